This is an optimization exercise on Yosys and OpenROAD, whose aim is small area and a short achievable clock period, not a production implementation. RTL that was checked went through simulation tests only; none was proved equivalent to the original. The runs stand in the order in which they began. Some may have run side by side, so a run need not build on the results above it, and the first need not be the original design. Not every run is shown, and edits may drop behaviour that the tests do not exercise. Function not checked in runs 2 to 15, 19, 20, 24, 33 to 35, 48 and 49: the RTL went through the layout flow alone. The clock cells of runs 10 and 12 to 51 come from the design's own scripts or RTL, not from TritonCTS. The flow treats the clock pin as an ideal source. Dropping or thinning the clock tree relies on that and would not hold on a real chip. No activity file was given, so power comes from the tool's default toggle rates.

[flow/design.v]
module fifo(
    input         clk,         
    input         rst,         
    input  [7:0]  data_in,     
    input         w_en,        
    input         r_en,        
    output reg [7:0] data_out,  
    output        full,        
    output        empty        
);
    reg [5:0] w_ptr;    
    reg [5:0] r_ptr;    
    reg [7:0] fifo [31:0];
    always @(posedge clk) begin
        if (!rst) begin
            w_ptr <= 0;
        end 
        else begin
            if (w_en && !full) begin
                fifo[w_ptr[4:0]] <= data_in;  
                w_ptr <= w_ptr + 1;           
            end
        end
    end
    always @(posedge clk) begin
        if (!rst) begin
            r_ptr    <= 0;
            data_out <= 0;
        end 
        else begin
            if (r_en && !empty) begin
                data_out <= fifo[r_ptr[4:0]];  
                r_ptr    <= r_ptr + 1;         
            end
        end
    end
    assign empty = (w_ptr == r_ptr);
    assign full = ({~w_ptr[5], w_ptr[4:0]} == r_ptr);
endmodule
[flow/run.sh]
#!/bin/bash
# synth_recipe.tcl (not shown) runs the flow's synth.tcl, then flattens the netlist and writes it again
# the make line also repeats each setting of config.mk as NAME=value (left out here)
make -C /OpenROAD-flow-scripts/flow DESIGN_CONFIG=/design/flow/config.mk WORK_HOME=/design/flow/orfs CLKGATE_MAP_FILE= SYNTH_SCRIPT=/design/flow/synth_recipe.tcl finish
[flow/config.mk]
export PLATFORM = sky130hd
export DESIGN_NAME = fifo
export DESIGN_NICKNAME = fifo
export VERILOG_FILES = /design/flow/design.v
export SDC_FILE = /design/flow/constraint.sdc
export NUM_CORES = 4
export LEC_CHECK = 0
export CAP_MARGIN = 20
export CORE_MARGIN = 2
export CORE_UTILIZATION = 40
export SETUP_SLACK_MARGIN = 0.8
export SLEW_MARGIN = 20
[flow/constraint.sdc]
create_clock -name core_clock -period 2.4 [get_ports {clk}]
set_input_delay 0.4800 -clock core_clock [delete_from_list [all_inputs] [get_ports {clk}]]
set_output_delay 0.4800 -clock core_clock [all_outputs]
set_load 0.01 [all_outputs]
==> results by group, run 1 <==
Status
  • Outcome: complete, no violations

Cells and area
  • Layout cells sized above 1: 34.49%
  • Nets: 656
  • FILL cells: 2,134
  • Sequential cell area: 8105 um^2
  • Multi-input logic area: 3065 um^2
  • Layout Cells excl Fill: 1,003
  • Final core utilization: 50.00%
  • Area Overhead vs Synth: 23.64%

Placed design
  • Placed cells: 938
  • Buffers on Ports: 21
  • Final Wtd Congestion: 0.8197
  • Post-DP HPWL: 16.60 mm
  • Dpl ws: 75.13 ps

Global routing
  • Largest net degree at the start of global routing: 33
  • Number of global-route vias before repair: 5,830
  • First-pass GRT wire length: 39.27 mm
  • Initial antenna violation count: 0
  • GR Overflow Total: 0
  • GRT Util Overall: 18.92%

Yosys
  • Synth Area in XOR/XNOR: 0.8888%
  • Compound-cell area share of the yosys netlist: 5.564%
  • Adder-cell area share of the yosys netlist: 0.5772%
  • Yosys warning total: 1
  • Area leader, netlist: edfxtp_1
  • Synth Cell Area: 10,840 um^2
  • Syn nets: 583
  • Yosys top cell area share: 70.92%
  • Syn Area/Cell: 19.15 um^2
  • Simple-Gate Fraction of Synth Area: 3.301%
  • Synthesized instance count: 566
  • Largest family of logic cells by synthesized area: multiplexers
  • Number of synthesized register bits: 276
  • Mux contribution to synthesized area: 13.18%
  • Seq/Total Area, Yosys: 74.62%
  • Netlist cell types: 40
  • Largest cells by area after synthesis: edfxtp_1 71%, mux4_2 9.6%, dfxtp_1 3.7%

Clock network
  • Clock-pin slew on the worst setup and hold paths: 70 ps
  • Hold Buf Count CTS: 0
  • H-tree depth: 1
  • Worst skew pair latency: 540 ps
  • Clock Path Buffers: 3
  • CTS Buf Count: 29
  • Clock root cell: clkbuf_16
  • CTS sink cnt: 276
  • CTS tree: done

Setup path
  • Startpoint type of the worst setup path: flop
  • WS Path Type: flop to output port
  • Worst-path maximum fanout: 5
  • Worst EP arrival: 1710 ps
  • Req. time, crit path: 1920 ps
  • Crit path capture type: output port

Timing
  • Final Max Slew Viols: 0
  • Hold Fails Final Rpt: 0
  • Final hold slack: 516.5 ps
  • Setup violators final: 0
  • Setup WS post-layout: 210.3 ps
  • Relative max-transition margin: 43.55%
  • Worst-margin pin slew: 845.8 ps
  • Crit share post-route: 91.24%
  • Clock Skews: 7.332 ps
  • Crit path time final: 2190 ps
  • RSZ-0062 raised after global routing: true
  • Max frequency: 0.4567 GHz

Worst hold path
  • Worst Hold Class: flop to flop

Floorplanning
  • Starting Density: 40.44%
  • Die Ht: 168.6 um
  • Core footprint: 26,800 um^2
  • I/O pins: 22
  • Die width: 168.6 um
  • Die area: 28,430 um^2
  • Row cnt: 60

Power and ir drop
  • PnR Total Power: 11.73 mW
  • Worst vdd ir: 0.7404 mV
  • Leak Pwr: 4.211 nW
  • P per Cell Area: 875.4 nW/um^2

Route
  • Vias/cell: 5.637
  • DR vias: 5,654
  • Drc violations: 0
  • Initial DRT Pass Iterations: 5
  • Remaining antenna violation count: 0
  • WL final: 26.68 mm
  • Routed wire per std cell: 26.60 um
  • DRT iter0 DRCs: 373

Flow run
  • Number of max-cap violations: 0
-- state kept, by name, indices dropped and copies added (netlist names) --
register and flops:
data_out 8, fifo 256, r_ptr 6, w_ptr 6
-- synth_stat cells (all sizes together) --
master,number
mux4,48
or3b,1
ha,5
xnor2,7
nor3,1
nor2,44
a22o,16
o311ai,2
and4,1
edfxtp,256
dfxtp,20
o221ai,8
a21oi,21
o31a,1
xor2,4
a2111oi,8
a22oi,8
or4,1
or3,4
o22ai,9
mux2i,34
a21bo,1
buf,18
and2,1
o21ai,3
nand3b,5
o31ai,2
clkbuf,14
nand3,10
nor2b,2
and3,1
nand2,5
or2,1
inv,4
-- layer usage --
metal / up-vias / global-route usage (%) / wire (um) / share of wire, %
met5: - / 0 / 0 / 0
met4: 0 / 6.634 / 921 / 3.5
met3: 48 / 3.647 / 1393 / 5.2
met2: 175 / 30.97 / 13090 / 49
met1: 2956 / 25.58 / 11270 / 42
li1: 2475 / - / - / -
-- repair_timing --
action	CTS	global route
pin swaps	3	12
buffers inserted	3	7
resized for setup	33	46
setup endpoints to repair	286	286
cloned	0	1
-- critical path, cell delays in order (launching register included) --
cell	delay [ps]
dfxtp_4	450
xnor2_4	140
nand3_2	110
or2_4	270
nor2_4	80
buf_6	100
-- layout by cell type (no fill, tap or decap), types with 4 or more instances in the layout --
master / synthesis / final
nor2_4: 0 / 34
clkinv_1: 0 / 5
a22oi_1: 8 / 5
a21oi_1: 21 / 16
o221ai_1: 8 / 8
nand3_1: 10 / 5
clkbuf_16: 0 / 30
nand3_4: 0 / 4
dlymetal6s2s_1: 0 / 4
a22o_1: 16 / 16
o22ai_1: 9 / 9
xor2_1: 4 / 4
nor2_1: 44 / 9
inv_1: 4 / 4
clkdlybuf4s50_1: 0 / 11
a2111oi_4: 0 / 5
mux4_2: 46 / 47
buf_12: 0 / 8
edfxtp_1: 256 / 256
xnor2_1: 7 / 4
a21oi_2: 0 / 5
nand2_1: 5 / 4
clkbuf_2: 0 / 4
nand3b_1: 5 / 5
buf_4: 3 / 34
buf_6: 3 / 9
dfxtp_1: 20 / 12
ha_1: 5 / 5
inv_6: 0 / 4
mux2i_1: 34 / 34
dfxtp_2: 0 / 5
bufinv_16: 0 / 6
-- kinds of logic (layout without fill, tap and decap cells) --
logic type / Yosys count / count (layout)
flip-flops: 276 / 276
multiplexers: 82 / 82
AO/OA/AOI/OAI: 79 / 79
AND/OR/NAND/NOR: 77 / 77
buffers and inverters: 36 / 131
XOR/XNOR: 11 / 11
adder cells (fa/ha/maj): 5 / 5
other: 0 / 1
-- power breakdown --
| group | internal (mW) | switching, mW |
|---|---|---|
| combinational | 0.781 | 0.794 |
| clock | 2.88 | 1.91 |
| sequential | 5.31 | 0.0656 |
-- per-stage QoR --
step / TNS (ps) / area, um^2
floorplan: 0 / 11210
global placement: -85.44 / 12000
detailed placement: 0 / 12000
CTS: 0 / 13160
global route: 0 / 13400
finish: 0 / 13400
-- worst paths after layout --
kind | from | end | slack [ps] | cells past startpoint
worst max-delay path | r_ptr[0] | empty | 210 | 5
worst min-delay path | data_out[0] | data_out[0] | 520 | 1
worst max register to register | r_ptr[0] | data_out[4] | 220 | 6
worst min register to register | data_out[0] | data_out[0] | 520 | 1
-- area by class of cell --
type	instances	share of cell area, %
multi-input cells	254	22.87
inverters	4	0.1120
clock buffers	31	5.471
clock inverters	22	2.138
repair buffers	74	5.723
flip-flops and latches	276	60.48
diodes	1	0.01867
well taps	341	3.184
==> inputs of run 2 (changes only) <==
==> flow/design.v (replaced) <==
module fifo(
    input         clk,
    input         rst,         
    input  [7:0]  data_in,
    input         w_en,
    input         r_en,
    output reg [7:0] data_out,
    output reg    full,
    output reg    empty
);
    reg [7:0] q [0:31];
    reg [7:0] lo;    
    reg [4:0] hi;    
    wire wok = w_en & ~full;
    wire rd  = r_en & ~empty;
    wire inc = wok & ~rd;
    wire dec = rd & ~wok;
    wire [31:0] wsel;
    genvar j;
    generate
        for (j = 0; j < 32; j = j + 1) begin : g_sel
            assign wsel[j] = w_en & lo[j % 8] & hi[j / 8];
        end
    endgenerate
    wire [7:0] x [0:31];
    generate
        for (j = 0; j < 32; j = j + 1) begin : g_x
            assign x[j] = wsel[j] ? data_in : q[j];
        end
        for (j = 0; j < 31; j = j + 1) begin : g_q
            always @(posedge clk)
                q[j] <= rd ? x[j + 1] : x[j];
        end
    endgenerate
    always @(posedge clk)
        q[31] <= x[31];
    always @(posedge clk) begin
        if (!rst) begin
            lo       <= 8'b1;
            hi       <= 5'b1;
            empty    <= 1'b1;
            full     <= 1'b0;
            data_out <= 8'b0;
        end else begin
            if (rd)
                data_out <= q[0];
            if (inc) begin
                lo <= {lo[6:0], lo[7]};
                if (lo[7])
                    hi <= {hi[3:0], 1'b0};
            end else if (dec) begin
                lo <= {lo[0], lo[7:1]};
                if (lo[0])
                    hi <= {1'b0, hi[4:1]};
            end
            empty <= (empty & ~inc) | (lo[1] & hi[0] & dec);
            full  <= (full & ~dec) | (lo[7] & hi[3] & inc);
        end
    end
endmodule
==> run 2 against run 1 <==
Effect of this change: global-route usage up 0.13 points; largest power group unchanged; via count rose by 49%; die area increased by 4.6%; synthesized area grew 4.7%; critical path depth increased by 2; register-to-register slack better by 600 ps; combinational power rose by 53%; largest cell class unchanged; sequential cell count grew 3; fmax is 38% higher; critical endpoint is now q[8][1]; critical path type is now flop to flop; clock power decreased by 9.4%.
==> results by group, run 2 <==
Cells and area
  • Diode count: 0 (-1)
  • Sequential cell area: 5680 um^2 (-30%)
  • Area Overhead vs Synth: 19.45%
  • Nets: 1,143 (+74%)
  • Commonest non-fill, non-tap cell in the layout: dfxtp_1
  • Most frequent cells in the layout: 263 x dfxtp_1, 209 x o221a_2, 170 x nand2b_1, 62 x nand2_1, 59 x buf_4
  • Max reg flops: 256 (unchanged)
  • Finished Cell Area: 13,560 um^2 (+1.2%)
  • Layout cells sized above 1: 41.44% (+6.9 points)
  • Multi-input logic area: 5628 um^2 (+84%)
  • FILL cells: 2,582 (+21%)

Setup path
  • Worst-path maximum fanout: 9 (+4)
  • Startpoint type of the worst setup path: flop
  • Req. time, crit path: 2820 ps (+900 ps)
  • WS Path Type: flop to flop
  • R2R cell count: 7 (+1)
  • Crit path capture type: flop
  • Worst EP arrival: 2000 ps (+290 ps)

Power and ir drop
  • Pint: 10.03 mW (+12%)
  • Leak Pwr: 5.003 nW (+19%)
  • Clock power share: 32.5% (-8.3 points)
  • P per Cell Area: 983.4 nW/um^2 (+12%)
  • Seq pwr share: 49.4% (+3.6 points)
  • Combinational share of power: 18.1% (+4.7 points)
  • Worst vdd ir: 0.6697 mV (-9.6%)
  • Switch share: 24.73% (+1.2 points)
  • Net Sw Power: 3.297 mW (+19%)
  • PnR Total Power: 13.33 mW (+14%)

Global routing
  • Largest net degree at the start of global routing: 33 (unchanged)
  • First-pass GRT wire length: 46.09 mm (+17%)
  • GR Overflow Total: 0 (unchanged)
  • Number of global-route vias before repair: 8,491 (+46%)
  • GRT Util Overall: 19.05% (+0.13 points)
  • Initial antenna violation count: 1 (+1)

Timing
  • Hold Fails Final Rpt: 0 (unchanged)
  • Crit share post-route: 65.93% (-25 points)
  • Worst-margin pin slew: 481.9 ps (-363.9 ps)
  • Final hold slack: 451.1 ps (-65.41 ps)
  • Final Max Slew Viols: 0 (unchanged)
  • Crit path time final: 1582 ps (-607.5 ps)
  • RSZ-0062 raised after global routing: true
  • Clock Skews: 14.69 ps (+7.355 ps)
  • Max frequency: 0.6320 GHz (+38%)
  • Relative max-transition margin: 67.77% (+24 points)
  • Setup violators final: 0 (unchanged)

Yosys
  • Synthesized instance count: 1,059 (+87%)
  • Number of synthesized register bits: 279 (+1.1%)
  • Area leader, netlist: dfxtp_1
  • Largest cells by area after synthesis: dfxtp_1 48%, o221a_2 21%, nand2b_1 9.4%
  • Async S/R FF share, synth: 0% (unchanged)
  • Syn Area/Cell: 10.72 um^2 (-44%)
  • Post-synth EDFFs: 8 (-97%)
  • Yosys top cell area share: 47.80% (-23 points)
  • Ys flop type: dfxtp_1
  • Synth Cell Area: 11,350 um^2 (+4.7%)
  • Syn nets: 1,071 (+84%)
  • Seq/Total Area, Yosys: 49.92% (-25 points)
  • Count leader, synth: dfxtp_1
  • Netlist cell types: 36 (-10%)
  • Yosys warning total: 2 (+1)
  • Most instantiated cells after synthesis: 271 x dfxtp_1, 209 x o221a_2, 170 x nand2b_1

Route
  • Initial DRT Pass Iterations: 5 (unchanged)
  • WL final: 27.58 mm (+3.4%)
  • Top sig layer: met5
  • DRT iter0 DRCs: 686 (+84%)
  • Drc violations: 0 (unchanged)
  • Remaining antenna violation count: 0 (unchanged)
  • Wire length on met2: 12.23 mm (-6.6%)
  • Met1 WL: 13.95 mm (+24%)
  • DR vias: 8,422 (+49%)
  • WL met3: 928 um (-33%)
  • Vias/cell: 5.508 (-2.3%)
  • Routed wire per std cell: 18.03 um (-32%)

Placed design
  • Buffers on Ports: 21 (unchanged)
  • Post-DP HPWL: 18.83 mm (+13%)
  • Placed Area: 12,370 um^2 (+3.1%)
  • Final Wtd Congestion: 0.8231 (+0.41%)

Floorplanning
  • Starting Density: 40.74% (+0.30 points)
  • Die Ht: 172.4 um (+2.3%)
  • Row cnt: 61 (+1.7%)
  • I/O pins: 22 (unchanged)
  • Die width: 172.4 um (+2.3%)
  • Core footprint: 27,860 um^2 (+3.9%)
  • Die area: 29,740 um^2 (+4.6%)

Worst hold path
  • Cell depth of the worst hold path: 2 (+1)
  • Worst Hold Class: flop to flop

Clock network
  • Hold Buf Count CTS: 0 (unchanged)
  • CTS sink cnt: 279 (+1.1%)
  • CTS tree: done
  • Clock-pin slew on the worst setup and hold paths: 60 ps (about the same)
  • Clock root cell: clkbuf_16
  • Worst skew pair latency: 540 ps (about the same)
  • CTS Buf Count: 29 (unchanged)
  • H-tree depth: 1 (unchanged)
  • Clock Path Buffers: 3 (unchanged)

Flow run
  • Number of max-cap violations: 0 (unchanged)

Status
  • Outcome: complete, no violations
[run 2: power groups by stage]
stage	combinational, mW	sequential [mW]	clock [mW]
global route	2.69	6.72	4.62
detailed placement	2.38	6.64	0
CTS	2.43	6.57	4.43
floorplan	1.99	6.40	0
global placement	2.33	6.66	0
finish	2.42	6.58	4.33
[run 2: final timing paths]
kind | from | to | slack [ps]
worst max-delay path | empty | q[8][1] | 820
worst min register to register | data_out[1] | data_out[1] | 450
worst max register to register | empty | q[8][1] | 820
worst min-delay path | data_out[1] | data_out[1] | 450
[run 2: kinds of logic after synthesis]
group / share of synthesized area (%)
AO/OA/AOI/OAI: 25.60
AND/OR/NAND/NOR: 19.27
multiplexers: 2.701
buffers and inverters: 2.370
XOR/XNOR: 0.1434
flip-flops: 49.92
[run 2: layout make-up]
| cell class | count | share of cell area (%) |
|---|---|---|
| tap | 378 | 3.489 |
| multi-input combinational | 726 | 41.51 |
| inverter | 2 | 0.05538 |
| timing repair buffer | 93 | 6.294 |
| clock buffer | 44 | 6.285 |
| clock inverter | 7 | 0.4615 |
| sequential | 279 | 41.90 |
[run 2: timing repair]
item	in CTS	in global routing
cloned	0	1
endpoints found under the hold margin	0	0
setup buffers	3	1
resized for setup	94	21
endpoints found under the setup margin	274	84
[run 2: metrics by stage]
step	utilization (%)	setup slack, ps	std cells	TNS [ps]
after floorplan	-	785.9	1059	0
after global placement	44.42	-35.75	1473	-657.7
after detailed placement	44.42	-98.72	1473	-1933
after CTS	48.43	742.4	1527	0
after global routing	48.66	747.0	1529	0
final	48.66	817.8	1529	0
[run 2: metal layers]
metal / track usage (%) / vias up
met3: 2.609 / 42
li1: - / 4136
met1: 27.14 / 4111
met4: 3.836 / 2
met2: 30.89 / 131
met5: 0 / -
[run 2: worst max-delay path, cell delays in order (launching register included)]
cell and delay, ps:
dfxtp_4 370, nand2b_1 180, buf_6 160, buf_4 170, a21oi_2 120, buf_6 130, or2b_1 230, o221a_2 120
==> inputs of run 3 (changes only) <==
--- a/flow/design.v
+++ b/flow/design.v
@@ -19,7 +19,10 @@
     genvar j;
     generate
         for (j = 0; j < 32; j = j + 1) begin : g_sel
-            assign wsel[j] = w_en & lo[j % 8] & hi[j / 8];
+            if (j == 1)
+                assign wsel[j] = w_en & (lo[0] | lo[1]) & hi[0];
+            else
+                assign wsel[j] = w_en & lo[j % 8] & hi[j / 8];
         end
     endgenerate
     wire [7:0] x [0:31];
@@ -29,7 +32,7 @@
         end
         for (j = 0; j < 31; j = j + 1) begin : g_q
             always @(posedge clk)
-                q[j] <= rd ? x[j + 1] : x[j];
+                q[j] <= r_en ? x[j + 1] : x[j];
         end
     endgenerate
     always @(posedge clk)
--- a/flow/config.mk
+++ b/flow/config.mk
@@ -7,6 +7,8 @@
 export LEC_CHECK = 0
 export CAP_MARGIN = 20
 export CORE_MARGIN = 2
-export CORE_UTILIZATION = 40
-export SETUP_SLACK_MARGIN = 0.8
+export CORE_UTILIZATION = 65
+export CTS_CLUSTER_DIAMETER = 80
+export CTS_CLUSTER_SIZE = 30
+export SETUP_SLACK_MARGIN = 1.2
 export SLEW_MARGIN = 20
==> run 3 against run 2 <==
Effect of this change: still clean on timing, DRC and antenna; via count fell by 9.5%; fmax fell by 2.3%; critical path depth fell by 1; design area rose by 13%; global-route usage rose by 7.3 points; sequential cell count did not move; sequential power fell by 22%; combinational power fell by 44%; routed wire length rose by 2.1%; total power fell by 32%; synthesized area rose by 7.7%; hold slack improved by 20 ps; critical endpoint is now hi[3].
==> results by group, run 3 <==
Cells and area
  • Commonest non-fill, non-tap cell in the layout: mux2i_1
  • Layout Cells excl Fill: 1,244 (-19%)
  • Multi-input logic area: 7662 um^2 (+36%)
  • Layout cells sized above 1: 34.26% (-7.2 points)
  • Most frequent cells in the layout: 323 x mux2i_1, 249 x dfxtp_1, 93 x mux2i_4, 85 x mux2i_2, 30 x nand3_4
  • Area Overhead vs Synth: 25.09%
  • Finished Cell Area: 15,290 um^2 (+13%)
  • Final core utilization: 82.32% (+34 points)
  • FILL cells: 978 (-62%)
  • Max reg flops: 256 (unchanged)
  • Sequential cell area: 5720 um^2 (+0.70%)
  • Diode count: 0 (unchanged)
  • Nets: 1,022 (-11%)

Global routing
  • GRT Util Overall: 26.30% (+7.3 points)
  • Initial antenna violation count: 0 (-1)
  • Number of global-route vias before repair: 7,602 (-10%)
  • First-pass GRT wire length: 41.99 mm (-8.9%)
  • Largest net degree at the start of global routing: 68 (+110%)
  • GR Overflow Total: 0 (unchanged)

Yosys
  • Syn Area/Cell: 12.50 um^2 (+17%)
  • Count leader, synth: mux2i_1
  • Seq/Total Area, Yosys: 46.34% (-3.6 points)
  • Adder-cell area share of the yosys netlist: 0.3070% (+0.31 points)
  • Syn nets: 993 (-7.3%)
  • Most instantiated cells after synthesis: 499 x mux2i_1, 271 x dfxtp_1, 33 x buf_2
  • Simple-Gate Fraction of Synth Area: 5.986% (-13 points)
  • Largest family of logic cells by synthesized area: multiplexers
  • Number of synthesized register bits: 279 (unchanged)
  • Async S/R FF share, synth: 0% (unchanged)
  • Post-synth EDFFs: 8 (unchanged)
  • Area leader, netlist: dfxtp_1
  • Synth Area in XOR/XNOR: 0% (-0.14 points)
  • Compound-cell area share of the yosys netlist: 1.596% (-24 points)
  • Synthesized instance count: 978 (-7.6%)
  • Largest cells by area after synthesis: dfxtp_1 44%, mux2i_1 41%, nand3_4 4.2%
  • Netlist cell types: 33 (-8.3%)
  • Ys flop type: dfxtp_1
  • Yosys warning total: 2 (unchanged)
  • Synth Cell Area: 12,230 um^2 (+7.7%)
  • Yosys top cell area share: 44.37% (-3.4 points)
  • Mux contribution to synthesized area: 42.04% (+39 points)

Timing
  • Relative max-transition margin: 52.16% (-16 points)
  • Clock Skews: 23.31 ps (+8.624 ps)
  • Worst-margin pin slew: 717.6 ps (+235.7 ps)
  • RSZ-0062 raised after global routing: true
  • Max frequency: 0.6176 GHz (-2.3%)
  • Hold Fails Final Rpt: 0 (unchanged)
  • Crit share post-route: 67.47% (+1.5 points)
  • Final hold slack: 470.7 ps (+19.66 ps)
  • Crit path time final: 1619 ps (+37.09 ps)
  • Setup violators final: 0 (unchanged)
  • Final Max Slew Viols: 0 (unchanged)
  • Setup WS post-layout: 780.7 ps (-37.09 ps)
  • Sum Neg Setup Slack: 0 ps (unchanged)

Power and ir drop
  • Worst vdd ir: 0.6153 mV (-8.1%)
  • P per Cell Area: 596.0 nW/um^2 (-39%)
  • PnR Total Power: 9.115 mW (-32%)
  • Leak Pwr: 6.429 nW (+29%)

Floorplanning
  • Die width: 141.2 um (-18%)
  • Die Ht: 141.2 um (-18%)
  • Core footprint: 18,580 um^2 (-33%)
  • I/O pins: 22 (unchanged)
  • Die area: 19,920 um^2 (-33%)
  • Starting Density: 65.80% (+25 points)
  • Row cnt: 50 (-18%)

Placed design
  • Post-DP HPWL: 15.40 mm (-18%)
  • Placed Area: 12,580 um^2 (+1.7%)
  • Final Wtd Congestion: 0.7961 (-3.3%)
  • Placed cells: 1,180 (-20%)
  • Dpl ws: 396.5 ps (+495.2 ps)
  • Buffers on Ports: 21 (unchanged)

Route
  • WL final: 28.16 mm (+2.1%)
  • DR vias: 7,620 (-9.5%)
  • DRT iter0 DRCs: 482 (-30%)
  • Drc violations: 0 (unchanged)
  • Routed wire per std cell: 22.64 um (+26%)
  • Remaining antenna violation count: 0 (unchanged)
  • Vias/cell: 6.125 (+11%)
  • Initial DRT Pass Iterations: 4 (-1)

Setup path
  • WS Path Type: flop to flop
  • Worst EP arrival: 2030 ps (+30 ps)
  • Crit path capture type: flop
  • Worst-path maximum fanout: 5 (-4)
  • Startpoint type of the worst setup path: flop
  • Req. time, crit path: 2810 ps (about the same)

Clock network
  • CTS Buf Count: 13 (-55%)
  • Clock Path Buffers: 3 (unchanged)
  • H-tree depth: 1 (unchanged)
  • CTS sink cnt: 279 (unchanged)
  • CTS tree: done
  • Worst skew pair latency: 490 ps (-50 ps)
  • Hold Buf Count CTS: 0 (unchanged)
  • Clock root cell: clkbuf_16
  • Clock-pin slew on the worst setup and hold paths: 120 ps (+60 ps)

Status
  • Outcome: complete, no violations

Worst hold path
  • Worst Hold Class: flop to flop

Flow run
  • Number of max-cap violations: 0 (unchanged)
## run 3: cell types whose count changed after synthesis, sizes merged, moves of 21 or more
| cell | previous run | this run |
|---|---|---|
| mux2i | 1 | 500 |
| or2 | 32 | 0 |
| a21oi | 38 | 1 |
| buf | 25 | 46 |
| o221a | 219 | 0 |
| nand3 | 10 | 34 |
| nand2 | 114 | 24 |
| o22ai | 24 | 0 |
| nand2b | 170 | 5 |
| nor2 | 51 | 0 |
## run 3: path summary, 6_finish.rpt
check | startpoint | endpoint | slack [ps] | cells after the start
max reg2reg | empty | hi[3] | 780 | 6
min reg2reg | data_out[0] | data_out[0] | 470 | 2
max | empty | hi[3] | 780 | 6
min | data_out[0] | data_out[0] | 470 | 2
## run 3: final cells by class
| type | count | area share [%] |
|---|---|---|
| Multi-Input combinational cell | 614 | 50.10 |
| Sequential cell | 279 | 37.40 |
| Timing Repair Buffer | 88 | 7.731 |
| Clock buffer | 15 | 2.241 |
| Tap cell | 234 | 1.914 |
| Clock inverter | 3 | 0.3109 |
| Inverter | 11 | 0.3027 |
## run 3: cell families (layout without fill, tap and decap cells)
family,after synthesis,in the layout
AND/OR/NAND/NOR,72,72
AO/OA/AOI/OAI,29,29
buffers and inverters,86,117
adder cells (fa/ha/maj),3,3
multiplexers,509,510
flip-flops,279,279
## run 3: report_power, final
part | internal, mW | switching, mW | total, mW
combinational | 0.676 | 0.686 | 1.36
clock | 1.15 | 1.45 | 2.60
sequential | 4.96 | 0.193 | 5.15
total | 6.79 | 2.33 | 9.12
## run 3: routing by layer
metal / up-vias / wire length [um] / track usage (%) / share of wire (%)
li1: 3589 / - / - / -
met1: 3819 / 12550 / 36.55 / 45
met2: 161 / 13950 / 44.00 / 50
met3: 51 / 938 / 2.853 / 3.3
met4: 0 / 716 / 7.158 / 2.5
met5: - / 0 / 0 / 0
## run 3: what timing repair did
action / CTS / global route
pin swaps: 9 / 2
gates resized for setup: 235 / 174
cloned: 2 / 0
setup buffers: 27 / 17
setup endpoints to repair: 296 / 281
## run 3: critical path, cell delays in order, from the launching register on
cell      delay [ps]
dfxtp_2          390
nand2b_4         180
ha_4             210
buf_12           110
mux2i_4          290
o21ai_0          130
a21boi_1         220
==> inputs of run 4 (changes only) <==
--- a/flow/config.mk
+++ b/flow/config.mk
@@ -7,8 +7,6 @@
 export LEC_CHECK = 0
 export CAP_MARGIN = 20
 export CORE_MARGIN = 2
-export CORE_UTILIZATION = 65
-export CTS_CLUSTER_DIAMETER = 80
-export CTS_CLUSTER_SIZE = 30
+export CORE_UTILIZATION = 40
 export SETUP_SLACK_MARGIN = 1.2
 export SLEW_MARGIN = 20
==> run 4 against run 3 <==
Effect of this change: register-to-register slack improved by 130 ps; sequential share of layout area shrank 1.5 points; synthesized area unchanged; critical path depth is 5 lower; highest routed layer unchanged; largest cell class unchanged; combinational power about the same; die area rose by 61%; non-clock buffer count grew 10.
==> results by group, run 4 <==
Placed design
  • Post-DP HPWL: 15.08 mm (-2.1%)
  • Dpl ws: 378.6 ps (-17.89 ps)
  • Final Wtd Congestion: 0.7196 (-9.6%)
  • Buffers on Ports: 21 (unchanged)

Global routing
  • Number of global-route vias before repair: 7,380 (-2.9%)
  • GRT Util Overall: 16.18% (-10 points)
  • First-pass GRT wire length: 41.43 mm (-1.3%)
  • GR Overflow Total: 0 (unchanged)
  • Initial antenna violation count: 0 (unchanged)
  • Largest net degree at the start of global routing: 145 (+110%)

Setup path
  • R2R cell count: 6 (unchanged)
  • Family with the most delay on the worst path: flip-flops
  • R2r endpoint: lo[0]
  • Worst-path cell chain: buf_6
  • Crit path max-delay cell type: dfxtp_2
  • Crit path capture type: output port
  • Req. time, crit path: 1920 ps (-890 ps)
  • WS Path Type: flop to output port
  • Worst r2r src: full
  • Crit. Startpoint: full
  • Startpoint type of the worst setup path: flop
  • Buf+Inv Stages, Crit Path: 1 (unchanged)
  • CP max stage delay: 360 ps (-30 ps)
  • FF-to-FF setup slack: 910 ps (+130 ps)
  • WP depth: 1 (-5)
  • Worst-path maximum fanout: 3 (-2)
  • Worst EP arrival: 1030 ps (-1000 ps)

Yosys
  • Post-synth EDFFs: 8 (unchanged)
  • Most instantiated cells after synthesis: 499 x mux2i_1, 271 x dfxtp_1, 33 x buf_2
  • Synthesized instance count: 978 (unchanged)
  • Largest cells by area after synthesis: dfxtp_1 44%, mux2i_1 41%, nand3_4 4.2%
  • Area leader, netlist: dfxtp_1
  • Yosys warning total: 2 (unchanged)
  • Netlist cell types: 33 (unchanged)
  • Async S/R FF share, synth: 0% (unchanged)
  • Synth Cell Area: 12,230 um^2 (unchanged)
  • Number of synthesized register bits: 279 (unchanged)
  • Ys flop type: dfxtp_1
  • Count leader, synth: mux2i_1
  • Syn nets: 993 (unchanged)
  • Seq/Total Area, Yosys: 46.34% (unchanged)
  • Yosys top cell area share: 44.37% (unchanged)
  • Syn Area/Cell: 12.50 um^2 (unchanged)

Route
  • Initial DRT Pass Iterations: 4 (unchanged)
  • DRT iter0 DRCs: 288 (-40%)
  • WL final: 26.23 mm (-6.8%)
  • Vias/cell: 5.151 (-16%)
  • DR vias: 7,485 (-1.8%)
  • Routed wire per std cell: 18.05 um (-20%)
  • Remaining antenna violation count: 0 (unchanged)
  • Drc violations: 0 (unchanged)

Power and ir drop
  • PnR Total Power: 10.97 mW (+20%)
  • Worst vdd ir: 0.4848 mV (-21%)
  • P per Cell Area: 687.5 nW/um^2 (+15%)
  • Leak Pwr: 6.666 nW (+3.7%)

Cells and area
  • Most frequent cells in the layout: 316 x mux2i_1, 249 x dfxtp_1, 113 x mux2i_2, 72 x mux2i_4, 34 x buf_6
  • Diode count: 0 (unchanged)
  • Layout cells sized above 1: 36.80% (+2.5 points)
  • Commonest non-fill, non-tap cell in the layout: mux2i_1
  • Nets: 1,049 (+2.6%)
  • Max reg flops: 256 (unchanged)
  • FILL cells: 2,486 (+150%)
  • Area Overhead vs Synth: 30.44%

Floorplanning
  • Die width: 178.8 um (+27%)
  • Die area: 31,980 um^2 (+61%)
  • Core footprint: 30,350 um^2 (+63%)
  • I/O pins: 22 (unchanged)
  • Row cnt: 64 (+28%)
  • Starting Density: 40.29% (-26 points)
  • Die Ht: 178.8 um (+27%)

Clock network
  • CTS Buf Count: 30 (+17)
  • Clock-pin slew on the worst setup and hold paths: 60 ps (-60 ps)
  • CTS sink cnt: 279 (unchanged)
  • Clock Path Buffers: 3 (unchanged)
  • CTS tree: done
  • H-tree depth: 1 (unchanged)
  • Worst skew pair latency: 560 ps (+70 ps)
  • Clock root cell: clkbuf_16

Timing
  • Max frequency: 0.6637 GHz (+7.5%)
  • Hold Fails Final Rpt: 0 (unchanged)
  • Final hold slack: 454.0 ps (-16.79 ps)
  • Setup WS post-layout: 893.2 ps (+112.5 ps)
  • Worst-margin pin slew: 943.4 ps (+225.8 ps)
  • Final Max Slew Viols: 0 (unchanged)
  • Crit share post-route: 62.78% (-4.7 points)
  • Relative max-transition margin: 37.10% (-15 points)
  • RSZ-0062 raised after global routing: true
  • Crit path time final: 1507 ps (-112.5 ps)
  • Sum Neg Setup Slack: 0 ps (unchanged)
  • Setup violators final: 0 (unchanged)
  • Clock Skews: 26.16 ps (+2.848 ps)

Status
  • Outcome: complete, no violations

Worst hold path
  • Hold Startpoint: q[31][6]
  • Cell depth of the worst hold path: 2 (unchanged)
  • Worst Hold Class: flop to flop
  • WHS Endpoint: q[31][6]

Flow run
  • Number of max-cap violations: 0 (unchanged)
[run 4: cell counts after synthesis]
No cell type changed its count.
[run 4: power by group]
part / internal (mW) / total, mW / switching (mW) / leakage, nW
combinational: 0.696 / 1.36 / 0.667 / 3.91
sequential: 4.96 / 5.13 / 0.161 / 2.29
clock: 2.63 / 4.48 / 1.84 / 0.473
[run 4: per-stage QoR]
stage          instance area (um^2)  util, %  instances
6_report                      15950    52.55       1453
5_1_grt                       15950    52.55       1453
4_1_cts                       15010    49.47       1439
3_5_place_dp                  12840    42.30       1344
3_3_place_gp                  12840    42.30       1344
2_1_floorplan                 12330        -        978
[run 4: timing repair]
item	4_1_cts	5_1_grt
pin swaps	20	10
endpoints found under the setup margin	289	288
setup buffers	37	14
gates resized for setup	249	145
hold buffers	0	0
gates cloned	3	0
[run 4: how the worst max path moves through the flow]
stage / slack [ps] / end
2_1_floorplan: 590 / hi[1]
3_3_place_gp: 420 / lo[0]
3_5_place_dp: 380 / lo[0]
4_1_cts: 870 / full
5_1_grt: 830 / hi[2]
6_report: 890 / full
[run 4: logic make-up (layout without fill, tap and decap cells)]
group | after synthesis | after routing | synth area share [%]
fa+ha+maj | 3 | 3 | 0.3070
simple gates | 72 | 72 | 5.987
buf+inv | 86 | 164 | 3.735
compound gates | 29 | 29 | 1.596
mux | 509 | 510 | 42.04
flops | 279 | 279 | 46.34
[run 4: area by class of cell]
class / instances / area, um^2 / share of cell area, %
multi-input combinational: 614 / 7517 / 47.13
sequential: 279 / 5723 / 35.88
timing repair buffer: 98 / 1206 / 7.563
clock buffer: 48 / 889.6 / 5.578
tap: 396 / 495.5 / 3.107
clock inverter: 7 / 71.32 / 0.4472
inverter: 11 / 46.29 / 0.2903
[run 4: metal layers]
layer / vias up / wire (um) / global-route usage, %
li1: 3679 / - / -
met1: 3687 / 13800 / 24.01
met2: 84 / 11190 / 24.49
met3: 35 / 795 / 2.545
met4: 0 / 450 / 3.828
met5: - / 0 / 0
==> inputs of run 5 (changes only) <==
==> flow/design.v (replaced) <==
module fifo(
    input         clk,
    input         rst,         
    input  [7:0]  data_in,
    input         w_en,
    input         r_en,
    output reg [7:0] data_out,
    output reg    full,
    output reg    empty
);
    reg [7:0] mem [0:31];
    reg [7:0] wlo, rlo;    
    reg [3:0] whi, rhi;    
    reg [5:0] cnt;         
    wire wok = w_en & ~full;
    wire rd  = r_en & ~empty;
    genvar j, g;
    generate
        for (j = 0; j < 32; j = j + 1) begin : g_w
            always @(posedge clk)
                if (wok & wlo[j % 8] & whi[j / 8])
                    mem[j] <= data_in;
        end
    endgenerate
    wire [7:0] grp [0:3];
    generate
        for (g = 0; g < 4; g = g + 1) begin : g_r
            assign grp[g] = ({8{rlo[0]}} & mem[8 * g + 0]) | ({8{rlo[1]}} & mem[8 * g + 1])
                          | ({8{rlo[2]}} & mem[8 * g + 2]) | ({8{rlo[3]}} & mem[8 * g + 3])
                          | ({8{rlo[4]}} & mem[8 * g + 4]) | ({8{rlo[5]}} & mem[8 * g + 5])
                          | ({8{rlo[6]}} & mem[8 * g + 6]) | ({8{rlo[7]}} & mem[8 * g + 7]);
        end
    endgenerate
    wire [7:0] head = ({8{rhi[0]}} & grp[0]) | ({8{rhi[1]}} & grp[1])
                    | ({8{rhi[2]}} & grp[2]) | ({8{rhi[3]}} & grp[3]);
    wire inc = wok & ~rd;
    wire dec = rd & ~wok;
    always @(posedge clk) begin
        if (!rst) begin
            wlo      <= 8'b1;
            whi      <= 4'b1;
            rlo      <= 8'b1;
            rhi      <= 4'b1;
            cnt      <= 6'd0;
            empty    <= 1'b1;
            full     <= 1'b0;
            data_out <= 8'b0;
        end else begin
            if (wok) begin
                wlo <= {wlo[6:0], wlo[7]};
                if (wlo[7])
                    whi <= {whi[2:0], whi[3]};
            end
            if (rd) begin
                data_out <= head;
                rlo <= {rlo[6:0], rlo[7]};
                if (rlo[7])
                    rhi <= {rhi[2:0], rhi[3]};
            end
            if (inc)
                cnt <= cnt + 6'd1;
            else if (dec)
                cnt <= cnt - 6'd1;
            empty <= (empty & ~inc) | ((cnt == 6'd1) & dec);
            full  <= (full & ~dec) | ((cnt == 6'd31) & inc);
        end
    end
endmodule
--- a/flow/config.mk
+++ b/flow/config.mk
@@ -8,5 +8,5 @@
 export CAP_MARGIN = 20
 export CORE_MARGIN = 2
 export CORE_UTILIZATION = 40
-export SETUP_SLACK_MARGIN = 1.2
+export SETUP_SLACK_MARGIN = 0.8
 export SLEW_MARGIN = 20
==> run 5 against run 4 <==
Effect of this change: combinational power down 61%; synthesized area fell by 11%; sequential cell count rose by 17; largest power group unchanged; critical path depth rose by 4.
==> results by group, run 5 <==
Status
  • Outcome: complete, no violations

Yosys
  • Count leader, synth: edfxtp_1
  • Post-synth EDFFs: 256 (+248)
  • Synth Cell Area: 10,910 um^2 (-11%)
  • Synthesized instance count: 683 (-30%)
  • Number of synthesized register bits: 296 (+6.1%)
  • Area leader, netlist: edfxtp_1
  • Syn nets: 700 (-30%)
  • Yosys warning total: 2 (unchanged)
  • Seq/Total Area, Yosys: 77.78% (+31 points)
  • Most instantiated cells after synthesis: 256 x edfxtp_1, 128 x a22oi_1, 45 x clkbuf_1
  • Yosys top cell area share: 70.44% (+26 points)
  • Largest cells by area after synthesis: edfxtp_1 70%, a22oi_1 8.8%, dfxtp_1 7.3%
  • Ys flop type: edfxtp_1
  • Syn Area/Cell: 15.98 um^2 (+28%)
  • Async S/R FF share, synth: 0% (unchanged)
  • Netlist cell types: 30 (-9.1%)

Route
  • WL final: 27.64 mm (+5.4%)
  • Initial DRT Pass Iterations: 8 (+4)
  • Remaining antenna violation count: 0 (unchanged)
  • Routed wire per std cell: 25.08 um (+39%)
  • Drc violations: 0 (unchanged)
  • Vias/cell: 5.897 (+14%)
  • DRT iter0 DRCs: 756 (+160%)
  • DR vias: 6,498 (-13%)

Timing
  • Clock Skews: 8.778 ps (-17.38 ps)
  • Worst-margin pin slew: 565.2 ps (-378.3 ps)
  • Crit path time final: 1790 ps (+282.9 ps)
  • Sum Neg Setup Slack: 0 ps (unchanged)
  • RSZ-0062 raised after global routing: true
  • Final Max Slew Viols: 0 (unchanged)
  • Hold Fails Final Rpt: 0 (unchanged)
  • Relative max-transition margin: 62.32% (+25 points)
  • Crit share post-route: 74.57% (+12 points)
  • Max frequency: 0.5587 GHz (-16%)
  • Setup violators final: 0 (unchanged)

Cells and area
  • Area Overhead vs Synth: 21.47%
  • Max reg flops: 256 (unchanged)
  • Diode count: 0 (unchanged)
  • Final core utilization: 49.33% (-3.2 points)
  • Nets: 757 (-28%)
  • Layout cells sized above 1: 27.73% (-9.1 points)
  • Finished Cell Area: 13,260 um^2 (-17%)
  • FILL cells: 2,204 (-11%)
  • Most frequent cells in the layout: 256 x edfxtp_1, 81 x a22oi_1, 47 x a22oi_2, 38 x nand2_1
  • Commonest non-fill, non-tap cell in the layout: edfxtp_1

Setup path
  • R2R cell count: 5 (-1)
  • Worst-path maximum fanout: 34 (+31)
  • WS Path Type: flop to flop
  • FF-to-FF setup slack: 610 ps (-300 ps)
  • Startpoint type of the worst setup path: flop
  • R2r endpoint: data_out[5]
  • Worst r2r src: rlo[2]
  • Req. time, crit path: 2800 ps (+880 ps)
  • Worst EP arrival: 2190 ps (+1160 ps)
  • Crit path capture type: flop

Clock network
  • CTS sink cnt: 296 (+6.1%)
  • CTS tree: done
  • Worst skew pair latency: 540 ps (-20 ps)
  • CTS Buf Count: 29 (-3.3%)
  • H-tree depth: 1 (unchanged)
  • Clock Path Buffers: 3 (unchanged)
  • Clock-pin slew on the worst setup and hold paths: 60 ps (about the same)
  • Hold Buf Count CTS: 0 (unchanged)
  • Clock root cell: clkbuf_16

Placed design
  • Placed Area: 11,710 um^2 (-8.8%)
  • Buffers on Ports: 21 (unchanged)
  • Post-DP HPWL: 17.08 mm (+13%)
  • Final Wtd Congestion: 0.8786 (+22%)

Floorplanning
  • Die area: 28,620 um^2 (-11%)
  • I/O pins: 22 (unchanged)
  • Starting Density: 40.61% (+0.32 points)
  • Core footprint: 26,880 um^2 (-11%)
  • Row cnt: 60 (-6.3%)
  • Die Ht: 169.2 um (-5.4%)
  • Die width: 169.2 um (-5.4%)

Power and ir drop
  • Leak Pwr: 4.299 nW (-36%)
  • P per Cell Area: 800.2 nW/um^2 (+16%)
  • Worst vdd ir: 0.6488 mV (+34%)

Global routing
  • GR Overflow Total: 0 (unchanged)
  • GRT Util Overall: 19.37% (+3.2 points)
  • Initial antenna violation count: 0 (unchanged)
  • First-pass GRT wire length: 41.28 mm (-0.38%)
  • Largest net degree at the start of global routing: 41 (-72%)
  • Number of global-route vias before repair: 6,401 (-13%)

Flow run
  • Number of max-cap violations: 0 (unchanged)

Worst hold path
  • Cell depth of the worst hold path: 2 (unchanged)
  • Hold Startpoint: empty
  • Worst Hold Class: flop to flop
  • WHS Endpoint: empty
[run 5: through the flow]
step	std cells	total power [mW]	setup WS [ps]	hold WS, ps
floorplan	683	6.002	282.8	475.4
global placement	1024	6.250	53.73	496.5
detailed placement	1024	6.261	56.48	483.7
CTS	1092	10.63	631.6	495.6
global route	1102	10.90	567.6	535.9
finish	1102	10.61	610.3	496.6
[run 5: layer usage]
layer	part of all wire, %	track usage (%)	up-vias
li1	-	-	2872
met1	42	26.91	3300
met2	49	32.35	267
met3	6.8	2.519	59
met4	3.0	5.277	0
met5	0	0	-
[run 5: power by group]
group | leakage [nW] | switching, mW | internal, mW
sequential | 2.64 | 0.0527 | 5.63
combinational | 1.20 | 0.311 | 0.221
clock | 0.460 | 1.84 | 2.56
[run 5: how the worst max path moves through the flow]
stage | from | end | slack (ps) | cells after the start
floorplan | w_en | cnt[5] | 280 | 10
global placement | w_en | cnt[5] | 50 | 8
detailed placement | w_en | cnt[5] | 60 | 8
CTS | rlo[4] | data_out[5] | 630 | 5
global route | full | cnt[5] | 570 | 7
finish | rlo[2] | data_out[5] | 610 | 5
[run 5: kinds of logic after synthesis]
kind of cell | Yosys count | synth area share, %
buf+inv | 55 | 1.915
xor+xnor | 5 | 0.4013
flops | 296 | 77.78
compound gates | 187 | 12.47
mux | 1 | 0.09173
simple gates | 134 | 6.765
fa+ha+maj | 5 | 0.5733
[run 5: critical path, cell delays in order (launching register included)]
cell and delay (ps):
dfxtp_1 330, buf_12 190, a22oi_2 200, nand4_1 200, a222oi_1 610, a21oi_1 120
[run 5: what timing repair did]
action                                  4_1_cts  5_1_grt
endpoints found under the setup margin       46      217
pin swaps                                    29       30
buffers inserted                             15       10
gates cloned                                  1        0
resized for setup                           100       63
[run 5: cell type report]
cell class | count | area [um^2] | share of cell area (%)
flip-flops and latches | 296 | 8516 | 64.24
clock inverters | 16 | 152.6 | 1.151
multi-input cells | 332 | 2587 | 19.52
repair buffers | 77 | 794.5 | 5.993
clock buffers | 36 | 762.0 | 5.748
inverters | 4 | 17.52 | 0.1321
well taps | 341 | 426.7 | 3.218
==> inputs of run 6 (changes only) <==
--- a/flow/config.mk
+++ b/flow/config.mk
@@ -8,5 +8,5 @@
 export CAP_MARGIN = 20
 export CORE_MARGIN = 2
 export CORE_UTILIZATION = 40
-export SETUP_SLACK_MARGIN = 0.8
+export SETUP_SLACK_MARGIN = 1.1
 export SLEW_MARGIN = 20
==> run 6 against run 5 <==
Effect of this change: clock power grew 4%; total power grew 2.4%; via count grew 3.8%; register-to-register slack lost 60 ps; die area is the same; highest routed layer unchanged; utilization grew 2.9 points; sequential power is essentially flat.
==> results by group, run 6 <==
Placed design
  • Placed Area: 11,860 um^2 (+1.2%)
  • Post-DP HPWL: 16.18 mm (-5.3%)
  • Buffers on Ports: 21 (unchanged)
  • Final Wtd Congestion: 0.8520 (-3.0%)

Timing
  • Sum Neg Setup Slack: 0 ps (unchanged)
  • Crit share post-route: 77.02% (+2.5 points)
  • Final Max Slew Viols: 0 (unchanged)
  • Crit path time final: 1849 ps (+58.87 ps)
  • Relative max-transition margin: 55.27% (-7.0 points)
  • Worst-margin pin slew: 670.0 ps (+104.8 ps)
  • Setup violators final: 0 (unchanged)
  • RSZ-0062 raised after global routing: true
  • Max frequency: 0.5410 GHz (-3.2%)
  • Hold Fails Final Rpt: 0 (unchanged)
  • Clock Skews: 26.02 ps (+17.24 ps)

Route
  • WL met3: 1.874 mm (-0.32%)
  • WL final: 29.90 mm (+8.2%)
  • DRT iter0 DRCs: 653 (-14%)
  • Vias/cell: 5.980 (+1.4%)
  • Routed wire per std cell: 26.50 um (+5.7%)
  • DR vias: 6,745 (+3.8%)
  • Initial DRT Pass Iterations: 7 (-1)
  • Met1 WL: 11.88 mm (+3.4%)
  • Wire length on met2: 15.04 mm (+12%)
  • Top sig layer: met4
  • Drc violations: 0 (unchanged)
  • Remaining antenna violation count: 0 (unchanged)

Yosys
  • Synth Cell Area: 10,910 um^2 (unchanged)
  • Adder-cell area share of the yosys netlist: 0.5733% (unchanged)
  • Most instantiated cells after synthesis: 256 x edfxtp_1, 128 x a22oi_1, 45 x clkbuf_1
  • Number of synthesized register bits: 296 (unchanged)
  • Count leader, synth: edfxtp_1
  • Netlist cell types: 30 (unchanged)
  • Ys flop type: edfxtp_1
  • Syn Area/Cell: 15.98 um^2 (unchanged)
  • Yosys warning total: 2 (unchanged)
  • Compound-cell area share of the yosys netlist: 12.47% (unchanged)
  • Area leader, netlist: edfxtp_1
  • Synthesized instance count: 683 (unchanged)
  • Async S/R FF share, synth: 0% (unchanged)
  • Seq/Total Area, Yosys: 77.78% (unchanged)
  • Mux contribution to synthesized area: 0.09172% (unchanged)
  • Largest family of logic cells by synthesized area: compound AO/OA/AOI/OAI gates
  • Largest cells by area after synthesis: edfxtp_1 70%, a22oi_1 8.8%, dfxtp_1 7.3%
  • Yosys top cell area share: 70.44% (unchanged)
  • Syn nets: 700 (unchanged)
  • Synth Area in XOR/XNOR: 0.4013% (unchanged)
  • Post-synth EDFFs: 256 (unchanged)
  • Simple-Gate Fraction of Synth Area: 6.765% (unchanged)

Setup path
  • Worst-path cell chain: buf_8 > a22oi_2 > nand4_1 > a222oi_1 > a21oi_1
  • Family with the most delay on the worst path: compound AO/OA/AOI/OAI gates
  • WS Path Type: flop to flop
  • Worst-path maximum fanout: 7 (-79%)
  • Buf+Inv Stages, Crit Path: 1 (unchanged)
  • Req. time, crit path: 2830 ps (+30 ps)
  • Crit path max-delay cell type: a222oi_1
  • Crit path capture type: flop
  • Startpoint type of the worst setup path: flop
  • CP max stage delay: 580 ps (-30 ps)
  • Worst EP arrival: 2280 ps (+90 ps)

Clock network
  • Clock-pin slew on the worst setup and hold paths: 70 ps (about the same)
  • Worst skew pair latency: 570 ps (+30 ps)
  • H-tree depth: 1 (unchanged)
  • Clock Path Buffers: 3 (unchanged)
  • Clock root cell: clkbuf_16
  • CTS sink cnt: 296 (unchanged)
  • CTS tree: done
  • CTS Buf Count: 31 (+6.9%)
  • Hold Buf Count CTS: 0 (unchanged)

Floorplanning
  • Die area: 28,620 um^2 (unchanged)
  • Core footprint: 26,880 um^2 (unchanged)
  • Starting Density: 40.61% (unchanged)
  • I/O pins: 22 (unchanged)
  • Die Ht: 169.2 um (unchanged)
  • Die width: 169.2 um (unchanged)
  • Row cnt: 60 (unchanged)

Power and ir drop
  • Worst vdd ir: 0.6353 mV (-2.1%)
  • P per Cell Area: 773.9 nW/um^2 (-3.3%)
  • Leak Pwr: 4.509 nW (+4.9%)

Global routing
  • GRT Util Overall: 20.43% (+1.1 points)
  • First-pass GRT wire length: 43.29 mm (+4.9%)
  • Number of global-route vias before repair: 6,665 (+4.1%)
  • Initial antenna violation count: 0 (unchanged)
  • Largest net degree at the start of global routing: 41 (unchanged)
  • GR Overflow Total: 0 (unchanged)

Flow run
  • Number of max-cap violations: 0 (unchanged)

Cells and area
  • Diode count: 0 (unchanged)
  • Area Overhead vs Synth: 28.65%
  • Nets: 782 (+3.3%)
  • Commonest non-fill, non-tap cell in the layout: edfxtp_1
  • Max reg flops: 256 (unchanged)
  • FILL cells: 2,126 (-3.5%)
  • Finished Cell Area: 14,040 um^2 (+5.9%)
  • Most frequent cells in the layout: 256 x edfxtp_1, 65 x a22oi_1, 63 x a22oi_2, 36 x and3_4, 35 x nand4_1
  • Layout cells sized above 1: 33.80% (+6.1 points)

Worst hold path
  • Worst Hold Class: flop to flop

Status
  • Outcome: complete, no violations
run 6: cell counts after synthesis:
Identical to the previous run, type by type.
run 6: path summary, 6_finish.rpt:
kind                    start          end  slack [ps]  cells past startpoint
setup / recovery       rlo[6]  data_out[1]         550                      5
hold / removal    data_out[6]  data_out[6]         550                      2
setup reg to reg       rlo[6]  data_out[1]         550                      5
hold reg to reg   data_out[6]  data_out[6]         550                      2
run 6: repair_timing:
| item | CTS | global route |
|---|---|---|
| buffers inserted | 21 | 20 |
| resized for setup | 129 | 86 |
| pin swaps | 31 | 54 |
| cloned | 10 | 3 |
| endpoints found under the setup margin | 297 | 298 |
run 6: cell type report:
class / instances / area [um^2] / share of cell area [%]
tap: 341 / 426.7 / 3.039
inverter: 4 / 25.02 / 0.1782
sequential: 296 / 8524 / 60.72
clock inverter: 17 / 160.2 / 1.141
timing repair buffer: 96 / 1237 / 8.814
multi-input combinational: 336 / 2864 / 20.40
clock buffer: 38 / 802.0 / 5.713
run 6: metrics by stage:
stage | total power [mW] | hold slack (ps) | std cells | util, % | setup WS, ps
floorplan | 6.028 | 484.6 | 683 | - | 283.3
global placement | 6.225 | 507.2 | 1019 | 44.11 | 99.44
detailed placement | 6.237 | 506.8 | 1019 | 44.11 | 37.90
CTS | 10.82 | 550.5 | 1105 | 50.30 | 615.3
global route | 11.15 | 580.6 | 1128 | 52.24 | 540.7
finish | 10.86 | 551.5 | 1128 | 52.24 | 551.4
run 6: logic make-up (layout without fill, tap and decap cells):
family                   count (synthesis)  after routing
adder cells (fa/ha/maj)                  5              5
multiplexers                             1              1
flip-flops                             296            296
AO/OA/AOI/OAI                          187            187
buffers and inverters                   55            155
AND/OR/NAND/NOR                        134            138
XOR/XNOR                                 5              5
run 6: worst reg2reg max path, cell delays in order, from the launching register on:
cell	delay, ps
dfxtp_4	420
buf_8	180
a22oi_2	170
nand4_1	230
a222oi_1	580
a21oi_1	140
run 6: where the power goes:
part           total (mW)  leakage [nW]  internal [mW]  switching, mW
sequential           5.68          2.64           5.63         0.0539
clock                4.58         0.464           2.67           1.91
combinational       0.600          1.41          0.266          0.334
total                10.9          4.51           8.57           2.29
run 6: metal layers:
| layer | vias up | global-route usage, % |
|---|---|---|
| met4 | 0 | 7.209 |
| met5 | - | 0 |
| met2 | 259 | 34.80 |
| met3 | 72 | 3.288 |
| met1 | 3479 | 26.70 |
| li1 | 2935 | - |
==> inputs of run 7 (changes only) <==
==> flow/design.v (replaced) <==
module fifo(
    input         clk,
    input         rst,         
    input  [7:0]  data_in,
    input         w_en,
    input         r_en,
    output reg [7:0] data_out,
    output reg    full,
    output reg    empty
);
    reg [7:0] mem_e [0:15];
    reg [7:0] mem_o [0:15];
    reg       wpar;             
    reg [3:0] wlo, whi;         
    reg       rpar;             
    reg [3:0] elo, ehi;         
    reg [3:0] olo, ohi;         
    reg [7:0] clo;              
    reg [4:0] chi;              
    reg [7:0] rd_e, rd_o;       
    reg [7:0] wd;               
    reg       byp;              
    wire wok = w_en & ~full;
    wire rd  = r_en & ~empty;
    wire inc = wok & ~rd;
    wire dec = rd & ~wok;
    wire wok_e = wok & ~wpar;
    wire wok_o = wok & wpar;
    genvar i;
    generate
        for (i = 0; i < 16; i = i + 1) begin : g_w
            always @(posedge clk) begin
                if (wok_e & wlo[i % 4] & whi[i / 4])
                    mem_e[i] <= data_in;
                if (wok_o & wlo[i % 4] & whi[i / 4])
                    mem_o[i] <= data_in;
            end
        end
    endgenerate
    function [7:0] bank_read;
        input [127:0] m;
        input [3:0]   lo;
        input [3:0]   hi;
        integer g, k;
        reg [7:0] grp;
        begin
            bank_read = 8'b0;
            for (g = 0; g < 4; g = g + 1) begin
                grp = 8'b0;
                for (k = 0; k < 4; k = k + 1)
                    grp = grp | ({8{lo[k]}} & m[(4 * g + k) * 8 +: 8]);
                bank_read = bank_read | ({8{hi[g]}} & grp);
            end
        end
    endfunction
    wire [127:0] flat_e, flat_o;
    generate
        for (i = 0; i < 16; i = i + 1) begin : g_flat
            assign flat_e[i * 8 +: 8] = mem_e[i];
            assign flat_o[i * 8 +: 8] = mem_o[i];
        end
    endgenerate
    always @(posedge clk) begin
        rd_e <= bank_read(flat_e, elo, ehi);
        rd_o <= bank_read(flat_o, olo, ohi);
        wd   <= data_in;
        byp  <= wok & (rd ? (clo[1] & chi[0]) : empty);
    end
    wire [7:0] head = byp ? wd : (rpar ? rd_o : rd_e);
    always @(posedge clk) begin
        if (!rst) begin
            wpar     <= 1'b0;
            wlo      <= 4'b1;
            whi      <= 4'b1;
            rpar     <= 1'b0;
            elo      <= 4'b1;
            ehi      <= 4'b1;
            olo      <= 4'b1;
            ohi      <= 4'b1;
            clo      <= 8'b1;
            chi      <= 5'b1;
            empty    <= 1'b1;
            full     <= 1'b0;
            data_out <= 8'b0;
        end else begin
            if (wok) begin
                wpar <= ~wpar;
                if (wpar) begin
                    wlo <= {wlo[2:0], wlo[3]};
                    if (wlo[3])
                        whi <= {whi[2:0], whi[3]};
                end
            end
            if (rd) begin
                data_out <= head;
                rpar <= ~rpar;
                if (rpar) begin
                    olo <= {olo[2:0], olo[3]};
                    if (olo[3])
                        ohi <= {ohi[2:0], ohi[3]};
                end else begin
                    elo <= {elo[2:0], elo[3]};
                    if (elo[3])
                        ehi <= {ehi[2:0], ehi[3]};
                end
            end
            if (inc) begin
                clo <= {clo[6:0], clo[7]};
                if (clo[7])
                    chi <= {chi[3:0], 1'b0};
            end else if (dec) begin
                clo <= {clo[0], clo[7:1]};
                if (clo[0])
                    chi <= {1'b0, chi[4:1]};
            end
            empty <= (empty & ~inc) | (clo[1] & chi[0] & dec);
            full  <= (full & ~dec) | (clo[7] & chi[3] & inc);
        end
    end
endmodule
--- a/flow/config.mk
+++ b/flow/config.mk
@@ -7,6 +7,6 @@
 export LEC_CHECK = 0
 export CAP_MARGIN = 20
 export CORE_MARGIN = 2
-export CORE_UTILIZATION = 40
-export SETUP_SLACK_MARGIN = 1.1
+export CORE_UTILIZATION = 55
+export SETUP_SLACK_MARGIN = 1.0
 export SLEW_MARGIN = 20
==> run 7 against run 6 <==
Effect of this change: still clean; register-to-register slack improved by 270 ps; worst setup slack improved by 270 ps; cell count increased by 4.1%; sequential share of layout area increased by 1.4 points; routed wire length decreased by 3.0%; design area increased by 5.5%; utilization increased by 15 points; die area decreased by 18%; critical path depth unchanged; clock-buffer cell count increased by 12; non-clock buffer count decreased by 5; first-iteration DRC count increased by 12%; critical path type unchanged; critical endpoint is now mem_o[15][6]; largest cell class unchanged; largest power group unchanged.
==> results by group, run 7 <==
Status
  • Outcome: complete, no violations

Cells and area
  • Nets: 883 (+13%)
  • Most frequent cells in the layout: 256 x edfxtp_1, 128 x a22o_1, 56 x dfxtp_1, 48 x buf_4, 38 x clkbuf_16
  • Area Overhead vs Synth: 20.52%
  • FILL cells: 1,528 (-28%)
  • Final core utilization: 67.69% (+15 points)
  • Diode count: 0 (unchanged)

Setup path
  • Crit path capture type: flop
  • WS Path Type: flop to flop
  • Worst-path cell chain: buf_4 > buf_6 > and4b_2 > buf_6 > and2_4
  • R2R cell count: 5 (unchanged)
  • Worst r2r src: full
  • Buf+Inv Stages, Crit Path: 3 (+2)
  • Req. time, crit path: 2610 ps (-220 ps)
  • CP max stage delay: 350 ps (-230 ps)
  • Worst-path maximum fanout: 8 (+1)
  • Worst EP arrival: 1780 ps (-500 ps)

Yosys
  • Syn nets: 807 (+15%)
  • Count leader, synth: edfxtp_1
  • Compound-cell area share of the yosys netlist: 14.49% (+2.0 points)
  • Most instantiated cells after synthesis: 256 x edfxtp_1, 128 x a22o_1, 74 x dfxtp_1
  • Synth Cell Area: 12,300 um^2 (+13%)
  • Synthesized instance count: 793 (+16%)
  • Yosys warning total: 3 (+1)
  • Seq/Total Area, Yosys: 74.57% (-3.2 points)
  • Yosys top cell area share: 62.52% (-7.9 points)
  • Simple-Gate Fraction of Synth Area: 6.238% (-0.53 points)
  • Synth Area in XOR/XNOR: 0% (-0.40 points)
  • Syn Area/Cell: 15.51 um^2 (-3.0%)

Global routing
  • First-pass GRT wire length: 42.47 mm (-1.9%)
  • Initial antenna violation count: 0 (unchanged)
  • Number of global-route vias before repair: 6,994 (+4.9%)
  • GR Overflow Total: 0 (unchanged)

Timing
  • Hold Fails Final Rpt: 0 (unchanged)
  • Relative max-transition margin: 57.76% (+2.5 points)
  • Crit path time final: 1576 ps (-272.8 ps)
  • RSZ-0062 raised after global routing: true
  • Crit share post-route: 65.66% (-11 points)
  • Max frequency: 0.6346 GHz (+17%)
  • Setup violators final: 0 (unchanged)
  • Worst-margin pin slew: 632.8 ps (-37.21 ps)

Worst hold path
  • WHS Endpoint: data_out[7]
  • Cell depth of the worst hold path: 2 (unchanged)

Route
  • Drc violations: 0 (unchanged)
  • Remaining antenna violation count: 0 (unchanged)
  • WL final: 28.99 mm (-3.0%)
  • DRT iter0 DRCs: 731 (+12%)
  • Vias/cell: 6.117 (+2.3%)
  • DR vias: 7,181 (+6.5%)

Placed design
  • Final Wtd Congestion: 0.8570 (+0.59%)
  • Post-DP HPWL: 17.25 mm (+6.6%)
  • Placed cells: 1,065 (+4.5%)
  • Buffers on Ports: 21 (unchanged)

Floorplanning
  • Die Ht: 153.5 um (-9.3%)
  • I/O pins: 22 (unchanged)
  • Starting Density: 56.17% (+16 points)

Clock network
  • CTS sink cnt: 330 (+11%)
  • CTS Buf Count: 36 (+16%)
  • CTS tree: done
  • Clock root cell: clkbuf_16
  • Clock-pin slew on the worst setup and hold paths: 60 ps (about the same)
  • Worst skew pair latency: 510 ps (-60 ps)

Power and ir drop
  • Worst vdd ir: 0.4773 mV (-25%)
  • Clock power share: 44.3% (+2.1 points)
  • P per Cell Area: 831.5 nW/um^2 (+7.5%)
  • Pint: 9.865 mW (+15%)
  • Leak Pwr: 5.126 nW (+14%)
  • Combinational share of power: 4.6% (-0.9 points)
  • Seq pwr share: 51.1% (-1.2 points)
  • Switch share: 19.94% (-1.2 points)

Flow run
  • Number of max-cap violations: 0 (unchanged)
-- run 7: kinds of logic after synthesis --
family,count (synthesis)
multiplexers,30
AND/OR/NAND/NOR,128
AO/OA/AOI/OAI,243
adder cells (fa/ha/maj),2
flip-flops,330
buffers and inverters,60
-- run 7: final cells by class --
type / instances / area [um^2] / share of cell area [%]
well taps: 280 / 350.3 / 2.364
flip-flops and latches: 330 / 9206 / 62.13
clock inverters: 13 / 172.7 / 1.165
clock buffers: 50 / 1015 / 6.848
multi-input cells: 406 / 3179 / 21.46
inverters: 4 / 15.01 / 0.1013
repair buffers: 91 / 879.6 / 5.936
-- run 7: worst min-delay path, stage by stage, from the launching register on --
cell	delay [ps]
dfxtp_2	320
nand2_1	50
a21boi_1	50
-- run 7: metal layers --
layer  routed length (um)  vias to the layer above  global-route usage [%]
met4                  711                        0                   8.257
met1                13310                     3570                   37.13
met2                12620                      274                   34.77
met3                 2345                       64                   5.919
met5                    0                        -                       0
li1                     -                     3273                       -
-- run 7: how the worst max path moves through the flow --
stage / startpoint / to / depth (start not counted)
2_1_floorplan: r_en / chi[4] / 7
3_3_place_gp: w_en / chi[4] / 7
3_5_place_dp: w_en / chi[4] / 7
4_1_cts: full / chi[4] / 6
5_1_grt: full / chi[4] / 6
6_report: full / mem_o[15][6] / 5
-- run 7: power by group through the flow --
| stage | Sequential (mW) | Combinational, mW | Clock (mW) |
|---|---|---|---|
| after CTS | 6.30 | 0.515 | 5.53 |
| after global routing | 6.30 | 0.601 | 5.76 |
| after detailed placement | 6.42 | 0.464 | 0 |
| after global placement | 6.41 | 0.453 | 0 |
| after floorplan | 6.38 | 0.254 | 0 |
| final | 6.30 | 0.561 | 5.46 |
-- run 7: what timing repair did --
action | 4_1_cts | 5_1_grt
pin swaps | 10 | 8
buffers inserted | 16 | 24
endpoints found under the setup margin | 318 | 302
cloned | 5 | 1
hold endpoints to repair | 0 | 0
resized for setup | 161 | 50
-- run 7: per-stage QoR --
| stage | area (um^2) | setup slack [ps] | hold slack (ps) | power, mW |
|---|---|---|---|---|
| final | 14820 | 824.2 | 457.9 | 12.32 |
| after global routing | 14820 | 753.5 | 478.8 | 12.66 |
| after CTS | 14500 | 851.1 | 460.2 | 12.34 |
| after detailed placement | 12950 | 72.51 | 446.8 | 6.881 |
| after global placement | 12950 | 120.0 | 443.0 | 6.866 |
| after floorplan | 12430 | 761.2 | 457.6 | 6.638 |
==> inputs of run 8 (changes only) <==
--- a/flow/config.mk
+++ b/flow/config.mk
@@ -7,6 +7,6 @@
 export LEC_CHECK = 0
 export CAP_MARGIN = 20
 export CORE_MARGIN = 2
-export CORE_UTILIZATION = 55
-export SETUP_SLACK_MARGIN = 1.0
+export CORE_UTILIZATION = 40
+export SETUP_SLACK_MARGIN = 0.8
 export SLEW_MARGIN = 20
==> run 8 against run 7 <==
Effect of this change: synthesized cell count unchanged; still clean; critical path depth rose by 1; total power down 4.8%; first-iteration DRC count is 6.0% lower; clock power decreased by 8.4%.
==> results by group, run 8 <==
Placed design
  • Dpl ws: 66.37 ps (-6.138 ps)
  • Final Wtd Congestion: 0.7922 (-7.6%)
  • Placed cells: 1,206 (+13%)
  • Buffers on Ports: 21 (unchanged)
  • Post-DP HPWL: 16.17 mm (-6.2%)

Power and ir drop
  • PnR Total Power: 11.73 mW (-4.8%)
  • Worst vdd ir: 0.5099 mV (+6.8%)
  • P per Cell Area: 816.4 nW/um^2 (-1.8%)
  • Leak Pwr: 4.946 nW (-3.5%)

Status
  • Outcome: complete, no violations

Setup path
  • Req. time, crit path: 2790 ps (+180 ps)
  • Startpoint type of the worst setup path: flop
  • WS Path Type: flop to flop
  • Crit path capture type: flop
  • R2R cell count: 6 (+1)
  • Worst EP arrival: 1980 ps (+200 ps)
  • Worst-path maximum fanout: 8 (unchanged)

Cells and area
  • Diode count: 0 (unchanged)
  • Most frequent cells in the layout: 256 x edfxtp_1, 128 x a22o_1, 71 x dfxtp_1, 54 x o21ai_0, 49 x buf_4
  • Layout cells sized above 1: 14.17%
  • FILL cells: 2,610 (+71%)
  • Nets: 863 (-2.3%)
  • Commonest non-fill, non-tap cell in the layout: edfxtp_1
  • Layout Cells excl Fill: 1,271
  • Area Overhead vs Synth: 16.85%

Yosys
  • Synth Cell Area: 12,300 um^2 (unchanged)
  • Post-synth EDFFs: 256
  • Async S/R FF share, synth: 0%
  • Yosys top cell area share: 62.52% (unchanged)
  • Syn nets: 807 (unchanged)
  • Largest cells by area after synthesis: edfxtp_1 63%, dfxtp_1 12%, a22o_1 9.1%
  • Number of synthesized register bits: 330
  • Synthesized instance count: 793 (unchanged)
  • Most instantiated cells after synthesis: 256 x edfxtp_1, 128 x a22o_1, 74 x dfxtp_1
  • Area leader, netlist: edfxtp_1
  • Seq/Total Area, Yosys: 74.57% (unchanged)
  • Yosys warning total: 3 (unchanged)
  • Ys flop type: edfxtp_1
  • Netlist cell types: 38
  • Syn Area/Cell: 15.51 um^2 (unchanged)
  • Count leader, synth: edfxtp_1

Clock network
  • H-tree depth: 2
  • Hold Buf Count CTS: 0
  • CTS tree: done
  • Clock Path Buffers: 3
  • CTS Buf Count: 34 (-5.6%)
  • Clock-pin slew on the worst setup and hold paths: 60 ps (about the same)
  • Worst skew pair latency: 500 ps (about the same)
  • CTS sink cnt: 330 (unchanged)
  • Clock root cell: clkbuf_16

Floorplanning
  • Die Ht: 179.3 um (+17%)
  • Row cnt: 64
  • Core footprint: 30,430 um^2
  • I/O pins: 22 (unchanged)
  • Starting Density: 40.41% (-16 points)
  • Die width: 179.3 um
  • Die area: 32,160 um^2

Timing
  • Worst-margin pin slew: 481.3 ps (-151.5 ps)
  • Clock Skews: 10.89 ps
  • Crit share post-route: 66.01% (+0.35 points)
  • Setup violators final: 0 (unchanged)
  • Final Max Slew Viols: 0
  • Hold Fails Final Rpt: 0 (unchanged)
  • Sum Neg Setup Slack: 0 ps
  • Relative max-transition margin: 67.87% (+10 points)
  • Crit path time final: 1584 ps (+8.425 ps)
  • RSZ-0062 raised after global routing: true
  • Setup WS post-layout: 815.8 ps (-8.425 ps)
  • Max frequency: 0.6312 GHz (-0.53%)

Route
  • Initial DRT Pass Iterations: 5
  • Drc violations: 0 (unchanged)
  • DRT iter0 DRCs: 687 (-6.0%)
  • DR vias: 6,872 (-4.3%)
  • WL final: 27.29 mm (-5.9%)
  • Remaining antenna violation count: 0 (unchanged)
  • Routed wire per std cell: 21.47 um
  • Vias/cell: 5.407 (-12%)

Global routing
  • GRT Util Overall: 17.40%
  • Largest net degree at the start of global routing: 50
  • GR Overflow Total: 0 (unchanged)
  • Initial antenna violation count: 0 (unchanged)
  • Number of global-route vias before repair: 6,635 (-5.1%)
  • First-pass GRT wire length: 41.42 mm (-2.5%)

Flow run
  • Number of max-cap violations: 0 (unchanged)

Worst hold path
  • Cell depth of the worst hold path: 2 (unchanged)
  • Worst Hold Class: flop to flop
run 8: cell type report:
class | count | area, um^2 | share of cell area [%]
sequential | 330 | 9178 | 63.88
multi-input combinational | 403 | 2939 | 20.46
clock buffer | 50 | 1017 | 7.080
timing repair buffer | 76 | 669.4 | 4.659
tap | 396 | 495.5 | 3.449
clock inverter | 12 | 53.80 | 0.3745
inverter | 4 | 15.01 | 0.1045
run 8: kinds of logic (layout without fill, tap and decap cells):
group / count (synthesis) / in the layout / synth area share, %
flip-flops: 330 / 330 / 74.57
AO/OA/AOI/OAI: 243 / 243 / 14.49
AND/OR/NAND/NOR: 128 / 128 / 6.238
buffers and inverters: 60 / 142 / 1.974
multiplexers: 30 / 30 / 2.524
adder cells (fa/ha/maj): 2 / 2 / 0.2035
run 8: stage by stage:
stage               hold slack (ps)  util [%]  area (um^2)
floorplan                     457.6         -        12350
global placement              441.1     43.58        13260
detailed placement            446.3     43.58        13260
CTS                           452.4     47.14        14350
global route                  476.3     47.22        14370
finish                        451.2     47.22        14370
run 8: timing repair:
| action | CTS | global route |
|---|---|---|
| setup endpoints to repair | 242 | 45 |
| setup buffers | 2 | 1 |
| gates cloned | 0 | 0 |
| resized for setup | 20 | 24 |
run 8: critical path, stage by stage (launching register included):
cell and delay (ps):
dfxtp_4 380, nand2b_4 190, inv_2 80, ha_4 130
and3b_2 240, buf_4 150, o311a_1 310
run 8: routing by layer:
metal / global-route usage [%] / up-vias / wire [um]
met3: 2.799 / 41 / 1418
met1: 25.11 / 3429 / 12590
li1: - / 3226 / -
met4: 4.200 / 0 / 486
met5: 0 / - / 0
met2: 27.68 / 176 / 12800
run 8: worst paths after layout:
path,start,end,slack [ps]
max,full,chi[2],820
min,data_out[7],data_out[7],450
max reg2reg,full,chi[2],820
min reg2reg,data_out[7],data_out[7],450
run 8: report_power, final:
part	internal [mW]	switching (mW)
Sequential	6.23	0.0480
Clock	2.94	2.06
Combinational	0.177	0.274
Total	9.35	2.38
==> inputs of run 9 (changes only) <==
==> flow/design.v (replaced) <==
module fifo(
    input         clk,
    input         rst,         
    input  [7:0]  data_in,
    input         w_en,
    input         r_en,
    output reg [7:0] data_out,
    output reg    full,
    output reg    empty
);
    reg [7:0] mem_e [0:15];
    reg [7:0] mem_o [0:15];
    reg        wpar;            
    reg [3:0]  wlo, whi;        
    reg        rpar;            
    reg [15:0] erow;            
    reg [15:0] orow;            
    reg [7:0]  clo;             
    reg [4:0]  chi;             
    reg [7:0]  cand_e, cand_o;  
    wire wok = w_en & ~full;
    wire rd  = r_en & ~empty;
    wire inc = wok & ~rd;
    wire dec = rd & ~wok;
    wire wok_e = wok & ~wpar;
    wire wok_o = wok & wpar;
    genvar i;
    generate
        for (i = 0; i < 16; i = i + 1) begin : g_w
            always @(posedge clk) begin
                if (wok_e & wlo[i % 4] & whi[i / 4])
                    mem_e[i] <= data_in;
                if (wok_o & wlo[i % 4] & whi[i / 4])
                    mem_o[i] <= data_in;
            end
        end
    endgenerate
    reg [7:0] bank_e, bank_o;
    integer k;
    always @* begin
        bank_e = 8'b0;
        bank_o = 8'b0;
        for (k = 0; k < 16; k = k + 1) begin
            bank_e = bank_e | ({8{erow[k]}} & mem_e[k]);
            bank_o = bank_o | ({8{orow[k]}} & mem_o[k]);
        end
    end
    wire low = empty | (clo[1] & chi[0]);
    always @(posedge clk) begin
        cand_e <= (wok_e & low) ? data_in : bank_e;
        cand_o <= (wok_o & low) ? data_in : bank_o;
    end
    always @(posedge clk) begin
        if (!rst) begin
            wpar     <= 1'b0;
            wlo      <= 4'b1;
            whi      <= 4'b1;
            rpar     <= 1'b0;
            erow     <= 16'b1;
            orow     <= 16'b1;
            clo      <= 8'b1;
            chi      <= 5'b1;
            empty    <= 1'b1;
            full     <= 1'b0;
            data_out <= 8'b0;
        end else begin
            if (wok) begin
                wpar <= ~wpar;
                if (wpar) begin
                    wlo <= {wlo[2:0], wlo[3]};
                    if (wlo[3])
                        whi <= {whi[2:0], whi[3]};
                end
            end
            if (rd) begin
                data_out <= rpar ? cand_o : cand_e;
                rpar <= ~rpar;
                if (rpar)
                    orow <= {orow[14:0], orow[15]};
                else
                    erow <= {erow[14:0], erow[15]};
            end
            if (inc) begin
                clo <= {clo[6:0], clo[7]};
                if (clo[7])
                    chi <= {chi[3:0], 1'b0};
            end else if (dec) begin
                clo <= {clo[0], clo[7:1]};
                if (clo[0])
                    chi <= {1'b0, chi[4:1]};
            end
            empty <= (empty & ~inc) | (clo[1] & chi[0] & dec);
            full  <= (full & ~dec) | (clo[7] & chi[3] & inc);
        end
    end
endmodule
==> flow/flow/run.sh (new file) <==
#!/bin/bash
set -euo pipefail
bash standard.sh finish PRE_CTS_TCL="$PWD/flow/my_cts.tcl" > standard.log 2>&1
==> flow/flow/my_cts.tcl (new file) <==
# Replaces clock_tree_synthesis with a two-level tree: one root buffer fed by
# the clock port, and K leaf buffers, each driving one cluster of clock sinks
# (k-means on sink locations). Every sink sees the same two buffer stages.
rename clock_tree_synthesis orig_clock_tree_synthesis
source [file join [file dirname [info script]] my_cts_params.tcl]

proc my_kmeans {pts k iters} {
  # pts: list of {x y}; returns list of cluster index per point
  set n [llength $pts]
  set sorted [lsort -real -index 0 $pts]
  set cents {}
  for {set i 0} {$i < $k} {incr i} {
    lappend cents [lindex $sorted [expr {int(($i + 0.5) * $n / $k)}]]
  }
  set asg {}
  for {set it 0} {$it < $iters} {incr it} {
    set asg {}
    foreach p $pts {
      set best 0; set bd 1e30; set ci 0
      foreach c $cents {
        set dx [expr {[lindex $p 0] - [lindex $c 0]}]
        set dy [expr {[lindex $p 1] - [lindex $c 1]}]
        set d [expr {$dx * $dx + $dy * $dy}]
        if {$d < $bd} { set bd $d; set best $ci }
        incr ci
      }
      lappend asg $best
    }
    # balance: cap cluster size, move overflow points to nearest non-full cluster
    set newc {}
    for {set c 0} {$c < $k} {incr c} { set sx($c) 0.0; set sy($c) 0.0; set sn($c) 0 }
    foreach p $pts a $asg {
      set sx($a) [expr {$sx($a) + [lindex $p 0]}]
      set sy($a) [expr {$sy($a) + [lindex $p 1]}]
      incr sn($a)
    }
    for {set c 0} {$c < $k} {incr c} {
      if {$sn($c) > 0} {
        lappend newc [list [expr {$sx($c) / $sn($c)}] [expr {$sy($c) / $sn($c)}]]
      } else {
        lappend newc [lindex $cents $c]
      }
    }
    set cents $newc
  }
  return [list $asg $cents]
}

proc clock_tree_synthesis {args} {
  global my_cts_k my_cts_leaf my_cts_root
  set k $my_cts_k
  set leafm $my_cts_leaf
  set rootm $my_cts_root
  set db [ord::get_db]
  set block [ord::get_db_block]
  set clknet [$block findNet clk]
  set sinks {}
  set pts {}
  foreach it [$clknet getITerms] {
    set inst [$it getInst]
    set loc [$inst getLocation]
    set bb [$inst getBBox]
    lappend sinks $it
    lappend pts [list [expr {([$bb xMin] + [$bb xMax]) / 2.0}] [expr {([$bb yMin] + [$bb yMax]) / 2.0}]]
  }
  puts "my_cts: [llength $sinks] sinks, $k leaves"
  lassign [my_kmeans $pts $k 30] asg cents
  set lm [$db findMaster $leafm]
  set rm [$db findMaster $rootm]
  # root
  set rootnet [odb::dbNet_create $block clknet_root]
  $rootnet setSigType CLOCK
  set root [odb::dbInst_create $block $rm clkbuf_root]
  # center of leaves
  set cx 0.0; set cy 0.0
  foreach c $cents { set cx [expr {$cx + [lindex $c 0]}]; set cy [expr {$cy + [lindex $c 1]}] }
  set cx [expr {int($cx / $k)}]; set cy [expr {int($cy / $k)}]
  $root setLocation $cx $cy
  $root setPlacementStatus PLACED
  [$root findITerm A] connect $clknet
  [$root findITerm X] connect $rootnet
  for {set c 0} {$c < $k} {incr c} {
    set n [odb::dbNet_create $block clknet_leaf_$c]
    $n setSigType CLOCK
    set b [odb::dbInst_create $block $lm clkbuf_leaf_$c]
    set cc [lindex $cents $c]
    $b setLocation [expr {int([lindex $cc 0])}] [expr {int([lindex $cc 1])}]
    $b setPlacementStatus PLACED
    [$b findITerm A] connect $rootnet
    [$b findITerm X] connect $n
    set leafnet($c) $n
    set cnt($c) 0
  }
  foreach it $sinks a $asg {
    $it disconnect
    $it connect $leafnet($a)
    incr cnt($a)
  }
  set_propagated_clock [all_clocks]
  for {set c 0} {$c < $k} {incr c} { puts "my_cts: leaf $c at [lindex $cents $c]: $cnt($c) sinks" }
  return ""
}
==> flow/flow/my_cts_params.tcl (new file) <==
set my_cts_k 10
set my_cts_leaf sky130_fd_sc_hd__clkbuf_16
set my_cts_root sky130_fd_sc_hd__clkbuf_16
==> flow/standard.sh (new file) <==
#!/bin/bash
# synth_recipe.tcl (not shown) runs the flow's synth.tcl, then flattens the netlist and writes it again
# the make line also repeats each setting of config.mk as NAME=value (left out here)
make -C /OpenROAD-flow-scripts/flow DESIGN_CONFIG=/design/flow/config.mk WORK_HOME=/design/flow/orfs CLKGATE_MAP_FILE= SYNTH_SCRIPT=/design/flow/synth_recipe.tcl "${@:-finish}"
removed: flow/run.sh
==> run 9 against run 8 <==
Effect of this change: the flow now stops in clock tree synthesis; synthesized cell count grew 1.1%; synthesized area grew 1.2%.
==> results by group, run 9 <==
Yosys
  • Syn Area/Cell: 15.52 um^2 (+0.11%)
  • Most instantiated cells after synthesis: 256 x edfxtp_1, 81 x dfxtp_1, 70 x nand2_1
  • Largest cells by area after synthesis: edfxtp_1 62%, dfxtp_1 13%, a221oi_1 3.9%
  • Syn nets: 816 (+1.1%)
  • Synth Cell Area: 12,450 um^2 (+1.2%)
  • Area leader, netlist: edfxtp_1
  • Post-synth EDFFs: 256 (unchanged)
  • Seq/Total Area, Yosys: 74.78% (+0.21 points)
  • Count leader, synth: edfxtp_1
  • Yosys top cell area share: 61.75% (-0.77 points)
  • Async S/R FF share, synth: 0% (unchanged)
  • Number of synthesized register bits: 337 (+2.1%)
  • Synthesized instance count: 802 (+1.1%)
  • Ys flop type: edfxtp_1
  • Yosys warning total: 3 (unchanged)
  • Netlist cell types: 43 (+13%)

Floorplanning
  • Starting Density: 40.69% (+0.29 points)
  • Die width: 180.4 um (+0.61%)
  • Row cnt: 64 (unchanged)
  • I/O pins: 22 (unchanged)
  • Die Ht: 180.4 um (+0.61%)

Status
  • Outcome: stopped before the end
  • Halt Stage: clock tree synthesis
  • Log Error: Error: cts.tcl, 36 can't read "my_cts_k": no such variable

Placed design
  • Placed Area: 13,350 um^2 (+0.65%)
  • Buffers on Ports: 21 (unchanged)
  • Placed cells: 1,219 (+1.1%)
  • Post-DP HPWL: 18.37 mm (+14%)
  • Final Wtd Congestion: 0.8191 (+3.4%)
run 9: through the flow:
step,setup slack [ps],hold WS (ps)
after detailed placement,248.8,486.4
after global placement,261.9,485.6
after floorplan,799.1,447.2
run 9: logic make-up after synthesis:
family / after synthesis / synth area share, %
DFF: 337 / 74.78
AOI/OAI and AO/OA: 195 / 12.19
and+or+nand+nor: 178 / 6.885
buffers and inverters: 60 / 3.216
muxes: 29 / 2.654
adders and majority gates: 2 / 0.2010
xor gates and xnor gates: 1 / 0.07037
run 9: power by group through the flow:
stage / Clock [mW] / Combinational, mW / Sequential (mW)
after floorplan: 0 / 0.281 / 6.52
after global placement: 0 / 0.532 / 6.55
after detailed placement: 0 / 0.535 / 6.55
run 9: worst max path at each step:
stage,endpoint,slack [ps],start
after floorplan,clo[0],800,r_en
after global placement,mem_e[14][1],260,w_en
after detailed placement,clo[4],250,w_en
==> inputs of run 10 (changes only) <==
--- a/flow/flow/my_cts.tcl
+++ b/flow/flow/my_cts.tcl
@@ -1,6 +1,7 @@
-# Replaces clock_tree_synthesis with a two-level tree: one root buffer fed by
-# the clock port, and K leaf buffers, each driving one cluster of clock sinks
-# (k-means on sink locations). Every sink sees the same two buffer stages.
+# Replaces clock_tree_synthesis with a two-level tree: K leaf buffers, each
+# driving one cluster of clock sinks (k-means on sink locations), fed by up to
+# R root buffers (k-means on the leaf locations), which the clock port feeds.
+# Every sink sees the same two buffer stages.
 rename clock_tree_synthesis orig_clock_tree_synthesis
 source [file join [file dirname [info script]] my_cts_params.tcl]
 
@@ -67,18 +68,20 @@
   lassign [my_kmeans $pts $k 30] asg cents
   set lm [$db findMaster $leafm]
   set rm [$db findMaster $rootm]
-  # root
-  set rootnet [odb::dbNet_create $block clknet_root]
-  $rootnet setSigType CLOCK
-  set root [odb::dbInst_create $block $rm clkbuf_root]
-  # center of leaves
-  set cx 0.0; set cy 0.0
-  foreach c $cents { set cx [expr {$cx + [lindex $c 0]}]; set cy [expr {$cy + [lindex $c 1]}] }
-  set cx [expr {int($cx / $k)}]; set cy [expr {int($cy / $k)}]
-  $root setLocation $cx $cy
-  $root setPlacementStatus PLACED
-  [$root findITerm A] connect $clknet
-  [$root findITerm X] connect $rootnet
+  # group the leaves under R root buffers, each fed by the clock port
+  set r $::my_cts_r
+  lassign [my_kmeans $cents $r 30] rasg rcents
+  for {set q 0} {$q < $r} {incr q} {
+    if {[lsearch -exact $rasg $q] < 0} { continue }
+    set rootnet($q) [odb::dbNet_create $block clknet_root_$q]
+    $rootnet($q) setSigType CLOCK
+    set root [odb::dbInst_create $block $rm clkbuf_root_$q]
+    set rc [lindex $rcents $q]
+    $root setLocation [expr {int([lindex $rc 0])}] [expr {int([lindex $rc 1])}]
+    $root setPlacementStatus PLACED
+    [$root findITerm A] connect $clknet
+    [$root findITerm X] connect $rootnet($q)
+  }
   for {set c 0} {$c < $k} {incr c} {
     set n [odb::dbNet_create $block clknet_leaf_$c]
     $n setSigType CLOCK
@@ -86,7 +89,7 @@
     set cc [lindex $cents $c]
     $b setLocation [expr {int([lindex $cc 0])}] [expr {int([lindex $cc 1])}]
     $b setPlacementStatus PLACED
-    [$b findITerm A] connect $rootnet
+    [$b findITerm A] connect $rootnet([lindex $rasg $c])
     [$b findITerm X] connect $n
     set leafnet($c) $n
     set cnt($c) 0
==> flow/flow/my_cts_params.tcl (replaced) <==
set ::my_cts_k 16
set ::my_cts_r 4
set ::my_cts_leaf sky130_fd_sc_hd__clkbuf_16
set ::my_cts_root sky130_fd_sc_hd__clkbuf_16
--- a/flow/config.mk
+++ b/flow/config.mk
@@ -8,5 +8,6 @@
 export CAP_MARGIN = 20
 export CORE_MARGIN = 2
 export CORE_UTILIZATION = 40
-export SETUP_SLACK_MARGIN = 0.8
+export SETUP_SLACK_MARGIN = 1.1
 export SLEW_MARGIN = 20
+export TNS_END_PERCENT = 5
==> run 10 against run 9 <==
Effect of this change: the run now finishes clean; synthesized area is the same; synthesized cell count is the same.
==> results by group, run 10 <==
Placed design
  • Buffers on Ports: 21 (unchanged)
  • Dpl ws: 172.7 ps (-76.07 ps)
  • Post-DP HPWL: 18.41 mm (+0.21%)
  • Placed cells: 1,192 (-2.2%)
  • Final Wtd Congestion: 0.7997 (-2.4%)

Route
  • Drc violations: 0
  • DR vias: 7,229
  • Routed wire per std cell: 24.42 um
  • Initial DRT Pass Iterations: 7
  • WL final: 30.20 mm
  • DRT iter0 DRCs: 784
  • Remaining antenna violation count: 0
  • Vias/cell: 5.844

Global routing
  • GR Overflow Total: 0
  • Initial antenna violation count: 1
  • Number of global-route vias before repair: 6,909
  • Largest net degree at the start of global routing: 38
  • First-pass GRT wire length: 43.96 mm
  • GRT Util Overall: 17.60%

Yosys
  • Area leader, netlist: edfxtp_1
  • Syn nets: 816 (unchanged)
  • Seq/Total Area, Yosys: 74.78% (unchanged)
  • Async S/R FF share, synth: 0% (unchanged)
  • Largest family of logic cells by synthesized area: compound AO/OA/AOI/OAI gates
  • Yosys warning total: 3 (unchanged)
  • Most instantiated cells after synthesis: 256 x edfxtp_1, 81 x dfxtp_1, 70 x nand2_1
  • Simple-Gate Fraction of Synth Area: 6.885% (unchanged)
  • Netlist cell types: 43 (unchanged)
  • Synthesized instance count: 802 (unchanged)
  • Mux contribution to synthesized area: 2.654% (unchanged)
  • Adder-cell area share of the yosys netlist: 0.2010% (unchanged)
  • Count leader, synth: edfxtp_1
  • Syn Area/Cell: 15.52 um^2 (unchanged)
  • Synth Cell Area: 12,450 um^2 (unchanged)
  • Synth Area in XOR/XNOR: 0.07036% (unchanged)
  • Number of synthesized register bits: 337 (unchanged)
  • Largest cells by area after synthesis: edfxtp_1 62%, dfxtp_1 13%, a221oi_1 3.9%
  • Post-synth EDFFs: 256 (unchanged)
  • Compound-cell area share of the yosys netlist: 12.19% (unchanged)
  • Yosys top cell area share: 61.75% (unchanged)
  • Ys flop type: edfxtp_1

Setup path
  • Worst EP arrival: 1820 ps
  • WS Path Type: flop to flop
  • Crit. Startpoint: erow[10]
  • Startpoint type of the worst setup path: flop
  • Worst r2r src: erow[10]
  • Req. time, crit path: 2600 ps
  • Worst-path maximum fanout: 10
  • Crit path capture type: flop

Floorplanning
  • Die area: 32,550 um^2
  • Die width: 180.4 um (unchanged)
  • Row cnt: 64 (unchanged)
  • Die Ht: 180.4 um (unchanged)
  • I/O pins: 22 (unchanged)
  • Starting Density: 40.69% (unchanged)
  • Core footprint: 30,590 um^2

Clock network
  • Clock-pin slew on the worst setup and hold paths: 100 ps
  • Hold Buf Count CTS: 0
  • Worst skew pair latency: 340 ps

Timing
  • Clock Skews: 69.34 ps
  • Setup violators final: 0
  • Sum Neg Setup Slack: 0 ps
  • Crit path time final: 1611 ps
  • Final hold slack: 488.4 ps
  • RSZ-0062 raised after global routing: true
  • Max frequency: 0.6207 GHz
  • Final Max Slew Viols: 0
  • Crit share post-route: 67.13%
  • Relative max-transition margin: 57.24%
  • Worst-margin pin slew: 640.4 ps
  • Hold Fails Final Rpt: 0
  • Setup WS post-layout: 789.0 ps

Cells and area
  • Nets: 856
  • Layout cells sized above 1: 22.98%
  • Area Overhead vs Synth: 15.36%
  • Commonest non-fill, non-tap cell in the layout: edfxtp_1
  • FILL cells: 2,618
  • Most frequent cells in the layout: 256 x edfxtp_1, 67 x nand2_1, 61 x dfxtp_1, 54 x a22o_1, 41 x a21oi_1
  • Final core utilization: 46.94%
  • Layout Cells excl Fill: 1,237

Worst hold path
  • Worst Hold Class: flop to flop
  • Hold Startpoint: chi[4]

Power and ir drop
  • Leak Pwr: 4.723 nW
  • Worst vdd ir: 0.3883 mV
  • P per Cell Area: 704.3 nW/um^2

Flow run
  • Number of max-cap violations: 0

Status
  • Outcome: complete, no violations
## run 10: cell counts after synthesis
No cell type changed its count.
## run 10: logic make-up after synthesis
logic type,Yosys count
AO/OA/AOI/OAI,195
XOR/XNOR,1
adder cells (fa/ha/maj),2
buffers and inverters,60
flip-flops,337
multiplexers,29
AND/OR/NAND/NOR,178
## run 10: what timing repair did
item	in CTS	in global routing
pin swaps	8	22
setup buffers	5	14
resized for setup	85	71
hold endpoints to repair	0	0
cloned	4	1
setup endpoints to repair	455	452
## run 10: final cells by class
type / instances / area, um^2 / area share [%]
antenna: 1 / 2.502 / 0.01743
buffer: 20 / 500.5 / 3.485
inverter: 5 / 26.28 / 0.1830
multi-input combinational: 409 / 3256 / 22.67
sequential: 337 / 9361 / 65.19
tap: 396 / 495.5 / 3.450
timing repair buffer: 69 / 718.2 / 5.001
## run 10: path summary, 6_finish.rpt
| check | slack [ps] | end | depth (start not counted) |
|---|---|---|---|
| max reg2reg | 790 | cand_e[2] | 4 |
| max | 790 | cand_e[2] | 4 |
| min reg2reg | 490 | chi[4] | 2 |
| min | 490 | chi[4] | 2 |
## run 10: power breakdown
part,switching [mW],internal [mW]
clock network,1.64,1.50
registers,0.0670,6.34
logic,0.334,0.242
## run 10: metal layers
layer	GRT usage, %	vias to the layer above	share of wire [%]
li1	-	3222	-
met1	25.61	3694	44
met2	28.64	260	47
met3	2.243	53	6.8
met4	3.419	0	2.5
met5	0	-	0
## run 10: worst max-delay path, stage by stage (launching register included)
cell	delay [ps]
dfxtp_4	390
a22o_1	250
a221oi_4	250
nand4_1	250
mux2_4	320
## run 10: per-stage QoR
step                      power, mW  cell area [um^2]
final                         10.11             14360
after global routing          10.42             14360
after CTS                     10.16             13920
after detailed placement      7.079             13150
after global placement        7.073             13150
after floorplan               6.807             12530
==> inputs of run 11 (changes only) <==
==> flow/run.sh (new file) <==
#!/bin/bash
# synth_recipe.tcl (not shown) runs the flow's synth.tcl, then flattens the netlist and writes it again
# the make line also repeats each setting of config.mk as NAME=value (left out here)
make -C /OpenROAD-flow-scripts/flow DESIGN_CONFIG=/design/flow/config.mk WORK_HOME=/design/flow/orfs CLKGATE_MAP_FILE= SYNTH_SCRIPT=/design/flow/synth_recipe.tcl finish
removed: flow/flow/run.sh
removed: flow/flow/my_cts.tcl
removed: flow/flow/my_cts_params.tcl
removed: flow/standard.sh
==> run 11 against run 10 <==
Effect of this change: cell count grew 2.2%; critical path depth is the same; sequential power is essentially flat; first-iteration DRC count grew 13%; design area grew 2.7%; total power grew 21%; worst setup slack gained 1.0 ps; register-to-register slack is essentially flat; combinational power grew 1%; synthesized area is the same; clock skew shrank 57 ps; via count grew 1.1%.
==> results by group, run 11 <==
Timing
  • Sum Neg Setup Slack: 0 ps (unchanged)
  • Final hold slack: 482.9 ps (-5.505 ps)
  • Worst-margin pin slew: 604.3 ps (-36.07 ps)
  • Max frequency: 0.6211 GHz (about the same)
  • Crit path time final: 1610 ps (-1.034 ps)
  • Setup violators final: 0 (unchanged)
  • Hold Fails Final Rpt: 0 (unchanged)
  • Clock Skews: 12.30 ps (-57.05 ps)
  • Crit share post-route: 67.08% (about the same)
  • Relative max-transition margin: 59.59% (+2.3 points)
  • Final Max Slew Viols: 0 (unchanged)
  • RSZ-0062 raised after global routing: true

Setup path
  • Crit path capture type: flop
  • WS Path Type: flop to flop
  • Startpoint type of the worst setup path: flop
  • CP max stage delay: 380 ps (about the same)
  • Worst EP arrival: 2010 ps (+190 ps)
  • Worst-path cell chain: a22o_1 > a221oi_2 > nand4_1 > mux2_4
  • R2r endpoint: cand_e[7]
  • Buf+Inv Stages, Crit Path: 0 (unchanged)
  • Crit path max-delay cell type: dfxtp_4
  • FF-to-FF setup slack: 790 ps (about the same)
  • Worst-path maximum fanout: 9 (-1)
  • Worst r2r src: erow[5]
  • R2R cell count: 4 (unchanged)
  • Req. time, crit path: 2800 ps (+200 ps)
  • Family with the most delay on the worst path: compound AO/OA/AOI/OAI gates

Floorplanning
  • Die area: 32,550 um^2 (unchanged)
  • Core footprint: 30,590 um^2 (unchanged)
  • Die Ht: 180.4 um (unchanged)
  • Row cnt: 64 (unchanged)
  • I/O pins: 22 (unchanged)
  • Starting Density: 40.69% (unchanged)
  • Die width: 180.4 um (unchanged)

Yosys
  • Ys flop type: edfxtp_1
  • Count leader, synth: edfxtp_1
  • Number of synthesized register bits: 337 (unchanged)
  • Yosys warning total: 3 (unchanged)
  • Most instantiated cells after synthesis: 256 x edfxtp_1, 81 x dfxtp_1, 70 x nand2_1
  • Synth Cell Area: 12,450 um^2 (unchanged)
  • Seq/Total Area, Yosys: 74.78% (unchanged)
  • Post-synth EDFFs: 256 (unchanged)
  • Netlist cell types: 43 (unchanged)
  • Yosys top cell area share: 61.75% (unchanged)
  • Async S/R FF share, synth: 0% (unchanged)
  • Synthesized instance count: 802 (unchanged)
  • Syn Area/Cell: 15.52 um^2 (unchanged)
  • Largest cells by area after synthesis: edfxtp_1 62%, dfxtp_1 13%, a221oi_1 3.9%
  • Syn nets: 816 (unchanged)
  • Area leader, netlist: edfxtp_1

Power and ir drop
  • P per Cell Area: 831.3 nW/um^2 (+18%)
  • Worst vdd ir: 0.4058 mV (+4.5%)
  • Leak Pwr: 4.901 nW (+3.8%)
  • PnR Total Power: 12.27 mW (+21%)

Global routing
  • GR Overflow Total: 0 (unchanged)
  • First-pass GRT wire length: 44.55 mm (+1.4%)
  • Largest net degree at the start of global routing: 38 (unchanged)
  • Initial antenna violation count: 0 (-1)
  • GRT Util Overall: 18.18% (+0.58 points)
  • Number of global-route vias before repair: 7,019 (+1.6%)

Cells and area
  • Most frequent cells in the layout: 256 x edfxtp_1, 68 x nand2_1, 54 x a22o_1, 54 x dfxtp_1, 41 x a21oi_1
  • Layout cells sized above 1: 24.77% (+1.8 points)
  • Diode count: 0 (-1)
  • Nets: 857 (+0.12%)
  • Commonest non-fill, non-tap cell in the layout: edfxtp_1
  • Area Overhead vs Synth: 18.52%
  • Finished Cell Area: 14,750 um^2 (+2.7%)

Worst hold path
  • Hold Startpoint: chi[4]
  • WHS Endpoint: chi[4]
  • Cell depth of the worst hold path: 2 (unchanged)
  • Worst Hold Class: flop to flop

Clock network
  • Clock-pin slew on the worst setup and hold paths: 60 ps (-40 ps)
  • Clock root cell: clkbuf_16
  • Clock Path Buffers: 3
  • CTS Buf Count: 34
  • Worst skew pair latency: 510 ps (+170 ps)
  • CTS sink cnt: 337
  • CTS tree: done
  • H-tree depth: 2

Flow run
  • Number of max-cap violations: 0 (unchanged)

Placed design
  • Final Wtd Congestion: 0.7997 (unchanged)
  • Post-DP HPWL: 18.41 mm (unchanged)
  • Buffers on Ports: 21 (unchanged)
  • Placed Area: 13,150 um^2 (unchanged)

Route
  • Drc violations: 0 (unchanged)
  • Remaining antenna violation count: 0 (unchanged)
  • WL final: 30.28 mm (+0.26%)
  • Vias/cell: 5.782 (-1.1%)
  • Initial DRT Pass Iterations: 5 (-2)
  • DRT iter0 DRCs: 882 (+13%)
  • DR vias: 7,309 (+1.1%)
  • Routed wire per std cell: 23.96 um (-1.9%)

Status
  • Outcome: complete, no violations
-- run 11: cell counts after synthesis --
No cell type changed its count.
-- run 11: cells by family after synthesis --
family,Yosys count,synth area share (%)
buffers and inverters,60,3.216
AND/OR/NAND/NOR,178,6.885
XOR/XNOR,1,0.07037
AO/OA/AOI/OAI,195,12.19
multiplexers,29,2.654
flip-flops,337,74.78
adder cells (fa/ha/maj),2,0.2010
-- run 11: where the power goes --
| part | switching (mW) | leakage [nW] | internal [mW] | total, mW |
|---|---|---|---|---|
| Combinational | 0.328 | 1.38 | 0.255 | 0.582 |
| Sequential | 0.0682 | 2.98 | 6.35 | 6.42 |
| Clock | 2.16 | 0.543 | 3.11 | 5.27 |
| Total | 2.56 | 4.90 | 9.71 | 12.3 |
-- run 11: worst max path at each step --
stage,start,endpoint,slack (ps),cells past startpoint
6_report,erow[5],cand_e[7],790,4
5_1_grt,erow[7],cand_e[2],810,3
4_1_cts,erow[5],cand_e[7],830,4
3_5_place_dp,w_en,mem_o[14][7],170,3
3_3_place_gp,w_en,mem_o[13][7],160,3
2_1_floorplan,r_en,clo[0],800,8
-- run 11: cell type report --
type                    count  area (um^2)
inverters                   5        18.77
well taps                 396        495.5
clock inverters            21        216.5
flip-flops and latches    337         9365
clock buffers              40        893.4
multi-input cells         406         3107
repair buffers             59        658.1
fillers                  2583        15840
-- run 11: timing repair --
action	in CTS	in global routing
hold buffers	0	0
setup buffers	6	2
endpoints found under the setup margin	345	353
hold endpoints to repair	0	0
gates resized for setup	130	28
pin swaps	15	13
cloned	2	1
-- run 11: worst min-delay path, cell delays in order (launching register included) --
cell     delay, ps
dfxtp_1        310
nand3_1         70
a21oi_1         60
-- run 11: stage by stage --
| step | instances | utilization (%) | setup slack [ps] |
|---|---|---|---|
| after CTS | 1261 | 47.73 | 827.8 |
| after global routing | 1264 | 48.23 | 810.0 |
| after floorplan | 802 | - | 804.0 |
| after global placement | 1192 | 42.99 | 164.7 |
| after detailed placement | 1192 | 42.99 | 172.7 |
| final | 1264 | 48.23 | 790.0 |
-- run 11: per-layer routing --
layer	vias up	global-route usage (%)	routed length, um
met4	0	5.355	632
li1	3243	-	-
met3	42	3.011	2050
met2	288	28.79	14280
met1	3736	25.94	13320
met5	-	0	0
==> inputs of run 12 (changes only) <==
==> flow/flow/run.sh (new file) <==
#!/bin/bash
set -euo pipefail
bash standard.sh finish PRE_CTS_TCL="$PWD/flow/my_cts.tcl" \
  BUFFER_PORTS_ARGS="-buffer_cell sky130_fd_sc_hd__buf_4" \
  MATCH_CELL_FOOTPRINT=0 > standard.log 2>&1
==> flow/flow/my_cts.tcl: back to that of run 10 <==
==> flow/flow/my_cts_params.tcl (new file) <==
set ::my_cts_k 16
set ::my_cts_r 4
set ::my_cts_leaf sky130_fd_sc_hd__clkbuf_16
set ::my_cts_root sky130_fd_sc_hd__clkbuf_16
==> flow/standard.sh (new file) <==
#!/bin/bash
# synth_recipe.tcl (not shown) runs the flow's synth.tcl, then flattens the netlist and writes it again
# the make line also repeats each setting of config.mk as NAME=value (left out here)
make -C /OpenROAD-flow-scripts/flow DESIGN_CONFIG=/design/flow/config.mk WORK_HOME=/design/flow/orfs CLKGATE_MAP_FILE= SYNTH_SCRIPT=/design/flow/synth_recipe.tcl "${@:-finish}"
--- a/flow/config.mk
+++ b/flow/config.mk
@@ -10,4 +10,3 @@
 export CORE_UTILIZATION = 40
 export SETUP_SLACK_MARGIN = 1.1
 export SLEW_MARGIN = 20
-export TNS_END_PERCENT = 5
removed: flow/run.sh
==> run 12 against run 11 <==
Effect of this change: still clean on timing, DRC and antenna; routed wire length rose by 0.11%; cell count fell by 2.5%; hold slack got worse by 65 ps; clock skew rose by 68 ps; synthesized area did not move; sequential share of layout area rose by 1.1 points; clock power fell by 41%; first-iteration DRC count fell by 20%; critical endpoint is now cand_e[4].
==> results by group, run 12 <==
Setup path
  • Family with the most delay on the worst path: flip-flops
  • WS Path Type: flop to flop
  • Worst-path cell chain: a221oi_2 > nand4_1 > mux2_4
  • Worst EP arrival: 1780 ps (-230 ps)
  • Startpoint type of the worst setup path: flop
  • Worst-path maximum fanout: 10 (+1)
  • FF-to-FF setup slack: 810 ps (+20 ps)
  • Buf+Inv Stages, Crit Path: 0 (unchanged)
  • Crit path max-delay cell type: dfxtp_1
  • Crit path capture type: flop
  • R2r endpoint: cand_e[4]
  • Req. time, crit path: 2590 ps (-210 ps)
  • CP max stage delay: 500 ps (+120 ps)
  • Worst r2r src: erow[1]
  • R2R cell count: 3 (-1)

Timing
  • Hold Fails Final Rpt: 0 (unchanged)
  • Setup violators final: 0 (unchanged)
  • Relative max-transition margin: 60.19% (+0.61 points)
  • Worst-margin pin slew: 596.3 ps (-8.036 ps)
  • Max frequency: 0.6307 GHz (+1.5%)
  • Final Max Slew Viols: 0 (unchanged)
  • Sum Neg Setup Slack: 0 ps (unchanged)
  • RSZ-0062 raised after global routing: true
  • Crit path time final: 1585 ps (-24.51 ps)
  • Clock Skews: 80.40 ps (+68.10 ps)
  • Crit share post-route: 66.06% (-1.0 points)
  • Final hold slack: 418.2 ps (-64.70 ps)

Yosys
  • Post-synth EDFFs: 256 (unchanged)
  • Yosys warning total: 3 (unchanged)
  • Synth Cell Area: 12,450 um^2 (unchanged)
  • Area leader, netlist: edfxtp_1
  • Largest cells by area after synthesis: edfxtp_1 62%, dfxtp_1 13%, a221oi_1 3.9%
  • Number of synthesized register bits: 337 (unchanged)
  • Compound-cell area share of the yosys netlist: 12.19% (unchanged)
  • Count leader, synth: edfxtp_1
  • Simple-Gate Fraction of Synth Area: 6.885% (unchanged)
  • Adder-cell area share of the yosys netlist: 0.2010% (unchanged)
  • Synth Area in XOR/XNOR: 0.07036% (unchanged)
  • Async S/R FF share, synth: 0% (unchanged)
  • Mux contribution to synthesized area: 2.654% (unchanged)
  • Syn nets: 816 (unchanged)
  • Ys flop type: edfxtp_1
  • Syn Area/Cell: 15.52 um^2 (unchanged)
  • Netlist cell types: 43 (unchanged)
  • Most instantiated cells after synthesis: 256 x edfxtp_1, 81 x dfxtp_1, 70 x nand2_1
  • Synthesized instance count: 802 (unchanged)
  • Yosys top cell area share: 61.75% (unchanged)
  • Seq/Total Area, Yosys: 74.78% (unchanged)
  • Largest family of logic cells by synthesized area: compound AO/OA/AOI/OAI gates

Power and ir drop
  • P per Cell Area: 697.2 nW/um^2 (-16%)
  • Worst vdd ir: 0.3308 mV (-18%)
  • Clock power share: 30.9% (-12 points)
  • Net Sw Power: 2.045 mW (-20%)
  • PnR Total Power: 10.13 mW (-17%)
  • Pint: 8.082 mW (-17%)
  • Leak Pwr: 4.795 nW (-2.2%)
  • Combinational share of power: 5.8% (+1.1 points)
  • Switch share: 20.20% (-0.65 points)
  • Seq pwr share: 63.3% (+11 points)

Global routing
  • Initial antenna violation count: 1 (+1)
  • GR Overflow Total: 0 (unchanged)
  • Number of global-route vias before repair: 6,986 (-0.47%)
  • GRT Util Overall: 17.89% (-0.30 points)
  • First-pass GRT wire length: 44.97 mm (+0.94%)
  • Largest net degree at the start of global routing: 35 (-7.9%)

Cells and area
  • Layout Cells excl Fill: 1,232 (-2.5%)
  • Diode count: 0 (unchanged)
  • Nets: 852 (-0.58%)
  • Layout cells sized above 1: 31.22% (+6.5 points)
  • Finished Cell Area: 14,530 um^2 (-1.5%)
  • Commonest non-fill, non-tap cell in the layout: edfxtp_1
  • Most frequent cells in the layout: 256 x edfxtp_1, 54 x a22o_1, 52 x nand2_1, 47 x dfxtp_1
  • Area Overhead vs Synth: 16.69%

Worst hold path
  • WHS Endpoint: wlo[0]
  • Cell depth of the worst hold path: 2 (unchanged)
  • Worst Hold Class: primary input to flop
  • Hold Startpoint: rst

Clock network
  • Worst skew pair latency: 360 ps (-150 ps)
  • Clock-pin slew on the worst setup and hold paths: 90 ps (+30 ps)
  • Hold Buf Count CTS: 0 (unchanged)

Floorplanning
  • Die width: 180.4 um (unchanged)
  • Die Ht: 180.4 um (unchanged)
  • Starting Density: 40.69% (unchanged)
  • Row cnt: 64 (unchanged)
  • Die area: 32,550 um^2 (unchanged)
  • Core footprint: 30,590 um^2 (unchanged)
  • I/O pins: 22 (unchanged)

Placed design
  • Placed cells: 1,171 (-1.8%)
  • Final Wtd Congestion: 0.7977 (-0.25%)
  • Buffers on Ports: 21 (unchanged)
  • Placed Area: 12,960 um^2 (-1.5%)
  • Post-DP HPWL: 18.13 mm (-1.5%)

Route
  • DR vias: 7,084 (-3.1%)
  • Drc violations: 0 (unchanged)
  • Met1 WL: 13.79 mm (+3.5%)
  • DRT iter0 DRCs: 702 (-20%)
  • WL met3: 1.305 mm (-36%)
  • WL final: 30.32 mm (+0.11%)
  • Wire length on met2: 14.73 mm (+3.1%)
  • Initial DRT Pass Iterations: 4 (-1)
  • Vias/cell: 5.750 (-0.56%)
  • Routed wire per std cell: 24.61 um (+2.7%)
  • Top sig layer: met5
  • Remaining antenna violation count: 0 (unchanged)

Status
  • Outcome: complete, no violations

Flow run
  • Number of max-cap violations: 0 (unchanged)
-- run 12: cell counts after synthesis --
No cell type changed its count.
-- run 12: cell families after synthesis --
| logic type | Yosys count |
|---|---|
| flops | 337 |
| compound gates | 195 |
| simple gates | 178 |
| buf+inv | 60 |
| mux | 29 |
| fa+ha+maj | 2 |
| xor+xnor | 1 |
-- run 12: power groups by stage --
stage	clock network, mW	registers [mW]	logic (mW)
2_1_floorplan	0	6.52	0.299
3_5_place_dp	0	6.55	0.468
4_1_cts	3.18	6.41	0.530
5_1_grt	3.39	6.42	0.626
6_report	3.13	6.41	0.586
3_3_place_gp	0	6.55	0.461
-- run 12: final cells by class --
cell class	instances	area (um^2)
inverter	5	36.28
buffer	20	500.5
tap	396	495.5
sequential	337	9382
timing repair inverter	2	17.52
fill	2595	16060
timing repair buffer	62	606.8
multi-input combinational	410	3488
-- run 12: what timing repair did --
| item | in CTS | in global routing |
|---|---|---|
| resized for setup | 106 | 85 |
| pin swaps | 21 | 22 |
| setup endpoints to repair | 329 | 261 |
| cloned | 7 | 1 |
| setup buffers | 20 | 13 |
-- run 12: worst max path at each step --
stage / start / endpoint / cells past startpoint
after floorplan: r_en / clo[0] / 8
after global placement: erow[10] / cand_e[3] / 4
after detailed placement: w_en / clo[6] / 9
after CTS: mem_e[0][4] / cand_e[4] / 5
after global routing: erow[1] / cand_e[4] / 3
final: erow[1] / cand_e[4] / 3
-- run 12: per-layer routing --
metal  vias up  global-route usage [%]
met2       165                   30.09
met3        36                   1.496
li1       3221                       -
met1      3660                   26.24
met5         -                       0
met4         2                   2.065
-- run 12: through the flow --
stage,setup WS [ps],util [%]
floorplan,827.5,-
global placement,510.8,42.36
detailed placement,474.5,42.36
CTS,861.0,46.13
global route,818.8,47.49
finish,814.5,47.49
==> inputs of run 13 (changes only) <==
--- a/flow/config.mk
+++ b/flow/config.mk
@@ -10,3 +10,4 @@
 export CORE_UTILIZATION = 40
 export SETUP_SLACK_MARGIN = 1.1
 export SLEW_MARGIN = 20
+export TNS_END_PERCENT = 5
==> run 13 against run 12 <==
Effect of this change: largest power group unchanged; combinational power is 9.9% lower; largest cell class unchanged; clock power about the same; hold slack worse by 16 ps; utilization decreased by 1.9 points; sequential share of layout area grew 2.5 points.
==> results by group, run 13 <==
Power and ir drop
  • PnR Total Power: 10.05 mW (-0.79%)
  • P per Cell Area: 719.8 nW/um^2 (+3.2%)
  • Leak Pwr: 4.499 nW (-6.2%)
  • Worst vdd ir: 0.3482 mV (+5.3%)

Setup path
  • Worst-path maximum fanout: 9 (-1)
  • Worst setup endpoint: cand_e[5]
  • Worst r2r src: erow[0]
  • FF-to-FF setup slack: 850 ps (+30 ps)
  • WS Path Type: flop to flop
  • R2R cell count: 4 (+1)
  • Worst EP arrival: 1750 ps (-30 ps)
  • Crit. Startpoint: erow[0]
  • R2r endpoint: cand_e[5]
  • Crit path capture type: flop
  • Req. time, crit path: 2590 ps (about the same)
  • Startpoint type of the worst setup path: flop

Timing
  • Worst-margin pin slew: 642.4 ps (+46.15 ps)
  • Setup violators final: 0 (unchanged)
  • Final Max Slew Viols: 0 (unchanged)
  • Clock Skews: 54.71 ps (-25.68 ps)
  • Sum Neg Setup Slack: 0 ps (unchanged)
  • RSZ-0062 raised after global routing: true
  • Relative max-transition margin: 57.11% (-3.1 points)
  • Crit path time final: 1555 ps (-30.62 ps)
  • Max frequency: 0.6431 GHz (+2.0%)
  • Hold Fails Final Rpt: 0 (unchanged)
  • Crit share post-route: 64.79% (-1.3 points)
  • Final hold slack: 402.7 ps (-15.54 ps)

Yosys
  • Syn Area/Cell: 15.52 um^2 (unchanged)
  • Count leader, synth: edfxtp_1
  • Number of synthesized register bits: 337 (unchanged)
  • Netlist cell types: 43 (unchanged)
  • Synth Cell Area: 12,450 um^2 (unchanged)
  • Async S/R FF share, synth: 0% (unchanged)
  • Area leader, netlist: edfxtp_1
  • Largest cells by area after synthesis: edfxtp_1 62%, dfxtp_1 13%, a221oi_1 3.9%
  • Yosys top cell area share: 61.75% (unchanged)
  • Yosys warning total: 3 (unchanged)
  • Most instantiated cells after synthesis: 256 x edfxtp_1, 81 x dfxtp_1, 70 x nand2_1
  • Seq/Total Area, Yosys: 74.78% (unchanged)
  • Synthesized instance count: 802 (unchanged)
  • Ys flop type: edfxtp_1
  • Post-synth EDFFs: 256 (unchanged)
  • Syn nets: 816 (unchanged)

Route
  • Initial DRT Pass Iterations: 5 (+1)
  • DRT iter0 DRCs: 686 (-2.3%)
  • WL final: 28.88 mm (-4.7%)
  • Drc violations: 0 (unchanged)
  • Remaining antenna violation count: 0 (unchanged)
  • Vias/cell: 5.715 (-0.61%)
  • Routed wire per std cell: 23.85 um (-3.1%)
  • DR vias: 6,921 (-2.3%)

Global routing
  • GR Overflow Total: 0 (unchanged)
  • First-pass GRT wire length: 43.15 mm (-4.1%)
  • Number of global-route vias before repair: 6,775 (-3.0%)
  • Largest net degree at the start of global routing: 40 (+14%)
  • GRT Util Overall: 17.14% (-0.75 points)
  • Initial antenna violation count: 0 (-1)

Cells and area
  • Layout Cells excl Fill: 1,211 (-1.7%)
  • Nets: 831 (-2.5%)
  • Most frequent cells in the layout: 256 x edfxtp_1, 68 x nand2_1, 55 x a22o_1, 55 x dfxtp_1
  • Diode count: 0 (unchanged)
  • Layout cells sized above 1: 23.68% (-7.5 points)
  • Area Overhead vs Synth: 12.13%
  • Commonest non-fill, non-tap cell in the layout: edfxtp_1
  • Finished Cell Area: 13,960 um^2 (-3.9%)
  • FILL cells: 2,601 (+0.23%)

Clock network
  • Clock-pin slew on the worst setup and hold paths: 80 ps (about the same)
  • Hold Buf Count CTS: 0 (unchanged)
  • Worst skew pair latency: 350 ps (about the same)

Placed design
  • Final Wtd Congestion: 0.7778 (-2.5%)
  • Placed cells: 1,169 (-0.17%)
  • Buffers on Ports: 21 (unchanged)
  • Post-DP HPWL: 17.57 mm (-3.1%)
  • Placed Area: 12,810 um^2 (-1.1%)

Floorplanning
  • Row cnt: 64 (unchanged)
  • Starting Density: 40.69% (unchanged)
  • Die Ht: 180.4 um (unchanged)
  • I/O pins: 22 (unchanged)
  • Die area: 32,550 um^2 (unchanged)
  • Core footprint: 30,590 um^2 (unchanged)
  • Die width: 180.4 um (unchanged)

Flow run
  • Number of max-cap violations: 0 (unchanged)

Worst hold path
  • Worst Hold Class: primary input to flop

Status
  • Outcome: complete, no violations
[run 13: cell types whose count changed in the layout (fill, tap and decap cells not counted), moves of 10 or more]
cell	before	now
and3_4	40	14
and3_2	0	25
nand2_1	52	68
a21oi_1	25	40
a21oi_2	16	1
buf_6	13	1
nand2_4	13	3
[run 13: through the flow]
step	util (%)	setup WS, ps
3_3_place_gp	41.88	505.9
4_1_cts	44.86	842.7
2_1_floorplan	-	827.5
3_5_place_dp	41.88	447.9
6_report	45.63	845.1
5_1_grt	45.63	805.4
[run 13: where the power goes]
part	internal (mW)	leakage (nW)	switching [mW]
clock	1.49	0.246	1.61
combinational	0.212	1.27	0.316
sequential	6.34	2.98	0.0752
total	8.05	4.50	2.00
[run 13: kinds of logic (layout without fill, tap and decap cells)]
family | Yosys count | after routing | share of synthesized area (%)
mux | 29 | 29 | 2.654
fa+ha+maj | 2 | 2 | 0.2010
xor+xnor | 1 | 1 | 0.07037
compound gates | 195 | 195 | 12.19
simple gates | 178 | 181 | 6.885
flops | 337 | 337 | 74.78
buf+inv | 60 | 70 | 3.216
[run 13: worst max-delay path, cell delays in order, from the launching register on]
cell and delay (ps):
dfxtp_4 390, a22o_1 270, a221oi_2 260, nand4_1 230
mux2_4 300
[run 13: what timing repair did]
item / in CTS / in global routing
gates resized for setup: 92 / 40
setup endpoints to repair: 331 / 322
cloned: 4 / 0
pin swaps: 11 / 15
setup buffers: 9 / 9
[run 13: worst min-delay path by stage]
stage	slack (ps)	cells past startpoint	endpoint	from
final	400	2	empty	rst
after global routing	390	2	orow[0]	rst
after floorplan	450	2	chi[4]	chi[4]
after CTS	390	2	clo[0]	rst
after detailed placement	480	2	chi[4]	chi[4]
after global placement	480	2	full	full
[run 13: cell type report]
| cell class | instances | area [um^2] | share of cell area, % |
|---|---|---|---|
| Timing Repair Buffer | 44 | 356.6 | 2.555 |
| Sequential cell | 337 | 9364 | 67.08 |
| Timing Repair inverter | 1 | 8.758 | 0.06275 |
| Multi-Input combinational cell | 408 | 3199 | 22.92 |
| Buffer | 20 | 500.5 | 3.586 |
| Inverter | 5 | 33.78 | 0.2420 |
| Tap cell | 396 | 495.5 | 3.550 |
[run 13: layer usage]
layer  up-vias  global-route usage [%]  part of all wire (%)
met4         0                   3.065                   1.7
met2       208                   27.69                    48
li1       3173                       -                     -
met1      3510                   25.06                    44
met5         -                       0                     0
met3        30                   2.385                   6.2
==> inputs of run 14 (changes only) <==
==> flow/design.v (replaced) <==
module fifo(
    input         clk,
    input         rst,         
    input  [7:0]  data_in,
    input         w_en,
    input         r_en,
    output reg [7:0] data_out,
    output reg    full,
    output reg    empty
);
    reg [7:0] mem [0:3][0:7];
    reg [3:0] wb;               
    reg [7:0] wr;               
    reg [3:0] rb;               
    reg [7:0] crow [0:3];       
    reg [7:0] clo;              
    reg [4:0] chi;              
    reg [7:0] cand [0:3];       
    wire wok = w_en & ~full;
    wire rd  = r_en & ~empty;
    wire inc = wok & ~rd;
    wire dec = rd & ~wok;
    wire low = chi[0] & (clo[0] | clo[1] | clo[2] | clo[3]);
    genvar b, i;
    generate
        for (b = 0; b < 4; b = b + 1) begin : g_bank
            for (i = 0; i < 8; i = i + 1) begin : g_row
                always @(posedge clk)
                    if (wok & wb[b] & wr[i])
                        mem[b][i] <= data_in;
            end
            reg [7:0] sel;
            integer k;
            always @* begin
                sel = 8'b0;
                for (k = 0; k < 8; k = k + 1)
                    sel = sel | ({8{crow[b][k]}} & mem[b][k]);
            end
            always @(posedge clk)
                cand[b] <= (wok & wb[b] & low) ? data_in : sel;
            always @(posedge clk)
                if (!rst)
                    crow[b] <= 8'b1;
                else if (rd & rb[b])
                    crow[b] <= {crow[b][6:0], crow[b][7]};
        end
    endgenerate
    wire [7:0] head = ({8{rb[0]}} & cand[0]) | ({8{rb[1]}} & cand[1])
                    | ({8{rb[2]}} & cand[2]) | ({8{rb[3]}} & cand[3]);
    always @(posedge clk) begin
        if (!rst) begin
            wb       <= 4'b1;
            wr       <= 8'b1;
            rb       <= 4'b1;
            clo      <= 8'b1;
            chi      <= 5'b1;
            empty    <= 1'b1;
            full     <= 1'b0;
            data_out <= 8'b0;
        end else begin
            if (wok) begin
                wb <= {wb[2:0], wb[3]};
                if (wb[3])
                    wr <= {wr[6:0], wr[7]};
            end
            if (rd) begin
                data_out <= head;
                rb <= {rb[2:0], rb[3]};
            end
            if (inc) begin
                clo <= {clo[6:0], clo[7]};
                if (clo[7])
                    chi <= {chi[3:0], 1'b0};
            end else if (dec) begin
                clo <= {clo[0], clo[7:1]};
                if (clo[0])
                    chi <= {1'b0, chi[4:1]};
            end
            empty <= (empty & ~inc) | (clo[1] & chi[0] & dec);
            full  <= (full & ~dec) | (clo[7] & chi[3] & inc);
        end
    end
endmodule
--- a/flow/config.mk
+++ b/flow/config.mk
@@ -8,6 +8,6 @@
 export CAP_MARGIN = 20
 export CORE_MARGIN = 2
 export CORE_UTILIZATION = 40
-export SETUP_SLACK_MARGIN = 1.1
+export SETUP_SLACK_MARGIN = 1.3
 export SLEW_MARGIN = 20
 export TNS_END_PERCENT = 5
==> run 14 against run 13 <==
Effect of this change: still clean; worst setup slack gained 4.2 ps; utilization decreased by 0.84 points; synthesized area up 5.6%; sequential power grew 5.8%; fmax rose by 0.27%; die area is 5.5% higher; largest power group unchanged.
==> results by group, run 14 <==
Power and ir drop
  • Clock power share: 30.7% (-0.2 points)
  • Worst vdd ir: 0.3601 mV (+3.4%)
  • Net Sw Power: 2.069 mW (+3.3%)
  • Seq pwr share: 64.7% (+0.9 points)
  • Leak Pwr: 4.840 nW (+7.6%)
  • Pint: 8.416 mW (+4.6%)
  • Switch share: 19.73% (-0.20 points)
  • P per Cell Area: 721.2 nW/um^2 (+0.20%)
  • PnR Total Power: 10.48 mW (+4.4%)
  • Combinational share of power: 4.6% (-0.7 points)

Timing
  • RSZ-0062 raised after global routing: true
  • Crit share post-route: 64.61% (-0.18 points)
  • Crit path time final: 1551 ps (-4.234 ps)
  • Hold Fails Final Rpt: 0 (unchanged)
  • Final Max Slew Viols: 0 (unchanged)
  • Clock Skews: 31.84 ps (-22.88 ps)
  • Sum Neg Setup Slack: 0 ps (unchanged)
  • Worst-margin pin slew: 709.8 ps (+67.38 ps)
  • Max frequency: 0.6449 GHz (+0.27%)
  • Relative max-transition margin: 52.68% (-4.4 points)
  • Setup violators final: 0 (unchanged)

Cells and area
  • Nets: 875 (+5.3%)
  • Finished Cell Area: 14,540 um^2 (+4.1%)
  • Sequential cell area: 9768 um^2 (+4.3%)
  • Diode count: 0 (unchanged)
  • Multi-input logic area: 3311 um^2 (+3.5%)
  • Commonest non-fill, non-tap cell in the layout: edfxtp_1
  • FILL cells: 2,843 (+9.3%)
  • Max reg flops: 256
  • Layout cells sized above 1: 14.67% (-9.0 points)
  • Area Overhead vs Synth: 10.57%
  • Most frequent cells in the layout: 256 x edfxtp_1, 144 x a22oi_1, 96 x dfxtp_1, 40 x buf_4, 38 x mux2i_1

Status
  • Outcome: complete, no violations

Route
  • DRT iter0 DRCs: 608 (-11%)
  • Vias/cell: 5.463 (-4.4%)
  • DR vias: 7,108 (+2.7%)
  • Drc violations: 0 (unchanged)
  • Routed wire per std cell: 22.38 um (-6.2%)
  • Initial DRT Pass Iterations: 5 (unchanged)
  • WL final: 29.12 mm (+0.80%)
  • Remaining antenna violation count: 0 (unchanged)

Yosys
  • Most instantiated cells after synthesis: 256 x edfxtp_1, 144 x a22oi_1, 103 x dfxtp_1
  • Seq/Total Area, Yosys: 74.16% (-0.62 points)
  • Netlist cell types: 31 (-28%)
  • Yosys top cell area share: 58.48% (-3.3 points)
  • Number of synthesized register bits: 359 (+6.5%)
  • Async S/R FF share, synth: 0% (unchanged)
  • Synth Cell Area: 13,150 um^2 (+5.6%)
  • Largest cells by area after synthesis: edfxtp_1 58%, dfxtp_1 16%, a22oi_1 8.2%
  • Post-synth EDFFs: 256 (unchanged)
  • Area leader, netlist: edfxtp_1
  • Syn nets: 864 (+5.9%)
  • Syn Area/Cell: 15.47 um^2 (-0.36%)
  • Count leader, synth: edfxtp_1
  • Synthesized instance count: 850 (+6.0%)
  • Yosys warning total: 4 (+1)
  • Ys flop type: edfxtp_1

Setup path
  • Buf+Inv Stages, Crit Path: 3 (+3)
  • WS Path Type: flop to output port
  • Family with the most delay on the worst path: flip-flops
  • Most frequent CP cell: buf_4
  • Startpoint type of the worst setup path: flop
  • CP max stage delay: 380 ps (about the same)
  • Worst-path cell chain: buf_6 > buf_4 > buf_4
  • Crit path max-delay cell type: dfxtp_4
  • Req. time, crit path: 1920 ps (-670 ps)
  • Crit path capture type: output port
  • Worst EP arrival: 1070 ps (-680 ps)
  • Worst-path maximum fanout: 6 (-3)

Global routing
  • GRT Util Overall: 16.89% (-0.25 points)
  • First-pass GRT wire length: 43.64 mm (+1.1%)
  • Largest net degree at the start of global routing: 66 (+65%)
  • GR Overflow Total: 0 (unchanged)
  • Met1 usage: 24.95% (-0.11 points)
  • M2 GR Usage: 27.37% (-0.32 points)
  • GRT busiest layer: met2
  • M3 GR Usage: 1.553% (-0.83 points)
  • Initial antenna violation count: 0 (unchanged)
  • Number of global-route vias before repair: 6,824 (+0.72%)

Flow run
  • Number of max-cap violations: 0 (unchanged)

Worst hold path
  • Worst Hold Class: flop to flop

Placed design
  • Buffers on Ports: 21 (unchanged)
  • Post-DP HPWL: 18.06 mm (+2.8%)
  • Final Wtd Congestion: 0.8088 (+4.0%)
  • Placed Area: 13,720 um^2 (+7.1%)

Floorplanning
  • Row cnt: 66 (+3.1%)
  • I/O pins: 22 (unchanged)
  • Die Ht: 185.3 um (+2.7%)
  • Core footprint: 32,450 um^2 (+6.1%)
  • Starting Density: 40.51% (-0.19 points)
  • Die width: 185.3 um (+2.7%)
  • Die area: 34,330 um^2 (+5.5%)

Clock network
  • Hold Buf Count CTS: 0 (unchanged)
  • Clock-pin slew on the worst setup and hold paths: 80 ps (about the same)
  • Worst skew pair latency: 320 ps (-30 ps)
-- run 14: cell count changes in the layout (fill, tap and decap cells not counted), sizes merged, moves of 24 or more --
cell / previous run / this run
nor2: 39 / 5
a221oi: 56 / 0
a21oi: 41 / 9
a22o: 56 / 0
and2: 2 / 47
nand4: 8 / 32
a22oi: 16 / 144
mux2: 8 / 32
and3: 41 / 0
nand2: 72 / 14
nor2b: 1 / 36
-- run 14: layer usage --
layer,vias to the layer above,routed length [um]
met3,35,1369
met4,0,651
met5,-,0
met2,162,13760
met1,3605,13330
li1,3306,-
-- run 14: kinds of logic after synthesis --
family | synth area share, %
DFF | 74.16
AOI/OAI and AO/OA | 11.01
and+or+nand+nor | 7.071
muxes | 5.634
buffers and inverters | 1.932
adders and majority gates | 0.1903
-- run 14: area by class of cell --
cell class	count	share of cell area, %
flip-flops and latches	359	67.20
multi-input cells	429	22.78
well taps	442	3.804
plain buffers	20	3.443
repair buffers	46	2.531
inverters	4	0.1894
repair inverters	1	0.06025
-- run 14: timing repair --
| item | 4_1_cts | 5_1_grt |
|---|---|---|
| pin swaps | 5 | 2 |
| buffers inserted | 14 | 4 |
| cloned | 2 | 2 |
| setup endpoints to repair | 365 | 366 |
| gates resized for setup | 34 | 24 |
-- run 14: path summary, 6_finish.rpt --
kind / startpoint / end / slack, ps / cells past startpoint
worst max-delay path: full / full / 850 / 3
worst min-delay path: chi[3] / chi[4] / 500 / 2
worst max register to register: wb[1] / cand[1][3] / 850 / 4
worst min register to register: chi[3] / chi[4] / 500 / 2
-- run 14: worst reg2reg max path: cells and delay by family (launching register included) --
kind / cells / cell delay [ps]
mux: 1 / 320
buf+inv: 1 / 180
simple gates: 2 / 540
flops: 1 / 410
-- run 14: power groups by stage --
stage	clock (mW)	sequential, mW	combinational [mW]
finish	3.22	6.78	0.486
global route	3.50	6.79	0.527
CTS	3.28	6.78	0.466
detailed placement	0	6.93	0.423
global placement	0	6.93	0.416
floorplan	0	6.89	0.254
-- run 14: stage by stage --
stage               setup slack [ps]  instances  utilization [%]  hold slack (ps)
CTS                            850.7       1295            44.46            484.1
floorplan                      741.0        850                -            430.4
global placement               395.9       1259            42.27            463.5
finish                         849.4       1301            44.79            500.2
detailed placement             370.0       1259            42.27            465.8
global route                   785.1       1301            44.79            511.3
==> inputs of run 15 (changes only) <==
--- a/flow/config.mk
+++ b/flow/config.mk
@@ -8,6 +8,6 @@
 export CAP_MARGIN = 20
 export CORE_MARGIN = 2
 export CORE_UTILIZATION = 40
-export SETUP_SLACK_MARGIN = 1.3
+export SETUP_SLACK_MARGIN = 1.1
 export SLEW_MARGIN = 20
 export TNS_END_PERCENT = 5
==> run 15 against run 14 <==
Effect of this change: total power barely moved; die area did not move; synthesized cell count did not move; first-iteration DRC count fell by 6.7%; sequential power barely moved; routed wire length rose by 1.8%; critical endpoint is now cand[0][6]; largest power group unchanged; highest routed layer unchanged.
==> results by group, run 15 <==
Route
  • Initial DRT Pass Iterations: 5 (unchanged)
  • DRT iter0 DRCs: 567 (-6.7%)
  • Drc violations: 0 (unchanged)
  • WL final: 29.63 mm (+1.8%)
  • DR vias: 7,096 (-0.17%)
  • Remaining antenna violation count: 0 (unchanged)
  • Routed wire per std cell: 22.78 um (+1.8%)
  • Vias/cell: 5.454 (-0.17%)

Floorplanning
  • Die Ht: 185.3 um (unchanged)
  • Die area: 34,330 um^2 (unchanged)
  • Core footprint: 32,450 um^2 (unchanged)
  • Row cnt: 66 (unchanged)
  • I/O pins: 22 (unchanged)
  • Die width: 185.3 um (unchanged)
  • Starting Density: 40.51% (unchanged)

Timing
  • Max frequency: 0.6446 GHz (about the same)
  • Sum Neg Setup Slack: 0 ps (unchanged)
  • Relative max-transition margin: 66.43% (+14 points)
  • Setup violators final: 0 (unchanged)
  • Hold Fails Final Rpt: 0 (unchanged)
  • Crit share post-route: 64.64% (about the same)
  • Crit path time final: 1551 ps (+0.8010 ps)
  • Final hold slack: 459.3 ps (-40.83 ps)
  • RSZ-0062 raised after global routing: true
  • Final Max Slew Viols: 0 (unchanged)
  • Clock Skews: 48.61 ps (+16.77 ps)
  • Worst-margin pin slew: 503.6 ps (-206.2 ps)

Cells and area
  • Commonest non-fill, non-tap cell in the layout: edfxtp_1
  • Multi-input logic area: 3277 um^2 (-1.0%)
  • Finished Cell Area: 14,490 um^2 (-0.30%)
  • Final core utilization: 44.66% (-0.13 points)
  • Most frequent cells in the layout: 256 x edfxtp_1, 144 x a22oi_1, 99 x dfxtp_1, 44 x buf_4, 38 x mux2i_1
  • Nets: 875 (unchanged)
  • Max reg flops: 256 (unchanged)
  • Area Overhead vs Synth: 10.24%
  • Layout cells sized above 1: 13.97% (-0.70 points)
  • Sequential cell area: 9762 um^2 (about the same)
  • FILL cells: 2,891 (+1.7%)
  • Diode count: 0 (unchanged)

Global routing
  • GR Overflow Total: 0 (unchanged)
  • GRT Util Overall: 17.08% (+0.19 points)
  • Largest net degree at the start of global routing: 37 (-44%)
  • First-pass GRT wire length: 44.58 mm (+2.2%)
  • Number of global-route vias before repair: 7,205 (+5.6%)
  • Initial antenna violation count: 0 (unchanged)

Setup path
  • Worst EP arrival: 1770 ps (+700 ps)
  • R2R cell count: 5 (+1)
  • Req. time, crit path: 2620 ps (+700 ps)
  • Startpoint type of the worst setup path: flop
  • Worst r2r src: clo[3]
  • Crit path capture type: flop
  • Worst-path maximum fanout: 8 (+2)
  • FF-to-FF setup slack: 850 ps (about the same)
  • WS Path Type: flop to flop
  • R2r endpoint: cand[0][6]

Clock network
  • Clock-pin slew on the worst setup and hold paths: 100 ps (+20 ps)
  • Hold Buf Count CTS: 0 (unchanged)
  • Worst skew pair latency: 340 ps (+20 ps)

Yosys
  • Post-synth EDFFs: 256 (unchanged)
  • Yosys top cell area share: 58.48% (unchanged)
  • Synthesized instance count: 850 (unchanged)
  • Syn nets: 864 (unchanged)
  • Largest cells by area after synthesis: edfxtp_1 58%, dfxtp_1 16%, a22oi_1 8.2%
  • Synth Cell Area: 13,150 um^2 (unchanged)
  • Async S/R FF share, synth: 0% (unchanged)
  • Most instantiated cells after synthesis: 256 x edfxtp_1, 144 x a22oi_1, 103 x dfxtp_1
  • Count leader, synth: edfxtp_1
  • Yosys warning total: 4 (unchanged)
  • Area leader, netlist: edfxtp_1
  • Netlist cell types: 31 (unchanged)
  • Ys flop type: edfxtp_1
  • Number of synthesized register bits: 359 (unchanged)
  • Syn Area/Cell: 15.47 um^2 (unchanged)
  • Seq/Total Area, Yosys: 74.16% (unchanged)

Power and ir drop
  • Leak Pwr: 4.812 nW (-0.57%)
  • Worst vdd ir: 0.3925 mV (+9.0%)
  • P per Cell Area: 723.1 nW/um^2 (+0.26%)

Placed design
  • Placed Area: 13,720 um^2 (unchanged)
  • Post-DP HPWL: 18.36 mm (+1.7%)
  • Final Wtd Congestion: 0.7978 (-1.4%)
  • Buffers on Ports: 21 (unchanged)

Flow run
  • Number of max-cap violations: 0 (unchanged)

Worst hold path
  • Worst Hold Class: primary input to flop
  • Hold Startpoint: rst
  • Cell depth of the worst hold path: 2 (unchanged)
  • WHS Endpoint: empty

Status
  • Outcome: complete, no violations
-- run 15: cell type report --
class,count,share of cell area (%)
inverters,4,0.2072
repair buffers,46,2.495
repair inverters,1,0.06043
plain buffers,20,3.453
flip-flops and latches,359,67.36
well taps,442,3.816
multi-input cells,429,22.61
-- run 15: worst max-delay path, cell delays in order (launching register included) --
cell     delay, ps
dfxtp_4        360
o41ai_4        350
buf_6          190
nor2b_1         50
buf_4          170
mux2_1         320
-- run 15: metal layers --
layer | global-route usage [%] | part of all wire (%)
met2 | 28.49 | 47
met4 | 3.143 | 2.0
met1 | 24.35 | 46
met3 | 1.947 | 4.1
met5 | 0 | 0
-- run 15: kinds of logic (layout without fill, tap and decap cells) --
group,Yosys count,in the layout,synth area share [%]
AO/OA/AOI/OAI,201,201,11.01
buffers and inverters,65,71,1.932
adder cells (fa/ha/maj),2,2,0.1903
flip-flops,359,359,74.16
AND/OR/NAND/NOR,153,156,7.071
multiplexers,70,70,5.634
-- run 15: what timing repair did --
action                     CTS  global route
resized for setup           35            14
pin swaps                    3             1
buffers inserted             9             8
setup endpoints to repair  339           349
hold endpoints to repair     0             0
cloned                       0             4
-- run 15: power by group --
group	leakage, nW	internal (mW)	switching (mW)
Combinational	1.41	0.193	0.273
Clock	0.246	1.50	1.73
Sequential	3.15	6.71	0.0773
Total	4.81	8.40	2.08
-- run 15: how the worst max path moves through the flow --
stage	endpoint	slack [ps]	start
2_1_floorplan	chi[4]	740	r_en
3_5_place_dp	chi[4]	380	w_en
4_1_cts	cand[0][6]	850	clo[3]
3_3_place_gp	chi[4]	400	w_en
6_report	cand[0][6]	850	clo[3]
5_1_grt	chi[4]	790	full
-- run 15: stage by stage --
stage               instances  power [mW]  setup slack, ps
finish                   1301       10.48            848.6
floorplan                 850       7.134            741.0
detailed placement       1260       7.348            381.4
CTS                      1289       10.51            853.3
global placement         1260       7.341            397.4
global route             1301       10.79            794.5
==> inputs of run 16 (changes only) <==
==> flow/design.v (replaced) <==
module fifo(
    input         clk,
    input         rst,         
    input  [7:0]  data_in,
    input         w_en,
    input         r_en,
    output reg [7:0] data_out,
    output reg    full,
    output reg    empty
);
    reg [7:0] mem [0:3][0:7];
    reg [3:0] wb;               
    reg [7:0] wr;               
    reg [3:0] rb;               
    reg [7:0] crow [0:3];       
    reg [3:0] cm;               
    reg [8:0] cq;               
    reg [7:0] cand [0:3];       
    wire wok = w_en & ~full;
    wire rd  = r_en & ~empty;
    wire low = cq[0];
    genvar b, i;
    generate
        for (b = 0; b < 4; b = b + 1) begin : g_bank
            for (i = 0; i < 8; i = i + 1) begin : g_row
                always @(posedge clk)
                    if (wok & wb[b] & wr[i])
                        mem[b][i] <= data_in;
            end
            reg [7:0] sel;
            integer k;
            always @* begin
                sel = 8'b0;
                for (k = 0; k < 8; k = k + 1)
                    sel = sel | ({8{crow[b][k]}} & mem[b][k]);
            end
            always @(posedge clk)
                cand[b] <= (w_en & wb[b] & low) ? data_in : sel;
            always @(posedge clk)
                if (!rst)
                    crow[b] <= 8'b1;
                else if (rd & rb[b])
                    crow[b] <= {crow[b][6:0], crow[b][7]};
        end
    endgenerate
    wire [3:0] cm_inc = {cm[2:0], cm[3]};
    wire [8:0] cq_inc = cm[3] ? {cq[7:0], 1'b0} : cq;
    wire [3:0] cm_dec = {cm[0], cm[3:1]};
    wire [8:0] cq_dec = cm[0] ? {1'b0, cq[8:1]} : cq;
    wire       one    = cq[0] & cm[1];
    wire       n31    = cq[7] & cm[3];
    wire [3:0] cm_w = full ? cm : cm_inc;
    wire [8:0] cq_w = full ? cq : cq_inc;
    wire       e_w  = 1'b0;
    wire       f_w  = full | n31;
    wire [3:0] cm_r = empty ? cm : cm_dec;
    wire [8:0] cq_r = empty ? cq : cq_dec;
    wire       e_r  = empty | one;
    wire       f_r  = 1'b0;
    wire [3:0] cm_wr = empty ? cm_inc : (full ? cm_dec : cm);
    wire [8:0] cq_wr = empty ? cq_inc : (full ? cq_dec : cq);
    wire       f_wr  = 1'b0;
    wire [7:0] head = ({8{rb[0]}} & cand[0]) | ({8{rb[1]}} & cand[1])
                    | ({8{rb[2]}} & cand[2]) | ({8{rb[3]}} & cand[3]);
    always @(posedge clk) begin
        if (!rst) begin
            wb       <= 4'b1;
            wr       <= 8'b1;
            rb       <= 4'b1;
            cm       <= 4'b1;
            cq       <= 9'b1;
            empty    <= 1'b1;
            full     <= 1'b0;
            data_out <= 8'b0;
        end else begin
            if (wok) begin
                wb <= {wb[2:0], wb[3]};
                if (wb[3])
                    wr <= {wr[6:0], wr[7]};
            end
            if (rd) begin
                data_out <= head;
                rb <= {rb[2:0], rb[3]};
            end
            case ({w_en, r_en})
                2'b10: begin
                    cm    <= cm_w;
                    cq    <= cq_w;
                    empty <= e_w;
                    full  <= f_w;
                end
                2'b01: begin
                    cm    <= cm_r;
                    cq    <= cq_r;
                    empty <= e_r;
                    full  <= f_r;
                end
                2'b11: begin
                    cm    <= cm_wr;
                    cq    <= cq_wr;
                    empty <= 1'b0;
                    full  <= f_wr;
                end
                default: ;
            endcase
        end
    end
endmodule
==> run 16 against run 15 <==
Effect of this change: die area about the same; routed wire length increased by 12%; cell count increased by 3.5%; combinational power increased by 9.4%; worst setup slack improved by 150 ps.
==> results by group, run 16 <==
Floorplanning
  • Core footprint: 32,450 um^2 (unchanged)
  • Row cnt: 66 (unchanged)
  • Die width: 185.4 um (about the same)
  • Die Ht: 185.4 um (about the same)
  • Die area: 34,360 um^2 (about the same)
  • Starting Density: 40.54% (about the same)
  • I/O pins: 22 (unchanged)

Cells and area
  • Diode count: 0 (unchanged)
  • Layout cells sized above 1: 17.90% (+3.9 points)
  • Most frequent cells in the layout: 256 x edfxtp_1, 80 x dfxtp_1, 64 x a22o_1, 57 x nand2_1, 51 x a221oi_1
  • Nets: 919 (+5.0%)
  • Commonest non-fill, non-tap cell in the layout: edfxtp_1
  • Final core utilization: 45.55% (+0.89 points)
  • Max reg flops: 256 (unchanged)
  • FILL cells: 2,803 (-3.0%)
  • Area Overhead vs Synth: 12.35%

Yosys
  • Yosys top cell area share: 58.43% (about the same)
  • Seq/Total Area, Yosys: 74.10% (about the same)
  • Ys flop type: edfxtp_1
  • Mux contribution to synthesized area: 0.5326% (-5.1 points)
  • Number of synthesized register bits: 359 (unchanged)
  • Async S/R FF share, synth: 0% (unchanged)
  • Simple-Gate Fraction of Synth Area: 7.437% (+0.37 points)
  • Syn Area/Cell: 14.62 um^2 (-5.5%)
  • Post-synth EDFFs: 256 (unchanged)
  • Area leader, netlist: edfxtp_1
  • Largest family of logic cells by synthesized area: compound AO/OA/AOI/OAI gates
  • Compound-cell area share of the yosys netlist: 15.63% (+4.6 points)
  • Yosys warning total: 4 (unchanged)
  • Largest cells by area after synthesis: edfxtp_1 58%, dfxtp_1 16%, a221oi_1 4.3%
  • Netlist cell types: 41 (+32%)
  • Adder-cell area share of the yosys netlist: 0% (-0.19 points)
  • Synth Cell Area: 13,160 um^2 (about the same)
  • Synth Area in XOR/XNOR: 0% (unchanged)
  • Syn nets: 912 (+5.6%)
  • Count leader, synth: edfxtp_1
  • Most instantiated cells after synthesis: 256 x edfxtp_1, 103 x dfxtp_1, 64 x a221oi_1, 64 x a22o_1, 60 x clkbuf_1
  • Synthesized instance count: 900 (+5.9%)

Status
  • Outcome: complete, no violations

Global routing
  • Number of global-route vias before repair: 7,538 (+4.6%)
  • Largest net degree at the start of global routing: 42 (+14%)
  • GR Overflow Total: 0 (unchanged)
  • First-pass GRT wire length: 49.18 mm (+10%)
  • GRT Util Overall: 19.06% (+2.0 points)
  • Initial antenna violation count: 0 (unchanged)

Setup path
  • WS Path Type: flop to flop
  • Crit path max-delay cell type: dfxtp_1
  • Worst-path maximum fanout: 10 (+2)
  • Crit path capture type: flop
  • Startpoint type of the worst setup path: flop
  • Req. time, crit path: 2610 ps (about the same)
  • CP max stage delay: 470 ps (+110 ps)
  • Worst-path cell chain: a22o_1 > a221oi_1 > a31oi_1
  • Worst EP arrival: 1620 ps (-150 ps)

Timing
  • Crit path time final: 1403 ps (-148.6 ps)
  • Relative max-transition margin: 64.03% (-2.4 points)
  • Clock Skews: 56.36 ps (+7.748 ps)
  • Hold Fails Final Rpt: 0 (unchanged)
  • RSZ-0062 raised after global routing: true
  • Setup violators final: 0 (unchanged)
  • Sum Neg Setup Slack: 0 ps (unchanged)
  • Worst-margin pin slew: 539.5 ps (+35.94 ps)
  • Max frequency: 0.7129 GHz (+11%)
  • Crit share post-route: 58.45% (-6.2 points)
  • Final Max Slew Viols: 0 (unchanged)

Route
  • WL final: 33.20 mm (+12%)
  • Routed wire per std cell: 24.65 um (+8.2%)
  • Drc violations: 0 (unchanged)
  • Remaining antenna violation count: 0 (unchanged)
  • DRT iter0 DRCs: 804 (+42%)
  • DR vias: 7,964 (+12%)
  • Vias/cell: 5.912 (+8.4%)
  • Initial DRT Pass Iterations: 5 (unchanged)

Placed design
  • Buffers on Ports: 21 (unchanged)
  • Final Wtd Congestion: 0.8288 (+3.9%)
  • Post-DP HPWL: 20.48 mm (+12%)

Power and ir drop
  • Worst vdd ir: 0.3382 mV (-14%)
  • Combinational share of power: 4.8% (+0.4 points)
  • Pint: 8.403 mW (about the same)
  • Clock power share: 30.7% (about the same)
  • Switch share: 20.23% (+0.38 points)
  • Seq pwr share: 64.4% (-0.3 points)
  • Net Sw Power: 2.131 mW (+2.4%)
  • P per Cell Area: 712.7 nW/um^2 (-1.4%)
  • Leak Pwr: 4.778 nW (-0.70%)

Clock network
  • Hold Buf Count CTS: 0 (unchanged)
  • Clock-pin slew on the worst setup and hold paths: 100 ps (about the same)
  • Worst skew pair latency: 340 ps (about the same)

Flow run
  • Number of max-cap violations: 0 (unchanged)

Worst hold path
  • Worst Hold Class: primary input to flop
-- run 16: metrics by stage --
step	worst slack (ps)	std cells	power [mW]	area, um^2	hold slack (ps)
after floorplan	999.5	900	7.161	13360	458.8
after global placement	500.7	1311	7.389	13900	480.8
after detailed placement	443.3	1311	7.390	13900	488.1
after CTS	913.0	1343	10.55	14580	454.0
after global routing	985.2	1347	10.84	14780	477.5
final	997.2	1347	10.53	14780	460.2
-- run 16: power groups by stage --
stage | logic (mW) | registers, mW | clock network, mW
2_1_floorplan | 0.276 | 6.88 | 0
3_3_place_gp | 0.459 | 6.93 | 0
3_5_place_dp | 0.462 | 6.93 | 0
4_1_cts | 0.494 | 6.79 | 3.27
5_1_grt | 0.555 | 6.80 | 3.49
6_report | 0.510 | 6.79 | 3.24
-- run 16: timing repair --
action | 4_1_cts | 5_1_grt
setup buffers | 11 | 1
gates cloned | 1 | 3
pin swaps | 3 | 8
gates resized for setup | 18 | 42
setup endpoints to repair | 347 | 327
hold endpoints to repair | 0 | 0
-- run 16: metal layers --
layer / up-vias / wire, um / track usage, %
met1: 4007 / 14390 / 28.49
met4: 0 / 914 / 4.476
li1: 3559 / - / -
met5: - / 0 / 0
met3: 57 / 2369 / 1.750
met2: 341 / 15530 / 30.16
-- run 16: worst max-delay path, delay by kind of cell (launching register included) --
family / cells / cell delay, ps
AOI/OAI and AO/OA: 3 / 810
DFF: 1 / 470
-- run 16: cell families after synthesis --
logic type | after synthesis
DFF | 359
and+or+nand+nor | 199
muxes | 7
buffers and inverters | 74
AOI/OAI and AO/OA | 261
-- run 16: path summary, 6_finish.rpt --
path | from | to | slack (ps) | cells past startpoint
max | crow[2][7] | cand[2][7] | 1000 | 3
min | r_en | full | 460 | 2
max reg2reg | crow[2][7] | cand[2][7] | 1000 | 3
min reg2reg | cq[4] | cq[4] | 500 | 2
-- run 16: cell type report --
class | instances | area [um^2] | area share (%)
inverters | 1 | 3.754 | 0.02539
flip-flops and latches | 359 | 9788 | 66.22
multi-input cells | 470 | 3417 | 23.12
repair buffers | 55 | 519.2 | 3.513
plain buffers | 20 | 500.5 | 3.386
well taps | 442 | 553.0 | 3.741
==> inputs of run 17 (changes only) <==
==> flow/flow/my_cts_params.tcl (replaced) <==
set ::my_cts_k 24
set ::my_cts_r 4
set ::my_cts_leaf sky130_fd_sc_hd__clkbuf_16
set ::my_cts_root sky130_fd_sc_hd__clkbuf_16
==> run 17 against run 16 <==
Effect of this change: synthesized area stayed put; cell count up 0.45%; routed wire length barely moved; design area grew 0.78%; combinational power decreased by 2%; critical path depth did not move; die area stayed put; largest cell class unchanged.
==> results by group, run 17 <==
Setup path
  • Family with the most delay on the worst path: compound AO/OA/AOI/OAI gates
  • Crit path max-delay cell type: dfxtp_1
  • CP max stage delay: 460 ps (about the same)
  • WS Path Type: flop to flop
  • Req. time, crit path: 2590 ps (-20 ps)
  • Startpoint type of the worst setup path: flop
  • Crit path capture type: flop
  • Buf+Inv Stages, Crit Path: 0 (unchanged)
  • Worst EP arrival: 1600 ps (-20 ps)
  • Worst-path maximum fanout: 10 (unchanged)
  • Worst-path cell chain: a22o_1 > a221oi_1 > a31oi_1

Cells and area
  • Diode count: 0 (unchanged)
  • Most frequent cells in the layout: 256 x edfxtp_1, 86 x dfxtp_1, 64 x a22o_1, 57 x nand2_1, 54 x a221oi_1
  • Layout cells sized above 1: 17.56% (-0.34 points)
  • Max reg flops: 256 (unchanged)
  • Nets: 925 (+0.65%)
  • Commonest non-fill, non-tap cell in the layout: edfxtp_1
  • Area Overhead vs Synth: 13.23%
  • Finished Cell Area: 14,900 um^2 (+0.78%)
  • FILL cells: 2,775 (-1.0%)

Global routing
  • Initial antenna violation count: 0 (unchanged)
  • Number of global-route vias before repair: 7,658 (+1.6%)
  • Largest net degree at the start of global routing: 42 (unchanged)
  • GR Overflow Total: 0 (unchanged)
  • GRT Util Overall: 19.25% (+0.18 points)
  • First-pass GRT wire length: 49.61 mm (+0.88%)

Timing
  • Relative max-transition margin: 64.79% (+0.75 points)
  • Hold Fails Final Rpt: 0 (unchanged)
  • Final hold slack: 446.9 ps (-13.26 ps)
  • Setup violators final: 0 (unchanged)
  • Clock Skews: 62.49 ps (+6.136 ps)
  • RSZ-0062 raised after global routing: true
  • Worst-margin pin slew: 528.2 ps (-11.30 ps)
  • Max frequency: 0.7095 GHz (-0.48%)
  • Final Max Slew Viols: 0 (unchanged)
  • Sum Neg Setup Slack: 0 ps (unchanged)
  • Crit path time final: 1410 ps (+6.701 ps)
  • Crit share post-route: 58.73% (+0.28 points)

Yosys
  • Yosys top cell area share: 58.43% (unchanged)
  • Ys flop type: edfxtp_1
  • Area leader, netlist: edfxtp_1
  • Yosys warning total: 4 (unchanged)
  • Syn nets: 912 (unchanged)
  • Post-synth EDFFs: 256 (unchanged)
  • Syn Area/Cell: 14.62 um^2 (unchanged)
  • Synthesized instance count: 900 (unchanged)
  • Async S/R FF share, synth: 0% (unchanged)
  • Number of synthesized register bits: 359 (unchanged)
  • Count leader, synth: edfxtp_1
  • Most instantiated cells after synthesis: 256 x edfxtp_1, 103 x dfxtp_1, 64 x a221oi_1, 64 x a22o_1, 60 x clkbuf_1
  • Netlist cell types: 41 (unchanged)
  • Synth Cell Area: 13,160 um^2 (unchanged)
  • Largest cells by area after synthesis: edfxtp_1 58%, dfxtp_1 16%, a221oi_1 4.3%
  • Seq/Total Area, Yosys: 74.10% (unchanged)

Route
  • Drc violations: 0 (unchanged)
  • Initial DRT Pass Iterations: 5 (unchanged)
  • WL final: 33.17 mm (about the same)
  • DR vias: 8,019 (+0.69%)
  • Remaining antenna violation count: 0 (unchanged)
  • Vias/cell: 5.927 (+0.24%)
  • Routed wire per std cell: 24.52 um (-0.52%)
  • DRT iter0 DRCs: 813 (+1.1%)

Placed design
  • Final Wtd Congestion: 0.8288 (unchanged)
  • Placed Area: 13,900 um^2 (unchanged)
  • Post-DP HPWL: 20.48 mm (unchanged)
  • Buffers on Ports: 21 (unchanged)

Floorplanning
  • Starting Density: 40.54% (unchanged)
  • I/O pins: 22 (unchanged)
  • Row cnt: 66 (unchanged)
  • Die width: 185.4 um (unchanged)
  • Die area: 34,360 um^2 (unchanged)
  • Core footprint: 32,450 um^2 (unchanged)
  • Die Ht: 185.4 um (unchanged)

Power and ir drop
  • Seq pwr share: 60.5% (-3.9 points)
  • Pint: 8.968 mW (+6.7%)
  • PnR Total Power: 11.22 mW (+6.5%)
  • Leak Pwr: 4.851 nW (+1.5%)
  • Worst vdd ir: 0.4109 mV (+21%)
  • Clock power share: 35.0% (+4.3 points)
  • P per Cell Area: 753.2 nW/um^2 (+5.7%)
  • Combinational share of power: 4.5% (-0.3 points)
  • Net Sw Power: 2.252 mW (+5.7%)
  • Switch share: 20.07% (-0.16 points)

Clock network
  • Worst skew pair latency: 370 ps (+30 ps)
  • Hold Buf Count CTS: 0 (unchanged)
  • Clock-pin slew on the worst setup and hold paths: 80 ps (-20 ps)

Flow run
  • Number of max-cap violations: 0 (unchanged)

Worst hold path
  • Worst Hold Class: primary input to flop

Status
  • Outcome: complete, no violations
[run 17: cell count changes in the layout (fill, tap and decap cells not counted), sizes merged]
cell	change
clkbuf	+8
and3	-2
[run 17: repair_timing]
item	4_1_cts	5_1_grt
buffers inserted	10	3
pin swaps	2	2
gates cloned	1	0
gates resized for setup	14	33
setup endpoints to repair	351	332
[run 17: stage by stage]
step                instances  setup WS [ps]  util (%)
global route             1353          966.0     45.90
finish                   1353          990.5     45.90
global placement         1311          500.7     42.82
detailed placement       1311          443.3     42.82
floorplan                 900          999.5         -
CTS                      1350          933.0     45.48
[run 17: kinds of logic (layout without fill, tap and decap cells)]
group | after synthesis | count (layout) | share of synthesized area, %
compound gates | 261 | 261 | 15.63
flops | 359 | 359 | 74.10
buf+inv | 74 | 84 | 2.301
simple gates | 199 | 200 | 7.437
mux | 7 | 7 | 0.5326
[run 17: power by group through the flow]
stage          Clock, mW  Sequential [mW]  Combinational [mW]
6_report            3.93             6.79               0.501
5_1_grt             4.21             6.80               0.543
4_1_cts             3.97             6.79               0.494
3_5_place_dp           0             6.93               0.462
3_3_place_gp           0             6.93               0.459
2_1_floorplan          0             6.88               0.276
[run 17: worst reg2reg max path, stage by stage, from the launching register on]
cell and delay, ps:
dfxtp_1 460, a22o_1 270, a221oi_1 330, a31oi_1 200
[run 17: cell type report]
class | count | area [um^2] | share of cell area [%]
buffer | 28 | 700.7 | 4.704
inverter | 1 | 3.754 | 0.02520
tap | 442 | 553.0 | 3.712
multi-input combinational | 468 | 3387 | 22.74
timing repair buffer | 55 | 471.7 | 3.166
sequential | 359 | 9781 | 65.66
[run 17: final timing paths]
kind	start	end	slack (ps)	depth (start not counted)
max	crow[2][0]	cand[2][3]	990	3
max reg2reg	crow[2][0]	cand[2][3]	990	3
min	r_en	full	450	2
min reg2reg	cq[4]	cq[4]	500	2
[run 17: per-layer routing]
layer	part of all wire (%)	wire length [um]	up-vias	track usage [%]
met5	0	0	-	0
met4	2.4	794	0	4.794
met3	6.1	2011	52	1.868
met2	47	15590	290	30.25
met1	45	14780	4114	28.76
li1	-	-	3563	-
==> inputs of run 18 (changes only) <==
==> flow/flow/my_cts_params.tcl (replaced) <==
set ::my_cts_k 16
set ::my_cts_r 4
set ::my_cts_leaf sky130_fd_sc_hd__clkbuf_16
set ::my_cts_root sky130_fd_sc_hd__clkbuf_16
--- a/flow/config.mk
+++ b/flow/config.mk
@@ -8,6 +8,6 @@
 export CAP_MARGIN = 20
 export CORE_MARGIN = 2
 export CORE_UTILIZATION = 40
-export SETUP_SLACK_MARGIN = 1.1
+export SETUP_SLACK_MARGIN = 1.0
 export SLEW_MARGIN = 20
-export TNS_END_PERCENT = 5
+export TNS_END_PERCENT = 20
==> run 18 against run 17 <==
Effect of this change: total power decreased by 6.6%; hold slack got worse by 24 ps; still clean on timing, DRC and antenna; sequential cell count unchanged; utilization decreased by 1.1 points; combinational power decreased by 6.6%; design area decreased by 2.4%; highest routed layer unchanged; largest cell class unchanged.
==> results by group, run 18 <==
Floorplanning
  • Row cnt: 66 (unchanged)
  • Die Ht: 185.4 um (unchanged)
  • Core footprint: 32,450 um^2 (unchanged)
  • Die width: 185.4 um (unchanged)
  • Starting Density: 40.54% (unchanged)
  • I/O pins: 22 (unchanged)
  • Die area: 34,360 um^2 (unchanged)

Setup path
  • Crit path capture type: flop
  • Worst EP arrival: 1480 ps (-120 ps)
  • WS Path Type: flop to flop
  • Worst-path cell chain: nor2b_4 > buf_4 > buf_12 > and3_4
  • R2R cell count: 4 (+1)
  • Family with the most delay on the worst path: simple AND/OR/NAND/NOR gates
  • Req. time, crit path: 2420 ps (-170 ps)
  • Worst-path maximum fanout: 20 (+10)
  • Worst r2r src: full
  • Startpoint type of the worst setup path: flop
  • WP depth: 4 (+1)
  • Crit. Startpoint: full
  • CP max stage delay: 370 ps (-90 ps)
  • Buf+Inv Stages, Crit Path: 2 (+2)
  • Crit path max-delay cell type: dfxtp_4

Global routing
  • First-pass GRT wire length: 47.07 mm (-5.1%)
  • GRT Util Overall: 18.26% (-0.98 points)
  • Largest net degree at the start of global routing: 45 (+7.1%)
  • Number of global-route vias before repair: 7,331 (-4.3%)
  • GR Overflow Total: 0 (unchanged)
  • Initial antenna violation count: 0 (unchanged)

Placed design
  • Dpl ws: 482.5 ps (+39.26 ps)
  • Buffers on Ports: 21 (unchanged)
  • Final Wtd Congestion: 0.8076 (-2.6%)
  • Post-DP HPWL: 19.92 mm (-2.7%)
  • Placed Area: 13,840 um^2 (-0.44%)

Route
  • DRT iter0 DRCs: 790 (-2.8%)
  • Routed wire per std cell: 23.74 um (-3.2%)
  • Initial DRT Pass Iterations: 5 (unchanged)
  • WL final: 31.74 mm (-4.3%)
  • DR vias: 7,759 (-3.2%)
  • Remaining antenna violation count: 0 (unchanged)
  • Drc violations: 0 (unchanged)
  • Vias/cell: 5.803 (-2.1%)

Yosys
  • Netlist cell types: 41 (unchanged)
  • Mux contribution to synthesized area: 0.5326% (unchanged)
  • Syn Area/Cell: 14.62 um^2 (unchanged)
  • Synthesized instance count: 900 (unchanged)
  • Largest family of logic cells by synthesized area: compound AO/OA/AOI/OAI gates
  • Count leader, synth: edfxtp_1
  • Area leader, netlist: edfxtp_1
  • Adder-cell area share of the yosys netlist: 0% (unchanged)
  • Ys flop type: edfxtp_1
  • Number of synthesized register bits: 359 (unchanged)
  • Synth Area in XOR/XNOR: 0% (unchanged)
  • Synth Cell Area: 13,160 um^2 (unchanged)
  • Async S/R FF share, synth: 0% (unchanged)
  • Yosys warning total: 4 (unchanged)
  • Simple-Gate Fraction of Synth Area: 7.437% (unchanged)
  • Syn nets: 912 (unchanged)
  • Compound-cell area share of the yosys netlist: 15.63% (unchanged)
  • Yosys top cell area share: 58.43% (unchanged)
  • Post-synth EDFFs: 256 (unchanged)
  • Most instantiated cells after synthesis: 256 x edfxtp_1, 103 x dfxtp_1, 64 x a221oi_1, 64 x a22o_1, 60 x clkbuf_1
  • Largest cells by area after synthesis: edfxtp_1 58%, dfxtp_1 16%, a221oi_1 4.3%
  • Seq/Total Area, Yosys: 74.10% (unchanged)

Cells and area
  • Layout cells sized above 1: 12.98% (-4.6 points)
  • Most frequent cells in the layout: 256 x edfxtp_1, 98 x dfxtp_1, 64 x a22o_1, 61 x a221oi_1, 57 x nand2_1
  • Commonest non-fill, non-tap cell in the layout: edfxtp_1
  • Max reg flops: 256 (unchanged)
  • Multi-input logic area: 3299 um^2 (-2.6%)
  • FILL cells: 2,861 (+3.1%)
  • Finished Cell Area: 14,540 um^2 (-2.4%)
  • Nets: 908 (-1.8%)
  • Area Overhead vs Synth: 10.54%
  • Sequential cell area: 9761 um^2 (-0.20%)

Status
  • Outcome: complete, no violations

Power and ir drop
  • Leak Pwr: 4.676 nW (-3.6%)
  • Net Sw Power: 2.099 mW (-6.8%)
  • Worst vdd ir: 0.3594 mV (-13%)
  • Combinational share of power: 4.5% (about the same)
  • PnR Total Power: 10.48 mW (-6.6%)
  • Switch share: 20.02% (-0.052 points)
  • Pint: 8.385 mW (-6.5%)
  • Clock power share: 30.7% (-4.3 points)
  • P per Cell Area: 720.9 nW/um^2 (-4.3%)
  • Seq pwr share: 64.8% (+4.3 points)

Timing
  • Setup WS post-layout: 938.5 ps (-52.03 ps)
  • Sum Neg Setup Slack: 0 ps (unchanged)
  • Final hold slack: 423.1 ps (-23.84 ps)
  • Crit path time final: 1462 ps (+52.03 ps)
  • Setup violators final: 0 (unchanged)
  • Crit share post-route: 60.90% (+2.2 points)
  • Worst-margin pin slew: 522.7 ps (-5.544 ps)
  • Clock Skews: 28.95 ps (-33.54 ps)
  • Max frequency: 0.6842 GHz (-3.6%)
  • Relative max-transition margin: 65.11% (+0.32 points)
  • Hold Fails Final Rpt: 0 (unchanged)
  • RSZ-0062 raised after global routing: true
  • Final Max Slew Viols: 0 (unchanged)

Clock network
  • Worst skew pair latency: 330 ps (-40 ps)
  • Clock-pin slew on the worst setup and hold paths: 90 ps (about the same)
  • Hold Buf Count CTS: 0 (unchanged)

Worst hold path
  • Worst Hold Class: primary input to flop
  • Cell depth of the worst hold path: 2 (unchanged)
  • Hold Startpoint: r_en

Flow run
  • Number of max-cap violations: 0 (unchanged)
[run 18: cell counts after synthesis]
No cell type changed its count.
[run 18: per-stage QoR]
| stage | util, % | instances |
|---|---|---|
| final | 44.81 | 1337 |
| after global routing | 44.80 | 1336 |
| after CTS | 44.48 | 1331 |
| after detailed placement | 42.63 | 1307 |
| after global placement | 42.63 | 1307 |
| after floorplan | - | 900 |
[run 18: area by class of cell]
type	count	share of cell area (%)
flip-flops and latches	359	67.12
multi-input cells	467	22.69
well taps	442	3.803
plain buffers	20	3.441
repair buffers	47	2.908
inverters	1	0.02581
diodes	1	0.01721
[run 18: cells by family after synthesis]
kind of cell | count (synthesis)
AOI/OAI and AO/OA | 261
DFF | 359
and+or+nand+nor | 199
buffers and inverters | 74
muxes | 7
[run 18: power groups by stage]
stage                     clock (mW)  sequential [mW]  combinational, mW
after floorplan                    0             6.88              0.272
after global placement             0             6.93              0.440
after detailed placement           0             6.93              0.442
after CTS                       3.29             6.79              0.461
after global routing            3.48             6.80              0.510
final                           3.22             6.79              0.468
[run 18: worst paths after layout]
path	endpoint	slack [ps]
min	full	420
min reg2reg	cq[6]	490
max	mem[10][6]	940
max reg2reg	mem[10][6]	940
[run 18: what timing repair did]
action                     CTS  global route
gates resized for setup     17            13
pin swaps                    1             0
setup buffers                4             4
gates cloned                 0             1
setup endpoints to repair  332           261
[run 18: metal layers]
metal | wire (um) | share of wire (%) | vias up | global-route usage [%]
met3 | 1810 | 5.7 | 40 | 1.317
met5 | 0 | 0 | - | 0
li1 | - | - | 3523 | -
met2 | 15070 | 47 | 248 | 29.97
met1 | 14270 | 45 | 3948 | 27.06
met4 | 593 | 1.9 | 0 | 3.143
==> inputs of run 19 (changes only) <==
--- a/flow/design.v
+++ b/flow/design.v
@@ -24,7 +24,7 @@
         for (b = 0; b < 4; b = b + 1) begin : g_bank
             for (i = 0; i < 8; i = i + 1) begin : g_row
                 always @(posedge clk)
-                    if (wok & wb[b] & wr[i])
+                    if (w_en & wb[b] & wr[i])
                         mem[b][i] <= data_in;
             end
             reg [7:0] sel;
@@ -35,7 +35,8 @@
                     sel = sel | ({8{crow[b][k]}} & mem[b][k]);
             end
             always @(posedge clk)
-                cand[b] <= (w_en & wb[b] & low) ? data_in : sel;
+                if (!(full & rb[b]))
+                    cand[b] <= (w_en & wb[b] & low) ? data_in : sel;
             always @(posedge clk)
                 if (!rst)
                     crow[b] <= 8'b1;
--- a/flow/config.mk
+++ b/flow/config.mk
@@ -7,7 +7,7 @@
 export LEC_CHECK = 0
 export CAP_MARGIN = 20
 export CORE_MARGIN = 2
-export CORE_UTILIZATION = 40
-export SETUP_SLACK_MARGIN = 1.0
+export CORE_UTILIZATION = 65
+export SETUP_SLACK_MARGIN = 1.1
 export SLEW_MARGIN = 20
-export TNS_END_PERCENT = 20
+export TNS_END_PERCENT = 5
==> run 19 against run 18 <==
Effect of this change: still clean on timing, DRC and antenna; total power down 0.19%; combinational power is 9.0% lower; worst setup slack gained 39 ps; clock power decreased by 1%; fmax up 2.8%; first-iteration DRC count is 28% higher; sequential cell count unchanged; synthesized area up 2.3%; critical endpoint is now cand[2][4]; highest routed layer unchanged.
==> results by group, run 19 <==
Status
  • Outcome: complete, no violations

Global routing
  • GR Overflow Total: 0 (unchanged)
  • Number of global-route vias before repair: 7,517 (+2.5%)
  • GRT Util Overall: 27.60% (+9.3 points)
  • Initial antenna violation count: 0 (unchanged)
  • First-pass GRT wire length: 45.65 mm (-3.0%)
  • Largest net degree at the start of global routing: 74 (+64%)

Timing
  • Clock Skews: 61.27 ps (+32.32 ps)
  • Final Max Slew Viols: 0 (unchanged)
  • Max frequency: 0.7031 GHz (+2.8%)
  • Crit share post-route: 59.27% (-1.6 points)
  • Crit path time final: 1422 ps (-39.18 ps)
  • Hold Fails Final Rpt: 0 (unchanged)
  • Relative max-transition margin: 55.45% (-9.7 points)
  • RSZ-0062 raised after global routing: true
  • Setup violators final: 0 (unchanged)
  • Worst-margin pin slew: 668.3 ps (+145.7 ps)
  • Sum Neg Setup Slack: 0 ps (unchanged)

Floorplanning
  • Die width: 147.9 um (-20%)
  • Starting Density: 66.31% (+26 points)
  • I/O pins: 22 (unchanged)
  • Die Ht: 147.9 um (-20%)
  • Row cnt: 52 (-21%)
  • Core footprint: 20,300 um^2 (-37%)
  • Die area: 21,880 um^2 (-36%)

Cells and area
  • Max reg flops: 256 (unchanged)
  • FILL cells: 1,288 (-55%)
  • Commonest non-fill, non-tap cell in the layout: edfxtp_1
  • Diode count: 0 (-1)
  • Finished Cell Area: 14,860 um^2 (+2.2%)
  • Nets: 903 (-0.55%)
  • Layout cells sized above 1: 20.81% (+7.8 points)
  • Most frequent cells in the layout: 288 x edfxtp_1, 74 x nand2_1, 64 x a22o_1, 42 x a31oi_1, 42 x nand3_1
  • Area Overhead vs Synth: 10.36%
  • Layout Cells excl Fill: 1,159 (-13%)

Clock network
  • Worst skew pair latency: 350 ps (+20 ps)
  • Clock-pin slew on the worst setup and hold paths: 90 ps (about the same)

Yosys
  • Count leader, synth: edfxtp_1
  • Seq/Total Area, Yosys: 74.81% (+0.71 points)
  • Ys flop type: edfxtp_1
  • Post-synth EDFFs: 288 (+13%)
  • Largest cells by area after synthesis: edfxtp_1 64%, dfxtp_1 11%, a221oi_1 4.2%
  • Most instantiated cells after synthesis: 288 x edfxtp_1, 76 x nand2_1, 71 x dfxtp_1
  • Async S/R FF share, synth: 0% (unchanged)
  • Syn nets: 914 (+0.22%)
  • Yosys warning total: 4 (unchanged)
  • Yosys top cell area share: 64.25% (+5.8 points)
  • Synthesized instance count: 902 (+0.22%)
  • Netlist cell types: 42 (+2.4%)
  • Area leader, netlist: edfxtp_1
  • Synth Cell Area: 13,460 um^2 (+2.3%)
  • Syn Area/Cell: 14.92 um^2 (+2.1%)
  • Number of synthesized register bits: 359 (unchanged)

Route
  • Initial DRT Pass Iterations: 6 (+1)
  • DR vias: 8,040 (+3.6%)
  • Drc violations: 0 (unchanged)
  • Met1 WL: 12.82 mm (-10%)
  • Remaining antenna violation count: 0 (unchanged)
  • DRT iter0 DRCs: 1,009 (+28%)
  • WL met3: 2.768 mm (+53%)
  • Vias/cell: 6.937 (+20%)
  • Wire length on met2: 14.32 mm (-5.0%)
  • Top sig layer: met4
  • WL final: 30.62 mm (-3.5%)
  • Routed wire per std cell: 26.42 um (+11%)

Placed design
  • Placed cells: 1,124 (-14%)
  • Post-DP HPWL: 18.60 mm (-6.6%)
  • Placed Area: 13,830 um^2 (about the same)
  • Final Wtd Congestion: 0.8461 (+4.8%)
  • Buffers on Ports: 21 (unchanged)

Power and ir drop
  • Leak Pwr: 4.711 nW (+0.74%)
  • Worst vdd ir: 0.6086 mV (+69%)
  • P per Cell Area: 704.4 nW/um^2 (-2.3%)

Setup path
  • Req. time, crit path: 2480 ps (+60 ps)
  • Worst-path maximum fanout: 10 (-50%)
  • WS Path Type: flop to flop
  • Startpoint type of the worst setup path: flop
  • R2R cell count: 3 (-1)
  • Crit path capture type: flop
  • Worst EP arrival: 1500 ps (+20 ps)

Worst hold path
  • Worst Hold Class: primary input to flop
  • Cell depth of the worst hold path: 2 (unchanged)

Flow run
  • Number of max-cap violations: 0 (unchanged)
run 19: changes by cell type after synthesis, moves of 3 or more:
cell      change
nand2_1      +18
a21boi_1     -32
clkbuf_1      -9
o21a_1        -7
nor2b_1       -5
dfxtp_1      -32
and2_1        -6
nand3_1       -5
edfxtp_1     +32
o21ai_0       +3
buf_2         +8
a21boi_0     +37
run 19: what timing repair did:
item	CTS	global route
hold buffers	0	0
pin swaps	4	3
endpoints found under the setup margin	219	275
gates cloned	0	1
buffers inserted	6	8
resized for setup	51	64
run 19: per-layer routing:
layer / global-route usage [%] / vias to the layer above
met2: 43.53 / 432
met4: 5.619 / 0
met1: 42.95 / 3994
met5: 0 / -
met3: 2.870 / 56
li1: - / 3558
run 19: worst paths after layout:
check	from	endpoint	slack [ps]
min reg2reg	cq[8]	cq[8]	480
min	r_en	full	420
max	crow[2][0]	cand[2][4]	980
max reg2reg	crow[2][0]	cand[2][4]	980
run 19: final cells by class:
| class | instances | area, um^2 | share of cell area [%] |
|---|---|---|---|
| Sequential cell | 359 | 10170 | 68.43 |
| Buffer | 20 | 500.5 | 3.369 |
| Tap cell | 270 | 337.8 | 2.274 |
| Timing Repair Buffer | 39 | 305.3 | 2.055 |
| Multi-Input combinational cell | 471 | 3546 | 23.87 |
run 19: critical path: stages, from the launching register on:
cell	delay, ps
dfxtp_2	400
a22o_1	230
a221oi_1	350
a31oi_1	190
run 19: where the power goes:
part / internal [mW] / switching, mW / total (mW)
Clock: 1.50 / 1.68 / 3.18
Sequential: 6.77 / 0.0836 / 6.86
Combinational: 0.153 / 0.273 / 0.426
run 19: cell families (layout without fill, tap and decap cells):
logic type      Yosys count  count (layout)  share of synthesized area, %
simple gates            205             206                         7.316
flops                   359             359                         74.81
mux                       7               7                        0.5391
buf+inv                  73              59                         2.361
compound gates          258             258                         14.97
run 19: per-stage QoR:
step                      hold WS [ps]  power (mW)  setup slack, ps  util [%]
after floorplan                  431.9       7.212             1006         -
after global placement           457.2       7.374            515.7     68.15
after detailed placement         460.8       7.392            415.7     68.15
after CTS                        408.4       10.47            951.6     71.67
after global routing             418.6       10.73            993.8     73.18
final                            417.7       10.46            977.6     73.18
==> inputs of run 20 (changes only) <==
--- a/flow/design.v
+++ b/flow/design.v
@@ -16,8 +16,9 @@
     reg [3:0] cm;               
     reg [8:0] cq;               
     reg [7:0] cand [0:3];       
-    wire wok = w_en & ~full;
-    wire rd  = r_en & ~empty;
+    reg nfull, nempty;
+    wire wok = w_en & nfull;
+    wire rd  = r_en & nempty;
     wire low = cq[0];
     genvar b, i;
     generate
@@ -35,7 +36,7 @@
                     sel = sel | ({8{crow[b][k]}} & mem[b][k]);
             end
             always @(posedge clk)
-                if (!(full & rb[b]))
+                if (nfull | ~rb[b])
                     cand[b] <= (w_en & wb[b] & low) ? data_in : sel;
             always @(posedge clk)
                 if (!rst)
@@ -50,16 +51,16 @@
     wire [8:0] cq_dec = cm[0] ? {1'b0, cq[8:1]} : cq;
     wire       one    = cq[0] & cm[1];
     wire       n31    = cq[7] & cm[3];
-    wire [3:0] cm_w = full ? cm : cm_inc;
-    wire [8:0] cq_w = full ? cq : cq_inc;
+    wire [3:0] cm_w = nfull ? cm_inc : cm;
+    wire [8:0] cq_w = nfull ? cq_inc : cq;
     wire       e_w  = 1'b0;
-    wire       f_w  = full | n31;
-    wire [3:0] cm_r = empty ? cm : cm_dec;
-    wire [8:0] cq_r = empty ? cq : cq_dec;
-    wire       e_r  = empty | one;
+    wire       f_w  = ~nfull | n31;
+    wire [3:0] cm_r = nempty ? cm_dec : cm;
+    wire [8:0] cq_r = nempty ? cq_dec : cq;
+    wire       e_r  = ~nempty | one;
     wire       f_r  = 1'b0;
-    wire [3:0] cm_wr = empty ? cm_inc : (full ? cm_dec : cm);
-    wire [8:0] cq_wr = empty ? cq_inc : (full ? cq_dec : cq);
+    wire [3:0] cm_wr = ~nempty ? cm_inc : (~nfull ? cm_dec : cm);
+    wire [8:0] cq_wr = ~nempty ? cq_inc : (~nfull ? cq_dec : cq);
     wire       f_wr  = 1'b0;
     wire [7:0] head = ({8{rb[0]}} & cand[0]) | ({8{rb[1]}} & cand[1])
                     | ({8{rb[2]}} & cand[2]) | ({8{rb[3]}} & cand[3]);
@@ -72,6 +73,8 @@
             cq       <= 9'b1;
             empty    <= 1'b1;
             full     <= 1'b0;
+            nempty   <= 1'b0;
+            nfull    <= 1'b1;
             data_out <= 8'b0;
         end else begin
             if (wok) begin
@@ -89,18 +92,24 @@
                     cq    <= cq_w;
                     empty <= e_w;
                     full  <= f_w;
+                    nempty <= ~e_w;
+                    nfull  <= ~f_w;
                 end
                 2'b01: begin
                     cm    <= cm_r;
                     cq    <= cq_r;
                     empty <= e_r;
                     full  <= f_r;
+                    nempty <= ~e_r;
+                    nfull  <= ~f_r;
                 end
                 2'b11: begin
                     cm    <= cm_wr;
                     cq    <= cq_wr;
                     empty <= 1'b0;
                     full  <= f_wr;
+                    nempty <= 1'b1;
+                    nfull  <= ~f_wr;
                 end
                 default: ;
             endcase
--- a/flow/config.mk
+++ b/flow/config.mk
@@ -7,7 +7,7 @@
 export LEC_CHECK = 0
 export CAP_MARGIN = 20
 export CORE_MARGIN = 2
-export CORE_UTILIZATION = 65
+export CORE_UTILIZATION = 55
 export SETUP_SLACK_MARGIN = 1.1
 export SLEW_MARGIN = 20
 export TNS_END_PERCENT = 5
==> run 20 against run 19 <==
Effect of this change: combinational power increased by 4%; largest cell class unchanged; die area increased by 18%; worst setup slack improved by 5.8 ps; sequential power increased by 0.6%; critical path type unchanged; first-iteration DRC count decreased by 17%; cell count increased by 7.4%.
==> results by group, run 20 <==
Floorplanning
  • I/O pins: 22 (unchanged)
  • Starting Density: 55.86% (-10 points)
  • Core footprint: 24,250 um^2 (+19%)
  • Die area: 25,900 um^2 (+18%)
  • Die width: 160.9 um (+8.8%)
  • Row cnt: 57 (+9.6%)
  • Die Ht: 160.9 um (+8.8%)

Status
  • Outcome: complete, no violations

Timing
  • Sum Neg Setup Slack: 0 ps (unchanged)
  • Max frequency: 0.7059 GHz (+0.41%)
  • RSZ-0062 raised after global routing: true
  • Setup violators final: 0 (unchanged)
  • Clock Skews: 50.16 ps (-11.11 ps)
  • Worst-margin pin slew: 485.4 ps (-182.9 ps)
  • Setup WS post-layout: 983.4 ps (+5.770 ps)
  • Relative max-transition margin: 67.64% (+12 points)
  • Hold Fails Final Rpt: 0 (unchanged)
  • Final Max Slew Viols: 0 (unchanged)
  • Crit share post-route: 59.02% (-0.24 points)
  • Final hold slack: 496.8 ps (+79.15 ps)
  • Crit path time final: 1417 ps (-5.770 ps)

Yosys
  • Async S/R FF share, synth: 0% (unchanged)
  • Number of synthesized register bits: 361 (+0.56%)
  • Synth Cell Area: 13,540 um^2 (+0.62%)
  • Ys flop type: edfxtp_1
  • Syn nets: 936 (+2.4%)
  • Synthesized instance count: 924 (+2.4%)
  • Largest cells by area after synthesis: edfxtp_1 64%, dfxtp_1 11%, a22o_1 4.7%
  • Netlist cell types: 37 (-12%)
  • Yosys warning total: 4 (unchanged)
  • Syn Area/Cell: 14.66 um^2 (-1.8%)
  • Yosys top cell area share: 63.85% (-0.40 points)
  • Seq/Total Area, Yosys: 74.64% (-0.17 points)
  • Post-synth EDFFs: 288 (unchanged)
  • Count leader, synth: edfxtp_1
  • Most instantiated cells after synthesis: 288 x edfxtp_1, 112 x nand2_1, 73 x dfxtp_1
  • Area leader, netlist: edfxtp_1

Placed design
  • Buffers on Ports: 21 (unchanged)
  • Post-DP HPWL: 19.91 mm (+7.0%)
  • Final Wtd Congestion: 0.8138 (-3.8%)
  • Dpl ws: 441.6 ps (+25.89 ps)

Setup path
  • Worst-path maximum fanout: 10 (unchanged)
  • WS Path Type: flop to flop
  • Crit path capture type: flop
  • Worst EP arrival: 1450 ps (-50 ps)
  • Startpoint type of the worst setup path: flop
  • R2R cell count: 3 (unchanged)
  • Req. time, crit path: 2430 ps (-50 ps)

Power and ir drop
  • P per Cell Area: 703.8 nW/um^2 (about the same)
  • Clock power share: 30.6% (+0.2 points)
  • Pint: 8.475 mW (+0.61%)
  • Switch share: 19.91% (+0.41 points)
  • Combinational share of power: 4.2% (about the same)
  • Seq pwr share: 65.2% (-0.3 points)
  • Net Sw Power: 2.107 mW (+3.2%)
  • Worst vdd ir: 0.6455 mV (+6.1%)
  • Leak Pwr: 4.838 nW (+2.7%)

Cells and area
  • Sequential cell area: 10,190 um^2 (+0.21%)
  • Layout cells sized above 1: 19.98% (-0.83 points)
  • Most frequent cells in the layout: 288 x edfxtp_1, 108 x nand2_1, 72 x a22o_1, 41 x a31oi_1
  • Nets: 935 (+3.5%)
  • Max reg flops: 256 (unchanged)
  • FILL cells: 1,808 (+40%)
  • Commonest non-fill, non-tap cell in the layout: edfxtp_1
  • Area Overhead vs Synth: 11.01%
  • Diode count: 0 (unchanged)
  • Multi-input logic area: 3517 um^2 (-0.81%)

Route
  • Routed wire per std cell: 25.88 um (-2.0%)
  • Vias/cell: 6.447 (-7.1%)
  • DRT iter0 DRCs: 838 (-17%)
  • Remaining antenna violation count: 0 (unchanged)
  • DR vias: 8,026 (-0.17%)
  • Drc violations: 0 (unchanged)
  • WL final: 32.22 mm (+5.2%)
  • Initial DRT Pass Iterations: 5 (-1)

Worst hold path
  • Cell depth of the worst hold path: 2 (unchanged)
  • Worst Hold Class: primary input to flop

Global routing
  • Largest net degree at the start of global routing: 59 (-20%)
  • Number of global-route vias before repair: 7,756 (+3.2%)
  • First-pass GRT wire length: 48.23 mm (+5.7%)
  • GRT Util Overall: 24.58% (-3.0 points)
  • Initial antenna violation count: 0 (unchanged)
  • GR Overflow Total: 0 (unchanged)

Clock network
  • Worst skew pair latency: 340 ps (about the same)
  • Hold Buf Count CTS: 0 (unchanged)
  • Clock-pin slew on the worst setup and hold paths: 90 ps (about the same)

Flow run
  • Number of max-cap violations: 0 (unchanged)
## run 20: changes by cell type in the layout (fill, tap and decap cells not counted), sizes merged, moves of 6 or more
cell	before	now
a22o	64	72
nand3	46	14
nand2	77	113
buf	39	48
and3	32	38
a21oi	4	10
## run 20: routing by layer
metal	GRT usage (%)	wire [um]
met5	0	0
met4	5.398	831
met3	2.867	2234
met2	40.81	15610
met1	35.49	13550
## run 20: area by class of cell
class	count	area share (%)
well taps	324	2.696
multi-input cells	490	23.39
plain buffers	20	3.329
flip-flops and latches	361	67.75
repair buffers	48	2.779
inverters	2	0.04993
## run 20: cells by family after synthesis
family,share of synthesized area [%]
compound gates,15.04
simple gates,7.520
flops,74.64
mux,0.5173
buf+inv,2.282
## run 20: worst paths after layout
| path | start | endpoint | slack, ps |
|---|---|---|---|
| max | crow[1][2] | cand[1][1] | 980 |
| min | r_en | full | 500 |
| max reg2reg | crow[1][2] | cand[1][1] | 980 |
| min reg2reg | cq[8] | cq[8] | 500 |
## run 20: power groups by stage
stage | registers, mW | clock network, mW | logic, mW
after floorplan | 7.00 | 0 | 0.255
after global placement | 7.05 | 0 | 0.380
after detailed placement | 7.05 | 0 | 0.395
after CTS | 6.90 | 3.28 | 0.432
after global routing | 6.91 | 3.49 | 0.480
final | 6.90 | 3.24 | 0.441
## run 20: what timing repair did
action	4_1_cts	5_1_grt
buffers inserted	14	9
pin swaps	8	10
gates resized for setup	70	43
setup endpoints to repair	289	238
cloned	1	0
## run 20: per-stage QoR
stage          power [mW]  instances  cell area (um^2)  utilization, %
4_1_cts             10.61       1236             14800           61.05
3_5_place_dp        7.447       1201             13960           57.56
2_1_floorplan       7.252        924             13710               -
5_1_grt             10.88       1245             15040           62.01
6_report            10.58       1245             15040           62.01
3_3_place_gp        7.426       1201             13960           57.56
## run 20: worst max-delay path: stages, from the launching register on
cell	delay [ps]
dfxtp_2	410
a22o_1	230
a221oi_1	310
a31oi_1	180
==> inputs of run 21 (changes only) <==
==> flow/design.v: back to that of run 16 <==
--- a/flow/flow/my_cts.tcl
+++ b/flow/flow/my_cts.tcl
@@ -47,11 +47,89 @@
   return [list $asg $cents]
 }
 
+# Reassign points so that no cluster holds more than cap * N / K points:
+# points with the most to lose pick first, each taking its nearest cluster
+# with room. Returns the assignment and the new cluster centres.
+proc my_balance {pts cents capf} {
+  set n [llength $pts]
+  set k [llength $cents]
+  set cap [expr {int(ceil($capf * $n / $k))}]
+  set order {}
+  set i 0
+  foreach p $pts {
+    set ds {}
+    set ci 0
+    foreach c $cents {
+      set dx [expr {[lindex $p 0] - [lindex $c 0]}]
+      set dy [expr {[lindex $p 1] - [lindex $c 1]}]
+      lappend ds [list $ci [expr {sqrt($dx * $dx + $dy * $dy)}]]
+      incr ci
+    }
+    set ds [lsort -real -index 1 $ds]
+    set dist($i) $ds
+    lappend order [list $i [expr {[lindex $ds 1 1] - [lindex $ds 0 1]}]]
+    incr i
+  }
+  for {set c 0} {$c < $k} {incr c} { set used($c) 0; set sx($c) 0.0; set sy($c) 0.0 }
+  foreach o [lsort -real -decreasing -index 1 $order] {
+    set i [lindex $o 0]
+    foreach d $dist($i) {
+      set c [lindex $d 0]
+      if {$used($c) < $cap} { set a($i) $c; incr used($c); break }
+    }
+  }
+  set asg {}
+  for {set i 0} {$i < $n} {incr i} {
+    lappend asg $a($i)
+    set p [lindex $pts $i]
+    set sx($a($i)) [expr {$sx($a($i)) + [lindex $p 0]}]
+    set sy($a($i)) [expr {$sy($a($i)) + [lindex $p 1]}]
+  }
+  set newc {}
+  for {set c 0} {$c < $k} {incr c} {
+    if {$used($c) > 0} {
+      lappend newc [list [expr {$sx($c) / $used($c)}] [expr {$sy($c) / $used($c)}]]
+    } else {
+      lappend newc [lindex $cents $c]
+    }
+  }
+  return [list $asg $newc]
+}
+
+# Registers that drive an output port (through its port buffer) get the
+# strongest drive of their cell type.
+proc my_upsize_port_flops {} {
+  set block [ord::get_db_block]
+  foreach bt [$block getBTerms] {
+    if {[$bt getIoType] ne "OUTPUT"} { continue }
+    set net [$bt getNet]
+    foreach it [$net getITerms] {
+      if {![$it isOutputSignal]} { continue }
+      set buf [$it getInst]
+      foreach bit [$buf getITerms] {
+        if {![$bit isInputSignal]} { continue }
+        set inet [$bit getNet]
+        if {$inet eq "NULL"} { continue }
+        foreach dit [$inet getITerms] {
+          if {![$dit isOutputSignal]} { continue }
+          set ff [$dit getInst]
+          set m [[$ff getMaster] getName]
+          if {[regexp {^(sky130_fd_sc_hd__dfxtp)_[0-9]+$} $m -> base]} {
+            puts "my_cts: [$ff getName] $m -> ${base}_4"
+            replace_cell [$ff getName] ${base}_4
+          }
+        }
+      }
+    }
+  }
+}
+
 proc clock_tree_synthesis {args} {
   global my_cts_k my_cts_leaf my_cts_root
   set k $my_cts_k
   set leafm $my_cts_leaf
   set rootm $my_cts_root
+  my_upsize_port_flops
   set db [ord::get_db]
   set block [ord::get_db_block]
   set clknet [$block findNet clk]
@@ -66,6 +144,7 @@
   }
   puts "my_cts: [llength $sinks] sinks, $k leaves"
   lassign [my_kmeans $pts $k 30] asg cents
+  lassign [my_balance $pts $cents $::my_cts_cap] asg cents
   set lm [$db findMaster $leafm]
   set rm [$db findMaster $rootm]
   # group the leaves under R root buffers, each fed by the clock port
==> flow/flow/my_cts_params.tcl (replaced) <==
set ::my_cts_k 16
set ::my_cts_r 4
set ::my_cts_leaf sky130_fd_sc_hd__clkbuf_16
set ::my_cts_root sky130_fd_sc_hd__clkbuf_16
set ::my_cts_cap 1.1
==> run 21 against run 20 <==
Effect of this change: via count is 2.6% lower; sequential power is 2% lower; cell count is 1.9% lower; utilization is 0.88 points higher; synthesized area is 2.9% lower; critical path depth stayed put.
==> results by group, run 21 <==
Status
  • Outcome: complete, no violations

Yosys
  • Ys flop type: edfxtp_1
  • Synth Cell Area: 13,160 um^2 (-2.9%)
  • Yosys warning total: 4 (unchanged)
  • Yosys top cell area share: 58.43% (-5.4 points)
  • Largest cells by area after synthesis: edfxtp_1 58%, dfxtp_1 16%, a221oi_1 4.3%
  • Syn Area/Cell: 14.62 um^2 (-0.27%)
  • Count leader, synth: edfxtp_1
  • Syn nets: 912 (-2.6%)
  • Most instantiated cells after synthesis: 256 x edfxtp_1, 103 x dfxtp_1, 64 x a221oi_1, 64 x a22o_1, 60 x clkbuf_1
  • Area leader, netlist: edfxtp_1
  • Netlist cell types: 41 (+11%)
  • Synthesized instance count: 900 (-2.6%)
  • Number of synthesized register bits: 359 (-0.55%)
  • Seq/Total Area, Yosys: 74.10% (-0.54 points)
  • Async S/R FF share, synth: 0% (unchanged)
  • Post-synth EDFFs: 256 (-11%)

Cells and area
  • Diode count: 0 (unchanged)
  • Layout cells sized above 1: 19.40% (-0.58 points)
  • Nets: 916 (-2.0%)
  • Final core utilization: 62.89% (+0.88 points)
  • Most frequent cells in the layout: 256 x edfxtp_1, 72 x dfxtp_1, 64 x a22o_1, 55 x nand2_1, 49 x a221oi_1
  • FILL cells: 1,727 (-4.5%)
  • Area Overhead vs Synth: 12.20%
  • Commonest non-fill, non-tap cell in the layout: edfxtp_1
  • Max reg flops: 256 (unchanged)
  • Layout Cells excl Fill: 1,221 (-1.9%)

Setup path
  • WS Path Type: flop to flop
  • Startpoint type of the worst setup path: flop
  • Req. time, crit path: 2550 ps (+120 ps)
  • R2R cell count: 3 (unchanged)
  • Crit path capture type: flop
  • FF-to-FF setup slack: 990 ps (about the same)
  • Worst-path maximum fanout: 10 (unchanged)
  • Worst EP arrival: 1560 ps (+110 ps)

Timing
  • Crit share post-route: 58.83% (-0.20 points)
  • Clock Skews: 61.89 ps (+11.72 ps)
  • Worst-margin pin slew: 540.1 ps (+54.63 ps)
  • Sum Neg Setup Slack: 0 ps (unchanged)
  • Hold Fails Final Rpt: 0 (unchanged)
  • Relative max-transition margin: 63.95% (-3.7 points)
  • Final Max Slew Viols: 0 (unchanged)
  • Setup violators final: 0 (unchanged)
  • RSZ-0062 raised after global routing: true
  • Max frequency: 0.7083 GHz (+0.34%)
  • Crit path time final: 1412 ps (-4.788 ps)

Placed design
  • Buffers on Ports: 21 (unchanged)
  • Post-DP HPWL: 19.57 mm (-1.7%)
  • Final Wtd Congestion: 0.8603 (+5.7%)
  • Placed cells: 1,178 (-1.9%)

Route
  • Routed wire per std cell: 26.20 um (+1.3%)
  • Vias/cell: 6.405 (-0.65%)
  • DR vias: 7,820 (-2.6%)
  • Remaining antenna violation count: 0 (unchanged)
  • WL final: 32.00 mm (-0.70%)
  • Initial DRT Pass Iterations: 5 (unchanged)
  • DRT iter0 DRCs: 660 (-21%)
  • Drc violations: 0 (unchanged)

Worst hold path
  • Cell depth of the worst hold path: 2 (unchanged)
  • Worst Hold Class: primary input to flop

Clock network
  • Hold Buf Count CTS: 0 (unchanged)
  • Worst skew pair latency: 340 ps (about the same)
  • Clock-pin slew on the worst setup and hold paths: 90 ps (about the same)

Floorplanning
  • Die Ht: 158.7 um (-1.4%)
  • I/O pins: 22 (unchanged)
  • Core footprint: 23,470 um^2 (-3.2%)
  • Starting Density: 56.05% (+0.19 points)
  • Row cnt: 56 (-1.8%)
  • Die area: 25,170 um^2 (-2.8%)
  • Die width: 158.7 um (-1.4%)

Power and ir drop
  • P per Cell Area: 713.8 nW/um^2 (+1.4%)
  • Worst vdd ir: 0.5973 mV (-7.5%)
  • Leak Pwr: 4.780 nW (-1.2%)

Global routing
  • Number of global-route vias before repair: 7,683 (-0.94%)
  • Largest net degree at the start of global routing: 45 (-24%)
  • GR Overflow Total: 0 (unchanged)
  • GRT Util Overall: 25.41% (+0.82 points)
  • Initial antenna violation count: 0 (unchanged)
  • First-pass GRT wire length: 47.16 mm (-2.2%)

Flow run
  • Number of max-cap violations: 0 (unchanged)
==> run 21: routing by layer <==
layer / wire length [um] / vias to the layer above / part of all wire (%) / global-route usage, %
met5: 0 / - / 0 / 0
met4: 1055 / 0 / 3.3 / 7.722
met3: 1943 / 59 / 6.1 / 2.885
met2: 15480 / 278 / 48 / 42.24
met1: 13510 / 3934 / 42 / 35.60
li1: - / 3549 / - / -
==> run 21: timing repair <==
item	4_1_cts	5_1_grt
gates cloned	1	3
setup endpoints to repair	354	349
gates resized for setup	58	28
setup buffers	9	10
pin swaps	6	6
==> run 21: final timing paths <==
| check | endpoint | from |
|---|---|---|
| worst min register to register | cq[4] | cq[4] |
| worst max register to register | cand[0][5] | crow[0][7] |
| worst min-delay path | empty | w_en |
| worst max-delay path | cand[0][5] | crow[0][7] |
==> run 21: worst max-delay path, stage by stage (launching register included) <==
cell      delay [ps]
dfxtp_1          460
a22o_1           270
a221oi_1         290
a31oi_1          210
==> run 21: cell type report <==
class | instances | area (um^2) | area share (%)
inverters | 1 | 3.754 | 0.02543
plain buffers | 20 | 500.5 | 3.390
flip-flops and latches | 359 | 9813 | 66.48
well taps | 319 | 399.1 | 2.704
repair buffers | 54 | 549.3 | 3.721
multi-input cells | 468 | 3496 | 23.68
==> run 21: kinds of logic after synthesis <==
group,Yosys count,share of synthesized area (%)
AND/OR/NAND/NOR,199,7.437
AO/OA/AOI/OAI,261,15.63
multiplexers,7,0.5326
buffers and inverters,74,2.301
flip-flops,359,74.10
==> run 21: report_power, final <==
group / switching, mW / total (mW) / internal, mW
logic: 0.323 / 0.540 / 0.217
clock network: 1.71 / 3.21 / 1.50
registers: 0.0832 / 6.79 / 6.71
==> run 21: metrics by stage <==
step / hold slack, ps / worst slack, ps / cell area (um^2) / power (mW)
after global routing: 467.7 / 981.3 / 14760 / 10.82
after detailed placement: 484.3 / 559.4 / 13670 / 7.375
after floorplan: 458.8 / 999.5 / 13360 / 7.161
final: 465.9 / 988.2 / 14760 / 10.54
after CTS: 457.6 / 989.2 / 14550 / 10.55
after global placement: 475.8 / 588.1 / 13670 / 7.366
==> inputs of run 22 (changes only) <==
==> flow/flow/my_cts.tcl: back to that of run 10 <==
==> flow/flow/my_cts_params.tcl (replaced) <==
set ::my_cts_k 16
set ::my_cts_r 4
set ::my_cts_leaf sky130_fd_sc_hd__clkbuf_16
set ::my_cts_root sky130_fd_sc_hd__clkbuf_16
==> run 22 against run 21 <==
Effect of this change: clock power barely moved; routed wire length fell by 1.0%; hold slack got worse by 13 ps; fmax rose by 0.93%.
==> results by group, run 22 <==
Global routing
  • GR Overflow Total: 0 (unchanged)
  • GRT Util Overall: 25.30% (-0.11 points)
  • Largest net degree at the start of global routing: 45 (unchanged)
  • Initial antenna violation count: 0 (unchanged)
  • First-pass GRT wire length: 47.04 mm (-0.26%)
  • Number of global-route vias before repair: 7,700 (+0.22%)

Placed design
  • Post-DP HPWL: 19.57 mm (unchanged)
  • Final Wtd Congestion: 0.8603 (unchanged)
  • Buffers on Ports: 21 (unchanged)
  • Dpl ws: 559.4 ps (unchanged)

Setup path
  • Startpoint type of the worst setup path: flop
  • WS Path Type: flop to flop
  • R2r endpoint: cm[0]
  • Worst-path cell chain: nand2b_4 > a211oi_4 > buf_12 > and3b_1 > o21ai_1
  • Req. time, crit path: 2560 ps (about the same)
  • Crit path capture type: flop
  • Worst r2r src: empty
  • FF-to-FF setup slack: 1000 ps (about the same)
  • Crit path max-delay cell type: dfxtp_4
  • Worst EP arrival: 1560 ps (about the same)
  • R2R cell count: 5 (+2)
  • Worst-path maximum fanout: 7 (-3)
  • CP max stage delay: 390 ps (-70 ps)

Timing
  • Setup violators final: 0 (unchanged)
  • Setup WS post-layout: 1001 ps (+12.99 ps)
  • RSZ-0062 raised after global routing: true
  • Clock Skews: 37.18 ps (-24.70 ps)
  • Relative max-transition margin: 66.03% (+2.1 points)
  • Crit path time final: 1399 ps (-12.99 ps)
  • Final Max Slew Viols: 0 (unchanged)
  • Hold Fails Final Rpt: 0 (unchanged)
  • Sum Neg Setup Slack: 0 ps (unchanged)
  • Worst-margin pin slew: 508.9 ps (-31.18 ps)
  • Max frequency: 0.7149 GHz (+0.93%)
  • Crit share post-route: 58.28% (-0.54 points)

Power and ir drop
  • Pint: 8.405 mW (-0.19%)
  • Worst vdd ir: 0.5982 mV (+0.15%)
  • Net Sw Power: 2.109 mW (-0.32%)
  • P per Cell Area: 718.6 nW/um^2 (+0.67%)
  • Switch share: 20.06% (-0.020 points)
  • Combinational share of power: 4.9% (-0.2 points)
  • Clock power share: 30.5% (about the same)
  • Seq pwr share: 64.6% (+0.2 points)
  • Leak Pwr: 4.715 nW (-1.3%)

Route
  • Initial DRT Pass Iterations: 5 (unchanged)
  • Routed wire per std cell: 26.17 um (-0.12%)
  • DRT iter0 DRCs: 766 (+16%)
  • Vias/cell: 6.414 (+0.15%)
  • Remaining antenna violation count: 0 (unchanged)
  • Drc violations: 0 (unchanged)
  • DR vias: 7,761 (-0.75%)
  • WL final: 31.67 mm (-1.0%)

Yosys
  • Count leader, synth: edfxtp_1
  • Most instantiated cells after synthesis: 256 x edfxtp_1, 103 x dfxtp_1, 64 x a221oi_1, 64 x a22o_1, 60 x clkbuf_1
  • Netlist cell types: 41 (unchanged)
  • Syn nets: 912 (unchanged)
  • Largest cells by area after synthesis: edfxtp_1 58%, dfxtp_1 16%, a221oi_1 4.3%
  • Synthesized instance count: 900 (unchanged)
  • Synth Cell Area: 13,160 um^2 (unchanged)
  • Seq/Total Area, Yosys: 74.10% (unchanged)
  • Area leader, netlist: edfxtp_1
  • Yosys warning total: 4 (unchanged)
  • Ys flop type: edfxtp_1
  • Post-synth EDFFs: 256 (unchanged)
  • Syn Area/Cell: 14.62 um^2 (unchanged)
  • Number of synthesized register bits: 359 (unchanged)
  • Async S/R FF share, synth: 0% (unchanged)
  • Yosys top cell area share: 58.43% (unchanged)

Floorplanning
  • Die width: 158.7 um (unchanged)
  • Die Ht: 158.7 um (unchanged)
  • Row cnt: 56 (unchanged)
  • Core footprint: 23,470 um^2 (unchanged)
  • Starting Density: 56.05% (unchanged)
  • Die area: 25,170 um^2 (unchanged)
  • I/O pins: 22 (unchanged)

Flow run
  • Number of max-cap violations: 0 (unchanged)

Cells and area
  • Commonest non-fill, non-tap cell in the layout: edfxtp_1
  • Layout cells sized above 1: 18.29% (-1.1 points)
  • FILL cells: 1,741 (+0.81%)
  • Max reg flops: 256 (unchanged)
  • Nets: 905 (-1.2%)
  • Most frequent cells in the layout: 256 x edfxtp_1, 75 x dfxtp_1, 64 x a22o_1, 55 x nand2_1, 48 x a221oi_1
  • Diode count: 0 (unchanged)
  • Final core utilization: 62.33% (-0.55 points)
  • Area Overhead vs Synth: 11.21%

Worst hold path
  • WHS Endpoint: full
  • Cell depth of the worst hold path: 2 (unchanged)
  • Hold Startpoint: r_en
  • Worst Hold Class: primary input to flop

Status
  • Outcome: complete, no violations

Clock network
  • Worst skew pair latency: 330 ps (about the same)
  • Hold Buf Count CTS: 0 (unchanged)
  • Clock-pin slew on the worst setup and hold paths: 70 ps (-20 ps)
[run 22: cell types whose count changed in the layout (fill, tap and decap cells not counted), moves of 2 or more]
cell | previous run | this run
dfxtp_2 | 21 | 25
buf_4 | 37 | 33
buf_6 | 9 | 3
dfxtp_1 | 72 | 75
a21oi_2 | 2 | 0
dfxtp_4 | 10 | 3
a21oi_1 | 1 | 3
[run 22: critical path, delay by kind of cell (launching register included)]
family | cells | cell delay [ps]
AOI/OAI and AO/OA | 2 | 380
and+or+nand+nor | 2 | 310
DFF | 1 | 390
buffers and inverters | 1 | 170
[run 22: metrics by stage]
| stage | hold WS (ps) | cell area [um^2] | total power [mW] | instances |
|---|---|---|---|---|
| after floorplan | 458.8 | 13360 | 7.161 | 900 |
| after global placement | 475.8 | 13670 | 7.366 | 1178 |
| after detailed placement | 484.3 | 13670 | 7.375 | 1178 |
| after CTS | 441.6 | 14520 | 10.55 | 1208 |
| after global routing | 449.3 | 14630 | 10.82 | 1210 |
| final | 453.2 | 14630 | 10.51 | 1210 |
[run 22: worst max-delay path by stage]
stage	from	endpoint	slack [ps]
after floorplan	r_en	cm[3]	1000
after global placement	r_en	cq[5]	590
after global routing	empty	cm[0]	960
after CTS	crow[1][0]	cand[1][1]	980
after detailed placement	r_en	cq[8]	560
final	empty	cm[0]	1000
[run 22: cells by family (layout without fill, tap and decap cells)]
group,Yosys count,in the layout,synth area share [%]
AOI/OAI and AO/OA,261,261,15.63
buffers and inverters,74,64,2.301
DFF,359,359,74.10
muxes,7,7,0.5326
and+or+nand+nor,199,200,7.437
[run 22: area by class of cell]
type / instances / area (um^2) / area share, %
inverters: 1 / 3.754 / 0.02565
repair buffers: 43 / 421.7 / 2.882
plain buffers: 20 / 500.5 / 3.421
well taps: 319 / 399.1 / 2.728
multi-input cells: 468 / 3515 / 24.02
flip-flops and latches: 359 / 9792 / 66.92
[run 22: metal layers]
metal,global-route usage (%),up-vias,wire length (um)
met5,0,-,0
met4,6.092,0,887
met3,3.756,61,2282
met2,41.64,273,15270
met1,35.92,3908,13230
li1,-,3519,-
[run 22: power by group through the flow]
stage	Sequential [mW]	Combinational (mW)	Clock, mW
floorplan	6.88	0.276	0
global placement	6.92	0.444	0
detailed placement	6.92	0.451	0
CTS	6.79	0.509	3.26
global route	6.80	0.557	3.46
finish	6.79	0.517	3.21
[run 22: timing repair]
| item | in CTS | in global routing |
|---|---|---|
| gates resized for setup | 55 | 32 |
| buffers inserted | 9 | 1 |
| cloned | 1 | 1 |
| pin swaps | 7 | 3 |
| endpoints found under the setup margin | 357 | 344 |
==> inputs of run 23 (changes only) <==
--- a/flow/flow/my_cts.tcl
+++ b/flow/flow/my_cts.tcl
@@ -47,11 +47,108 @@
   return [list $asg $cents]
 }
 
+# Reassign points so that no cluster holds more than cap * N / K points:
+# points with the most to lose pick first, each taking its nearest cluster
+# with room. Returns the assignment and the new cluster centres.
+proc my_balance {pts cents capf} {
+  set n [llength $pts]
+  set k [llength $cents]
+  set cap [expr {int(ceil($capf * $n / $k))}]
+  set order {}
+  set i 0
+  foreach p $pts {
+    set ds {}
+    set ci 0
+    foreach c $cents {
+      set dx [expr {[lindex $p 0] - [lindex $c 0]}]
+      set dy [expr {[lindex $p 1] - [lindex $c 1]}]
+      lappend ds [list $ci [expr {sqrt($dx * $dx + $dy * $dy)}]]
+      incr ci
+    }
+    set ds [lsort -real -index 1 $ds]
+    set dist($i) $ds
+    lappend order [list $i [expr {[lindex $ds 1 1] - [lindex $ds 0 1]}]]
+    incr i
+  }
+  for {set c 0} {$c < $k} {incr c} { set used($c) 0; set sx($c) 0.0; set sy($c) 0.0 }
+  foreach o [lsort -real -decreasing -index 1 $order] {
+    set i [lindex $o 0]
+    foreach d $dist($i) {
+      set c [lindex $d 0]
+      if {$used($c) < $cap} { set a($i) $c; incr used($c); break }
+    }
+  }
+  set asg {}
+  for {set i 0} {$i < $n} {incr i} {
+    lappend asg $a($i)
+    set p [lindex $pts $i]
+    set sx($a($i)) [expr {$sx($a($i)) + [lindex $p 0]}]
+    set sy($a($i)) [expr {$sy($a($i)) + [lindex $p 1]}]
+  }
+  set newc {}
+  for {set c 0} {$c < $k} {incr c} {
+    if {$used($c) > 0} {
+      lappend newc [list [expr {$sx($c) / $used($c)}] [expr {$sy($c) / $used($c)}]]
+    } else {
+      lappend newc [lindex $cents $c]
+    }
+  }
+  return [list $asg $newc]
+}
+
+# Registers that drive an output port (through its port buffer) get the
+# strongest drive of their cell type.
+proc my_upsize_port_flops {} {
+  set block [ord::get_db_block]
+  foreach bt [$block getBTerms] {
+    if {[$bt getIoType] ne "OUTPUT"} { continue }
+    set net [$bt getNet]
+    foreach it [$net getITerms] {
+      if {![$it isOutputSignal]} { continue }
+      set buf [$it getInst]
+      foreach bit [$buf getITerms] {
+        if {![$bit isInputSignal]} { continue }
+        set inet [$bit getNet]
+        if {$inet eq "NULL"} { continue }
+        foreach dit [$inet getITerms] {
+          if {![$dit isOutputSignal]} { continue }
+          set ff [$dit getInst]
+          set m [[$ff getMaster] getName]
+          if {[regexp {^(sky130_fd_sc_hd__dfxtp)_[0-9]+$} $m -> base]} {
+            puts "my_cts: [$ff getName] $m -> ${base}_4"
+            replace_cell [$ff getName] ${base}_4
+          }
+        }
+      }
+    }
+  }
+}
+
+# Plain registers whose output feeds many pins get a stronger drive.
+proc my_upsize_fanout_flops {} {
+  set block [ord::get_db_block]
+  foreach inst [$block getInsts] {
+    set m [[$inst getMaster] getName]
+    if {![regexp {^sky130_fd_sc_hd__dfxtp_1$} $m]} { continue }
+    set q [$inst findITerm Q]
+    set net [$q getNet]
+    if {$net eq "NULL"} { continue }
+    set n [expr {[llength [$net getITerms]] - 1}]
+    if {$n >= $::my_cts_ff4} {
+      replace_cell [$inst getName] sky130_fd_sc_hd__dfxtp_4
+    } elseif {$n >= $::my_cts_ff2} {
+      replace_cell [$inst getName] sky130_fd_sc_hd__dfxtp_2
+    }
+  }
+}
+
 proc clock_tree_synthesis {args} {
   global my_cts_k my_cts_leaf my_cts_root
   set k $my_cts_k
   set leafm $my_cts_leaf
   set rootm $my_cts_root
+  my_upsize_port_flops
+  my_upsize_fanout_flops
   set db [ord::get_db]
   set block [ord::get_db_block]
   set clknet [$block findNet clk]
@@ -66,6 +163,7 @@
   }
   puts "my_cts: [llength $sinks] sinks, $k leaves"
   lassign [my_kmeans $pts $k 30] asg cents
+  lassign [my_balance $pts $cents $::my_cts_cap] asg cents
   set lm [$db findMaster $leafm]
   set rm [$db findMaster $rootm]
   # group the leaves under R root buffers, each fed by the clock port
==> flow/flow/my_cts_params.tcl (replaced) <==
set ::my_cts_k 16
set ::my_cts_r 4
set ::my_cts_leaf sky130_fd_sc_hd__clkbuf_16
set ::my_cts_root sky130_fd_sc_hd__clkbuf_16
set ::my_cts_cap 1.1
set ::my_cts_ff4 7
set ::my_cts_ff2 4
==> run 23 against run 22 <==
Effect of this change: clock power about the same; critical path type is now flop to output port; sequential share of layout area is 1.3 points higher; design area decreased by 0.31%.
==> results by group, run 23 <==
Global routing
  • GRT Util Overall: 25.35% (+0.048 points)
  • GRT busiest layer: met2
  • Largest net degree at the start of global routing: 45 (unchanged)
  • First-pass GRT wire length: 47.21 mm (+0.37%)
  • Number of global-route vias before repair: 7,695 (-0.065%)
  • M3 GR Usage: 3.076% (-0.68 points)
  • GR Overflow Total: 0 (unchanged)
  • Initial antenna violation count: 0 (unchanged)
  • M2 GR Usage: 42.12% (+0.47 points)
  • Met1 usage: 35.95% (about the same)

Floorplanning
  • Starting Density: 56.05% (unchanged)
  • I/O pins: 22 (unchanged)
  • Row cnt: 56 (unchanged)
  • Die width: 158.7 um (unchanged)
  • Core footprint: 23,470 um^2 (unchanged)
  • Die area: 25,170 um^2 (unchanged)
  • Die Ht: 158.7 um (unchanged)

Setup path
  • R2R cell count: 4 (-1)
  • Worst r2r src: full
  • R2r endpoint: mem[9][0]
  • WS Path Type: flop to output port
  • Worst setup endpoint: empty
  • Startpoint type of the worst setup path: flop
  • Crit. Startpoint: empty
  • Req. time, crit path: 1920 ps (-640 ps)
  • FF-to-FF setup slack: 1000 ps (about the same)
  • Worst EP arrival: 940 ps (-620 ps)
  • Crit path capture type: output port
  • Worst-path maximum fanout: 8 (+1)

Cells and area
  • Most frequent cells in the layout: 256 x edfxtp_1, 64 x a22o_1, 61 x a221oi_1, 57 x nand2_1, 49 x dfxtp_4
  • Layout Cells excl Fill: 1,211 (+0.083%)
  • Nets: 906 (+0.11%)
  • Layout cells sized above 1: 20.07% (+1.8 points)
  • Commonest non-fill, non-tap cell in the layout: edfxtp_1
  • Diode count: 0 (unchanged)
  • Max reg flops: 256 (unchanged)
  • FILL cells: 1,741 (unchanged)
  • Multi-input logic area: 3346 um^2 (-4.8%)
  • Sequential cell area: 9948 um^2 (+1.6%)
  • Area Overhead vs Synth: 10.87%
  • Final core utilization: 62.14% (-0.19 points)

Timing
  • Hold Fails Final Rpt: 0 (unchanged)
  • Max frequency: 0.7040 GHz (-1.5%)
  • Crit share post-route: 59.18% (+0.90 points)
  • Setup violators final: 0 (unchanged)
  • Sum Neg Setup Slack: 0 ps (unchanged)
  • Final Max Slew Viols: 0 (unchanged)
  • Relative max-transition margin: 61.85% (-4.2 points)
  • Worst-margin pin slew: 572.2 ps (+63.33 ps)
  • Crit path time final: 1420 ps (+21.59 ps)
  • Clock Skews: 108.1 ps (+70.88 ps)
  • RSZ-0062 raised after global routing: true

Yosys
  • Synth Cell Area: 13,160 um^2 (unchanged)
  • Syn Area/Cell: 14.62 um^2 (unchanged)
  • Largest cells by area after synthesis: edfxtp_1 58%, dfxtp_1 16%, a221oi_1 4.3%
  • Syn nets: 912 (unchanged)
  • Seq/Total Area, Yosys: 74.10% (unchanged)
  • Synthesized instance count: 900 (unchanged)
  • Post-synth EDFFs: 256 (unchanged)
  • Area leader, netlist: edfxtp_1
  • Yosys top cell area share: 58.43% (unchanged)
  • Yosys warning total: 4 (unchanged)
  • Ys flop type: edfxtp_1
  • Count leader, synth: edfxtp_1
  • Async S/R FF share, synth: 0% (unchanged)
  • Most instantiated cells after synthesis: 256 x edfxtp_1, 103 x dfxtp_1, 64 x a221oi_1, 64 x a22o_1, 60 x clkbuf_1
  • Number of synthesized register bits: 359 (unchanged)
  • Netlist cell types: 41 (unchanged)

Route
  • DR vias: 7,747 (-0.18%)
  • Drc violations: 0 (unchanged)
  • Initial DRT Pass Iterations: 6 (+1)
  • WL final: 31.55 mm (-0.37%)
  • Remaining antenna violation count: 0 (unchanged)
  • Vias/cell: 6.397 (-0.26%)
  • Routed wire per std cell: 26.05 um (-0.45%)
  • DRT iter0 DRCs: 698 (-8.9%)

Power and ir drop
  • Leak Pwr: 4.708 nW (-0.15%)
  • Switch share: 20.14% (+0.084 points)
  • Combinational share of power: 4.7% (-0.2 points)
  • P per Cell Area: 716.6 nW/um^2 (-0.28%)
  • Clock power share: 30.7% (+0.2 points)
  • Seq pwr share: 64.6% (about the same)
  • Worst vdd ir: 0.6017 mV (+0.59%)
  • Pint: 8.347 mW (-0.69%)
  • Net Sw Power: 2.106 mW (-0.17%)

Clock network
  • Clock-pin slew on the worst setup and hold paths: 80 ps (about the same)
  • Worst skew pair latency: 370 ps (+40 ps)

Status
  • Outcome: complete, no violations

Worst hold path
  • Worst Hold Class: primary input to flop

Placed design
  • Buffers on Ports: 21 (unchanged)
  • Placed cells: 1,178 (unchanged)
  • Final Wtd Congestion: 0.8603 (unchanged)
  • Post-DP HPWL: 19.57 mm (unchanged)

Flow run
  • Number of max-cap violations: 0 (unchanged)
## run 23: cell count changes in the layout (fill, tap and decap cells not counted), sizes merged
| cell | delta |
|---|---|
| buf | +1 |
| clkbuf | -1 |
| and3 | +1 |
## run 23: what timing repair did
action | in CTS | in global routing
pin swaps | 4 | 1
cloned | 2 | 0
hold endpoints to repair | 0 | 0
resized for setup | 11 | 14
setup endpoints to repair | 350 | 316
buffers inserted | 9 | 2
hold buffers | 0 | 0
## run 23: stage by stage
step | area [um^2] | hold WS [ps] | power, mW | setup WS (ps)
2_1_floorplan | 13360 | 458.8 | 7.161 | 999.5
3_3_place_gp | 13670 | 475.8 | 7.366 | 588.1
3_5_place_dp | 13670 | 484.3 | 7.375 | 559.4
4_1_cts | 14510 | 486.6 | 10.47 | 976.0
5_1_grt | 14590 | 489.9 | 10.74 | 938.2
6_report | 14590 | 462.8 | 10.45 | 979.6
## run 23: layout make-up
cell class / instances / share of cell area, %
Multi-Input combinational cell: 469 / 22.94
Timing Repair Buffer: 43 / 2.668
Buffer: 20 / 3.431
Tap cell: 319 / 2.736
Sequential cell: 359 / 68.20
Inverter: 1 / 0.02573
## run 23: power by group through the flow
stage	clock network [mW]	logic, mW	registers (mW)
floorplan	0	0.276	6.88
global placement	0	0.444	6.92
detailed placement	0	0.451	6.92
CTS	3.24	0.480	6.75
global route	3.44	0.532	6.76
finish	3.21	0.492	6.75
## run 23: how the worst min path moves through the flow
stage	start	endpoint	slack, ps	cells past startpoint
finish	w_en	empty	460	2
global route	r_en	full	490	2
CTS	r_en	full	490	2
detailed placement	cq[5]	cq[5]	480	2
global placement	cq[5]	cq[5]	480	2
floorplan	cq[2]	cq[2]	460	2
## run 23: critical path, cell delays in order, from the launching register on
cell and delay (ps):
dfxtp_4 400, buf_4 150, buf_4 130
## run 23: metal layers
layer | share of wire, % | routed length, um
met4 | 2.7 | 865
met1 | 43 | 13550
met2 | 48 | 15140
met5 | 0 | 0
met3 | 6.3 | 1998
## run 23: kinds of logic (layout without fill, tap and decap cells)
kind of cell,count (synthesis),count (layout),synth area share [%]
AND/OR/NAND/NOR,199,201,7.437
buffers and inverters,74,64,2.301
flip-flops,359,359,74.10
multiplexers,7,7,0.5326
AO/OA/AOI/OAI,261,261,15.63
==> inputs of run 24 (changes only) <==
==> flow/design.v (replaced) <==
module fifo(
    input         clk,
    input         rst,         
    input  [7:0]  data_in,
    input         w_en,
    input         r_en,
    output reg [7:0] data_out,
    output reg    full,
    output reg    empty
);
    reg [7:0] mem [0:3][0:7];
    reg [3:0] wb;               
    reg [3:0] wbok;             
    reg [7:0] wr;               
    reg [3:0] rb;               
    reg [3:0] rbok;             
    reg [7:0] crow [0:3];       
    reg [3:0] cm;               
    reg [8:0] cq;               
    reg [7:0] cand [0:3];       
    reg       nfull, nempty;    
    reg       up_q, dn_q;       
    wire wok = w_en & nfull;
    wire rd  = r_en & nempty;
    wire low = cq[0];
    genvar b, i;
    generate
        for (b = 0; b < 4; b = b + 1) begin : g_bank
            for (i = 0; i < 8; i = i + 1) begin : g_row
                always @(posedge clk)
                    if (w_en & wbok[b] & wr[i])
                        mem[b][i] <= data_in;
            end
            reg [7:0] sel;
            integer k;
            always @* begin
                sel = 8'b0;
                for (k = 0; k < 8; k = k + 1)
                    sel = sel | ({8{crow[b][k]}} & mem[b][k]);
            end
            always @(posedge clk)
                cand[b] <= (w_en & wb[b] & low) ? data_in : sel;
            always @(posedge clk)
                if (!rst)
                    crow[b] <= 8'b1;
                else if (r_en & rbok[b])
                    crow[b] <= {crow[b][6:0], crow[b][7]};
        end
    endgenerate
    wire [7:0] head = ({8{rb[0]}} & cand[0]) | ({8{rb[1]}} & cand[1])
                    | ({8{rb[2]}} & cand[2]) | ({8{rb[3]}} & cand[3]);
    wire inc = w_en & (r_en ? empty : nfull);
    wire dec = r_en & (w_en ? full : nempty);
    wire       one_n   = cq[0] & cm[1];
    wire       n31_n   = cq[7] & cm[3];
    wire       empty_n = ~w_en & (empty | (r_en & one_n));
    wire       full_n  = ~r_en & (full | (w_en & n31_n));
    wire [3:0] wb_n    = wok ? {wb[2:0], wb[3]} : wb;
    wire [3:0] rb_n    = rd ? {rb[2:0], rb[3]} : rb;
    wire [3:0] cm_n    = inc ? {cm[2:0], cm[3]} : (dec ? {cm[0], cm[3:1]} : cm);
    wire       up      = w_en & ~r_en & up_q;
    wire       dn      = r_en & (w_en ? full : dn_q);
    always @(posedge clk) begin
        if (!rst) begin
            wb       <= 4'b1;
            wbok     <= 4'b1;
            wr       <= 8'b1;
            rb       <= 4'b1;
            rbok     <= 4'b0;
            cm       <= 4'b1;
            cq       <= 9'b1;
            up_q     <= 1'b0;
            dn_q     <= 1'b0;
            empty    <= 1'b1;
            full     <= 1'b0;
            nempty   <= 1'b0;
            nfull    <= 1'b1;
            data_out <= 8'b0;
        end else begin
            wb     <= wb_n;
            wbok   <= full_n ? 4'b0 : wb_n;
            if (w_en & wbok[3])
                wr <= {wr[6:0], wr[7]};
            rb     <= rb_n;
            rbok   <= empty_n ? 4'b0 : rb_n;
            if (rd)
                data_out <= head;
            cm     <= cm_n;
            if (up)
                cq <= {cq[7:0], 1'b0};
            else if (dn)
                cq <= {1'b0, cq[8:1]};
            up_q   <= cm_n[3] & ~full_n;
            dn_q   <= cm_n[0] & ~empty_n;
            empty  <= empty_n;
            full   <= full_n;
            nempty <= ~empty_n;
            nfull  <= ~full_n;
        end
    end
endmodule
==> run 24 against run 23 <==
Effect of this change: worst setup slack improved by 37 ps; hold slack improved by 42 ps; cell count decreased by 0.17%; design area is 0.27% higher; via count shrank 0.48%; clock skew is 61 ps lower; critical endpoint is now cand[2][1].
==> results by group, run 24 <==
Timing
  • Max frequency: 0.7227 GHz (+2.6%)
  • Sum Neg Setup Slack: 0 ps (unchanged)
  • Relative max-transition margin: 62.16% (+0.31 points)
  • Final Max Slew Viols: 0 (unchanged)
  • Setup violators final: 0 (unchanged)
  • Crit share post-route: 57.66% (-1.5 points)
  • Clock Skews: 47.11 ps (-60.95 ps)
  • Worst-margin pin slew: 567.6 ps (-4.603 ps)
  • Hold Fails Final Rpt: 0 (unchanged)
  • Crit path time final: 1384 ps (-36.63 ps)
  • Setup WS post-layout: 1016 ps (+36.63 ps)
  • RSZ-0062 raised after global routing: true

Cells and area
  • Most frequent cells in the layout: 256 x edfxtp_1, 64 x a22o_1, 62 x a221oi_1, 55 x dfxtp_4, 52 x nand2_1
  • Final core utilization: 60.68% (-1.5 points)
  • Multi-input logic area: 3236 um^2 (-3.3%)
  • Sequential cell area: 10,210 um^2 (+2.6%)
  • Nets: 899 (-0.77%)
  • Max reg flops: 256 (unchanged)
  • Diode count: 0 (unchanged)
  • Finished Cell Area: 14,630 um^2 (+0.27%)
  • Layout cells sized above 1: 17.18% (-2.9 points)
  • Area Overhead vs Synth: 8.987%
  • FILL cells: 1,851 (+6.3%)
  • Commonest non-fill, non-tap cell in the layout: edfxtp_1

Floorplanning
  • Row cnt: 57 (+1.8%)
  • I/O pins: 22 (unchanged)
  • Die width: 160.2 um (+0.97%)
  • Die Ht: 160.2 um (+0.97%)
  • Core footprint: 24,110 um^2 (+2.7%)
  • Starting Density: 55.67% (-0.38 points)
  • Die area: 25,670 um^2 (+2.0%)

Global routing
  • GR Overflow Total: 0 (unchanged)
  • M2 GR Usage: 39.45% (-2.7 points)
  • M3 GR Usage: 2.597% (-0.48 points)
  • GRT Util Overall: 24.20% (-1.1 points)
  • Initial antenna violation count: 0 (unchanged)
  • GRT busiest layer: met2
  • Met1 usage: 36.53% (+0.58 points)
  • First-pass GRT wire length: 46.94 mm (-0.57%)
  • Largest net degree at the start of global routing: 38 (-16%)
  • Number of global-route vias before repair: 7,407 (-3.7%)

Power and ir drop
  • P per Cell Area: 729.4 nW/um^2 (+1.8%)
  • Leak Pwr: 4.831 nW (+2.6%)
  • Worst vdd ir: 0.5431 mV (-9.7%)
  • Seq pwr share: 65.2% (+0.6 points)
  • Pint: 8.533 mW (+2.2%)
  • Clock power share: 30.8% (about the same)
  • Switch share: 20.02% (-0.13 points)
  • Combinational share of power: 4.0% (-0.7 points)
  • Net Sw Power: 2.135 mW (+1.4%)

Setup path
  • Worst-path maximum fanout: 10 (+2)
  • Startpoint type of the worst setup path: flop
  • Worst EP arrival: 1600 ps (+660 ps)
  • CP max stage delay: 470 ps (+70 ps)
  • Worst-path cell chain: a22o_1 > a221oi_1 > a31oi_1
  • Crit path capture type: flop
  • Family with the most delay on the worst path: compound AO/OA/AOI/OAI gates
  • Crit path max-delay cell type: a221oi_1
  • Req. time, crit path: 2610 ps (+690 ps)
  • Buf+Inv Stages, Crit Path: 0 (-2)
  • WS Path Type: flop to flop

Route
  • Routed wire per std cell: 26.10 um (+0.18%)
  • Remaining antenna violation count: 0 (unchanged)
  • WL final: 31.56 mm (about the same)
  • DRT iter0 DRCs: 944 (+35%)
  • Initial DRT Pass Iterations: 5 (-1)
  • Vias/cell: 6.377 (-0.31%)
  • DR vias: 7,710 (-0.48%)
  • Drc violations: 0 (unchanged)

Yosys
  • Netlist cell types: 40 (-2.4%)
  • Syn nets: 914 (+0.22%)
  • Count leader, synth: edfxtp_1
  • Synthesized instance count: 902 (+0.22%)
  • Ys flop type: edfxtp_1
  • Largest cells by area after synthesis: edfxtp_1 57%, dfxtp_1 17%, a221oi_1 4.2%
  • Yosys warning total: 4 (unchanged)
  • Area leader, netlist: edfxtp_1
  • Number of synthesized register bits: 371 (+3.3%)
  • Yosys top cell area share: 57.28% (-1.1 points)
  • Async S/R FF share, synth: 0% (unchanged)
  • Syn Area/Cell: 14.88 um^2 (+1.8%)
  • Seq/Total Area, Yosys: 74.44% (+0.33 points)
  • Synth Cell Area: 13,420 um^2 (+2.0%)
  • Post-synth EDFFs: 256 (unchanged)
  • Most instantiated cells after synthesis: 256 x edfxtp_1, 115 x dfxtp_1, 64 x a221oi_1, 64 x a22o_1, 52 x nand2_1

Status
  • Outcome: complete, no violations

Worst hold path
  • Worst Hold Class: flop to flop

Placed design
  • Post-DP HPWL: 19.25 mm (-1.6%)
  • Buffers on Ports: 21 (unchanged)
  • Final Wtd Congestion: 0.8597 (about the same)
  • Placed Area: 13,820 um^2 (+1.1%)
  • Dpl ws: 476.2 ps (-83.21 ps)

Clock network
  • Setup Fix Bufs, Post-CTS: 0 (-9)
  • Worst skew pair latency: 330 ps (-40 ps)
  • Clock-pin slew on the worst setup and hold paths: 100 ps (+20 ps)

Flow run
  • Number of max-cap violations: 0 (unchanged)
[run 24: changes by cell type in the layout (fill, tap and decap cells not counted), moves of 10 or more]
cell	delta
a21boi_1	-29
and3_2	-10
nor2b_1	+11
a21boi_0	+24
and3_1	+12
buf_4	-12
[run 24: cell families (layout without fill, tap and decap cells)]
family / after synthesis / count (layout) / synth area share (%)
AO/OA/AOI/OAI: 255 / 256 / 14.87
flip-flops: 371 / 371 / 74.44
multiplexers: 17 / 17 / 1.343
buffers and inverters: 72 / 54 / 2.480
AND/OR/NAND/NOR: 187 / 187 / 6.871
[run 24: path summary, 6_finish.rpt]
path              startpoint    endpoint  slack (ps)  cells past startpoint
setup / recovery  crow[2][1]  cand[2][1]        1020                      3
hold / removal         cq[1]       cq[1]         510                      1
hold reg to reg        cq[1]       cq[1]         510                      1
setup reg to reg  crow[2][1]  cand[2][1]        1020                      3
[run 24: power groups by stage]
stage / combinational [mW] / clock [mW] / sequential, mW
2_1_floorplan: 0.255 / 0 / 7.10
3_3_place_gp: 0.395 / 0 / 7.14
3_5_place_dp: 0.411 / 0 / 7.15
4_1_cts: 0.425 / 3.31 / 6.96
5_1_grt: 0.463 / 3.56 / 6.97
6_report: 0.423 / 3.28 / 6.96
[run 24: repair_timing]
| action | 4_1_cts | 5_1_grt |
|---|---|---|
| resized for setup | 6 | 5 |
| pin swaps | 1 | 0 |
| hold buffers | 0 | 0 |
| setup endpoints to repair | 190 | 89 |
| cloned | 2 | 0 |
[run 24: metrics by stage]
step / power (mW) / hold WS [ps] / instances
2_1_floorplan: 7.360 / 458.1 / 902
3_3_place_gp: 7.540 / 478.7 / 1187
3_5_place_dp: 7.559 / 486.0 / 1187
4_1_cts: 10.70 / 502.5 / 1209
5_1_grt: 10.99 / 523.6 / 1209
6_report: 10.67 / 505.2 / 1209
[run 24: worst reg2reg max path, stage by stage, from the launching register on]
cell	delay, ps
dfxtp_4	410
a22o_1	220
a221oi_1	470
a31oi_1	160
[run 24: final cells by class]
cell class / instances / share of cell area, %
Sequential cell: 371 / 69.81
Tap cell: 324 / 2.772
Buffer: 20 / 3.422
Timing Repair Buffer: 28 / 1.719
Multi-Input combinational cell: 460 / 22.12
Inverter: 6 / 0.1540
[run 24: per-layer routing]
layer  vias up  wire (um)  share of wire (%)
met3        37       2045                6.5
met5         -          0                  0
li1       3509          -                  -
met1      3897      14090                 45
met4         0        507                1.6
met2       267      14910                 47
==> inputs of run 25 (changes only) <==
==> flow/design.v (replaced) <==
module fifo(
    input         clk,
    input         rst,         
    input  [7:0]  data_in,
    input         w_en,
    input         r_en,
    output reg [7:0] data_out,
    output reg    full,
    output reg    empty
);
    reg [7:0] mem [0:3][0:7];
    reg [3:0] wb;               
    reg [3:0] wbok;             
    reg [7:0] wr;               
    reg [3:0] rb;               
    reg [7:0] crow [0:3];       
    reg [3:0] cm;               
    reg [8:0] cq;               
    reg [7:0] cand [0:3];       
    wire wok = w_en & ~full;
    wire rd  = r_en & ~empty;
    wire low = cq[0];
    genvar b, i;
    generate
        for (b = 0; b < 4; b = b + 1) begin : g_bank
            for (i = 0; i < 8; i = i + 1) begin : g_row
                always @(posedge clk)
                    if (w_en & wbok[b] & wr[i])
                        mem[b][i] <= data_in;
            end
            reg [7:0] sel;
            integer k;
            always @* begin
                sel = 8'b0;
                for (k = 0; k < 8; k = k + 1)
                    sel = sel | ({8{crow[b][k]}} & mem[b][k]);
            end
            always @(posedge clk)
                cand[b] <= (w_en & wb[b] & low) ? data_in : sel;
            always @(posedge clk)
                if (!rst)
                    crow[b] <= 8'b1;
                else if (rd & rb[b])
                    crow[b] <= {crow[b][6:0], crow[b][7]};
        end
    endgenerate
    wire [3:0] cm_inc = {cm[2:0], cm[3]};
    wire [8:0] cq_inc = cm[3] ? {cq[7:0], 1'b0} : cq;
    wire [3:0] cm_dec = {cm[0], cm[3:1]};
    wire [8:0] cq_dec = cm[0] ? {1'b0, cq[8:1]} : cq;
    wire       one    = cq[0] & cm[1];
    wire       n31    = cq[7] & cm[3];
    wire [3:0] cm_w = full ? cm : cm_inc;
    wire [8:0] cq_w = full ? cq : cq_inc;
    wire       e_w  = 1'b0;
    wire       f_w  = full | n31;
    wire [3:0] cm_r = empty ? cm : cm_dec;
    wire [8:0] cq_r = empty ? cq : cq_dec;
    wire       e_r  = empty | one;
    wire       f_r  = 1'b0;
    wire [3:0] cm_wr = empty ? cm_inc : (full ? cm_dec : cm);
    wire [8:0] cq_wr = empty ? cq_inc : (full ? cq_dec : cq);
    wire       f_wr  = 1'b0;
    wire       full_n = ~r_en & (full | (w_en & n31));
    wire [3:0] wb_n   = wok ? {wb[2:0], wb[3]} : wb;
    wire [7:0] head = ({8{rb[0]}} & cand[0]) | ({8{rb[1]}} & cand[1])
                    | ({8{rb[2]}} & cand[2]) | ({8{rb[3]}} & cand[3]);
    always @(posedge clk) begin
        if (!rst) begin
            wb       <= 4'b1;
            wbok     <= 4'b1;
            wr       <= 8'b1;
            rb       <= 4'b1;
            cm       <= 4'b1;
            cq       <= 9'b1;
            empty    <= 1'b1;
            full     <= 1'b0;
            data_out <= 8'b0;
        end else begin
            wbok <= full_n ? 4'b0 : wb_n;
            if (wok) begin
                wb <= wb_n;
                if (wb[3])
                    wr <= {wr[6:0], wr[7]};
            end
            if (rd) begin
                data_out <= head;
                rb <= {rb[2:0], rb[3]};
            end
            case ({w_en, r_en})
                2'b10: begin
                    cm    <= cm_w;
                    cq    <= cq_w;
                    empty <= e_w;
                    full  <= f_w;
                end
                2'b01: begin
                    cm    <= cm_r;
                    cq    <= cq_r;
                    empty <= e_r;
                    full  <= f_r;
                end
                2'b11: begin
                    cm    <= cm_wr;
                    cq    <= cq_wr;
                    empty <= 1'b0;
                    full  <= f_wr;
                end
                default: ;
            endcase
        end
    end
endmodule
==> run 25 against run 24 <==
Effect of this change: still clean on timing, DRC and antenna; first-iteration DRC count is 13% higher; via count is 2.2% higher; register-to-register slack hardly changed; sequential share of layout area is 0.27 points higher; routed wire length is 0.99% lower; sequential cell count is 8 lower; critical path type is now primary input to flop.
==> results by group, run 25 <==
Timing
  • Crit path time final: 1392 ps (+8.330 ps)
  • Final hold slack: 427.1 ps (-78.17 ps)
  • Worst-margin pin slew: 563.5 ps (-4.124 ps)
  • Sum Neg Setup Slack: 0 ps (unchanged)
  • Setup violators final: 0 (unchanged)
  • Clock Skews: 26.71 ps (-20.41 ps)
  • Relative max-transition margin: 62.43% (+0.27 points)
  • Final Max Slew Viols: 0 (unchanged)
  • Crit share post-route: 58.00% (+0.35 points)
  • Hold Fails Final Rpt: 0 (unchanged)
  • RSZ-0062 raised after global routing: true
  • Max frequency: 0.7183 GHz (-0.60%)
  • Setup WS post-layout: 1008 ps (-8.330 ps)

Route
  • WL final: 31.25 mm (-0.99%)
  • Vias/cell: 6.534 (+2.5%)
  • WL met3: 2.096 mm (+2.5%)
  • Top sig layer: met4
  • Initial DRT Pass Iterations: 5 (unchanged)
  • Drc violations: 0 (unchanged)
  • DRT iter0 DRCs: 1,065 (+13%)
  • DR vias: 7,880 (+2.2%)
  • Wire length on met2: 14.30 mm (-4.1%)
  • Routed wire per std cell: 25.91 um (-0.74%)
  • Met1 WL: 14.22 mm (+0.86%)
  • Remaining antenna violation count: 0 (unchanged)

Setup path
  • Crit path max-delay cell type: or3b_1
  • Worst r2r src: empty
  • Req. time, crit path: 2650 ps (+40 ps)
  • Crit. Startpoint: r_en
  • Buf+Inv Stages, Crit Path: 1 (+1)
  • R2r endpoint: cq[7]
  • Family with the most delay on the worst path: simple AND/OR/NAND/NOR gates
  • WP depth: 5 (+2)
  • Worst-path cell chain: buf_4 > nand2b_1 > and4_2 > or3b_1 > a21oi_1
  • Worst setup endpoint: cq[8]
  • Worst-path maximum fanout: 10 (unchanged)
  • CP max stage delay: 360 ps (-110 ps)
  • R2R cell count: 5 (+2)
  • Startpoint type of the worst setup path: primary input
  • Worst EP arrival: 1650 ps (+50 ps)
  • WS Path Type: primary input to flop
  • FF-to-FF setup slack: 1010 ps (about the same)
  • Crit path capture type: flop

Placed design
  • Final Wtd Congestion: 0.8025 (-6.7%)
  • Buffers on Ports: 21 (unchanged)
  • Placed cells: 1,180 (-0.59%)
  • Post-DP HPWL: 19.16 mm (-0.48%)
  • Dpl ws: 442.3 ps (-33.89 ps)

Floorplanning
  • Die Ht: 158.3 um (-1.2%)
  • Row cnt: 56 (-1.8%)
  • Starting Density: 55.95% (+0.27 points)
  • Die area: 25,050 um^2 (-2.4%)
  • Core footprint: 23,400 um^2 (-2.9%)
  • I/O pins: 22 (unchanged)
  • Die width: 158.3 um (-1.2%)

Power and ir drop
  • P per Cell Area: 733.6 nW/um^2 (+0.58%)
  • Worst vdd ir: 0.6050 mV (+11%)
  • Leak Pwr: 4.549 nW (-5.8%)

Yosys
  • Area leader, netlist: edfxtp_1
  • Async S/R FF share, synth: 0% (unchanged)
  • Yosys warning total: 4 (unchanged)
  • Most instantiated cells after synthesis: 256 x edfxtp_1, 107 x dfxtp_1, 65 x a22o_1
  • Synthesized instance count: 904 (+0.22%)
  • Netlist cell types: 43 (+7.5%)
  • Ys flop type: edfxtp_1
  • Syn nets: 916 (+0.22%)
  • Post-synth EDFFs: 256 (unchanged)
  • Yosys top cell area share: 58.72% (+1.4 points)
  • Synth Cell Area: 13,090 um^2 (-2.4%)
  • Seq/Total Area, Yosys: 75.08% (+0.64 points)
  • Largest cells by area after synthesis: edfxtp_1 59%, dfxtp_1 16%, a22o_1 4.3%
  • Number of synthesized register bits: 363 (-2.2%)
  • Count leader, synth: edfxtp_1
  • Syn Area/Cell: 14.48 um^2 (-2.7%)

Cells and area
  • Most frequent cells in the layout: 256 x edfxtp_1, 65 x a22o_1, 62 x a221oi_1, 61 x nand2_1, 53 x dfxtp_4
  • Layout Cells excl Fill: 1,206 (-0.25%)
  • Diode count: 0 (unchanged)
  • Max reg flops: 256 (unchanged)
  • Final core utilization: 61.23% (+0.56 points)
  • Commonest non-fill, non-tap cell in the layout: edfxtp_1
  • Nets: 901 (+0.22%)
  • Area Overhead vs Synth: 9.451%
  • Layout cells sized above 1: 18.60% (+1.4 points)

Global routing
  • Number of global-route vias before repair: 7,384 (-0.31%)
  • Largest net degree at the start of global routing: 52 (+37%)
  • Initial antenna violation count: 0 (unchanged)
  • GR Overflow Total: 0 (unchanged)
  • First-pass GRT wire length: 46.60 mm (-0.72%)
  • GRT Util Overall: 24.88% (+0.68 points)

Clock network
  • Worst skew pair latency: 330 ps (about the same)
  • Hold Buf Count CTS: 0 (unchanged)
  • Clock-pin slew on the worst setup and hold paths: 100 ps (about the same)

Worst hold path
  • Worst Hold Class: primary input to flop

Flow run
  • Number of max-cap violations: 0 (unchanged)

Status
  • Outcome: complete, no violations
-- run 25: cell count changes in the layout (fill, tap and decap cells not counted), sizes merged, moves of 6 or more --
cell,before,now
nand3,43,49
nor2,36,42
a21oi,10,42
mux2i,15,4
a21boi,31,1
nand2,54,64
dfxtp,115,107
nor2b,15,3
-- run 25: kinds of logic (layout without fill, tap and decap cells) --
logic type | count (synthesis) | in the layout | share of synthesized area, %
flops | 363 | 363 | 75.08
compound gates | 262 | 263 | 14.85
simple gates | 205 | 205 | 7.464
buf+inv | 70 | 52 | 2.303
mux | 4 | 4 | 0.3058
-- run 25: how the worst min path moves through the flow --
| stage | start | to | slack, ps | depth (start not counted) |
|---|---|---|---|---|
| finish | r_en | full | 430 | 2 |
| global route | r_en | full | 420 | 2 |
| CTS | r_en | full | 420 | 2 |
| detailed placement | cq[1] | cq[1] | 480 | 2 |
| global placement | cq[5] | cq[5] | 480 | 2 |
| floorplan | cq[4] | cq[4] | 460 | 2 |
-- run 25: what timing repair did --
| action | CTS | global route |
|---|---|---|
| setup buffers | 5 | 0 |
| gates resized for setup | 13 | 11 |
| gates cloned | 0 | 1 |
| endpoints found under the setup margin | 132 | 127 |
| pin swaps | 0 | 4 |
-- run 25: through the flow --
step | instance area, um^2 | total power, mW
finish | 14330 | 10.51
global route | 14330 | 10.82
CTS | 14270 | 10.53
detailed placement | 13490 | 7.407
global placement | 13490 | 7.392
floorplan | 13210 | 7.209
-- run 25: layout make-up --
cell class                      instances  area (um^2)
Buffer                                 20        500.5
Fill cell                            1794         9072
Inverter                                2        7.507
Multi-Input combinational cell        472         3137
Sequential cell                       363        10040
Tap cell                              319        399.1
Timing Repair Buffer                   30        244.0
-- run 25: power by group --
group	switching (mW)	total, mW	internal [mW]
clock	1.76	3.26	1.50
sequential	0.0905	6.83	6.74
combinational	0.279	0.426	0.147
-- run 25: routing by layer --
layer | vias up | global-route usage, %
met1 | 4001 | 39.03
met2 | 299 | 39.01
li1 | 3526 | -
met5 | - | 0
met4 | 0 | 3.775
met3 | 54 | 2.395
==> inputs of run 26 (changes only) <==
==> flow/flow/run.sh (replaced) <==
#!/bin/bash
set -euo pipefail
bash standard.sh finish PRE_CTS_TCL="$PWD/flow/my_cts.tcl" \
  POST_CTS_TCL="$PWD/flow/post_cts.tcl" \
  BUFFER_PORTS_ARGS="-buffer_cell sky130_fd_sc_hd__buf_4" \
  MATCH_CELL_FOOTPRINT=0 > standard.log 2>&1
==> flow/flow/post_cts.tcl (new file) <==
# A second setup repair after the standard post-CTS one, over all endpoints.
estimate_parasitics -placement
repair_timing -setup -setup_margin 1.2 -repair_tns 100 -verbose
detailed_placement
check_placement -verbose
==> run 26 against run 25 <==
Effect of this change: sequential power barely moved; total power rose by 0.44%; fmax rose by 1.2%; routed wire length rose by 0.76%; clock power barely moved; combinational power rose by 9.9%; sequential share of layout area fell by 1.5 points; synthesized area did not move; via count rose by 0.58%; worst setup slack improved by 16 ps; design area rose by 2.2%; largest power group unchanged.
==> results by group, run 26 <==
Status
  • Outcome: complete, no violations

Cells and area
  • Layout Cells excl Fill: 1,215 (+0.75%)
  • Diode count: 0 (unchanged)
  • Most frequent cells in the layout: 256 x edfxtp_1, 65 x a22o_1, 58 x nand2_1, 53 x dfxtp_4, 48 x a221oi_1
  • Sequential cell area: 10,040 um^2 (unchanged)
  • Commonest non-fill, non-tap cell in the layout: edfxtp_1
  • Multi-input logic area: 3278 um^2 (+4.5%)
  • Area Overhead vs Synth: 11.81%
  • FILL cells: 1,753 (-2.3%)
  • Max reg flops: 256 (unchanged)
  • Layout cells sized above 1: 21.99% (+3.4 points)
  • Nets: 910 (+1.0%)

Yosys
  • Synthesized instance count: 904 (unchanged)
  • Area leader, netlist: edfxtp_1
  • Syn nets: 916 (unchanged)
  • Number of synthesized register bits: 363 (unchanged)
  • Count leader, synth: edfxtp_1
  • Yosys warning total: 4 (unchanged)
  • Ys flop type: edfxtp_1
  • Post-synth EDFFs: 256 (unchanged)
  • Async S/R FF share, synth: 0% (unchanged)
  • Yosys top cell area share: 58.72% (unchanged)
  • Syn Area/Cell: 14.48 um^2 (unchanged)
  • Seq/Total Area, Yosys: 75.08% (unchanged)
  • Synth Cell Area: 13,090 um^2 (unchanged)
  • Largest cells by area after synthesis: edfxtp_1 59%, dfxtp_1 16%, a22o_1 4.3%
  • Netlist cell types: 43 (unchanged)
  • Most instantiated cells after synthesis: 256 x edfxtp_1, 107 x dfxtp_1, 65 x a22o_1

Placed design
  • Placed cells: 1,180 (unchanged)
  • Buffers on Ports: 21 (unchanged)
  • Post-DP HPWL: 19.16 mm (unchanged)
  • Final Wtd Congestion: 0.8025 (unchanged)

Global routing
  • First-pass GRT wire length: 46.99 mm (+0.83%)
  • Initial antenna violation count: 0 (unchanged)
  • Number of global-route vias before repair: 7,448 (+0.87%)
  • GR Overflow Total: 0 (unchanged)
  • Largest net degree at the start of global routing: 52 (unchanged)
  • GRT Util Overall: 25.08% (+0.20 points)

Route
  • Top sig layer: met4
  • WL final: 31.49 mm (+0.76%)
  • Wire length on met2: 14.53 mm (+1.6%)
  • DRT iter0 DRCs: 1,169 (+9.8%)
  • WL met3: 2.233 mm (+6.5%)
  • DR vias: 7,926 (+0.58%)
  • Met1 WL: 14.24 mm (+0.16%)
  • Drc violations: 0 (unchanged)
  • Initial DRT Pass Iterations: 5 (unchanged)
  • Vias/cell: 6.523 (-0.16%)
  • Remaining antenna violation count: 0 (unchanged)
  • Routed wire per std cell: 25.91 um (about the same)

Timing
  • Setup violators final: 0 (unchanged)
  • RSZ-0062 raised after global routing: true
  • Crit path time final: 1376 ps (-15.97 ps)
  • Sum Neg Setup Slack: 0 ps (unchanged)
  • Final Max Slew Viols: 0 (unchanged)
  • Clock Skews: 21.63 ps (-5.079 ps)
  • Crit share post-route: 57.34% (-0.67 points)
  • Relative max-transition margin: 62.49% (about the same)
  • Hold Fails Final Rpt: 0 (unchanged)
  • Worst-margin pin slew: 561.0 ps (-2.475 ps)
  • Max frequency: 0.7267 GHz (+1.2%)

Floorplanning
  • Starting Density: 55.95% (unchanged)
  • I/O pins: 22 (unchanged)
  • Core footprint: 23,400 um^2 (unchanged)
  • Die area: 25,050 um^2 (unchanged)
  • Die width: 158.3 um (unchanged)
  • Row cnt: 56 (unchanged)
  • Die Ht: 158.3 um (unchanged)

Worst hold path
  • Worst Hold Class: primary input to flop

Setup path
  • Worst EP arrival: 1590 ps (-60 ps)
  • Worst-path maximum fanout: 5 (-5)
  • Req. time, crit path: 2610 ps (-40 ps)
  • Crit path capture type: flop
  • WS Path Type: flop to flop
  • Startpoint type of the worst setup path: flop

Power and ir drop
  • P per Cell Area: 721.2 nW/um^2 (-1.7%)
  • Leak Pwr: 4.667 nW (+2.6%)
  • Worst vdd ir: 0.6100 mV (+0.82%)

Clock network
  • Worst skew pair latency: 320 ps (about the same)
  • Clock-pin slew on the worst setup and hold paths: 90 ps (about the same)

Flow run
  • Number of max-cap violations: 0 (unchanged)
## run 26: cell counts after synthesis
No cell type changed its count.
## run 26: final timing paths
check / from / end / slack, ps / depth (start not counted)
min reg2reg: cm[2] / cm[1] / 500 / 2
min: r_en / full / 450 / 2
max reg2reg: empty / cq[7] / 1020 / 6
max: empty / cq[7] / 1020 / 6
## run 26: cell type report
type	instances	share of cell area, %
sequential	363	68.60
multi-input combinational	472	22.39
buffer	20	3.419
timing repair buffer	39	2.812
tap	319	2.727
inverter	2	0.05128
## run 26: cells by family (layout without fill, tap and decap cells)
group | after synthesis | after routing | share of synthesized area, %
buffers and inverters | 70 | 61 | 2.303
AO/OA/AOI/OAI | 262 | 263 | 14.85
AND/OR/NAND/NOR | 205 | 205 | 7.464
flip-flops | 363 | 363 | 75.08
multiplexers | 4 | 4 | 0.3058
## run 26: critical path, stage by stage, from the launching register on
cell and delay (ps):
dfxtp_4 390, buf_6 130, buf_6 110, nor2b_1 120, a311oi_1 270, a32o_1 180
a21oi_1 70
## run 26: report_power, final
group	switching, mW	internal [mW]
clock network	1.76	1.50
registers	0.0940	6.74
logic	0.287	0.180
## run 26: stage by stage
step                      total power, mW  instance area (um^2)  hold slack (ps)  setup WS, ps  utilization, %
after detailed placement            7.407                 13490            483.4         442.3           57.63
after global placement              7.392                 13490            479.3         559.7           57.63
after floorplan                     7.209                 13210            462.1         888.1               -
final                               10.56                 14640            445.3          1024           62.55
after global routing                10.87                 14640            440.4         928.2           62.55
## run 26: layer usage
layer,up-vias,track usage [%]
li1,3546,-
met3,40,2.368
met4,0,3.218
met5,-,0
met1,4024,39.30
met2,316,39.69
==> inputs of run 27 (changes only) <==
==> flow/flow/run.sh (replaced) <==
#!/bin/bash
set -euo pipefail
bash standard.sh finish PRE_CTS_TCL="$PWD/flow/my_cts.tcl" \
  BUFFER_PORTS_ARGS="-buffer_cell sky130_fd_sc_hd__buf_4" \
  MATCH_CELL_FOOTPRINT=0 RECOVER_POWER=100 > standard.log 2>&1
removed: flow/flow/post_cts.tcl
==> run 27 against run 26 <==
Effect of this change: synthesized area did not move; sequential power barely moved; first-iteration DRC count fell by 5.6%; clock power barely moved; sequential share of layout area rose by 2.1 points; fmax fell by 23%; hold slack got worse by 12 ps; die area did not move; register-to-register slack got worse by 400 ps; worst setup slack got worse by 400 ps; largest power group unchanged.
==> results by group, run 27 <==
Timing
  • Worst-margin pin slew: 1076 ps (+515.2 ps)
  • Max frequency: 0.5617 GHz (-23%)
  • RSZ-0062 raised after global routing: true
  • Final Max Slew Viols: 0 (unchanged)
  • Crit share post-route: 74.18% (+17 points)
  • Setup violators final: 0 (unchanged)
  • Crit path time final: 1780 ps (+404.1 ps)
  • Relative max-transition margin: 28.25% (-34 points)
  • Sum Neg Setup Slack: 0 ps (unchanged)
  • Clock Skews: 22.77 ps (+1.141 ps)
  • Hold Fails Final Rpt: 0 (unchanged)

Global routing
  • Number of global-route vias before repair: 7,384 (-0.86%)
  • GRT Util Overall: 24.88% (-0.20 points)
  • GRT busiest layer: met1
  • M2 GR Usage: 39.01% (-0.68 points)
  • Largest net degree at the start of global routing: 52 (unchanged)
  • GR Overflow Total: 0 (unchanged)
  • Initial antenna violation count: 0 (unchanged)
  • M3 GR Usage: 2.395% (+0.027 points)
  • First-pass GRT wire length: 46.60 mm (-0.82%)
  • Met1 usage: 39.03% (-0.26 points)

Floorplanning
  • Row cnt: 56 (unchanged)
  • Core footprint: 23,400 um^2 (unchanged)
  • I/O pins: 22 (unchanged)
  • Starting Density: 55.95% (unchanged)
  • Die Ht: 158.3 um (unchanged)
  • Die width: 158.3 um (unchanged)
  • Die area: 25,050 um^2 (unchanged)

Cells and area
  • Multi-input logic area: 3017 um^2 (-8.0%)
  • Layout Cells excl Fill: 1,206 (-0.74%)
  • Most frequent cells in the layout: 256 x edfxtp_1, 65 x a22o_1, 62 x a221oi_1, 62 x nand2_1, 56 x dfxtp_1
  • Diode count: 0 (unchanged)
  • Sequential cell area: 9993 um^2 (-0.49%)
  • Nets: 901 (-0.99%)
  • Layout cells sized above 1: 12.40% (-9.6 points)
  • FILL cells: 1,842 (+5.1%)
  • Area Overhead vs Synth: 7.951%
  • Max reg flops: 256 (unchanged)
  • Commonest non-fill, non-tap cell in the layout: edfxtp_1

Status
  • Outcome: complete, no violations

Setup path
  • Worst r2r src: empty
  • Startpoint type of the worst setup path: flop
  • Worst-path maximum fanout: 6 (+1)
  • R2R cell count: 5 (-1)
  • Req. time, crit path: 2640 ps (+30 ps)
  • FF-to-FF setup slack: 620 ps (-400 ps)
  • R2r endpoint: cq[5]
  • Worst EP arrival: 2020 ps (+430 ps)
  • WS Path Type: flop to flop
  • Crit path capture type: flop

Yosys
  • Largest cells by area after synthesis: edfxtp_1 59%, dfxtp_1 16%, a22o_1 4.3%
  • Number of synthesized register bits: 363 (unchanged)
  • Post-synth EDFFs: 256 (unchanged)
  • Yosys top cell area share: 58.72% (unchanged)
  • Synthesized instance count: 904 (unchanged)
  • Count leader, synth: edfxtp_1
  • Yosys warning total: 4 (unchanged)
  • Syn nets: 916 (unchanged)
  • Most instantiated cells after synthesis: 256 x edfxtp_1, 107 x dfxtp_1, 65 x a22o_1
  • Synth Cell Area: 13,090 um^2 (unchanged)
  • Ys flop type: edfxtp_1
  • Syn Area/Cell: 14.48 um^2 (unchanged)
  • Area leader, netlist: edfxtp_1
  • Async S/R FF share, synth: 0% (unchanged)
  • Seq/Total Area, Yosys: 75.08% (unchanged)
  • Netlist cell types: 43 (unchanged)

Route
  • Vias/cell: 6.503 (-0.31%)
  • Remaining antenna violation count: 0 (unchanged)
  • DR vias: 7,843 (-1.0%)
  • WL final: 31.34 mm (-0.47%)
  • Drc violations: 0 (unchanged)
  • DRT iter0 DRCs: 1,104 (-5.6%)
  • Routed wire per std cell: 25.98 um (+0.27%)
  • Initial DRT Pass Iterations: 6 (+1)

Power and ir drop
  • P per Cell Area: 743.7 nW/um^2 (+3.1%)
  • Leak Pwr: 4.549 nW (-2.5%)
  • Worst vdd ir: 0.6061 mV (-0.64%)

Worst hold path
  • Hold Startpoint: r_en
  • Worst Hold Class: primary input to flop
  • WHS Endpoint: full
  • Cell depth of the worst hold path: 2 (unchanged)

Placed design
  • Post-DP HPWL: 19.16 mm (unchanged)
  • Buffers on Ports: 21 (unchanged)
  • Final Wtd Congestion: 0.8025 (unchanged)
  • Placed cells: 1,180 (unchanged)

Clock network
  • Worst skew pair latency: 320 ps (about the same)
  • Hold Buf Count CTS: 0
  • Clock-pin slew on the worst setup and hold paths: 100 ps (about the same)

Flow run
  • Number of max-cap violations: 0 (unchanged)
[run 27: per-stage QoR]
step | cell area, um^2 | hold slack [ps] | total power, mW | utilization (%) | worst slack [ps]
after floorplan | 13210 | 462.1 | 7.209 | - | 888.1
after global routing | 14130 | 425.4 | 10.81 | 60.39 | 533.8
after global placement | 13490 | 479.3 | 7.392 | 57.63 | 559.7
final | 14130 | 433.8 | 10.51 | 60.39 | 619.8
after detailed placement | 13490 | 483.4 | 7.407 | 57.63 | 442.3
after CTS | 14270 | 417.5 | 10.53 | 60.99 | 1017
[run 27: area by class of cell]
| type | count | area share [%] |
|---|---|---|
| Buffer | 20 | 3.541 |
| Sequential cell | 363 | 70.71 |
| Timing Repair Buffer | 30 | 1.532 |
| Multi-Input combinational cell | 472 | 21.34 |
| Tap cell | 319 | 2.824 |
| Inverter | 2 | 0.05312 |
[run 27: metal layers]
layer	share of wire, %	vias to the layer above
li1	-	3523
met1	46	3969
met2	46	305
met3	6.6	46
met4	1.9	0
met5	0	-
[run 27: worst max path at each step]
stage                     start  endpoint  slack (ps)
after floorplan            r_en     cm[0]         890
after global placement     w_en     wr[0]         560
after detailed placement   w_en     wr[5]         440
after CTS                 empty     cq[8]        1020
after global routing      empty     cq[5]         530
final                     empty     cq[5]         620
[run 27: repair_timing]
action / CTS / global route
setup endpoints to repair: 132 / 127
setup buffers: 5 / 0
resized for setup: 13 / 11
pin swaps: 0 / 4
cloned: 0 / 1
[run 27: cell families (layout without fill, tap and decap cells)]
| family | Yosys count | after routing | synth area share [%] |
|---|---|---|---|
| AOI/OAI and AO/OA | 262 | 263 | 14.85 |
| buffers and inverters | 70 | 52 | 2.303 |
| muxes | 4 | 4 | 0.3058 |
| DFF | 363 | 363 | 75.08 |
| and+or+nand+nor | 205 | 205 | 7.464 |
[run 27: report_power, final]
group | total (mW) | internal [mW] | switching, mW | leakage [nW]
Combinational | 0.413 | 0.135 | 0.277 | 1.09
Sequential | 6.83 | 6.74 | 0.0874 | 3.22
Clock | 3.27 | 1.50 | 1.76 | 0.246
[run 27: critical path: stages (launching register included)]
cell	delay, ps
dfxtp_1	470
clkbuf_1	310
nand4bb_1	240
o211a_1	280
nand2_1	170
o22ai_1	240
==> inputs of run 28 (changes only) <==
==> flow/design.v (replaced) <==
module fifo(
    input         clk,
    input         rst,         
    input  [7:0]  data_in,
    input         w_en,
    input         r_en,
    output reg [7:0] data_out,
    output reg    full,
    output reg    empty
);
    reg [7:0] mem [0:3][0:7];
    reg [3:0] wb;               
    reg [3:0] wbok;             
    reg [7:0] wr;               
    reg [3:0] rb;               
    reg [3:0] rbok;             
    reg [7:0] crow [0:3];       
    reg [3:0] cm;               
    reg [8:0] cq;               
    reg [7:0] cand [0:3];       
    reg [7:0] wd;               
    reg       byp;              
    reg       nfull, nempty;    
    reg       up_q, dn_q;       
    wire wok = w_en & nfull;
    wire rd  = r_en & nempty;
    genvar b, i;
    generate
        for (b = 0; b < 4; b = b + 1) begin : g_bank
            for (i = 0; i < 8; i = i + 1) begin : g_row
                always @(posedge clk)
                    if (w_en & wbok[b] & wr[i])
                        mem[b][i] <= data_in;
            end
            reg [7:0] sel;
            integer k;
            always @* begin
                sel = 8'b0;
                for (k = 0; k < 8; k = k + 1)
                    sel = sel | ({8{crow[b][k]}} & mem[b][k]);
            end
            always @(posedge clk)
                cand[b] <= sel;
            always @(posedge clk)
                if (!rst)
                    crow[b] <= 8'b1;
                else if (r_en & rbok[b])
                    crow[b] <= {crow[b][6:0], crow[b][7]};
        end
    endgenerate
    wire [3:0] hs = rb & {4{~byp}};
    wire [7:0] head = ({8{hs[0]}} & cand[0]) | ({8{hs[1]}} & cand[1])
                    | ({8{hs[2]}} & cand[2]) | ({8{hs[3]}} & cand[3])
                    | ({8{byp}} & wd);
    wire inc = w_en & (r_en ? empty : nfull);
    wire dec = r_en & (w_en ? full : nempty);
    wire       one_n   = cq[0] & cm[1];
    wire       n31_n   = cq[7] & cm[3];
    wire       empty_n = ~w_en & (empty | (r_en & one_n));
    wire       full_n  = ~r_en & (full | (w_en & n31_n));
    wire [3:0] wb_n    = wok ? {wb[2:0], wb[3]} : wb;
    wire [3:0] rb_n    = rd ? {rb[2:0], rb[3]} : rb;
    wire [3:0] cm_n    = inc ? {cm[2:0], cm[3]} : (dec ? {cm[0], cm[3:1]} : cm);
    wire       up      = w_en & ~r_en & up_q;
    wire       dn      = r_en & (w_en ? full : dn_q);
    always @(posedge clk) begin
        wd  <= data_in;
        byp <= wok & (empty | (r_en & one_n));
    end
    always @(posedge clk) begin
        if (!rst) begin
            wb       <= 4'b1;
            wbok     <= 4'b1;
            wr       <= 8'b1;
            rb       <= 4'b1;
            rbok     <= 4'b0;
            cm       <= 4'b1;
            cq       <= 9'b1;
            up_q     <= 1'b0;
            dn_q     <= 1'b0;
            empty    <= 1'b1;
            full     <= 1'b0;
            nempty   <= 1'b0;
            nfull    <= 1'b1;
            data_out <= 8'b0;
        end else begin
            wb     <= wb_n;
            wbok   <= full_n ? 4'b0 : wb_n;
            if (w_en & wbok[3])
                wr <= {wr[6:0], wr[7]};
            rb     <= rb_n;
            rbok   <= empty_n ? 4'b0 : rb_n;
            if (rd)
                data_out <= head;
            cm     <= cm_n;
            if (up)
                cq <= {cq[7:0], 1'b0};
            else if (dn)
                cq <= {1'b0, cq[8:1]};
            up_q   <= cm_n[3] & ~full_n;
            dn_q   <= cm_n[0] & ~empty_n;
            empty  <= empty_n;
            full   <= full_n;
            nempty <= ~empty_n;
            nfull  <= ~full_n;
        end
    end
endmodule
==> flow/flow/run.sh (replaced) <==
#!/bin/bash
set -euo pipefail
bash standard.sh finish PRE_CTS_TCL="$PWD/flow/my_cts.tcl" \
  POST_CTS_TCL="$PWD/flow/post_cts.tcl" \
  BUFFER_PORTS_ARGS="-buffer_cell sky130_fd_sc_hd__buf_4" \
  MATCH_CELL_FOOTPRINT=0 > standard.log 2>&1
==> flow/flow/post_cts.tcl (new file) <==
# A second setup repair after the standard post-CTS one, over all endpoints.
estimate_parasitics -placement
repair_timing -setup -setup_margin 1.2 -repair_tns 100 -verbose
detailed_placement
check_placement -verbose
==> run 28 against run 27 <==
Effect of this change: hold slack better by 58 ps; via count is 4.2% lower; combinational power hardly changed; still clean; sequential cell count is 17 higher; worst setup slack better by 470 ps; total power is 2.7% higher; utilization is 1.7 points higher; critical endpoint is now full; die area is 1.6% higher; routed wire length is 3.4% lower; synthesized area is 1.6% higher; register-to-register slack better by 540 ps.
==> results by group, run 28 <==
Status
  • Outcome: complete, no violations

Setup path
  • WS Path Type: flop to output port
  • Crit path max-delay cell type: dfxtp_4
  • WP depth: 1 (-4)
  • Family with the most delay on the worst path: flip-flops
  • FF-to-FF setup slack: 1160 ps (+540 ps)
  • Req. time, crit path: 1920 ps (-720 ps)
  • Crit path capture type: output port
  • CP max stage delay: 370 ps (-100 ps)
  • Worst r2r src: full
  • R2R cell count: 4 (-1)
  • R2r endpoint: dn_q
  • Worst-path maximum fanout: 4 (-2)
  • Startpoint type of the worst setup path: flop
  • Worst EP arrival: 830 ps (-1190 ps)
  • Buf+Inv Stages, Crit Path: 1 (unchanged)
  • Worst-path cell chain: buf_6

Timing
  • Final Max Slew Viols: 0 (unchanged)
  • Crit path time final: 1311 ps (-469.4 ps)
  • Crit share post-route: 54.62% (-20 points)
  • Setup WS post-layout: 1089 ps (+469.4 ps)
  • RSZ-0062 raised after global routing: true
  • Max frequency: 0.7629 GHz (+36%)
  • Worst-margin pin slew: 448.9 ps (-627.3 ps)
  • Setup violators final: 0 (unchanged)
  • Clock Skews: 65.74 ps (+42.97 ps)
  • Relative max-transition margin: 70.07% (+42 points)
  • Sum Neg Setup Slack: 0 ps (unchanged)
  • Hold Fails Final Rpt: 0 (unchanged)

Placed design
  • Dpl ws: 420.7 ps (-21.61 ps)
  • Buffers on Ports: 21 (unchanged)
  • Post-DP HPWL: 18.72 mm (-2.3%)
  • Final Wtd Congestion: 0.8347 (+4.0%)
  • Placed cells: 1,170 (-0.85%)
  • Placed Area: 13,720 um^2 (+1.7%)

Cells and area
  • Layout cells sized above 1: 18.89% (+6.5 points)
  • Diode count: 0 (unchanged)
  • Layout Cells excl Fill: 1,198 (-0.66%)
  • Most frequent cells in the layout: 256 x edfxtp_1, 141 x a22oi_1, 57 x dfxtp_1, 55 x dfxtp_4, 48 x nand3_1
  • Nets: 893 (-0.89%)
  • Max reg flops: 256 (unchanged)
  • Commonest non-fill, non-tap cell in the layout: edfxtp_1
  • Area Overhead vs Synth: 10.19%
  • Finished Cell Area: 14,660 um^2 (+3.7%)

Yosys
  • Yosys warning total: 4 (unchanged)
  • Number of synthesized register bits: 380 (+4.7%)
  • Post-synth EDFFs: 256 (unchanged)
  • Syn Area/Cell: 14.95 um^2 (+3.2%)
  • Ys flop type: edfxtp_1
  • Largest cells by area after synthesis: edfxtp_1 58%, dfxtp_1 19%, a22oi_1 8.2%
  • Netlist cell types: 31 (-28%)
  • Count leader, synth: edfxtp_1
  • Area leader, netlist: edfxtp_1
  • Async S/R FF share, synth: 0% (unchanged)
  • Most instantiated cells after synthesis: 256 x edfxtp_1, 145 x a22oi_1, 124 x dfxtp_1
  • Syn nets: 902 (-1.5%)
  • Synthesized instance count: 890 (-1.5%)
  • Yosys top cell area share: 57.79% (-0.92 points)
  • Seq/Total Area, Yosys: 76.46% (+1.4 points)
  • Synth Cell Area: 13,300 um^2 (+1.6%)

Route
  • Vias/cell: 6.270 (-3.6%)
  • Drc violations: 0 (unchanged)
  • DR vias: 7,512 (-4.2%)
  • Routed wire per std cell: 25.27 um (-2.8%)
  • DRT iter0 DRCs: 723 (-35%)
  • Initial DRT Pass Iterations: 5 (-1)
  • Remaining antenna violation count: 0 (unchanged)
  • WL final: 30.27 mm (-3.4%)

Global routing
  • GRT Util Overall: 23.42% (-1.5 points)
  • First-pass GRT wire length: 45.86 mm (-1.6%)
  • GRT busiest layer: met2
  • M2 GR Usage: 38.61% (-0.40 points)
  • Number of global-route vias before repair: 7,437 (+0.72%)
  • M3 GR Usage: 2.266% (-0.13 points)
  • Largest net degree at the start of global routing: 60 (+15%)
  • GR Overflow Total: 0 (unchanged)
  • Met1 usage: 34.03% (-5.0 points)
  • Initial antenna violation count: 2 (+2)

Worst hold path
  • WHS Endpoint: cand[2][1]
  • Hold Startpoint: mem[19][1]
  • Cell depth of the worst hold path: 2 (unchanged)
  • Worst Hold Class: flop to flop

Floorplanning
  • Starting Density: 56.33% (+0.39 points)
  • Row cnt: 56 (unchanged)
  • Die width: 159.5 um (+0.78%)
  • Die area: 25,450 um^2 (+1.6%)
  • Core footprint: 23,610 um^2 (+0.90%)
  • I/O pins: 22 (unchanged)
  • Die Ht: 159.5 um (+0.78%)

Power and ir drop
  • Worst vdd ir: 0.6007 mV (-0.89%)
  • P per Cell Area: 736.6 nW/um^2 (-0.96%)
  • Leak Pwr: 4.663 nW (+2.5%)

Clock network
  • Clock-pin slew on the worst setup and hold paths: 90 ps (about the same)
  • Worst skew pair latency: 350 ps (+30 ps)

Flow run
  • Number of max-cap violations: 0 (unchanged)
[run 28: changes by cell type after synthesis, moves of 18 or more]
cell | previous run | this run
a21boi_0 | 0 | 31
nor2_1 | 42 | 7
a22o_1 | 65 | 0
a21oi_1 | 42 | 24
a31oi_1 | 42 | 3
nand4_1 | 0 | 32
a22oi_1 | 21 | 145
nand2_1 | 64 | 44
a221oi_1 | 64 | 0
[run 28: how the worst max path moves through the flow]
stage          endpoint  slack, ps  from
5_1_grt            full       1070  full
3_3_place_gp      cq[1]        520  w_en
3_5_place_dp      cq[1]        420  w_en
6_report           full       1090  full
2_1_floorplan      up_q        970  w_en
[run 28: cell type report]
| type | count | area (um^2) |
|---|---|---|
| multi-input cells | 445 | 3030 |
| well taps | 319 | 399.1 |
| inverters | 5 | 18.77 |
| flip-flops and latches | 380 | 10390 |
| fillers | 1754 | 8956 |
| plain buffers | 20 | 500.5 |
| repair buffers | 29 | 316.6 |
[run 28: metal layers]
layer,wire length [um],part of all wire (%),vias to the layer above
met5,28,0.093,-
met3,1677,5.5,45
met2,14510,48,269
li1,-,-,3420
met1,13220,44,3774
met4,826,2.7,4
[run 28: metrics by stage]
step | util (%) | power (mW) | hold WS (ps)
finish | 62.07 | 10.80 | 491.6
global route | 62.07 | 11.08 | 501.2
detailed placement | 58.10 | 7.657 | 461.0
global placement | 58.10 | 7.642 | 471.9
floorplan | - | 7.467 | 440.4
[run 28: logic make-up (layout without fill, tap and decap cells)]
family	Yosys count	count (layout)	share of synthesized area, %
DFF	380	380	76.46
AOI/OAI and AO/OA	236	236	12.37
and+or+nand+nor	190	192	7.657
buffers and inverters	67	54	2.154
muxes	17	17	1.364
[run 28: where the power goes]
group | switching, mW | internal, mW | leakage, nW
clock | 1.79 | 1.50 | 0.246
combinational | 0.266 | 0.148 | 1.05
sequential | 0.0767 | 7.02 | 3.37
total | 2.13 | 8.67 | 4.66
==> inputs of run 29 (changes only) <==
==> flow/flow/run.sh (replaced) <==
#!/bin/bash
set -euo pipefail
bash standard.sh finish PRE_CTS_TCL="$PWD/flow/my_cts.tcl" \
  BUFFER_PORTS_ARGS="-buffer_cell sky130_fd_sc_hd__buf_4" \
  MATCH_CELL_FOOTPRINT=0 > standard.log 2>&1
removed: flow/flow/post_cts.tcl
==> run 29 against run 28 <==
Effect of this change: design area shrank 0.94%; register-to-register slack lost 40 ps; worst setup slack lost 4.1 ps; synthesized cell count is the same; sequential power is essentially flat; die area is the same; synthesized area is the same; clock power is essentially flat; cell count shrank 0.25%; global-route usage shrank 0.42 points; still clean; critical endpoint is now empty; largest cell class unchanged; sequential share of layout area grew 0.66 points; total power shrank 0.27%.
==> results by group, run 29 <==
Cells and area
  • Max reg flops: 256 (unchanged)
  • Area Overhead vs Synth: 9.152%
  • Nets: 890 (-0.34%)
  • FILL cells: 1,761 (+0.40%)
  • Layout Cells excl Fill: 1,195 (-0.25%)
  • Commonest non-fill, non-tap cell in the layout: edfxtp_1
  • Most frequent cells in the layout: 256 x edfxtp_1, 145 x a22oi_1, 57 x dfxtp_1, 54 x dfxtp_4, 48 x nand3_1
  • Finished Cell Area: 14,520 um^2 (-0.94%)
  • Diode count: 0 (unchanged)
  • Layout cells sized above 1: 16.89% (-2.0 points)

Power and ir drop
  • Combinational share of power: 3.6% (-0.2 points)
  • Net Sw Power: 2.117 mW (-0.58%)
  • Pint: 8.649 mW (-0.19%)
  • PnR Total Power: 10.77 mW (-0.27%)
  • Leak Pwr: 4.628 nW (-0.75%)
  • Clock power share: 30.5% (about the same)
  • Switch share: 19.66% (-0.061 points)
  • Seq pwr share: 65.9% (+0.2 points)
  • P per Cell Area: 741.6 nW/um^2 (+0.68%)
  • Worst vdd ir: 0.6036 mV (+0.47%)

Setup path
  • Req. time, crit path: 1920 ps (about the same)
  • WS Path Type: flop to output port
  • Worst-path maximum fanout: 3 (-1)
  • Buf+Inv Stages, Crit Path: 1 (unchanged)
  • Family with the most delay on the worst path: flip-flops
  • Worst-path cell chain: buf_4
  • CP max stage delay: 360 ps (about the same)
  • Crit path capture type: output port
  • Worst EP arrival: 830 ps (about the same)
  • Startpoint type of the worst setup path: flop
  • Crit path max-delay cell type: dfxtp_4

Route
  • Vias/cell: 6.258 (-0.20%)
  • DRT iter0 DRCs: 762 (+5.4%)
  • Routed wire per std cell: 25.04 um (-0.91%)
  • Initial DRT Pass Iterations: 7 (+2)
  • WL final: 29.92 mm (-1.2%)
  • Drc violations: 0 (unchanged)
  • Remaining antenna violation count: 0 (unchanged)
  • DR vias: 7,478 (-0.45%)

Yosys
  • Count leader, synth: edfxtp_1
  • Largest family of logic cells by synthesized area: compound AO/OA/AOI/OAI gates
  • Largest cells by area after synthesis: edfxtp_1 58%, dfxtp_1 19%, a22oi_1 8.2%
  • Area leader, netlist: edfxtp_1
  • Yosys warning total: 4 (unchanged)
  • Seq/Total Area, Yosys: 76.46% (unchanged)
  • Yosys top cell area share: 57.79% (unchanged)
  • Syn Area/Cell: 14.95 um^2 (unchanged)
  • Ys flop type: edfxtp_1
  • Synth Area in XOR/XNOR: 0% (unchanged)
  • Simple-Gate Fraction of Synth Area: 7.657% (unchanged)
  • Async S/R FF share, synth: 0% (unchanged)
  • Synth Cell Area: 13,300 um^2 (unchanged)
  • Number of synthesized register bits: 380 (unchanged)
  • Post-synth EDFFs: 256 (unchanged)
  • Netlist cell types: 31 (unchanged)
  • Compound-cell area share of the yosys netlist: 12.37% (unchanged)
  • Adder-cell area share of the yosys netlist: 0% (unchanged)
  • Syn nets: 902 (unchanged)
  • Most instantiated cells after synthesis: 256 x edfxtp_1, 145 x a22oi_1, 124 x dfxtp_1
  • Synthesized instance count: 890 (unchanged)
  • Mux contribution to synthesized area: 1.364% (unchanged)

Placed design
  • Buffers on Ports: 21 (unchanged)
  • Post-DP HPWL: 18.72 mm (unchanged)
  • Placed cells: 1,170 (unchanged)
  • Placed Area: 13,720 um^2 (unchanged)
  • Final Wtd Congestion: 0.8347 (unchanged)
  • Dpl ws: 420.7 ps (unchanged)

Timing
  • RSZ-0062 raised after global routing: true
  • Sum Neg Setup Slack: 0 ps (unchanged)
  • Max frequency: 0.7605 GHz (-0.31%)
  • Clock Skews: 65.17 ps (-0.5700 ps)
  • Relative max-transition margin: 67.88% (-2.2 points)
  • Final Max Slew Viols: 0 (unchanged)
  • Setup WS post-layout: 1085 ps (-4.100 ps)
  • Hold Fails Final Rpt: 0 (unchanged)
  • Crit share post-route: 54.79% (+0.17 points)
  • Setup violators final: 0 (unchanged)
  • Worst-margin pin slew: 481.8 ps (+32.91 ps)
  • Crit path time final: 1315 ps (+4.100 ps)

Floorplanning
  • Starting Density: 56.33% (unchanged)
  • Die area: 25,450 um^2 (unchanged)
  • Row cnt: 56 (unchanged)
  • I/O pins: 22 (unchanged)
  • Die width: 159.5 um (unchanged)
  • Die Ht: 159.5 um (unchanged)
  • Core footprint: 23,610 um^2 (unchanged)

Flow run
  • Number of max-cap violations: 0 (unchanged)

Global routing
  • First-pass GRT wire length: 45.18 mm (-1.5%)
  • Initial antenna violation count: 1 (-1)
  • GR Overflow Total: 0 (unchanged)
  • Largest net degree at the start of global routing: 60 (unchanged)
  • GRT Util Overall: 23.00% (-0.42 points)
  • Number of global-route vias before repair: 7,378 (-0.79%)

Clock network
  • Hold Buf Count CTS: 0
  • Worst skew pair latency: 350 ps (about the same)
  • Clock-pin slew on the worst setup and hold paths: 90 ps (about the same)

Worst hold path
  • Worst Hold Class: flop to flop

Status
  • Outcome: complete, no violations
-- run 29: per-stage QoR --
step,hold WS [ps],utilization [%]
final,487.0,61.49
after global routing,501.2,61.49
after CTS,482.0,61.33
after detailed placement,461.0,58.10
after global placement,471.9,58.10
after floorplan,440.4,-
-- run 29: layer usage --
metal	routed length, um	vias to the layer above	track usage [%]
met5	14	-	0
met4	791	2	4.959
li1	-	3414	-
met2	14240	267	37.66
met1	13180	3749	33.89
met3	1688	46	2.266
-- run 29: final cells by class --
type	count	area (um^2)	share of cell area (%)
inverter	5	18.77	0.1293
buffer	20	500.5	3.447
timing repair buffer	27	239.0	1.646
multi-input combinational	444	2973	20.48
tap	319	399.1	2.749
sequential	380	10390	71.55
-- run 29: repair_timing --
item / CTS / global route
gates cloned: 0 / 1
setup buffers: 2 / 2
pin swaps: 1 / 1
gates resized for setup: 9 / 4
setup endpoints to repair: 150 / 46
-- run 29: worst paths after layout --
kind | start | to | slack, ps | cells after the start
worst min register to register | mem[19][1] | cand[2][1] | 490 | 2
worst max register to register | wr[4] | mem[28][6] | 1120 | 1
worst min-delay path | mem[19][1] | cand[2][1] | 490 | 2
worst max-delay path | empty | empty | 1090 | 1
-- run 29: power groups by stage --
| stage | Clock [mW] | Combinational, mW | Sequential (mW) |
|---|---|---|---|
| global route | 3.53 | 0.426 | 7.10 |
| floorplan | 0 | 0.222 | 7.25 |
| global placement | 0 | 0.365 | 7.28 |
| CTS | 3.33 | 0.386 | 7.09 |
| detailed placement | 0 | 0.377 | 7.28 |
| finish | 3.28 | 0.391 | 7.09 |
-- run 29: cell families after synthesis --
family | Yosys count
DFF | 380
AOI/OAI and AO/OA | 236
and+or+nand+nor | 190
buffers and inverters | 67
muxes | 17
==> inputs of run 30 (changes only) <==
--- a/flow/design.v
+++ b/flow/design.v
@@ -52,20 +52,20 @@
     wire [7:0] head = ({8{hs[0]}} & cand[0]) | ({8{hs[1]}} & cand[1])
                     | ({8{hs[2]}} & cand[2]) | ({8{hs[3]}} & cand[3])
                     | ({8{byp}} & wd);
-    wire inc = w_en & (r_en ? empty : nfull);
-    wire dec = r_en & (w_en ? full : nempty);
+    wire inc = w_en & (r_en ? ~nempty : nfull);
+    wire dec = r_en & (w_en ? ~nfull : nempty);
     wire       one_n   = cq[0] & cm[1];
     wire       n31_n   = cq[7] & cm[3];
-    wire       empty_n = ~w_en & (empty | (r_en & one_n));
-    wire       full_n  = ~r_en & (full | (w_en & n31_n));
+    wire       empty_n = ~w_en & (~nempty | (r_en & one_n));
+    wire       full_n  = ~r_en & (~nfull | (w_en & n31_n));
     wire [3:0] wb_n    = wok ? {wb[2:0], wb[3]} : wb;
     wire [3:0] rb_n    = rd ? {rb[2:0], rb[3]} : rb;
     wire [3:0] cm_n    = inc ? {cm[2:0], cm[3]} : (dec ? {cm[0], cm[3:1]} : cm);
     wire       up      = w_en & ~r_en & up_q;
-    wire       dn      = r_en & (w_en ? full : dn_q);
+    wire       dn      = r_en & (w_en ? ~nfull : dn_q);
     always @(posedge clk) begin
         wd  <= data_in;
-        byp <= wok & (empty | (r_en & one_n));
+        byp <= wok & (~nempty | (r_en & one_n));
     end
     always @(posedge clk) begin
         if (!rst) begin
--- a/flow/config.mk
+++ b/flow/config.mk
@@ -8,6 +8,6 @@
 export CAP_MARGIN = 20
 export CORE_MARGIN = 2
 export CORE_UTILIZATION = 55
-export SETUP_SLACK_MARGIN = 1.1
+export SETUP_SLACK_MARGIN = 1.2
 export SLEW_MARGIN = 20
 export TNS_END_PERCENT = 5
==> run 30 against run 29 <==
Effect of this change: still clean on timing, DRC and antenna; sequential cell count stayed put; die area is 0.19% higher; fmax fell by 0.55%; total power increased by 0.35%; register-to-register slack hardly changed; synthesized area grew 0.20%; combinational power about the same; routed wire length grew 1.5%; critical path type unchanged.
==> results by group, run 30 <==
Global routing
  • Largest net degree at the start of global routing: 73 (+22%)
  • GR Overflow Total: 0 (unchanged)
  • GRT Util Overall: 23.16% (+0.16 points)
  • Number of global-route vias before repair: 7,273 (-1.4%)
  • First-pass GRT wire length: 45.11 mm (-0.15%)
  • Initial antenna violation count: 0 (-1)

Yosys
  • Largest cells by area after synthesis: edfxtp_1 58%, dfxtp_1 19%, a22oi_1 8.1%
  • Yosys top cell area share: 57.68% (-0.11 points)
  • Area leader, netlist: edfxtp_1
  • Synthesized instance count: 889 (-0.11%)
  • Async S/R FF share, synth: 0% (unchanged)
  • Count leader, synth: edfxtp_1
  • Yosys warning total: 4 (unchanged)
  • Ys flop type: edfxtp_1
  • Number of synthesized register bits: 380 (unchanged)
  • Syn nets: 901 (-0.11%)
  • Synth Cell Area: 13,330 um^2 (+0.20%)
  • Post-synth EDFFs: 256 (unchanged)
  • Most instantiated cells after synthesis: 256 x edfxtp_1, 144 x a22oi_1, 124 x dfxtp_1
  • Seq/Total Area, Yosys: 76.30% (-0.15 points)
  • Syn Area/Cell: 14.99 um^2 (+0.31%)
  • Netlist cell types: 35 (+13%)

Timing
  • Max frequency: 0.7563 GHz (-0.55%)
  • Crit path time final: 1322 ps (+7.260 ps)
  • Sum Neg Setup Slack: 0 ps (unchanged)
  • Worst-margin pin slew: 524.9 ps (+43.05 ps)
  • RSZ-0062 raised after global routing: true
  • Clock Skews: 80.23 ps (+15.05 ps)
  • Setup WS post-layout: 1078 ps (-7.260 ps)
  • Final Max Slew Viols: 0 (unchanged)
  • Final hold slack: 459.1 ps (-27.95 ps)
  • Relative max-transition margin: 65.01% (-2.9 points)
  • Crit share post-route: 55.09% (+0.30 points)
  • Hold Fails Final Rpt: 0 (unchanged)
  • Setup violators final: 0 (unchanged)

Cells and area
  • Sequential cell area: 10,400 um^2 (about the same)
  • Layout cells sized above 1: 19.31% (+2.4 points)
  • Area Overhead vs Synth: 10.13%
  • FILL cells: 1,750 (-0.62%)
  • Nets: 889 (-0.11%)
  • Multi-input logic area: 3054 um^2 (+2.7%)
  • Diode count: 0 (unchanged)
  • Commonest non-fill, non-tap cell in the layout: edfxtp_1
  • Most frequent cells in the layout: 256 x edfxtp_1, 144 x a22oi_1, 57 x dfxtp_4, 56 x nand2_1, 55 x dfxtp_1
  • Max reg flops: 256 (unchanged)

Power and ir drop
  • P per Cell Area: 736.1 nW/um^2 (-0.74%)
  • Worst vdd ir: 0.4867 mV (-19%)
  • Leak Pwr: 4.594 nW (-0.72%)

Clock network
  • Clock-pin slew on the worst setup and hold paths: 100 ps (about the same)
  • Worst skew pair latency: 370 ps (+20 ps)

Route
  • WL final: 30.37 mm (+1.5%)
  • Remaining antenna violation count: 0 (unchanged)
  • Routed wire per std cell: 25.43 um (+1.6%)
  • DR vias: 7,518 (+0.53%)
  • Vias/cell: 6.296 (+0.62%)
  • Drc violations: 0 (unchanged)
  • Initial DRT Pass Iterations: 5 (-2)
  • DRT iter0 DRCs: 782 (+2.6%)

Worst hold path
  • Cell depth of the worst hold path: 2 (unchanged)
  • Worst Hold Class: flop to flop

Setup path
  • Worst-path maximum fanout: 2 (-1)
  • Family with the most delay on the worst path: flip-flops
  • Worst-path cell chain: buf_6
  • Req. time, crit path: 1920 ps (about the same)
  • R2R cell count: 1 (unchanged)
  • WP depth: 1 (unchanged)
  • Startpoint type of the worst setup path: flop
  • Worst EP arrival: 840 ps (about the same)
  • Crit path capture type: output port
  • Crit path max-delay cell type: dfxtp_4
  • CP max stage delay: 360 ps (about the same)
  • WS Path Type: flop to output port
  • Buf+Inv Stages, Crit Path: 1 (unchanged)

Floorplanning
  • Die Ht: 159.7 um (about the same)
  • Row cnt: 56 (unchanged)
  • Die width: 159.7 um (about the same)
  • Die area: 25,490 um^2 (+0.19%)
  • I/O pins: 22 (unchanged)
  • Starting Density: 56.44% (+0.11 points)
  • Core footprint: 23,610 um^2 (unchanged)

Placed design
  • Post-DP HPWL: 18.54 mm (-0.99%)
  • Buffers on Ports: 21 (unchanged)
  • Final Wtd Congestion: 0.8520 (+2.1%)
  • Dpl ws: 394.9 ps (-25.79 ps)

Flow run
  • Number of max-cap violations: 0 (unchanged)

Status
  • Outcome: complete, no violations
## run 30: changes by cell type in the layout (fill, tap and decap cells not counted), moves of 4 or more
cell      previous run  this run
a21oi_1             24        12
a31oi_1              3         8
and3_1              13         4
and3_2               0         8
buf_4               22        18
mux2i_1             12         4
nand2_1             44        56
nand3_1             48        40
nand3b_1             2        10
o211ai_1             0         8
o21a_1               1         6
o21ai_0             27         6
o221a_2              0         6
## run 30: cell type report
class                           count  share of cell area (%)
Sequential cell                   380                   70.85
Multi-Input combinational cell    445                   20.81
Buffer                             20                   3.410
Tap cell                          319                   2.719
Timing Repair Buffer               28                   2.165
Inverter                            2                 0.05115
## run 30: path summary, 6_finish.rpt
kind	to	start	slack (ps)
worst max-delay path	data_out[0]	data_out[0]	1080
worst min-delay path	cand[3][3]	mem[31][3]	460
worst max register to register	mem[20][4]	wr[4]	1130
worst min register to register	cand[3][3]	mem[31][3]	460
## run 30: power by group
part / internal, mW / switching, mW
clock: 1.50 / 1.81
sequential: 7.02 / 0.0871
combinational: 0.150 / 0.239
total: 8.67 / 2.13
## run 30: metrics by stage
stage          util (%)  power (mW)  area [um^2]  instances
2_1_floorplan         -       7.471        13470        889
4_1_cts           61.77       10.82        14590       1191
5_1_grt           62.16       11.09        14680       1194
6_report          62.16       10.80        14680       1194
3_3_place_gp      58.14       7.623        13730       1168
3_5_place_dp      58.14       7.640        13730       1168
## run 30: kinds of logic after synthesis
logic type	after synthesis	share of synthesized area (%)
compound gates	238	13.17
buf+inv	64	2.093
flops	380	76.30
mux	5	0.3755
simple gates	202	8.055
## run 30: repair_timing
action                     in CTS  in global routing
pin swaps                       1                  1
gates resized for setup        29                 10
gates cloned                    1                  2
hold endpoints to repair        0                  0
setup endpoints to repair     276                 88
hold buffers                    0                  0
buffers inserted                2                  1
## run 30: per-layer routing
layer,track usage [%],vias to the layer above,part of all wire [%]
li1,-,3436,-
met1,35.71,3810,46
met2,36.52,230,47
met3,1.844,42,4.9
met4,5.124,0,2.5
met5,0,-,0
==> inputs of run 31 (changes only) <==
==> flow/flow/my_cts_params.tcl (replaced) <==
set ::my_cts_k 24
set ::my_cts_r 4
set ::my_cts_leaf sky130_fd_sc_hd__clkbuf_16
set ::my_cts_root sky130_fd_sc_hd__clkbuf_16
set ::my_cts_cap 1.1
set ::my_cts_ff4 7
set ::my_cts_ff2 4
==> run 31 against run 30 <==
Effect of this change: still clean; routed wire length is 0.82% lower; die area stayed put; total power is 6.0% higher; global-route usage hardly changed; worst setup slack better by 19 ps; critical path type unchanged; critical endpoint is now data_out[7]; largest cell class unchanged; largest power group unchanged; highest routed layer unchanged.
==> results by group, run 31 <==
Status
  • Outcome: complete, no violations

Cells and area
  • Diode count: 0 (unchanged)
  • Area Overhead vs Synth: 11.20%
  • Most frequent cells in the layout: 256 x edfxtp_1, 144 x a22oi_1, 57 x dfxtp_4, 56 x nand2_1, 55 x dfxtp_1
  • Max reg flops: 256 (unchanged)
  • Finished Cell Area: 14,820 um^2 (+0.97%)
  • Nets: 896 (+0.79%)
  • Layout cells sized above 1: 19.50% (+0.19 points)
  • Commonest non-fill, non-tap cell in the layout: edfxtp_1
  • FILL cells: 1,727 (-1.3%)

Floorplanning
  • Row cnt: 56 (unchanged)
  • Die width: 159.7 um (unchanged)
  • Core footprint: 23,610 um^2 (unchanged)
  • I/O pins: 22 (unchanged)
  • Starting Density: 56.44% (unchanged)
  • Die Ht: 159.7 um (unchanged)
  • Die area: 25,490 um^2 (unchanged)

Timing
  • Crit share post-route: 54.31% (-0.78 points)
  • Worst-margin pin slew: 529.6 ps (+4.752 ps)
  • Setup violators final: 0 (unchanged)
  • RSZ-0062 raised after global routing: true
  • Relative max-transition margin: 64.69% (-0.32 points)
  • Sum Neg Setup Slack: 0 ps (unchanged)
  • Hold Fails Final Rpt: 0 (unchanged)
  • Final hold slack: 459.5 ps (+0.4360 ps)
  • Setup WS post-layout: 1097 ps (+18.79 ps)
  • Clock Skews: 61.29 ps (-18.94 ps)
  • Final Max Slew Viols: 0 (unchanged)
  • Crit path time final: 1303 ps (-18.79 ps)
  • Max frequency: 0.7672 GHz (+1.4%)

Placed design
  • Placed Area: 13,730 um^2 (unchanged)
  • Buffers on Ports: 21 (unchanged)
  • Final Wtd Congestion: 0.8520 (unchanged)
  • Post-DP HPWL: 18.54 mm (unchanged)
  • Dpl ws: 394.9 ps (unchanged)

Worst hold path
  • Worst Hold Class: flop to flop

Yosys
  • Post-synth EDFFs: 256 (unchanged)
  • Netlist cell types: 35 (unchanged)
  • Count leader, synth: edfxtp_1
  • Yosys warning total: 4 (unchanged)
  • Seq/Total Area, Yosys: 76.30% (unchanged)
  • Yosys top cell area share: 57.68% (unchanged)
  • Most instantiated cells after synthesis: 256 x edfxtp_1, 144 x a22oi_1, 124 x dfxtp_1
  • Syn nets: 901 (unchanged)
  • Syn Area/Cell: 14.99 um^2 (unchanged)
  • Number of synthesized register bits: 380 (unchanged)
  • Ys flop type: edfxtp_1
  • Synthesized instance count: 889 (unchanged)
  • Async S/R FF share, synth: 0% (unchanged)
  • Area leader, netlist: edfxtp_1
  • Largest cells by area after synthesis: edfxtp_1 58%, dfxtp_1 19%, a22oi_1 8.1%
  • Synth Cell Area: 13,330 um^2 (unchanged)

Clock network
  • Clock-pin slew on the worst setup and hold paths: 70 ps (-30 ps)
  • Worst skew pair latency: 350 ps (-20 ps)

Power and ir drop
  • PnR Total Power: 11.45 mW (+6.0%)
  • Worst vdd ir: 0.5727 mV (+18%)
  • Leak Pwr: 4.668 nW (+1.6%)
  • P per Cell Area: 772.5 nW/um^2 (+4.9%)

Route
  • Vias/cell: 6.293 (about the same)
  • Routed wire per std cell: 25.08 um (-1.4%)
  • Drc violations: 0 (unchanged)
  • Remaining antenna violation count: 0 (unchanged)
  • Initial DRT Pass Iterations: 5 (unchanged)
  • DR vias: 7,558 (+0.53%)
  • WL final: 30.12 mm (-0.82%)
  • DRT iter0 DRCs: 752 (-3.8%)

Setup path
  • Family with the most delay on the worst path: flip-flops
  • Worst-path cell chain: buf_6
  • CP max stage delay: 360 ps (about the same)
  • Worst-path maximum fanout: 2 (unchanged)
  • Buf+Inv Stages, Crit Path: 1 (unchanged)
  • Crit path capture type: output port
  • WS Path Type: flop to output port
  • Worst EP arrival: 820 ps (-20 ps)
  • Crit path max-delay cell type: dfxtp_4
  • Startpoint type of the worst setup path: flop
  • Req. time, crit path: 1920 ps (about the same)

Global routing
  • Largest net degree at the start of global routing: 73 (unchanged)
  • Initial antenna violation count: 0 (unchanged)
  • First-pass GRT wire length: 45.12 mm (about the same)
  • GR Overflow Total: 0 (unchanged)
  • Number of global-route vias before repair: 7,352 (+1.1%)
  • GRT Util Overall: 23.13% (-0.028 points)

Flow run
  • Number of max-cap violations: 0 (unchanged)
-- run 31: cell counts after synthesis --
No cell type changed its count.
-- run 31: area by class of cell --
type	count	area, um^2	share of cell area (%)
Multi-Input combinational cell	445	3037	20.49
Sequential cell	380	10400	70.16
Buffer	28	700.7	4.728
Timing Repair Buffer	27	277.8	1.874
Tap cell	319	399.1	2.693
Inverter	2	7.507	0.05065
-- run 31: final timing paths --
check              startpoint           to  slack, ps  cells after the start
setup / recovery  data_out[7]  data_out[7]       1100                      1
setup reg to reg        wr[5]   mem[29][0]       1160                      1
hold / removal          wb[1]        wb[2]        460                      2
hold reg to reg         wb[1]        wb[2]        460                      2
-- run 31: per-stage QoR --
step / util [%] / instances
finish: 62.76 / 1201
global route: 62.76 / 1201
CTS: 62.52 / 1201
detailed placement: 58.14 / 1168
global placement: 58.14 / 1168
floorplan: - / 889
-- run 31: layer usage --
| metal | track usage [%] | vias to the layer above | share of wire (%) |
|---|---|---|---|
| met4 | 6.198 | 0 | 3.2 |
| li1 | - | 3445 | - |
| met2 | 35.85 | 261 | 46 |
| met3 | 2.234 | 52 | 5.6 |
| met1 | 35.49 | 3800 | 45 |
| met5 | 0 | - | 0 |
-- run 31: cell families (layout without fill, tap and decap cells) --
group / Yosys count / in the layout / share of synthesized area, %
flops: 380 / 380 / 76.30
compound gates: 238 / 238 / 13.17
simple gates: 202 / 202 / 8.055
buf+inv: 64 / 57 / 2.093
mux: 5 / 5 / 0.3755
-- run 31: what timing repair did --
| item | CTS | global route |
|---|---|---|
| setup buffers | 4 | 0 |
| endpoints found under the setup margin | 218 | 128 |
| pin swaps | 0 | 2 |
| hold buffers | 0 | 0 |
| gates cloned | 1 | 0 |
| gates resized for setup | 23 | 16 |
-- run 31: where the power goes --
group          total, mW  switching [mW]  leakage, nW  internal, mW
Combinational      0.380           0.235        0.954         0.145
Sequential          7.11          0.0875         3.37          7.02
Clock               3.96            1.89        0.345          2.07
==> inputs of run 32 (changes only) <==
==> flow/flow/my_cts_params.tcl (replaced) <==
set ::my_cts_k 16
set ::my_cts_r 4
set ::my_cts_leaf sky130_fd_sc_hd__clkbuf_16
set ::my_cts_root sky130_fd_sc_hd__clkbuf_16
set ::my_cts_cap 1.1
set ::my_cts_ff4 7
set ::my_cts_ff2 4
--- a/flow/config.mk
+++ b/flow/config.mk
@@ -7,7 +7,7 @@
 export LEC_CHECK = 0
 export CAP_MARGIN = 20
 export CORE_MARGIN = 2
-export CORE_UTILIZATION = 55
-export SETUP_SLACK_MARGIN = 1.2
+export CORE_UTILIZATION = 45
+export SETUP_SLACK_MARGIN = 1.15
 export SLEW_MARGIN = 20
 export TNS_END_PERCENT = 5
==> run 32 against run 31 <==
Effect of this change: still clean; clock power decreased by 16%; clock skew shrank 21 ps; combinational power down 2%; sequential power about the same; synthesized area is the same; first-iteration DRC count fell by 6.9%; critical endpoint is now data_out[2]; largest cell class unchanged; highest routed layer is now met5.
==> results by group, run 32 <==
Setup path
  • Startpoint type of the worst setup path: flop
  • WP depth: 1 (unchanged)
  • Worst-path maximum fanout: 2 (unchanged)
  • Req. time, crit path: 1920 ps (about the same)
  • Crit path max-delay cell type: dfxtp_4
  • Worst-path cell chain: buf_4
  • WS Path Type: flop to output port
  • Family with the most delay on the worst path: flip-flops
  • R2R cell count: 1 (unchanged)
  • Worst EP arrival: 820 ps (about the same)
  • CP max stage delay: 360 ps (about the same)
  • Crit path capture type: output port
  • Buf+Inv Stages, Crit Path: 1 (unchanged)

Timing
  • Hold Fails Final Rpt: 0 (unchanged)
  • Clock Skews: 39.81 ps (-21.48 ps)
  • Relative max-transition margin: 64.70% (about the same)
  • RSZ-0062 raised after global routing: true
  • Worst-margin pin slew: 529.5 ps (-0.08923 ps)
  • Setup violators final: 0 (unchanged)
  • Sum Neg Setup Slack: 0 ps (unchanged)
  • Crit share post-route: 54.25% (-0.055 points)
  • Crit path time final: 1302 ps (-1.320 ps)
  • Max frequency: 0.7680 GHz (+0.10%)
  • Final Max Slew Viols: 0 (unchanged)

Cells and area
  • Layout cells sized above 1: 18.36% (-1.1 points)
  • Multi-input logic area: 3019 um^2 (-0.58%)
  • Diode count: 0 (unchanged)
  • Max reg flops: 256 (unchanged)
  • FILL cells: 2,486 (+44%)
  • Nets: 891 (-0.56%)
  • Area Overhead vs Synth: 9.933%
  • Commonest non-fill, non-tap cell in the layout: edfxtp_1
  • Sequential cell area: 10,400 um^2 (about the same)
  • Most frequent cells in the layout: 256 x edfxtp_1, 144 x a22oi_1, 57 x nand2_1, 56 x dfxtp_4, 55 x dfxtp_1

Route
  • Drc violations: 0 (unchanged)
  • DR vias: 7,451 (-1.4%)
  • Routed wire per std cell: 23.63 um (-5.8%)
  • Initial DRT Pass Iterations: 5 (unchanged)
  • Remaining antenna violation count: 0 (unchanged)
  • Vias/cell: 5.881 (-6.6%)
  • WL final: 29.94 mm (-0.61%)
  • DRT iter0 DRCs: 700 (-6.9%)

Floorplanning
  • Die Ht: 176.1 um (+10%)
  • Starting Density: 45.33% (-11 points)
  • Row cnt: 63 (+13%)
  • Die area: 31,010 um^2 (+22%)
  • I/O pins: 22 (unchanged)
  • Die width: 176.1 um (+10%)
  • Core footprint: 29,400 um^2 (+25%)

Placed design
  • Post-DP HPWL: 18.31 mm (-1.2%)
  • Final Wtd Congestion: 0.7591 (-11%)
  • Buffers on Ports: 21 (unchanged)

Flow run
  • Number of max-cap violations: 0 (unchanged)

Yosys
  • Seq/Total Area, Yosys: 76.30% (unchanged)
  • Async S/R FF share, synth: 0% (unchanged)
  • Post-synth EDFFs: 256 (unchanged)
  • Syn nets: 901 (unchanged)
  • Synth Cell Area: 13,330 um^2 (unchanged)
  • Most instantiated cells after synthesis: 256 x edfxtp_1, 144 x a22oi_1, 124 x dfxtp_1
  • Number of synthesized register bits: 380 (unchanged)
  • Synthesized instance count: 889 (unchanged)
  • Count leader, synth: edfxtp_1
  • Syn Area/Cell: 14.99 um^2 (unchanged)
  • Netlist cell types: 35 (unchanged)
  • Yosys top cell area share: 57.68% (unchanged)
  • Largest cells by area after synthesis: edfxtp_1 58%, dfxtp_1 19%, a22oi_1 8.1%
  • Area leader, netlist: edfxtp_1
  • Ys flop type: edfxtp_1
  • Yosys warning total: 4 (unchanged)

Global routing
  • GRT Util Overall: 19.14% (-4.0 points)
  • Largest net degree at the start of global routing: 55 (-25%)
  • Number of global-route vias before repair: 7,157 (-2.7%)
  • First-pass GRT wire length: 45.20 mm (+0.17%)
  • Initial antenna violation count: 1 (+1)
  • GR Overflow Total: 0 (unchanged)

Power and ir drop
  • Worst vdd ir: 0.3483 mV (-39%)
  • P per Cell Area: 738.5 nW/um^2 (-4.4%)
  • PnR Total Power: 10.82 mW (-5.5%)
  • Leak Pwr: 4.549 nW (-2.5%)

Status
  • Outcome: complete, no violations

Clock network
  • Worst skew pair latency: 330 ps (-20 ps)
  • Clock-pin slew on the worst setup and hold paths: 90 ps (+20 ps)
  • Hold Buf Count CTS: 0 (unchanged)

Worst hold path
  • Cell depth of the worst hold path: 2 (unchanged)
  • Worst Hold Class: flop to flop
## run 32: cell counts after synthesis
Identical to the previous run, type by type.
## run 32: final cells by class
class | count | area share, %
buffer | 20 | 3.416
inverter | 2 | 0.05124
multi-input combinational | 446 | 20.61
sequential | 380 | 70.96
tap | 390 | 3.330
timing repair buffer | 29 | 1.640
## run 32: metal layers
metal,GRT usage (%),vias up,share of wire (%)
met4,3.065,2,1.8
met3,1.701,40,4.9
li1,-,3432,-
met1,28.77,3799,47
met5,0,-,0.050
met2,31.11,178,47
## run 32: through the flow
stage               cells  utilization, %  hold WS [ps]  setup slack (ps)  instance area (um^2)
floorplan             889               -         440.4              1062                 13470
CTS                  1267           49.81         485.3              1089                 14650
finish               1267           49.83         483.0              1098                 14650
global placement     1245           47.15         459.6             564.1                 13860
detailed placement   1245           47.15         465.5             540.4                 13860
global route         1267           49.83         506.6              1065                 14650
## run 32: where the power goes
group | leakage [nW] | switching (mW) | total, mW | internal (mW)
Sequential | 3.37 | 0.0889 | 7.11 | 7.02
Clock | 0.246 | 1.83 | 3.34 | 1.50
Combinational | 0.935 | 0.239 | 0.374 | 0.135
## run 32: path summary, 6_finish.rpt
path          startpoint          end  slack [ps]
max          data_out[2]  data_out[2]        1100
min            mem[4][5]   cand[0][5]         480
max reg2reg        wr[7]   mem[23][6]        1160
min reg2reg    mem[4][5]   cand[0][5]         480
## run 32: what timing repair did
item / CTS / global route
setup buffers: 1 / 0
setup endpoints to repair: 152 / 98
gates resized for setup: 16 / 2
cloned: 1 / 0
## run 32: logic make-up after synthesis
logic type,after synthesis,share of synthesized area (%)
compound gates,238,13.17
buf+inv,64,2.093
flops,380,76.30
mux,5,0.3755
simple gates,202,8.055
==> inputs of run 33 (changes only) <==
--- a/flow/design.v
+++ b/flow/design.v
@@ -9,10 +9,8 @@
     output reg    empty
 );
     reg [7:0] mem [0:3][0:7];
-    reg [3:0] wb;               
     reg [3:0] wbok;             
     reg [7:0] wr;               
-    reg [3:0] rb;               
     reg [3:0] rbok;             
     reg [7:0] crow [0:3];       
     reg [3:0] cm;               
@@ -48,7 +46,7 @@
                     crow[b] <= {crow[b][6:0], crow[b][7]};
         end
     endgenerate
-    wire [3:0] hs = rb & {4{~byp}};
+    wire [3:0] hs = rbok & {4{~byp}};
     wire [7:0] head = ({8{hs[0]}} & cand[0]) | ({8{hs[1]}} & cand[1])
                     | ({8{hs[2]}} & cand[2]) | ({8{hs[3]}} & cand[3])
                     | ({8{byp}} & wd);
@@ -58,8 +56,10 @@
     wire       n31_n   = cq[7] & cm[3];
     wire       empty_n = ~w_en & (~nempty | (r_en & one_n));
     wire       full_n  = ~r_en & (~nfull | (w_en & n31_n));
-    wire [3:0] wb_n    = wok ? {wb[2:0], wb[3]} : wb;
-    wire [3:0] rb_n    = rd ? {rb[2:0], rb[3]} : rb;
+    wire [3:0] wb      = nfull ? wbok : rbok;
+    wire [3:0] rb      = nempty ? rbok : wbok;
+    wire [3:0] wb_n    = wok ? {wbok[2:0], wbok[3]} : wb;
+    wire [3:0] rb_n    = rd ? {rbok[2:0], rbok[3]} : rb;
     wire [3:0] cm_n    = inc ? {cm[2:0], cm[3]} : (dec ? {cm[0], cm[3:1]} : cm);
     wire       up      = w_en & ~r_en & up_q;
     wire       dn      = r_en & (w_en ? ~nfull : dn_q);
@@ -69,10 +69,8 @@
     end
     always @(posedge clk) begin
         if (!rst) begin
-            wb       <= 4'b1;
             wbok     <= 4'b1;
             wr       <= 8'b1;
-            rb       <= 4'b1;
             rbok     <= 4'b0;
             cm       <= 4'b1;
             cq       <= 9'b1;
@@ -84,11 +82,9 @@
             nfull    <= 1'b1;
             data_out <= 8'b0;
         end else begin
-            wb     <= wb_n;
             wbok   <= full_n ? 4'b0 : wb_n;
             if (w_en & wbok[3])
                 wr <= {wr[6:0], wr[7]};
-            rb     <= rb_n;
             rbok   <= empty_n ? 4'b0 : rb_n;
             if (rd)
                 data_out <= head;
--- a/flow/config.mk
+++ b/flow/config.mk
@@ -7,7 +7,7 @@
 export LEC_CHECK = 0
 export CAP_MARGIN = 20
 export CORE_MARGIN = 2
-export CORE_UTILIZATION = 45
+export CORE_UTILIZATION = 65
 export SETUP_SLACK_MARGIN = 1.15
 export SLEW_MARGIN = 20
 export TNS_END_PERCENT = 5
==> run 33 against run 32 <==
Effect of this change: clock skew up 15 ps; via count about the same; sequential share of layout area up 0.59 points; sequential cell count down 8; first-iteration DRC count up 2.3%; clock power down 4%; combinational power up 11%; routed wire length down 2.6%; largest power group unchanged; global-route usage up 8.0 points; hold slack worse by 4.1 ps; still clean on timing, DRC and antenna; critical path type is now flop to flop; register-to-register slack worse by 250 ps.
==> results by group, run 33 <==
Timing
  • Hold Fails Final Rpt: 0 (unchanged)
  • Crit share post-route: 62.26% (+8.0 points)
  • Max frequency: 0.6693 GHz (-13%)
  • Relative max-transition margin: 57.30% (-7.4 points)
  • Final hold slack: 478.8 ps (-4.125 ps)
  • RSZ-0062 raised after global routing: true
  • Sum Neg Setup Slack: 0 ps (unchanged)
  • Setup violators final: 0 (unchanged)
  • Crit path time final: 1494 ps (+192.1 ps)
  • Final Max Slew Viols: 0 (unchanged)
  • Setup WS post-layout: 905.8 ps (-192.1 ps)
  • Clock Skews: 54.74 ps (+14.93 ps)
  • Worst-margin pin slew: 640.4 ps (+110.9 ps)

Clock network
  • Clock-pin slew on the worst setup and hold paths: 90 ps (about the same)
  • Hold Buf Count CTS: 0 (unchanged)
  • Worst skew pair latency: 330 ps (about the same)

Yosys
  • Seq/Total Area, Yosys: 75.74% (-0.56 points)
  • Yosys warning total: 4 (unchanged)
  • Synth Cell Area: 13,220 um^2 (-0.84%)
  • Largest cells by area after synthesis: edfxtp_1 58%, dfxtp_1 18%, a22oi_1 7.3%
  • Post-synth EDFFs: 256 (unchanged)
  • Ys flop type: edfxtp_1
  • Syn nets: 893 (-0.89%)
  • Synthesized instance count: 881 (-0.90%)
  • Netlist cell types: 43 (+23%)
  • Async S/R FF share, synth: 0% (unchanged)
  • Number of synthesized register bits: 372 (-2.1%)
  • Yosys top cell area share: 58.17% (+0.49 points)
  • Syn Area/Cell: 15.00 um^2 (about the same)
  • Count leader, synth: edfxtp_1
  • Area leader, netlist: edfxtp_1
  • Most instantiated cells after synthesis: 256 x edfxtp_1, 128 x a22oi_1, 116 x dfxtp_1

Floorplanning
  • Die Ht: 146.6 um (-17%)
  • Row cnt: 52 (-17%)
  • Core footprint: 20,100 um^2 (-32%)
  • Die area: 21,490 um^2 (-31%)
  • Starting Density: 65.73% (+20 points)
  • Die width: 146.6 um (-17%)
  • I/O pins: 22 (unchanged)

Power and ir drop
  • P per Cell Area: 742.9 nW/um^2 (+0.59%)
  • PnR Total Power: 10.62 mW (-1.9%)
  • Leak Pwr: 4.521 nW (-0.62%)
  • Worst vdd ir: 0.6164 mV (+77%)

Global routing
  • Number of global-route vias before repair: 7,234 (+1.1%)
  • GRT Util Overall: 27.14% (+8.0 points)
  • Largest net degree at the start of global routing: 53 (-3.6%)
  • First-pass GRT wire length: 44.09 mm (-2.4%)
  • GR Overflow Total: 0 (unchanged)
  • Initial antenna violation count: 0 (-1)

Setup path
  • WS Path Type: flop to flop
  • Crit path capture type: flop
  • CP max stage delay: 580 ps (+220 ps)
  • Family with the most delay on the worst path: compound AO/OA/AOI/OAI gates
  • Worst-path cell chain: a222oi_1 > a21oi_1 > a22o_1
  • Worst EP arrival: 1710 ps (+890 ps)
  • Startpoint type of the worst setup path: flop
  • Crit path max-delay cell type: a222oi_1
  • Req. time, crit path: 2620 ps (+700 ps)
  • Buf+Inv Stages, Crit Path: 0 (-1)
  • Worst-path maximum fanout: 10 (+8)

Cells and area
  • Area Overhead vs Synth: 8.152%
  • Commonest non-fill, non-tap cell in the layout: edfxtp_1
  • FILL cells: 1,334 (-46%)
  • Diode count: 0 (unchanged)
  • Layout cells sized above 1: 18.19% (-0.17 points)
  • Nets: 877 (-1.6%)
  • Max reg flops: 256 (unchanged)
  • Most frequent cells in the layout: 256 x edfxtp_1, 128 x a22oi_1, 76 x nand2_1, 54 x dfxtp_4, 51 x dfxtp_1

Placed design
  • Final Wtd Congestion: 0.8956 (+18%)
  • Buffers on Ports: 21 (unchanged)
  • Dpl ws: 572.8 ps (+32.36 ps)
  • Post-DP HPWL: 18.58 mm (+1.5%)

Route
  • DR vias: 7,449 (-0.027%)
  • Initial DRT Pass Iterations: 6 (+1)
  • Remaining antenna violation count: 0 (unchanged)
  • WL final: 29.15 mm (-2.6%)
  • DRT iter0 DRCs: 716 (+2.3%)
  • Routed wire per std cell: 25.72 um (+8.9%)
  • Drc violations: 0 (unchanged)
  • Vias/cell: 6.575 (+12%)

Worst hold path
  • Worst Hold Class: flop to flop

Flow run
  • Number of max-cap violations: 0 (unchanged)

Status
  • Outcome: complete, no violations
## run 33: worst min-delay path: stages (launching register included)
cell and delay, ps:
edfxtp_1 340, a22oi_1 70, nand4_1 80
## run 33: layer usage
metal / wire [um] / up-vias / GRT usage [%]
li1: - / 3385 / -
met4: 794 / 0 / 6.408
met2: 14120 / 267 / 44.93
met5: 0 / - / 0
met1: 12410 / 3748 / 39.96
met3: 1821 / 49 / 2.438
## run 33: repair_timing
action                     CTS  global route
setup endpoints to repair  232            58
gates cloned                 0             0
gates resized for setup      5             0
setup buffers                2             0
## run 33: worst paths after layout
kind	slack [ps]	startpoint	endpoint	depth (start not counted)
setup reg to reg	910	rbok[0]	data_out[4]	3
hold / removal	480	mem[27][3]	cand[3][3]	2
hold reg to reg	480	mem[27][3]	cand[3][3]	2
setup / recovery	910	rbok[0]	data_out[4]	3
## run 33: stage by stage
step	cell area (um^2)	utilization [%]	cells
after floorplan	13370	-	881
after detailed placement	13540	67.36	1111
after global placement	13540	67.36	1111
after CTS	14290	71.09	1133
after global routing	14290	71.09	1133
final	14290	71.09	1133
## run 33: area by class of cell
cell class	count	area [um^2]	area share, %
flip-flops and latches	372	10230	71.55
repair buffers	24	196.4	1.374
multi-input cells	442	3013	21.08
plain buffers	20	500.5	3.502
inverters	5	18.77	0.1313
well taps	270	337.8	2.364
## run 33: kinds of logic after synthesis
family,count (synthesis),share of synthesized area (%)
AOI/OAI and AO/OA,247,14.01
muxes,6,0.4545
DFF,372,75.74
and+or+nand+nor,189,7.338
buffers and inverters,67,2.452
## run 33: power breakdown
group	total (mW)	switching, mW	internal, mW
Sequential	7.01	0.106	6.90
Clock	3.20	1.70	1.50
Combinational	0.416	0.267	0.149
Total	10.6	2.07	8.55
==> inputs of run 34 (changes only) <==
--- a/flow/config.mk
+++ b/flow/config.mk
@@ -7,7 +7,7 @@
 export LEC_CHECK = 0
 export CAP_MARGIN = 20
 export CORE_MARGIN = 2
-export CORE_UTILIZATION = 65
+export CORE_UTILIZATION = 75
 export SETUP_SLACK_MARGIN = 1.15
 export SLEW_MARGIN = 20
 export TNS_END_PERCENT = 5
==> run 34 against run 33 <==
Effect of this change: utilization is 12 points higher; sequential share of layout area up 0.26 points; sequential cell count stayed put; register-to-register slack better by 80 ps; synthesized area did not move.
==> results by group, run 34 <==
Yosys
  • Post-synth EDFFs: 256 (unchanged)
  • Count leader, synth: edfxtp_1
  • Most instantiated cells after synthesis: 256 x edfxtp_1, 128 x a22oi_1, 116 x dfxtp_1
  • Async S/R FF share, synth: 0% (unchanged)
  • Yosys top cell area share: 58.17% (unchanged)
  • Syn Area/Cell: 15.00 um^2 (unchanged)
  • Number of synthesized register bits: 372 (unchanged)
  • Ys flop type: edfxtp_1
  • Largest cells by area after synthesis: edfxtp_1 58%, dfxtp_1 18%, a22oi_1 7.3%
  • Syn nets: 893 (unchanged)
  • Yosys warning total: 4 (unchanged)
  • Synth Cell Area: 13,220 um^2 (unchanged)
  • Netlist cell types: 43 (unchanged)
  • Synthesized instance count: 881 (unchanged)
  • Area leader, netlist: edfxtp_1
  • Seq/Total Area, Yosys: 75.74% (unchanged)

Timing
  • Hold Fails Final Rpt: 0 (unchanged)
  • Crit path time final: 1412 ps (-82.56 ps)
  • Clock Skews: 63.95 ps (+9.206 ps)
  • Worst-margin pin slew: 528.4 ps (-112.1 ps)
  • Relative max-transition margin: 64.78% (+7.5 points)
  • RSZ-0062 raised after global routing: true
  • Max frequency: 0.7084 GHz (+5.8%)
  • Final Max Slew Viols: 0 (unchanged)
  • Sum Neg Setup Slack: 0 ps (unchanged)
  • Setup violators final: 0 (unchanged)
  • Crit share post-route: 58.82% (-3.4 points)

Placed design
  • Final Wtd Congestion: 0.8801 (-1.7%)
  • Placed Area: 13,490 um^2 (-0.42%)
  • Buffers on Ports: 21 (unchanged)
  • Post-DP HPWL: 18.09 mm (-2.7%)

Setup path
  • CP max stage delay: 450 ps (-130 ps)
  • Crit path max-delay cell type: a222oi_1
  • Buf+Inv Stages, Crit Path: 1 (+1)
  • Startpoint type of the worst setup path: flop
  • Req. time, crit path: 2640 ps (+20 ps)
  • Worst r2r src: rbok[0]
  • Worst-path maximum fanout: 6 (-4)
  • Crit path capture type: flop
  • R2r endpoint: data_out[0]
  • Family with the most delay on the worst path: compound AO/OA/AOI/OAI gates
  • R2R cell count: 4 (+1)
  • WS Path Type: flop to flop
  • Worst-path cell chain: buf_6 > a222oi_1 > a21oi_1 > a22o_1
  • FF-to-FF setup slack: 990 ps (+80 ps)
  • Crit. Startpoint: rbok[0]
  • Worst EP arrival: 1650 ps (-60 ps)

Floorplanning
  • Core footprint: 17,240 um^2 (-14%)
  • Die Ht: 136.7 um (-6.7%)
  • I/O pins: 22 (unchanged)
  • Starting Density: 76.67% (+11 points)
  • Row cnt: 48 (-7.7%)
  • Die width: 136.7 um (-6.7%)
  • Die area: 18,700 um^2 (-13%)

Cells and area
  • Commonest non-fill, non-tap cell in the layout: edfxtp_1
  • Diode count: 0 (unchanged)
  • Most frequent cells in the layout: 256 x edfxtp_1, 128 x a22oi_1, 76 x nand2_1, 54 x dfxtp_4, 51 x dfxtp_1
  • Finished Cell Area: 14,240 um^2 (-0.36%)
  • Nets: 877 (unchanged)
  • Max reg flops: 256 (unchanged)
  • Area Overhead vs Synth: 7.764%
  • Layout cells sized above 1: 18.31% (+0.12 points)

Status
  • Outcome: complete, no violations

Global routing
  • Largest net degree at the start of global routing: 53 (unchanged)
  • GR Overflow Total: 0 (unchanged)
  • Number of global-route vias before repair: 7,378 (+2.0%)
  • First-pass GRT wire length: 44.37 mm (+0.63%)
  • M2 GR Usage: 50.19% (+5.3 points)
  • Met1 usage: 49.61% (+9.7 points)
  • GRT Util Overall: 32.07% (+4.9 points)
  • M3 GR Usage: 4.630% (+2.2 points)
  • Initial antenna violation count: 0 (unchanged)
  • GRT busiest layer: met2

Route
  • Drc violations: 0 (unchanged)
  • Routed wire per std cell: 27.17 um (+5.6%)
  • WL final: 29.56 mm (+1.4%)
  • DRT iter0 DRCs: 1,066 (+49%)
  • DR vias: 7,785 (+4.5%)
  • Initial DRT Pass Iterations: 7 (+1)
  • Vias/cell: 7.155 (+8.8%)
  • Remaining antenna violation count: 0 (unchanged)

Worst hold path
  • Worst Hold Class: primary input to flop
  • Cell depth of the worst hold path: 1 (-1)
  • Hold Startpoint: data_in[7]
  • WHS Endpoint: wd[7]

Power and ir drop
  • Leak Pwr: 4.523 nW (about the same)
  • Worst vdd ir: 0.6583 mV (+6.8%)
  • P per Cell Area: 751.1 nW/um^2 (+1.1%)

Flow run
  • Number of max-cap violations: 0 (unchanged)

Clock network
  • Hold Buf Count CTS: 0 (unchanged)
  • Worst skew pair latency: 330 ps (about the same)
  • Clock-pin slew on the worst setup and hold paths: 110 ps (+20 ps)
run 34: cell types whose count changed in the layout (fill, tap and decap cells not counted):
cell,before,now
and2_1,6,5
and2_2,0,1
buf_4,22,21
buf_6,1,2
run 34: cell type report:
type / count / area, um^2
sequential: 372 / 10230
fill: 862 / 2995
tap: 225 / 281.5
timing repair buffer: 24 / 200.2
multi-input combinational: 442 / 3014
buffer: 20 / 500.5
inverter: 5 / 18.77
run 34: what timing repair did:
| item | CTS | global route |
|---|---|---|
| gates resized for setup | 9 | 0 |
| endpoints found under the setup margin | 186 | 55 |
| setup buffers | 2 | 0 |
| cloned | 0 | 0 |
| pin swaps | 6 | 1 |
run 34: worst reg2reg max path, stage by stage, from the launching register on:
cell and delay, ps:
dfxtp_4 390, buf_6 130, a222oi_1 450, a21oi_1 130, a22o_1 220
run 34: cell families after synthesis:
family	count (synthesis)	synth area share, %
buffers and inverters	67	2.452
and+or+nand+nor	189	7.338
AOI/OAI and AO/OA	247	14.01
muxes	6	0.4545
DFF	372	75.74
run 34: stage by stage:
stage	power (mW)	setup WS (ps)	instances	util, %	hold WS, ps
5_1_grt	10.97	962.1	1088	82.62	471.6
3_5_place_dp	7.586	583.3	1066	78.24	471.0
3_3_place_gp	7.565	633.6	1066	78.24	460.0
2_1_floorplan	7.399	1054	881	-	440.4
4_1_cts	10.69	1043	1088	82.62	460.3
6_report	10.70	988.4	1088	82.62	474.2
run 34: worst max path at each step:
stage / slack [ps] / to / cells past startpoint
finish: 990 / data_out[0] / 4
global route: 960 / data_out[0] / 4
CTS: 1040 / data_out[7] / 4
detailed placement: 580 / cq[5] / 5
global placement: 630 / cq[4] / 5
floorplan: 1050 / mem[10][0] / 4
run 34: per-layer routing:
metal	up-vias	share of wire, %
met1	3849	40
met2	503	47
met5	-	0
met4	0	2.2
met3	53	10
li1	3380	-
run 34: power breakdown:
group / leakage, nW / internal (mW) / switching, mW
Sequential: 3.30 / 6.90 / 0.106
Clock: 0.246 / 1.50 / 1.77
Combinational: 0.975 / 0.151 / 0.269
==> inputs of run 35 (changes only) <==
==> flow/flow/my_cts_params.tcl (replaced) <==
set ::my_cts_k 16
set ::my_cts_r 4
set ::my_cts_leaf sky130_fd_sc_hd__clkbuf_16
set ::my_cts_root sky130_fd_sc_hd__clkbuf_16
set ::my_cts_cap 1.1
set ::my_cts_ff4 1000
set ::my_cts_ff2 6
--- a/flow/config.mk
+++ b/flow/config.mk
@@ -7,7 +7,7 @@
 export LEC_CHECK = 0
 export CAP_MARGIN = 20
 export CORE_MARGIN = 2
-export CORE_UTILIZATION = 75
+export CORE_UTILIZATION = 65
 export SETUP_SLACK_MARGIN = 1.15
 export SLEW_MARGIN = 20
 export TNS_END_PERCENT = 5
==> run 35 against run 34 <==
Effect of this change: cell count up 4.5%; sequential power is essentially flat; register-to-register slack worse by 150 ps; largest cell class unchanged; routed wire length fell by 0.57%; total power shrank 0.11%; utilization decreased by 12 points; design area shrank 0.18%; still clean; global-route usage down 4.8 points; clock skew is 2.7 ps higher.
==> results by group, run 35 <==
Cells and area
  • Layout Cells excl Fill: 1,137 (+4.5%)
  • Nets: 881 (+0.46%)
  • Area Overhead vs Synth: 7.565%
  • Layout cells sized above 1: 17.42% (-0.89 points)
  • Most frequent cells in the layout: 256 x edfxtp_1, 128 x a22oi_1, 76 x nand2_1, 62 x dfxtp_1, 42 x dfxtp_2
  • Diode count: 0 (unchanged)
  • Commonest non-fill, non-tap cell in the layout: edfxtp_1
  • Max reg flops: 256 (unchanged)

Global routing
  • GRT Util Overall: 27.29% (-4.8 points)
  • Number of global-route vias before repair: 7,225 (-2.1%)
  • First-pass GRT wire length: 44.33 mm (about the same)
  • GR Overflow Total: 0 (unchanged)
  • Initial antenna violation count: 1 (+1)
  • Largest net degree at the start of global routing: 53 (unchanged)

Setup path
  • Req. time, crit path: 2590 ps (-50 ps)
  • Worst r2r src: rbok[0]
  • R2r endpoint: data_out[3]
  • Worst-path maximum fanout: 6 (unchanged)
  • Crit path capture type: flop
  • R2R cell count: 4 (unchanged)
  • WS Path Type: flop to flop
  • Worst EP arrival: 1750 ps (+100 ps)
  • Startpoint type of the worst setup path: flop
  • FF-to-FF setup slack: 840 ps (-150 ps)

Yosys
  • Seq/Total Area, Yosys: 75.74% (unchanged)
  • Synthesized instance count: 881 (unchanged)
  • Area leader, netlist: edfxtp_1
  • Yosys warning total: 4 (unchanged)
  • Syn nets: 893 (unchanged)
  • Post-synth EDFFs: 256 (unchanged)
  • Ys flop type: edfxtp_1
  • Async S/R FF share, synth: 0% (unchanged)
  • Number of synthesized register bits: 372 (unchanged)
  • Syn Area/Cell: 15.00 um^2 (unchanged)
  • Count leader, synth: edfxtp_1
  • Most instantiated cells after synthesis: 256 x edfxtp_1, 128 x a22oi_1, 116 x dfxtp_1
  • Yosys top cell area share: 58.17% (unchanged)
  • Largest cells by area after synthesis: edfxtp_1 58%, dfxtp_1 18%, a22oi_1 7.3%
  • Netlist cell types: 43 (unchanged)
  • Synth Cell Area: 13,220 um^2 (unchanged)

Placed design
  • Placed cells: 1,111 (+4.2%)
  • Buffers on Ports: 21 (unchanged)
  • Final Wtd Congestion: 0.8956 (+1.8%)
  • Post-DP HPWL: 18.58 mm (+2.7%)

Timing
  • Hold Fails Final Rpt: 0 (unchanged)
  • Clock Skews: 66.69 ps (+2.741 ps)
  • Setup violators final: 0 (unchanged)
  • Max frequency: 0.6397 GHz (-9.7%)
  • Crit path time final: 1563 ps (+151.6 ps)
  • Final hold slack: 473.0 ps (-1.215 ps)
  • Crit share post-route: 65.13% (+6.3 points)
  • RSZ-0062 raised after global routing: true
  • Relative max-transition margin: 57.81% (-7.0 points)
  • Sum Neg Setup Slack: 0 ps (unchanged)
  • Final Max Slew Viols: 0 (unchanged)
  • Worst-margin pin slew: 632.9 ps (+104.5 ps)

Floorplanning
  • Starting Density: 65.73% (-11 points)
  • Core footprint: 20,100 um^2 (+17%)
  • I/O pins: 22 (unchanged)
  • Die area: 21,490 um^2 (+15%)
  • Die Ht: 146.6 um (+7.2%)
  • Row cnt: 52 (+8.3%)
  • Die width: 146.6 um (+7.2%)

Worst hold path
  • WHS Endpoint: cand[2][3]
  • Cell depth of the worst hold path: 2 (+1)
  • Hold Startpoint: mem[23][3]
  • Worst Hold Class: flop to flop

Flow run
  • Number of max-cap violations: 0 (unchanged)

Clock network
  • Hold Buf Count CTS: 0 (unchanged)
  • Worst skew pair latency: 350 ps (+20 ps)
  • Clock-pin slew on the worst setup and hold paths: 100 ps (about the same)

Power and ir drop
  • P per Cell Area: 751.6 nW/um^2 (about the same)
  • Worst vdd ir: 0.5640 mV (-14%)
  • Leak Pwr: 4.522 nW (about the same)

Route
  • Remaining antenna violation count: 0 (unchanged)
  • DR vias: 7,450 (-4.3%)
  • DRT iter0 DRCs: 703 (-34%)
  • WL final: 29.39 mm (-0.57%)
  • Initial DRT Pass Iterations: 6 (-1)
  • Drc violations: 0 (unchanged)
  • Routed wire per std cell: 25.85 um (-4.9%)
  • Vias/cell: 6.552 (-8.4%)

Status
  • Outcome: complete, no violations
[run 35: worst max-delay path by stage]
stage / start / to / slack, ps / cells past startpoint
after global routing: rbok[0] / data_out[3] / 810 / 4
final: rbok[0] / data_out[3] / 840 / 4
after floorplan: w_en / mem[10][0] / 1050 / 4
after global placement: w_en / cq[5] / 630 / 5
after detailed placement: w_en / cq[0] / 570 / 5
after CTS: rbok[0] / data_out[7] / 880 / 4
[run 35: cell type report]
cell class / count / area [um^2]
Buffer: 20 / 500.5
Fill cell: 1336 / 5889
Inverter: 5 / 18.77
Multi-Input combinational cell: 443 / 3024
Sequential cell: 372 / 10110
Tap cell: 270 / 337.8
Timing Repair Buffer: 27 / 226.5
[run 35: what timing repair did]
action                     CTS  global route
setup endpoints to repair  245           125
gates resized for setup     12             0
cloned                       1             0
pin swaps                   15            14
setup buffers                4             1
[run 35: cells by family (layout without fill, tap and decap cells)]
group	Yosys count	after routing	share of synthesized area, %
AO/OA/AOI/OAI	247	248	14.01
buffers and inverters	67	52	2.452
flip-flops	372	372	75.74
multiplexers	6	6	0.4545
AND/OR/NAND/NOR	189	189	7.338
[run 35: routing by layer]
layer / track usage, % / routed length [um] / up-vias
met2: 45.99 / 14320 / 291
met3: 3.031 / 2008 / 40
li1: - / - / 3381
met1: 39.73 / 12430 / 3736
met4: 4.854 / 624 / 2
met5: 0 / 11 / -
[run 35: per-stage QoR]
step / power (mW) / setup WS [ps] / util (%) / cell area, um^2
2_1_floorplan: 7.399 / 1054 / - / 13370
4_1_cts: 10.70 / 882.0 / 70.67 / 14210
6_report: 10.68 / 836.8 / 70.71 / 14210
3_3_place_gp: 7.577 / 631.0 / 67.36 / 13540
3_5_place_dp: 7.593 / 572.8 / 67.36 / 13540
5_1_grt: 10.96 / 808.8 / 70.71 / 14210
[run 35: where the power goes]
part           internal [mW]  switching [mW]
sequential              6.94           0.106
combinational          0.155           0.268
clock                   1.50            1.72
total                   8.59            2.09
[run 35: worst max-delay path, stage by stage, from the launching register on]
cell and delay [ps]:
dfxtp_4 380, buf_6 130, a222oi_1 550, a21oi_1 140, a22o_1 210
==> inputs of run 36 (changes only) <==
--- a/flow/design.v
+++ b/flow/design.v
@@ -9,8 +9,10 @@
     output reg    empty
 );
     reg [7:0] mem [0:3][0:7];
+    reg [3:0] wb;               
     reg [3:0] wbok;             
     reg [7:0] wr;               
+    reg [3:0] rb;               
     reg [3:0] rbok;             
     reg [7:0] crow [0:3];       
     reg [3:0] cm;               
@@ -46,7 +48,7 @@
                     crow[b] <= {crow[b][6:0], crow[b][7]};
         end
     endgenerate
-    wire [3:0] hs = rbok & {4{~byp}};
+    wire [3:0] hs = rb & {4{~byp}};
     wire [7:0] head = ({8{hs[0]}} & cand[0]) | ({8{hs[1]}} & cand[1])
                     | ({8{hs[2]}} & cand[2]) | ({8{hs[3]}} & cand[3])
                     | ({8{byp}} & wd);
@@ -56,10 +58,8 @@
     wire       n31_n   = cq[7] & cm[3];
     wire       empty_n = ~w_en & (~nempty | (r_en & one_n));
     wire       full_n  = ~r_en & (~nfull | (w_en & n31_n));
-    wire [3:0] wb      = nfull ? wbok : rbok;
-    wire [3:0] rb      = nempty ? rbok : wbok;
-    wire [3:0] wb_n    = wok ? {wbok[2:0], wbok[3]} : wb;
-    wire [3:0] rb_n    = rd ? {rbok[2:0], rbok[3]} : rb;
+    wire [3:0] wb_n    = wok ? {wb[2:0], wb[3]} : wb;
+    wire [3:0] rb_n    = rd ? {rb[2:0], rb[3]} : rb;
     wire [3:0] cm_n    = inc ? {cm[2:0], cm[3]} : (dec ? {cm[0], cm[3:1]} : cm);
     wire       up      = w_en & ~r_en & up_q;
     wire       dn      = r_en & (w_en ? ~nfull : dn_q);
@@ -69,8 +69,10 @@
     end
     always @(posedge clk) begin
         if (!rst) begin
+            wb       <= 4'b1;
             wbok     <= 4'b1;
             wr       <= 8'b1;
+            rb       <= 4'b1;
             rbok     <= 4'b0;
             cm       <= 4'b1;
             cq       <= 9'b1;
@@ -82,9 +84,11 @@
             nfull    <= 1'b1;
             data_out <= 8'b0;
         end else begin
+            wb     <= wb_n;
             wbok   <= full_n ? 4'b0 : wb_n;
             if (w_en & wbok[3])
                 wr <= {wr[6:0], wr[7]};
+            rb     <= rb_n;
             rbok   <= empty_n ? 4'b0 : rb_n;
             if (rd)
                 data_out <= head;
==> flow/flow/my_cts_params.tcl (replaced) <==
set ::my_cts_k 16
set ::my_cts_r 4
set ::my_cts_leaf sky130_fd_sc_hd__clkbuf_16
set ::my_cts_root sky130_fd_sc_hd__clkbuf_16
set ::my_cts_cap 1.1
set ::my_cts_ff4 7
set ::my_cts_ff2 4
==> run 36 against run 35 <==
Effect of this change: design area is 2.7% higher; cell count increased by 1.1%; sequential cell count rose by 8; clock skew fell by 27 ps; synthesized cell count up 0.91%; clock power barely moved; largest power group unchanged; first-iteration DRC count is 30% higher; worst setup slack better by 280 ps; synthesized area rose by 0.85%.
==> results by group, run 36 <==
Yosys
  • Ys flop type: edfxtp_1
  • Synthesized instance count: 889 (+0.91%)
  • Synth Cell Area: 13,330 um^2 (+0.85%)
  • Area leader, netlist: edfxtp_1
  • Mux contribution to synthesized area: 0.3755% (-0.079 points)
  • Syn nets: 901 (+0.90%)
  • Yosys top cell area share: 57.68% (-0.49 points)
  • Yosys warning total: 4 (unchanged)
  • Number of synthesized register bits: 380 (+2.2%)
  • Adder-cell area share of the yosys netlist: 0% (unchanged)
  • Post-synth EDFFs: 256 (unchanged)
  • Largest cells by area after synthesis: edfxtp_1 58%, dfxtp_1 19%, a22oi_1 8.1%
  • Synth Area in XOR/XNOR: 0% (unchanged)
  • Netlist cell types: 35 (-19%)
  • Syn Area/Cell: 14.99 um^2 (about the same)
  • Most instantiated cells after synthesis: 256 x edfxtp_1, 144 x a22oi_1, 124 x dfxtp_1
  • Async S/R FF share, synth: 0% (unchanged)
  • Count leader, synth: edfxtp_1
  • Compound-cell area share of the yosys netlist: 13.17% (-0.84 points)
  • Simple-Gate Fraction of Synth Area: 8.055% (+0.72 points)
  • Seq/Total Area, Yosys: 76.30% (+0.56 points)
  • Largest family of logic cells by synthesized area: compound AO/OA/AOI/OAI gates

Timing
  • Crit share post-route: 53.65% (-11 points)
  • Crit path time final: 1288 ps (-275.5 ps)
  • Final Max Slew Viols: 0 (unchanged)
  • Clock Skews: 39.88 ps (-26.81 ps)
  • Sum Neg Setup Slack: 0 ps (unchanged)
  • Hold Fails Final Rpt: 0 (unchanged)
  • Max frequency: 0.7766 GHz (+21%)
  • Relative max-transition margin: 67.71% (+9.9 points)
  • Setup WS post-layout: 1112 ps (+275.5 ps)
  • Setup violators final: 0 (unchanged)
  • Final hold slack: 462.8 ps (-10.27 ps)
  • RSZ-0062 raised after global routing: true
  • Worst-margin pin slew: 484.3 ps (-148.6 ps)

Route
  • WL final: 29.38 mm (about the same)
  • DRT iter0 DRCs: 911 (+30%)
  • Routed wire per std cell: 25.57 um (-1.1%)
  • Drc violations: 0 (unchanged)
  • Remaining antenna violation count: 0 (unchanged)
  • Vias/cell: 6.608 (+0.86%)
  • Initial DRT Pass Iterations: 5 (-1)
  • DR vias: 7,593 (+1.9%)

Setup path
  • Crit path max-delay cell type: dfxtp_4
  • R2r endpoint: mem[29][5]
  • Crit. Startpoint: data_out[7]
  • Worst-path maximum fanout: 2 (-4)
  • Worst EP arrival: 810 ps (-940 ps)
  • FF-to-FF setup slack: 1140 ps (+300 ps)
  • Worst r2r src: wr[5]
  • Worst-path cell chain: buf_6
  • Startpoint type of the worst setup path: flop
  • Req. time, crit path: 1920 ps (-670 ps)
  • R2R cell count: 1 (-3)
  • Family with the most delay on the worst path: flip-flops
  • WS Path Type: flop to output port
  • CP max stage delay: 360 ps (-190 ps)
  • Crit path capture type: output port
  • Buf+Inv Stages, Crit Path: 1 (unchanged)

Worst hold path
  • Worst Hold Class: flop to flop
  • Cell depth of the worst hold path: 2 (unchanged)
  • WHS Endpoint: cand[3][0]
  • Hold Startpoint: mem[28][0]

Cells and area
  • Layout cells sized above 1: 19.23% (+1.8 points)
  • Most frequent cells in the layout: 256 x edfxtp_1, 144 x a22oi_1, 56 x nand2_1, 56 x dfxtp_4, 55 x dfxtp_1
  • FILL cells: 1,299 (-2.8%)
  • Diode count: 0 (unchanged)
  • Layout Cells excl Fill: 1,149 (+1.1%)
  • Final core utilization: 72.40% (+1.7 points)
  • Area Overhead vs Synth: 9.567%
  • Finished Cell Area: 14,600 um^2 (+2.7%)
  • Commonest non-fill, non-tap cell in the layout: edfxtp_1
  • Max reg flops: 256 (unchanged)
  • Multi-input logic area: 3050 um^2 (+0.87%)
  • Nets: 893 (+1.4%)
  • Sequential cell area: 10,400 um^2 (+2.9%)

Placed design
  • Dpl ws: 399.6 ps (-173.2 ps)
  • Post-DP HPWL: 17.70 mm (-4.8%)
  • Placed cells: 1,120 (+0.81%)
  • Buffers on Ports: 21 (unchanged)
  • Final Wtd Congestion: 0.9340 (+4.3%)
  • Placed Area: 13,680 um^2 (+0.98%)

Flow run
  • Number of max-cap violations: 0 (unchanged)

Global routing
  • Initial antenna violation count: 1 (unchanged)
  • GRT Util Overall: 26.66% (-0.62 points)
  • First-pass GRT wire length: 43.73 mm (-1.4%)
  • GR Overflow Total: 0 (unchanged)
  • Number of global-route vias before repair: 7,232 (+0.097%)
  • Largest net degree at the start of global routing: 73 (+38%)

Status
  • Outcome: complete, no violations

Floorplanning
  • I/O pins: 22 (unchanged)
  • Row cnt: 52 (unchanged)
  • Starting Density: 66.08% (+0.35 points)
  • Die area: 21,670 um^2 (+0.83%)
  • Die width: 147.2 um (+0.42%)
  • Core footprint: 20,170 um^2 (+0.32%)
  • Die Ht: 147.2 um (+0.42%)

Power and ir drop
  • Leak Pwr: 4.589 nW (+1.5%)
  • PnR Total Power: 10.74 mW (+0.54%)
  • P per Cell Area: 735.7 nW/um^2 (-2.1%)
  • Worst vdd ir: 0.5955 mV (+5.6%)

Clock network
  • Clock-pin slew on the worst setup and hold paths: 90 ps (about the same)
  • Hold Buf Count CTS: 0 (unchanged)
  • Worst skew pair latency: 340 ps (about the same)
[run 36: final cells by class]
cell class                 count  area share (%)
buffer                        20           3.427
inverter                       2         0.05141
multi-input combinational    446           20.89
sequential                   380           71.19
tap                          270           2.313
timing repair buffer          31           2.125
[run 36: where the power goes]
part           total, mW  switching, mW  internal [mW]
clock               3.25           1.75           1.50
sequential          7.11         0.0861           7.02
combinational      0.389          0.239          0.150
total               10.7           2.07           8.67
[run 36: worst min-delay path: stages (launching register included)]
cell and delay, ps:
edfxtp_1 320, a22oi_1 50, nand4_1 70
[run 36: timing repair]
| action | 4_1_cts | 5_1_grt |
|---|---|---|
| endpoints found under the setup margin | 160 | 103 |
| pin swaps | 0 | 2 |
| buffers inserted | 0 | 7 |
| gates resized for setup | 14 | 22 |
| gates cloned | 0 | 2 |
[run 36: kinds of logic after synthesis]
family                 after synthesis
AND/OR/NAND/NOR                    202
flip-flops                         380
multiplexers                         5
AO/OA/AOI/OAI                      238
buffers and inverters               64
[run 36: how the worst max path moves through the flow]
stage | to | cells past startpoint
after floorplan | mem[0][0] | 4
after global placement | up_q | 5
after detailed placement | data_out[1] | 5
after CTS | data_out[7] | 1
after global routing | data_out[2] | 1
final | data_out[7] | 1
[run 36: metal layers]
| metal | vias up | GRT usage [%] | wire length (um) |
|---|---|---|---|
| li1 | 3441 | - | - |
| met1 | 3762 | 40.56 | 12380 |
| met2 | 346 | 43.29 | 14070 |
| met3 | 42 | 3.012 | 2337 |
| met4 | 2 | 4.327 | 581 |
| met5 | - | 0 | 13 |
==> inputs of run 37 (changes only) <==
--- a/flow/config.mk
+++ b/flow/config.mk
@@ -8,6 +8,6 @@
 export CAP_MARGIN = 20
 export CORE_MARGIN = 2
 export CORE_UTILIZATION = 65
-export SETUP_SLACK_MARGIN = 1.15
+export SETUP_SLACK_MARGIN = 1.2
 export SLEW_MARGIN = 20
-export TNS_END_PERCENT = 5
+export TNS_END_PERCENT = 100
==> run 37 against run 36 <==
Effect of this change: still clean on timing, DRC and antenna; total power is 0.51% higher; first-iteration DRC count shrank 7.8%; clock skew decreased by 14 ps; utilization increased by 1.0 points; sequential power is essentially flat; global-route usage hardly changed; synthesized cell count did not move; worst setup slack better by 11 ps; sequential cell count did not move; largest cell class unchanged.
==> results by group, run 37 <==
Power and ir drop
  • P per Cell Area: 728.9 nW/um^2 (-0.92%)
  • Net Sw Power: 2.106 mW (+1.6%)
  • Combinational share of power: 3.9% (+0.3 points)
  • Seq pwr share: 65.8% (-0.3 points)
  • Switch share: 19.51% (+0.21 points)
  • PnR Total Power: 10.80 mW (+0.51%)
  • Worst vdd ir: 0.5618 mV (-5.7%)
  • Pint: 8.691 mW (+0.24%)
  • Leak Pwr: 4.661 nW (+1.6%)
  • Clock power share: 30.3% (about the same)

Timing
  • Final hold slack: 486.0 ps (+23.26 ps)
  • Sum Neg Setup Slack: 0 ps (unchanged)
  • RSZ-0062 raised after global routing: true
  • Relative max-transition margin: 66.89% (-0.82 points)
  • Hold Fails Final Rpt: 0 (unchanged)
  • Worst-margin pin slew: 496.6 ps (+12.29 ps)
  • Setup violators final: 0 (unchanged)
  • Crit path time final: 1277 ps (-11.14 ps)
  • Crit share post-route: 53.19% (-0.46 points)
  • Final Max Slew Viols: 0 (unchanged)
  • Clock Skews: 25.77 ps (-14.11 ps)
  • Max frequency: 0.7834 GHz (+0.87%)

Cells and area
  • Nets: 894 (+0.11%)
  • FILL cells: 1,264 (-2.7%)
  • Finished Cell Area: 14,810 um^2 (+1.4%)
  • Multi-input logic area: 3199 um^2 (+4.9%)
  • Layout cells sized above 1: 22.39% (+3.2 points)
  • Commonest non-fill, non-tap cell in the layout: edfxtp_1
  • Layout Cells excl Fill: 1,150 (+0.087%)
  • Diode count: 0 (unchanged)
  • Most frequent cells in the layout: 256 x edfxtp_1, 144 x a22oi_1, 57 x dfxtp_4, 54 x dfxtp_1, 52 x nand2_1
  • Max reg flops: 256 (unchanged)
  • Sequential cell area: 10,400 um^2 (about the same)
  • Area Overhead vs Synth: 11.14%

Clock network
  • Clock-pin slew on the worst setup and hold paths: 90 ps (about the same)
  • Hold Buf Count CTS: 0 (unchanged)
  • Worst skew pair latency: 320 ps (-20 ps)

Flow run
  • Number of max-cap violations: 0 (unchanged)

Route
  • WL final: 29.46 mm (+0.27%)
  • DRT iter0 DRCs: 840 (-7.8%)
  • Initial DRT Pass Iterations: 5 (unchanged)
  • Remaining antenna violation count: 0 (unchanged)
  • DR vias: 7,772 (+2.4%)
  • Routed wire per std cell: 25.62 um (+0.18%)
  • Vias/cell: 6.758 (+2.3%)
  • Drc violations: 0 (unchanged)

Setup path
  • Req. time, crit path: 1920 ps (about the same)
  • WP depth: 1 (unchanged)
  • Worst r2r src: nempty
  • WS Path Type: flop to output port
  • Crit. Startpoint: data_out[4]
  • Buf+Inv Stages, Crit Path: 1 (unchanged)
  • Crit path max-delay cell type: dfxtp_4
  • Crit path capture type: output port
  • Worst setup endpoint: data_out[4]
  • Family with the most delay on the worst path: flip-flops
  • R2r endpoint: data_out[1]
  • Startpoint type of the worst setup path: flop
  • R2R cell count: 5 (+4)
  • Worst EP arrival: 800 ps (about the same)
  • CP max stage delay: 360 ps (about the same)
  • Worst-path cell chain: buf_6
  • FF-to-FF setup slack: 1190 ps (+50 ps)
  • Worst-path maximum fanout: 2 (unchanged)

Yosys
  • Post-synth EDFFs: 256 (unchanged)
  • Number of synthesized register bits: 380 (unchanged)
  • Async S/R FF share, synth: 0% (unchanged)
  • Syn Area/Cell: 14.99 um^2 (unchanged)
  • Yosys top cell area share: 57.68% (unchanged)
  • Yosys warning total: 4 (unchanged)
  • Synthesized instance count: 889 (unchanged)
  • Synth Cell Area: 13,330 um^2 (unchanged)
  • Most instantiated cells after synthesis: 256 x edfxtp_1, 144 x a22oi_1, 124 x dfxtp_1
  • Count leader, synth: edfxtp_1
  • Seq/Total Area, Yosys: 76.30% (unchanged)
  • Area leader, netlist: edfxtp_1
  • Netlist cell types: 35 (unchanged)
  • Syn nets: 901 (unchanged)
  • Largest cells by area after synthesis: edfxtp_1 58%, dfxtp_1 19%, a22oi_1 8.1%
  • Ys flop type: edfxtp_1

Floorplanning
  • I/O pins: 22 (unchanged)
  • Core footprint: 20,170 um^2 (unchanged)
  • Starting Density: 66.08% (unchanged)
  • Die area: 21,670 um^2 (unchanged)
  • Die Ht: 147.2 um (unchanged)
  • Row cnt: 52 (unchanged)
  • Die width: 147.2 um (unchanged)

Global routing
  • Initial antenna violation count: 0 (-1)
  • GR Overflow Total: 0 (unchanged)
  • First-pass GRT wire length: 43.86 mm (+0.32%)
  • Largest net degree at the start of global routing: 73 (unchanged)
  • Number of global-route vias before repair: 7,285 (+0.73%)
  • GRT Util Overall: 26.65% (about the same)

Placed design
  • Placed cells: 1,120 (unchanged)
  • Post-DP HPWL: 17.77 mm (+0.42%)
  • Placed Area: 13,780 um^2 (+0.73%)
  • Buffers on Ports: 21 (unchanged)
  • Final Wtd Congestion: 0.9533 (+2.1%)

Worst hold path
  • Worst Hold Class: flop to flop

Status
  • Outcome: complete, no violations
run 37: final cells by class:
type	count	area share (%)
inverters	2	0.05068
multi-input cells	446	21.60
repair buffers	32	2.483
flip-flops and latches	380	70.21
well taps	270	2.281
plain buffers	20	3.379
run 37: per-layer routing:
metal	GRT usage (%)	vias up	share of wire (%)
met5	0	-	0
met4	4.279	0	1.9
met3	1.863	38	7.7
met2	44.14	378	49
met1	40.57	3906	42
li1	-	3450	-
run 37: worst min-delay path by stage:
stage	from	depth (start not counted)	to	slack (ps)
final	cq[8]	2	cq[8]	490
after global routing	data_in[2]	1	wd[2]	490
after CTS	data_in[2]	1	wd[2]	480
after detailed placement	mem[30][5]	2	cand[3][5]	470
after global placement	mem[30][5]	2	cand[3][5]	460
after floorplan	mem[7][0]	2	cand[0][0]	440
run 37: cells by family after synthesis:
group / synth area share, %
AO/OA/AOI/OAI: 13.17
flip-flops: 76.30
AND/OR/NAND/NOR: 8.055
buffers and inverters: 2.093
multiplexers: 0.3755
run 37: power groups by stage:
stage / Combinational (mW) / Clock (mW) / Sequential (mW)
2_1_floorplan: 0.236 / 0 / 7.25
3_3_place_gp: 0.339 / 0 / 7.29
3_5_place_dp: 0.357 / 0 / 7.29
4_1_cts: 0.382 / 3.31 / 7.10
5_1_grt: 0.451 / 3.55 / 7.12
6_report: 0.420 / 3.27 / 7.11
run 37: through the flow:
stage | setup slack, ps | utilization, %
CTS | 1114 | 72.50
global placement | 645.8 | 68.30
floorplan | 1063 | -
finish | 1123 | 73.44
global route | 1102 | 73.44
detailed placement | 523.5 | 68.30
run 37: what timing repair did:
action / CTS / global route
gates resized for setup: 32 / 27
endpoints found under the hold margin: 0 / 0
cloned: 1 / 4
setup endpoints to repair: 321 / 39
pin swaps: 1 / 8
setup buffers: 1 / 4
==> inputs of run 38 (changes only) <==
--- a/flow/config.mk
+++ b/flow/config.mk
@@ -7,7 +7,7 @@
 export LEC_CHECK = 0
 export CAP_MARGIN = 20
 export CORE_MARGIN = 2
-export CORE_UTILIZATION = 65
-export SETUP_SLACK_MARGIN = 1.2
+export CORE_UTILIZATION = 70
+export SETUP_SLACK_MARGIN = 1.15
 export SLEW_MARGIN = 20
 export TNS_END_PERCENT = 100
==> run 38 against run 37 <==
Effect of this change: combinational power down 6.0%; critical path depth unchanged; clock power about the same; utilization up 4.6 points; fmax down 0.72%; hold slack worse by 1.3 ps; still clean on timing, DRC and antenna; cell count down 3.6%.
==> results by group, run 38 <==
Yosys
  • Yosys warning total: 4 (unchanged)
  • Syn Area/Cell: 14.99 um^2 (unchanged)
  • Count leader, synth: edfxtp_1
  • Number of synthesized register bits: 380 (unchanged)
  • Post-synth EDFFs: 256 (unchanged)
  • Most instantiated cells after synthesis: 256 x edfxtp_1, 144 x a22oi_1, 124 x dfxtp_1
  • Syn nets: 901 (unchanged)
  • Async S/R FF share, synth: 0% (unchanged)
  • Largest cells by area after synthesis: edfxtp_1 58%, dfxtp_1 19%, a22oi_1 8.1%
  • Yosys top cell area share: 57.68% (unchanged)
  • Netlist cell types: 35 (unchanged)
  • Synthesized instance count: 889 (unchanged)
  • Ys flop type: edfxtp_1
  • Area leader, netlist: edfxtp_1
  • Synth Cell Area: 13,330 um^2 (unchanged)
  • Seq/Total Area, Yosys: 76.30% (unchanged)

Setup path
  • Worst-path maximum fanout: 2 (unchanged)
  • Worst-path cell chain: buf_6
  • Worst r2r src: nfull
  • Buf+Inv Stages, Crit Path: 1 (unchanged)
  • Startpoint type of the worst setup path: flop
  • WS Path Type: flop to output port
  • CP max stage delay: 370 ps (about the same)
  • Crit path capture type: output port
  • R2R cell count: 4 (-1)
  • Worst EP arrival: 810 ps (about the same)
  • R2r endpoint: up_q
  • Family with the most delay on the worst path: flip-flops
  • Req. time, crit path: 1920 ps (about the same)
  • Crit path max-delay cell type: dfxtp_4
  • FF-to-FF setup slack: 1190 ps (about the same)

Placed design
  • Buffers on Ports: 21 (unchanged)
  • Post-DP HPWL: 18.03 mm (+1.4%)
  • Final Wtd Congestion: 1.049 (+10%)

Route
  • WL final: 29.74 mm (+0.95%)
  • Routed wire per std cell: 26.82 um (+4.7%)
  • Drc violations: 0 (unchanged)
  • DRT iter0 DRCs: 1,027 (+22%)
  • Initial DRT Pass Iterations: 5 (unchanged)
  • Remaining antenna violation count: 0 (unchanged)
  • Vias/cell: 7.034 (+4.1%)
  • DR vias: 7,801 (+0.37%)

Worst hold path
  • Hold Startpoint: mem[28][5]
  • WHS Endpoint: cand[3][5]
  • Worst Hold Class: flop to flop
  • Cell depth of the worst hold path: 2 (unchanged)

Timing
  • Final Max Slew Viols: 0 (unchanged)
  • RSZ-0062 raised after global routing: true
  • Final hold slack: 484.8 ps (-1.267 ps)
  • Worst-margin pin slew: 507.1 ps (+10.48 ps)
  • Setup violators final: 0 (unchanged)
  • Crit share post-route: 53.57% (+0.39 points)
  • Relative max-transition margin: 66.20% (-0.70 points)
  • Crit path time final: 1286 ps (+9.240 ps)
  • Sum Neg Setup Slack: 0 ps (unchanged)
  • Clock Skews: 32.19 ps (+6.423 ps)
  • Hold Fails Final Rpt: 0 (unchanged)
  • Max frequency: 0.7777 GHz (-0.72%)

Status
  • Outcome: complete, no violations

Clock network
  • Hold Buf Count CTS: 0 (unchanged)
  • Worst skew pair latency: 330 ps (about the same)
  • Clock-pin slew on the worst setup and hold paths: 100 ps (about the same)

Floorplanning
  • Die width: 142.0 um (-3.5%)
  • Die Ht: 142.0 um (-3.5%)
  • Row cnt: 50 (-3.8%)
  • Core footprint: 18,710 um^2 (-7.3%)
  • I/O pins: 22 (unchanged)
  • Die area: 20,160 um^2 (-7.0%)
  • Starting Density: 71.25% (+5.2 points)

Power and ir drop
  • P per Cell Area: 736.4 nW/um^2 (+1.0%)
  • Leak Pwr: 4.580 nW (-1.7%)
  • Worst vdd ir: 0.6467 mV (+15%)

Cells and area
  • Most frequent cells in the layout: 256 x edfxtp_1, 144 x a22oi_1, 57 x dfxtp_4, 55 x nand2_1, 54 x dfxtp_1
  • Commonest non-fill, non-tap cell in the layout: edfxtp_1
  • Layout cells sized above 1: 20.46% (-1.9 points)
  • Max reg flops: 256 (unchanged)
  • FILL cells: 1,030 (-19%)
  • Nets: 889 (-0.56%)
  • Diode count: 0 (unchanged)
  • Area Overhead vs Synth: 9.585%
  • Multi-input logic area: 3120 um^2 (-2.5%)
  • Sequential cell area: 10,400 um^2 (unchanged)

Global routing
  • GRT Util Overall: 29.48% (+2.8 points)
  • First-pass GRT wire length: 44.39 mm (+1.2%)
  • Number of global-route vias before repair: 7,410 (+1.7%)
  • GR Overflow Total: 0 (unchanged)
  • Largest net degree at the start of global routing: 73 (unchanged)
  • Initial antenna violation count: 1 (+1)

Flow run
  • Number of max-cap violations: 0 (unchanged)
run 38: cell types whose count changed in the layout (fill, tap and decap cells not counted), moves of 3 or more:
cell     delta
nand2_1     +3
nand2_4     -3
a21oi_1     +3
buf_4       -3
a21oi_2     -3
run 38: routing by layer:
layer / vias to the layer above / track usage [%] / wire (um) / share of wire (%)
met5: - / 0 / 0 / 0
li1: 3427 / - / - / -
met2: 428 / 47.39 / 14150 / 48
met3: 58 / 2.961 / 2551 / 8.6
met1: 3888 / 44.14 / 12080 / 41
met4: 0 / 8.158 / 956 / 3.2
run 38: worst reg2reg max path, delay by kind of cell (launching register included):
kind	cells	cell delay [ps]
and+or+nand+nor	2	400
AOI/OAI and AO/OA	2	340
DFF	1	380
run 38: metrics by stage:
stage               instances  setup slack [ps]  total power, mW  util, %  area (um^2)
finish                   1109              1114            10.76    78.08        14610
global route             1109              1091            11.05    78.08        14610
CTS                      1106              1111            10.75    77.62        14520
detailed placement       1084             590.4            7.646    73.24        13700
global placement         1084             664.0            7.623    73.24        13700
floorplan                 889              1062            7.484        -        13540
run 38: cell type report:
| class | instances | share of cell area [%] |
|---|---|---|
| inverters | 2 | 0.05140 |
| well taps | 234 | 2.005 |
| plain buffers | 20 | 3.427 |
| multi-input cells | 446 | 21.37 |
| repair buffers | 27 | 1.945 |
| flip-flops and latches | 380 | 71.21 |
run 38: worst max-delay path by stage:
stage	startpoint	end	slack [ps]	depth (start not counted)
2_1_floorplan	w_en	mem[0][0]	1060	4
3_3_place_gp	w_en	mem[29][7]	660	2
3_5_place_dp	w_en	wbok[0]	590	4
4_1_cts	data_out[4]	data_out[4]	1110	1
5_1_grt	data_out[4]	data_out[4]	1090	1
6_report	data_out[4]	data_out[4]	1110	1
run 38: repair_timing:
action | 4_1_cts | 5_1_grt
pin swaps | 0 | 1
cloned | 1 | 1
setup buffers | 1 | 2
setup endpoints to repair | 132 | 55
resized for setup | 25 | 18
run 38: where the power goes:
group          leakage, nW  switching, mW  internal [mW]
registers             3.37         0.0869           7.02
logic                0.966          0.242          0.153
clock network        0.246           1.75           1.50
run 38: logic make-up (layout without fill, tap and decap cells):
logic type	count (synthesis)	count (layout)	share of synthesized area, %
DFF	380	380	76.30
AOI/OAI and AO/OA	238	239	13.17
and+or+nand+nor	202	202	8.055
buffers and inverters	64	49	2.093
muxes	5	5	0.3755
==> inputs of run 39 (changes only) <==
==> flow/flow/my_cts_params.tcl (replaced) <==
set ::my_cts_k 16
set ::my_cts_r 4
set ::my_cts_leaf sky130_fd_sc_hd__clkbuf_16
set ::my_cts_root sky130_fd_sc_hd__clkbuf_16
set ::my_cts_cap 1.1
set ::my_cts_ff4 1000
set ::my_cts_ff2 6
--- a/flow/config.mk
+++ b/flow/config.mk
@@ -7,7 +7,7 @@
 export LEC_CHECK = 0
 export CAP_MARGIN = 20
 export CORE_MARGIN = 2
-export CORE_UTILIZATION = 70
+export CORE_UTILIZATION = 65
 export SETUP_SLACK_MARGIN = 1.15
 export SLEW_MARGIN = 20
 export TNS_END_PERCENT = 100
==> run 39 against run 38 <==
Effect of this change: routed wire length shrank 0.27%; via count shrank 0.97%; utilization shrank 6.3 points; critical path depth is the same; fmax is essentially flat; clock power is essentially flat; sequential share of layout area shrank 0.28 points; worst setup slack is essentially flat; hold slack lost 29 ps; sequential power grew 0.6%; critical endpoint is now data_out[1]; highest routed layer unchanged.
==> results by group, run 39 <==
Status
  • Outcome: complete, no violations

Cells and area
  • Nets: 888 (-0.11%)
  • Most frequent cells in the layout: 256 x edfxtp_1, 144 x a22oi_1, 66 x dfxtp_1, 55 x nand2_1, 46 x dfxtp_2
  • FILL cells: 1,332 (+29%)
  • Area Overhead vs Synth: 8.674%
  • Finished Cell Area: 14,480 um^2 (-0.83%)
  • Layout cells sized above 1: 18.42% (-2.0 points)
  • Final core utilization: 71.81% (-6.3 points)
  • Max reg flops: 256 (unchanged)
  • Commonest non-fill, non-tap cell in the layout: edfxtp_1

Floorplanning
  • I/O pins: 22 (unchanged)
  • Core footprint: 20,170 um^2 (+7.8%)
  • Die Ht: 147.2 um (+3.7%)
  • Row cnt: 52 (+4.0%)
  • Starting Density: 66.08% (-5.2 points)
  • Die area: 21,670 um^2 (+7.5%)
  • Die width: 147.2 um (+3.7%)

Power and ir drop
  • P per Cell Area: 742.8 nW/um^2 (+0.86%)
  • Worst vdd ir: 0.5476 mV (-15%)
  • Net Sw Power: 2.053 mW (-1.5%)
  • Combinational share of power: 3.6% (about the same)
  • PnR Total Power: 10.76 mW (about the same)
  • Pint: 8.706 mW (+0.38%)
  • Seq pwr share: 66.4% (+0.3 points)
  • Clock power share: 30.0% (-0.3 points)
  • Leak Pwr: 4.534 nW (-1.0%)
  • Switch share: 19.08% (-0.29 points)

Yosys
  • Count leader, synth: edfxtp_1
  • Async S/R FF share, synth: 0% (unchanged)
  • Area leader, netlist: edfxtp_1
  • Ys flop type: edfxtp_1
  • Number of synthesized register bits: 380 (unchanged)
  • Mux contribution to synthesized area: 0.3755% (unchanged)
  • Most instantiated cells after synthesis: 256 x edfxtp_1, 144 x a22oi_1, 124 x dfxtp_1
  • Netlist cell types: 35 (unchanged)
  • Syn nets: 901 (unchanged)
  • Post-synth EDFFs: 256 (unchanged)
  • Compound-cell area share of the yosys netlist: 13.17% (unchanged)
  • Syn Area/Cell: 14.99 um^2 (unchanged)
  • Synthesized instance count: 889 (unchanged)
  • Largest family of logic cells by synthesized area: compound AO/OA/AOI/OAI gates
  • Simple-Gate Fraction of Synth Area: 8.055% (unchanged)
  • Seq/Total Area, Yosys: 76.30% (unchanged)
  • Synth Cell Area: 13,330 um^2 (unchanged)
  • Largest cells by area after synthesis: edfxtp_1 58%, dfxtp_1 19%, a22oi_1 8.1%
  • Synth Area in XOR/XNOR: 0% (unchanged)
  • Yosys top cell area share: 57.68% (unchanged)
  • Yosys warning total: 4 (unchanged)
  • Adder-cell area share of the yosys netlist: 0% (unchanged)

Global routing
  • Largest net degree at the start of global routing: 48 (-34%)
  • GR Overflow Total: 0 (unchanged)
  • Number of global-route vias before repair: 7,366 (-0.59%)
  • First-pass GRT wire length: 44.88 mm (+1.1%)
  • GRT Util Overall: 27.44% (-2.0 points)
  • Initial antenna violation count: 0 (-1)

Setup path
  • Crit path capture type: output port
  • Worst-path maximum fanout: 2 (unchanged)
  • Family with the most delay on the worst path: flip-flops
  • Req. time, crit path: 1920 ps (about the same)
  • Buf+Inv Stages, Crit Path: 1 (unchanged)
  • Worst-path cell chain: buf_6
  • CP max stage delay: 370 ps (about the same)
  • Startpoint type of the worst setup path: flop
  • Crit path max-delay cell type: dfxtp_4
  • Worst EP arrival: 810 ps (about the same)
  • WS Path Type: flop to output port

Timing
  • Relative max-transition margin: 65.72% (-0.47 points)
  • Crit share post-route: 53.59% (about the same)
  • Hold Fails Final Rpt: 0 (unchanged)
  • Setup violators final: 0 (unchanged)
  • Setup WS post-layout: 1114 ps (-0.4500 ps)
  • Max frequency: 0.7775 GHz (about the same)
  • RSZ-0062 raised after global routing: true
  • Worst-margin pin slew: 514.2 ps (+7.112 ps)
  • Crit path time final: 1286 ps (+0.4500 ps)
  • Sum Neg Setup Slack: 0 ps (unchanged)
  • Final Max Slew Viols: 0 (unchanged)
  • Clock Skews: 28.58 ps (-3.618 ps)

Clock network
  • Worst skew pair latency: 310 ps (-20 ps)
  • Clock-pin slew on the worst setup and hold paths: 100 ps (about the same)
  • Hold Buf Count CTS: 0 (unchanged)

Placed design
  • Post-DP HPWL: 18.25 mm (+1.3%)
  • Buffers on Ports: 21 (unchanged)
  • Dpl ws: 586.3 ps (-4.137 ps)
  • Placed Area: 13,760 um^2 (+0.44%)
  • Final Wtd Congestion: 1.013 (-3.4%)

Route
  • Initial DRT Pass Iterations: 5 (unchanged)
  • Vias/cell: 6.747 (-4.1%)
  • Routed wire per std cell: 25.90 um (-3.4%)
  • WL final: 29.66 mm (-0.27%)
  • Drc violations: 0 (unchanged)
  • DRT iter0 DRCs: 932 (-9.3%)
  • Remaining antenna violation count: 0 (unchanged)
  • DR vias: 7,725 (-0.97%)

Flow run
  • Number of max-cap violations: 0 (unchanged)

Worst hold path
  • Worst Hold Class: primary input to flop
-- run 39: changes by cell type in the layout (fill, tap and decap cells not counted), moves of 3 or more --
cell / delta
and3_4: +4
dfxtp_1: +12
o21ai_2: -3
dfxtp_4: -45
dfxtp_2: +33
and3_2: -3
-- run 39: layer usage --
metal / global-route usage [%] / wire (um) / up-vias
li1: - / - / 3427
met5: 0 / 0 / -
met3: 2.174 / 2240 / 63
met1: 42.04 / 12370 / 3893
met4: 5.721 / 848 / 0
met2: 44.35 / 14200 / 342
-- run 39: final cells by class --
type | count | area, um^2 | share of cell area, %
inverter | 2 | 7.507 | 0.05183
antenna | 1 | 2.502 | 0.01728
timing repair buffer | 27 | 275.3 | 1.900
tap | 270 | 337.8 | 2.332
multi-input combinational | 445 | 3088 | 21.32
buffer | 20 | 500.5 | 3.455
sequential | 380 | 10270 | 70.92
-- run 39: final timing paths --
path	from	endpoint	slack [ps]	depth (start not counted)
worst min-delay path	rst	cm[0]	460	2
worst max-delay path	data_out[1]	data_out[1]	1110	1
worst max register to register	nempty	data_out[2]	1160	5
worst min register to register	cq[8]	cq[8]	480	2
-- run 39: kinds of logic after synthesis --
kind of cell | Yosys count
compound gates | 238
mux | 5
buf+inv | 64
simple gates | 202
flops | 380
-- run 39: power groups by stage --
stage / clock network, mW / registers, mW / logic (mW)
2_1_floorplan: 0 / 7.25 / 0.230
3_3_place_gp: 0 / 7.29 / 0.342
3_5_place_dp: 0 / 7.29 / 0.360
4_1_cts: 3.26 / 7.15 / 0.378
5_1_grt: 3.49 / 7.16 / 0.414
6_report: 3.23 / 7.15 / 0.382
-- run 39: per-stage QoR --
step | hold slack, ps | std cells
after floorplan | 440.4 | 889
after global placement | 454.4 | 1122
after detailed placement | 456.0 | 1122
after CTS | 466.8 | 1144
after global routing | 463.5 | 1144
final | 455.9 | 1145
-- run 39: timing repair --
| action | 4_1_cts | 5_1_grt |
|---|---|---|
| setup buffers | 2 | 0 |
| gates resized for setup | 26 | 9 |
| pin swaps | 0 | 1 |
| endpoints found under the setup margin | 139 | 46 |
==> inputs of run 40 (changes only) <==
==> flow/flow/my_cts_params.tcl (replaced) <==
set ::my_cts_k 16
set ::my_cts_r 4
set ::my_cts_leaf sky130_fd_sc_hd__clkbuf_16
set ::my_cts_root sky130_fd_sc_hd__clkbuf_16
set ::my_cts_cap 1.1
set ::my_cts_ff4 7
set ::my_cts_ff2 4
==> run 40 against run 39 <==
Effect of this change: first-iteration DRC count down 1.4%; design area rose by 1.3%; cell count is 0.35% higher; global-route usage increased by 0.42 points; critical path type unchanged; largest power group unchanged.
==> results by group, run 40 <==
Clock network
  • Clock-pin slew on the worst setup and hold paths: 90 ps (about the same)
  • Worst skew pair latency: 360 ps (+50 ps)

Setup path
  • Worst-path cell chain: buf_6
  • Req. time, crit path: 1920 ps (about the same)
  • Buf+Inv Stages, Crit Path: 1 (unchanged)
  • R2R cell count: 1 (-4)
  • CP max stage delay: 350 ps (-20 ps)
  • Crit path max-delay cell type: dfxtp_4
  • Worst EP arrival: 780 ps (-30 ps)
  • Crit path capture type: output port
  • Family with the most delay on the worst path: flip-flops
  • Worst r2r src: wr[5]
  • WS Path Type: flop to output port
  • Worst-path maximum fanout: 1 (-1)
  • Startpoint type of the worst setup path: flop
  • R2r endpoint: mem[29][6]
  • FF-to-FF setup slack: 1190 ps (+30 ps)

Yosys
  • Netlist cell types: 35 (unchanged)
  • Async S/R FF share, synth: 0% (unchanged)
  • Seq/Total Area, Yosys: 76.30% (unchanged)
  • Yosys top cell area share: 57.68% (unchanged)
  • Yosys warning total: 4 (unchanged)
  • Synth Cell Area: 13,330 um^2 (unchanged)
  • Synthesized instance count: 889 (unchanged)
  • Count leader, synth: edfxtp_1
  • Largest cells by area after synthesis: edfxtp_1 58%, dfxtp_1 19%, a22oi_1 8.1%
  • Post-synth EDFFs: 256 (unchanged)
  • Syn nets: 901 (unchanged)
  • Most instantiated cells after synthesis: 256 x edfxtp_1, 144 x a22oi_1, 124 x dfxtp_1
  • Number of synthesized register bits: 380 (unchanged)
  • Area leader, netlist: edfxtp_1
  • Ys flop type: edfxtp_1
  • Syn Area/Cell: 14.99 um^2 (unchanged)

Global routing
  • GRT Util Overall: 27.86% (+0.42 points)
  • Largest net degree at the start of global routing: 48 (unchanged)
  • GR Overflow Total: 0 (unchanged)
  • Number of global-route vias before repair: 7,430 (+0.87%)
  • Initial antenna violation count: 0 (unchanged)
  • First-pass GRT wire length: 45.33 mm (+1.0%)

Power and ir drop
  • Leak Pwr: 4.601 nW (+1.5%)
  • P per Cell Area: 733.2 nW/um^2 (-1.3%)
  • Worst vdd ir: 0.5447 mV (-0.52%)

Timing
  • Hold Fails Final Rpt: 0 (unchanged)
  • RSZ-0062 raised after global routing: true
  • Max frequency: 0.7961 GHz (+2.4%)
  • Sum Neg Setup Slack: 0 ps (unchanged)
  • Relative max-transition margin: 66.18% (+0.46 points)
  • Setup violators final: 0 (unchanged)
  • Worst-margin pin slew: 507.3 ps (-6.893 ps)
  • Final Max Slew Viols: 0 (unchanged)
  • Final hold slack: 444.0 ps (-11.86 ps)
  • Crit share post-route: 52.34% (-1.3 points)
  • Clock Skews: 72.19 ps (+43.61 ps)
  • Crit path time final: 1256 ps (-30.11 ps)

Worst hold path
  • Cell depth of the worst hold path: 2 (unchanged)
  • WHS Endpoint: wb[0]
  • Worst Hold Class: primary input to flop
  • Hold Startpoint: rst

Route
  • DR vias: 7,680 (-0.58%)
  • Vias/cell: 6.684 (-0.93%)
  • Drc violations: 0 (unchanged)
  • WL final: 30.26 mm (+2.0%)
  • Remaining antenna violation count: 0 (unchanged)
  • Initial DRT Pass Iterations: 5 (unchanged)
  • DRT iter0 DRCs: 919 (-1.4%)
  • Routed wire per std cell: 26.34 um (+1.7%)

Cells and area
  • Commonest non-fill, non-tap cell in the layout: edfxtp_1
  • Layout cells sized above 1: 19.80% (+1.4 points)
  • Area Overhead vs Synth: 10.13%
  • FILL cells: 1,312 (-1.5%)
  • Diode count: 0 (-1)
  • Nets: 893 (+0.56%)
  • Most frequent cells in the layout: 256 x edfxtp_1, 144 x a22oi_1, 57 x dfxtp_4, 56 x nand2_1, 55 x dfxtp_1
  • Max reg flops: 256 (unchanged)

Floorplanning
  • Core footprint: 20,170 um^2 (unchanged)
  • Row cnt: 52 (unchanged)
  • Starting Density: 66.08% (unchanged)
  • I/O pins: 22 (unchanged)
  • Die area: 21,670 um^2 (unchanged)
  • Die Ht: 147.2 um (unchanged)
  • Die width: 147.2 um (unchanged)

Flow run
  • Number of max-cap violations: 0 (unchanged)

Placed design
  • Post-DP HPWL: 18.25 mm (unchanged)
  • Final Wtd Congestion: 1.013 (unchanged)
  • Buffers on Ports: 21 (unchanged)

Status
  • Outcome: complete, no violations
run 40: changes by cell type in the layout (fill, tap and decap cells not counted), sizes merged:
cell	before	now
o21ai	10	11
diode	1	0
buf	27	30
clkbuf	20	21
run 40: power by group:
group / total (mW) / switching [mW] / internal, mW
clock network: 3.26 / 1.76 / 1.50
logic: 0.403 / 0.247 / 0.156
registers: 7.10 / 0.0868 / 7.02
run 40: worst max-delay path by stage:
| stage | from | endpoint | slack [ps] | depth (start not counted) |
|---|---|---|---|---|
| after floorplan | w_en | mem[0][0] | 1060 | 4 |
| after global routing | data_out[1] | data_out[1] | 1130 | 1 |
| after detailed placement | r_en | up_q | 590 | 6 |
| after global placement | r_en | cm[3] | 600 | 6 |
| final | empty | empty | 1140 | 1 |
| after CTS | data_out[1] | data_out[1] | 1130 | 1 |
run 40: per-layer routing:
layer / GRT usage, % / part of all wire (%) / up-vias
li1: - / - / 3442
met3: 2.484 / 7.6 / 43
met1: 42.14 / 42 / 3855
met2: 45.02 / 48 / 340
met4: 6.587 / 2.8 / 0
met5: 0 / 0 / -
run 40: final cells by class:
class                      instances  area (um^2)  area share [%]
buffer                            20        500.5           3.410
inverter                           2        7.507         0.05115
multi-input combinational        446         3100           21.12
sequential                       380        10400           70.85
tap                              270        337.8           2.302
timing repair buffer              31        332.8           2.267
run 40: cells by family (layout without fill, tap and decap cells):
| logic type | Yosys count | after routing | share of synthesized area [%] |
|---|---|---|---|
| simple gates | 202 | 202 | 8.055 |
| flops | 380 | 380 | 76.30 |
| mux | 5 | 5 | 0.3755 |
| buf+inv | 64 | 53 | 2.093 |
| compound gates | 238 | 239 | 13.17 |
run 40: what timing repair did:
item	in CTS	in global routing
hold buffers	0	0
gates cloned	0	2
setup endpoints to repair	133	39
buffers inserted	3	2
gates resized for setup	20	11
pin swaps	0	2
run 40: through the flow:
stage | cell area, um^2 | setup slack (ps) | util, % | std cells | power [mW]
global placement | 13760 | 597.7 | 68.23 | 1122 | 7.633
CTS | 14580 | 1129 | 72.28 | 1145 | 10.77
detailed placement | 13760 | 586.3 | 68.23 | 1122 | 7.653
floorplan | 13540 | 1062 | - | 889 | 7.484
global route | 14680 | 1126 | 72.77 | 1149 | 11.08
finish | 14680 | 1144 | 72.77 | 1149 | 10.76
==> inputs of run 41 (changes only) <==
==> flow/flow/my_cts_params.tcl (replaced) <==
set ::my_cts_k 16
set ::my_cts_r 4
set ::my_cts_leaf sky130_fd_sc_hd__clkbuf_16
set ::my_cts_root sky130_fd_sc_hd__clkbuf_16
set ::my_cts_cap 1.0
set ::my_cts_ff4 7
set ::my_cts_ff2 4
==> run 41 against run 40 <==
Effect of this change: still clean; worst setup slack worse by 31 ps; register-to-register slack barely moved; design area decreased by 0.19%; clock skew is 25 ps lower; critical endpoint unchanged; synthesized cell count is the same; largest cell class unchanged; sequential cell count unchanged; sequential power about the same; cell count shrank 0.26%; via count grew 1.1%; fmax down 2.4%; global-route usage is 0.082 points higher; sequential share of layout area up 0.13 points.
==> results by group, run 41 <==
Status
  • Outcome: complete, no violations

Floorplanning
  • Core footprint: 20,170 um^2 (unchanged)
  • Die width: 147.2 um (unchanged)
  • Die Ht: 147.2 um (unchanged)
  • I/O pins: 22 (unchanged)
  • Starting Density: 66.08% (unchanged)
  • Row cnt: 52 (unchanged)
  • Die area: 21,670 um^2 (unchanged)

Cells and area
  • Max reg flops: 256 (unchanged)
  • Nets: 890 (-0.34%)
  • FILL cells: 1,319 (+0.53%)
  • Area Overhead vs Synth: 9.923%
  • Sequential cell area: 10,400 um^2 (unchanged)
  • Layout cells sized above 1: 19.86% (+0.068 points)
  • Multi-input logic area: 3095 um^2 (-0.16%)
  • Diode count: 0 (unchanged)
  • Commonest non-fill, non-tap cell in the layout: edfxtp_1
  • Most frequent cells in the layout: 256 x edfxtp_1, 144 x a22oi_1, 57 x dfxtp_4, 55 x nand2_1, 55 x dfxtp_1
  • Finished Cell Area: 14,650 um^2 (-0.19%)

Yosys
  • Netlist cell types: 35 (unchanged)
  • Syn Area/Cell: 14.99 um^2 (unchanged)
  • Count leader, synth: edfxtp_1
  • Ys flop type: edfxtp_1
  • Synth Area in XOR/XNOR: 0% (unchanged)
  • Yosys warning total: 4 (unchanged)
  • Simple-Gate Fraction of Synth Area: 8.055% (unchanged)
  • Seq/Total Area, Yosys: 76.30% (unchanged)
  • Async S/R FF share, synth: 0% (unchanged)
  • Synthesized instance count: 889 (unchanged)
  • Most instantiated cells after synthesis: 256 x edfxtp_1, 144 x a22oi_1, 124 x dfxtp_1
  • Yosys top cell area share: 57.68% (unchanged)
  • Number of synthesized register bits: 380 (unchanged)
  • Compound-cell area share of the yosys netlist: 13.17% (unchanged)
  • Adder-cell area share of the yosys netlist: 0% (unchanged)
  • Largest cells by area after synthesis: edfxtp_1 58%, dfxtp_1 19%, a22oi_1 8.1%
  • Mux contribution to synthesized area: 0.3755% (unchanged)
  • Syn nets: 901 (unchanged)
  • Area leader, netlist: edfxtp_1
  • Post-synth EDFFs: 256 (unchanged)
  • Synth Cell Area: 13,330 um^2 (unchanged)
  • Largest family of logic cells by synthesized area: compound AO/OA/AOI/OAI gates

Power and ir drop
  • Leak Pwr: 4.578 nW (-0.51%)
  • Net Sw Power: 2.151 mW (+3.0%)
  • Combinational share of power: 3.7% (about the same)
  • PnR Total Power: 10.83 mW (+0.59%)
  • Seq pwr share: 65.6% (-0.4 points)
  • Clock power share: 30.7% (+0.5 points)
  • P per Cell Area: 738.9 nW/um^2 (+0.78%)
  • Worst vdd ir: 0.5456 mV (+0.17%)
  • Switch share: 19.87% (+0.46 points)
  • Pint: 8.675 mW (about the same)

Route
  • Remaining antenna violation count: 0 (unchanged)
  • Routed wire per std cell: 26.55 um (+0.80%)
  • Vias/cell: 6.777 (+1.4%)
  • Drc violations: 0 (unchanged)
  • Initial DRT Pass Iterations: 5 (unchanged)
  • WL final: 30.43 mm (+0.54%)
  • DR vias: 7,766 (+1.1%)
  • DRT iter0 DRCs: 887 (-3.5%)

Global routing
  • GR Overflow Total: 0 (unchanged)
  • Largest net degree at the start of global routing: 48 (unchanged)
  • Initial antenna violation count: 0 (unchanged)
  • GRT Util Overall: 27.94% (+0.082 points)
  • First-pass GRT wire length: 45.39 mm (+0.12%)
  • Number of global-route vias before repair: 7,432 (+0.027%)

Timing
  • Relative max-transition margin: 64.07% (-2.1 points)
  • Setup violators final: 0 (unchanged)
  • Sum Neg Setup Slack: 0 ps (unchanged)
  • Final Max Slew Viols: 0 (unchanged)
  • RSZ-0062 raised after global routing: true
  • Clock Skews: 47.67 ps (-24.52 ps)
  • Worst-margin pin slew: 538.9 ps (+31.59 ps)
  • Hold Fails Final Rpt: 0 (unchanged)
  • Setup WS post-layout: 1113 ps (-31.11 ps)
  • Crit share post-route: 53.63% (+1.3 points)
  • Max frequency: 0.7769 GHz (-2.4%)
  • Crit path time final: 1287 ps (+31.11 ps)

Setup path
  • Crit path max-delay cell type: dfxtp_4
  • R2R cell count: 4 (+3)
  • Worst r2r src: up_q
  • Worst-path maximum fanout: 1 (unchanged)
  • Family with the most delay on the worst path: flip-flops
  • Crit path capture type: output port
  • Buf+Inv Stages, Crit Path: 1 (unchanged)
  • Worst-path cell chain: buf_6
  • CP max stage delay: 360 ps (about the same)
  • Worst EP arrival: 810 ps (+30 ps)
  • WS Path Type: flop to output port
  • Req. time, crit path: 1920 ps (about the same)
  • Startpoint type of the worst setup path: flop
  • R2r endpoint: cq[3]
  • FF-to-FF setup slack: 1190 ps (about the same)

Worst hold path
  • WHS Endpoint: wb[0]
  • Hold Startpoint: rst
  • Worst Hold Class: primary input to flop
  • Cell depth of the worst hold path: 2 (unchanged)

Clock network
  • Clock-pin slew on the worst setup and hold paths: 110 ps (+20 ps)
  • Worst skew pair latency: 340 ps (-20 ps)

Placed design
  • Buffers on Ports: 21 (unchanged)
  • Dpl ws: 586.3 ps (unchanged)
  • Post-DP HPWL: 18.25 mm (unchanged)
  • Placed Area: 13,760 um^2 (unchanged)
  • Final Wtd Congestion: 1.013 (unchanged)

Flow run
  • Number of max-cap violations: 0 (unchanged)
-- run 41: kinds of logic after synthesis --
kind of cell | Yosys count
AOI/OAI and AO/OA | 238
buffers and inverters | 64
DFF | 380
muxes | 5
and+or+nand+nor | 202
-- run 41: power by group through the flow --
stage	registers [mW]	clock network, mW	logic [mW]
2_1_floorplan	7.25	0	0.230
3_3_place_gp	7.29	0	0.342
3_5_place_dp	7.29	0	0.360
4_1_cts	7.10	3.33	0.378
5_1_grt	7.12	3.56	0.431
6_report	7.11	3.32	0.399
-- run 41: worst max-delay path by stage --
stage,start,endpoint,slack [ps],cells past startpoint
3_5_place_dp,r_en,up_q,590,6
5_1_grt,empty,empty,1090,1
3_3_place_gp,r_en,cm[3],600,6
2_1_floorplan,w_en,mem[0][0],1060,4
4_1_cts,empty,empty,1110,1
6_report,empty,empty,1110,1
-- run 41: what timing repair did --
action | CTS | global route
setup buffers | 1 | 1
hold buffers | 0 | 0
pin swaps | 0 | 1
cloned | 0 | 2
resized for setup | 20 | 15
endpoints found under the setup margin | 135 | 52
-- run 41: final cells by class --
type                       count  share of cell area (%)
sequential                   380                   70.98
multi-input combinational    446                   21.13
buffer                        20                   3.416
tap                          270                   2.306
timing repair buffer          28                   2.118
inverter                       2                 0.05124
-- run 41: stage by stage --
stage | util [%] | cells | hold slack, ps
final | 72.64 | 1146 | 465.4
after global routing | 72.64 | 1146 | 465.9
after CTS | 72.22 | 1143 | 464.1
after detailed placement | 68.23 | 1122 | 456.0
after global placement | 68.23 | 1122 | 454.4
after floorplan | - | 889 | 440.4
-- run 41: routing by layer --
layer,GRT usage [%],vias to the layer above,routed length (um)
li1,-,3444,-
met1,42.28,3912,12940
met2,45.12,357,14370
met3,2.484,53,2170
met4,6.635,0,940
met5,0,-,0
==> inputs of run 42 (changes only) <==
==> flow/flow/my_cts_params.tcl (replaced) <==
set ::my_cts_k 16
set ::my_cts_r 4
set ::my_cts_leaf sky130_fd_sc_hd__clkbuf_16
set ::my_cts_root sky130_fd_sc_hd__clkbuf_16
set ::my_cts_cap 1.1
set ::my_cts_ff4 7
set ::my_cts_ff2 4
--- a/flow/config.mk
+++ b/flow/config.mk
@@ -8,6 +8,7 @@
 export CAP_MARGIN = 20
 export CORE_MARGIN = 2
 export CORE_UTILIZATION = 65
+export GPL_ROUTABILITY_DRIVEN = 0
 export SETUP_SLACK_MARGIN = 1.15
 export SLEW_MARGIN = 20
 export TNS_END_PERCENT = 100
==> run 42 against run 41 <==
Effect of this change: still clean; clock power fell by 3%; total power fell by 0.96%; routed wire length is 3.3% lower; design area down 0.27%.
==> results by group, run 42 <==
Status
  • Outcome: complete, no violations

Setup path
  • Buf+Inv Stages, Crit Path: 1 (unchanged)
  • Family with the most delay on the worst path: flip-flops
  • Crit path max-delay cell type: dfxtp_4
  • Worst EP arrival: 800 ps (about the same)
  • WS Path Type: flop to output port
  • Startpoint type of the worst setup path: flop
  • CP max stage delay: 360 ps (about the same)
  • Crit path capture type: output port
  • Worst-path maximum fanout: 1 (unchanged)
  • Worst-path cell chain: buf_6
  • Req. time, crit path: 1920 ps (about the same)

Yosys
  • Compound-cell area share of the yosys netlist: 13.17% (unchanged)
  • Yosys top cell area share: 57.68% (unchanged)
  • Seq/Total Area, Yosys: 76.30% (unchanged)
  • Synth Area in XOR/XNOR: 0% (unchanged)
  • Adder-cell area share of the yosys netlist: 0% (unchanged)
  • Netlist cell types: 35 (unchanged)
  • Async S/R FF share, synth: 0% (unchanged)
  • Area leader, netlist: edfxtp_1
  • Synthesized instance count: 889 (unchanged)
  • Mux contribution to synthesized area: 0.3755% (unchanged)
  • Post-synth EDFFs: 256 (unchanged)
  • Largest family of logic cells by synthesized area: compound AO/OA/AOI/OAI gates
  • Simple-Gate Fraction of Synth Area: 8.055% (unchanged)
  • Yosys warning total: 4 (unchanged)
  • Count leader, synth: edfxtp_1
  • Ys flop type: edfxtp_1
  • Most instantiated cells after synthesis: 256 x edfxtp_1, 144 x a22oi_1, 124 x dfxtp_1
  • Number of synthesized register bits: 380 (unchanged)
  • Synth Cell Area: 13,330 um^2 (unchanged)
  • Syn nets: 901 (unchanged)
  • Syn Area/Cell: 14.99 um^2 (unchanged)
  • Largest cells by area after synthesis: edfxtp_1 58%, dfxtp_1 19%, a22oi_1 8.1%

Global routing
  • GR Overflow Total: 0 (unchanged)
  • Largest net degree at the start of global routing: 58 (+21%)
  • First-pass GRT wire length: 43.95 mm (-3.2%)
  • Initial antenna violation count: 1 (+1)
  • Number of global-route vias before repair: 7,276 (-2.1%)
  • GRT Util Overall: 26.84% (-1.1 points)

Timing
  • Sum Neg Setup Slack: 0 ps (unchanged)
  • Worst-margin pin slew: 456.2 ps (-82.63 ps)
  • Final hold slack: 484.0 ps (+18.64 ps)
  • Final Max Slew Viols: 0 (unchanged)
  • Crit path time final: 1280 ps (-7.010 ps)
  • Relative max-transition margin: 69.58% (+5.5 points)
  • RSZ-0062 raised after global routing: true
  • Crit share post-route: 53.34% (-0.29 points)
  • Hold Fails Final Rpt: 0 (unchanged)
  • Clock Skews: 30.55 ps (-17.12 ps)
  • Max frequency: 0.7811 GHz (+0.55%)
  • Setup violators final: 0 (unchanged)

Floorplanning
  • I/O pins: 22 (unchanged)
  • Die Ht: 147.2 um (unchanged)
  • Die width: 147.2 um (unchanged)
  • Starting Density: 66.08% (unchanged)
  • Die area: 21,670 um^2 (unchanged)
  • Core footprint: 20,170 um^2 (unchanged)
  • Row cnt: 52 (unchanged)

Power and ir drop
  • Switch share: 19.15% (-0.72 points)
  • Combinational share of power: 3.6% (about the same)
  • Clock power share: 30.1% (-0.6 points)
  • Net Sw Power: 2.053 mW (-4.5%)
  • Worst vdd ir: 0.6011 mV (+10%)
  • Pint: 8.668 mW (about the same)
  • P per Cell Area: 733.8 nW/um^2 (-0.69%)
  • Leak Pwr: 4.563 nW (-0.32%)
  • Seq pwr share: 66.3% (+0.7 points)

Route
  • DRT iter0 DRCs: 892 (+0.56%)
  • Vias/cell: 6.675 (-1.5%)
  • WL final: 29.44 mm (-3.3%)
  • Remaining antenna violation count: 0 (unchanged)
  • Initial DRT Pass Iterations: 7 (+2)
  • Drc violations: 0 (unchanged)
  • Routed wire per std cell: 25.73 um (-3.1%)
  • DR vias: 7,636 (-1.7%)

Cells and area
  • Diode count: 0 (unchanged)
  • Commonest non-fill, non-tap cell in the layout: edfxtp_1
  • Final core utilization: 72.44% (-0.20 points)
  • Layout cells sized above 1: 19.79% (-0.069 points)
  • Most frequent cells in the layout: 256 x edfxtp_1, 144 x a22oi_1, 57 x dfxtp_4, 55 x nand2_1, 55 x dfxtp_1
  • FILL cells: 1,298 (-1.6%)
  • Area Overhead vs Synth: 9.623%
  • Max reg flops: 256 (unchanged)
  • Nets: 888 (-0.22%)

Worst hold path
  • Worst Hold Class: primary input to flop

Flow run
  • Number of max-cap violations: 0 (unchanged)

Clock network
  • Worst skew pair latency: 330 ps (about the same)
  • Clock-pin slew on the worst setup and hold paths: 100 ps (about the same)

Placed design
  • Post-DP HPWL: 17.98 mm (-1.5%)
  • Buffers on Ports: 21 (unchanged)
-- run 42: cell type report --
cell class	count	area, um^2	area share (%)
flip-flops and latches	380	10400	71.17
plain buffers	20	500.5	3.426
well taps	270	337.8	2.312
multi-input cells	445	3089	21.14
inverters	2	7.507	0.05138
repair buffers	27	276.5	1.893
-- run 42: power groups by stage --
stage / registers (mW) / clock network, mW / logic, mW
5_1_grt: 7.12 / 3.49 / 0.418
4_1_cts: 7.11 / 3.25 / 0.369
6_report: 7.11 / 3.23 / 0.384
2_1_floorplan: 7.25 / 0 / 0.230
3_5_place_dp: 7.30 / 0 / 0.354
3_3_place_gp: 7.29 / 0 / 0.339
-- run 42: worst paths after layout --
kind | from | to | slack, ps | cells after the start
worst min register to register | mem[31][3] | cand[3][3] | 490 | 2
worst max register to register | wr[6] | mem[30][5] | 1210 | 1
worst max-delay path | full | full | 1120 | 1
worst min-delay path | data_in[3] | wd[3] | 480 | 1
-- run 42: cell families after synthesis --
logic type	count (synthesis)
and+or+nand+nor	202
muxes	5
AOI/OAI and AO/OA	238
buffers and inverters	64
DFF	380
-- run 42: per-layer routing --
layer  wire, um  GRT usage (%)
met2      14250          44.07
met1      12520          40.51
met3       2025          2.205
met4        646          5.240
met5          0              0
-- run 42: per-stage QoR --
step / cell area, um^2 / power (mW) / std cells / worst slack [ps]
after global routing: 14610 / 11.03 / 1144 / 1102
after floorplan: 13540 / 7.484 / 889 / 1062
final: 14610 / 10.72 / 1144 / 1120
after detailed placement: 13750 / 7.650 / 1121 / 549.8
after global placement: 13750 / 7.629 / 1121 / 593.1
after CTS: 14560 / 10.72 / 1142 / 1107
-- run 42: what timing repair did --
item,in CTS,in global routing
gates cloned,0,0
pin swaps,0,0
hold buffers,0,0
gates resized for setup,21,12
endpoints found under the setup margin,131,52
setup buffers,1,2
==> inputs of run 43 (changes only) <==
--- a/flow/config.mk
+++ b/flow/config.mk
@@ -8,7 +8,7 @@
 export CAP_MARGIN = 20
 export CORE_MARGIN = 2
 export CORE_UTILIZATION = 65
-export GPL_ROUTABILITY_DRIVEN = 0
+export PLACE_DENSITY = 0.75
 export SETUP_SLACK_MARGIN = 1.15
 export SLEW_MARGIN = 20
 export TNS_END_PERCENT = 100
==> run 43 against run 42 <==
Effect of this change: still clean; design area about the same; register-to-register slack about the same; critical path depth is the same; hold slack worse by 24 ps; synthesized area unchanged; total power grew 0.38%.
==> results by group, run 43 <==
Floorplanning
  • Starting Density: 66.08% (unchanged)
  • Row cnt: 52 (unchanged)
  • Die width: 147.2 um (unchanged)
  • Die Ht: 147.2 um (unchanged)
  • I/O pins: 22 (unchanged)
  • Core footprint: 20,170 um^2 (unchanged)
  • Die area: 21,670 um^2 (unchanged)

Cells and area
  • Layout Cells excl Fill: 1,142 (-0.17%)
  • Commonest non-fill, non-tap cell in the layout: edfxtp_1
  • Final core utilization: 72.43% (about the same)
  • Max reg flops: 256 (unchanged)
  • Nets: 886 (-0.23%)
  • Most frequent cells in the layout: 256 x edfxtp_1, 144 x a22oi_1, 57 x dfxtp_4, 55 x nand2_1, 55 x dfxtp_1
  • Diode count: 0 (unchanged)
  • Area Overhead vs Synth: 9.604% (about the same)
  • Layout cells sized above 1: 19.95% (+0.16 points)

Timing
  • RSZ-0062 raised after global routing: true
  • Crit path time final: 1320 ps (+40.18 ps)
  • Final Max Slew Viols: 0 (unchanged)
  • Max frequency: 0.7574 GHz (-3.0%)
  • Setup violators final: 0 (unchanged)
  • Crit share post-route: 55.02% (+1.7 points)
  • Clock Skews: 58.48 ps (+27.92 ps)
  • Relative max-transition margin: 68.91% (-0.67 points)
  • Worst-margin pin slew: 466.4 ps (+10.10 ps)
  • Hold Fails Final Rpt: 0 (unchanged)
  • Sum Neg Setup Slack: 0 ps (unchanged)

Power and ir drop
  • Worst vdd ir: 0.6032 mV (+0.35%)
  • Switch share: 19.46% (+0.31 points)
  • Clock power share: 30.4% (+0.3 points)
  • Seq pwr share: 66.1% (-0.2 points)
  • PnR Total Power: 10.76 mW (+0.38%)
  • Leak Pwr: 4.554 nW (-0.20%)
  • Combinational share of power: 3.6% (about the same)
  • P per Cell Area: 736.7 nW/um^2 (+0.40%)
  • Pint: 8.668 mW (about the same)
  • Net Sw Power: 2.095 mW (+2.0%)

Worst hold path
  • WHS Endpoint: wb[1]
  • Worst Hold Class: flop to flop
  • Hold Startpoint: wb[0]
  • Cell depth of the worst hold path: 2 (+1)

Setup path
  • WS Path Type: flop to output port
  • Worst EP arrival: 840 ps (+40 ps)
  • Req. time, crit path: 1920 ps (about the same)
  • Startpoint type of the worst setup path: flop
  • Worst r2r src: dn_q
  • R2r endpoint: cq[2]
  • Crit path capture type: output port
  • Worst-path maximum fanout: 2 (+1)
  • FF-to-FF setup slack: 1200 ps (about the same)
  • Crit path max-delay cell type: dfxtp_4
  • Crit. Startpoint: data_out[3]
  • Family with the most delay on the worst path: flip-flops
  • Worst-path cell chain: buf_6
  • Buf+Inv Stages, Crit Path: 1 (unchanged)
  • R2R cell count: 4 (+3)
  • CP max stage delay: 380 ps (+20 ps)

Route
  • Vias/cell: 6.840 (+2.5%)
  • Remaining antenna violation count: 0 (unchanged)
  • DR vias: 7,811 (+2.3%)
  • DRT iter0 DRCs: 831 (-6.8%)
  • WL final: 29.29 mm (-0.50%)
  • Drc violations: 0 (unchanged)
  • Routed wire per std cell: 25.65 um (-0.33%)
  • Initial DRT Pass Iterations: 5 (-2)

Global routing
  • Number of global-route vias before repair: 7,490 (+2.9%)
  • Largest net degree at the start of global routing: 73 (+26%)
  • GRT Util Overall: 26.65% (-0.18 points)
  • Initial antenna violation count: 0 (-1)
  • GR Overflow Total: 0 (unchanged)
  • First-pass GRT wire length: 44.22 mm (+0.61%)

Yosys
  • Largest cells by area after synthesis: edfxtp_1 58%, dfxtp_1 19%, a22oi_1 8.1%
  • Netlist cell types: 35 (unchanged)
  • Most instantiated cells after synthesis: 256 x edfxtp_1, 144 x a22oi_1, 124 x dfxtp_1
  • Post-synth EDFFs: 256 (unchanged)
  • Yosys warning total: 4 (unchanged)
  • Number of synthesized register bits: 380 (unchanged)
  • Count leader, synth: edfxtp_1
  • Ys flop type: edfxtp_1
  • Area leader, netlist: edfxtp_1
  • Synth Cell Area: 13,330 um^2 (unchanged)
  • Syn nets: 901 (unchanged)
  • Synthesized instance count: 889 (unchanged)
  • Yosys top cell area share: 57.68% (unchanged)
  • Syn Area/Cell: 14.99 um^2 (unchanged)
  • Seq/Total Area, Yosys: 76.30% (unchanged)
  • Async S/R FF share, synth: 0% (unchanged)

Clock network
  • Worst skew pair latency: 340 ps (about the same)
  • Hold Buf Count CTS: 0 (unchanged)
  • Clock-pin slew on the worst setup and hold paths: 100 ps (about the same)

Placed design
  • Final Wtd Congestion: 0.8468
  • Placed cells: 1,120 (-0.089%)
  • Post-DP HPWL: 18.08 mm (+0.58%)
  • Buffers on Ports: 21 (unchanged)

Status
  • Outcome: complete, no violations

Flow run
  • Number of max-cap violations: 0 (unchanged)
run 43: per-layer routing:
layer | vias up | track usage (%) | wire length (um)
li1 | 3421 | - | -
met2 | 384 | 44.67 | 14200
met3 | 71 | 2.174 | 2086
met5 | - | 0 | 0
met1 | 3935 | 38.69 | 12060
met4 | 0 | 6.827 | 945
run 43: worst max-delay path by stage:
stage,to,slack [ps],cells past startpoint
2_1_floorplan,mem[0][0],1060,4
3_3_place_gp,wbok[1],590,5
3_5_place_dp,wbok[1],540,5
4_1_cts,data_out[7],1080,1
5_1_grt,data_out[2],1070,1
6_report,data_out[3],1080,1
run 43: stage by stage:
| stage | area (um^2) | hold WS [ps] | setup WS (ps) |
|---|---|---|---|
| 2_1_floorplan | 13540 | 440.4 | 1062 |
| 3_3_place_gp | 13750 | 456.0 | 591.2 |
| 3_5_place_dp | 13750 | 475.9 | 542.4 |
| 4_1_cts | 14560 | 462.7 | 1085 |
| 5_1_grt | 14610 | 466.6 | 1069 |
| 6_report | 14610 | 460.0 | 1080 |
run 43: power by group through the flow:
stage	Clock (mW)	Sequential [mW]	Combinational (mW)
global placement	0	7.29	0.345
finish	3.27	7.11	0.387
floorplan	0	7.25	0.230
CTS	3.27	7.11	0.378
detailed placement	0	7.30	0.361
global route	3.51	7.12	0.417
run 43: kinds of logic (layout without fill, tap and decap cells):
kind of cell,Yosys count,count (layout),synth area share (%)
AND/OR/NAND/NOR,202,202,8.055
flip-flops,380,380,76.30
AO/OA/AOI/OAI,238,239,13.17
multiplexers,5,5,0.3755
buffers and inverters,64,46,2.093
run 43: cell type report:
cell class	instances	area, um^2
multi-input combinational	446	3103
inverter	2	7.507
tap	270	337.8
buffer	20	500.5
fill	1231	5562
sequential	380	10400
timing repair buffer	24	260.3
run 43: timing repair:
item,in CTS,in global routing
pin swaps,0,1
setup endpoints to repair,155,36
cloned,1,1
resized for setup,25,12
buffers inserted,0,0
==> inputs of run 44 (changes only) <==
==> flow/flow/run.sh (replaced) <==
#!/bin/bash
set -euo pipefail
bash standard.sh finish PRE_CTS_TCL="$PWD/flow/my_cts.tcl" \
  BUFFER_PORTS_ARGS="-buffer_cell sky130_fd_sc_hd__buf_6" \
  MATCH_CELL_FOOTPRINT=0 > standard.log 2>&1
--- a/flow/flow/my_cts.tcl
+++ b/flow/flow/my_cts.tcl
@@ -97,7 +97,7 @@
 }
 
 # Registers that drive an output port (through its port buffer) get the
-# strongest drive of their cell type.
+# drive strength ::my_cts_portff (default 4).
 proc my_upsize_port_flops {} {
   set block [ord::get_db_block]
   foreach bt [$block getBTerms] {
@@ -115,8 +115,9 @@
           set ff [$dit getInst]
           set m [[$ff getMaster] getName]
           if {[regexp {^(sky130_fd_sc_hd__dfxtp)_[0-9]+$} $m -> base]} {
-            puts "my_cts: [$ff getName] $m -> ${base}_4"
-            replace_cell [$ff getName] ${base}_4
+            set size [expr {[info exists ::my_cts_portff] ? $::my_cts_portff : 4}]
+            puts "my_cts: [$ff getName] $m -> ${base}_$size"
+            replace_cell [$ff getName] ${base}_$size
           }
         }
       }
--- a/flow/flow/my_cts_params.tcl
+++ b/flow/flow/my_cts_params.tcl
@@ -5,3 +5,4 @@
 set ::my_cts_cap 1.1
 set ::my_cts_ff4 7
 set ::my_cts_ff2 4
+set ::my_cts_portff 2
--- a/flow/config.mk
+++ b/flow/config.mk
@@ -8,7 +8,6 @@
 export CAP_MARGIN = 20
 export CORE_MARGIN = 2
 export CORE_UTILIZATION = 65
-export PLACE_DENSITY = 0.75
 export SETUP_SLACK_MARGIN = 1.15
 export SLEW_MARGIN = 20
 export TNS_END_PERCENT = 100
==> run 44 against run 43 <==
Effect of this change: total power increased by 0.17%; sequential power is essentially flat; sequential cell count is the same; register-to-register slack got worse by 80 ps; critical endpoint is now cm[1]; largest cell class unchanged; largest power group unchanged.
==> results by group, run 44 <==
Cells and area
  • Finished Cell Area: 14,700 um^2 (+0.61%)
  • Diode count: 0 (unchanged)
  • Commonest non-fill, non-tap cell in the layout: edfxtp_1
  • Final core utilization: 72.87% (+0.44 points)
  • Area Overhead vs Synth: 10.27%
  • Layout Cells excl Fill: 1,152 (+0.88%)
  • Max reg flops: 256 (unchanged)
  • Most frequent cells in the layout: 256 x edfxtp_1, 144 x a22oi_1, 55 x nand2_1, 55 x dfxtp_1, 47 x dfxtp_4
  • Layout cells sized above 1: 20.75% (+0.79 points)
  • Nets: 896 (+1.1%)

Floorplanning
  • Starting Density: 66.08% (unchanged)
  • I/O pins: 22 (unchanged)
  • Die width: 147.2 um (unchanged)
  • Die area: 21,670 um^2 (unchanged)
  • Row cnt: 52 (unchanged)
  • Die Ht: 147.2 um (unchanged)
  • Core footprint: 20,170 um^2 (unchanged)

Route
  • Remaining antenna violation count: 0 (unchanged)
  • Vias/cell: 6.668 (-2.5%)
  • Initial DRT Pass Iterations: 5 (unchanged)
  • DRT iter0 DRCs: 734 (-12%)
  • Drc violations: 0 (unchanged)
  • WL final: 29.70 mm (+1.4%)
  • DR vias: 7,681 (-1.7%)
  • Routed wire per std cell: 25.78 um (+0.51%)

Yosys
  • Post-synth EDFFs: 256 (unchanged)
  • Syn Area/Cell: 14.99 um^2 (unchanged)
  • Seq/Total Area, Yosys: 76.30% (unchanged)
  • Async S/R FF share, synth: 0% (unchanged)
  • Largest cells by area after synthesis: edfxtp_1 58%, dfxtp_1 19%, a22oi_1 8.1%
  • Most instantiated cells after synthesis: 256 x edfxtp_1, 144 x a22oi_1, 124 x dfxtp_1
  • Area leader, netlist: edfxtp_1
  • Netlist cell types: 35 (unchanged)
  • Number of synthesized register bits: 380 (unchanged)
  • Synth Cell Area: 13,330 um^2 (unchanged)
  • Yosys warning total: 4 (unchanged)
  • Synthesized instance count: 889 (unchanged)
  • Syn nets: 901 (unchanged)
  • Count leader, synth: edfxtp_1
  • Ys flop type: edfxtp_1
  • Yosys top cell area share: 57.68% (unchanged)

Setup path
  • Crit path max-delay cell type: dfxtp_4
  • Worst-path maximum fanout: 6 (+4)
  • Family with the most delay on the worst path: flip-flops
  • Startpoint type of the worst setup path: flop
  • Worst EP arrival: 1480 ps (+640 ps)
  • Worst-path cell chain: buf_4 > nor2_1 > nand3b_1 > mux2i_1 > a21oi_1
  • Crit path capture type: flop
  • Req. time, crit path: 2590 ps (+670 ps)
  • Buf+Inv Stages, Crit Path: 1 (unchanged)
  • WS Path Type: flop to flop
  • CP max stage delay: 380 ps (about the same)

Placed design
  • Final Wtd Congestion: 1.016 (+20%)
  • Placed cells: 1,120 (unchanged)
  • Buffers on Ports: 21 (unchanged)
  • Placed Area: 13,820 um^2 (+0.57%)
  • Post-DP HPWL: 18.43 mm (+1.9%)

Timing
  • Relative max-transition margin: 63.05% (-5.9 points)
  • Sum Neg Setup Slack: 0 ps (unchanged)
  • Final hold slack: 414.2 ps (-45.77 ps)
  • Setup violators final: 0 (unchanged)
  • Clock Skews: 23.04 ps (-35.44 ps)
  • Final Max Slew Viols: 0 (unchanged)
  • Crit share post-route: 53.54% (-1.5 points)
  • Max frequency: 0.7782 GHz (+2.8%)
  • Hold Fails Final Rpt: 0 (unchanged)
  • RSZ-0062 raised after global routing: true
  • Worst-margin pin slew: 554.3 ps (+87.94 ps)
  • Crit path time final: 1285 ps (-35.41 ps)

Clock network
  • Worst skew pair latency: 320 ps (-20 ps)
  • Clock-pin slew on the worst setup and hold paths: 90 ps (about the same)
  • Hold Buf Count CTS: 0 (unchanged)

Global routing
  • Initial antenna violation count: 0 (unchanged)
  • Largest net degree at the start of global routing: 73 (unchanged)
  • GR Overflow Total: 0 (unchanged)
  • Number of global-route vias before repair: 7,532 (+0.56%)
  • GRT Util Overall: 27.38% (+0.72 points)
  • First-pass GRT wire length: 45.04 mm (+1.9%)

Worst hold path
  • Worst Hold Class: primary input to flop

Power and ir drop
  • P per Cell Area: 733.5 nW/um^2 (-0.44%)
  • Combinational share of power: 3.8% (+0.2 points)
  • Seq pwr share: 66.0% (about the same)
  • Switch share: 19.37% (-0.097 points)
  • Net Sw Power: 2.088 mW (-0.33%)
  • Clock power share: 30.2% (-0.2 points)
  • Pint: 8.692 mW (+0.29%)
  • Worst vdd ir: 0.7983 mV (+32%)
  • Leak Pwr: 4.621 nW (+1.5%)

Status
  • Outcome: complete, no violations

Flow run
  • Number of max-cap violations: 0 (unchanged)
## run 44: cell type report
class / count / area (um^2)
Inverter: 2 / 7.507
Timing Repair Buffer: 35 / 382.9
Fill cell: 1281 / 5473
Multi-Input combinational cell: 445 / 3094
Buffer: 20 / 500.5
Tap cell: 270 / 337.8
Sequential cell: 380 / 10370
## run 44: worst reg2reg max path, stage by stage (launching register included)
cell and delay (ps):
dfxtp_4 380, buf_4 150, nor2_1 140, nand3b_1 190, mux2i_1 220, a21oi_1 90
## run 44: cells by family (layout without fill, tap and decap cells)
kind of cell           Yosys count  count (layout)  synth area share (%)
flip-flops                     380             380                 76.30
AO/OA/AOI/OAI                  238             238                 13.17
AND/OR/NAND/NOR                202             202                 8.055
buffers and inverters           64              57                 2.093
multiplexers                     5               5                0.3755
## run 44: path summary, 6_finish.rpt
kind	slack (ps)	end	cells after the start	from
min reg2reg	490	cand[1][2]	2	mem[15][2]
max reg2reg	1120	cm[1]	5	nempty
min	410	wd[3]	1	data_in[3]
max	1120	cm[1]	5	nempty
## run 44: per-layer routing
metal | global-route usage, % | vias up | routed length, um
li1 | - | 3450 | -
met5 | 0 | - | 0
met1 | 41.65 | 3837 | 12620
met3 | 2.143 | 52 | 2015
met4 | 8.221 | 0 | 1032
met2 | 43.27 | 342 | 14030
## run 44: what timing repair did
action / in CTS / in global routing
endpoints found under the setup margin: 69 / 43
resized for setup: 13 / 12
pin swaps: 1 / 2
setup buffers: 6 / 6
## run 44: metrics by stage
stage / power [mW] / worst slack (ps)
4_1_cts: 10.79 / 1097
5_1_grt: 11.07 / 1084
3_3_place_gp: 7.644 / 722.9
2_1_floorplan: 7.484 / 1062
6_report: 10.78 / 1115
3_5_place_dp: 7.666 / 605.4
## run 44: power by group through the flow
| stage | registers (mW) | clock network [mW] | logic, mW |
|---|---|---|---|
| floorplan | 7.25 | 0 | 0.230 |
| global placement | 7.29 | 0 | 0.350 |
| detailed placement | 7.30 | 0 | 0.367 |
| CTS | 7.11 | 3.29 | 0.386 |
| global route | 7.12 | 3.50 | 0.443 |
| finish | 7.11 | 3.26 | 0.410 |
==> inputs of run 45 (changes only) <==
==> flow/flow/run.sh (replaced) <==
#!/bin/bash
set -euo pipefail
bash standard.sh finish PRE_CTS_TCL="$PWD/flow/my_cts.tcl" \
  BUFFER_PORTS_ARGS="-buffer_cell sky130_fd_sc_hd__buf_4" \
  MATCH_CELL_FOOTPRINT=0 > standard.log 2>&1
==> run 45 against run 44 <==
Effect of this change: critical path depth fell by 4; design area fell by 0.52%; clock power is essentially flat; hold slack gained 52 ps; largest power group unchanged.
==> results by group, run 45 <==
Status
  • Outcome: complete, no violations

Timing
  • Clock Skews: 26.48 ps (+3.439 ps)
  • Worst-margin pin slew: 530.1 ps (-24.15 ps)
  • Sum Neg Setup Slack: 0 ps (unchanged)
  • Hold Fails Final Rpt: 0 (unchanged)
  • Max frequency: 0.7884 GHz (+1.3%)
  • Crit path time final: 1268 ps (-16.58 ps)
  • RSZ-0062 raised after global routing: true
  • Setup WS post-layout: 1132 ps (+16.58 ps)
  • Setup violators final: 0 (unchanged)
  • Crit share post-route: 52.85% (-0.69 points)
  • Relative max-transition margin: 64.66% (+1.6 points)
  • Final Max Slew Viols: 0 (unchanged)

Setup path
  • Buf+Inv Stages, Crit Path: 1 (unchanged)
  • Startpoint type of the worst setup path: flop
  • CP max stage delay: 370 ps (about the same)
  • Worst-path maximum fanout: 2 (-4)
  • Worst-path cell chain: buf_6
  • Worst EP arrival: 790 ps (-690 ps)
  • WS Path Type: flop to output port
  • Crit path capture type: output port
  • Crit path max-delay cell type: dfxtp_2
  • Req. time, crit path: 1920 ps (-670 ps)
  • Family with the most delay on the worst path: flip-flops

Route
  • Routed wire per std cell: 26.44 um (+2.6%)
  • WL final: 30.33 mm (+2.1%)
  • Drc violations: 0 (unchanged)
  • Initial DRT Pass Iterations: 6 (+1)
  • Remaining antenna violation count: 0 (unchanged)
  • DR vias: 7,741 (+0.78%)
  • DRT iter0 DRCs: 1,012 (+38%)
  • Vias/cell: 6.749 (+1.2%)

Yosys
  • Syn Area/Cell: 14.99 um^2 (unchanged)
  • Synth Cell Area: 13,330 um^2 (unchanged)
  • Seq/Total Area, Yosys: 76.30% (unchanged)
  • Count leader, synth: edfxtp_1
  • Largest cells by area after synthesis: edfxtp_1 58%, dfxtp_1 19%, a22oi_1 8.1%
  • Number of synthesized register bits: 380 (unchanged)
  • Most instantiated cells after synthesis: 256 x edfxtp_1, 144 x a22oi_1, 124 x dfxtp_1
  • Async S/R FF share, synth: 0% (unchanged)
  • Synthesized instance count: 889 (unchanged)
  • Ys flop type: edfxtp_1
  • Yosys top cell area share: 57.68% (unchanged)
  • Syn nets: 901 (unchanged)
  • Post-synth EDFFs: 256 (unchanged)
  • Yosys warning total: 4 (unchanged)
  • Area leader, netlist: edfxtp_1
  • Netlist cell types: 35 (unchanged)

Cells and area
  • Layout cells sized above 1: 19.61% (-1.1 points)
  • Commonest non-fill, non-tap cell in the layout: edfxtp_1
  • Diode count: 0 (unchanged)
  • Nets: 891 (-0.56%)
  • Area Overhead vs Synth: 9.698%
  • Finished Cell Area: 14,620 um^2 (-0.52%)
  • FILL cells: 1,322 (+3.2%)
  • Max reg flops: 256 (unchanged)
  • Final core utilization: 72.49% (-0.38 points)
  • Most frequent cells in the layout: 256 x edfxtp_1, 144 x a22oi_1, 55 x nand2_1, 55 x dfxtp_1, 47 x dfxtp_4

Floorplanning
  • Starting Density: 66.08% (unchanged)
  • Row cnt: 52 (unchanged)
  • Die width: 147.2 um (unchanged)
  • Die Ht: 147.2 um (unchanged)
  • Die area: 21,670 um^2 (unchanged)
  • Core footprint: 20,170 um^2 (unchanged)
  • I/O pins: 22 (unchanged)

Global routing
  • Number of global-route vias before repair: 7,443 (-1.2%)
  • First-pass GRT wire length: 45.30 mm (+0.57%)
  • GRT Util Overall: 27.84% (+0.46 points)
  • Initial antenna violation count: 0 (unchanged)
  • GR Overflow Total: 0 (unchanged)
  • Largest net degree at the start of global routing: 48 (-34%)

Clock network
  • Hold Buf Count CTS: 0 (unchanged)
  • Worst skew pair latency: 320 ps (about the same)
  • Clock-pin slew on the worst setup and hold paths: 90 ps (about the same)

Power and ir drop
  • Pint: 8.679 mW (-0.15%)
  • PnR Total Power: 10.77 mW (-0.13%)
  • P per Cell Area: 736.4 nW/um^2 (+0.39%)
  • Seq pwr share: 66.0% (about the same)
  • Leak Pwr: 4.584 nW (-0.80%)
  • Clock power share: 30.3% (about the same)
  • Switch share: 19.38% (about the same)
  • Net Sw Power: 2.087 mW (about the same)
  • Worst vdd ir: 0.5162 mV (-35%)
  • Combinational share of power: 3.7% (about the same)

Placed design
  • Dpl ws: 586.3 ps (-19.14 ps)
  • Placed Area: 13,760 um^2 (-0.46%)
  • Final Wtd Congestion: 1.013 (-0.32%)
  • Post-DP HPWL: 18.25 mm (-0.98%)
  • Buffers on Ports: 21 (unchanged)

Flow run
  • Number of max-cap violations: 0 (unchanged)

Worst hold path
  • Worst Hold Class: primary input to flop
[run 45: cell type report]
type / count / area [um^2] / share of cell area [%]
Inverter: 2 / 7.507 / 0.05135
Tap cell: 270 / 337.8 / 2.311
Sequential cell: 380 / 10370 / 70.95
Multi-Input combinational cell: 445 / 3075 / 21.04
Buffer: 20 / 500.5 / 3.423
Timing Repair Buffer: 30 / 325.3 / 2.225
[run 45: per-stage QoR]
step | hold slack (ps) | cells
floorplan | 440.4 | 889
global placement | 454.4 | 1122
detailed placement | 456.0 | 1122
CTS | 477.1 | 1145
global route | 467.7 | 1147
finish | 466.0 | 1147
[run 45: power groups by stage]
stage	logic, mW	registers, mW	clock network [mW]
global route	0.429	7.12	3.52
finish	0.399	7.11	3.26
detailed placement	0.360	7.29	0
floorplan	0.230	7.25	0
CTS	0.383	7.11	3.29
global placement	0.342	7.29	0
[run 45: cells by family after synthesis]
kind of cell           share of synthesized area (%)
buffers and inverters                          2.093
AO/OA/AOI/OAI                                  13.17
flip-flops                                     76.30
multiplexers                                  0.3755
AND/OR/NAND/NOR                                8.055
[run 45: layer usage]
layer | wire, um | global-route usage [%] | up-vias
met2 | 14380 | 44.70 | 361
met3 | 2554 | 2.888 | 56
li1 | - | - | 3431
met5 | 0 | 0 | -
met4 | 969 | 6.923 | 0
met1 | 12430 | 41.93 | 3893
[run 45: path summary, 6_finish.rpt]
path          startpoint     endpoint  slack (ps)  cells after the start
max          data_out[1]  data_out[1]        1130                      1
min                  rst        cm[0]         470                      2
max reg2reg       nempty  data_out[4]        1150                      5
min reg2reg        cq[8]        cq[8]         480                      2
[run 45: timing repair]
item / 4_1_cts / 5_1_grt
cloned: 0 / 1
endpoints found under the setup margin: 139 / 54
gates resized for setup: 22 / 9
endpoints found under the hold margin: 0 / 0
pin swaps: 0 / 1
buffers inserted: 3 / 1
==> inputs of run 46 (changes only) <==
--- a/flow/flow/my_cts.tcl
+++ b/flow/flow/my_cts.tcl
@@ -97,7 +97,7 @@
 }
 
 # Registers that drive an output port (through its port buffer) get the
-# drive strength ::my_cts_portff (default 4).
+# strongest drive of their cell type.
 proc my_upsize_port_flops {} {
   set block [ord::get_db_block]
   foreach bt [$block getBTerms] {
@@ -115,9 +115,8 @@
           set ff [$dit getInst]
           set m [[$ff getMaster] getName]
           if {[regexp {^(sky130_fd_sc_hd__dfxtp)_[0-9]+$} $m -> base]} {
-            set size [expr {[info exists ::my_cts_portff] ? $::my_cts_portff : 4}]
-            puts "my_cts: [$ff getName] $m -> ${base}_$size"
-            replace_cell [$ff getName] ${base}_$size
+            puts "my_cts: [$ff getName] $m -> ${base}_4"
+            replace_cell [$ff getName] ${base}_4
           }
         }
       }
==> flow/flow/my_cts_params.tcl (replaced) <==
set ::my_cts_k 16
set ::my_cts_r 4
set ::my_cts_leaf sky130_fd_sc_hd__buf_16
set ::my_cts_root sky130_fd_sc_hd__buf_16
set ::my_cts_cap 1.1
set ::my_cts_ff4 7
set ::my_cts_ff2 4
==> run 46 against run 45 <==
Effect of this change: via count up 0.16%; first-iteration DRC count shrank 12%; worst setup slack better by 31 ps; critical endpoint is now dn_q.
==> results by group, run 46 <==
Status
  • Outcome: complete, no violations

Setup path
  • Worst-path maximum fanout: 31 (+29)
  • Worst EP arrival: 1390 ps (+600 ps)
  • WS Path Type: primary input to flop
  • FF-to-FF setup slack: 1170 ps (+20 ps)
  • Worst r2r src: cm[3]
  • Crit path capture type: flop
  • R2R cell count: 4 (-1)
  • Startpoint type of the worst setup path: primary input
  • Req. time, crit path: 2550 ps (+630 ps)
  • R2r endpoint: nfull
  • Family with the most delay on the worst path: compound AO/OA/AOI/OAI gates
  • Worst-path cell chain: buf_16 > buf_12 > nand2_4 > o221ai_2 > o2bb2ai_2 > nor2_1
  • Buf+Inv Stages, Crit Path: 2 (+1)
  • Crit path max-delay cell type: o221ai_2
  • CP max stage delay: 210 ps (-160 ps)

Yosys
  • Synth Cell Area: 13,330 um^2 (unchanged)
  • Netlist cell types: 35 (unchanged)
  • Ys flop type: edfxtp_1
  • Yosys top cell area share: 57.68% (unchanged)
  • Count leader, synth: edfxtp_1
  • Number of synthesized register bits: 380 (unchanged)
  • Area leader, netlist: edfxtp_1
  • Synthesized instance count: 889 (unchanged)
  • Syn Area/Cell: 14.99 um^2 (unchanged)
  • Yosys warning total: 4 (unchanged)
  • Syn nets: 901 (unchanged)
  • Async S/R FF share, synth: 0% (unchanged)
  • Seq/Total Area, Yosys: 76.30% (unchanged)
  • Post-synth EDFFs: 256 (unchanged)
  • Most instantiated cells after synthesis: 256 x edfxtp_1, 144 x a22oi_1, 124 x dfxtp_1
  • Largest cells by area after synthesis: edfxtp_1 58%, dfxtp_1 19%, a22oi_1 8.1%

Route
  • Vias/cell: 6.759 (+0.16%)
  • Routed wire per std cell: 26.49 um (+0.17%)
  • DR vias: 7,753 (+0.16%)
  • Drc violations: 0 (unchanged)
  • WL final: 30.38 mm (+0.17%)
  • Initial DRT Pass Iterations: 5 (-1)
  • Remaining antenna violation count: 0 (unchanged)
  • DRT iter0 DRCs: 894 (-12%)

Cells and area
  • Finished Cell Area: 14,750 um^2 (+0.92%)
  • Diode count: 0 (unchanged)
  • Commonest non-fill, non-tap cell in the layout: edfxtp_1
  • FILL cells: 1,299 (-1.7%)
  • Most frequent cells in the layout: 256 x edfxtp_1, 144 x a22oi_1, 57 x dfxtp_4, 56 x nand2_1, 55 x dfxtp_1
  • Nets: 891 (unchanged)
  • Layout cells sized above 1: 19.61% (unchanged)
  • Area Overhead vs Synth: 10.70%
  • Max reg flops: 256 (unchanged)

Global routing
  • Largest net degree at the start of global routing: 48 (unchanged)
  • Initial antenna violation count: 0 (unchanged)
  • GRT Util Overall: 27.68% (-0.16 points)
  • First-pass GRT wire length: 45.10 mm (-0.44%)
  • Number of global-route vias before repair: 7,418 (-0.34%)
  • GR Overflow Total: 0 (unchanged)

Placed design
  • Post-DP HPWL: 18.25 mm (unchanged)
  • Placed Area: 13,760 um^2 (unchanged)
  • Buffers on Ports: 21 (unchanged)
  • Final Wtd Congestion: 1.013 (unchanged)

Timing
  • RSZ-0062 raised after global routing: true
  • Hold Fails Final Rpt: 0 (unchanged)
  • Setup violators final: 0 (unchanged)
  • Sum Neg Setup Slack: 0 ps (unchanged)
  • Clock Skews: 89.42 ps (+62.94 ps)
  • Crit share post-route: 51.55% (-1.3 points)
  • Final Max Slew Viols: 0 (unchanged)
  • Worst-margin pin slew: 520.2 ps (-9.891 ps)
  • Max frequency: 0.8083 GHz (+2.5%)
  • Crit path time final: 1237 ps (-31.19 ps)
  • Relative max-transition margin: 65.32% (+0.66 points)

Worst hold path
  • WHS Endpoint: wb[0]
  • Cell depth of the worst hold path: 2 (unchanged)
  • Hold Startpoint: rst
  • Worst Hold Class: primary input to flop

Flow run
  • Number of max-cap violations: 0 (unchanged)

Power and ir drop
  • Worst vdd ir: 0.5684 mV (+10%)
  • PnR Total Power: 11.24 mW (+4.4%)
  • P per Cell Area: 761.7 nW/um^2 (+3.4%)
  • Leak Pwr: 4.613 nW (+0.63%)

Floorplanning
  • I/O pins: 22 (unchanged)
  • Die Ht: 147.2 um (unchanged)
  • Starting Density: 66.08% (unchanged)
  • Core footprint: 20,170 um^2 (unchanged)
  • Die width: 147.2 um (unchanged)
  • Row cnt: 52 (unchanged)
  • Die area: 21,670 um^2 (unchanged)

Clock network
  • Worst skew pair latency: 350 ps (+30 ps)
  • Clock-pin slew on the worst setup and hold paths: 90 ps (about the same)
  • Hold Buf Count CTS: 0 (unchanged)
## run 46: cell counts after synthesis
Identical to the previous run, type by type.
## run 46: worst register-to-register path: stages (launching register included)
cell     delay [ps]
dfxtp_2         400
nand3_1         110
a21oi_2         290
and2_1          190
inv_1            40
## run 46: stage by stage
step,hold WS [ps],worst slack [ps],util [%],cells
2_1_floorplan,440.4,1062,-,889
3_3_place_gp,454.4,597.7,68.23,1122
3_5_place_dp,456.0,586.3,68.23,1122
4_1_cts,452.0,1153,72.36,1143
5_1_grt,447.6,1072,73.15,1147
6_report,455.3,1163,73.15,1147
## run 46: where the power goes
part	total (mW)	switching, mW	internal (mW)
combinational	0.410	0.249	0.161
clock	3.72	1.87	1.85
sequential	7.11	0.0897	7.02
## run 46: cells by family (layout without fill, tap and decap cells)
logic type | Yosys count | after routing | synth area share (%)
buffers and inverters | 64 | 51 | 2.093
and+or+nand+nor | 202 | 202 | 8.055
AOI/OAI and AO/OA | 238 | 239 | 13.17
muxes | 5 | 5 | 0.3755
DFF | 380 | 380 | 76.30
## run 46: per-layer routing
layer  track usage [%]  vias to the layer above  share of wire [%]
met5                 0                        -                  0
met4             7.692                        0                3.4
met3             2.267                       58                7.9
met2             44.04                      360                 47
met1             42.14                     3888                 41
li1                  -                     3447                  -
## run 46: worst max-delay path by stage
stage,start,endpoint,cells past startpoint
2_1_floorplan,w_en,mem[0][0],4
3_3_place_gp,r_en,cm[3],6
3_5_place_dp,r_en,up_q,6
4_1_cts,data_out[4],data_out[4],1
5_1_grt,cm[3],nfull,4
6_report,r_en,dn_q,6
## run 46: area by class of cell
| cell class | instances | area [um^2] | share of cell area (%) |
|---|---|---|---|
| buffer | 20 | 550.5 | 3.731 |
| inverter | 2 | 7.507 | 0.05088 |
| multi-input combinational | 446 | 3113 | 21.10 |
| sequential | 380 | 10400 | 70.48 |
| tap | 270 | 337.8 | 2.290 |
| timing repair buffer | 29 | 346.6 | 2.349 |
## run 46: timing repair
action,CTS,global route
resized for setup,14,20
setup buffers,1,1
pin swaps,0,1
endpoints found under the setup margin,228,33
cloned,0,3
hold endpoints to repair,0,0
==> inputs of run 47 (changes only) <==
==> flow/flow/my_cts_params.tcl (replaced) <==
set ::my_cts_k 16
set ::my_cts_r 4
set ::my_cts_leaf sky130_fd_sc_hd__clkbuf_16
set ::my_cts_root sky130_fd_sc_hd__clkbuf_16
set ::my_cts_cap 1.1
set ::my_cts_ff4 7
set ::my_cts_ff2 4
--- a/flow/config.mk
+++ b/flow/config.mk
@@ -7,7 +7,7 @@
 export LEC_CHECK = 0
 export CAP_MARGIN = 20
 export CORE_MARGIN = 2
-export CORE_UTILIZATION = 65
+export CORE_UTILIZATION = 60
 export SETUP_SLACK_MARGIN = 1.15
 export SLEW_MARGIN = 20
 export TNS_END_PERCENT = 100
==> run 47 against run 46 <==
Effect of this change: hold slack improved by 36 ps; largest power group unchanged; synthesized area stayed put; sequential power is essentially flat; largest cell class unchanged; cell count is 0.70% higher; utilization fell by 5.9 points; sequential cell count did not move; worst setup slack lost 52 ps; first-iteration DRC count down 9.6%; still clean.
==> results by group, run 47 <==
Timing
  • Final hold slack: 491.6 ps (+36.26 ps)
  • Crit share post-route: 53.73% (+2.2 points)
  • Max frequency: 0.7755 GHz (-4.1%)
  • Final Max Slew Viols: 0 (unchanged)
  • Sum Neg Setup Slack: 0 ps (unchanged)
  • RSZ-0062 raised after global routing: true
  • Clock Skews: 43.42 ps (-46.00 ps)
  • Setup violators final: 0 (unchanged)
  • Crit path time final: 1289 ps (+52.24 ps)
  • Relative max-transition margin: 65.19% (-0.12 points)
  • Hold Fails Final Rpt: 0 (unchanged)
  • Worst-margin pin slew: 522.1 ps (+1.870 ps)

Setup path
  • Startpoint type of the worst setup path: flop
  • Req. time, crit path: 1920 ps (-630 ps)
  • FF-to-FF setup slack: 1190 ps (+20 ps)
  • Crit path max-delay cell type: dfxtp_4
  • Worst EP arrival: 810 ps (-580 ps)
  • Worst-path maximum fanout: 2 (-94%)
  • Crit path capture type: output port
  • Worst-path cell chain: buf_6
  • CP max stage delay: 360 ps (+150 ps)
  • R2R cell count: 1 (-3)
  • WS Path Type: flop to output port
  • Worst r2r src: wr[6]
  • Family with the most delay on the worst path: flip-flops
  • Buf+Inv Stages, Crit Path: 1 (-1)
  • R2r endpoint: mem[30][2]

Global routing
  • GR Overflow Total: 0 (unchanged)
  • Number of global-route vias before repair: 7,345 (-0.98%)
  • First-pass GRT wire length: 45.79 mm (+1.5%)
  • GRT Util Overall: 25.57% (-2.1 points)
  • Initial antenna violation count: 0 (unchanged)
  • Largest net degree at the start of global routing: 73 (+52%)

Route
  • Routed wire per std cell: 26.25 um (-0.88%)
  • Drc violations: 0 (unchanged)
  • DRT iter0 DRCs: 808 (-9.6%)
  • Remaining antenna violation count: 0 (unchanged)
  • Vias/cell: 6.612 (-2.2%)
  • Initial DRT Pass Iterations: 7 (+2)
  • DR vias: 7,637 (-1.5%)
  • WL final: 30.32 mm (-0.19%)

Yosys
  • Async S/R FF share, synth: 0% (unchanged)
  • Netlist cell types: 35 (unchanged)
  • Synth Cell Area: 13,330 um^2 (unchanged)
  • Seq/Total Area, Yosys: 76.30% (unchanged)
  • Syn Area/Cell: 14.99 um^2 (unchanged)
  • Post-synth EDFFs: 256 (unchanged)
  • Synthesized instance count: 889 (unchanged)
  • Yosys warning total: 4 (unchanged)
  • Ys flop type: edfxtp_1
  • Area leader, netlist: edfxtp_1
  • Syn nets: 901 (unchanged)
  • Most instantiated cells after synthesis: 256 x edfxtp_1, 144 x a22oi_1, 124 x dfxtp_1
  • Number of synthesized register bits: 380 (unchanged)
  • Largest cells by area after synthesis: edfxtp_1 58%, dfxtp_1 19%, a22oi_1 8.1%
  • Yosys top cell area share: 57.68% (unchanged)
  • Count leader, synth: edfxtp_1

Placed design
  • Final Wtd Congestion: 0.8505 (-16%)
  • Post-DP HPWL: 18.44 mm (+1.0%)
  • Buffers on Ports: 21 (unchanged)

Clock network
  • Worst skew pair latency: 330 ps (-20 ps)
  • Clock-pin slew on the worst setup and hold paths: 100 ps (about the same)
  • Hold Buf Count CTS: 0 (unchanged)

Floorplanning
  • I/O pins: 22 (unchanged)
  • Die width: 153.0 um (+4.0%)
  • Row cnt: 54 (+3.8%)
  • Core footprint: 21,820 um^2 (+8.2%)
  • Die area: 23,420 um^2 (+8.1%)
  • Starting Density: 61.07% (-5.0 points)
  • Die Ht: 153.0 um (+4.0%)

Power and ir drop
  • Seq pwr share: 65.8% (+2.5 points)
  • Clock power share: 30.5% (-2.6 points)
  • Worst vdd ir: 0.5738 mV (+0.95%)
  • Pint: 8.676 mW (-3.9%)
  • Net Sw Power: 2.131 mW (-3.7%)
  • Combinational share of power: 3.7% (about the same)
  • Leak Pwr: 4.588 nW (-0.54%)
  • Switch share: 19.72% (+0.038 points)
  • P per Cell Area: 736.6 nW/um^2 (-3.3%)

Status
  • Outcome: complete, no violations

Cells and area
  • Layout cells sized above 1: 20.11% (+0.50 points)
  • Area Overhead vs Synth: 10.08%
  • Nets: 889 (-0.22%)
  • Most frequent cells in the layout: 256 x edfxtp_1, 144 x a22oi_1, 57 x dfxtp_4, 55 x nand2_1, 55 x dfxtp_1
  • Commonest non-fill, non-tap cell in the layout: edfxtp_1
  • Diode count: 0 (unchanged)
  • Max reg flops: 256 (unchanged)

Worst hold path
  • WHS Endpoint: cq[8]
  • Hold Startpoint: cq[8]
  • Worst Hold Class: flop to flop
  • Cell depth of the worst hold path: 2 (unchanged)

Flow run
  • Number of max-cap violations: 0 (unchanged)
==> run 47: worst max-delay path by stage <==
stage,end,slack (ps),cells past startpoint,start
global route,data_out[1],1090,1,data_out[1]
detailed placement,rbok[3],560,6,r_en
CTS,empty,1100,1,empty
global placement,rb[0],620,5,r_en
finish,data_out[5],1110,1,data_out[5]
floorplan,mem[0][0],1060,4,w_en
==> run 47: metal layers <==
| layer | vias to the layer above | share of wire (%) | GRT usage [%] |
|---|---|---|---|
| met5 | - | 0 | 0 |
| met4 | 0 | 3.0 | 6.526 |
| met3 | 45 | 6.3 | 2.608 |
| met2 | 304 | 47 | 39.33 |
| met1 | 3851 | 44 | 39.84 |
| li1 | 3437 | - | - |
==> run 47: area by class of cell <==
type                       instances  area, um^2
fill                            1499        7152
timing repair buffer              28       292.8
buffer                            20       500.5
multi-input combinational        445        3122
inverter                           2       7.507
tap                              280       350.3
sequential                       380       10400
==> run 47: logic make-up (layout without fill, tap and decap cells) <==
kind of cell | Yosys count | count (layout) | share of synthesized area, %
AOI/OAI and AO/OA | 238 | 238 | 13.17
muxes | 5 | 5 | 0.3755
buffers and inverters | 64 | 50 | 2.093
and+or+nand+nor | 202 | 202 | 8.055
DFF | 380 | 380 | 76.30
==> run 47: power groups by stage <==
stage / Sequential, mW / Clock, mW / Combinational (mW)
final: 7.11 / 3.30 / 0.402
after global routing: 7.12 / 3.59 / 0.435
after CTS: 7.10 / 3.35 / 0.383
after detailed placement: 7.29 / 0 / 0.360
after global placement: 7.29 / 0 / 0.346
after floorplan: 7.25 / 0 / 0.230
==> run 47: stage by stage <==
| step | setup slack, ps | instances | instance area, um^2 | util, % | total power [mW] |
|---|---|---|---|---|---|
| 6_report | 1111 | 1155 | 14670 | 67.23 | 10.81 |
| 3_5_place_dp | 559.4 | 1130 | 13760 | 63.04 | 7.654 |
| 3_3_place_gp | 618.4 | 1130 | 13760 | 63.04 | 7.637 |
| 4_1_cts | 1099 | 1153 | 14590 | 66.87 | 10.84 |
| 2_1_floorplan | 1062 | 889 | 13540 | - | 7.484 |
| 5_1_grt | 1086 | 1155 | 14670 | 67.23 | 11.14 |
==> run 47: repair_timing <==
action	4_1_cts	5_1_grt
setup buffers	2	2
pin swaps	0	2
gates cloned	1	0
gates resized for setup	27	13
endpoints found under the setup margin	135	46
==> inputs of run 48 (changes only) <==
--- a/flow/design.v
+++ b/flow/design.v
@@ -52,15 +52,12 @@
     wire [7:0] head = ({8{hs[0]}} & cand[0]) | ({8{hs[1]}} & cand[1])
                     | ({8{hs[2]}} & cand[2]) | ({8{hs[3]}} & cand[3])
                     | ({8{byp}} & wd);
-    wire inc = w_en & (r_en ? ~nempty : nfull);
-    wire dec = r_en & (w_en ? ~nfull : nempty);
     wire       one_n   = cq[0] & cm[1];
     wire       n31_n   = cq[7] & cm[3];
     wire       empty_n = ~w_en & (~nempty | (r_en & one_n));
     wire       full_n  = ~r_en & (~nfull | (w_en & n31_n));
     wire [3:0] wb_n    = wok ? {wb[2:0], wb[3]} : wb;
     wire [3:0] rb_n    = rd ? {rb[2:0], rb[3]} : rb;
-    wire [3:0] cm_n    = inc ? {cm[2:0], cm[3]} : (dec ? {cm[0], cm[3:1]} : cm);
     wire       up      = w_en & ~r_en & up_q;
     wire       dn      = r_en & (w_en ? ~nfull : dn_q);
     always @(posedge clk) begin
@@ -92,13 +89,28 @@
             rbok   <= empty_n ? 4'b0 : rb_n;
             if (rd)
                 data_out <= head;
-            cm     <= cm_n;
             if (up)
                 cq <= {cq[7:0], 1'b0};
             else if (dn)
                 cq <= {1'b0, cq[8:1]};
-            up_q   <= cm_n[3] & ~full_n;
-            dn_q   <= cm_n[0] & ~empty_n;
+            case ({w_en, r_en})
+                2'b10: begin
+                    cm   <= nfull ? {cm[2:0], cm[3]} : cm;
+                    up_q <= nfull & cm[2];
+                    dn_q <= ~nfull | cm[3];
+                end
+                2'b01: begin
+                    cm   <= nempty ? {cm[0], cm[3:1]} : cm;
+                    up_q <= nempty & cm[0];
+                    dn_q <= nempty & cm[1] & ~cq[0];
+                end
+                2'b11: begin
+                    cm   <= ~nempty ? {cm[2:0], cm[3]} : (~nfull ? {cm[0], cm[3:1]} : cm);
+                    up_q <= ~nfull | (nempty & up_q);
+                    dn_q <= nempty & nfull & dn_q;
+                end
+                default: ;
+            endcase
             empty  <= empty_n;
             full   <= full_n;
             nempty <= ~empty_n;
--- a/flow/config.mk
+++ b/flow/config.mk
@@ -7,7 +7,7 @@
 export LEC_CHECK = 0
 export CAP_MARGIN = 20
 export CORE_MARGIN = 2
-export CORE_UTILIZATION = 60
+export CORE_UTILIZATION = 65
 export SETUP_SLACK_MARGIN = 1.15
 export SLEW_MARGIN = 20
 export TNS_END_PERCENT = 100
==> run 48 against run 47 <==
Effect of this change: largest cell class unchanged; still clean on timing, DRC and antenna; combinational power about the same; clock power down 2%; die area down 7.3%; utilization up 5.3 points; design area about the same.
==> results by group, run 48 <==
Power and ir drop
  • Switch share: 19.50% (-0.21 points)
  • Clock power share: 30.2% (-0.3 points)
  • Seq pwr share: 66.1% (+0.3 points)
  • Pint: 8.660 mW (-0.19%)
  • Combinational share of power: 3.7% (about the same)
  • Leak Pwr: 4.550 nW (-0.83%)
  • P per Cell Area: 732.9 nW/um^2 (-0.51%)
  • Net Sw Power: 2.098 mW (-1.5%)
  • Worst vdd ir: 0.5249 mV (-8.5%)

Setup path
  • Worst EP arrival: 820 ps (about the same)
  • R2r endpoint: rbok[0]
  • Worst-path maximum fanout: 2 (unchanged)
  • R2R cell count: 4 (+3)
  • Family with the most delay on the worst path: flip-flops
  • Worst-path cell chain: buf_6
  • Req. time, crit path: 1920 ps (about the same)
  • Buf+Inv Stages, Crit Path: 1 (unchanged)
  • Startpoint type of the worst setup path: flop
  • CP max stage delay: 370 ps (about the same)
  • Crit path capture type: output port
  • FF-to-FF setup slack: 1190 ps (about the same)
  • WS Path Type: flop to output port
  • Crit path max-delay cell type: dfxtp_4
  • Worst r2r src: nempty

Clock network
  • Clock-pin slew on the worst setup and hold paths: 90 ps (about the same)
  • Hold Buf Count CTS: 0 (unchanged)
  • Worst skew pair latency: 330 ps (about the same)

Yosys
  • Count leader, synth: edfxtp_1
  • Largest family of logic cells by synthesized area: compound AO/OA/AOI/OAI gates
  • Post-synth EDFFs: 256 (unchanged)
  • Netlist cell types: 38 (+8.6%)
  • Seq/Total Area, Yosys: 76.13% (-0.18 points)
  • Synth Cell Area: 13,360 um^2 (+0.23%)
  • Number of synthesized register bits: 380 (unchanged)
  • Async S/R FF share, synth: 0% (unchanged)
  • Syn nets: 927 (+2.9%)
  • Ys flop type: edfxtp_1
  • Largest cells by area after synthesis: edfxtp_1 58%, dfxtp_1 19%, a22oi_1 8.1%
  • Synth Area in XOR/XNOR: 0% (unchanged)
  • Yosys top cell area share: 57.54% (-0.14 points)
  • Compound-cell area share of the yosys netlist: 12.97% (-0.20 points)
  • Simple-Gate Fraction of Synth Area: 8.401% (+0.35 points)
  • Syn Area/Cell: 14.60 um^2 (-2.6%)
  • Mux contribution to synthesized area: 0.1499% (-0.23 points)
  • Yosys warning total: 4 (unchanged)
  • Area leader, netlist: edfxtp_1
  • Most instantiated cells after synthesis: 256 x edfxtp_1, 144 x a22oi_1, 124 x dfxtp_1
  • Synthesized instance count: 915 (+2.9%)
  • Adder-cell area share of the yosys netlist: 0% (unchanged)

Timing
  • Setup violators final: 0 (unchanged)
  • Hold Fails Final Rpt: 0 (unchanged)
  • Sum Neg Setup Slack: 0 ps (unchanged)
  • Worst-margin pin slew: 431.1 ps (-90.98 ps)
  • RSZ-0062 raised after global routing: true
  • Max frequency: 0.7717 GHz (-0.50%)
  • Relative max-transition margin: 71.26% (+6.1 points)
  • Crit share post-route: 54.00% (+0.27 points)
  • Clock Skews: 37.38 ps (-6.035 ps)
  • Crit path time final: 1296 ps (+6.450 ps)
  • Final Max Slew Viols: 0 (unchanged)

Cells and area
  • Nets: 912 (+2.6%)
  • Commonest non-fill, non-tap cell in the layout: edfxtp_1
  • Max reg flops: 256 (unchanged)
  • Area Overhead vs Synth: 9.881%
  • Final core utilization: 72.55% (+5.3 points)
  • Layout cells sized above 1: 19.93% (-0.18 points)
  • Most frequent cells in the layout: 256 x edfxtp_1, 144 x a22oi_1, 58 x nand3_1, 57 x dfxtp_4
  • Diode count: 0 (unchanged)

Floorplanning
  • Row cnt: 52 (-3.7%)
  • Die area: 21,720 um^2 (-7.3%)
  • Die width: 147.4 um (-3.7%)
  • Core footprint: 20,230 um^2 (-7.3%)
  • Die Ht: 147.4 um (-3.7%)
  • I/O pins: 22 (unchanged)
  • Starting Density: 66.02% (+5.0 points)

Route
  • WL final: 31.10 mm (+2.6%)
  • Drc violations: 0 (unchanged)
  • Vias/cell: 6.824 (+3.2%)
  • Routed wire per std cell: 26.63 um (+1.4%)
  • Remaining antenna violation count: 0 (unchanged)
  • DRT iter0 DRCs: 926 (+15%)
  • Initial DRT Pass Iterations: 6 (-1)
  • DR vias: 7,971 (+4.4%)

Flow run
  • Number of max-cap violations: 0 (unchanged)

Placed design
  • Post-DP HPWL: 18.85 mm (+2.2%)
  • Final Wtd Congestion: 0.8427 (-0.92%)
  • Buffers on Ports: 21 (unchanged)

Global routing
  • GR Overflow Total: 0 (unchanged)
  • GRT Util Overall: 28.75% (+3.2 points)
  • First-pass GRT wire length: 47.19 mm (+3.1%)
  • Largest net degree at the start of global routing: 45 (-38%)
  • Initial antenna violation count: 0 (unchanged)
  • Number of global-route vias before repair: 7,664 (+4.3%)

Worst hold path
  • WHS Endpoint: rb[0]
  • Cell depth of the worst hold path: 2 (unchanged)
  • Hold Startpoint: rst
  • Worst Hold Class: primary input to flop

Status
  • Outcome: complete, no violations
## run 48: cell types whose count changed after synthesis, sizes merged, moves of 4 or more
cell,before,now
o21a,6,1
a211oi,0,6
o2111a,0,8
a31oi,8,13
a21oi,14,46
a311oi,0,4
nor2b,18,0
nand3,40,58
clkbuf,45,49
nand2,58,54
o221a,6,0
o21ai,10,23
a21boi,36,0
o211ai,8,2
## run 48: layer usage
metal | vias up | share of wire, % | global-route usage (%)
met5 | - | 0 | 0
met4 | 0 | 2.2 | 4.760
met3 | 61 | 8.8 | 2.950
met2 | 381 | 48 | 46.78
met1 | 3988 | 41 | 43.76
li1 | 3541 | - | -
## run 48: cell type report
cell class | count | area [um^2]
repair buffers | 32 | 349.1
multi-input cells | 464 | 3082
fillers | 1273 | 5555
well taps | 270 | 337.8
plain buffers | 20 | 500.5
inverters | 2 | 7.507
flip-flops and latches | 380 | 10400
## run 48: power groups by stage
stage | combinational (mW) | clock (mW) | sequential [mW]
detailed placement | 0.349 | 0 | 7.29
global route | 0.431 | 3.52 | 7.12
floorplan | 0.222 | 0 | 7.24
CTS | 0.376 | 3.29 | 7.10
finish | 0.400 | 3.25 | 7.11
global placement | 0.334 | 0 | 7.29
## run 48: cells by family (layout without fill, tap and decap cells)
kind of cell,after synthesis,in the layout
AO/OA/AOI/OAI,250,250
buffers and inverters,71,54
flip-flops,380,380
multiplexers,2,2
AND/OR/NAND/NOR,212,212
## run 48: per-stage QoR
| stage | total power [mW] | instances | setup WS, ps | cell area [um^2] | hold WS [ps] |
|---|---|---|---|---|---|
| floorplan | 7.464 | 915 | 1115 | 13520 | 440.4 |
| global placement | 7.624 | 1142 | 653.0 | 13710 | 463.1 |
| detailed placement | 7.642 | 1142 | 605.7 | 13710 | 456.0 |
| CTS | 10.77 | 1165 | 1099 | 14570 | 424.3 |
| global route | 11.07 | 1168 | 1091 | 14680 | 420.9 |
| finish | 10.76 | 1168 | 1104 | 14680 | 415.7 |
## run 48: worst max path at each step
stage	startpoint	endpoint	slack, ps	depth (start not counted)
6_report	data_out[7]	data_out[7]	1100	1
3_3_place_gp	w_en	wbok[0]	650	4
2_1_floorplan	r_en	cm[1]	1120	4
3_5_place_dp	w_en	cm[3]	610	5
4_1_cts	data_out[1]	data_out[1]	1100	1
5_1_grt	data_out[6]	data_out[6]	1090	1
## run 48: repair_timing
item | 4_1_cts | 5_1_grt
gates resized for setup | 32 | 19
buffers inserted | 2 | 3
pin swaps | 0 | 2
gates cloned | 1 | 0
endpoints found under the setup margin | 198 | 48
endpoints found under the hold margin | 0 | 0
==> inputs of run 49 (changes only) <==
==> flow/flow/my_cts_params.tcl (replaced) <==
set ::my_cts_k 16
set ::my_cts_r 4
set ::my_cts_leaf sky130_fd_sc_hd__buf_16
set ::my_cts_root sky130_fd_sc_hd__buf_16
set ::my_cts_cap 1.1
set ::my_cts_ff4 7
set ::my_cts_ff2 4
==> run 49 against run 48 <==
Effect of this change: still clean; first-iteration DRC count shrank 2.2%; sequential cell count is the same; routed wire length shrank 0.76%; utilization shrank 0.068 points; sequential share of layout area grew 0.067 points; combinational power shrank 3%; hold slack gained 27 ps; clock power grew 15%; via count grew 0.35%; worst setup slack lost 13 ps; synthesized area is the same; critical endpoint is now cm[3].
==> results by group, run 49 <==
Worst hold path
  • Hold Startpoint: rst
  • Cell depth of the worst hold path: 2 (unchanged)
  • Worst Hold Class: primary input to flop
  • WHS Endpoint: wb[0]

Yosys
  • Synthesized instance count: 915 (unchanged)
  • Post-synth EDFFs: 256 (unchanged)
  • Netlist cell types: 38 (unchanged)
  • Synth Cell Area: 13,360 um^2 (unchanged)
  • Most instantiated cells after synthesis: 256 x edfxtp_1, 144 x a22oi_1, 124 x dfxtp_1
  • Yosys warning total: 4 (unchanged)
  • Seq/Total Area, Yosys: 76.13% (unchanged)
  • Count leader, synth: edfxtp_1
  • Area leader, netlist: edfxtp_1
  • Async S/R FF share, synth: 0% (unchanged)
  • Yosys top cell area share: 57.54% (unchanged)
  • Syn Area/Cell: 14.60 um^2 (unchanged)
  • Number of synthesized register bits: 380 (unchanged)
  • Largest cells by area after synthesis: edfxtp_1 58%, dfxtp_1 19%, a22oi_1 8.1%
  • Syn nets: 927 (unchanged)
  • Ys flop type: edfxtp_1

Route
  • Remaining antenna violation count: 0 (unchanged)
  • Initial DRT Pass Iterations: 5 (-1)
  • Routed wire per std cell: 26.47 um (-0.59%)
  • DRT iter0 DRCs: 906 (-2.2%)
  • WL final: 30.86 mm (-0.76%)
  • DR vias: 7,999 (+0.35%)
  • Drc violations: 0 (unchanged)
  • Vias/cell: 6.860 (+0.52%)

Global routing
  • First-pass GRT wire length: 46.95 mm (-0.50%)
  • Initial antenna violation count: 0 (unchanged)
  • Largest net degree at the start of global routing: 45 (unchanged)
  • GRT Util Overall: 28.56% (-0.19 points)
  • GR Overflow Total: 0 (unchanged)
  • Number of global-route vias before repair: 7,678 (+0.18%)

Placed design
  • Placed cells: 1,142 (unchanged)
  • Buffers on Ports: 21 (unchanged)
  • Final Wtd Congestion: 0.8427 (unchanged)
  • Dpl ws: 605.7 ps (unchanged)
  • Post-DP HPWL: 18.85 mm (unchanged)

Power and ir drop
  • Worst vdd ir: 0.5462 mV (+4.1%)
  • Pint: 9.001 mW (+3.9%)
  • Combinational share of power: 3.5% (-0.2 points)
  • Leak Pwr: 4.520 nW (-0.65%)
  • Seq pwr share: 63.3% (-2.8 points)
  • Clock power share: 33.2% (+3.0 points)
  • Switch share: 19.87% (+0.37 points)
  • P per Cell Area: 765.9 nW/um^2 (+4.5%)
  • Net Sw Power: 2.232 mW (+6.4%)

Cells and area
  • Area Overhead vs Synth: 9.778% (about the same)
  • Nets: 910 (-0.22%)
  • Diode count: 0 (unchanged)
  • Layout Cells excl Fill: 1,166 (-0.17%)
  • Max reg flops: 256 (unchanged)
  • Layout cells sized above 1: 19.31% (-0.63 points)
  • Most frequent cells in the layout: 256 x edfxtp_1, 144 x a22oi_1, 58 x nand3_1, 57 x dfxtp_4, 53 x nand2_1
  • FILL cells: 1,262 (-0.86%)
  • Commonest non-fill, non-tap cell in the layout: edfxtp_1

Setup path
  • Worst EP arrival: 1470 ps (+650 ps)
  • WS Path Type: primary input to flop
  • Req. time, crit path: 2560 ps (+640 ps)
  • Crit path capture type: flop
  • Worst r2r src: nempty
  • R2R cell count: 3 (-1)
  • Crit. Startpoint: w_en
  • FF-to-FF setup slack: 1170 ps (-20 ps)
  • Worst-path maximum fanout: 37 (+35)
  • R2r endpoint: rbok[3]
  • Startpoint type of the worst setup path: primary input

Floorplanning
  • Row cnt: 52 (unchanged)
  • Starting Density: 66.02% (unchanged)
  • Die Ht: 147.4 um (unchanged)
  • Die width: 147.4 um (unchanged)
  • I/O pins: 22 (unchanged)
  • Core footprint: 20,230 um^2 (unchanged)
  • Die area: 21,720 um^2 (unchanged)

Timing
  • Sum Neg Setup Slack: 0 ps (unchanged)
  • Crit path time final: 1309 ps (+12.76 ps)
  • Hold Fails Final Rpt: 0 (unchanged)
  • Max frequency: 0.7641 GHz (-0.98%)
  • Setup violators final: 0 (unchanged)
  • Clock Skews: 48.86 ps (+11.48 ps)
  • Setup WS post-layout: 1091 ps (-12.76 ps)
  • Relative max-transition margin: 63.35% (-7.9 points)
  • RSZ-0062 raised after global routing: true
  • Crit share post-route: 54.53% (+0.53 points)
  • Final hold slack: 443.0 ps (+27.28 ps)
  • Final Max Slew Viols: 0 (unchanged)
  • Worst-margin pin slew: 549.7 ps (+118.6 ps)

Flow run
  • Number of max-cap violations: 0 (unchanged)

Status
  • Outcome: complete, no violations

Clock network
  • Clock-pin slew on the worst setup and hold paths: 90 ps (about the same)
  • Worst skew pair latency: 310 ps (-20 ps)
[run 49: cells by family (layout without fill, tap and decap cells)]
| logic type | count (synthesis) | count (layout) | share of synthesized area, % |
|---|---|---|---|
| multiplexers | 2 | 2 | 0.1499 |
| AO/OA/AOI/OAI | 250 | 250 | 12.97 |
| AND/OR/NAND/NOR | 212 | 212 | 8.401 |
| flip-flops | 380 | 380 | 76.13 |
| buffers and inverters | 71 | 52 | 2.351 |
[run 49: worst max-delay path, cell delays in order]
cell	delay, ps
buf_12	150
buf_12	160
and2b_1	190
o21ai_0	320
a311oi_2	150
[run 49: power by group through the flow]
stage	combinational (mW)	sequential, mW	clock [mW]
6_report	0.390	7.11	3.73
3_5_place_dp	0.349	7.29	0
4_1_cts	0.375	7.10	3.78
2_1_floorplan	0.222	7.24	0
5_1_grt	0.421	7.12	4.01
3_3_place_gp	0.334	7.29	0
[run 49: final cells by class]
cell class / instances / area, um^2 / share of cell area [%]
flip-flops and latches: 380 / 10400 / 70.93
multi-input cells: 464 / 3057 / 20.84
plain buffers: 20 / 550.5 / 3.754
well taps: 270 / 337.8 / 2.304
repair buffers: 30 / 310.3 / 2.116
inverters: 2 / 7.507 / 0.05119
[run 49: per-layer routing]
metal	global-route usage, %	part of all wire [%]
met1	43.35	42
met2	46.43	47
met3	2.547	8.8
met4	5.625	2.8
met5	0	0
[run 49: through the flow]
stage | power [mW] | area, um^2 | util, %
6_report | 11.23 | 14670 | 72.48
3_5_place_dp | 7.642 | 13710 | 67.73
4_1_cts | 11.26 | 14610 | 72.21
2_1_floorplan | 7.464 | 13520 | -
5_1_grt | 11.55 | 14670 | 72.48
3_3_place_gp | 7.624 | 13710 | 67.73
[run 49: what timing repair did]
action                                  in CTS  in global routing
gates cloned                                 1                  0
pin swaps                                    2                  3
setup buffers                                2                  1
gates resized for setup                     31                 12
hold buffers                                 0                  0
endpoints found under the setup margin     208                 59
[run 49: worst max path at each step]
stage / to / cells after the start
2_1_floorplan: cm[1] / 4
3_3_place_gp: wbok[0] / 4
3_5_place_dp: cm[3] / 5
4_1_cts: data_out[1] / 1
5_1_grt: cm[3] / 5
6_report: cm[3] / 5
==> inputs of run 50 (changes only) <==
--- a/flow/design.v
+++ b/flow/design.v
@@ -52,12 +52,15 @@
     wire [7:0] head = ({8{hs[0]}} & cand[0]) | ({8{hs[1]}} & cand[1])
                     | ({8{hs[2]}} & cand[2]) | ({8{hs[3]}} & cand[3])
                     | ({8{byp}} & wd);
+    wire inc = w_en & (r_en ? ~nempty : nfull);
+    wire dec = r_en & (w_en ? ~nfull : nempty);
     wire       one_n   = cq[0] & cm[1];
     wire       n31_n   = cq[7] & cm[3];
     wire       empty_n = ~w_en & (~nempty | (r_en & one_n));
     wire       full_n  = ~r_en & (~nfull | (w_en & n31_n));
     wire [3:0] wb_n    = wok ? {wb[2:0], wb[3]} : wb;
     wire [3:0] rb_n    = rd ? {rb[2:0], rb[3]} : rb;
+    wire [3:0] cm_n    = inc ? {cm[2:0], cm[3]} : (dec ? {cm[0], cm[3:1]} : cm);
     wire       up      = w_en & ~r_en & up_q;
     wire       dn      = r_en & (w_en ? ~nfull : dn_q);
     always @(posedge clk) begin
@@ -89,28 +92,13 @@
             rbok   <= empty_n ? 4'b0 : rb_n;
             if (rd)
                 data_out <= head;
+            cm     <= cm_n;
             if (up)
                 cq <= {cq[7:0], 1'b0};
             else if (dn)
                 cq <= {1'b0, cq[8:1]};
-            case ({w_en, r_en})
-                2'b10: begin
-                    cm   <= nfull ? {cm[2:0], cm[3]} : cm;
-                    up_q <= nfull & cm[2];
-                    dn_q <= ~nfull | cm[3];
-                end
-                2'b01: begin
-                    cm   <= nempty ? {cm[0], cm[3:1]} : cm;
-                    up_q <= nempty & cm[0];
-                    dn_q <= nempty & cm[1] & ~cq[0];
-                end
-                2'b11: begin
-                    cm   <= ~nempty ? {cm[2:0], cm[3]} : (~nfull ? {cm[0], cm[3:1]} : cm);
-                    up_q <= ~nfull | (nempty & up_q);
-                    dn_q <= nempty & nfull & dn_q;
-                end
-                default: ;
-            endcase
+            up_q   <= cm_n[3] & ~full_n;
+            dn_q   <= cm_n[0] & ~empty_n;
             empty  <= empty_n;
             full   <= full_n;
             nempty <= ~empty_n;
--- a/flow/flow/my_cts.tcl
+++ b/flow/flow/my_cts.tcl
@@ -97,7 +97,7 @@
 }
 
 # Registers that drive an output port (through its port buffer) get the
-# strongest drive of their cell type.
+# drive strength ::my_cts_portff (default 4).
 proc my_upsize_port_flops {} {
   set block [ord::get_db_block]
   foreach bt [$block getBTerms] {
@@ -115,8 +115,9 @@
           set ff [$dit getInst]
           set m [[$ff getMaster] getName]
           if {[regexp {^(sky130_fd_sc_hd__dfxtp)_[0-9]+$} $m -> base]} {
-            puts "my_cts: [$ff getName] $m -> ${base}_4"
-            replace_cell [$ff getName] ${base}_4
+            set size [expr {[info exists ::my_cts_portff] ? $::my_cts_portff : 4}]
+            puts "my_cts: [$ff getName] $m -> ${base}_$size"
+            replace_cell [$ff getName] ${base}_$size
           }
         }
       }
--- a/flow/flow/my_cts_params.tcl
+++ b/flow/flow/my_cts_params.tcl
@@ -5,3 +5,4 @@
 set ::my_cts_cap 1.1
 set ::my_cts_ff4 7
 set ::my_cts_ff2 4
+set ::my_cts_portff 2
==> run 50 against run 49 <==
Effect of this change: still clean; combinational power up 2%; utilization rose by 0.20 points; clock skew down 7.0 ps; global-route usage down 0.65 points; sequential power hardly changed; fmax is 4.1% higher; total power about the same; sequential cell count is the same; cell count down 1.6%; critical endpoint is now cq[1]; highest routed layer unchanged.
==> results by group, run 50 <==
Yosys
  • Seq/Total Area, Yosys: 76.30% (+0.18 points)
  • Yosys top cell area share: 57.68% (+0.14 points)
  • Syn Area/Cell: 14.99 um^2 (+2.7%)
  • Area leader, netlist: edfxtp_1
  • Synthesized instance count: 889 (-2.8%)
  • Async S/R FF share, synth: 0% (unchanged)
  • Ys flop type: edfxtp_1
  • Netlist cell types: 35 (-7.9%)
  • Number of synthesized register bits: 380 (unchanged)
  • Most instantiated cells after synthesis: 256 x edfxtp_1, 144 x a22oi_1, 124 x dfxtp_1
  • Synth Cell Area: 13,330 um^2 (-0.23%)
  • Yosys warning total: 4 (unchanged)
  • Syn nets: 901 (-2.8%)
  • Count leader, synth: edfxtp_1
  • Post-synth EDFFs: 256 (unchanged)
  • Largest cells by area after synthesis: edfxtp_1 58%, dfxtp_1 19%, a22oi_1 8.1%

Placed design
  • Buffers on Ports: 21 (unchanged)
  • Post-DP HPWL: 18.25 mm (-3.2%)
  • Placed cells: 1,122 (-1.8%)
  • Final Wtd Congestion: 1.013 (+20%)

Flow run
  • Number of max-cap violations: 0 (unchanged)

Timing
  • Clock Skews: 41.84 ps (-7.017 ps)
  • RSZ-0062 raised after global routing: true
  • Sum Neg Setup Slack: 0 ps (unchanged)
  • Crit share post-route: 52.40% (-2.1 points)
  • Setup violators final: 0 (unchanged)
  • Max frequency: 0.7952 GHz (+4.1%)
  • Crit path time final: 1258 ps (-51.05 ps)
  • Hold Fails Final Rpt: 0 (unchanged)
  • Final Max Slew Viols: 0 (unchanged)
  • Worst-margin pin slew: 535.7 ps (-14.03 ps)
  • Relative max-transition margin: 64.29% (+0.94 points)

Setup path
  • Crit path max-delay cell type: o221a_2
  • Worst r2r src: wr[5]
  • CP max stage delay: 290 ps (-30 ps)
  • Buf+Inv Stages, Crit Path: 1 (-1)
  • Startpoint type of the worst setup path: primary input
  • Worst-path maximum fanout: 47 (+27%)
  • WS Path Type: primary input to flop
  • R2R cell count: 1 (-2)
  • Crit path capture type: flop
  • Worst-path cell chain: buf_12 > nor2b_4 > o21ai_2 > o221a_2 > o21a_1
  • FF-to-FF setup slack: 1180 ps (about the same)
  • Worst EP arrival: 1450 ps (-20 ps)
  • R2r endpoint: mem[29][6]
  • Req. time, crit path: 2590 ps (+30 ps)
  • Family with the most delay on the worst path: compound AO/OA/AOI/OAI gates

Clock network
  • Worst skew pair latency: 300 ps (about the same)
  • Hold Buf Count CTS: 0 (unchanged)
  • Clock-pin slew on the worst setup and hold paths: 90 ps (about the same)

Power and ir drop
  • Worst vdd ir: 0.5489 mV (+0.49%)
  • P per Cell Area: 767.0 nW/um^2 (+0.14%)
  • Leak Pwr: 4.582 nW (+1.4%)

Cells and area
  • Commonest non-fill, non-tap cell in the layout: edfxtp_1
  • Layout cells sized above 1: 19.84% (+0.53 points)
  • Final core utilization: 72.67% (+0.20 points)
  • Max reg flops: 256 (unchanged)
  • Layout Cells excl Fill: 1,147 (-1.6%)
  • Diode count: 0 (unchanged)
  • Nets: 891 (-2.1%)
  • Most frequent cells in the layout: 256 x edfxtp_1, 144 x a22oi_1, 55 x nand2_1, 55 x dfxtp_1, 47 x dfxtp_4
  • Area Overhead vs Synth: 9.979%

Route
  • DRT iter0 DRCs: 896 (-1.1%)
  • Routed wire per std cell: 26.40 um (-0.27%)
  • Vias/cell: 6.772 (-1.3%)
  • Drc violations: 0 (unchanged)
  • DR vias: 7,767 (-2.9%)
  • Initial DRT Pass Iterations: 5 (unchanged)
  • WL final: 30.28 mm (-1.9%)
  • Remaining antenna violation count: 0 (unchanged)

Global routing
  • Number of global-route vias before repair: 7,461 (-2.8%)
  • First-pass GRT wire length: 45.39 mm (-3.3%)
  • Largest net degree at the start of global routing: 48 (+6.7%)
  • Initial antenna violation count: 0 (unchanged)
  • M3 GR Usage: 2.764% (+0.22 points)
  • M2 GR Usage: 45.02% (-1.4 points)
  • Met1 usage: 41.82% (-1.5 points)
  • GRT busiest layer: met2
  • GRT Util Overall: 27.91% (-0.65 points)
  • GR Overflow Total: 0 (unchanged)

Floorplanning
  • Starting Density: 66.08% (about the same)
  • Die width: 147.2 um (-0.11%)
  • Core footprint: 20,170 um^2 (-0.32%)
  • Die Ht: 147.2 um (-0.11%)
  • Die area: 21,670 um^2 (-0.22%)
  • Row cnt: 52 (unchanged)
  • I/O pins: 22 (unchanged)

Worst hold path
  • Cell depth of the worst hold path: 2 (unchanged)
  • Worst Hold Class: primary input to flop
  • Hold Startpoint: rst
  • WHS Endpoint: cm[0]

Status
  • Outcome: complete, no violations
[run 50: changes by cell type after synthesis, sizes merged, moves of 6 or more]
| cell | change |
|---|---|
| nor2b | +18 |
| o221a | +6 |
| a211oi | -6 |
| nand3 | -18 |
| o21ai | -13 |
| o2111a | -8 |
| o211ai | +6 |
| a21boi | +36 |
| a21oi | -32 |
[run 50: layer usage]
| layer | part of all wire (%) | vias up |
|---|---|---|
| li1 | - | 3456 |
| met1 | 41 | 3885 |
| met4 | 3.4 | 0 |
| met3 | 7.8 | 56 |
| met5 | 0 | - |
| met2 | 48 | 370 |
[run 50: timing repair]
| item | CTS | global route |
|---|---|---|
| pin swaps | 0 | 1 |
| resized for setup | 20 | 14 |
| endpoints found under the setup margin | 235 | 32 |
| gates cloned | 0 | 1 |
| setup buffers | 2 | 2 |
[run 50: cell families (layout without fill, tap and decap cells)]
kind of cell,count (synthesis),in the layout,synth area share (%)
buf+inv,64,51,2.093
compound gates,238,239,13.17
flops,380,380,76.30
simple gates,202,202,8.055
mux,5,5,0.3755
[run 50: through the flow]
step / area, um^2 / worst slack, ps / hold WS [ps] / power (mW)
after CTS: 14600 / 1147 / 477.3 / 11.27
after detailed placement: 13760 / 586.3 / 456.0 / 7.653
final: 14660 / 1142 / 474.3 / 11.24
after floorplan: 13540 / 1062 / 440.4 / 7.484
after global routing: 14660 / 1125 / 471.9 / 11.55
after global placement: 13760 / 597.7 / 454.4 / 7.633
[run 50: worst max path at each step]
| stage | from | to | slack (ps) | cells past startpoint |
|---|---|---|---|---|
| after detailed placement | r_en | up_q | 590 | 6 |
| after floorplan | w_en | mem[0][0] | 1060 | 4 |
| after global routing | cq[0] | dn_q | 1120 | 4 |
| final | w_en | cq[1] | 1140 | 5 |
| after global placement | r_en | cm[3] | 600 | 6 |
| after CTS | data_out[1] | data_out[1] | 1150 | 1 |
[run 50: cell type report]
| cell class | instances | area (um^2) |
|---|---|---|
| flip-flops and latches | 380 | 10370 |
| fillers | 1314 | 5512 |
| plain buffers | 20 | 550.5 |
| multi-input cells | 446 | 3092 |
| repair buffers | 29 | 296.5 |
| well taps | 270 | 337.8 |
| inverters | 2 | 7.507 |
[run 50: report_power, final]
| group | switching [mW] | total (mW) | leakage [nW] | internal [mW] |
|---|---|---|---|---|
| registers | 0.0855 | 7.11 | 3.37 | 7.03 |
| logic | 0.246 | 0.397 | 0.963 | 0.151 |
| clock network | 1.88 | 3.73 | 0.254 | 1.85 |
| total | 2.22 | 11.2 | 4.58 | 9.03 |
==> inputs of run 51 (changes only) <==
==> flow/flow/my_cts_params.tcl (replaced) <==
set ::my_cts_k 16
set ::my_cts_r 4
set ::my_cts_leaf sky130_fd_sc_hd__buf_16
set ::my_cts_root sky130_fd_sc_hd__clkbuf_16
set ::my_cts_cap 1.1
set ::my_cts_ff4 7
set ::my_cts_ff2 4
==> run 51 against run 50 <==
Effect of this change: routed wire length barely moved; total power fell by 0.81%; sequential cell count did not move; register-to-register slack improved by 20 ps; synthesized cell count did not move; hold slack got worse by 35 ps; critical path depth fell by 4; fmax rose by 0.60%; sequential power barely moved; utilization rose by 0.47 points; synthesized area did not move; critical path type is now flop to output port; critical endpoint is now data_out[1].
==> results by group, run 51 <==
Timing
  • Setup WS post-layout: 1150 ps (+7.450 ps)
  • Max frequency: 0.7999 GHz (+0.60%)
  • Sum Neg Setup Slack: 0 ps (unchanged)
  • Worst-margin pin slew: 516.2 ps (-19.50 ps)
  • Crit path time final: 1250 ps (-7.450 ps)
  • Final Max Slew Viols: 0 (unchanged)
  • RSZ-0062 raised after global routing: true
  • Hold Fails Final Rpt: 0 (unchanged)
  • Relative max-transition margin: 65.59% (+1.3 points)
  • Crit share post-route: 52.09% (-0.31 points)
  • Clock Skews: 87.59 ps (+45.75 ps)
  • Setup violators final: 0 (unchanged)

Route
  • Remaining antenna violation count: 0 (unchanged)
  • WL final: 30.27 mm (about the same)
  • Routed wire per std cell: 26.30 um (-0.38%)
  • DRT iter0 DRCs: 786 (-12%)
  • Vias/cell: 6.720 (-0.76%)
  • Initial DRT Pass Iterations: 5 (unchanged)
  • Drc violations: 0 (unchanged)
  • DR vias: 7,735 (-0.41%)

Clock network
  • Clock-pin slew on the worst setup and hold paths: 90 ps (about the same)
  • Worst skew pair latency: 370 ps (+70 ps)
  • Hold Buf Count CTS: 0 (unchanged)

Setup path
  • Startpoint type of the worst setup path: flop
  • CP max stage delay: 370 ps (+80 ps)
  • Crit path max-delay cell type: dfxtp_4
  • Crit path capture type: output port
  • Req. time, crit path: 1920 ps (-670 ps)
  • WS Path Type: flop to output port
  • Family with the most delay on the worst path: flip-flops
  • Worst-path cell chain: buf_6
  • Worst EP arrival: 770 ps (-680 ps)
  • R2R cell count: 4 (+3)
  • WP depth: 1 (-4)
  • Buf+Inv Stages, Crit Path: 1 (unchanged)
  • Worst-path maximum fanout: 2 (-96%)

Yosys
  • Synthesized instance count: 889 (unchanged)
  • Ys flop type: edfxtp_1
  • Post-synth EDFFs: 256 (unchanged)
  • Yosys warning total: 4 (unchanged)
  • Synth Cell Area: 13,330 um^2 (unchanged)
  • Seq/Total Area, Yosys: 76.30% (unchanged)
  • Most instantiated cells after synthesis: 256 x edfxtp_1, 144 x a22oi_1, 124 x dfxtp_1
  • Count leader, synth: edfxtp_1
  • Async S/R FF share, synth: 0% (unchanged)
  • Area leader, netlist: edfxtp_1
  • Syn Area/Cell: 14.99 um^2 (unchanged)
  • Largest cells by area after synthesis: edfxtp_1 58%, dfxtp_1 19%, a22oi_1 8.1%
  • Syn nets: 901 (unchanged)
  • Yosys top cell area share: 57.68% (unchanged)
  • Number of synthesized register bits: 380 (unchanged)
  • Netlist cell types: 35 (unchanged)

Power and ir drop
  • Worst vdd ir: 0.5655 mV (+3.0%)
  • PnR Total Power: 11.15 mW (-0.81%)
  • P per Cell Area: 755.9 nW/um^2 (-1.4%)
  • Leak Pwr: 4.624 nW (+0.92%)

Cells and area
  • Multi-input logic area: 3112 um^2 (+0.65%)
  • Area Overhead vs Synth: 10.68%
  • Most frequent cells in the layout: 256 x edfxtp_1, 144 x a22oi_1, 57 x dfxtp_4, 56 x nand2_1, 55 x dfxtp_1
  • Nets: 895 (+0.45%)
  • Finished Cell Area: 14,750 um^2 (+0.64%)
  • Layout cells sized above 1: 19.98% (+0.14 points)
  • Diode count: 0 (unchanged)
  • Final core utilization: 73.14% (+0.47 points)
  • Max reg flops: 256 (unchanged)
  • Commonest non-fill, non-tap cell in the layout: edfxtp_1
  • FILL cells: 1,301 (-0.99%)
  • Sequential cell area: 10,400 um^2 (+0.24%)

Worst hold path
  • Cell depth of the worst hold path: 2 (unchanged)
  • Worst Hold Class: primary input to flop

Placed design
  • Final Wtd Congestion: 1.013 (unchanged)
  • Dpl ws: 586.3 ps (unchanged)
  • Buffers on Ports: 21 (unchanged)
  • Post-DP HPWL: 18.25 mm (unchanged)
  • Placed Area: 13,760 um^2 (unchanged)

Global routing
  • GRT Util Overall: 27.75% (-0.16 points)
  • GR Overflow Total: 0 (unchanged)
  • Largest net degree at the start of global routing: 48 (unchanged)
  • Number of global-route vias before repair: 7,418 (-0.58%)
  • Initial antenna violation count: 0 (unchanged)
  • First-pass GRT wire length: 45.20 mm (-0.43%)

Floorplanning
  • Die width: 147.2 um (unchanged)
  • Die area: 21,670 um^2 (unchanged)
  • Starting Density: 66.08% (unchanged)
  • Core footprint: 20,170 um^2 (unchanged)
  • Row cnt: 52 (unchanged)
  • Die Ht: 147.2 um (unchanged)
  • I/O pins: 22 (unchanged)

Flow run
  • Number of max-cap violations: 0 (unchanged)

Status
  • Outcome: complete, no violations
## run 51: final timing paths
check | from | end | slack (ps)
hold / removal | rst | crow[3][0] | 440
setup / recovery | data_out[1] | data_out[1] | 1150
hold reg to reg | mem[20][7] | cand[2][7] | 470
setup reg to reg | nfull | cq[2] | 1200
## run 51: stage by stage
step	instances	hold WS [ps]
after floorplan	889	440.4
after global placement	1122	454.4
after detailed placement	1122	456.0
after CTS	1144	451.5
after global routing	1151	423.4
final	1151	439.3
## run 51: report_power, final
part           internal (mW)  switching (mW)  leakage [nW]
logic                  0.158           0.247          1.00
clock network           1.77            1.87         0.252
registers               7.02          0.0881          3.37
total                   8.95            2.20          4.62
## run 51: final cells by class
cell class | instances | share of cell area [%]
multi-input combinational | 445 | 21.09
sequential | 380 | 70.49
timing repair buffer | 34 | 2.409
buffer | 20 | 3.664
tap | 270 | 2.290
inverter | 2 | 0.05089
## run 51: cells by family (layout without fill, tap and decap cells)
kind of cell,after synthesis,count (layout),share of synthesized area (%)
multiplexers,5,5,0.3755
buffers and inverters,64,56,2.093
flip-flops,380,380,76.30
AND/OR/NAND/NOR,202,202,8.055
AO/OA/AOI/OAI,238,238,13.17
## run 51: metal layers
| metal | wire (um) | GRT usage, % | vias up | share of wire, % |
|---|---|---|---|---|
| met5 | 0 | 0 | - | 0 |
| met4 | 1031 | 7.740 | 0 | 3.4 |
| met3 | 2145 | 2.205 | 49 | 7.1 |
| met2 | 14410 | 44.21 | 356 | 48 |
| met1 | 12680 | 42.23 | 3881 | 42 |
| li1 | - | - | 3449 | - |
## run 51: repair_timing
item                       in CTS  in global routing
setup endpoints to repair     159                 36
setup buffers                   2                  6
gates resized for setup        21                 13
gates cloned                    0                  1
pin swaps                       0                  3

re-timing with driven ports:
The flow's constraints put no driver on any port. The routed layouts listed below were extracted and timed again, unchanged, in two steps.
Step 1 sets driving cells, clkbuf_16 on the clock port and buf_2 on the other inputs (assumed; they add their load-dependent delay and slew).
Step 2 moves the port delays by t, midway between the first and last clock arrival at a register: inputs arrive t later, outputs are due t later. That takes back most of the time a late clock gives input paths.
Three values: no drivers, after step 1, after step 2; two values: the first two.
run | t, ns | slack for setup (ns) | slew at the worst register clock pin (ns)
run 1 | 0.583 | 0.210 / 0.166 / -0.032 | 0.07 / 0.07
run 2 | 0.585 | 0.818 / 0.789 / 0.309 | 0.06 / 0.06
run 3 | 0.526 | 0.781 / 0.781 / 0.508 | 0.12 / 0.12
run 4 | 0.591 | 0.893 / 0.847 / 0.429 | 0.06 / 0.06
run 5 | 0.581 | 0.610 / 0.610 / 0.248 | 0.06 / 0.06
run 6 | 0.603 | 0.551 / 0.547 / 0.215 | 0.07 / 0.07
run 7 | 0.547 | 0.824 / 0.783 / 0.343 | 0.06 / 0.06
run 8 | 0.548 | 0.816 / 0.806 / 0.303 | 0.06 / 0.06
run 10 | 0.411 | 0.789 / 0.789 / 0.602 | 0.11 / 0.11
run 11 | 0.557 | 0.790 / 0.790 / 0.375 | 0.07 / 0.07
run 12 | 0.424 | 0.815 / 0.814 / 0.730 | 0.10 / 0.10
run 13 | 0.424 | 0.845 / 0.837 / 0.692 | 0.10 / 0.10
run 14 | 0.413 | 0.849 / 0.745 / 0.615 | 0.10 / 0.10
run 15 | 0.421 | 0.849 / 0.849 / 0.620 | 0.12 / 0.12
run 16 | 0.416 | 0.997 / 0.921 / 0.675 | 0.11 / 0.11
run 17 | 0.442 | 0.990 / 0.937 / 0.636 | 0.10 / 0.10
run 18 | 0.416 | 0.938 / 0.865 / 0.590 | 0.11 / 0.11
run 19 | 0.421 | 0.978 / 0.941 / 0.678 | 0.12 / 0.12
run 20 | 0.413 | 0.983 / 0.949 / 0.716 | 0.11 / 0.11
run 21 | 0.407 | 0.988 / 0.928 / 0.643 | 0.10 / 0.10
run 22 | 0.410 | 1.001 / 0.929 / 0.696 | 0.10 / 0.10
run 23 | 0.415 | 0.980 / 0.877 / 0.638 | 0.09 / 0.09
run 24 | 0.419 | 1.016 / 0.965 / 0.631 | 0.10 / 0.10
run 25 | 0.419 | 1.008 / 0.947 / 0.665 | 0.10 / 0.10
run 26 | 0.417 | 1.024 / 0.956 / 0.725 | 0.10 / 0.10
run 27 | 0.420 | 0.620 / 0.620 / 0.342 | 0.10 / 0.10
run 28 | 0.423 | 1.089 / 0.982 / 0.717 | 0.10 / 0.10
run 29 | 0.423 | 1.085 / 0.979 / 0.753 | 0.10 / 0.10
run 30 | 0.431 | 1.078 / 0.975 / 0.759 | 0.12 / 0.12
run 31 | 0.432 | 1.097 / 0.988 / 0.769 | 0.07 / 0.07
run 32 | 0.419 | 1.098 / 0.993 / 0.776 | 0.10 / 0.10
run 33 | 0.405 | 0.906 / 0.906 / 0.756 | 0.09 / 0.09
run 34 | 0.401 | 0.988 / 0.986 / 0.764 | 0.11 / 0.11
run 35 | 0.436 | 0.837 / 0.837 / 0.750 | 0.10 / 0.10
run 36 | 0.407 | 1.112 / 1.019 / 0.815 | 0.09 / 0.09
run 37 | 0.412 | 1.123 / 1.024 / 0.777 | 0.09 / 0.09
run 38 | 0.421 | 1.114 / 1.010 / 0.755 | 0.10 / 0.10
run 39 | 0.417 | 1.114 / 1.002 / 0.790 | 0.10 / 0.10
run 40 | 0.425 | 1.144 / 1.045 / 0.764 | 0.09 / 0.09
run 41 | 0.416 | 1.113 / 1.014 / 0.789 | 0.11 / 0.11
run 42 | 0.412 | 1.120 / 1.018 / 0.815 | 0.10 / 0.10
run 43 | 0.415 | 1.080 / 0.978 / 0.817 | 0.10 / 0.10
run 44 | 0.396 | 1.115 / 1.050 / 0.789 | 0.10 / 0.10
run 45 | 0.410 | 1.132 / 1.029 / 0.820 | 0.10 / 0.10
run 46 | 0.421 | 1.163 / 1.055 / 0.770 | 0.09 / 0.09
run 47 | 0.418 | 1.111 / 1.004 / 0.804 | 0.10 / 0.10
run 48 | 0.416 | 1.104 / 1.000 / 0.785 | 0.10 / 0.10
run 49 | 0.406 | 1.091 / 1.010 / 0.733 | 0.10 / 0.10
run 50 | 0.407 | 1.142 / 1.037 / 0.769 | 0.10 / 0.10
run 51 | 0.423 | 1.150 / 1.052 / 0.783 | 0.10 / 0.10
With both steps, setup timing fails in run 1, where it was met with ideal ports. The setup slack of run 8, which loses most, moves by -0.010 ns with the drivers and by -0.513 ns with both steps.
